From an optimization exercise on the open Yosys and OpenROAD flow, aimed at small area; shortcuts taken in it are not production practice. RTL that was checked went through simulation tests only; none was proved equivalent to the original. Runs are listed by start time; runs that overlapped did not see each other's results, and the first one shown may already differ from the original design. The series may have gaps, and a smaller design here may also do less where the tests do not look. Function not checked in runs 3 to 7: the RTL went through the layout flow alone. No activity file was given, so power comes from the tool's default toggle rates.

$ cat flow/run.sh
#!/bin/bash
# synth_recipe.tcl (not shown) runs the flow's synth.tcl, then flattens the netlist and writes it again
# the make line also repeats each setting of config.mk as NAME=value (left out here)
make -C /OpenROAD-flow-scripts/flow DESIGN_CONFIG=/design/flow/config.mk WORK_HOME=/design/flow/orfs CLKGATE_MAP_FILE= SYNTH_SCRIPT=/design/flow/synth_recipe.tcl finish
$ cat flow/config.mk
export PLATFORM = sky130hd
export DESIGN_NAME = fir_lowpass
export DESIGN_NICKNAME = fir_lowpass
export VERILOG_FILES = /design/flow/design.v
export SDC_FILE = /design/flow/constraint.sdc
export NUM_CORES = 4
export LEC_CHECK = 0
export CAP_MARGIN = 20
export CORE_MARGIN = 2
export CORE_UTILIZATION = 40
export SLEW_MARGIN = 20
$ cat flow/constraint.sdc
create_clock -name core_clock -period 8.0 [get_ports {clk}]
set_input_delay 1.6000 -clock core_clock [delete_from_list [all_inputs] [get_ports {clk}]]
set_output_delay 1.6000 -clock core_clock [all_outputs]
set_load 0.01 [all_outputs]
$ cat flow/design.v
module fir_lowpass #(
    parameter DATA_WIDTH = 16
) (
    input signed [DATA_WIDTH-1:0] i2s_data_in,
    output reg signed [(DATA_WIDTH+16)-1:0] i2s_data_out,
    input clk,
    input resetn
);
  reg signed [15:0] buffer0, buffer1, buffer2, buffer3, buffer4, buffer5, buffer6, buffer7, buffer8, buffer9, buffer10, buffer11, buffer12, buffer13, buffer14, buffer15;
  reg signed [(DATA_WIDTH+16)-1:0] mul0, mul1, mul2, mul3, mul4, mul5, mul6, mul7, mul8, mul9, mul10, mul11, mul12, mul13, mul14, mul15;
  wire signed [15:0] coef0, coef1, coef2, coef3, coef4, coef5, coef6, coef7, coef8, coef9, coef10, coef11, coef12, coef13, coef14, coef15;
  assign coef0  = 16'hF70E;
  assign coef1  = 16'hFF78;
  assign coef2  = 16'h01A8;
  assign coef3  = 16'h052E;
  assign coef4  = 16'h09A2;
  assign coef5  = 16'h0E54;
  assign coef6  = 16'h1277;
  assign coef7  = 16'h1550;
  assign coef8  = 16'h1655;
  assign coef9  = 16'h1550;
  assign coef10 = 16'h1277;
  assign coef11 = 16'h0E54;
  assign coef12 = 16'h09A2;
  assign coef13 = 16'h052E;
  assign coef14 = 16'h01A8;
  assign coef15 = 16'hFF78;
  always @(posedge clk) begin
    if (!resetn) begin
      buffer0  <= 'h00;
      buffer1  <= 'h00;
      buffer2  <= 'h00;
      buffer3  <= 'h00;
      buffer4  <= 'h00;
      buffer5  <= 'h00;
      buffer6  <= 'h00;
      buffer7  <= 'h00;
      buffer8  <= 'h00;
      buffer9  <= 'h00;
      buffer10 <= 'h00;
      buffer11 <= 'h00;
      buffer12 <= 'h00;
      buffer13 <= 'h00;
      buffer14 <= 'h00;
      buffer15 <= 'h00;
    end else begin
      buffer0  <= i2s_data_in;
      buffer1  <= buffer0;
      buffer2  <= buffer1;
      buffer3  <= buffer2;
      buffer4  <= buffer3;
      buffer5  <= buffer4;
      buffer6  <= buffer5;
      buffer7  <= buffer6;
      buffer8  <= buffer7;
      buffer9  <= buffer8;
      buffer10 <= buffer9;
      buffer11 <= buffer10;
      buffer12 <= buffer11;
      buffer13 <= buffer12;
      buffer14 <= buffer13;
      buffer15 <= buffer14;
    end
  end
  always @(posedge clk) begin
    if (!resetn) begin
      mul0  <= 'h00;
      mul1  <= 'h00;
      mul2  <= 'h00;
      mul3  <= 'h00;
      mul4  <= 'h00;
      mul5  <= 'h00;
      mul6  <= 'h00;
      mul7  <= 'h00;
      mul8  <= 'h00;
      mul9  <= 'h00;
      mul10 <= 'h00;
      mul11 <= 'h00;
      mul12 <= 'h00;
      mul13 <= 'h00;
      mul14 <= 'h00;
      mul15 <= 'h00;
    end else begin
      mul0  <= coef0 * buffer0;
      mul1  <= coef1 * buffer1;
      mul2  <= coef2 * buffer2;
      mul3  <= coef3 * buffer3;
      mul4  <= coef4 * buffer4;
      mul5  <= coef5 * buffer5;
      mul6  <= coef6 * buffer6;
      mul7  <= coef7 * buffer7;
      mul8  <= coef8 * buffer8;
      mul9  <= coef9 * buffer9;
      mul10 <= coef10 * buffer10;
      mul11 <= coef11 * buffer11;
      mul12 <= coef12 * buffer12;
      mul13 <= coef13 * buffer13;
      mul14 <= coef14 * buffer14;
      mul15 <= coef15 * buffer15;
    end
  end
  always @(posedge clk) begin
    if (!resetn) begin
      i2s_data_out <= 'h00;
    end else begin
      i2s_data_out <= mul0 + mul1 + mul2 + mul3 + mul4 + mul5 + mul6 + mul7 + mul8 + mul9 + mul10 + mul11 + mul12 + mul13 + mul14 + mul15;
    end
  end
endmodule
==> results of run 1 <==
==> layout by cell type (no fill, tap or decap), drive strengths merged, types with 20 or more instances in the layout <==
cell           instances
clkbuf               111
fa                  1254
nor3                  98
nand3                 54
mux2i                 30
ha                  1368
a21oi                247
nor2b                 46
nand2                166
o21ai                177
dfxtp                684
o21a                  35
nand2b                47
and2                 209
and3                  30
nand4                 20
clkinv                24
clkdlybuf4s50         48
o21bai                45
a211oi                31
o211ai                21
xor2                 178
inv                 2219
nor2                 606
a21o                 132
xnor2                233
a31oi                 28
==> final cells by class <==
type / instances / share of cell area (%)
antenna: 2 / 0.00575
clock buffer: 110 / 2.68
clock inverter: 43 / 0.731
inverter: 2219 / 9.58
multi-input combinational: 5259 / 66.7
sequential: 684 / 15.7
tap: 2656 / 3.82
timing repair buffer: 64 / 0.741
==> kinds of logic after synthesis <==
logic type / after synthesis
compound gates: 846
fa+ha+maj: 2623
flops: 684
xor+xnor: 411
buf+inv: 2315
mux: 33
simple gates: 1346
==> metrics by stage <==
stage	instances	setup slack [ns]	util, %	power (mW)
floorplan	8258	1.73	-	6.93
global placement	10900	1.63	42.0	8.60
detailed placement	10900	1.66	42.0	8.60
CTS	11000	1.67	43.5	12.8
global route	11000	1.41	43.5	13.5
finish	11000	1.66	43.5	12.7
==> worst max path at each step <==
stage | endpoint | slack (ns) | cells after the start
floorplan | mul10[28]$_SDFF_PN0_ | 1.73 | 18
global placement | i2s_data_out[29]$_SDFF_PN0_ | 1.63 | 22
detailed placement | i2s_data_out[29]$_SDFF_PN0_ | 1.66 | 22
CTS | i2s_data_out[29]$_SDFF_PN0_ | 1.67 | 22
global route | i2s_data_out[29]$_SDFF_PN0_ | 1.41 | 20
finish | i2s_data_out[19]$_SDFF_PN0_ | 1.66 | 22
==> state kept, by name, summed over array words and instances (netlist names), 23 cells and up <==
| name | cells |
|---|---|
| mul12 | 24 |
| mul4 | 28 |
| mul13 | 26 |
| mul5 | 27 |
| i2s_data_out | 32 |
| mul3 | 27 |
| mul2 | 23 |
| mul10 | 30 |
| mul9 | 26 |
| mul0 | 28 |
| mul11 | 27 |
| mul8 | 30 |
| mul7 | 26 |
| mul6 | 30 |
==> routing by layer <==
layer	wire length [µm]	part of all wire, %
met1	95400	47
met2	94400	46
met3	8420	4.1
met4	6580	3.2
met5	0	0
==> report_power, final <==
group          switching, mW  internal, mW  leakage, nW
clock network           1.69          2.46         1.43
logic                   2.86          1.96         39.7
registers              0.161          3.60         5.54
==> critical path: stages, from the launching register on <==
cell	delay, ns
sky130_fd_sc_hd__dfxtp_1	0.45
sky130_fd_sc_hd__inv_1	0.15
sky130_fd_sc_hd__fa_1	0.53
sky130_fd_sc_hd__fa_1	0.59
sky130_fd_sc_hd__fa_1	0.53
sky130_fd_sc_hd__inv_1	0.05
sky130_fd_sc_hd__fa_1	0.52
sky130_fd_sc_hd__inv_1	0.05
sky130_fd_sc_hd__fa_1	0.35
sky130_fd_sc_hd__inv_1	0.08
sky130_fd_sc_hd__fa_1	0.42
sky130_fd_sc_hd__ha_1	0.23
sky130_fd_sc_hd__fa_1	0.46
sky130_fd_sc_hd__a21oi_1	0.18
sky130_fd_sc_hd__o21bai_1	0.13
sky130_fd_sc_hd__a211o_1	0.34
sky130_fd_sc_hd__nand2_1	0.14
sky130_fd_sc_hd__o21bai_1	0.08
sky130_fd_sc_hd__a21oi_1	0.25
sky130_fd_sc_hd__o22ai_1	0.13
sky130_fd_sc_hd__o41a_1	0.35
sky130_fd_sc_hd__xnor2_1	0.14
sky130_fd_sc_hd__nor2_1	0.05
==> impl_metrics.env, run 1 <==
export IMPL_power_density_normalized_to_cell_area_nw_per_um2=146
export IMPL_synth_top_cell_by_area="sky130_fd_sc_hd__fa_1"
export IMPL_slew_worst_pin_ns=0.903
export IMPL_number_of_hold_buffers_added_after_cts=0
export IMPL_worst_case_reg_to_reg_path_depth=22
export IMPL_post_cts_setup_buffers=0
export IMPL_route_detailed_drc=0
export IMPL_route_final_wire_length_um=205000
export IMPL_die_height_um=452
export IMPL_fraction_of_synthesized_area_in_multiplexers_pct=0.415
export IMPL_post_route_period_util_pct=79.2
export IMPL_placement_rows=164
export IMPL_synth_edff_count=0
export IMPL_io_buffers=49
export IMPL_prevailing_post_synth_register_cell="sky130_fd_sc_hd__dfxtp_1"
export IMPL_nFillCells=19400
export IMPL_holdCritPathClass="flop to flop"
export IMPL_synth_seq_area_share_pct=17.0
export IMPL_cts_repair_resized=0
export IMPL_synth_cell_type_count=82
export IMPL_yosysTopAreaCellShare_pct=31.2
export IMPL_finalSetupViolations=0
export IMPL_drtIter0Drc=2862
export IMPL_htree_levels=3
export IMPL_slew_violations=0
export IMPL_clock_skew_final_ns=0.0518
export IMPL_worstPathArrival_ns=6.89
export IMPL_netlist_top_cells_area="sky130_fd_sc_hd__fa_1 31%, sky130_fd_sc_hd__ha_1 21%, sky130_fd_sc_hd__dfxtp_1 17%"
export IMPL_final_design_area_no_fill_um2=87000
export IMPL_post_synth_xor_area_fraction_pct=4.48
export IMPL_dominant_combinational_cell_family_by_area_after_synthesis="adder cells"
export IMPL_vdd_drop_max_uv=174
export IMPL_use_met2_pct=33.5
export IMPL_dpl_hpwl_um=174000
export IMPL_clock_fmax_mhz=158
export IMPL_layout_area_seq_um2=13700
export IMPL_dieArea_um2=205000
export IMPL_grt_overflow=0
export IMPL_timing_hold_ws_ns=0.579
export IMPL_final_report_hold_violation_count=0
export IMPL_core_area_um2=200000
export IMPL_critical_path_reg2reg_startpoint="buffer15[1]$_SDFF_PN0_"
export IMPL_cts_root_buf="sky130_fd_sc_hd__clkbuf_16"
export IMPL_io_pin_count=50
export IMPL_post_layout_nets=11000
export IMPL_synth_ff_latch_count=684
export IMPL_ctsLongestPathBuffers=3
export IMPL_outcome="finished clean"
export IMPL_clkLatencyLatePin_ns=0.72
export IMPL_crit_path_start="buffer15[1]$_SDFF_PN0_"
export IMPL_syn_area_um2=80400
export IMPL_post_synth_cell_area_avg_um2=9.74
export IMPL_via_count_of_the_first_global_routing_pass=56700
export IMPL_min_path_cells=1
export IMPL_largest_net_degree_at_the_start_of_global_routing=151
export IMPL_antenna_violating_nets_post_route=0
export IMPL_synth_simple_gate_area_share_pct=7.92
export IMPL_max_cap_violations=0
export IMPL_via_count=53200
export IMPL_grt_setup_unrepaired="false"
export IMPL_maxSlewHeadroom_pct=39.7
export IMPL_synth_compound_gate_area_share_pct=6.83
export IMPL_first_pass_grt_wire_length_um=325000
export IMPL_worst_path_maximum_fanout=5
export IMPL_detailedRoute_firstPassIterationCount=6
export IMPL_tritoncts="done"
export IMPL_cts_sink_count=684
export IMPL_grt_total_usage_pct=20.6
export IMPL_syn_inst=8258
export IMPL_gr_peak_layer="met2"
export IMPL_p_leak_nw=46.7
export IMPL_finalWeightedCongestion=0.930
export IMPL_period_minus_ws_final_ns=6.34
export IMPL_start_util_pct=40.2
export IMPL_clk_pin_slew_worst_paths_ns=0.06
export IMPL_end_of_the_worst_register_to_register_path="i2s_data_out[19]$_SDFF_PN0_"
export IMPL_grt_met3_usage_pct=2.55
export IMPL_multiInputGateArea_um2=58000
export IMPL_r2r_slack_ns=1.66
export IMPL_crit_type="flop to flop"
export IMPL_hp_start="buffer14[2]$_SDFF_PN0_"
export IMPL_grtUsageMet1_pct=28.8
export IMPL_cts_buffers=84
export IMPL_synth_top_cells_by_count="2216 x sky130_fd_sc_hd__inv_1, 1368 x sky130_fd_sc_hd__ha_1, 1254 x sky130_fd_sc_hd__fa_1, 684 x sky130_fd_sc_hd__dfxtp_1, 606 x sky130_fd_sc_hd__nor2_1"
export IMPL_post_drt_wl_per_cell_um=18.6
export IMPL_cp_start_kind="flop"
export IMPL_synth_adder_area_share_pct=52.5
export IMPL_worstSetupEndpointType="flop"
export IMPL_dpl_instance_area_um2=84000
export IMPL_vias_per_cell=4.82
export IMPL_layout_drive_gt1_share_pct=2.34
export IMPL_holdPathEnd="buffer15[2]$_SDFF_PN0_"
export IMPL_synthMostInstantiatedCell="sky130_fd_sc_hd__inv_1"
export IMPL_floorplan_die_width_um=452
export IMPL_cp_data_required_time_ns=8.55
export IMPL_synth_async_sr_flop_share_pct=0
export IMPL_final_setup_tns_ns=0
export IMPL_antenna_found_initial=11
export IMPL_synthesis_yosys_warnings=1
export IMPL_flow_area_growth_from_synthesis_pct=8.19
==> inputs of run 2 (changes only) <==
==> flow/design.v (replaced) <==
module fir_lowpass #(
    parameter DATA_WIDTH = 16
) (
    input signed [DATA_WIDTH-1:0] i2s_data_in,
    output reg signed [(DATA_WIDTH+16)-1:0] i2s_data_out,
    input clk,
    input resetn
);
  reg [15:0] r0;
  reg [15:0] r1;
  reg [15:0] r2;
  reg [15:0] r3;
  reg [15:0] r4;
  reg [15:0] r5;
  reg [15:0] r6;
  reg [15:0] r7;
  reg [15:0] r8;
  reg [15:0] r9;
  reg [15:0] r10;
  reg [15:0] r11;
  reg [15:0] r12;
  reg [15:0] r13;
  reg [15:0] r14;
  reg [15:0] r15;
  reg rst_d;
  reg q0_0;
  reg q1_0;
  reg q2_0;
  reg q3_0;
  reg q4_0;
  reg q4_1;
  reg q5_0;
  reg q5_1;
  reg q6_0;
  reg q7_0;
  reg q7_1;
  reg q8_0;
  reg q8_1;
  reg q9_0;
  reg q10_0;
  reg q10_1;
  reg q11_0;
  reg q12_0;
  reg q13_0;
  reg q14_0;
  reg q15_0;
  reg q16_0;
  reg q16_1;
  reg q17_0;
  reg q18_0;
  reg q18_1;
  reg q19_0;
  reg q19_1;
  reg q20_0;
  reg q21_0;
  reg q21_1;
  reg q22_0;
  reg q22_1;
  reg q23_0;
  reg q23_1;
  reg q24_0;
  reg q25_0;
  reg q25_1;
  reg q26_0;
  reg q26_1;
  reg q27_0;
  reg q28_0;
  reg q28_1;
  reg q29_0;
  reg q30_0;
  wire s1, c2;
  fir_ha us1 (r1[0], r15[0], s1, c2);
  wire s3, c4;
  fir_fa us3 (r1[1], r15[1], c2, s3, c4);
  wire s5, c6;
  fir_fa us5 (r1[2], r15[2], c4, s5, c6);
  wire s7, c8;
  fir_fa us7 (r1[3], r15[3], c6, s7, c8);
  wire s9, c10;
  fir_fa us9 (r1[4], r15[4], c8, s9, c10);
  wire s11, c12;
  fir_fa us11 (r1[5], r15[5], c10, s11, c12);
  wire s13, c14;
  fir_fa us13 (r1[6], r15[6], c12, s13, c14);
  wire s15, c16;
  fir_fa us15 (r1[7], r15[7], c14, s15, c16);
  wire s17, c18;
  fir_ha us17 (r1[8], r15[8], s17, c18);
  wire s19, c20;
  fir_fa us19 (r1[9], r15[9], c18, s19, c20);
  wire s21, c22;
  fir_fa us21 (r1[10], r15[10], c20, s21, c22);
  wire s23, c24;
  fir_fa us23 (r1[11], r15[11], c22, s23, c24);
  wire s25, c26;
  fir_fa us25 (r1[12], r15[12], c24, s25, c26);
  wire s27, c28;
  fir_fa us27 (r1[13], r15[13], c26, s27, c28);
  wire s29, c30;
  fir_fa us29 (r1[14], r15[14], c28, s29, c30);
  wire s31, c32;
  fir_fa us31 (r1[15], r15[15], c30, s31, c32);
  wire s33 = r1[15] ^ r15[15] ^ c32;
  wire s34, c35;
  fir_ha us34 (r2[0], r14[0], s34, c35);
  wire s36, c37;
  fir_fa us36 (r2[1], r14[1], c35, s36, c37);
  wire s38, c39;
  fir_fa us38 (r2[2], r14[2], c37, s38, c39);
  wire s40, c41;
  fir_fa us40 (r2[3], r14[3], c39, s40, c41);
  wire s42, c43;
  fir_fa us42 (r2[4], r14[4], c41, s42, c43);
  wire s44, c45;
  fir_fa us44 (r2[5], r14[5], c43, s44, c45);
  wire s46, c47;
  fir_fa us46 (r2[6], r14[6], c45, s46, c47);
  wire s48, c49;
  fir_fa us48 (r2[7], r14[7], c47, s48, c49);
  wire s50, c51;
  fir_ha us50 (r2[8], r14[8], s50, c51);
  wire s52, c53;
  fir_fa us52 (r2[9], r14[9], c51, s52, c53);
  wire s54, c55;
  fir_fa us54 (r2[10], r14[10], c53, s54, c55);
  wire s56, c57;
  fir_fa us56 (r2[11], r14[11], c55, s56, c57);
  wire s58, c59;
  fir_fa us58 (r2[12], r14[12], c57, s58, c59);
  wire s60, c61;
  fir_fa us60 (r2[13], r14[13], c59, s60, c61);
  wire s62, c63;
  fir_fa us62 (r2[14], r14[14], c61, s62, c63);
  wire s64, c65;
  fir_fa us64 (r2[15], r14[15], c63, s64, c65);
  wire s66 = r2[15] ^ r14[15] ^ c65;
  wire s67, c68;
  fir_ha us67 (r3[0], r13[0], s67, c68);
  wire s69, c70;
  fir_fa us69 (r3[1], r13[1], c68, s69, c70);
  wire s71, c72;
  fir_fa us71 (r3[2], r13[2], c70, s71, c72);
  wire s73, c74;
  fir_fa us73 (r3[3], r13[3], c72, s73, c74);
  wire s75, c76;
  fir_fa us75 (r3[4], r13[4], c74, s75, c76);
  wire s77, c78;
  fir_fa us77 (r3[5], r13[5], c76, s77, c78);
  wire s79, c80;
  fir_fa us79 (r3[6], r13[6], c78, s79, c80);
  wire s81, c82;
  fir_fa us81 (r3[7], r13[7], c80, s81, c82);
  wire s83, c84;
  fir_ha us83 (r3[8], r13[8], s83, c84);
  wire s85, c86;
  fir_fa us85 (r3[9], r13[9], c84, s85, c86);
  wire s87, c88;
  fir_fa us87 (r3[10], r13[10], c86, s87, c88);
  wire s89, c90;
  fir_fa us89 (r3[11], r13[11], c88, s89, c90);
  wire s91, c92;
  fir_fa us91 (r3[12], r13[12], c90, s91, c92);
  wire s93, c94;
  fir_fa us93 (r3[13], r13[13], c92, s93, c94);
  wire s95, c96;
  fir_fa us95 (r3[14], r13[14], c94, s95, c96);
  wire s97, c98;
  fir_fa us97 (r3[15], r13[15], c96, s97, c98);
  wire s99 = r3[15] ^ r13[15] ^ c98;
  wire s100, c101;
  fir_ha us100 (r4[0], r12[0], s100, c101);
  wire s102, c103;
  fir_fa us102 (r4[1], r12[1], c101, s102, c103);
  wire s104, c105;
  fir_fa us104 (r4[2], r12[2], c103, s104, c105);
  wire s106, c107;
  fir_fa us106 (r4[3], r12[3], c105, s106, c107);
  wire s108, c109;
  fir_fa us108 (r4[4], r12[4], c107, s108, c109);
  wire s110, c111;
  fir_fa us110 (r4[5], r12[5], c109, s110, c111);
  wire s112, c113;
  fir_fa us112 (r4[6], r12[6], c111, s112, c113);
  wire s114, c115;
  fir_fa us114 (r4[7], r12[7], c113, s114, c115);
  wire s116, c117;
  fir_ha us116 (r4[8], r12[8], s116, c117);
  wire s118, c119;
  fir_fa us118 (r4[9], r12[9], c117, s118, c119);
  wire s120, c121;
  fir_fa us120 (r4[10], r12[10], c119, s120, c121);
  wire s122, c123;
  fir_fa us122 (r4[11], r12[11], c121, s122, c123);
  wire s124, c125;
  fir_fa us124 (r4[12], r12[12], c123, s124, c125);
  wire s126, c127;
  fir_fa us126 (r4[13], r12[13], c125, s126, c127);
  wire s128, c129;
  fir_fa us128 (r4[14], r12[14], c127, s128, c129);
  wire s130, c131;
  fir_fa us130 (r4[15], r12[15], c129, s130, c131);
  wire s132 = r4[15] ^ r12[15] ^ c131;
  wire s133, c134;
  fir_ha us133 (r5[0], r11[0], s133, c134);
  wire s135, c136;
  fir_fa us135 (r5[1], r11[1], c134, s135, c136);
  wire s137, c138;
  fir_fa us137 (r5[2], r11[2], c136, s137, c138);
  wire s139, c140;
  fir_fa us139 (r5[3], r11[3], c138, s139, c140);
  wire s141, c142;
  fir_fa us141 (r5[4], r11[4], c140, s141, c142);
  wire s143, c144;
  fir_fa us143 (r5[5], r11[5], c142, s143, c144);
  wire s145, c146;
  fir_fa us145 (r5[6], r11[6], c144, s145, c146);
  wire s147, c148;
  fir_fa us147 (r5[7], r11[7], c146, s147, c148);
  wire s149, c150;
  fir_ha us149 (r5[8], r11[8], s149, c150);
  wire s151, c152;
  fir_fa us151 (r5[9], r11[9], c150, s151, c152);
  wire s153, c154;
  fir_fa us153 (r5[10], r11[10], c152, s153, c154);
  wire s155, c156;
  fir_fa us155 (r5[11], r11[11], c154, s155, c156);
  wire s157, c158;
  fir_fa us157 (r5[12], r11[12], c156, s157, c158);
  wire s159, c160;
  fir_fa us159 (r5[13], r11[13], c158, s159, c160);
  wire s161, c162;
  fir_fa us161 (r5[14], r11[14], c160, s161, c162);
  wire s163, c164;
  fir_fa us163 (r5[15], r11[15], c162, s163, c164);
  wire s165 = r5[15] ^ r11[15] ^ c164;
  wire s166, c167;
  fir_ha us166 (r6[0], r10[0], s166, c167);
  wire s168, c169;
  fir_fa us168 (r6[1], r10[1], c167, s168, c169);
  wire s170, c171;
  fir_fa us170 (r6[2], r10[2], c169, s170, c171);
  wire s172, c173;
  fir_fa us172 (r6[3], r10[3], c171, s172, c173);
  wire s174, c175;
  fir_fa us174 (r6[4], r10[4], c173, s174, c175);
  wire s176, c177;
  fir_fa us176 (r6[5], r10[5], c175, s176, c177);
  wire s178, c179;
  fir_fa us178 (r6[6], r10[6], c177, s178, c179);
  wire s180, c181;
  fir_fa us180 (r6[7], r10[7], c179, s180, c181);
  wire s182, c183;
  fir_ha us182 (r6[8], r10[8], s182, c183);
  wire s184, c185;
  fir_fa us184 (r6[9], r10[9], c183, s184, c185);
  wire s186, c187;
  fir_fa us186 (r6[10], r10[10], c185, s186, c187);
  wire s188, c189;
  fir_fa us188 (r6[11], r10[11], c187, s188, c189);
  wire s190, c191;
  fir_fa us190 (r6[12], r10[12], c189, s190, c191);
  wire s192, c193;
  fir_fa us192 (r6[13], r10[13], c191, s192, c193);
  wire s194, c195;
  fir_fa us194 (r6[14], r10[14], c193, s194, c195);
  wire s196, c197;
  fir_fa us196 (r6[15], r10[15], c195, s196, c197);
  wire s198 = r6[15] ^ r10[15] ^ c197;
  wire s199, c200;
  fir_ha us199 (r7[0], r9[0], s199, c200);
  wire s201, c202;
  fir_fa us201 (r7[1], r9[1], c200, s201, c202);
  wire s203, c204;
  fir_fa us203 (r7[2], r9[2], c202, s203, c204);
  wire s205, c206;
  fir_fa us205 (r7[3], r9[3], c204, s205, c206);
  wire s207, c208;
  fir_fa us207 (r7[4], r9[4], c206, s207, c208);
  wire s209, c210;
  fir_fa us209 (r7[5], r9[5], c208, s209, c210);
  wire s211, c212;
  fir_fa us211 (r7[6], r9[6], c210, s211, c212);
  wire s213, c214;
  fir_fa us213 (r7[7], r9[7], c212, s213, c214);
  wire s215, c216;
  fir_ha us215 (r7[8], r9[8], s215, c216);
  wire s217, c218;
  fir_fa us217 (r7[9], r9[9], c216, s217, c218);
  wire s219, c220;
  fir_fa us219 (r7[10], r9[10], c218, s219, c220);
  wire s221, c222;
  fir_fa us221 (r7[11], r9[11], c220, s221, c222);
  wire s223, c224;
  fir_fa us223 (r7[12], r9[12], c222, s223, c224);
  wire s225, c226;
  fir_fa us225 (r7[13], r9[13], c224, s225, c226);
  wire s227, c228;
  fir_fa us227 (r7[14], r9[14], c226, s227, c228);
  wire s229, c230;
  fir_fa us229 (r7[15], r9[15], c228, s229, c230);
  wire s231 = r7[15] ^ r9[15] ^ c230;
  wire n232 = ~s168;
  wire s233, c234;
  fir_fa us233 (s67, s100, n232, s233, c234);
  wire n235 = ~s133;
  wire s236, c237;
  fir_fa us236 (n235, s69, s102, s236, c237);
  wire n238 = ~s170;
  wire s239, c240;
  fir_fa us239 (n238, c234, s236, s239, c240);
  wire n241 = ~s166;
  wire s242, c243;
  fir_fa us242 (s1, s34, n241, s242, c243);
  wire s244, c245;
  fir_fa us244 (s242, s71, s104, s244, c245);
  wire s246, c247;
  fir_fa us246 (c237, c240, s244, s246, c247);
  wire n248 = ~s246;
  wire s249, c250;
  fir_fa us249 (s135, s172, n248, s249, c250);
  wire n251 = ~s67;
  wire s252, c253;
  fir_fa us252 (n251, s133, s199, s252, c253);
  wire s254, c255;
  fir_fa us254 (s3, s36, c243, s254, c255);
  wire s256, c257;
  fir_fa us256 (s168, s252, s137, s256, c257);
  wire s258, c259;
  fir_fa us258 (s254, s73, s106, s258, c259);
  wire s260, c261;
  fir_fa us260 (c245, s258, c247, s260, c261);
  wire s262, c263;
  fir_fa us262 (s256, s174, c250, s262, c263);
  wire s264, c265;
  fir_fa us264 (s34, s100, s69, s264, c265);
  wire s266, c267;
  fir_fa us266 (s135, s201, c253, s266, c267);
  wire s268, c269;
  fir_fa us268 (s5, s38, c255, s268, c269);
  wire n270 = ~s264;
  wire s271, c272;
  fir_fa us271 (s170, n270, s266, s271, c272);
  wire s273, c274;
  fir_fa us273 (s139, c257, s271, s273, c274);
  wire s275, c276;
  fir_fa us275 (s268, s75, s108, s275, c276);
  wire s277, c278;
  fir_fa us277 (c259, c261, s275, s277, c278);
  wire s279, c280;
  fir_fa us279 (s273, s176, c263, s279, c280);
  wire s281, c282;
  fir_fa us281 (s67, s133, s199, s281, c282);
  wire n283 = ~s281;
  wire s284, c285;
  fir_fa us284 (s36, s102, n283, s284, c285);
  wire s286, c287;
  fir_fa us286 (s137, s203, c267, s286, c287);
  wire s288, c289;
  fir_fa us288 (s71, c265, s284, s288, c289);
  wire s290, c291;
  fir_fa us290 (s7, s40, c269, s290, c291);
  wire s292, c293;
  fir_fa us292 (s172, s286, c272, s292, c293);
  wire s294, c295;
  fir_fa us294 (s141, s292, c274, s294, c295);
  wire s296, c297;
  fir_fa us296 (s288, s290, s77, s296, c297);
  wire s298, c299;
  fir_fa us298 (s110, c276, c278, s298, c299);
  wire n300 = ~s296;
  wire s301, c302;
  fir_fa us301 (s294, s178, n300, s301, c302);
  wire n303 = ~s298;
  wire s304, c305;
  fir_fa us304 (n303, c280, s301, s304, c305);
  wire s306, c307;
  fir_fa us306 (s1, s34, s100, s306, c307);
  wire s308, c309;
  fir_fa us308 (c282, s69, s135, s308, c309);
  wire n310 = ~s201;
  wire s311, c312;
  fir_fa us311 (s166, n310, s306, s311, c312);
  wire s313, c314;
  fir_fa us313 (s38, s104, c285, s313, c314);
  wire s315, c316;
  fir_fa us315 (s308, s139, s205, s315, c316);
  wire s317, c318;
  fir_fa us317 (s311, s73, c289, s317, c318);
  wire s319, c320;
  fir_fa us319 (s313, s9, s42, s319, c320);
  wire s321, c322;
  fir_fa us321 (c287, s174, s315, s321, c322);
  wire s323, c324;
  fir_fa us323 (c291, s317, s319, s323, c324);
  wire s325, c326;
  fir_fa us325 (c293, s143, s321, s325, c326);
  wire s327, c328;
  fir_fa us327 (s79, s112, c297, s327, c328);
  wire s329, c330;
  fir_fa us329 (c295, s325, s180, s329, c330);
  wire s331, c332;
  fir_fa us331 (s323, c299, s327, s331, c332);
  wire s333, c334;
  fir_fa us333 (c302, s329, c305, s333, c334);
  wire s335, c336;
  fir_fa us335 (s67, s182, s199, s335, c336);
  wire s337, c338;
  fir_fa us337 (s34, s100, c307, s337, c338);
  wire s339, c340;
  fir_fa us339 (s3, s36, s102, s339, c340);
  wire s341, c342;
  fir_fa us341 (s335, s71, s137, s341, c342);
  wire s343, c344;
  fir_fa us343 (s168, s337, c312, s343, c344);
  wire n345 = ~s339;
  wire s346, c347;
  fir_fa us346 (s203, c309, n345, s346, c347);
  wire s348, c349;
  fir_fa us348 (s40, s106, c314, s348, c349);
  wire s350, c351;
  fir_fa us350 (s341, s346, s141, s350, c351);
  wire s352, c353;
  fir_fa us352 (s343, s75, c318, s352, c353);
  wire s354, c355;
  fir_fa us354 (s348, s11, s44, s354, c355);
  wire s356, c357;
  fir_fa us356 (s207, c316, s176, s356, c357);
  wire n358 = ~c320;
  wire s359, c360;
  fir_fa us359 (n358, c322, s350, s359, c360);
  wire s361, c362;
  fir_fa us361 (s352, c324, s354, s361, c362);
  wire s363, c364;
  fir_fa us363 (s145, s356, c326, s363, c364);
  wire s365, c366;
  fir_fa us365 (s81, s114, c328, s365, c366);
  wire s367, c368;
  fir_fa us367 (s359, c181, s363, s367, c368);
  wire s369, c370;
  fir_fa us369 (s361, c332, s365, s369, c370);
  wire s371, c372;
  fir_fa us371 (c330, s367, c334, s371, c372);
  wire s373, c374;
  fir_fa us373 (s83, s116, s133, s373, c374);
  wire s375, c376;
  fir_fa us375 (s166, s36, s102, s375, c376);
  wire s377, c378;
  fir_fa us377 (c336, s69, s184, s377, c378);
  wire s379, c380;
  fir_fa us379 (s373, c338, s5, s379, c380);
  wire s381, c382;
  fir_fa us381 (s38, s104, s170, s381, c382);
  wire n383 = ~s201;
  wire s384, c385;
  fir_fa us384 (n383, c340, s375, s384, c385);
  wire s386, c387;
  fir_fa us386 (s377, s73, s139, s386, c387);
  wire s388, c389;
  fir_fa us388 (c344, s379, s381, s388, c389);
  wire s390, c391;
  fir_fa us390 (s205, c342, c347, s390, c391);
  wire s392, c393;
  fir_fa us392 (s384, s42, s108, s392, c393);
  wire s394, c395;
  fir_fa us394 (c349, s388, s77, s394, c395);
  wire s396, c397;
  fir_fa us396 (s386, s390, s143, s396, c397);
  wire n398 = ~s392;
  wire s399, c400;
  fir_fa us399 (s209, c351, n398, s399, c400);
  wire s401, c402;
  fir_fa us401 (c353, s13, s46, s401, c402);
  wire s403, c404;
  fir_fa us403 (s178, c357, c360, s403, c404);
  wire s405, c406;
  fir_fa us405 (c355, s394, c82, s405, c406);
  wire s407, c408;
  fir_fa us407 (s396, s399, s147, s407, c408);
  wire s409, c410;
  fir_fa us409 (c115, c362, s401, s409, c410);
  wire s411, c412;
  fir_fa us411 (c364, s403, s407, s411, c412);
  wire s413, c414;
  fir_fa us413 (c366, s405, s409, s413, c414);
  wire n415 = ~c370;
  wire s416, c417;
  fir_fa us416 (c368, n415, s411, s416, c417);
  wire n418 = ~s413;
  wire s419, c420;
  fir_fa us419 (n418, c372, s416, s419, c420);
  wire s421, c422;
  fir_fa us421 (s67, s149, s199, s421, c422);
  wire s423, c424;
  fir_fa us423 (c374, s85, s118, s423, c424);
  wire n425 = ~s421;
  wire s426, c427;
  fir_fa us426 (s135, s168, n425, s426, c427);
  wire s428, c429;
  fir_fa us428 (s38, s104, c376, s428, c429);
  wire s430, c431;
  fir_fa us430 (s71, s186, s203, s430, c431);
  wire s432, c433;
  fir_fa us432 (s423, s426, s7, s432, c433);
  wire s434, c435;
  fir_fa us434 (s40, s106, s172, s434, c435);
  wire s436, c437;
  fir_fa us436 (c380, c382, c385, s436, c437);
  wire n438 = ~s428;
  wire s439, c440;
  fir_fa us439 (c378, n438, s430, s439, c440);
  wire s441, c442;
  fir_fa us441 (s75, s141, s207, s441, c442);
  wire s443, c444;
  fir_fa us443 (s432, s434, c389, s443, c444);
  wire s445, c446;
  fir_fa us445 (c387, c391, s439, s445, c446);
  wire s447, c448;
  fir_fa us447 (s436, s44, s110, s447, c448);
  wire s449, c450;
  fir_fa us449 (c393, s443, s79, s449, c450);
  wire s451, c452;
  fir_fa us451 (s441, s445, s145, s451, c452);
  wire s453, c454;
  fir_fa us453 (s211, c397, c400, s453, c454);
  wire s455, c456;
  fir_fa us455 (c395, s447, s15, s455, c456);
  wire s457, c458;
  fir_fa us457 (s48, c402, s449, s457, c458);
  wire s459, c460;
  fir_fa us459 (c148, s180, c404, s459, c460);
  wire s461, c462;
  fir_fa us461 (s451, s453, c408, s461, c462);
  wire s463, c464;
  fir_fa us463 (c406, c410, s455, s463, c464);
  wire s465, c466;
  fir_fa us465 (s459, s461, c412, s465, c466);
  wire s467, c468;
  fir_fa us467 (s457, c414, s463, s467, c468);
  wire n469 = ~s467;
  wire s470, c471;
  fir_fa us470 (c417, s465, n469, s470, c471);
  wire s472, c473;
  fir_fa us472 (s17, s50, s100, s472, c473);
  wire s474, c475;
  fir_fa us474 (s182, c422, s69, s474, c475);
  wire n476 = ~s472;
  wire s477, c478;
  fir_fa us477 (s151, s201, n476, s477, c478);
  wire s479, c480;
  fir_fa us479 (s87, s120, s137, s479, c480);
  wire s481, c482;
  fir_fa us481 (s170, c424, c427, s481, c482);
  wire s483, c484;
  fir_fa us483 (s40, s106, c429, s483, c484);
  wire s485, c486;
  fir_fa us485 (s474, s477, s73, s485, c486);
  wire s487, c488;
  fir_fa us487 (s188, s205, c431, s487, c488);
  wire s489, c490;
  fir_fa us489 (s479, s481, s9, s489, c490);
  wire s491, c492;
  fir_fa us491 (s42, s108, s174, s491, c492);
  wire s493, c494;
  fir_fa us493 (c433, c435, s483, s493, c494);
  wire s495, c496;
  fir_fa us495 (s485, s487, c440, s495, c496);
  wire s497, c498;
  fir_fa us497 (s77, s143, s209, s497, c498);
  wire s499, c500;
  fir_fa us499 (c437, c444, s489, s499, c500);
  wire s501, c502;
  fir_fa us501 (c442, c446, s495, s501, c502);
  wire s503, c504;
  fir_fa us503 (s491, s493, s46, s503, c504);
  wire s505, c506;
  fir_fa us505 (s112, c448, s499, s505, c506);
  wire s507, c508;
  fir_fa us507 (s497, s501, c181, s507, c508);
  wire s509, c510;
  fir_fa us509 (c16, c49, s81, s509, c510);
  wire s511, c512;
  fir_fa us511 (s147, s213, c452, s511, c512);
  wire s513, c514;
  fir_fa us513 (c450, s503, s505, s513, c514);
  wire s515, c516;
  fir_fa us515 (c456, c458, s509, s515, c516);
  wire s517, c518;
  fir_fa us517 (c454, s507, c460, s517, c518);
  wire s519, c520;
  fir_fa us519 (s513, c464, s515, s519, c520);
  wire s521, c522;
  fir_fa us521 (s511, c462, s517, s521, c522);
  wire n523 = ~c466;
  wire s524, c525;
  fir_fa us524 (n523, c468, s519, s524, c525);
  wire n526 = ~s524;
  wire s527, c528;
  fir_fa us527 (s521, c471, n526, s527, c528);
  wire s529, c530;
  fir_fa us529 (s149, s133, s215, s529, c530);
  wire n531 = ~s199;
  wire s532, c533;
  fir_fa us532 (s83, s166, n531, s532, c533);
  wire s534, c535;
  fir_fa us534 (c473, s19, s52, s534, c535);
  wire n536 = ~s102;
  wire s537, c538;
  fir_fa us537 (n536, s184, s529, s537, c538);
  wire s539, c540;
  fir_fa us539 (s71, s153, s203, s539, c540);
  wire s541, c542;
  fir_fa us541 (c475, c478, s537, s541, c542);
  wire s543, c544;
  fir_fa us543 (s532, s534, s89, s543, c544);
  wire s545, c546;
  fir_fa us545 (s122, s139, s172, s545, c546);
  wire n547 = ~s539;
  wire s548, c549;
  fir_fa us548 (c480, c482, n547, s548, c549);
  wire s550, c551;
  fir_fa us550 (s42, s108, c484, s550, c551);
  wire s552, c553;
  fir_fa us552 (s541, s75, s190, s552, c553);
  wire s554, c555;
  fir_fa us554 (s207, c486, c488, s554, c555);
  wire s556, c557;
  fir_fa us556 (s543, s545, s548, s556, c557);
  wire s558, c559;
  fir_fa us558 (s11, s44, s110, s558, c559);
  wire s560, c561;
  fir_fa us560 (s176, c490, c492, s560, c561);
  wire s562, c563;
  fir_fa us562 (s552, s554, c496, s562, c563);
  wire s564, c565;
  fir_fa us564 (c494, s550, s556, s564, c565);
  wire s566, c567;
  fir_fa us566 (s79, s145, s211, s566, c567);
  wire s568, c569;
  fir_fa us568 (c500, s558, s560, s568, c569);
  wire s570, c571;
  fir_fa us570 (c498, c502, s562, s570, c571);
  wire s572, c573;
  fir_fa us572 (s564, c82, s48, s572, c573);
  wire s574, c575;
  fir_fa us574 (c148, c214, s566, s574, c575);
  wire s576, c577;
  fir_fa us576 (s114, c504, c506, s576, c577);
  wire s578, c579;
  fir_fa us578 (s570, c508, c512, s578, c579);
  wire s580, c581;
  fir_fa us580 (s568, c510, s572, s580, c581);
  wire s582, c583;
  fir_fa us582 (c514, s576, c516, s582, c583);
  wire s584, c585;
  fir_fa us584 (s574, s578, c518, s584, c585);
  wire s586, c587;
  fir_fa us586 (s580, c520, s582, s586, c587);
  wire n588 = ~c525;
  wire s589, c590;
  fir_fa us589 (c522, s584, n588, s589, c590);
  wire n591 = ~s586;
  wire s592, c593;
  fir_fa us592 (n591, s589, c528, s592, c593);
  wire s594, c595;
  fir_fa us594 (s50, s116, s85, s594, c595);
  wire s596, c597;
  fir_fa us596 (c530, s151, s135, s596, c597);
  wire n598 = ~s168;
  wire s599, c600;
  fir_fa us599 (n598, s217, s201, s599, c600);
  wire s601, c602;
  fir_fa us601 (c533, s21, s54, s601, c602);
  wire s603, c604;
  fir_fa us603 (s104, c535, s594, s603, c604);
  wire s605, c606;
  fir_fa us605 (s186, c538, s596, s605, c606);
  wire s607, c608;
  fir_fa us607 (s599, s73, s155, s607, c608);
  wire s609, c610;
  fir_fa us609 (s205, c540, c542, s609, c610);
  wire s611, c612;
  fir_fa us611 (s601, s603, s91, s611, c612);
  wire s613, c614;
  fir_fa us613 (s124, s141, s174, s613, c614);
  wire s615, c616;
  fir_fa us615 (c544, c546, c549, s615, c616);
  wire s617, c618;
  fir_fa us617 (s605, s607, s609, s617, c618);
  wire s619, c620;
  fir_fa us619 (s44, s110, c551, s619, c620);
  wire s621, c622;
  fir_fa us621 (s77, s192, s209, s621, c622);
  wire s623, c624;
  fir_fa us623 (s611, s613, c557, s623, c624);
  wire s625, c626;
  fir_fa us625 (c553, c555, s617, s625, c626);
  wire s627, c628;
  fir_fa us627 (s615, s13, s46, s627, c628);
  wire s629, c630;
  fir_fa us629 (s112, s178, c559, s629, c630);
  wire s631, c632;
  fir_fa us631 (c561, s619, c565, s631, c632);
  wire s633, c634;
  fir_fa us633 (s621, c563, s625, s633, c634);
  wire s635, c636;
  fir_fa us635 (s623, c49, c115, s635, c636);
  wire s637, c638;
  fir_fa us637 (s81, s147, s213, s637, c638);
  wire s639, c640;
  fir_fa us639 (c569, s627, s629, s639, c640);
  wire s641, c642;
  fir_fa us641 (c567, c571, s633, s641, c642);
  wire s643, c644;
  fir_fa us643 (s631, c573, s635, s643, c644);
  wire s645, c646;
  fir_fa us645 (c575, s637, c579, s645, c646);
  wire s647, c648;
  fir_fa us647 (c577, s639, s643, s647, c648);
  wire s649, c650;
  fir_fa us649 (s641, s645, c585, s649, c650);
  wire s651, c652;
  fir_fa us651 (c581, c583, s647, s651, c652);
  wire n653 = ~s649;
  wire s654, c655;
  fir_fa us654 (c587, n653, s651, s654, c655);
  wire n656 = ~s654;
  wire s657, c658;
  fir_fa us657 (c590, n656, c593, s657, c658);
  wire s659, c660;
  fir_fa us659 (s83, s149, s215, s659, c660);
  wire n661 = ~s659;
  wire s662, c663;
  fir_fa us662 (s52, s118, n661, s662, c663);
  wire s664, c665;
  fir_fa us664 (s87, s170, c595, s664, c665);
  wire s666, c667;
  fir_fa us666 (s153, s137, s219, s666, c667);
  wire s668, c669;
  fir_fa us668 (s203, c597, c600, s668, c669);
  wire s670, c671;
  fir_fa us670 (s662, s23, s56, s670, c671);
  wire s672, c673;
  fir_fa us672 (s106, c602, c604, s672, c673);
  wire s674, c675;
  fir_fa us674 (s188, c606, s666, s674, c675);
  wire s676, c677;
  fir_fa us676 (s668, s75, s157, s676, c677);
  wire s678, c679;
  fir_fa us678 (s664, s670, s672, s678, c679);
  wire s680, c681;
  fir_fa us680 (s207, c608, c610, s680, c681);
  wire s682, c683;
  fir_fa us682 (s93, s126, s143, s682, c683);
  wire s684, c685;
  fir_fa us684 (s176, c612, c614, s684, c685);
  wire s686, c687;
  fir_fa us686 (s674, s676, c618, s686, c687);
  wire s688, c689;
  fir_fa us688 (c616, s678, s46, s688, c689);
  wire s690, c691;
  fir_fa us690 (s680, s79, s194, s690, c691);
  wire s692, c693;
  fir_fa us692 (s112, c620, s682, s692, c693);
  wire s694, c695;
  fir_fa us694 (s211, c622, c626, s694, c695);
  wire s696, c697;
  fir_fa us696 (s686, c82, c148, s696, c697);
  wire s698, c699;
  fir_fa us698 (s684, c624, s15, s698, c699);
  wire s700, c701;
  fir_fa us700 (s48, s114, s180, s700, c701);
  wire s702, c703;
  fir_fa us702 (c628, c630, s688, s702, c703);
  wire s704, c705;
  fir_fa us704 (c214, s690, c634, s704, c705);
  wire s706, c707;
  fir_fa us706 (s692, c632, c636, s706, c707);
  wire s708, c709;
  fir_fa us708 (s694, c638, s696, s708, c709);
  wire s710, c711;
  fir_fa us710 (c640, s698, s700, s710, c711);
  wire s712, c713;
  fir_fa us712 (s702, c644, s706, s712, c713);
  wire s714, c715;
  fir_fa us714 (c642, s704, s708, s714, c715);
  wire s716, c717;
  fir_fa us716 (s710, c648, s712, s716, c717);
  wire s718, c719;
  fir_fa us718 (c646, s714, c650, s718, c719);
  wire s720, c721;
  fir_fa us720 (c652, s716, c655, s720, c721);
  wire n722 = ~s720;
  wire s723, c724;
  fir_fa us723 (s718, n722, c658, s723, c724);
  wire s725, c726;
  fir_fa us725 (s17, s50, s116, s725, c726);
  wire s727, c728;
  fir_fa us727 (c660, s85, s151, s727, c728);
  wire n729 = ~s217;
  wire s730, c731;
  fir_fa us730 (s182, n729, s725, s730, c731);
  wire s732, c733;
  fir_fa us732 (s54, s120, c663, s732, c733);
  wire s734, c735;
  fir_fa us734 (s730, s89, s172, s734, c735);
  wire s736, c737;
  fir_fa us736 (s727, s155, s139, s736, c737);
  wire s738, c739;
  fir_fa us738 (s221, s205, c667, s738, c739);
  wire s740, c741;
  fir_fa us740 (c665, s732, s25, s740, c741);
  wire s742, c743;
  fir_fa us742 (s58, s108, c671, s742, c743);
  wire s744, c745;
  fir_fa us744 (c669, s190, s736, s744, c745);
  wire n746 = ~s738;
  wire s747, c748;
  fir_fa us747 (s734, n746, c673, s747, c748);
  wire s749, c750;
  fir_fa us749 (c675, s77, s159, s749, c750);
  wire s751, c752;
  fir_fa us751 (s209, c677, s744, s751, c752);
  wire s753, c754;
  fir_fa us753 (s740, s742, c679, s753, c754);
  wire s755, c756;
  fir_fa us755 (s747, s95, s128, s755, c756);
  wire s757, c758;
  fir_fa us757 (s145, s178, c683, s757, c758);
  wire s759, c760;
  fir_fa us759 (c681, s749, c687, s759, c760);
  wire s761, c762;
  fir_fa us761 (c685, s753, c16, s761, c762);
  wire s763, c764;
  fir_fa us763 (c49, c115, c181, s763, c764);
  wire s765, c766;
  fir_fa us765 (s48, s114, c689, s765, c766);
  wire s767, c768;
  fir_fa us767 (s751, s81, s196, s767, c768);
  wire s769, c770;
  fir_fa us769 (c693, s755, s757, s769, c770);
  wire s771, c772;
  fir_fa us771 (s213, c691, c695, s771, c772);
  wire s773, c774;
  fir_fa us773 (c699, c701, s761, s773, c774);
  wire s775, c776;
  fir_fa us775 (s763, c703, s765, s775, c776);
  wire s777, c778;
  fir_fa us777 (s759, c697, s767, s777, c778);
  wire s779, c780;
  fir_fa us779 (c705, s771, c709, s779, c780);
  wire s781, c782;
  fir_fa us781 (s769, c707, s773, s781, c782);
  wire s783, c784;
  fir_fa us783 (c711, s775, c713, s783, c784);
  wire s785, c786;
  fir_fa us785 (s777, c715, s779, s785, c786);
  wire s787, c788;
  fir_fa us787 (s781, c717, s783, s787, c788);
  wire n789 = ~s787;
  wire s790, c791;
  fir_fa us790 (s785, c719, n789, s790, c791);
  wire n792 = ~c721;
  wire s793, c794;
  fir_fa us793 (n792, s790, c724, s793, c794);
  wire n795 = ~s83;
  wire s796, c797;
  fir_fa us796 (s50, n795, s116, s796, c797);
  wire s798, c799;
  fir_fa us798 (c726, s19, s52, s798, c799);
  wire s800, c801;
  fir_fa us800 (s118, s184, s796, s800, c801);
  wire s802, c803;
  fir_fa us802 (s215, s87, s153, s802, c803);
  wire s804, c805;
  fir_fa us804 (c731, s798, s800, s804, c805);
  wire s806, c807;
  fir_fa us806 (s56, s122, c733, s806, c807);
  wire s808, c809;
  fir_fa us808 (s219, c728, s802, s808, c809);
  wire s810, c811;
  fir_fa us810 (s804, s91, s174, s810, c811);
  wire s812, c813;
  fir_fa us812 (s157, s141, s223, s812, c813);
  wire s814, c815;
  fir_fa us814 (s207, c737, c739, s814, c815);
  wire s816, c817;
  fir_fa us816 (c735, s806, s27, s816, c817);
  wire s818, c819;
  fir_fa us818 (s60, s110, c741, s818, c819);
  wire s820, c821;
  fir_fa us820 (s808, s192, c745, s820, c821);
  wire s822, c823;
  fir_fa us822 (c743, s810, c748, s822, c823);
  wire s824, c825;
  fir_fa us824 (s812, s814, s79, s824, c825);
  wire s826, c827;
  fir_fa us826 (s161, s211, c750, s826, c827);
  wire s828, c829;
  fir_fa us828 (s816, s818, c754, s828, c829);
  wire s830, c831;
  fir_fa us830 (s822, c49, c115, s830, c831);
  wire s832, c833;
  fir_fa us832 (c752, s820, c82, s832, c833);
  wire s834, c835;
  fir_fa us834 (s97, s130, s147, s834, c835);
  wire s836, c837;
  fir_fa us836 (s180, c756, c758, s836, c837);
  wire s838, c839;
  fir_fa us838 (c214, s824, s826, s838, c839);
  wire s840, c841;
  fir_fa us840 (s828, c762, c764, s840, c841);
  wire s842, c843;
  fir_fa us842 (s198, c766, s830, s842, c843);
  wire s844, c845;
  fir_fa us844 (c760, c768, s832, s844, c845);
  wire s846, c847;
  fir_fa us846 (c770, s834, s836, s846, c847);
  wire s848, c849;
  fir_fa us848 (c774, s840, s842, s848, c849);
  wire s850, c851;
  fir_fa us850 (s838, c772, s844, s850, c851);
  wire n852 = ~c778;
  wire s853, c854;
  fir_fa us853 (c776, n852, s846, s853, c854);
  wire s855, c856;
  fir_fa us855 (c782, s848, s853, s855, c856);
  wire s857, c858;
  fir_fa us857 (c780, s850, c786, s857, c858);
  wire s859, c860;
  fir_fa us859 (c784, s855, c788, s859, c860);
  wire n861 = ~s859;
  wire s862, c863;
  fir_fa us862 (s857, n861, c791, s862, c863);
  wire s864, c865;
  fir_fa us864 (s149, s182, s52, s864, c865);
  wire n866 = ~s118;
  wire s867, c868;
  fir_fa us867 (s85, n866, s217, s867, c868);
  wire s869, c870;
  fir_fa us869 (c797, s21, s54, s869, c870);
  wire s871, c872;
  fir_fa us871 (s120, s186, c799, s871, c872);
  wire s873, c874;
  fir_fa us873 (s867, s89, s155, s873, c874);
  wire s875, c876;
  fir_fa us875 (c801, s864, s869, s875, c876);
  wire n877 = ~s871;
  wire s878, c879;
  fir_fa us878 (s221, c803, n877, s878, c879);
  wire s880, c881;
  fir_fa us880 (c805, s58, s124, s880, c881);
  wire s882, c883;
  fir_fa us882 (s873, c809, s878, s882, c883);
  wire s884, c885;
  fir_fa us884 (c807, s875, s93, s884, c885);
  wire s886, c887;
  fir_fa us886 (s159, s143, s225, s886, c887);
  wire s888, c889;
  fir_fa us888 (s209, c813, c815, s888, c889);
  wire s890, c891;
  fir_fa us890 (s176, c811, s880, s890, c891);
  wire s892, c893;
  fir_fa us892 (s29, s62, s112, s892, c893);
  wire s894, c895;
  fir_fa us894 (s882, s194, c821, s894, c895);
  wire s896, c897;
  fir_fa us896 (c817, c819, s884, s896, c897);
  wire s898, c899;
  fir_fa us898 (c823, s890, c148, s898, c899);
  wire s900, c901;
  fir_fa us900 (s886, s888, s81, s900, c901);
  wire s902, c903;
  fir_fa us902 (s163, s213, c825, s902, c903);
  wire s904, c905;
  fir_fa us904 (c181, s892, c829, s904, c905);
  wire s906, c907;
  fir_fa us906 (c827, s894, c833, s906, c907);
  wire s908, c909;
  fir_fa us908 (s896, c831, c835, s908, c909);
  wire s910, c911;
  fir_fa us910 (s99, s132, c839, s910, c911);
  wire s912, c913;
  fir_fa us912 (c837, s898, s904, s912, c913);
  wire s914, c915;
  fir_fa us914 (s900, s902, c845, s914, c915);
  wire s916, c917;
  fir_fa us916 (c841, c843, s908, s916, c917);
  wire n918 = ~c847;
  wire s919, c920;
  fir_fa us919 (s906, n918, s910, s919, c920);
  wire s921, c922;
  fir_fa us921 (s912, c849, c854, s921, c922);
  wire s923, c924;
  fir_fa us923 (c851, s914, s919, s923, c924);
  wire s925, c926;
  fir_fa us925 (s916, c856, s921, s925, c926);
  wire n927 = ~s925;
  wire s928, c929;
  fir_fa us928 (s923, c858, n927, s928, c929);
  wire n930 = ~c860;
  wire s931, c932;
  fir_fa us931 (n930, s928, c863, s931, c932);
  wire n933 = ~s151;
  wire s934, c935;
  fir_fa us934 (s83, s215, n933, s934, c935);
  wire s936, c937;
  fir_fa us936 (s184, s54, s120, s936, c937);
  wire s938, c939;
  fir_fa us938 (s87, s219, c868, s938, c939);
  wire s940, c941;
  fir_fa us940 (c865, s23, s56, s940, c941);
  wire s942, c943;
  fir_fa us942 (s122, s188, c870, s942, c943);
  wire n944 = ~s934;
  wire s945, c946;
  fir_fa us945 (n944, c872, s936, s945, c946);
  wire s947, c948;
  fir_fa us947 (s938, s91, s157, s947, c948);
  wire s949, c950;
  fir_fa us949 (s940, s942, c876, s949, c950);
  wire s951, c952;
  fir_fa us951 (s223, c874, c879, s951, c952);
  wire s953, c954;
  fir_fa us953 (s945, s60, s126, s953, c954);
  wire s955, c956;
  fir_fa us955 (s947, c883, s951, s955, c956);
  wire s957, c958;
  fir_fa us957 (c881, s949, s95, s957, c958);
  wire s959, c960;
  fir_fa us959 (s161, s145, s227, s959, c960);
  wire s961, c962;
  fir_fa us961 (s211, c887, c889, s961, c962);
  wire s963, c964;
  fir_fa us963 (s178, c885, c891, s963, c964);
  wire s965, c966;
  fir_fa us965 (s955, c82, c214, s965, c966);
  wire s967, c968;
  fir_fa us967 (s953, s31, s64, s967, c968);
  wire s969, c970;
  fir_fa us969 (s114, c893, c897, s969, c970);
  wire s971, c972;
  fir_fa us971 (s196, c895, s959, s971, c972);
  wire s973, c974;
  fir_fa us973 (s957, s963, c899, s973, c974);
  wire s975, c976;
  fir_fa us975 (s961, c901, c903, s975, c976);
  wire s977, c978;
  fir_fa us977 (s165, s967, c905, s977, c978);
  wire s979, c980;
  fir_fa us979 (s965, s971, c907, s979, c980);
  wire s981, c982;
  fir_fa us981 (s969, c909, s973, s981, c982);
  wire s983, c984;
  fir_fa us983 (s975, c911, c915, s983, c984);
  wire s985, c986;
  fir_fa us985 (c913, s977, c917, s985, c986);
  wire n987 = ~s981;
  wire s988, c989;
  fir_fa us988 (s979, n987, c920, s988, c989);
  wire s990, c991;
  fir_fa us990 (s983, c924, s988, s990, c991);
  wire s992, c993;
  fir_fa us992 (c922, s985, c926, s992, c993);
  wire n994 = ~s992;
  wire s995, c996;
  fir_fa us995 (s990, n994, c929, s995, c996);
  wire n997 = ~s116;
  wire s998, c999;
  fir_fa us998 (n997, s85, s217, s998, c999);
  wire n1000 = ~c935;
  wire s1001, c1002;
  fir_fa us1001 (s153, s186, n1000, s1001, c1002);
  wire s1003, c1004;
  fir_fa us1003 (s56, s122, c937, s1003, c1004);
  wire s1005, c1006;
  fir_fa us1005 (s998, s89, s221, s1005, c1006);
  wire s1007, c1008;
  fir_fa us1007 (s1001, s25, s58, s1007, c1008);
  wire s1009, c1010;
  fir_fa us1009 (s124, s190, c941, s1009, c1010);
  wire s1011, c1012;
  fir_fa us1011 (c943, s1003, c946, s1011, c1012);
  wire s1013, c1014;
  fir_fa us1013 (c939, s1005, s93, s1013, c1014);
  wire s1015, c1016;
  fir_fa us1015 (s159, s225, c948, s1015, c1016);
  wire s1017, c1018;
  fir_fa us1017 (c950, s1007, s1009, s1017, c1018);
  wire s1019, c1020;
  fir_fa us1019 (s1011, s62, s128, s1019, c1020);
  wire s1021, c1022;
  fir_fa us1021 (c952, s1013, s1015, s1021, c1022);
  wire s1023, c1024;
  fir_fa us1023 (c954, s1017, c115, s1023, c1024);
  wire s1025, c1026;
  fir_fa us1025 (s97, s180, c958, s1025, c1026);
  wire s1027, c1028;
  fir_fa us1027 (c956, s163, s147, s1027, c1028);
  wire s1029, c1030;
  fir_fa us1029 (s229, s213, c960, s1029, c1030);
  wire s1031, c1032;
  fir_fa us1031 (c962, s1021, c966, s1031, c1032);
  wire s1033, c1034;
  fir_fa us1033 (c964, s1019, s198, s1033, c1034);
  wire s1035, c1036;
  fir_fa us1035 (c968, s1023, c970, s1035, c1036);
  wire s1037, c1038;
  fir_fa us1037 (s33, s66, c972, s1037, c1038);
  wire n1039 = ~s1025;
  wire s1040, c1041;
  fir_fa us1040 (n1039, s1027, s1029, s1040, c1041);
  wire s1042, c1043;
  fir_fa us1042 (c974, s1033, c978, s1042, c1043);
  wire s1044, c1045;
  fir_fa us1044 (c976, s1031, s1037, s1044, c1045);
  wire s1046, c1047;
  fir_fa us1046 (s1035, c982, s1042, s1046, c1047);
  wire s1048, c1049;
  fir_fa us1048 (s1040, c980, s1044, s1048, c1049);
  wire s1050, c1051;
  fir_fa us1050 (c984, c989, s1048, s1050, c1051);
  wire n1052 = ~c991;
  wire s1053, c1054;
  fir_fa us1053 (c986, s1046, n1052, s1053, c1054);
  wire n1055 = ~s1050;
  wire s1056, c1057;
  fir_fa us1056 (n1055, c993, s1053, s1056, c1057);
  wire n1058 = ~s182;
  wire s1059, c1060;
  fir_fa us1059 (s149, n1058, s215, s1059, c1060);
  wire s1061, c1062;
  fir_fa us1061 (s1059, s87, s219, s1061, c1062);
  wire s1063, c1064;
  fir_fa us1063 (s118, s155, s188, s1063, c1064);
  wire s1065, c1066;
  fir_fa us1065 (c1002, s58, s124, s1065, c1066);
  wire s1067, c1068;
  fir_fa us1067 (c999, s1061, s91, s1067, c1068);
  wire n1069 = ~c1004;
  wire s1070, c1071;
  fir_fa us1070 (s223, n1069, c1006, s1070, c1071);
  wire s1072, c1073;
  fir_fa us1072 (s1063, s27, s60, s1072, c1073);
  wire s1074, c1075;
  fir_fa us1074 (s126, s192, c1008, s1074, c1075);
  wire s1076, c1077;
  fir_fa us1076 (c1010, c1012, s1065, s1076, c1077);
  wire s1078, c1079;
  fir_fa us1078 (s1067, s1070, s95, s1078, c1079);
  wire s1080, c1081;
  fir_fa us1080 (s161, s227, c1014, s1080, c1081);
  wire s1082, c1083;
  fir_fa us1082 (c1018, s1072, s1074, s1082, c1083);
  wire s1084, c1085;
  fir_fa us1084 (c1016, c148, c214, s1084, c1085);
  wire s1086, c1087;
  fir_fa us1086 (s1076, c181, s64, s1086, c1087);
  wire s1088, c1089;
  fir_fa us1088 (c1022, s1078, s1080, s1088, c1089);
  wire s1090, c1091;
  fir_fa us1090 (s130, c1020, s1082, s1090, c1091);
  wire s1092, c1093;
  fir_fa us1092 (c1024, s165, s231, s1092, c1093);
  wire s1094, c1095;
  fir_fa us1094 (s99, c1028, c1030, s1094, c1095);
  wire s1096, c1097;
  fir_fa us1096 (c1026, s1086, s1090, s1096, c1097);
  wire s1098, c1099;
  fir_fa us1098 (s1084, s1088, c1032, s1098, c1099);
  wire s1100, c1101;
  fir_fa us1100 (c1034, s1092, c1036, s1100, c1101);
  wire s1102, c1103;
  fir_fa us1102 (s1094, c1038, c1041, s1102, c1103);
  wire s1104, c1105;
  fir_fa us1104 (s1096, c1043, s1100, s1104, c1105);
  wire s1106, c1107;
  fir_fa us1106 (s1098, c1045, s1102, s1106, c1107);
  wire n1108 = ~c1049;
  wire s1109, c1110;
  fir_fa us1109 (c1047, n1108, s1104, s1109, c1110);
  wire n1111 = ~s1109;
  wire s1112, c1113;
  fir_fa us1112 (s1106, c1051, n1111, s1112, c1113);
  wire n1114 = ~s1112;
  wire s1115, c1116;
  fir_fa us1115 (c1054, n1114, c1057, s1115, c1116);
  wire s1117, c1118;
  fir_fa us1117 (s151, s217, c1060, s1117, c1118);
  wire n1119 = ~s1117;
  wire s1120, c1121;
  fir_fa us1120 (s184, s120, n1119, s1120, c1121);
  wire s1122, c1123;
  fir_fa us1122 (s89, s221, c1062, s1122, c1123);
  wire s1124, c1125;
  fir_fa us1124 (s1120, s157, s190, s1124, c1125);
  wire s1126, c1127;
  fir_fa us1126 (c1064, s60, s126, s1126, c1127);
  wire s1128, c1129;
  fir_fa us1128 (s1122, s93, s225, s1128, c1129);
  wire n1130 = ~c1066;
  wire s1131, c1132;
  fir_fa us1131 (n1130, c1068, c1071, s1131, c1132);
  wire s1133, c1134;
  fir_fa us1133 (s1124, s29, s62, s1133, c1134);
  wire s1135, c1136;
  fir_fa us1135 (s128, s194, c1073, s1135, c1136);
  wire s1137, c1138;
  fir_fa us1137 (c1075, c1077, s1126, s1137, c1138);
  wire s1139, c1140;
  fir_fa us1139 (s1128, s1131, s97, s1139, c1140);
  wire s1141, c1142;
  fir_fa us1141 (s163, s229, c1079, s1141, c1142);
  wire s1143, c1144;
  fir_fa us1143 (c1083, s1133, s1135, s1143, c1144);
  wire s1145, c1146;
  fir_fa us1145 (c1081, c1085, s66, s1145, c1146);
  wire s1147, c1148;
  fir_fa us1147 (s132, c1089, s1139, s1147, c1148);
  wire s1149, c1150;
  fir_fa us1149 (s1137, c1087, c1091, s1149, c1150);
  wire s1151, c1152;
  fir_fa us1151 (s1141, c1095, s1145, s1151, c1152);
  wire s1153, c1154;
  fir_fa us1153 (s1143, c1093, c1097, s1153, c1154);
  wire s1155, c1156;
  fir_fa us1155 (s1147, c1099, c1103, s1155, c1156);
  wire s1157, c1158;
  fir_fa us1157 (s1149, c1101, s1153, s1157, c1158);
  wire s1159, c1160;
  fir_fa us1159 (s1151, c1107, s1155, s1159, c1160);
  wire s1161, c1162;
  fir_fa us1161 (c1105, s1157, c1110, s1161, c1162);
  wire n1163 = ~s1161;
  wire s1164, c1165;
  fir_fa us1164 (s1159, n1163, c1113, s1164, c1165);
  wire s1166, c1167;
  fir_fa us1166 (s153, s219, c1118, s1166, c1167);
  wire s1168, c1169;
  fir_fa us1168 (s186, s122, c1121, s1168, c1169);
  wire s1170, c1171;
  fir_fa us1170 (s1166, s91, s223, s1170, c1171);
  wire s1172, c1173;
  fir_fa us1172 (s1168, s159, s192, s1172, c1173);
  wire n1174 = ~c1125;
  wire s1175, c1176;
  fir_fa us1175 (c1123, n1174, s1170, s1175, c1176);
  wire s1177, c1178;
  fir_fa us1177 (s62, s128, c1127, s1177, c1178);
  wire s1179, c1180;
  fir_fa us1179 (s95, s227, c1129, s1179, c1180);
  wire s1181, c1182;
  fir_fa us1181 (s1172, s31, s64, s1181, c1182);
  wire s1183, c1184;
  fir_fa us1183 (s130, s196, c1134, s1183, c1184);
  wire s1185, c1186;
  fir_fa us1185 (c1136, c1138, s1177, s1185, c1186);
  wire s1187, c1188;
  fir_fa us1187 (c1132, s1175, s1179, s1187, c1188);
  wire s1189, c1190;
  fir_fa us1189 (s99, s165, s231, s1189, c1190);
  wire s1191, c1192;
  fir_fa us1191 (c1144, s1181, s1183, s1191, c1192);
  wire s1193, c1194;
  fir_fa us1193 (c1140, c1142, s1187, s1193, c1194);
  wire s1195, c1196;
  fir_fa us1195 (s1185, s1189, c1150, s1195, c1196);
  wire s1197, c1198;
  fir_fa us1197 (c1146, c1148, s1193, s1197, c1198);
  wire s1199, c1200;
  fir_fa us1199 (s1191, c1154, s1195, s1199, c1200);
  wire s1201, c1202;
  fir_fa us1201 (c1152, s1197, c1156, s1201, c1202);
  wire n1203 = ~c1160;
  wire s1204, c1205;
  fir_fa us1204 (c1158, s1199, n1203, s1204, c1205);
  wire n1206 = ~s1201;
  wire s1207, c1208;
  fir_fa us1207 (n1206, c1162, s1204, s1207, c1208);
  wire s1209, c1210;
  fir_fa us1209 (s155, s221, c1167, s1209, c1210);
  wire s1211, c1212;
  fir_fa us1211 (s188, s124, c1169, s1211, c1212);
  wire s1213, c1214;
  fir_fa us1213 (s1209, s93, s225, s1213, c1214);
  wire s1215, c1216;
  fir_fa us1215 (s1211, s161, s194, s1215, c1216);
  wire s1217, c1218;
  fir_fa us1217 (c1171, c1176, s1213, s1217, c1218);
  wire s1219, c1220;
  fir_fa us1219 (c1173, s64, s130, s1219, c1220);
  wire s1221, c1222;
  fir_fa us1221 (s97, s229, c1180, s1221, c1222);
  wire s1223, c1224;
  fir_fa us1223 (c1178, s1215, c1182, s1223, c1224);
  wire s1225, c1226;
  fir_fa us1225 (s1217, s33, s66, s1225, c1226);
  wire s1227, c1228;
  fir_fa us1227 (c1184, c1186, s1219, s1227, c1228);
  wire s1229, c1230;
  fir_fa us1229 (s132, s198, c1188, s1229, c1230);
  wire s1231, c1232;
  fir_fa us1231 (c1190, s1223, c1192, s1231, c1232);
  wire s1233, c1234;
  fir_fa us1233 (s1221, s1225, c1194, s1233, c1234);
  wire s1235, c1236;
  fir_fa us1235 (s1227, c1196, s1231, s1235, c1236);
  wire s1237, c1238;
  fir_fa us1237 (s1229, c1198, s1233, s1237, c1238);
  wire n1239 = ~s1237;
  wire s1240, c1241;
  fir_fa us1240 (c1200, s1235, n1239, s1240, c1241);
  wire n1242 = ~c1202;
  wire s1243, c1244;
  fir_fa us1243 (n1242, s1240, c1205, s1243, c1244);
  wire s1245, c1246;
  fir_fa us1245 (s157, s223, c1210, s1245, c1246);
  wire s1247, c1248;
  fir_fa us1247 (s190, s126, c1212, s1247, c1248);
  wire s1249, c1250;
  fir_fa us1249 (s1245, s95, s227, s1249, c1250);
  wire s1251, c1252;
  fir_fa us1251 (s1247, s163, s196, s1251, c1252);
  wire s1253, c1254;
  fir_fa us1253 (c1214, c1218, s1249, s1253, c1254);
  wire s1255, c1256;
  fir_fa us1255 (c1216, s99, s231, s1255, c1256);
  wire s1257, c1258;
  fir_fa us1257 (s66, s132, c1222, s1257, c1258);
  wire s1259, c1260;
  fir_fa us1259 (c1220, s1251, c1224, s1259, c1260);
  wire s1261, c1262;
  fir_fa us1261 (s1253, c1226, s1257, s1261, c1262);
  wire n1263 = ~c1230;
  wire s1264, c1265;
  fir_fa us1264 (s1255, c1228, n1263, s1264, c1265);
  wire s1266, c1267;
  fir_fa us1266 (s1259, c1232, s1264, s1266, c1267);
  wire s1268, c1269;
  fir_fa us1268 (c1234, s1261, c1238, s1268, c1269);
  wire s1270, c1271;
  fir_fa us1270 (c1236, s1266, c1241, s1270, c1271);
  wire n1272 = ~s1268;
  wire s1273, c1274;
  fir_fa us1273 (n1272, s1270, c1244, s1273, c1274);
  wire s1275, c1276;
  fir_fa us1275 (s159, s225, c1246, s1275, c1276);
  wire s1277, c1278;
  fir_fa us1277 (s192, s128, c1248, s1277, c1278);
  wire s1279, c1280;
  fir_fa us1279 (s1275, s97, s229, s1279, c1280);
  wire s1281, c1282;
  fir_fa us1281 (c1250, s165, s198, s1281, c1282);
  wire n1283 = ~c1254;
  wire s1284, c1285;
  fir_fa us1284 (s1277, c1252, n1283, s1284, c1285);
  wire s1286, c1287;
  fir_fa us1286 (s1279, c1258, s1281, s1286, c1287);
  wire s1288, c1289;
  fir_fa us1288 (c1256, s1284, c1260, s1288, c1289);
  wire n1290 = ~c1265;
  wire s1291, c1292;
  fir_fa us1291 (c1262, n1290, s1286, s1291, c1292);
  wire n1293 = ~s1291;
  wire s1294, c1295;
  fir_fa us1294 (s1288, c1267, n1293, s1294, c1295);
  wire n1296 = ~c1269;
  wire s1297, c1298;
  fir_fa us1297 (n1296, s1294, c1271, s1297, c1298);
  wire s1299, c1300;
  fir_fa us1299 (s161, s227, c1276, s1299, c1300);
  wire s1301, c1302;
  fir_fa us1301 (s194, s130, c1278, s1301, c1302);
  wire s1303, c1304;
  fir_fa us1303 (s99, s231, s1301, s1303, c1304);
  wire s1305, c1306;
  fir_fa us1305 (s1299, c1280, c1282, s1305, c1306);
  wire n1307 = ~c1287;
  wire s1308, c1309;
  fir_fa us1308 (c1285, s1303, n1307, s1308, c1309);
  wire n1310 = ~s1305;
  wire s1311, c1312;
  fir_fa us1311 (n1310, c1289, s1308, s1311, c1312);
  wire n1313 = ~c1292;
  wire s1314, c1315;
  fir_fa us1314 (n1313, s1311, c1295, s1314, c1315);
  wire s1316, c1317;
  fir_fa us1316 (s163, s229, c1300, s1316, c1317);
  wire n1318 = ~s196;
  wire s1319, c1320;
  fir_fa us1319 (n1318, s132, s1316, s1319, c1320);
  wire n1321 = ~s1319;
  wire s1322, c1323;
  fir_fa us1322 (c1302, n1321, c1304, s1322, c1323);
  wire n1324 = ~c1306;
  wire s1325, c1326;
  fir_fa us1325 (n1324, s1322, c1309, s1325, c1326);
  wire s1327, c1328;
  fir_fa us1327 (c1312, s1325, c1315, s1327, c1328);
  wire n1329 = ~s198;
  wire s1330, c1331;
  fir_fa us1330 (s165, n1329, s231, s1330, c1331);
  wire n1332 = ~s1330;
  wire s1333, c1334;
  fir_fa us1333 (c1317, c1320, n1332, s1333, c1334);
  wire n1335 = ~s1333;
  wire s1336, c1337;
  fir_fa us1336 (c1323, n1335, c1326, s1336, c1337);
  wire n1338 = ~c1334;
  wire s1339, c1340;
  fir_fa us1339 (c1331, n1338, c1337, s1339, c1340);
  wire n1341 = ~q0_0;
  wire n1342 = ~r9[1];
  wire n1343 = ~r9[2];
  wire n1344 = ~q3_0;
  wire n1345 = ~q5_1;
  wire n1346 = ~q6_0;
  wire n1347 = ~q7_1;
  wire n1348 = ~q8_1;
  wire n1349 = ~q9_0;
  wire n1350 = ~q13_0;
  wire n1351 = ~q14_0;
  wire n1352 = ~q15_0;
  wire n1353 = ~q19_0;
  wire n1354 = ~r9[14];
  wire n1355 = ~q21_1;
  wire n1356 = ~q22_0;
  wire n1357 = ~r1[15];
  wire n1358 = ~r1[15];
  wire n1359 = ~r9[0];
  wire s1360, c1361;
  fir_fa us1360 (q1_0, r1[0], n1342, s1360, c1361);
  wire s1362, c1363;
  fir_fa us1362 (q2_0, r1[1], n1343, s1362, c1363);
  wire n1364 = ~r9[0];
  wire s1365, c1366;
  fir_fa us1365 (n1364, c1361, s1362, s1365, c1366);
  wire n1367 = ~r1[2];
  wire s1368, c1369;
  fir_fa us1368 (n1367, r9[3], r9[1], s1368, c1369);
  wire n1370 = ~s1368;
  wire s1371, c1372;
  fir_fa us1371 (n1344, c1363, n1370, s1371, c1372);
  wire s1373, c1374;
  fir_fa us1373 (q4_1, r1[0], r9[4], s1373, c1374);
  wire n1375 = ~r9[2];
  wire s1376, c1377;
  fir_fa us1376 (q4_0, r1[3], n1375, s1376, c1377);
  wire s1378, c1379;
  fir_fa us1378 (r9[0], c1369, s1373, s1378, c1379);
  wire n1380 = ~s1378;
  wire s1381, c1382;
  fir_fa us1381 (s1376, n1380, c1372, s1381, c1382);
  wire s1383, c1384;
  fir_fa us1383 (r1[1], r9[5], r9[3], s1383, c1384);
  wire s1385, c1386;
  fir_fa us1385 (q5_0, r1[4], n1345, s1385, c1386);
  wire s1387, c1388;
  fir_fa us1387 (r9[1], c1374, s1383, s1387, c1388);
  wire n1389 = ~c1379;
  wire s1390, c1391;
  fir_fa us1390 (c1377, s1385, n1389, s1390, c1391);
  wire n1392 = ~s1387;
  wire s1393, c1394;
  fir_fa us1393 (n1392, c1382, s1390, s1393, c1394);
  wire s1395, c1396;
  fir_fa us1395 (r1[2], r9[6], r9[4], s1395, c1396);
  wire n1397 = ~r1[5];
  wire s1398, c1399;
  fir_fa us1398 (n1397, r9[2], r9[0], s1398, c1399);
  wire s1400, c1401;
  fir_fa us1400 (c1384, s1395, s1398, s1400, c1401);
  wire n1402 = ~c1388;
  wire s1403, c1404;
  fir_fa us1403 (n1346, c1386, n1402, s1403, c1404);
  wire n1405 = ~s1400;
  wire s1406, c1407;
  fir_fa us1406 (n1405, c1391, s1403, s1406, c1407);
  wire s1408, c1409;
  fir_fa us1408 (r1[3], r9[7], r9[5], s1408, c1409);
  wire s1410, c1411;
  fir_fa us1410 (q7_0, r1[6], n1347, s1410, c1411);
  wire s1412, c1413;
  fir_fa us1412 (r9[3], r9[1], c1396, s1412, c1413);
  wire n1414 = ~s1410;
  wire s1415, c1416;
  fir_fa us1415 (c1399, s1408, n1414, s1415, c1416);
  wire s1417, c1418;
  fir_fa us1417 (s1412, c1401, s1415, s1417, c1418);
  wire n1419 = ~s1417;
  wire s1420, c1421;
  fir_fa us1420 (c1404, n1419, c1407, s1420, c1421);
  wire s1422, c1423;
  fir_fa us1422 (q8_0, r1[7], r1[0], s1422, c1423);
  wire s1424, c1425;
  fir_fa us1424 (r1[4], r9[8], r9[6], s1424, c1425);
  wire n1426 = ~n1348;
  wire s1427, c1428;
  fir_fa us1427 (r9[4], r9[2], n1426, s1427, c1428);
  wire s1429, c1430;
  fir_fa us1429 (c1409, s1424, s1427, s1429, c1430);
  wire s1431, c1432;
  fir_fa us1431 (c1413, c1416, s1429, s1431, c1432);
  wire n1433 = ~c1418;
  wire s1434, c1435;
  fir_fa us1434 (c1411, s1422, n1433, s1434, c1435);
  wire n1436 = ~s1431;
  wire s1437, c1438;
  fir_fa us1437 (n1436, s1434, c1421, s1437, c1438);
  wire s1439, c1440;
  fir_fa us1439 (r1[5], r9[9], r9[7], s1439, c1440);
  wire s1441, c1442;
  fir_fa us1441 (r9[5], r9[3], r9[0], s1441, c1442);
  wire s1443, c1444;
  fir_fa us1443 (r1[8], r1[1], n1349, s1443, c1444);
  wire s1445, c1446;
  fir_fa us1445 (c1425, s1439, s1441, s1445, c1446);
  wire n1447 = ~c1428;
  wire s1448, c1449;
  fir_fa us1448 (c1423, n1447, s1443, s1448, c1449);
  wire n1450 = ~s1448;
  wire s1451, c1452;
  fir_fa us1451 (s1445, c1430, n1450, s1451, c1452);
  wire n1453 = ~c1435;
  wire s1454, c1455;
  fir_fa us1454 (c1432, s1451, n1453, s1454, c1455);
  wire n1456 = ~s1454;
  wire s1457, c1458;
  fir_fa us1457 (q10_0, q10_1, r1[6], s1457, c1458);
  wire s1459, c1460;
  fir_fa us1459 (r9[10], r9[8], r9[6], s1459, c1460);
  wire s1461, c1462;
  fir_fa us1461 (r9[4], r9[1], r9[0], s1461, c1462);
  wire s1463, c1464;
  fir_fa us1463 (r1[9], r1[2], c1444, s1463, c1464);
  wire s1465, c1466;
  fir_fa us1465 (c1440, c1442, s1457, s1465, c1466);
  wire s1467, c1468;
  fir_fa us1467 (s1459, s1461, c1446, s1467, c1468);
  wire n1469 = ~s1465;
  wire s1470, c1471;
  fir_fa us1470 (s1463, n1469, c1449, s1470, c1471);
  wire n1472 = ~s1470;
  wire s1473, c1474;
  fir_fa us1473 (s1467, n1472, c1452, s1473, c1474);
  wire n1475 = ~c1455;
  wire n1476 = ~s1473;
  wire s1477, c1478;
  fir_fa us1477 (r1[10], r1[3], r1[0], s1477, c1478);
  wire s1479, c1480;
  fir_fa us1479 (q11_0, r1[7], r9[11], s1479, c1480);
  wire s1481, c1482;
  fir_fa us1481 (r9[9], r9[7], r9[5], s1481, c1482);
  wire s1483, c1484;
  fir_fa us1483 (r9[2], r9[1], c1458, s1483, c1484);
  wire s1485, c1486;
  fir_fa us1485 (c1460, c1462, s1479, s1485, c1486);
  wire s1487, c1488;
  fir_fa us1487 (s1481, c1466, s1483, s1487, c1488);
  wire n1489 = ~s1485;
  wire s1490, c1491;
  fir_fa us1490 (s1477, c1464, n1489, s1490, c1491);
  wire n1492 = ~c1471;
  wire s1493, c1494;
  fir_fa us1493 (c1468, s1487, n1492, s1493, c1494);
  wire n1495 = ~s1490;
  wire s1496, c1497;
  fir_fa us1496 (n1495, c1474, s1493, s1496, c1497);
  wire n1498 = ~s1496;
  wire s1499, c1500;
  fir_fa us1499 (r1[11], r1[4], r1[1], s1499, c1500);
  wire s1501, c1502;
  fir_fa us1501 (q12_0, r1[8], r9[12], s1501, c1502);
  wire s1503, c1504;
  fir_fa us1503 (r9[10], r9[8], r9[6], s1503, c1504);
  wire s1505, c1506;
  fir_fa us1505 (r9[3], r9[2], r9[0], s1505, c1506);
  wire s1507, c1508;
  fir_fa us1507 (c1480, c1482, s1501, s1507, c1508);
  wire n1509 = ~s1503;
  wire s1510, c1511;
  fir_fa us1510 (c1478, s1499, n1509, s1510, c1511);
  wire s1512, c1513;
  fir_fa us1512 (s1505, c1484, c1486, s1512, c1513);
  wire s1514, c1515;
  fir_fa us1514 (s1507, c1488, s1512, s1514, c1515);
  wire n1516 = ~s1514;
  wire s1517, c1518;
  fir_fa us1517 (s1510, c1491, n1516, s1517, c1518);
  wire n1519 = ~s1517;
  wire s1520, c1521;
  fir_fa us1520 (c1494, c1497, n1519, s1520, c1521);
  wire n1522 = ~s1520;
  wire s1523, c1524;
  fir_fa us1523 (r1[12], r1[5], r1[2], s1523, c1524);
  wire s1525, c1526;
  fir_fa us1525 (r1[9], r9[13], r9[11], s1525, c1526);
  wire s1527, c1528;
  fir_fa us1527 (r9[9], r9[7], r9[4], s1527, c1528);
  wire n1529 = ~n1350;
  wire s1530, c1531;
  fir_fa us1530 (r9[3], r9[1], n1529, s1530, c1531);
  wire s1532, c1533;
  fir_fa us1532 (c1502, c1504, c1506, s1532, c1533);
  wire s1534, c1535;
  fir_fa us1534 (s1525, s1527, s1530, s1534, c1535);
  wire s1536, c1537;
  fir_fa us1536 (c1500, s1523, c1511, s1536, c1537);
  wire s1538, c1539;
  fir_fa us1538 (c1508, s1532, s1534, s1538, c1539);
  wire s1540, c1541;
  fir_fa us1540 (c1513, s1538, c1515, s1540, c1541);
  wire n1542 = ~s1540;
  wire s1543, c1544;
  fir_fa us1543 (s1536, n1542, c1518, s1543, c1544);
  wire n1545 = ~c1521;
  wire s1546, c1547;
  fir_fa us1546 (r1[13], r1[6], r1[3], s1546, c1547);
  wire s1548, c1549;
  fir_fa us1548 (r1[10], r9[14], r9[12], s1548, c1549);
  wire s1550, c1551;
  fir_fa us1550 (r9[10], r9[8], r9[5], s1550, c1551);
  wire n1552 = ~n1351;
  wire s1553, c1554;
  fir_fa us1553 (r9[4], r9[2], n1552, s1553, c1554);
  wire s1555, c1556;
  fir_fa us1555 (c1526, c1528, s1548, s1555, c1556);
  wire s1557, c1558;
  fir_fa us1557 (s1550, c1531, s1553, s1557, c1558);
  wire s1559, c1560;
  fir_fa us1559 (c1533, s1555, c1535, s1559, c1560);
  wire s1561, c1562;
  fir_fa us1561 (c1524, s1546, c1537, s1561, c1562);
  wire s1563, c1564;
  fir_fa us1563 (s1557, c1539, s1559, s1563, c1564);
  wire n1565 = ~s1561;
  wire s1566, c1567;
  fir_fa us1566 (n1565, s1563, c1541, s1566, c1567);
  wire n1568 = ~s1566;
  wire s1569, c1570;
  fir_fa us1569 (r1[14], r1[7], r1[4], s1569, c1570);
  wire s1571, c1572;
  fir_fa us1571 (r1[11], r9[13], r9[11], s1571, c1572);
  wire s1573, c1574;
  fir_fa us1573 (r9[9], r9[6], r9[5], s1573, c1574);
  wire n1575 = ~r9[3];
  wire s1576, c1577;
  fir_fa us1576 (r9[15], n1575, n1352, s1576, c1577);
  wire s1578, c1579;
  fir_fa us1578 (c1549, c1551, s1571, s1578, c1579);
  wire s1580, c1581;
  fir_fa us1580 (c1547, s1569, s1576, s1580, c1581);
  wire s1582, c1583;
  fir_fa us1582 (s1573, c1554, c1556, s1582, c1583);
  wire n1584 = ~s1580;
  wire s1585, c1586;
  fir_fa us1585 (s1578, c1558, n1584, s1585, c1586);
  wire s1587, c1588;
  fir_fa us1587 (s1582, c1560, s1585, s1587, c1588);
  wire n1589 = ~c1562;
  wire s1590, c1591;
  fir_fa us1590 (n1589, c1564, s1587, s1590, c1591);
  wire n1592 = ~c1567;
  wire n1593 = ~s1590;
  wire s1594, c1595;
  fir_fa us1594 (q16_0, q16_1, r1[15], s1594, c1595);
  wire s1596, c1597;
  fir_fa us1596 (r1[12], r9[14], r9[12], s1596, c1597);
  wire s1598, c1599;
  fir_fa us1598 (r9[10], r9[7], r9[6], s1598, c1599);
  wire n1600 = ~r9[4];
  wire s1601, c1602;
  fir_fa us1601 (r1[8], r1[5], n1600, s1601, c1602);
  wire s1603, c1604;
  fir_fa us1603 (c1572, c1574, s1594, s1603, c1604);
  wire s1605, c1606;
  fir_fa us1605 (c1570, c1577, s1601, s1605, c1606);
  wire s1607, c1608;
  fir_fa us1607 (s1596, s1598, c1579, s1607, c1608);
  wire n1609 = ~s1603;
  wire s1610, c1611;
  fir_fa us1610 (c1581, n1609, s1605, s1610, c1611);
  wire s1612, c1613;
  fir_fa us1612 (c1583, s1607, c1586, s1612, c1613);
  wire n1614 = ~s1610;
  wire s1615, c1616;
  fir_fa us1615 (n1614, c1588, s1612, s1615, c1616);
  wire n1617 = ~c1591;
  wire n1618 = ~s1615;
  wire s1619, c1620;
  fir_fa us1619 (r1[9], r1[6], r9[15], s1619, c1620);
  wire s1621, c1622;
  fir_fa us1621 (q17_0, r1[13], r9[13], s1621, c1622);
  wire s1623, c1624;
  fir_fa us1623 (r9[11], r9[8], r9[7], s1623, c1624);
  wire s1625, c1626;
  fir_fa us1625 (r9[5], c1595, c1597, s1625, c1626);
  wire s1627, c1628;
  fir_fa us1627 (c1599, s1621, s1623, s1627, c1628);
  wire s1629, c1630;
  fir_fa us1629 (c1602, s1619, c1606, s1629, c1630);
  wire s1631, c1632;
  fir_fa us1631 (c1604, s1625, s1627, s1631, c1632);
  wire n1633 = ~c1608;
  wire s1634, c1635;
  fir_fa us1634 (n1633, c1611, s1629, s1634, c1635);
  wire n1636 = ~s1634;
  wire s1637, c1638;
  fir_fa us1637 (s1631, c1613, n1636, s1637, c1638);
  wire n1639 = ~c1616;
  wire n1640 = ~s1637;
  wire s1641, c1642;
  fir_fa us1641 (q18_0, q18_1, r1[14], s1641, c1642);
  wire s1643, c1644;
  fir_fa us1643 (r9[14], r9[12], r9[9], s1643, c1644);
  wire n1645 = ~r9[8];
  wire s1646, c1647;
  fir_fa us1646 (r1[10], r1[7], n1645, s1646, c1647);
  wire s1648, c1649;
  fir_fa us1648 (r9[6], c1622, c1624, s1648, c1649);
  wire n1650 = ~c1620;
  wire s1651, c1652;
  fir_fa us1651 (n1650, s1641, s1643, s1651, c1652);
  wire s1653, c1654;
  fir_fa us1653 (c1626, c1628, s1648, s1653, c1654);
  wire s1655, c1656;
  fir_fa us1655 (s1651, c1632, s1653, s1655, c1656);
  wire s1657, c1658;
  fir_fa us1657 (s1646, c1630, c1635, s1657, c1658);
  wire n1659 = ~s1657;
  wire s1660, c1661;
  fir_fa us1660 (s1655, n1659, c1638, s1660, c1661);
  wire n1662 = ~s1660;
  wire s1663, c1664;
  fir_fa us1663 (q19_1, r1[15], r1[11], s1663, c1664);
  wire s1665, c1666;
  fir_fa us1665 (r9[13], r9[10], r9[9], s1665, c1666);
  wire s1667, c1668;
  fir_fa us1667 (r1[8], r9[15], n1353, s1667, c1668);
  wire s1669, c1670;
  fir_fa us1669 (r9[7], c1642, c1644, s1669, c1670);
  wire s1671, c1672;
  fir_fa us1671 (c1647, s1663, s1667, s1671, c1672);
  wire s1673, c1674;
  fir_fa us1673 (s1665, c1649, c1652, s1673, c1674);
  wire s1675, c1676;
  fir_fa us1675 (s1669, c1654, s1673, s1675, c1676);
  wire n1677 = ~s1671;
  wire s1678, c1679;
  fir_fa us1678 (n1677, c1656, s1675, s1678, c1679);
  wire n1680 = ~c1658;
  wire s1681, c1682;
  fir_fa us1681 (n1680, s1678, c1661, s1681, c1682);
  wire n1683 = ~s1681;
  wire s1684, c1685;
  fir_fa us1684 (q20_0, r1[12], r1[9], s1684, c1685);
  wire s1686, c1687;
  fir_fa us1686 (r9[11], r9[10], r9[8], s1686, c1687);
  wire s1688, c1689;
  fir_fa us1688 (n1354, c1664, c1668, s1688, c1689);
  wire n1690 = ~s1684;
  wire s1691, c1692;
  fir_fa us1691 (c1666, n1690, s1686, s1691, c1692);
  wire n1693 = ~c1670;
  wire s1694, c1695;
  fir_fa us1694 (n1693, c1672, s1688, s1694, c1695);
  wire n1696 = ~s1694;
  wire s1697, c1698;
  fir_fa us1697 (s1691, c1674, n1696, s1697, c1698);
  wire s1699, c1700;
  fir_fa us1699 (c1676, s1697, c1679, s1699, c1700);
  wire n1701 = ~c1682;
  wire n1702 = ~s1699;
  wire s1703, c1704;
  fir_fa us1703 (q21_0, r1[13], r1[10], s1703, c1704);
  wire s1705, c1706;
  fir_fa us1705 (r9[12], r9[11], r9[9], s1705, c1706);
  wire s1707, c1708;
  fir_fa us1707 (r9[15], n1355, c1685, s1707, c1708);
  wire n1709 = ~s1703;
  wire s1710, c1711;
  fir_fa us1710 (c1687, n1709, s1705, s1710, c1711);
  wire n1712 = ~c1692;
  wire s1713, c1714;
  fir_fa us1713 (c1689, s1707, n1712, s1713, c1714);
  wire n1715 = ~s1710;
  wire s1716, c1717;
  fir_fa us1716 (n1715, c1695, s1713, s1716, c1717);
  wire n1718 = ~s1716;
  wire s1719, c1720;
  fir_fa us1719 (c1698, n1718, c1700, s1719, c1720);
  wire n1721 = ~s1719;
  wire s1722, c1723;
  fir_fa us1722 (q22_1, r1[14], r1[11], s1722, c1723);
  wire s1724, c1725;
  fir_fa us1724 (r9[13], r9[12], r9[10], s1724, c1725);
  wire s1726, c1727;
  fir_fa us1726 (n1356, c1704, s1722, s1726, c1727);
  wire s1728, c1729;
  fir_fa us1728 (c1706, s1724, c1711, s1728, c1729);
  wire s1730, c1731;
  fir_fa us1730 (c1708, s1726, c1714, s1730, c1731);
  wire n1732 = ~s1728;
  wire s1733, c1734;
  fir_fa us1733 (n1732, c1717, s1730, s1733, c1734);
  wire n1735 = ~c1720;
  wire s1736, c1737;
  fir_fa us1736 (q23_0, q23_1, r1[12], s1736, c1737);
  wire s1738, c1739;
  fir_fa us1738 (r9[14], r9[13], r9[11], s1738, c1739);
  wire s1740, c1741;
  fir_fa us1740 (n1357, c1723, s1736, s1740, c1741);
  wire n1742 = ~c1727;
  wire s1743, c1744;
  fir_fa us1743 (c1725, s1738, n1742, s1743, c1744);
  wire n1745 = ~s1740;
  wire s1746, c1747;
  fir_fa us1746 (n1745, c1729, s1743, s1746, c1747);
  wire n1748 = ~s1746;
  wire s1749, c1750;
  fir_fa us1749 (c1731, n1748, c1734, s1749, c1750);
  wire s1751, c1752;
  fir_fa us1751 (q24_0, r1[13], r9[15], s1751, c1752);
  wire s1753, c1754;
  fir_fa us1753 (r9[14], r9[12], c1739, s1753, c1754);
  wire s1755, c1756;
  fir_fa us1755 (c1737, s1751, c1741, s1755, c1756);
  wire n1757 = ~s1755;
  wire s1758, c1759;
  fir_fa us1758 (s1753, c1744, n1757, s1758, c1759);
  wire n1760 = ~c1750;
  wire s1761, c1762;
  fir_fa us1761 (c1747, s1758, n1760, s1761, c1762);
  wire n1763 = ~s1761;
  wire s1764, c1765;
  fir_fa us1764 (q25_0, q25_1, r1[14], s1764, c1765);
  wire s1766, c1767;
  fir_fa us1766 (r9[15], c1752, s1764, s1766, c1767);
  wire n1768 = ~s1766;
  wire s1769, c1770;
  fir_fa us1769 (r9[13], c1754, n1768, s1769, c1770);
  wire n1771 = ~c1756;
  wire s1772, c1773;
  fir_fa us1772 (n1771, s1769, c1759, s1772, c1773);
  wire n1774 = ~c1762;
  wire n1775 = ~s1772;
  wire s1776, c1777;
  fir_fa us1776 (q26_0, q26_1, n1358, s1776, c1777);
  wire n1778 = ~r9[14];
  wire s1779, c1780;
  fir_fa us1779 (n1778, c1765, s1776, s1779, c1780);
  wire n1781 = ~c1770;
  wire s1782, c1783;
  fir_fa us1782 (c1767, s1779, n1781, s1782, c1783);
  wire n1784 = ~c1773;
  wire s1785, c1786;
  fir_fa us1785 (q27_0, r9[15], c1777, s1785, c1786);
  wire s1787, c1788;
  fir_fa us1787 (c1780, s1785, c1783, s1787, c1788);
  wire s1789, c1790;
  fir_fa us1789 (1'b1, q28_0, q28_1, s1789, c1790);
  wire s1791, c1792;
  fir_fa us1791 (s1789, c1786, c1788, s1791, c1792);
  wire s1793, c1794;
  fir_fa us1793 (1'b1, q29_0, c1790, s1793, c1794);
  wire s1795, c1796;
  fir_fa us1795 (1'b1, n1359, n1341, s1795, c1796);
  wire s1797, c1798;
  fir_fa us1797 (1'b1, c1796, s1360, s1797, c1798);
  wire s1799, c1800;
  fir_fa us1799 (1'b1, c1366, s1371, s1799, c1800);
  wire s1801, c1802;
  fir_fa us1801 (1'b1, s1381, c1800, s1801, c1802);
  wire s1803, c1804;
  fir_fa us1803 (1'b1, c1394, s1406, s1803, c1804);
  wire s1805, c1806;
  fir_fa us1805 (1'b1, n1456, c1438, s1805, c1806);
  wire s1807, c1808;
  fir_fa us1807 (1'b1, n1476, n1475, s1807, c1808);
  wire s1809, c1810;
  fir_fa us1809 (1'b1, s1543, n1545, s1809, c1810);
  wire s1811, c1812;
  fir_fa us1811 (1'b1, c1544, n1568, s1811, c1812);
  wire s1813, c1814;
  fir_fa us1813 (n1593, n1592, c1812, s1813, c1814);
  wire s1815, c1816;
  fir_fa us1815 (n1617, n1618, c1814, s1815, c1816);
  wire s1817, c1818;
  fir_fa us1817 (n1639, n1640, c1816, s1817, c1818);
  wire s1819, c1820;
  fir_fa us1819 (1'b1, n1702, n1701, s1819, c1820);
  wire s1821, c1822;
  fir_fa us1821 (1'b1, s1733, n1735, s1821, c1822);
  wire s1823, c1824;
  fir_fa us1823 (1'b1, s1749, c1822, s1823, c1824);
  wire s1825, c1826;
  fir_fa us1825 (1'b1, s1782, n1784, s1825, c1826);
  wire s1827, c1828;
  fir_fa us1827 (1'b1, s1793, c1792, s1827, c1828);
  wire s1829, c1830;
  fir_fa us1829 (1'b1, q30_0, c1794, s1829, c1830);
  wire s1831, c1832;
  fir_fa us1831 (1'b1, 1'b1, c1830, s1831, c1832);
  wire [31:0] fa_a = {s1831, c1828, s1827, s1791, s1787, s1825, n1774, n1763, s1823, s1821, n1721, s1819, n1683, n1662, s1817, s1815, s1813, c1810, s1809, n1522, n1498, c1806, s1805, s1437, s1420, s1803, s1393, s1801, s1799, s1365, s1797, s1795};
  wire [31:0] fa_b = {1'b0, s1829, 1'b0, 1'b1, c1826, 1'b0, n1775, c1824, 1'b0, 1'b0, c1820, 1'b0, 1'b0, c1818, 1'b0, 1'b0, 1'b0, s1811, 1'b0, 1'b1, c1808, s1807, 1'b0, 1'b0, c1804, 1'b0, c1802, 1'b0, 1'b0, c1798, 1'b0, 1'b0};
  wire [31:0] acc = fa_a + fa_b;
  always @(posedge clk) begin
    if (!resetn) begin
      r0 <= 16'h0000;
      r1 <= 16'hffff;
      r2 <= 16'h0000;
      r3 <= 16'hffff;
      r4 <= 16'h0000;
      r5 <= 16'hffff;
      r6 <= 16'h0000;
      r7 <= 16'hffff;
      r8 <= 16'h0000;
      r9 <= 16'hffff;
      r10 <= 16'h0000;
      r11 <= 16'hffff;
      r12 <= 16'h0000;
      r13 <= 16'hffff;
      r14 <= 16'h0000;
      r15 <= 16'hffff;
    end else begin
      r0 <= i2s_data_in;
      r1 <= ~r0;
      r2 <= ~r1;
      r3 <= ~r2;
      r4 <= ~r3;
      r5 <= ~r4;
      r6 <= ~r5;
      r7 <= ~r6;
      r8 <= ~r7;
      r9 <= ~r8;
      r10 <= ~r9;
      r11 <= ~r10;
      r12 <= ~r11;
      r13 <= ~r12;
      r14 <= ~r13;
      r15 <= ~r14;
    end
  end
  always @(posedge clk) begin
    rst_d <= resetn;
      q0_0 <= s166;
      q1_0 <= s233;
      q2_0 <= s239;
      q3_0 <= s249;
      q4_0 <= s260;
      q4_1 <= s262;
      q5_0 <= s277;
      q5_1 <= s279;
      q6_0 <= s304;
      q7_0 <= s331;
      q7_1 <= s333;
      q8_0 <= s369;
      q8_1 <= s371;
      q9_0 <= s419;
      q10_0 <= c420;
      q10_1 <= s470;
      q11_0 <= s527;
      q12_0 <= s592;
      q13_0 <= s657;
      q14_0 <= s723;
      q15_0 <= s793;
      q16_0 <= c794;
      q16_1 <= s862;
      q17_0 <= s931;
      q18_0 <= c932;
      q18_1 <= s995;
      q19_0 <= c996;
      q19_1 <= s1056;
      q20_0 <= s1115;
      q21_0 <= c1116;
      q21_1 <= s1164;
      q22_0 <= c1165;
      q22_1 <= s1207;
      q23_0 <= c1208;
      q23_1 <= s1243;
      q24_0 <= s1273;
      q25_0 <= c1274;
      q25_1 <= s1297;
      q26_0 <= c1298;
      q26_1 <= s1314;
      q27_0 <= s1327;
      q28_0 <= c1328;
      q28_1 <= s1336;
      q29_0 <= s1339;
      q30_0 <= c1340;
  end
  always @(posedge clk) begin
    if (!resetn || !rst_d)
      i2s_data_out <= 32'd0;
    else
      i2s_data_out <= acc;
  end
endmodule
module fir_fa (input a, input b, input c, output s, output co);
  assign s = a ^ b ^ c;
  assign co = (a & b) | (c & (a ^ b));
endmodule
module fir_ha (input a, input b, output s, output co);
  assign s = a ^ b;
  assign co = a & b;
endmodule
--- a/flow/config.mk
+++ b/flow/config.mk
@@ -10,2 +10,4 @@
 export CORE_UTILIZATION = 40
 export SLEW_MARGIN = 20
+export SYNTH_HIERARCHICAL = 1
+export SYNTH_MINIMUM_KEEP_SIZE = 0
==> run 2 against run 1 <==
Net effect: maximum frequency down 18%; final area decreased by 66%; die area fell by 67%; area after synthesis is 67% lower; clock-buffer cell count shrank 57; via count fell by 74%; critical path depth shrank 4; largest cell class unchanged; non-clock buffer count rose by 69; clock power fell by 54%.
==> impl_metrics.env, run 2 <==
export IMPL_outcome="finished clean"
export IMPL_post_layout_nets=2831
export IMPL_layout_drive_gt1_share_pct=7.72
export IMPL_htree_levels=2
export IMPL_start_util_pct=40.3
export IMPL_vias_per_cell=4.87
export IMPL_tritoncts="done"
export IMPL_worst_path_buf_inv=1
export IMPL_worst_case_reg_to_reg_path_depth=18
export IMPL_largest_register_ff_count=32
export IMPL_synth_top_cell_by_area="sky130_fd_sc_hd__fa_1"
export IMPL_ctsLongestPathBuffers=3
export IMPL_grt_overflow=0
export IMPL_clk_pin_slew_worst_paths_ns=0.06
export IMPL_number_of_hold_buffers_added_after_cts=0
export IMPL_finalSetupViolations=0
export IMPL_crit_family="adder cells"
export IMPL_netlist_top_cells_area="sky130_fd_sc_hd__fa_1 61%, sky130_fd_sc_hd__dfxtp_1 25%, sky130_fd_sc_hd__nor2b_1 2.7%"
export IMPL_power_density_normalized_to_cell_area_nw_per_um2=359
export IMPL_die_height_um=261
export IMPL_synthesis_yosys_warnings=7
export IMPL_slew_violations=0
export IMPL_synthMostInstantiatedCell="sky130_fd_sc_hd__fa_1"
export IMPL_cpMostUsedCell="sky130_fd_sc_hd__fa_1"
export IMPL_cts_sink_count=334
export IMPL_hp_start="r8[6]$_SDFF_PN0_"
export IMPL_clock_fmax_mhz=129
export IMPL_cp_start_kind="flop"
export IMPL_crit_type="flop to flop"
export IMPL_synth_edff_count=0
export IMPL_worstPathArrival_ns=8.18
export IMPL_antenna_violating_nets_post_route=0
export IMPL_first_pass_grt_wire_length_um=101000
export IMPL_final_setup_tns_ns=0
export IMPL_post_synth_cell_area_avg_um2=14.5
export IMPL_detailedRoute_firstPassIterationCount=4
export IMPL_cp_data_required_time_ns=8.44
export IMPL_most_frequent_cells_in_the_layout="806 x sky130_fd_sc_hd__fa_1, 334 x sky130_fd_sc_hd__dfxtp_1, 175 x sky130_fd_sc_hd__inv_1, 142 x sky130_fd_sc_hd__nand2_1, 114 x sky130_fd_sc_hd__nor2b_1"
export IMPL_drtIter0Drc=923
export IMPL_synth_seq_area_share_pct=25.2
export IMPL_post_cts_setup_buffers=0
export IMPL_holdPathEnd="r9[6]$_SDFF_PN1_"
export IMPL_final_report_hold_violation_count=0
export IMPL_dieArea_um2=68400
export IMPL_clock_skew_final_ns=0.0218
export IMPL_p_leak_nw=11.1
export IMPL_clkLatencyLatePin_ns=0.56
export IMPL_yosysTopAreaCellShare_pct=60.8
export IMPL_mostFrequentLayoutCell="sky130_fd_sc_hd__fa_1"
export IMPL_antenna_found_initial=0
export IMPL_vdd_drop_max_uv=411
export IMPL_flow_area_growth_from_synthesis_pct=13.1
export IMPL_worst_path_max_delay_cell="sky130_fd_sc_hd__fa_1"
export IMPL_finalWeightedCongestion=0.959
export IMPL_worst_path_maximum_fanout=3
export IMPL_dpl_hpwl_um=58000
export IMPL_max_stage_delay_ns=0.70
export IMPL_via_count=14000
export IMPL_core_area_um2=65700
export IMPL_cts_root_buf="sky130_fd_sc_hd__clkbuf_16"
export IMPL_grt_setup_unrepaired="false"
export IMPL_largest_net_degree_at_the_start_of_global_routing=149
export IMPL_route_final_wire_length_um=65400
export IMPL_post_route_period_util_pct=96.9
export IMPL_insertedDiodeCount=0
export IMPL_route_detailed_drc=0
export IMPL_cts_buffers=39
export IMPL_ordered_cell_list_for_the_critical_path="ha_1 > fa_1 > fa_1 > fa_1 > fa_1 > fa_1 > fa_1 > fa_1 > fa_1 > fa_1 > fa_1 > fa_1 > inv_1 > fa_1 > fa_1 > fa_1 > fa_1 > fa_1"
export IMPL_end_of_the_worst_register_to_register_path="q15_0$_DFF_P_"
export IMPL_synth_top_cells_by_count="806 x sky130_fd_sc_hd__fa_1, 334 x sky130_fd_sc_hd__dfxtp_1, 175 x sky130_fd_sc_hd__inv_1, 142 x sky130_fd_sc_hd__nand2_1, 114 x sky130_fd_sc_hd__nor2b_1"
export IMPL_post_drt_wl_per_cell_um=22.8
export IMPL_io_buffers=49
export IMPL_slew_worst_pin_ns=0.963
export IMPL_registers_top_by_ff_count="i2s_data_out"
export IMPL_holdCritPathClass="flop to flop"
export IMPL_synth_cell_type_count=60
export IMPL_io_pin_count=50
export IMPL_via_count_of_the_first_global_routing_pass=16400
export IMPL_timing_hold_ws_ns=0.360
export IMPL_placement_rows=94
export IMPL_cts_repair_resized=0
export IMPL_synth_async_sr_flop_share_pct=0
export IMPL_worstSetupEndpointType="flop"
export IMPL_period_minus_ws_final_ns=7.75
export IMPL_critical_path_reg2reg_startpoint="r3[0]$_SDFF_PN1_"
export IMPL_syn_inst=1825
export IMPL_maxSlewHeadroom_pct=34.1
export IMPL_floorplan_die_width_um=261
export IMPL_max_cap_violations=0
export IMPL_min_path_cells=1
export IMPL_syn_area_um2=26500
export IMPL_r2r_slack_ns=0.25
export IMPL_grt_total_usage_pct=20.4
export IMPL_prevailing_post_synth_register_cell="sky130_fd_sc_hd__dfxtp_1"
export IMPL_synth_ff_latch_count=334
-- run 2: changes by cell type after synthesis, sizes merged, moves of 68 or more --
cell | before | now
nor2b | 46 | 114
nor2 | 606 | 21
dfxtp | 684 | 334
ha | 1368 | 27
inv | 2217 | 175
xor2 | 178 | 7
nor3 | 98 | 6
fa | 1254 | 806
and2 | 209 | 18
o21ai | 177 | 10
a21oi | 247 | 13
a21o | 132 | 3
xnor2 | 233 | 22
-- run 2: metal layers --
layer	global-route usage (%)	wire, µm	vias to the layer above
met3	3.37	3310	67
met2	34.0	32800	337
met1	28.1	27700	7747
met5	0	0	-
li1	-	-	5819
met4	5.21	1570	0
-- run 2: worst reg2reg max path: cells and delay by family, from the launching register on --
kind	cells	cell delay [ns]
fa+ha+maj	17	7.25
flops	1	0.32
buf+inv	1	0.05
-- run 2: where the power goes --
group	total (mW)	switching [mW]	internal, mW
Clock	1.89	0.729	1.16
Combinational	6.90	3.94	2.96
Sequential	1.97	0.0732	1.90
Total	10.8	4.74	6.02
-- run 2: cell families after synthesis --
logic type               count (synthesis)  share of synthesized area (%)
flip-flops                             334                           25.2
multiplexers                             3                          0.113
other                                    1                         0.0141
AND/OR/NAND/NOR                        346                           6.68
adder cells (fa/ha/maj)                833                           62.1
AO/OA/AOI/OAI                           67                           1.82
buffers and inverters                  212                           3.09
XOR/XNOR                                29                          0.958
-- run 2: through the flow --
stage	utilization [%]	cell area, µm²	worst slack, ns	power, mW	std cells
2_1_floorplan	-	26600	0.564	7.20	1843
3_3_place_gp	43.6	28600	0.288	8.76	2803
3_5_place_dp	43.6	28600	0.234	8.88	2803
4_1_cts	45.6	30000	0.237	10.9	2871
5_1_grt	45.6	30000	0.0106	11.8	2871
6_report	45.6	30000	0.251	10.8	2871
-- run 2: final cells by class --
class	instances	area, µm²
fill	5879	35700
multi-input combinational	1297	19100
sequential	334	6690
timing repair buffer	133	1130
clock buffer	53	1100
tap	864	1080
inverter	175	657
clock inverter	15	256
-- run 2: how the worst max path moves through the flow --
stage | startpoint | end | cells after the start
5_1_grt | r2[0]$_SDFF_PN0_ | q15_0$_DFF_P_ | 18
3_5_place_dp | r2[0]$_SDFF_PN0_ | q15_0$_DFF_P_ | 18
4_1_cts | r3[0]$_SDFF_PN1_ | q15_0$_DFF_P_ | 18
6_report | r3[0]$_SDFF_PN1_ | q15_0$_DFF_P_ | 18
2_1_floorplan | r9[0]$_SDFF_PN1_ | q15_0$_DFF_P_ | 18
3_3_place_gp | r2[0]$_SDFF_PN0_ | q15_0$_DFF_P_ | 18
-- run 2: per-module statistics from Yosys (local to each module, per instance) --
module	flip-flops and latches	cells	cell area, µm²
fir_fa	0	1	20.0
fir_ha	0	1	12.5
fir_lowpass	334	1005	10200
==> inputs of run 3 (changes only) <==
--- a/flow/design.v
+++ b/flow/design.v
@@ -1904,38 +1904,45 @@
   wire [31:0] fa_b = {1'b0, s1829, 1'b0, 1'b1, c1826, 1'b0, n1775, c1824, 1'b0, 1'b0, c1820, 1'b0, 1'b0, c1818, 1'b0, 1'b0, 1'b0, s1811, 1'b0, 1'b1, c1808, s1807, 1'b0, 1'b0, c1804, 1'b0, c1802, 1'b0, 1'b0, c1798, 1'b0, 1'b0};
   wire [31:0] acc = fa_a + fa_b;
+  wire rstb;
+  fir_inv u_rstb (resetn, rstb);
   always @(posedge clk) begin
-    if (!resetn) begin
+    if (rstb) begin
       r0 <= 16'h0000;
-      r1 <= 16'hffff;
       r2 <= 16'h0000;
-      r3 <= 16'hffff;
       r4 <= 16'h0000;
-      r5 <= 16'hffff;
       r6 <= 16'h0000;
-      r7 <= 16'hffff;
       r8 <= 16'h0000;
-      r9 <= 16'hffff;
       r10 <= 16'h0000;
-      r11 <= 16'hffff;
       r12 <= 16'h0000;
-      r13 <= 16'hffff;
       r14 <= 16'h0000;
-      r15 <= 16'hffff;
     end else begin
       r0 <= i2s_data_in;
-      r1 <= ~r0;
       r2 <= ~r1;
-      r3 <= ~r2;
       r4 <= ~r3;
-      r5 <= ~r4;
       r6 <= ~r5;
-      r7 <= ~r6;
       r8 <= ~r7;
-      r9 <= ~r8;
       r10 <= ~r9;
-      r11 <= ~r10;
       r12 <= ~r11;
-      r13 <= ~r12;
       r14 <= ~r13;
+    end
+  end
+  always @(posedge clk) begin
+    if (!resetn) begin
+      r1 <= 16'hffff;
+      r3 <= 16'hffff;
+      r5 <= 16'hffff;
+      r7 <= 16'hffff;
+      r9 <= 16'hffff;
+      r11 <= 16'hffff;
+      r13 <= 16'hffff;
+      r15 <= 16'hffff;
+    end else begin
+      r1 <= ~r0;
+      r3 <= ~r2;
+      r5 <= ~r4;
+      r7 <= ~r6;
+      r9 <= ~r8;
+      r11 <= ~r10;
+      r13 <= ~r12;
       r15 <= ~r14;
     end
@@ -2000,4 +2007,7 @@
   assign co = (a & b) | (c & (a ^ b));
 endmodule
+module fir_inv (input a, output y);
+  assign y = ~a;
+endmodule
 module fir_ha (input a, input b, output s, output co);
   assign s = a ^ b;
--- a/flow/config.mk
+++ b/flow/config.mk
@@ -8,5 +8,6 @@
 export CAP_MARGIN = 20
 export CORE_MARGIN = 2
-export CORE_UTILIZATION = 40
+export CORE_UTILIZATION = 60
+export PLACE_DENSITY = 0.7
 export SLEW_MARGIN = 20
 export SYNTH_HIERARCHICAL = 1
==> run 3 against run 2 <==
Net effect: still clean on timing, DRC and antenna; sequential power about the same; die area down 34%; wire length down 3.3%; critical endpoint unchanged; largest cell class unchanged.
==> impl_metrics.env, run 3 <==
export IMPL_final_setup_tns_ns=0
export IMPL_htree_levels=2
export IMPL_floorplan_die_width_um=213
export IMPL_antenna_found_initial=2
export IMPL_netlist_top_cells_area="sky130_fd_sc_hd__fa_1 61%, sky130_fd_sc_hd__dfxtp_1 25%, sky130_fd_sc_hd__inv_1 2.5%"
export IMPL_clock_skew_final_ns=0.0215
export IMPL_io_pin_count=50
export IMPL_end_of_the_worst_register_to_register_path="q15_0$_DFF_P_"
export IMPL_holdPathEnd="r9[3]$_SDFF_PN1_"
export IMPL_stdcell_count=2583
export IMPL_r2r_slack_ns=0.29
export IMPL_mostFrequentLayoutCell="sky130_fd_sc_hd__fa_1"
export IMPL_clock_fmax_mhz=130
export IMPL_post_cts_setup_buffers=0
export IMPL_start_util_pct=60.8
export IMPL_final_report_hold_violation_count=0
export IMPL_outcome="finished clean"
export IMPL_finalWorstSetupSlack_ns=0.291
export IMPL_slew_violations=0
export IMPL_power_density_normalized_to_cell_area_nw_per_um2=366
export IMPL_period_minus_ws_final_ns=7.71
export IMPL_finalSetupViolations=0
export IMPL_cts_sink_count=334
export IMPL_most_frequent_cells_in_the_layout="806 x sky130_fd_sc_hd__fa_1, 334 x sky130_fd_sc_hd__dfxtp_1, 175 x sky130_fd_sc_hd__inv_1, 142 x sky130_fd_sc_hd__nand2_1, 133 x sky130_fd_sc_hd__nor2_1"
export IMPL_core_area_um2=43200
export IMPL_timing_hold_ws_ns=0.363
export IMPL_hp_start="r8[3]$_SDFF_PP0_"
export IMPL_worstPathArrival_ns=8.15
export IMPL_tritoncts="done"
export IMPL_number_of_hold_buffers_added_after_cts=0
export IMPL_synthMostInstantiatedCell="sky130_fd_sc_hd__fa_1"
export IMPL_cts_buffers=37
export IMPL_placement_rows=76
export IMPL_critical_path_reg2reg_startpoint="r2[0]$_SDFF_PP0_"
export IMPL_via_count=14200
export IMPL_dp_cells=2518
export IMPL_post_synth_cell_area_avg_um2=14.4
export IMPL_syn_inst=1826
export IMPL_finalWeightedCongestion=1.01
export IMPL_power_combinational_fraction_pct=64.7
export IMPL_synth_edff_count=0
export IMPL_internal_power_mw=5.95
export IMPL_synth_top_cell_by_area="sky130_fd_sc_hd__fa_1"
export IMPL_largest_register_ff_count=32
export IMPL_worst_path_maximum_fanout=4
export IMPL_vias_per_cell=5.48
export IMPL_p_seq_share_pct=18.5
export IMPL_detailedRoute_firstPassIterationCount=5
export IMPL_route_detailed_drc=0
export IMPL_largest_net_degree_at_the_start_of_global_routing=82
export IMPL_synth_cell_type_count=60
export IMPL_flow_area_growth_from_synthesis_pct=11.3
export IMPL_vdd_drop_max_uv=557
export IMPL_synth_ff_latch_count=334
export IMPL_synth_seq_area_share_pct=25.5
export IMPL_io_buffers=49
export IMPL_place_ws_ns=0.252
export IMPL_post_drt_wl_per_cell_um=24.5
export IMPL_registers_top_by_ff_count="i2s_data_out"
export IMPL_layout_drive_gt1_share_pct=7.46
export IMPL_crit_path_start="r2[0]$_SDFF_PP0_"
export IMPL_synthesis_yosys_warnings=7
export IMPL_cp_start_kind="flop"
export IMPL_p_leak_nw=11.0
export IMPL_p_switching_mw=4.76
export IMPL_synth_async_sr_flop_share_pct=0
export IMPL_route_final_wire_length_um=63200
export IMPL_yosysTopAreaCellShare_pct=61.5
export IMPL_grt_total_usage_pct=30.8
export IMPL_post_layout_nets=2823
export IMPL_dieArea_um2=45400
export IMPL_grt_setup_unrepaired="false"
export IMPL_crit_type="flop to flop"
export IMPL_insertedDiodeCount=0
export IMPL_cts_repair_resized=0
export IMPL_clkLatencyLatePin_ns=0.56
export IMPL_dpl_hpwl_um=54800
export IMPL_clk_pin_slew_worst_paths_ns=0.06
export IMPL_antenna_violating_nets_post_route=0
export IMPL_switching_share_pct=44.4
export IMPL_drtIter0Drc=927
export IMPL_die_height_um=213
export IMPL_cp_data_required_time_ns=8.44
export IMPL_worst_case_reg_to_reg_path_depth=18
export IMPL_maxSlewHeadroom_pct=35.4
export IMPL_syn_area_um2=26200
export IMPL_grt_overflow=0
export IMPL_holdCritPathClass="flop to flop"
export IMPL_max_cap_violations=0
export IMPL_min_path_cells=1
export IMPL_first_pass_grt_wire_length_um=98700
export IMPL_cts_root_buf="sky130_fd_sc_hd__clkbuf_16"
export IMPL_slew_worst_pin_ns=0.969
export IMPL_worstSetupEndpointType="flop"
export IMPL_prevailing_post_synth_register_cell="sky130_fd_sc_hd__dfxtp_1"
export IMPL_via_count_of_the_first_global_routing_pass=16900
export IMPL_ctsLongestPathBuffers=3
export IMPL_synth_top_cells_by_count="806 x sky130_fd_sc_hd__fa_1, 334 x sky130_fd_sc_hd__dfxtp_1, 176 x sky130_fd_sc_hd__inv_1, 142 x sky130_fd_sc_hd__nand2_1, 133 x sky130_fd_sc_hd__nor2_1"
export IMPL_power_clock_fraction_pct=16.8
export IMPL_post_route_period_util_pct=96.4
[run 3: worst max-delay path by stage]
stage | endpoint | slack (ns) | cells after the start
2_1_floorplan | q15_0$_DFF_P_ | 0.56 | 18
3_3_place_gp | q15_0$_DFF_P_ | 0.38 | 18
3_5_place_dp | q15_0$_DFF_P_ | 0.25 | 18
4_1_cts | q15_0$_DFF_P_ | 0.26 | 18
5_1_grt | q15_0$_DFF_P_ | 0.06 | 18
6_report | q15_0$_DFF_P_ | 0.29 | 18
[run 3: layer usage]
metal / up-vias / GRT usage [%] / routed length, µm
met4: 2 / 12.7 / 2770
met3: 120 / 6.38 / 3810
met1: 7818 / 40.7 / 24300
met5: - / 0 / 10
met2: 428 / 50.6 / 32300
li1: 5794 / - / -
[run 3: logic make-up (layout without fill, tap and decap cells)]
| family | after synthesis | in the layout | synth area share, % |
|---|---|---|---|
| compound gates | 67 | 67 | 1.84 |
| xor+xnor | 29 | 29 | 0.968 |
| fa+ha+maj | 833 | 833 | 62.8 |
| buf+inv | 213 | 367 | 3.15 |
| flops | 334 | 334 | 25.5 |
| mux | 3 | 3 | 0.114 |
| other cells | 1 | 19 | 0.0143 |
| simple gates | 346 | 346 | 5.68 |
[run 3: critical path, cell delays in order (launching register included)]
cell and delay (ns):
sky130_fd_sc_hd__dfxtp_1 0.32, sky130_fd_sc_hd__ha_1 0.21, sky130_fd_sc_hd__fa_1 0.38, sky130_fd_sc_hd__fa_1 0.41
sky130_fd_sc_hd__fa_1 0.40, sky130_fd_sc_hd__fa_1 0.39, sky130_fd_sc_hd__fa_1 0.43, sky130_fd_sc_hd__fa_1 0.71
sky130_fd_sc_hd__fa_1 0.49, sky130_fd_sc_hd__fa_1 0.41, sky130_fd_sc_hd__fa_1 0.48, sky130_fd_sc_hd__fa_1 0.41
sky130_fd_sc_hd__fa_1 0.41, sky130_fd_sc_hd__inv_1 0.08, sky130_fd_sc_hd__fa_1 0.43, sky130_fd_sc_hd__fa_1 0.42
sky130_fd_sc_hd__fa_1 0.39, sky130_fd_sc_hd__fa_1 0.39, sky130_fd_sc_hd__fa_1 0.44
[run 3: cell type report]
class / count / area [µm²]
Timing Repair Buffer: 126 / 1070
Inverter: 176 / 663
Fill cell: 3186 / 13900
Tap cell: 585 / 732
Clock inverter: 18 / 228
Sequential cell: 334 / 6690
Clock buffer: 47 / 1050
Multi-Input combinational cell: 1297 / 18800
[run 3: stage by stage]
stage,power [mW],instance area (µm²),utilization [%]
global route,11.8,29200,67.7
global placement,8.66,27900,64.7
detailed placement,8.91,27900,64.7
CTS,10.8,29200,67.7
floorplan,7.19,26300,-
finish,10.7,29200,67.7
[run 3: power by group through the flow]
stage / sequential, mW / combinational [mW] / clock, mW
after floorplan: 2.02 / 5.17 / 0
after global placement: 2.01 / 6.65 / 0
after detailed placement: 2.02 / 6.89 / 0
after CTS: 1.98 / 6.95 / 1.84
after global routing: 1.99 / 7.86 / 1.91
final: 1.98 / 6.93 / 1.80
[run 3: per-module statistics from Yosys (local to each module, per instance)]
| module | area (µm²) | flip-flops and latches | cells inside | times used |
|---|---|---|---|---|
| fir_ha | 12.5 | 0 | 1 | 14 |
| fir_lowpass | 9930 | 334 | 1005 | 1 |
| fir_fa | 20.0 | 0 | 1 | 806 |
| fir_inv | 3.75 | 0 | 1 | 1 |
==> inputs of run 4 (changes only) <==
--- a/flow/config.mk
+++ b/flow/config.mk
@@ -9,4 +9,5 @@
 export CORE_MARGIN = 2
 export CORE_UTILIZATION = 60
+export CTS_BUF_LIST = sky130_fd_sc_hd__clkbuf_4 sky130_fd_sc_hd__clkbuf_8
 export PLACE_DENSITY = 0.7
 export SLEW_MARGIN = 20
==> run 4 against run 3 <==
Net effect: sequential cell count is the same; wire length shrank 0.18%; sequential power is essentially flat; combinational power is essentially flat; area after synthesis is the same; clock power shrank 4%; die area is the same; sequential share of layout area is essentially flat; still clean on timing, DRC and antenna; synthesized cell count is the same; critical endpoint unchanged; maximum frequency is essentially flat; first-iteration DRC count shrank 5.7%; global-route usage shrank 0.090 points.
==> impl_metrics.env, run 4 <==
export IMPL_outcome="finished clean"
export IMPL_htree_levels=2
export IMPL_synthesis_yosys_warnings=7
export IMPL_synth_top_cell_by_area="sky130_fd_sc_hd__fa_1"
export IMPL_number_of_hold_buffers_added_after_cts=0
export IMPL_synthMostInstantiatedCell="sky130_fd_sc_hd__fa_1"
export IMPL_post_synth_xor_area_fraction_pct=0.968
export IMPL_netlist_top_cells_area="sky130_fd_sc_hd__fa_1 61%, sky130_fd_sc_hd__dfxtp_1 25%, sky130_fd_sc_hd__inv_1 2.5%"
export IMPL_cp_data_required_time_ns=8.56
export IMPL_first_pass_grt_wire_length_um=98700
export IMPL_worstSetupEndpointType="flop"
export IMPL_ordered_cell_list_for_the_critical_path="ha_1 > fa_1 > fa_1 > fa_1 > fa_1 > fa_1 > fa_1 > fa_1 > fa_1 > fa_1 > fa_1 > fa_1 > inv_1 > fa_1 > fa_1 > fa_1 > fa_1 > fa_1"
export IMPL_grt_setup_unrepaired="false"
export IMPL_dieArea_um2=45400
export IMPL_route_final_wire_length_um=63100
export IMPL_p_seq_share_pct=18.6
export IMPL_core_area_um2=43200
export IMPL_clk_pin_slew_worst_paths_ns=0.07
export IMPL_route_detailed_drc=0
export IMPL_period_minus_ws_final_ns=7.71
export IMPL_vias_per_cell=5.45
export IMPL_internal_power_mw=5.85
export IMPL_final_report_hold_violation_count=0
export IMPL_p_leak_nw=11.1
export IMPL_crit_family="adder cells"
export IMPL_synth_top_cells_by_count="806 x sky130_fd_sc_hd__fa_1, 334 x sky130_fd_sc_hd__dfxtp_1, 176 x sky130_fd_sc_hd__inv_1, 142 x sky130_fd_sc_hd__nand2_1, 133 x sky130_fd_sc_hd__nor2_1"
export IMPL_die_height_um=213
export IMPL_synth_cell_type_count=60
export IMPL_cts_repair_resized=0
export IMPL_placement_rows=76
export IMPL_antenna_violating_nets_post_route=0
export IMPL_most_frequent_cells_in_the_layout="806 x sky130_fd_sc_hd__fa_1, 334 x sky130_fd_sc_hd__dfxtp_1, 175 x sky130_fd_sc_hd__inv_1, 142 x sky130_fd_sc_hd__nand2_1, 133 x sky130_fd_sc_hd__nor2_1"
export IMPL_synth_simple_gate_area_share_pct=5.68
export IMPL_cts_sink_count=334
export IMPL_finalCoreUtilization_pct=67.8
export IMPL_yosysTopAreaCellShare_pct=61.5
export IMPL_drtIter0Drc=874
export IMPL_clock_fmax_mhz=130
export IMPL_p_switching_mw=4.77
export IMPL_synth_ff_latch_count=334
export IMPL_power_clock_fraction_pct=16.3
export IMPL_vdd_drop_max_uv=547
export IMPL_syn_inst=1826
export IMPL_largest_register_ff_count=32
export IMPL_worst_path_max_delay_cell="sky130_fd_sc_hd__fa_1"
export IMPL_finalSetupViolations=0
export IMPL_post_cts_setup_buffers=0
export IMPL_cts_buffers=57
export IMPL_dominant_combinational_cell_family_by_area_after_synthesis="adder cells"
export IMPL_post_layout_nets=2843
export IMPL_grt_overflow=0
export IMPL_post_drt_wl_per_cell_um=24.1
export IMPL_maxSlewHeadroom_pct=35.1
export IMPL_tritoncts="done"
export IMPL_cts_root_buf="sky130_fd_sc_hd__clkbuf_8"
export IMPL_clock_skew_final_ns=0.0444
export IMPL_syn_area_um2=26200
export IMPL_post_synth_cell_area_avg_um2=14.4
export IMPL_largest_net_degree_at_the_start_of_global_routing=82
export IMPL_io_pin_count=50
export IMPL_worst_path_maximum_fanout=4
export IMPL_floorplan_die_width_um=213
export IMPL_layout_drive_gt1_share_pct=9.43
export IMPL_via_count=14300
export IMPL_post_route_period_util_pct=96.4
export IMPL_synth_seq_area_share_pct=25.5
export IMPL_synth_adder_area_share_pct=62.8
export IMPL_flow_area_growth_from_synthesis_pct=11.5
export IMPL_antenna_found_initial=1
export IMPL_power_combinational_fraction_pct=65.1
export IMPL_slew_violations=0
export IMPL_synth_async_sr_flop_share_pct=0
export IMPL_worstPathArrival_ns=8.27
export IMPL_io_buffers=49
export IMPL_power_density_normalized_to_cell_area_nw_per_um2=363
export IMPL_slew_worst_pin_ns=0.973
export IMPL_cpMostUsedCell="sky130_fd_sc_hd__fa_1"
export IMPL_cp_start_kind="flop"
export IMPL_worst_path_buf_inv=1
export IMPL_insertedDiodeCount=0
export IMPL_final_setup_tns_ns=0
export IMPL_clkLatencyLatePin_ns=0.69
export IMPL_finalWeightedCongestion=1.01
export IMPL_ctsLongestPathBuffers=3
export IMPL_detailedRoute_firstPassIterationCount=5
export IMPL_synth_compound_gate_area_share_pct=1.84
export IMPL_registers_top_by_ff_count="i2s_data_out"
export IMPL_fraction_of_synthesized_area_in_multiplexers_pct=0.114
export IMPL_start_util_pct=60.8
export IMPL_via_count_of_the_first_global_routing_pass=16900
export IMPL_prevailing_post_synth_register_cell="sky130_fd_sc_hd__dfxtp_1"
export IMPL_nFillCells=3207
export IMPL_max_cap_violations=0
export IMPL_synth_edff_count=0
export IMPL_mostFrequentLayoutCell="sky130_fd_sc_hd__fa_1"
export IMPL_switching_share_pct=44.9
export IMPL_dpl_hpwl_um=54800
export IMPL_max_stage_delay_ns=0.72
export IMPL_holdCritPathClass="flop to flop"
export IMPL_crit_type="flop to flop"
export IMPL_grt_total_usage_pct=30.7
export IMPL_total_power_mw=10.6
-- run 4: cell counts after synthesis --
Identical to the previous run, type by type.
-- run 4: per-module statistics from Yosys, one instance, submodules excluded --
module	copies in the design	flip-flops and latches	cells
fir_inv	1	0	1
fir_lowpass	1	334	1005
fir_ha	14	0	1
fir_fa	806	0	1
-- run 4: cell families (layout without fill, tap and decap cells) --
group,after synthesis,after routing
AO/OA/AOI/OAI,67,67
XOR/XNOR,29,29
adder cells (fa/ha/maj),833,833
buffers and inverters,213,406
flip-flops,334,334
multiplexers,3,3
other,1,19
AND/OR/NAND/NOR,346,346
-- run 4: final cells by class --
type / count / area, µm² / share of cell area, %
multi-input combinational: 1297 / 18800 / 64.3
clock inverter: 15 / 139 / 0.475
inverter: 176 / 663 / 2.27
sequential: 334 / 6690 / 22.9
timing repair buffer: 126 / 1070 / 3.64
clock buffer: 89 / 1170 / 3.99
tap: 585 / 732 / 2.50
-- run 4: worst register-to-register path: cells and delay by family (launching register included) --
kind / cells / cell delay (ns)
buffers and inverters: 1 / 0.08
flip-flops: 1 / 0.32
adder cells (fa/ha/maj): 17 / 7.22
-- run 4: final timing paths --
path | from | to | slack (ns) | cells past startpoint
worst max register to register | r2[0]$_SDFF_PP0_ | q15_0$_DFF_P_ | 0.29 | 18
worst min register to register | r8[8]$_SDFF_PP0_ | r9[8]$_SDFF_PN1_ | 0.35 | 1
worst min-delay path | r8[8]$_SDFF_PP0_ | r9[8]$_SDFF_PN1_ | 0.35 | 1
worst max-delay path | r2[0]$_SDFF_PP0_ | q15_0$_DFF_P_ | 0.29 | 18
-- run 4: through the flow --
step	instance area, µm²	setup WS (ns)	hold WS [ns]	cells
6_report	29300	0.290	0.355	2622
5_1_grt	29300	0.0732	0.369	2622
4_1_cts	29300	0.276	0.357	2622
3_5_place_dp	27900	0.252	0.347	2518
3_3_place_gp	27900	0.375	0.345	2518
2_1_floorplan	26300	0.564	0.343	1844
-- run 4: power groups by stage --
stage,clock network [mW],logic [mW],registers [mW]
4_1_cts,1.77,6.95,1.98
5_1_grt,1.84,7.85,1.99
3_3_place_gp,0,6.65,2.01
2_1_floorplan,0,5.17,2.02
3_5_place_dp,0,6.89,2.02
6_report,1.73,6.92,1.98
-- run 4: metal layers --
layer,global-route usage [%],vias to the layer above,wire [µm]
met4,11.7,0,2560
li1,-,5850,-
met1,40.9,7876,24400
met3,6.57,117,4030
met2,50.4,438,32100
met5,0,-,0
==> inputs of run 5 (changes only) <==
--- a/flow/config.mk
+++ b/flow/config.mk
@@ -9,5 +9,6 @@
 export CORE_MARGIN = 2
 export CORE_UTILIZATION = 60
-export CTS_BUF_LIST = sky130_fd_sc_hd__clkbuf_4 sky130_fd_sc_hd__clkbuf_8
+export CTS_CLUSTER_DIAMETER = 80
+export CTS_CLUSTER_SIZE = 30
 export PLACE_DENSITY = 0.7
 export SLEW_MARGIN = 20
==> run 5 against run 4 <==
Net effect: final area down 1.6%; power is 3.9% lower; sequential power about the same; largest power group unchanged.
==> impl_metrics.env, run 5 <==
export IMPL_cp_data_required_time_ns=8.44
export IMPL_finalSetupViolations=0
export IMPL_p_leak_nw=10.8
export IMPL_synth_ff_latch_count=334
export IMPL_tritoncts="done"
export IMPL_grt_setup_unrepaired="false"
export IMPL_die_height_um=213
export IMPL_registers_top_by_ff_count="i2s_data_out"
export IMPL_crit_type="flop to flop"
export IMPL_start_util_pct=60.8
export IMPL_syn_area_um2=26200
export IMPL_nFillCells=3217
export IMPL_cts_root_buf="sky130_fd_sc_hd__clkbuf_16"
export IMPL_io_buffers=49
export IMPL_route_final_wire_length_um=61900
export IMPL_floorplan_die_width_um=213
export IMPL_synth_seq_area_share_pct=25.5
export IMPL_detailedRoute_firstPassIterationCount=6
export IMPL_worstSetupEndpointType="flop"
export IMPL_final_report_hold_violation_count=0
export IMPL_finalWeightedCongestion=1.01
export IMPL_post_layout_nets=2809
export IMPL_core_area_um2=43200
export IMPL_cp_start_kind="flop"
export IMPL_cts_repair_resized=0
export IMPL_via_count=14000
export IMPL_most_frequent_cells_in_the_layout="806 x sky130_fd_sc_hd__fa_1, 334 x sky130_fd_sc_hd__dfxtp_1, 175 x sky130_fd_sc_hd__inv_1, 142 x sky130_fd_sc_hd__nand2_1, 133 x sky130_fd_sc_hd__nor2_1"
export IMPL_flow_area_growth_from_synthesis_pct=9.69
export IMPL_clkLatencyLatePin_ns=0.57
export IMPL_post_drt_wl_per_cell_um=24.2
export IMPL_prevailing_post_synth_register_cell="sky130_fd_sc_hd__dfxtp_1"
export IMPL_via_count_of_the_first_global_routing_pass=16600
export IMPL_ctsLongestPathBuffers=3
export IMPL_io_pin_count=50
export IMPL_cts_buffers=23
export IMPL_worstPathArrival_ns=8.17
export IMPL_first_pass_grt_wire_length_um=97200
export IMPL_grt_overflow=0
export IMPL_final_setup_tns_ns=0
export IMPL_synthesis_yosys_warnings=7
export IMPL_period_minus_ws_final_ns=7.73
export IMPL_synth_edff_count=0
export IMPL_synthMostInstantiatedCell="sky130_fd_sc_hd__fa_1"
export IMPL_clock_skew_final_ns=0.0200
export IMPL_layout_drive_gt1_share_pct=6.49
export IMPL_mostFrequentLayoutCell="sky130_fd_sc_hd__fa_1"
export IMPL_yosysTopAreaCellShare_pct=61.5
export IMPL_synth_cell_type_count=60
export IMPL_clk_pin_slew_worst_paths_ns=0.09
export IMPL_slew_worst_pin_ns=0.952
export IMPL_post_cts_setup_buffers=0
export IMPL_synth_async_sr_flop_share_pct=0
export IMPL_clock_fmax_mhz=129
export IMPL_outcome="finished clean"
export IMPL_number_of_hold_buffers_added_after_cts=0
export IMPL_htree_levels=1
export IMPL_largest_net_degree_at_the_start_of_global_routing=82
export IMPL_insertedDiodeCount=0
export IMPL_synth_top_cells_by_count="806 x sky130_fd_sc_hd__fa_1, 334 x sky130_fd_sc_hd__dfxtp_1, 176 x sky130_fd_sc_hd__inv_1, 142 x sky130_fd_sc_hd__nand2_1, 133 x sky130_fd_sc_hd__nor2_1"
export IMPL_route_detailed_drc=0
export IMPL_max_cap_violations=0
export IMPL_largest_register_ff_count=32
export IMPL_holdCritPathClass="flop to flop"
export IMPL_cts_sink_count=334
export IMPL_total_power_mw=10.2
export IMPL_post_route_period_util_pct=96.6
export IMPL_synth_top_cell_by_area="sky130_fd_sc_hd__fa_1"
export IMPL_maxSlewHeadroom_pct=36.5
export IMPL_dieArea_um2=45400
export IMPL_worst_path_maximum_fanout=4
export IMPL_dpl_hpwl_um=54800
export IMPL_antenna_violating_nets_post_route=0
export IMPL_r2r_slack_ns=0.27
export IMPL_grt_total_usage_pct=30.1
export IMPL_vias_per_cell=5.46
export IMPL_netlist_top_cells_area="sky130_fd_sc_hd__fa_1 61%, sky130_fd_sc_hd__dfxtp_1 25%, sky130_fd_sc_hd__inv_1 2.5%"
export IMPL_post_synth_cell_area_avg_um2=14.4
export IMPL_drtIter0Drc=885
export IMPL_vdd_drop_max_uv=558
export IMPL_slew_violations=0
export IMPL_power_density_normalized_to_cell_area_nw_per_um2=355
export IMPL_placement_rows=76
export IMPL_antenna_found_initial=1
export IMPL_syn_inst=1826
## run 5: critical path: stages, from the launching register on
cell	delay, ns
sky130_fd_sc_hd__dfxtp_1	0.33
sky130_fd_sc_hd__ha_1	0.21
sky130_fd_sc_hd__fa_1	0.38
sky130_fd_sc_hd__fa_1	0.41
sky130_fd_sc_hd__fa_1	0.40
sky130_fd_sc_hd__fa_1	0.39
sky130_fd_sc_hd__fa_1	0.69
sky130_fd_sc_hd__fa_1	0.49
sky130_fd_sc_hd__fa_1	0.42
sky130_fd_sc_hd__fa_1	0.44
sky130_fd_sc_hd__fa_1	0.48
sky130_fd_sc_hd__fa_1	0.41
sky130_fd_sc_hd__fa_1	0.41
sky130_fd_sc_hd__inv_1	0.08
sky130_fd_sc_hd__fa_1	0.43
sky130_fd_sc_hd__fa_1	0.42
sky130_fd_sc_hd__fa_1	0.39
sky130_fd_sc_hd__fa_1	0.39
sky130_fd_sc_hd__fa_1	0.44
## run 5: per-module statistics from Yosys, one instance, submodules excluded
module	flip-flops and latches	copies in the design
fir_lowpass	334	1
fir_inv	0	1
fir_ha	0	14
fir_fa	0	806
## run 5: per-stage QoR
| stage | utilization, % | instances | hold slack [ns] | cell area [µm²] | worst slack [ns] |
|---|---|---|---|---|---|
| after floorplan | - | 1844 | 0.343 | 26300 | 0.564 |
| after global placement | 64.7 | 2518 | 0.345 | 27900 | 0.375 |
| after detailed placement | 64.7 | 2518 | 0.347 | 27900 | 0.252 |
| after CTS | 66.7 | 2558 | 0.368 | 28800 | 0.250 |
| after global routing | 66.7 | 2558 | 0.378 | 28800 | 0.0592 |
| final | 66.7 | 2558 | 0.367 | 28800 | 0.270 |
## run 5: area by class of cell
class / count / area, µm² / share of cell area (%)
inverters: 176 / 663 / 2.30
clock inverters: 16 / 253 / 0.878
repair buffers: 126 / 1070 / 3.70
flip-flops and latches: 334 / 6690 / 23.2
well taps: 585 / 732 / 2.54
multi-input cells: 1297 / 18800 / 65.3
clock buffers: 24 / 589 / 2.05
## run 5: kinds of logic after synthesis
kind of cell	after synthesis	share of synthesized area, %
buffers and inverters	213	3.15
adder cells (fa/ha/maj)	833	62.8
AND/OR/NAND/NOR	346	5.68
AO/OA/AOI/OAI	67	1.84
flip-flops	334	25.5
multiplexers	3	0.114
other	1	0.0143
XOR/XNOR	29	0.968
## run 5: path summary, 6_finish.rpt
kind	end	depth (start not counted)	from
max	q15_0$_DFF_P_	18	r2[0]$_SDFF_PP0_
min	r9[7]$_SDFF_PN1_	1	r8[7]$_SDFF_PP0_
max reg2reg	q15_0$_DFF_P_	18	r2[0]$_SDFF_PP0_
min reg2reg	r9[7]$_SDFF_PN1_	1	r8[7]$_SDFF_PP0_
## run 5: layer usage
metal  up-vias  GRT usage [%]  share of wire, %
met3       105           5.91               6.3
met5         -              0                 0
met4         0           10.4               3.9
li1       5756              -                 -
met1      7679           40.4                38
met2       418           50.1                51
## run 5: where the power goes
group | leakage [nW] | total [mW] | switching (mW) | internal [mW]
sequential | 2.73 | 1.97 | 0.0768 | 1.90
combinational | 7.68 | 6.93 | 3.96 | 2.96
clock | 0.404 | 1.31 | 0.710 | 0.599
total | 10.8 | 10.2 | 4.75 | 5.46
==> inputs of run 6 (changes only) <==
--- a/flow/config.mk
+++ b/flow/config.mk
@@ -9,6 +9,5 @@
 export CORE_MARGIN = 2
 export CORE_UTILIZATION = 60
-export CTS_CLUSTER_DIAMETER = 80
-export CTS_CLUSTER_SIZE = 30
+export GPL_TIMING_DRIVEN = 0
 export PLACE_DENSITY = 0.7
 export SLEW_MARGIN = 20
==> run 6 against run 5 <==
Net effect: clock skew shrank 0.0029 ns; clock-buffer cell count up 30; critical path depth shrank 1; clock power rose by 46%; sequential power about the same; global-route usage grew 1.5 points; setup slack lost 0.13 ns; sequential share of layout area is 0.18 points lower; critical path type unchanged; critical endpoint unchanged.
==> impl_metrics.env, run 6 <==
export IMPL_outcome="finished clean"
export IMPL_tritoncts="done"
export IMPL_core_area_um2=43200
export IMPL_synth_cell_type_count=60
export IMPL_largest_net_degree_at_the_start_of_global_routing=15
export IMPL_layout_area_seq_um2=6700
export IMPL_htree_levels=2
export IMPL_final_setup_tns_ns=0
export IMPL_finalWeightedCongestion=0.985
export IMPL_floorplan_die_width_um=213
export IMPL_antenna_violating_nets_post_route=0
export IMPL_total_power_mw=10.8
export IMPL_finalCoreUtilization_pct=67.3
export IMPL_post_drt_wl_per_cell_um=25.5
export IMPL_clkLatencyLatePin_ns=0.57
export IMPL_mostFrequentLayoutCell="sky130_fd_sc_hd__fa_1"
export IMPL_synth_seq_area_share_pct=25.5
export IMPL_die_height_um=213
export IMPL_flow_area_growth_from_synthesis_pct=10.7
export IMPL_hp_start="r8[13]$_SDFF_PP0_"
export IMPL_power_density_normalized_to_cell_area_nw_per_um2=373
export IMPL_worstPathArrival_ns=8.29
export IMPL_place_ws_ns=-0.219
export IMPL_antenna_found_initial=0
export IMPL_synth_top_cell_by_area="sky130_fd_sc_hd__fa_1"
export IMPL_dpl_hpwl_um=55800
export IMPL_maxSlewHeadroom_pct=31.2
export IMPL_crit_type="flop to flop"
export IMPL_period_minus_ws_final_ns=7.86
export IMPL_cp_data_required_time_ns=8.43
export IMPL_most_frequent_cells_in_the_layout="797 x sky130_fd_sc_hd__fa_1, 329 x sky130_fd_sc_hd__dfxtp_1, 176 x sky130_fd_sc_hd__inv_1, 142 x sky130_fd_sc_hd__nand2_1, 133 x sky130_fd_sc_hd__nor2_1"
export IMPL_multiInputGateArea_um2=18900
export IMPL_post_route_period_util_pct=98.2
export IMPL_route_final_wire_length_um=65200
export IMPL_p_leak_nw=10.8
export IMPL_route_detailed_drc=0
export IMPL_slew_worst_pin_ns=1.03
export IMPL_power_clock_fraction_pct=17.6
export IMPL_number_of_hold_buffers_added_after_cts=0
export IMPL_worst_path_maximum_fanout=5
export IMPL_holdPathEnd="r9[13]$_SDFF_PN1_"
export IMPL_worst_case_reg_to_reg_path_depth=17
export IMPL_final_report_hold_violation_count=0
export IMPL_grt_total_usage_pct=31.7
export IMPL_cts_sink_count=334
export IMPL_netlist_top_cells_area="sky130_fd_sc_hd__fa_1 61%, sky130_fd_sc_hd__dfxtp_1 25%, sky130_fd_sc_hd__inv_1 2.5%"
export IMPL_synthesis_yosys_warnings=7
export IMPL_internal_power_mw=6.04
export IMPL_largest_register_ff_count=32
export IMPL_power_combinational_fraction_pct=64.0
export IMPL_synth_top_cells_by_count="806 x sky130_fd_sc_hd__fa_1, 334 x sky130_fd_sc_hd__dfxtp_1, 176 x sky130_fd_sc_hd__inv_1, 142 x sky130_fd_sc_hd__nand2_1, 133 x sky130_fd_sc_hd__nor2_1"
export IMPL_dieArea_um2=45400
export IMPL_grt_overflow=0
export IMPL_layout_drive_gt1_share_pct=5.53
export IMPL_synth_async_sr_flop_share_pct=0
export IMPL_via_count=14400
export IMPL_vias_per_cell=5.63
export IMPL_vdd_drop_max_uv=561
export IMPL_synth_ff_latch_count=334
export IMPL_grt_setup_unrepaired="false"
export IMPL_yosysTopAreaCellShare_pct=61.5
export IMPL_synth_edff_count=0
export IMPL_registers_top_by_ff_count="i2s_data_out"
export IMPL_first_pass_grt_wire_length_um=99900
export IMPL_clock_fmax_mhz=127
export IMPL_detailedRoute_firstPassIterationCount=6
export IMPL_p_seq_share_pct=18.3
export IMPL_synthMostInstantiatedCell="sky130_fd_sc_hd__fa_1"
export IMPL_io_buffers=49
export IMPL_min_path_cells=1
export IMPL_nFillCells=3149
export IMPL_clk_pin_slew_worst_paths_ns=0.06
export IMPL_r2r_slack_ns=0.14
export IMPL_syn_area_um2=26200
export IMPL_max_cap_violations=0
export IMPL_finalSetupViolations=0
export IMPL_finalWorstSetupSlack_ns=0.142
export IMPL_holdCritPathClass="flop to flop"
export IMPL_io_pin_count=50
export IMPL_slew_violations=0
export IMPL_critical_path_reg2reg_startpoint="r5[0]$_SDFF_PN1_"
export IMPL_placement_rows=76
export IMPL_cts_root_buf="sky130_fd_sc_hd__clkbuf_16"
export IMPL_p_switching_mw=4.81
export IMPL_switching_share_pct=44.3
export IMPL_syn_inst=1826
export IMPL_clock_skew_final_ns=0.0171
export IMPL_worstSetupEndpointType="flop"
export IMPL_cp_start_kind="flop"
export IMPL_end_of_the_worst_register_to_register_path="q15_0$_DFF_P_"
export IMPL_ctsLongestPathBuffers=3
export IMPL_via_count_of_the_first_global_routing_pass=16500
export IMPL_start_util_pct=60.8
export IMPL_post_synth_cell_area_avg_um2=14.4
export IMPL_cts_buffers=39
export IMPL_post_layout_nets=2791
export IMPL_drtIter0Drc=886
export IMPL_prevailing_post_synth_register_cell="sky130_fd_sc_hd__dfxtp_1"
[run 6: cell counts after synthesis]
Identical to the previous run, type by type.
[run 6: repair_timing]
| action | 4_1_cts | 5_1_grt |
|---|---|---|
| setup endpoints to repair | 2 | 4 |
| gates resized for setup | 4 | 15 |
| pin swaps | 0 | 4 |
| setup buffers | 0 | 6 |
[run 6: logic make-up after synthesis]
logic type / count (synthesis) / share of synthesized area (%)
AOI/OAI and AO/OA: 67 / 1.84
buffers and inverters: 213 / 3.15
adders and majority gates: 833 / 62.8
DFF: 334 / 25.5
xor gates and xnor gates: 29 / 0.968
other: 1 / 0.0143
muxes: 3 / 0.114
and+or+nand+nor: 346 / 5.68
[run 6: modules after synthesis (local to each module, per instance)]
module       area (µm²)  flops+latches  times used  cells inside
fir_ha             12.5              0          14             1
fir_fa             20.0              0         806             1
fir_lowpass        9930            334           1          1005
fir_inv            3.75              0           1             1
[run 6: area by class of cell]
type | instances | area share [%]
diodes | 1 | 0.00861
plain buffers | 37 | 0.573
clock buffers | 54 | 3.93
clock inverters | 17 | 0.866
inverters | 176 | 2.27
multi-input cells | 1297 | 64.9
flip-flops and latches | 334 | 23.0
well taps | 585 | 2.52
repair buffers | 55 | 1.84
[run 6: power groups by stage]
stage          clock (mW)  combinational [mW]  sequential (mW)
2_1_floorplan           0                5.17             2.02
3_3_place_gp            0                6.63             2.02
3_5_place_dp            0                6.87             2.03
4_1_cts              1.95                6.95             1.99
5_1_grt              2.01                7.81             2.01
6_report             1.91                6.95             1.99
[run 6: worst max-delay path by stage]
stage                startpoint            end
3_5_place_dp   r9[0]$_SDFF_PN1_  q15_0$_DFF_P_
3_3_place_gp   r9[0]$_SDFF_PN1_  q15_0$_DFF_P_
6_report       r5[0]$_SDFF_PN1_  q15_0$_DFF_P_
4_1_cts        r9[8]$_SDFF_PN1_  q15_0$_DFF_P_
2_1_floorplan  r9[0]$_SDFF_PN1_  q15_0$_DFF_P_
5_1_grt        r1[0]$_SDFF_PN1_  q15_0$_DFF_P_
[run 6: per-stage QoR]
stage / hold slack (ns) / area (µm²) / std cells
final: 0.364 / 29100 / 2556
after detailed placement: 0.348 / 27500 / 2478
after global placement: 0.345 / 27500 / 2478
after CTS: 0.363 / 28900 / 2549
after global routing: 0.371 / 29000 / 2555
after floorplan: 0.343 / 26300 / 1844
[run 6: per-layer routing]
layer	vias to the layer above	wire (µm)	global-route usage (%)
met5	-	0	0
met4	0	3000	13.1
met3	143	4430	6.46
met2	509	33200	52.1
met1	8005	24600	41.8
li1	5738	-	-
[run 6: worst max-delay path, stage by stage (launching register included)]
cell and delay [ns]:
sky130_fd_sc_hd__dfxtp_1 0.33, sky130_fd_sc_hd__ha_2 0.19, sky130_fd_sc_hd__fa_1 0.40, sky130_fd_sc_hd__fa_1 0.39, sky130_fd_sc_hd__fa_1 0.40, sky130_fd_sc_hd__fa_1 0.41
sky130_fd_sc_hd__fa_1 0.41, sky130_fd_sc_hd__fa_1 0.41, sky130_fd_sc_hd__fa_1 0.93, sky130_fd_sc_hd__fa_1 0.55, sky130_fd_sc_hd__fa_1 0.45, sky130_fd_sc_hd__fa_1 0.40
sky130_fd_sc_hd__fa_1 0.45, sky130_fd_sc_hd__fa_1 0.41, sky130_fd_sc_hd__fa_1 0.38, sky130_fd_sc_hd__fa_1 0.39, sky130_fd_sc_hd__fa_1 0.39, sky130_fd_sc_hd__fa_1 0.42
==> inputs of run 7 (changes only) <==
--- a/flow/design.v
+++ b/flow/design.v
@@ -1857,28 +1857,28 @@
   wire s1787, c1788;
   fir_fa us1787 (c1780, s1785, c1783, s1787, c1788);
-  wire s1789, c1790;
-  fir_fa us1789 (1'b1, q28_0, q28_1, s1789, c1790);
+  wire s1789 = 1'b1 ^ q28_0 ^ q28_1;
+  wire c1790 = (1'b1 & q28_0) | (q28_1 & (1'b1 ^ q28_0));
   wire s1791, c1792;
   fir_fa us1791 (s1789, c1786, c1788, s1791, c1792);
-  wire s1793, c1794;
-  fir_fa us1793 (1'b1, q29_0, c1790, s1793, c1794);
-  wire s1795, c1796;
-  fir_fa us1795 (1'b1, n1359, n1341, s1795, c1796);
-  wire s1797, c1798;
-  fir_fa us1797 (1'b1, c1796, s1360, s1797, c1798);
-  wire s1799, c1800;
-  fir_fa us1799 (1'b1, c1366, s1371, s1799, c1800);
-  wire s1801, c1802;
-  fir_fa us1801 (1'b1, s1381, c1800, s1801, c1802);
-  wire s1803, c1804;
-  fir_fa us1803 (1'b1, c1394, s1406, s1803, c1804);
-  wire s1805, c1806;
-  fir_fa us1805 (1'b1, n1456, c1438, s1805, c1806);
-  wire s1807, c1808;
-  fir_fa us1807 (1'b1, n1476, n1475, s1807, c1808);
-  wire s1809, c1810;
-  fir_fa us1809 (1'b1, s1543, n1545, s1809, c1810);
-  wire s1811, c1812;
-  fir_fa us1811 (1'b1, c1544, n1568, s1811, c1812);
+  wire s1793 = 1'b1 ^ q29_0 ^ c1790;
+  wire c1794 = (1'b1 & q29_0) | (c1790 & (1'b1 ^ q29_0));
+  wire s1795 = 1'b1 ^ n1359 ^ n1341;
+  wire c1796 = (1'b1 & n1359) | (n1341 & (1'b1 ^ n1359));
+  wire s1797 = 1'b1 ^ c1796 ^ s1360;
+  wire c1798 = (1'b1 & c1796) | (s1360 & (1'b1 ^ c1796));
+  wire s1799 = 1'b1 ^ c1366 ^ s1371;
+  wire c1800 = (1'b1 & c1366) | (s1371 & (1'b1 ^ c1366));
+  wire s1801 = 1'b1 ^ s1381 ^ c1800;
+  wire c1802 = (1'b1 & s1381) | (c1800 & (1'b1 ^ s1381));
+  wire s1803 = 1'b1 ^ c1394 ^ s1406;
+  wire c1804 = (1'b1 & c1394) | (s1406 & (1'b1 ^ c1394));
+  wire s1805 = 1'b1 ^ n1456 ^ c1438;
+  wire c1806 = (1'b1 & n1456) | (c1438 & (1'b1 ^ n1456));
+  wire s1807 = 1'b1 ^ n1476 ^ n1475;
+  wire c1808 = (1'b1 & n1476) | (n1475 & (1'b1 ^ n1476));
+  wire s1809 = 1'b1 ^ s1543 ^ n1545;
+  wire c1810 = (1'b1 & s1543) | (n1545 & (1'b1 ^ s1543));
+  wire s1811 = 1'b1 ^ c1544 ^ n1568;
+  wire c1812 = (1'b1 & c1544) | (n1568 & (1'b1 ^ c1544));
   wire s1813, c1814;
   fir_fa us1813 (n1593, n1592, c1812, s1813, c1814);
@@ -1887,18 +1887,18 @@
   wire s1817, c1818;
   fir_fa us1817 (n1639, n1640, c1816, s1817, c1818);
-  wire s1819, c1820;
-  fir_fa us1819 (1'b1, n1702, n1701, s1819, c1820);
-  wire s1821, c1822;
-  fir_fa us1821 (1'b1, s1733, n1735, s1821, c1822);
-  wire s1823, c1824;
-  fir_fa us1823 (1'b1, s1749, c1822, s1823, c1824);
-  wire s1825, c1826;
-  fir_fa us1825 (1'b1, s1782, n1784, s1825, c1826);
-  wire s1827, c1828;
-  fir_fa us1827 (1'b1, s1793, c1792, s1827, c1828);
-  wire s1829, c1830;
-  fir_fa us1829 (1'b1, q30_0, c1794, s1829, c1830);
-  wire s1831, c1832;
-  fir_fa us1831 (1'b1, 1'b1, c1830, s1831, c1832);
+  wire s1819 = 1'b1 ^ n1702 ^ n1701;
+  wire c1820 = (1'b1 & n1702) | (n1701 & (1'b1 ^ n1702));
+  wire s1821 = 1'b1 ^ s1733 ^ n1735;
+  wire c1822 = (1'b1 & s1733) | (n1735 & (1'b1 ^ s1733));
+  wire s1823 = 1'b1 ^ s1749 ^ c1822;
+  wire c1824 = (1'b1 & s1749) | (c1822 & (1'b1 ^ s1749));
+  wire s1825 = 1'b1 ^ s1782 ^ n1784;
+  wire c1826 = (1'b1 & s1782) | (n1784 & (1'b1 ^ s1782));
+  wire s1827 = 1'b1 ^ s1793 ^ c1792;
+  wire c1828 = (1'b1 & s1793) | (c1792 & (1'b1 ^ s1793));
+  wire s1829 = 1'b1 ^ q30_0 ^ c1794;
+  wire c1830 = (1'b1 & q30_0) | (c1794 & (1'b1 ^ q30_0));
+  wire s1831 = 1'b1 ^ 1'b1 ^ c1830;
+  wire c1832 = (1'b1 & 1'b1) | (c1830 & (1'b1 ^ 1'b1));
   wire [31:0] fa_a = {s1831, c1828, s1827, s1791, s1787, s1825, n1774, n1763, s1823, s1821, n1721, s1819, n1683, n1662, s1817, s1815, s1813, c1810, s1809, n1522, n1498, c1806, s1805, s1437, s1420, s1803, s1393, s1801, s1799, s1365, s1797, s1795};
   wire [31:0] fa_b = {1'b0, s1829, 1'b0, 1'b1, c1826, 1'b0, n1775, c1824, 1'b0, 1'b0, c1820, 1'b0, 1'b0, c1818, 1'b0, 1'b0, 1'b0, s1811, 1'b0, 1'b1, c1808, s1807, 1'b0, 1'b0, c1804, 1'b0, c1802, 1'b0, 1'b0, c1798, 1'b0, 1'b0};
--- a/flow/config.mk
+++ b/flow/config.mk
@@ -9,4 +9,6 @@
 export CORE_MARGIN = 2
 export CORE_UTILIZATION = 60
+export CTS_CLUSTER_DIAMETER = 80
+export CTS_CLUSTER_SIZE = 30
 export GPL_TIMING_DRIVEN = 0
 export PLACE_DENSITY = 0.7
==> run 7 against run 6 <==
Net effect: still clean; final cell count shrank 2.5%; wire length is 4.6% lower; global-route usage is 1.1 points lower; setup slack better by 0.0020 ns; sequential cell count unchanged; critical path type unchanged.
==> impl_metrics.env, run 7 <==
export IMPL_final_setup_tns_ns=0
export IMPL_ordered_cell_list_for_the_critical_path="ha_1 > fa_1 > fa_1 > fa_1 > fa_1 > fa_1 > fa_1 > fa_1 > fa_1 > fa_1 > fa_1 > inv_1 > fa_1 > fa_1 > fa_1 > fa_1 > fa_1"
export IMPL_met3WireLength_um=3700
export IMPL_drtIter0Drc=748
export IMPL_max_stage_delay_ns=0.61
export IMPL_insertedDiodeCount=0
export IMPL_via_count_of_the_first_global_routing_pass=16000
export IMPL_finalWorstSetupSlack_ns=0.144
export IMPL_synth_adder_area_share_pct=63.0
export IMPL_tritoncts="done"
export IMPL_synth_cell_type_count=50
export IMPL_slew_violations=0
export IMPL_synth_edff_count=0
export IMPL_syn_area_um2=25900
export IMPL_cp_data_required_time_ns=8.42
export IMPL_clkLatencyLatePin_ns=0.59
export IMPL_synth_ff_latch_count=334
export IMPL_start_util_pct=60.4
export IMPL_ctsLongestPathBuffers=3
export IMPL_via_count=13900
export IMPL_antenna_violating_nets_post_route=0
export IMPL_largest_register_ff_count=32
export IMPL_place_ws_ns=-0.0909
export IMPL_fraction_of_synthesized_area_in_multiplexers_pct=0.0386
export IMPL_dpl_instance_area_um2=27200
export IMPL_end_of_the_worst_register_to_register_path="q15_0$_DFF_P_"
export IMPL_grt_total_usage_pct=30.6
export IMPL_hp_start="r8[9]$_SDFF_PP0_"
export IMPL_outcome="finished clean"
export IMPL_route_final_wire_length_um=62200
export IMPL_critical_path_reg2reg_startpoint="r12[0]$_SDFF_PP0_"
export IMPL_layout_drive_gt1_share_pct=3.78
export IMPL_io_pin_count=50
export IMPL_core_area_um2=42900
export IMPL_synth_compound_gate_area_share_pct=1.19
export IMPL_vdd_drop_max_uv=554
export IMPL_cpMostUsedCell="sky130_fd_sc_hd__fa_1"
export IMPL_crit_type="flop to flop"
export IMPL_p_leak_nw=10.5
export IMPL_cts_root_buf="sky130_fd_sc_hd__clkbuf_16"
export IMPL_synth_simple_gate_area_share_pct=5.54
export IMPL_clock_fmax_mhz=127
export IMPL_synthMostInstantiatedCell="sky130_fd_sc_hd__fa_1"
export IMPL_die_height_um=212
export IMPL_netlist_top_cells_area="sky130_fd_sc_hd__fa_1 61%, sky130_fd_sc_hd__dfxtp_1 26%, sky130_fd_sc_hd__inv_1 2.9%"
export IMPL_flow_area_growth_from_synthesis_pct=8.20
export IMPL_cts_sink_count=334
export IMPL_first_pass_grt_wire_length_um=96100
export IMPL_mostFrequentLayoutCell="sky130_fd_sc_hd__fa_1"
export IMPL_post_layout_nets=2743
export IMPL_min_path_cells=1
export IMPL_htree_levels=1
export IMPL_io_buffers=49
export IMPL_power_density_normalized_to_cell_area_nw_per_um2=352
export IMPL_max_cap_violations=0
export IMPL_cts_buffers=22
export IMPL_nFillCells=3194
export IMPL_period_minus_ws_final_ns=7.86
export IMPL_syn_inst=1814
export IMPL_grt_overflow=0
export IMPL_finalSetupViolations=0
export IMPL_worst_path_buf_inv=1
export IMPL_synth_top_cells_by_count="788 x sky130_fd_sc_hd__fa_1, 334 x sky130_fd_sc_hd__dfxtp_1, 198 x sky130_fd_sc_hd__inv_1, 147 x sky130_fd_sc_hd__nor2_1, 137 x sky130_fd_sc_hd__nand2_1"
export IMPL_worstPathArrival_ns=8.28
export IMPL_most_frequent_cells_in_the_layout="780 x sky130_fd_sc_hd__fa_1, 331 x sky130_fd_sc_hd__dfxtp_1, 198 x sky130_fd_sc_hd__inv_1, 147 x sky130_fd_sc_hd__nor2_1, 137 x sky130_fd_sc_hd__nand2_1"
export IMPL_dpl_hpwl_um=54300
export IMPL_wirelength_met1_um=23200
export IMPL_post_route_period_util_pct=98.2
export IMPL_worst_path_maximum_fanout=5
export IMPL_floorplan_die_width_um=212
export IMPL_crit_family="adder cells"
export IMPL_worstSetupEndpointType="flop"
export IMPL_antenna_found_initial=1
export IMPL_grt_setup_unrepaired="true"
export IMPL_route_detailed_drc=0
export IMPL_maxUsedRoutingLayer="met4"
export IMPL_vias_per_cell=5.56
export IMPL_dominant_combinational_cell_family_by_area_after_synthesis="adder cells"
export IMPL_largest_net_degree_at_the_start_of_global_routing=31
export IMPL_final_design_area_no_fill_um2=28000
export IMPL_final_report_hold_violation_count=0
export IMPL_synthesis_yosys_warnings=7
export IMPL_detailroute_wirelength_met2_um=31500
export IMPL_synth_seq_area_share_pct=25.8
export IMPL_slew_worst_pin_ns=1.00
export IMPL_post_synth_cell_area_avg_um2=14.3
export IMPL_placement_rows=76
export IMPL_prevailing_post_synth_register_cell="sky130_fd_sc_hd__dfxtp_1"
export IMPL_detailedRoute_firstPassIterationCount=4
export IMPL_registers_top_by_ff_count="i2s_data_out"
export IMPL_post_drt_wl_per_cell_um=25.0
export IMPL_holdCritPathClass="flop to flop"
export IMPL_r2r_slack_ns=0.14
export IMPL_holdPathEnd="r9[9]$_SDFF_PN1_"
export IMPL_synth_top_cell_by_area="sky130_fd_sc_hd__fa_1"
export IMPL_finalWeightedCongestion=0.956
export IMPL_clk_pin_slew_worst_paths_ns=0.11
export IMPL_worst_case_reg_to_reg_path_depth=17
export IMPL_post_synth_xor_area_fraction_pct=1.08
export IMPL_maxSlewHeadroom_pct=33.3
export IMPL_worst_path_max_delay_cell="sky130_fd_sc_hd__ha_1"
export IMPL_dieArea_um2=44900
export IMPL_clock_skew_final_ns=0.0535
export IMPL_cp_start_kind="flop"
export IMPL_number_of_hold_buffers_added_after_cts=0
export IMPL_synth_async_sr_flop_share_pct=0
export IMPL_yosysTopAreaCellShare_pct=60.9
-- run 7: changes by cell type after synthesis, moves of 7 or more --
cell and delta:
sky130_fd_sc_hd__nor2_1 +14, sky130_fd_sc_hd__inv_1 +22, sky130_fd_sc_hd__fa_1 -18, sky130_fd_sc_hd__a211oi_1 -7, sky130_fd_sc_hd__ha_1 +17
-- run 7: worst max path at each step --
| stage | start | to | slack, ns | cells after the start |
|---|---|---|---|---|
| finish | r12[0]$_SDFF_PP0_ | q15_0$_DFF_P_ | 0.14 | 17 |
| global route | r14[0]$_SDFF_PP0_ | q15_0$_DFF_P_ | -0.07 | 18 |
| CTS | r14[0]$_SDFF_PP0_ | q15_0$_DFF_P_ | 0.003 | 18 |
| detailed placement | r9[0]$_SDFF_PN1_ | q15_0$_DFF_P_ | -0.09 | 18 |
| global placement | r9[0]$_SDFF_PN1_ | q15_0$_DFF_P_ | -0.06 | 18 |
| floorplan | r9[0]$_SDFF_PN1_ | q15_0$_DFF_P_ | 0.55 | 18 |
-- run 7: final cells by class --
| class | count | area [µm²] | area share (%) |
|---|---|---|---|
| inverter | 198 | 743 | 2.65 |
| timing repair buffer | 55 | 536 | 1.91 |
| buffer | 34 | 128 | 0.455 |
| clock buffer | 23 | 576 | 2.05 |
| sequential | 334 | 6690 | 23.9 |
| multi-input combinational | 1248 | 18400 | 65.7 |
| tap | 585 | 732 | 2.61 |
| clock inverter | 15 | 218 | 0.776 |
-- run 7: per-module statistics from Yosys (local to each module, per instance) --
module       cells inside  copies in the design  area (µm²)  flops+latches
fir_fa                  1                   788        20.0              0
fir_lowpass          1011                     1        9960            334
fir_ha                  1                    14        12.5              0
fir_inv                 1                     1        3.75              0
-- run 7: kinds of logic (layout without fill, tap and decap cells) --
logic type / count (synthesis) / in the layout
adders and majority gates: 832 / 832
and+or+nand+nor: 340 / 340
DFF: 334 / 334
buffers and inverters: 232 / 325
AOI/OAI and AO/OA: 43 / 43
xor gates and xnor gates: 32 / 32
muxes: 1 / 1
-- run 7: report_power, final --
group          leakage (nW)  total [mW]  internal, mW  switching, mW
Sequential             2.72        1.98          1.90         0.0853
Combinational          7.38        6.60          2.93           3.67
Clock                 0.386        1.28         0.601          0.682
Total                  10.5        9.87          5.43           4.44
-- run 7: layer usage --
metal,up-vias,global-route usage (%)
li1,5577,-
met3,150,5.22
met1,7666,39.8
met5,-,0
met2,457,50.5
met4,0,15.4
-- run 7: through the flow --
stage / hold WS, ns / power (mW) / std cells / util [%]
after floorplan: 0.343 / 7.09 / 1814 / -
after global placement: 0.344 / 8.45 / 2448 / 63.3
after detailed placement: 0.347 / 8.64 / 2448 / 63.4
after CTS: 0.357 / 9.97 / 2486 / 65.2
after global routing: 0.362 / 10.9 / 2492 / 65.4
final: 0.348 / 9.87 / 2492 / 65.4
-- run 7: what timing repair did --
item,in CTS,in global routing
pin swaps,0,3
setup buffers,0,6
resized for setup,5,8
setup endpoints to repair,2,4
hold endpoints to repair,0,0
==> inputs of run 8 (changes only) <==
==> flow/design.v (replaced) <==
module fir_lowpass #(
    parameter DATA_WIDTH = 16
) (
    input signed [DATA_WIDTH-1:0] i2s_data_in,
    output reg signed [(DATA_WIDTH+16)-1:0] i2s_data_out,
    input clk,
    input resetn
);
  reg [15:0] r0;
  reg [15:0] r1;
  reg [15:0] r2;
  reg [15:0] r3;
  reg [15:0] r4;
  reg [15:0] r5;
  reg [15:0] r6;
  reg [15:0] r7;
  reg [15:0] r8;
  reg [15:0] r9;
  reg [15:0] r10;
  reg [15:0] r11;
  reg [15:0] r12;
  reg [15:0] r13;
  reg [15:0] r14;
  reg [15:0] r15;
  reg rst_d;
  reg q0_0;
  reg q1_0;
  reg q2_0;
  reg q3_0;
  reg q4_0;
  reg q4_1;
  reg q5_0;
  reg q6_0;
  reg q7_0;
  reg q8_0;
  reg q9_0;
  reg q10_0;
  reg q11_0;
  reg q12_0;
  reg q12_1;
  reg q13_0;
  reg q13_1;
  reg q14_0;
  reg q14_1;
  reg q15_0;
  reg q16_0;
  reg q17_0;
  reg q17_1;
  reg q18_0;
  reg q18_1;
  reg q19_0;
  reg q19_1;
  reg q20_0;
  reg q20_1;
  reg q21_0;
  reg q22_0;
  reg q23_0;
  reg q23_1;
  reg q24_0;
  reg q24_1;
  reg q25_0;
  reg q26_0;
  reg q26_1;
  reg q27_0;
  reg q27_1;
  reg q28_0;
  reg q29_0;
  reg q29_1;
  reg q30_0;
  wire n1 = ~r1[15];
  wire n2 = ~r15[15];
  wire s3, c4;
  fir_ha us3 (r1[0], r15[0], s3, c4);
  wire s5, c6;
  fir_fa us5 (r1[1], r15[1], c4, s5, c6);
  wire s7, c8;
  fir_fa us7 (r1[2], r15[2], c6, s7, c8);
  wire s9, c10;
  fir_fa us9 (r1[3], r15[3], c8, s9, c10);
  wire s11, c12;
  fir_fa us11 (r1[4], r15[4], c10, s11, c12);
  wire s13, c14;
  fir_fa us13 (r1[5], r15[5], c12, s13, c14);
  wire s15, c16;
  fir_fa us15 (r1[6], r15[6], c14, s15, c16);
  wire s17, c18;
  fir_fa us17 (r1[7], r15[7], c16, s17, c18);
  wire s19, c20;
  fir_ha us19 (r1[8], r15[8], s19, c20);
  wire s21, c22;
  fir_fa us21 (r1[9], r15[9], c20, s21, c22);
  wire s23, c24;
  fir_fa us23 (r1[10], r15[10], c22, s23, c24);
  wire s25, c26;
  fir_fa us25 (r1[11], r15[11], c24, s25, c26);
  wire s27, c28;
  fir_fa us27 (r1[12], r15[12], c26, s27, c28);
  wire s29, c30;
  fir_fa us29 (r1[13], r15[13], c28, s29, c30);
  wire s31, c32;
  fir_fa us31 (r1[14], r15[14], c30, s31, c32);
  wire s33, c34;
  fir_fa us33 (n1, n2, c32, s33, c34);
  wire n35 = ~r2[15];
  wire n36 = ~r14[15];
  wire s37, c38;
  fir_ha us37 (r2[0], r14[0], s37, c38);
  wire s39, c40;
  fir_fa us39 (r2[1], r14[1], c38, s39, c40);
  wire s41, c42;
  fir_fa us41 (r2[2], r14[2], c40, s41, c42);
  wire s43, c44;
  fir_fa us43 (r2[3], r14[3], c42, s43, c44);
  wire s45, c46;
  fir_fa us45 (r2[4], r14[4], c44, s45, c46);
  wire s47, c48;
  fir_fa us47 (r2[5], r14[5], c46, s47, c48);
  wire s49, c50;
  fir_fa us49 (r2[6], r14[6], c48, s49, c50);
  wire s51, c52;
  fir_fa us51 (r2[7], r14[7], c50, s51, c52);
  wire s53, c54;
  fir_ha us53 (r2[8], r14[8], s53, c54);
  wire s55, c56;
  fir_fa us55 (r2[9], r14[9], c54, s55, c56);
  wire s57, c58;
  fir_fa us57 (r2[10], r14[10], c56, s57, c58);
  wire s59, c60;
  fir_fa us59 (r2[11], r14[11], c58, s59, c60);
  wire s61, c62;
  fir_fa us61 (r2[12], r14[12], c60, s61, c62);
  wire s63, c64;
  fir_fa us63 (r2[13], r14[13], c62, s63, c64);
  wire s65, c66;
  fir_fa us65 (r2[14], r14[14], c64, s65, c66);
  wire s67, c68;
  fir_fa us67 (n35, n36, c66, s67, c68);
  wire n69 = ~r3[15];
  wire n70 = ~r13[15];
  wire s71, c72;
  fir_ha us71 (r3[0], r13[0], s71, c72);
  wire s73, c74;
  fir_fa us73 (r3[1], r13[1], c72, s73, c74);
  wire s75, c76;
  fir_fa us75 (r3[2], r13[2], c74, s75, c76);
  wire s77, c78;
  fir_fa us77 (r3[3], r13[3], c76, s77, c78);
  wire s79, c80;
  fir_fa us79 (r3[4], r13[4], c78, s79, c80);
  wire s81, c82;
  fir_fa us81 (r3[5], r13[5], c80, s81, c82);
  wire s83, c84;
  fir_fa us83 (r3[6], r13[6], c82, s83, c84);
  wire s85, c86;
  fir_fa us85 (r3[7], r13[7], c84, s85, c86);
  wire s87, c88;
  fir_ha us87 (r3[8], r13[8], s87, c88);
  wire s89, c90;
  fir_fa us89 (r3[9], r13[9], c88, s89, c90);
  wire s91, c92;
  fir_fa us91 (r3[10], r13[10], c90, s91, c92);
  wire s93, c94;
  fir_fa us93 (r3[11], r13[11], c92, s93, c94);
  wire s95, c96;
  fir_fa us95 (r3[12], r13[12], c94, s95, c96);
  wire s97, c98;
  fir_fa us97 (r3[13], r13[13], c96, s97, c98);
  wire s99, c100;
  fir_fa us99 (r3[14], r13[14], c98, s99, c100);
  wire s101, c102;
  fir_fa us101 (n69, n70, c100, s101, c102);
  wire n103 = ~r4[15];
  wire n104 = ~r12[15];
  wire s105, c106;
  fir_ha us105 (r4[0], r12[0], s105, c106);
  wire s107, c108;
  fir_fa us107 (r4[1], r12[1], c106, s107, c108);
  wire s109, c110;
  fir_fa us109 (r4[2], r12[2], c108, s109, c110);
  wire s111, c112;
  fir_fa us111 (r4[3], r12[3], c110, s111, c112);
  wire s113, c114;
  fir_fa us113 (r4[4], r12[4], c112, s113, c114);
  wire s115, c116;
  fir_fa us115 (r4[5], r12[5], c114, s115, c116);
  wire s117, c118;
  fir_fa us117 (r4[6], r12[6], c116, s117, c118);
  wire s119, c120;
  fir_fa us119 (r4[7], r12[7], c118, s119, c120);
  wire s121, c122;
  fir_ha us121 (r4[8], r12[8], s121, c122);
  wire s123, c124;
  fir_fa us123 (r4[9], r12[9], c122, s123, c124);
  wire s125, c126;
  fir_fa us125 (r4[10], r12[10], c124, s125, c126);
  wire s127, c128;
  fir_fa us127 (r4[11], r12[11], c126, s127, c128);
  wire s129, c130;
  fir_fa us129 (r4[12], r12[12], c128, s129, c130);
  wire s131, c132;
  fir_fa us131 (r4[13], r12[13], c130, s131, c132);
  wire s133, c134;
  fir_fa us133 (r4[14], r12[14], c132, s133, c134);
  wire s135, c136;
  fir_fa us135 (n103, n104, c134, s135, c136);
  wire n137 = ~r5[15];
  wire n138 = ~r11[15];
  wire s139, c140;
  fir_ha us139 (r5[0], r11[0], s139, c140);
  wire s141, c142;
  fir_fa us141 (r5[1], r11[1], c140, s141, c142);
  wire s143, c144;
  fir_fa us143 (r5[2], r11[2], c142, s143, c144);
  wire s145, c146;
  fir_fa us145 (r5[3], r11[3], c144, s145, c146);
  wire s147, c148;
  fir_fa us147 (r5[4], r11[4], c146, s147, c148);
  wire s149, c150;
  fir_fa us149 (r5[5], r11[5], c148, s149, c150);
  wire s151, c152;
  fir_fa us151 (r5[6], r11[6], c150, s151, c152);
  wire s153, c154;
  fir_fa us153 (r5[7], r11[7], c152, s153, c154);
  wire s155, c156;
  fir_ha us155 (r5[8], r11[8], s155, c156);
  wire s157, c158;
  fir_fa us157 (r5[9], r11[9], c156, s157, c158);
  wire s159, c160;
  fir_fa us159 (r5[10], r11[10], c158, s159, c160);
  wire s161, c162;
  fir_fa us161 (r5[11], r11[11], c160, s161, c162);
  wire s163, c164;
  fir_fa us163 (r5[12], r11[12], c162, s163, c164);
  wire s165, c166;
  fir_fa us165 (r5[13], r11[13], c164, s165, c166);
  wire s167, c168;
  fir_fa us167 (r5[14], r11[14], c166, s167, c168);
  wire s169, c170;
  fir_fa us169 (n137, n138, c168, s169, c170);
  wire n171 = ~r6[15];
  wire n172 = ~r10[15];
  wire s173, c174;
  fir_ha us173 (r6[0], r10[0], s173, c174);
  wire s175, c176;
  fir_fa us175 (r6[1], r10[1], c174, s175, c176);
  wire s177, c178;
  fir_fa us177 (r6[2], r10[2], c176, s177, c178);
  wire s179, c180;
  fir_fa us179 (r6[3], r10[3], c178, s179, c180);
  wire s181, c182;
  fir_fa us181 (r6[4], r10[4], c180, s181, c182);
  wire s183, c184;
  fir_fa us183 (r6[5], r10[5], c182, s183, c184);
  wire s185, c186;
  fir_fa us185 (r6[6], r10[6], c184, s185, c186);
  wire s187, c188;
  fir_fa us187 (r6[7], r10[7], c186, s187, c188);
  wire s189, c190;
  fir_ha us189 (r6[8], r10[8], s189, c190);
  wire s191, c192;
  fir_fa us191 (r6[9], r10[9], c190, s191, c192);
  wire s193, c194;
  fir_fa us193 (r6[10], r10[10], c192, s193, c194);
  wire s195, c196;
  fir_fa us195 (r6[11], r10[11], c194, s195, c196);
  wire s197, c198;
  fir_fa us197 (r6[12], r10[12], c196, s197, c198);
  wire s199, c200;
  fir_fa us199 (r6[13], r10[13], c198, s199, c200);
  wire s201, c202;
  fir_fa us201 (r6[14], r10[14], c200, s201, c202);
  wire s203, c204;
  fir_fa us203 (n171, n172, c202, s203, c204);
  wire n205 = ~r7[15];
  wire n206 = ~r9[15];
  wire s207, c208;
  fir_ha us207 (r7[0], r9[0], s207, c208);
  wire s209, c210;
  fir_fa us209 (r7[1], r9[1], c208, s209, c210);
  wire s211, c212;
  fir_fa us211 (r7[2], r9[2], c210, s211, c212);
  wire s213, c214;
  fir_fa us213 (r7[3], r9[3], c212, s213, c214);
  wire s215, c216;
  fir_fa us215 (r7[4], r9[4], c214, s215, c216);
  wire s217, c218;
  fir_fa us217 (r7[5], r9[5], c216, s217, c218);
  wire s219, c220;
  fir_fa us219 (r7[6], r9[6], c218, s219, c220);
  wire s221, c222;
  fir_fa us221 (r7[7], r9[7], c220, s221, c222);
  wire s223, c224;
  fir_ha us223 (r7[8], r9[8], s223, c224);
  wire s225, c226;
  fir_fa us225 (r7[9], r9[9], c224, s225, c226);
  wire s227, c228;
  fir_fa us227 (r7[10], r9[10], c226, s227, c228);
  wire s229, c230;
  fir_fa us229 (r7[11], r9[11], c228, s229, c230);
  wire s231, c232;
  fir_fa us231 (r7[12], r9[12], c230, s231, c232);
  wire s233, c234;
  fir_fa us233 (r7[13], r9[13], c232, s233, c234);
  wire s235, c236;
  fir_fa us235 (r7[14], r9[14], c234, s235, c236);
  wire s237, c238;
  fir_fa us237 (n205, n206, c236, s237, c238);
  wire n239 = ~r4[15];
  wire n240 = ~r12[15];
  wire n241 = ~r8[15];
  wire s242, c243;
  fir_fa us242 (r4[1], r12[1], r8[0], s242, c243);
  wire s244, c245;
  fir_fa us244 (r4[2], r12[2], r8[1], s244, c245);
  wire s246, c247;
  fir_fa us246 (r4[3], r12[3], r8[2], s246, c247);
  wire s248, c249;
  fir_fa us248 (r4[4], r12[4], r8[3], s248, c249);
  wire s250, c251;
  fir_fa us250 (r4[5], r12[5], r8[4], s250, c251);
  wire s252, c253;
  fir_fa us252 (r4[6], r12[6], r8[5], s252, c253);
  wire s254, c255;
  fir_fa us254 (r4[7], r12[7], r8[6], s254, c255);
  wire s256, c257;
  fir_fa us256 (r4[8], r12[8], r8[7], s256, c257);
  wire s258, c259;
  fir_fa us258 (r4[9], r12[9], r8[8], s258, c259);
  wire s260, c261;
  fir_fa us260 (r4[10], r12[10], r8[9], s260, c261);
  wire s262, c263;
  fir_fa us262 (r4[11], r12[11], r8[10], s262, c263);
  wire s264, c265;
  fir_fa us264 (r4[12], r12[12], r8[11], s264, c265);
  wire s266, c267;
  fir_fa us266 (r4[13], r12[13], r8[12], s266, c267);
  wire s268, c269;
  fir_fa us268 (r4[14], r12[14], r8[13], s268, c269);
  wire s270, c271;
  fir_fa us270 (r8[14], n239, n240, s270, c271);
  wire s272, c273;
  fir_ha us272 (r4[0], r12[0], s272, c273);
  wire s274, c275;
  fir_ha us274 (s242, c273, s274, c275);
  wire s276, c277;
  fir_fa us276 (c243, s244, c275, s276, c277);
  wire s278, c279;
  fir_fa us278 (c245, s246, c277, s278, c279);
  wire s280, c281;
  fir_fa us280 (c247, s248, c279, s280, c281);
  wire s282, c283;
  fir_ha us282 (c249, s250, s282, c283);
  wire s284, c285;
  fir_fa us284 (c251, s252, c283, s284, c285);
  wire s286, c287;
  fir_fa us286 (c253, s254, c285, s286, c287);
  wire s288, c289;
  fir_fa us288 (c255, s256, c287, s288, c289);
  wire s290, c291;
  fir_fa us290 (c257, s258, c289, s290, c291);
  wire s292, c293;
  fir_ha us292 (c259, s260, s292, c293);
  wire s294, c295;
  fir_fa us294 (c261, s262, c293, s294, c295);
  wire s296, c297;
  fir_fa us296 (c263, s264, c295, s296, c297);
  wire s298, c299;
  fir_fa us298 (c265, s266, c297, s298, c299);
  wire s300, c301;
  fir_fa us300 (c267, s268, c299, s300, c301);
  wire s302, c303;
  fir_ha us302 (c269, s270, s302, c303);
  wire s304, c305;
  fir_fa us304 (n241, c271, c303, s304, c305);
  wire n306 = ~s175;
  wire s307, c308;
  fir_fa us307 (s272, s71, n306, s307, c308);
  wire n309 = ~s139;
  wire s310, c311;
  fir_fa us310 (n309, s274, s73, s310, c311);
  wire n312 = ~s177;
  wire s313, c314;
  fir_fa us313 (n312, c308, s310, s313, c314);
  wire n315 = ~s173;
  wire s316, c317;
  fir_fa us316 (s3, s37, n315, s316, c317);
  wire s318, c319;
  fir_fa us318 (s316, s75, c311, s318, c319);
  wire s320, c321;
  fir_fa us320 (s276, c314, s318, s320, c321);
  wire n322 = ~s320;
  wire s323, c324;
  fir_fa us323 (s141, s179, n322, s323, c324);
  wire s325, c326;
  fir_fa us325 (s71, s139, s207, s325, c326);
  wire s327, c328;
  fir_fa us327 (s5, s39, c317, s327, c328);
  wire s329, c330;
  fir_fa us329 (s175, s325, s143, s329, c330);
  wire s331, c332;
  fir_fa us331 (s327, s77, c319, s331, c332);
  wire s333, c334;
  fir_fa us333 (s278, s331, c321, s333, c334);
  wire s335, c336;
  fir_fa us335 (s329, s181, c324, s335, c336);
  wire n337 = ~s71;
  wire s338, c339;
  fir_fa us338 (s272, s37, n337, s338, c339);
  wire s340, c341;
  fir_fa us340 (c326, s73, s141, s340, c341);
  wire s342, c343;
  fir_fa us342 (s338, s7, s41, s342, c343);
  wire s344, c345;
  fir_fa us344 (s209, s177, s340, s344, c345);
  wire s346, c347;
  fir_fa us346 (s145, c330, s344, s346, c347);
  wire s348, c349;
  fir_fa us348 (c328, s342, s79, s348, c349);
  wire s350, c351;
  fir_fa us350 (c332, s280, c334, s350, c351);
  wire n352 = ~s348;
  wire s353, c354;
  fir_fa us353 (s346, s183, n352, s353, c354);
  wire n355 = ~s350;
  wire s356, c357;
  fir_fa us356 (n355, c336, s353, s356, c357);
  wire s358, c359;
  fir_fa us358 (s282, s274, s39, s358, c359);
  wire s360, c361;
  fir_fa us360 (s139, s207, s73, s360, c361);
  wire s362, c363;
  fir_fa us362 (s75, s143, s211, s362, c363);
  wire n364 = ~c341;
  wire s365, c366;
  fir_fa us365 (c339, n364, s358, s365, c366);
  wire s367, c368;
  fir_fa us367 (s9, s43, c343, s367, c368);
  wire s369, c370;
  fir_fa us369 (s360, s179, c345, s369, c370);
  wire s371, c372;
  fir_fa us371 (s365, c281, s367, s371, c372);
  wire s373, c374;
  fir_fa us373 (s362, s147, c347, s373, c374);
  wire s375, c376;
  fir_fa us375 (s81, c349, s371, s375, c376);
  wire s377, c378;
  fir_fa us377 (s369, s373, s185, s377, c378);
  wire n379 = ~c354;
  wire s380, c381;
  fir_fa us380 (c351, n379, s375, s380, c381);
  wire n382 = ~s380;
  wire s383, c384;
  fir_fa us383 (s377, c357, n382, s383, c384);
  wire s385, c386;
  fir_fa us385 (s105, s3, s37, s385, c386);
  wire n387 = ~s173;
  wire s388, c389;
  fir_fa us388 (n387, s141, s209, s388, c389);
  wire s390, c391;
  fir_fa us390 (s385, s41, c359, s390, c391);
  wire s392, c393;
  fir_fa us392 (s75, c361, s388, s392, c393);
  wire s394, c395;
  fir_fa us394 (s77, s145, s213, s394, c395);
  wire s396, c397;
  fir_fa us396 (s284, s276, c366, s396, c397);
  wire s398, c399;
  fir_fa us398 (s390, s11, s45, s398, c399);
  wire s400, c401;
  fir_fa us400 (c363, s392, s181, s400, c401);
  wire n402 = ~c368;
  wire s403, c404;
  fir_fa us403 (n402, s394, c370, s403, c404);
  wire s405, c406;
  fir_fa us405 (s396, c372, s398, s405, c406);
  wire s407, c408;
  fir_fa us407 (s149, s400, c374, s407, c408);
  wire s409, c410;
  fir_fa us409 (s83, c376, s405, s409, c410);
  wire s411, c412;
  fir_fa us411 (s403, s407, s187, s411, c412);
  wire n413 = ~c378;
  wire s414, c415;
  fir_fa us414 (n413, c381, s409, s414, c415);
  wire n416 = ~s414;
  wire s417, c418;
  fir_fa us417 (s411, n416, c384, s417, c418);
  wire s419, c420;
  fir_fa us419 (s71, s189, s207, s419, c420);
  wire s421, c422;
  fir_fa us421 (s272, s37, c386, s421, c422);
  wire s423, c424;
  fir_fa us423 (s107, s5, s39, s423, c424);
  wire s425, c426;
  fir_fa us425 (s419, s143, s211, s425, c426);
  wire s427, c428;
  fir_fa us427 (s175, s421, s423, s427, c428);
  wire s429, c430;
  fir_fa us429 (s43, c391, s286, s429, c430);
  wire s431, c432;
  fir_fa us431 (c389, s77, c393, s431, c432);
  wire s433, c434;
  fir_fa us433 (s425, s79, s147, s433, c434);
  wire s435, c436;
  fir_fa us435 (s278, s427, c397, s435, c436);
  wire s437, c438;
  fir_fa us437 (s215, c395, s431, s437, c438);
  wire s439, c440;
  fir_fa us439 (s429, s13, s47, s439, c440);
  wire s441, c442;
  fir_fa us441 (s183, c401, c404, s441, c442);
  wire s443, c444;
  fir_fa us443 (s433, s437, s151, s443, c444);
  wire s445, c446;
  fir_fa us445 (c399, s435, c406, s445, c446);
  wire s447, c448;
  fir_fa us447 (c408, s441, c188, s447, c448);
  wire s449, c450;
  fir_fa us449 (s439, s85, c410, s449, c450);
  wire s451, c452;
  fir_fa us451 (s443, c412, s447, s451, c452);
  wire s453, c454;
  fir_fa us453 (s445, c415, s449, s453, c454);
  wire n455 = ~s453;
  wire s456, c457;
  fir_fa us456 (s451, n455, c418, s456, c457);
  wire s458, c459;
  fir_fa us458 (s87, s139, s173, s458, c459);
  wire s460, c461;
  fir_fa us460 (s274, s39, s458, s460, c461);
  wire s462, c463;
  fir_fa us462 (c420, s73, s191, s462, c463);
  wire s464, c465;
  fir_fa us464 (c422, s109, s7, s464, c465);
  wire s466, c467;
  fir_fa us466 (s41, s177, c424, s466, c467);
  wire n468 = ~s460;
  wire s469, c470;
  fir_fa us469 (s209, n468, s462, s469, c470);
  wire s471, c472;
  fir_fa us471 (s145, s213, c426, s471, c472);
  wire s473, c474;
  fir_fa us473 (c428, s464, s466, s473, c474);
  wire s475, c476;
  fir_fa us475 (s45, s288, s280, s475, c476);
  wire s477, c478;
  fir_fa us477 (s469, s79, s471, s477, c478);
  wire s479, c480;
  fir_fa us479 (c432, s81, s149, s479, c480);
  wire s481, c482;
  fir_fa us481 (c430, s473, c436, s481, c482);
  wire s483, c484;
  fir_fa us483 (s217, c434, s477, s483, c484);
  wire s485, c486;
  fir_fa us485 (s475, s15, s49, s485, c486);
  wire s487, c488;
  fir_fa us487 (c438, s185, c442, s487, c488);
  wire s489, c490;
  fir_fa us489 (c440, s481, c86, s489, c490);
  wire s491, c492;
  fir_fa us491 (s479, s483, s153, s491, c492);
  wire s493, c494;
  fir_fa us493 (c444, s487, c448, s493, c494);
  wire s495, c496;
  fir_fa us495 (c446, s485, s489, s495, c496);
  wire s497, c498;
  fir_fa us497 (s491, c452, s493, s497, c498);
  wire s499, c500;
  fir_fa us499 (c450, s495, c454, s499, c500);
  wire n501 = ~s499;
  wire s502, c503;
  fir_fa us502 (s497, n501, c457, s502, c503);
  wire s504, c505;
  fir_fa us504 (s71, s155, s207, s504, c505);
  wire s506, c507;
  fir_fa us506 (c459, s282, s89, s506, c507);
  wire n508 = ~s504;
  wire s509, c510;
  fir_fa us509 (s141, s175, n508, s509, c510);
  wire s511, c512;
  fir_fa us511 (s75, s193, s211, s511, c512);
  wire s513, c514;
  fir_fa us513 (s41, c461, s276, s513, c514);
  wire s515, c516;
  fir_fa us515 (s506, s509, s111, s515, c516);
  wire s517, c518;
  fir_fa us517 (s9, s43, s179, s517, c518);
  wire s519, c520;
  fir_fa us519 (c465, c467, s513, s519, c520);
  wire s521, c522;
  fir_fa us521 (c463, s511, c470, s521, c522);
  wire s523, c524;
  fir_fa us523 (s147, s215, c472, s523, c524);
  wire s525, c526;
  fir_fa us525 (c281, s515, s517, s525, c526);
  wire s527, c528;
  fir_fa us527 (c474, s519, s47, s527, c528);
  wire s529, c530;
  fir_fa us529 (s521, s81, c478, s529, c530);
  wire s531, c532;
  fir_fa us531 (c476, s290, s525, s531, c532);
  wire s533, c534;
  fir_fa us533 (s523, s83, s151, s533, c534);
  wire s535, c536;
  fir_fa us535 (s219, c480, c484, s535, c536);
  wire s537, c538;
  fir_fa us537 (c482, s527, s531, s537, c538);
  wire s539, c540;
  fir_fa us539 (s17, s51, c486, s539, c540);
  wire s541, c542;
  fir_fa us541 (s529, c154, s187, s541, c542);
  wire s543, c544;
  fir_fa us543 (c488, s533, s535, s543, c544);
  wire s545, c546;
  fir_fa us545 (s537, c490, s539, s545, c546);
  wire s547, c548;
  fir_fa us547 (c492, s541, s543, s547, c548);
  wire s549, c550;
  fir_fa us549 (c494, s547, c498, s549, c550);
  wire s551, c552;
  fir_fa us551 (c496, s545, c500, s551, c552);
  wire n553 = ~s551;
  wire s554, c555;
  fir_fa us554 (s549, n553, c503, s554, c555);
  wire s556, c557;
  fir_fa us556 (s272, s19, s53, s556, c557);
  wire s558, c559;
  fir_fa us558 (s189, c505, s73, s558, c559);
  wire n560 = ~s292;
  wire s561, c562;
  fir_fa us561 (n560, s157, s209, s561, c562);
  wire s563, c564;
  fir_fa us563 (s556, s91, s143, s563, c564);
  wire s565, c566;
  fir_fa us565 (s177, c507, s284, s565, c566);
  wire s567, c568;
  fir_fa us567 (s558, s561, s77, s567, c568);
  wire s569, c570;
  fir_fa us569 (s195, s213, c512, s569, c570);
  wire s571, c572;
  fir_fa us571 (c510, s43, s278, s571, c572);
  wire s573, c574;
  fir_fa us573 (c514, s563, s565, s573, c574);
  wire s575, c576;
  fir_fa us575 (s113, s11, s45, s575, c576);
  wire s577, c578;
  fir_fa us577 (s181, c516, c518, s577, c578);
  wire s579, c580;
  fir_fa us579 (s567, s569, c522, s579, c580);
  wire s581, c582;
  fir_fa us581 (c520, s571, s573, s581, c582);
  wire s583, c584;
  fir_fa us583 (s149, s217, c524, s583, c584);
  wire s585, c586;
  fir_fa us585 (c291, c526, s575, s585, c586);
  wire s587, c588;
  fir_fa us587 (s577, s581, s49, s587, c588);
  wire s589, c590;
  fir_fa us589 (s579, s83, c530, s589, c590);
  wire s591, c592;
  fir_fa us591 (c528, c532, s585, s591, c592);
  wire s593, c594;
  fir_fa us593 (s583, c188, s85, s593, c594);
  wire s595, c596;
  fir_fa us595 (s153, s221, c534, s595, c596);
  wire s597, c598;
  fir_fa us597 (c18, c52, s587, s597, c598);
  wire s599, c600;
  fir_fa us599 (c538, s591, c540, s599, c600);
  wire s601, c602;
  fir_fa us601 (c536, s589, c542, s601, c602);
  wire s603, c604;
  fir_fa us603 (s593, s595, c544, s603, c604);
  wire s605, c606;
  fir_fa us605 (s597, s599, c546, s605, c606);
  wire s607, c608;
  fir_fa us607 (s601, s603, c548, s607, c608);
  wire n609 = ~s605;
  wire s610, c611;
  fir_fa us610 (n609, s607, c550, s610, c611);
  wire n612 = ~c552;
  wire s613, c614;
  fir_fa us613 (n612, s610, c555, s613, c614);
  wire s615, c616;
  fir_fa us615 (s87, s139, s155, s615, c616);
  wire n617 = ~s173;
  wire s618, c619;
  fir_fa us618 (n617, s207, s223, s618, c619);
  wire s620, c621;
  fir_fa us620 (c557, s274, s21, s620, c621);
  wire s622, c623;
  fir_fa us622 (s191, s615, s618, s622, c623);
  wire s624, c625;
  fir_fa us624 (s75, s159, s211, s624, c625);
  wire s626, c627;
  fir_fa us626 (s55, s294, s620, s626, c627);
  wire s628, c629;
  fir_fa us628 (c559, c562, s622, s628, c629);
  wire s630, c631;
  fir_fa us630 (s93, s145, s179, s630, c631);
  wire s632, c633;
  fir_fa us632 (c564, s286, c566, s632, c633);
  wire s634, c635;
  fir_fa us634 (s624, s628, s79, s634, c635);
  wire s636, c637;
  fir_fa us636 (s197, s215, c568, s636, c637);
  wire s638, c639;
  fir_fa us638 (s626, s45, s280, s638, c639);
  wire s640, c641;
  fir_fa us640 (s630, c572, c574, s640, c641);
  wire s642, c643;
  fir_fa us642 (s632, s115, s13, s642, c643);
  wire s644, c645;
  fir_fa us644 (s47, s183, c576, s644, c645);
  wire s646, c647;
  fir_fa us646 (c570, s634, s636, s646, c647);
  wire s648, c649;
  fir_fa us648 (c578, s638, c582, s648, c649);
  wire s650, c651;
  fir_fa us650 (c580, s151, s219, s650, c651);
  wire s652, c653;
  fir_fa us652 (s640, c586, s642, s652, c653);
  wire s654, c655;
  fir_fa us654 (c584, s646, c86, s654, c655);
  wire s656, c657;
  fir_fa us656 (s644, s648, s51, s656, c657);
  wire s658, c659;
  fir_fa us658 (c154, c222, s85, s658, c659);
  wire s660, c661;
  fir_fa us660 (c588, c592, s652, s660, c661);
  wire s662, c663;
  fir_fa us662 (c590, s650, c594, s662, c663);
  wire s664, c665;
  fir_fa us664 (c596, s654, s658, s664, c665);
  wire s666, c667;
  fir_fa us666 (c598, s656, s660, s666, c667);
  wire s668, c669;
  fir_fa us668 (c602, s662, s664, s668, c669);
  wire s670, c671;
  fir_fa us670 (c600, s666, c606, s670, c671);
  wire s672, c673;
  fir_fa us672 (c604, s668, c608, s672, c673);
  wire n674 = ~s670;
  wire s675, c676;
  fir_fa us675 (n674, s672, c611, s675, c676);
  wire s677, c678;
  fir_fa us677 (s53, s282, s175, s677, c678);
  wire s679, c680;
  fir_fa us679 (s87, c616, s89, s679, c680);
  wire s681, c682;
  fir_fa us681 (s141, s157, s209, s681, c682);
  wire s683, c684;
  fir_fa us683 (s23, s57, c621, s683, c684);
  wire s685, c686;
  fir_fa us685 (s225, c619, s193, s685, c686);
  wire s687, c688;
  fir_fa us687 (c623, s679, s681, s687, c688);
  wire s689, c690;
  fir_fa us689 (s77, s161, s213, s689, c690);
  wire s691, c692;
  fir_fa us691 (s276, s677, s296, s691, c692);
  wire s693, c694;
  fir_fa us693 (c625, s685, c629, s693, c694);
  wire s695, c696;
  fir_fa us695 (c627, s683, c281, s695, c696);
  wire s697, c698;
  fir_fa us697 (s95, s147, s181, s697, c698);
  wire s699, c700;
  fir_fa us699 (c631, s288, c633, s699, c700);
  wire s701, c702;
  fir_fa us701 (s687, s689, s693, s701, c702);
  wire s703, c704;
  fir_fa us703 (s81, s199, s217, s703, c704);
  wire s705, c706;
  fir_fa us705 (s691, s47, c639, s705, c706);
  wire s707, c708;
  fir_fa us707 (s695, s697, c641, s707, c708);
  wire s709, c710;
  fir_fa us709 (c635, c637, s701, s709, c710);
  wire s711, c712;
  fir_fa us711 (s699, s117, s15, s711, c712);
  wire s713, c714;
  fir_fa us713 (s49, s185, c643, s713, c714);
  wire s715, c716;
  fir_fa us715 (c645, s705, c649, s715, c716);
  wire s717, c718;
  fir_fa us717 (c647, s703, s709, s717, c718);
  wire s719, c720;
  fir_fa us719 (c86, s153, s221, s719, c720);
  wire s721, c722;
  fir_fa us721 (s707, c52, c653, s721, c722);
  wire s723, c724;
  fir_fa us723 (s711, s713, s715, s723, c724);
  wire s725, c726;
  fir_fa us725 (c651, c655, s717, s725, c726);
  wire s727, c728;
  fir_fa us727 (c657, c661, s721, s727, c728);
  wire s729, c730;
  fir_fa us729 (c659, s719, c663, s729, c730);
  wire s731, c732;
  fir_fa us731 (s723, c667, s727, s731, c732);
  wire s733, c734;
  fir_fa us733 (s725, c665, s729, s733, c734);
  wire s735, c736;
  fir_fa us735 (c669, s733, c673, s735, c736);
  wire n737 = ~s735;
  wire s738, c739;
  fir_fa us738 (s731, c671, n737, s738, c739);
  wire s740, c741;
  fir_fa us740 (s155, s223, s89, s740, c741);
  wire s742, c743;
  fir_fa us742 (s55, s177, c678, s742, c743);
  wire s744, c745;
  fir_fa us744 (s91, s143, s159, s744, c745);
  wire s746, c747;
  fir_fa us746 (s211, s227, c680, s746, c747);
  wire n748 = ~s284;
  wire s749, c750;
  fir_fa us749 (c682, n748, s740, s749, c750);
  wire s751, c752;
  fir_fa us751 (s25, s59, c684, s751, c752);
  wire s753, c754;
  fir_fa us753 (s195, c686, c688, s753, c754);
  wire s755, c756;
  fir_fa us755 (s744, s746, s749, s755, c756);
  wire s757, c758;
  fir_fa us757 (s79, s163, s215, s757, c758);
  wire s759, c760;
  fir_fa us759 (s278, s742, s298, s759, c760);
  wire s761, c762;
  fir_fa us761 (c690, c694, s753, s761, c762);
  wire s763, c764;
  fir_fa us763 (s751, c692, s97, s763, c764);
  wire s765, c766;
  fir_fa us765 (s149, s183, c696, s765, c766);
  wire s767, c768;
  fir_fa us767 (c698, s290, c700, s767, c768);
  wire s769, c770;
  fir_fa us769 (s755, s757, c702, s769, c770);
  wire s771, c772;
  fir_fa us771 (s761, s83, s201, s771, c772);
  wire s773, c774;
  fir_fa us773 (s759, s49, c706, s773, c774);
  wire s775, c776;
  fir_fa us775 (s763, s765, c708, s775, c776);
  wire s777, c778;
  fir_fa us777 (s219, c704, c710, s777, c778);
  wire s779, c780;
  fir_fa us779 (s769, c154, c222, s779, c780);
  wire s781, c782;
  fir_fa us781 (s767, s119, s17, s781, c782);
  wire s783, c784;
  fir_fa us783 (s51, s187, c712, s783, c784);
  wire s785, c786;
  fir_fa us785 (c714, s773, c716, s785, c786);
  wire s787, c788;
  fir_fa us787 (s771, c718, s777, s787, c788);
  wire s789, c790;
  fir_fa us789 (s775, c722, s781, s789, c790);
  wire s791, c792;
  fir_fa us791 (s783, c724, s785, s791, c792);
  wire s793, c794;
  fir_fa us793 (c720, s779, c726, s793, c794);
  wire s795, c796;
  fir_fa us795 (c728, s789, s791, s795, c796);
  wire s797, c798;
  fir_fa us797 (s787, c730, s793, s797, c798);
  wire n799 = ~c734;
  wire s800, c801;
  fir_fa us800 (c732, s795, n799, s800, c801);
  wire n802 = ~s800;
  wire s803, c804;
  fir_fa us803 (s797, n802, c736, s803, c804);
  wire s805, c806;
  fir_fa us805 (s121, s19, s53, s805, c806);
  wire s807, c808;
  fir_fa us807 (s189, s292, s805, s807, c808);
  wire s809, c810;
  fir_fa us809 (s157, s225, s91, s809, c810);
  wire n811 = ~c741;
  wire s812, c813;
  fir_fa us812 (s57, n811, s807, s812, c813);
  wire s814, c815;
  fir_fa us814 (s93, s145, s161, s814, c815);
  wire s816, c817;
  fir_fa us816 (s213, s229, c745, s816, c817);
  wire s818, c819;
  fir_fa us818 (s179, c743, s286, s818, c819);
  wire s820, c821;
  fir_fa us820 (c747, s809, c750, s820, c821);
  wire s822, c823;
  fir_fa us822 (s812, s27, s61, s822, c823);
  wire s824, c825;
  fir_fa us824 (s197, s814, s816, s824, c825);
  wire s826, c827;
  fir_fa us826 (c752, s280, s818, s826, c827);
  wire s828, c829;
  fir_fa us828 (c754, s820, c756, s828, c829);
  wire s830, c831;
  fir_fa us830 (s81, s165, s217, s830, c831);
  wire s832, c833;
  fir_fa us832 (c291, c760, s300, s832, c833);
  wire s834, c835;
  fir_fa us834 (c758, s824, c762, s834, c835);
  wire s836, c837;
  fir_fa us836 (s822, s826, s99, s836, c837);
  wire s838, c839;
  fir_fa us838 (s151, s185, c764, s838, c839);
  wire s840, c841;
  fir_fa us840 (c766, c768, s832, s840, c841);
  wire s842, c843;
  fir_fa us842 (s828, s830, c770, s842, c843);
  wire s844, c845;
  fir_fa us844 (c120, c18, c52, s844, c845);
  wire s846, c847;
  fir_fa us846 (s834, s85, s203, s846, c847);
  wire s848, c849;
  fir_fa us848 (c188, s51, c774, s848, c849);
  wire s850, c851;
  fir_fa us850 (s836, s838, c776, s850, c851);
  wire s852, c853;
  fir_fa us852 (s221, c772, c778, s852, c853);
  wire s854, c855;
  fir_fa us854 (s840, c782, c784, s854, c855);
  wire s856, c857;
  fir_fa us856 (s842, c780, s846, s856, c857);
  wire s858, c859;
  fir_fa us858 (s844, s848, c786, s858, c859);
  wire s860, c861;
  fir_fa us860 (s850, s854, c790, s860, c861);
  wire s862, c863;
  fir_fa us862 (c788, s852, s856, s862, c863);
  wire s864, c865;
  fir_fa us864 (s858, c792, s860, s864, c865);
  wire s866, c867;
  fir_fa us866 (c794, s862, c798, s866, c867);
  wire s868, c869;
  fir_fa us868 (c796, s864, c801, s868, c869);
  wire n870 = ~s868;
  wire s871, c872;
  fir_fa us871 (s866, n870, c804, s871, c872);
  wire n873 = ~s53;
  wire s874, c875;
  fir_fa us874 (n873, s87, s223, s874, c875);
  wire s876, c877;
  fir_fa us876 (c806, s282, s123, s876, c877);
  wire s878, c879;
  fir_fa us878 (s21, s55, s191, s878, c879);
  wire s880, c881;
  fir_fa us880 (s874, s159, s227, s880, c881);
  wire s882, c883;
  fir_fa us882 (s302, c808, s294, s882, c883);
  wire s884, c885;
  fir_fa us884 (s876, s878, s59, s884, c885);
  wire s886, c887;
  fir_fa us886 (s93, c810, s880, s886, c887);
  wire s888, c889;
  fir_fa us888 (c813, s882, c281, s888, c889);
  wire s890, c891;
  fir_fa us890 (s95, s147, s163, s890, c891);
  wire s892, c893;
  fir_fa us892 (s215, s231, c815, s892, c893);
  wire s894, c895;
  fir_fa us894 (s181, s288, s884, s894, c895);
  wire s896, c897;
  fir_fa us896 (c817, c821, s886, s896, c897);
  wire s898, c899;
  fir_fa us898 (c819, c301, s29, s898, c899);
  wire s900, c901;
  fir_fa us900 (s63, c823, s888, s900, c901);
  wire s902, c903;
  fir_fa us902 (s199, c825, s890, s902, c903);
  wire s904, c905;
  fir_fa us904 (s892, c829, s896, s904, c905);
  wire s906, c907;
  fir_fa us906 (s83, s167, s219, s906, c907);
  wire s908, c909;
  fir_fa us908 (s894, c827, c833, s908, c909);
  wire s910, c911;
  fir_fa us910 (c831, c835, s902, s910, c911);
  wire s912, c913;
  fir_fa us912 (s898, s900, c52, s912, c913);
  wire s914, c915;
  fir_fa us914 (s904, c86, c204, s914, c915);
  wire s916, c917;
  fir_fa us916 (s101, s153, s187, s916, c917);
  wire s918, c919;
  fir_fa us918 (c837, c839, c841, s918, c919);
  wire s920, c921;
  fir_fa us920 (c222, s906, c843, s920, c921);
  wire s922, c923;
  fir_fa us922 (s908, c845, s912, s922, c923);
  wire s924, c925;
  fir_fa us924 (s910, c847, s914, s924, c925);
  wire s926, c927;
  fir_fa us926 (c849, s916, c851, s926, c927);
  wire s928, c929;
  fir_fa us928 (s918, c855, s922, s928, c929);
  wire s930, c931;
  fir_fa us930 (c853, s920, s924, s930, c931);
  wire s932, c933;
  fir_fa us932 (c859, s926, c861, s932, c933);
  wire s934, c935;
  fir_fa us934 (c857, c863, s930, s934, c935);
  wire s936, c937;
  fir_fa us936 (s928, c865, s932, s936, c937);
  wire n938 = ~s936;
  wire s939, c940;
  fir_fa us939 (s934, c867, n938, s939, c940);
  wire n941 = ~c869;
  wire s942, c943;
  fir_fa us942 (n941, s939, c872, s942, c943);
  wire s944, c945;
  fir_fa us944 (s155, s189, s55, s944, c945);
  wire s946, c947;
  fir_fa us946 (s89, s225, c875, s946, c947);
  wire s948, c949;
  fir_fa us948 (s125, s23, s57, s948, c949);
  wire s950, c951;
  fir_fa us950 (s193, c877, c879, s950, c951);
  wire s952, c953;
  fir_fa us952 (s284, s944, s304, s952, c953);
  wire s954, c955;
  fir_fa us954 (s946, s161, s229, s954, c955);
  wire s956, c957;
  fir_fa us956 (s296, c883, s948, s956, c957);
  wire s958, c959;
  fir_fa us958 (s950, s952, s61, s958, c959);
  wire s960, c961;
  fir_fa us960 (c881, s95, s954, s960, c961);
  wire s962, c963;
  fir_fa us962 (c885, s956, s183, s962, c963);
  wire s964, c965;
  fir_fa us964 (c887, s97, s149, s964, c965);
  wire s966, c967;
  fir_fa us966 (s165, s217, s233, s966, c967);
  wire s968, c969;
  fir_fa us968 (c889, c895, s290, s968, c969);
  wire s970, c971;
  fir_fa us970 (c891, c893, s960, s970, c971);
  wire s972, c973;
  fir_fa us972 (s958, s31, s65, s972, c973);
  wire s974, c975;
  fir_fa us974 (c899, c901, s962, s974, c975);
  wire s976, c977;
  fir_fa us976 (c897, s201, c903, s976, c977);
  wire s978, c979;
  fir_fa us978 (s964, s966, s970, s978, c979);
  wire s980, c981;
  fir_fa us980 (s968, c102, c154, s980, c981);
  wire s982, c983;
  fir_fa us982 (c905, s85, s169, s982, c983);
  wire s984, c985;
  fir_fa us984 (c188, c909, s972, s984, c985);
  wire s986, c987;
  fir_fa us986 (s221, c907, c911, s986, c987);
  wire s988, c989;
  fir_fa us988 (s976, s978, c915, s988, c989);
  wire s990, c991;
  fir_fa us990 (s974, c913, c917, s990, c991);
  wire s992, c993;
  fir_fa us992 (s980, c919, s984, s992, c993);
  wire s994, c995;
  fir_fa us994 (s982, c921, s986, s994, c995);
  wire s996, c997;
  fir_fa us996 (c923, s990, c927, s996, c997);
  wire s998, c999;
  fir_fa us998 (c925, s988, s994, s998, c999);
  wire s1000, c1001;
  fir_fa us1000 (s992, c929, s996, s1000, c1001);
  wire s1002, c1003;
  fir_fa us1002 (c931, s998, c935, s1002, c1003);
  wire s1004, c1005;
  fir_fa us1004 (c933, s1000, c937, s1004, c1005);
  wire n1006 = ~s1004;
  wire s1007, c1008;
  fir_fa us1007 (s1002, n1006, c940, s1007, c1008);
  wire s1009, c1010;
  fir_fa us1009 (s292, s157, s191, s1009, c1010);
  wire s1011, c1012;
  fir_fa us1011 (s87, s223, s91, s1011, c1012);
  wire s1013, c1014;
  fir_fa us1013 (s57, c945, c305, s1013, c1014);
  wire n1015 = ~s1009;
  wire s1016, c1017;
  fir_fa us1016 (s227, c947, n1015, s1016, c1017);
  wire s1018, c1019;
  fir_fa us1018 (s127, s25, s59, s1018, c1019);
  wire s1020, c1021;
  fir_fa us1020 (s195, c949, c951, s1020, c1021);
  wire s1022, c1023;
  fir_fa us1022 (s286, c953, s1013, s1022, c1023);
  wire s1024, c1025;
  fir_fa us1024 (s1011, s1016, s163, s1024, c1025);
  wire s1026, c1027;
  fir_fa us1026 (s298, s1018, s1020, s1026, c1027);
  wire n1028 = ~c957;
  wire s1029, c1030;
  fir_fa us1029 (s231, c955, n1028, s1029, c1030);
  wire s1031, c1032;
  fir_fa us1031 (s1022, c291, s63, s1031, c1032);
  wire s1033, c1034;
  fir_fa us1033 (s97, c961, s1024, s1033, c1034);
  wire s1035, c1036;
  fir_fa us1035 (c959, s1026, s185, s1035, c1036);
  wire s1037, c1038;
  fir_fa us1037 (s1029, s99, s151, s1037, c1038);
  wire s1039, c1040;
  fir_fa us1039 (s167, s219, s235, s1039, c1040);
  wire s1041, c1042;
  fir_fa us1041 (c963, c969, s1031, s1041, c1042);
  wire s1043, c1044;
  fir_fa us1043 (c965, c967, c971, s1043, c1044);
  wire s1045, c1046;
  fir_fa us1045 (s1033, c86, c170, s1045, c1046);
  wire s1047, c1048;
  fir_fa us1047 (s33, s67, c973, s1047, c1048);
  wire s1049, c1050;
  fir_fa us1049 (c222, s203, c977, s1049, c1050);
  wire s1051, c1052;
  fir_fa us1051 (c975, s1035, s1041, s1051, c1052);
  wire s1053, c1054;
  fir_fa us1053 (s1037, s1039, c979, s1053, c1054);
  wire s1055, c1056;
  fir_fa us1055 (s1043, c983, s1045, s1055, c1056);
  wire s1057, c1058;
  fir_fa us1057 (c981, c985, s1047, s1057, c1058);
  wire s1059, c1060;
  fir_fa us1059 (c987, s1049, s1053, s1059, c1060);
  wire s1061, c1062;
  fir_fa us1061 (s1051, c991, c993, s1061, c1062);
  wire s1063, c1064;
  fir_fa us1063 (c989, s1055, c995, s1063, c1064);
  wire s1065, c1066;
  fir_fa us1065 (s1057, c997, s1061, s1065, c1066);
  wire s1067, c1068;
  fir_fa us1067 (s1059, c999, s1063, s1067, c1068);
  wire n1069 = ~s1067;
  wire s1070, c1071;
  fir_fa us1070 (c1001, s1065, n1069, s1070, c1071);
  wire n1072 = ~c1003;
  wire s1073, c1074;
  fir_fa us1073 (n1072, s1070, c1005, s1073, c1074);
  wire s1075, c1076;
  fir_fa us1075 (s159, s193, c1010, s1075, c1076);
  wire n1077 = ~s294;
  wire s1078, c1079;
  fir_fa us1078 (s89, s225, n1077, s1078, c1079);
  wire s1080, c1081;
  fir_fa us1080 (s93, s229, c1012, s1080, c1081);
  wire s1082, c1083;
  fir_fa us1082 (s59, c1014, s1075, s1082, c1083);
  wire s1084, c1085;
  fir_fa us1084 (s129, s27, s61, s1084, c1085);
  wire s1086, c1087;
  fir_fa us1086 (s197, c1019, c1021, s1086, c1087);
  wire s1088, c1089;
  fir_fa us1088 (c1017, s1078, s1080, s1088, c1089);
  wire s1090, c1091;
  fir_fa us1090 (s288, c1023, s1082, s1090, c1091);
  wire s1092, c1093;
  fir_fa us1092 (s165, s233, c1025, s1092, c1093);
  wire s1094, c1095;
  fir_fa us1094 (c1027, s300, s1084, s1094, c1095);
  wire s1096, c1097;
  fir_fa us1096 (s1086, s1090, s65, s1096, c1097);
  wire s1098, c1099;
  fir_fa us1098 (s1088, c1030, s99, s1098, c1099);
  wire s1100, c1101;
  fir_fa us1100 (c1032, s1094, c34, s1100, c1101);
  wire s1102, c1103;
  fir_fa us1102 (c1034, s1092, c204, s1102, c1103);
  wire s1104, c1105;
  fir_fa us1104 (c68, s187, c1036, s1104, c1105);
  wire s1106, c1107;
  fir_fa us1106 (s101, s153, s169, s1106, c1107);
  wire s1108, c1109;
  fir_fa us1108 (s221, s237, c1038, s1108, c1109);
  wire s1110, c1111;
  fir_fa us1110 (c1040, s1098, c1044, s1110, c1111);
  wire s1112, c1113;
  fir_fa us1112 (c1042, s1096, c1048, s1112, c1113);
  wire s1114, c1115;
  fir_fa us1114 (c1046, s1102, c1050, s1114, c1115);
  wire s1116, c1117;
  fir_fa us1116 (s1100, s1104, c1052, s1116, c1117);
  wire s1118, c1119;
  fir_fa us1118 (s1106, s1108, c1054, s1118, c1119);
  wire s1120, c1121;
  fir_fa us1120 (s1110, c1056, s1114, s1120, c1121);
  wire s1122, c1123;
  fir_fa us1122 (s1112, c1058, s1116, s1122, c1123);
  wire s1124, c1125;
  fir_fa us1124 (s1118, c1060, c1064, s1124, c1125);
  wire n1126 = ~s1120;
  wire s1127, c1128;
  fir_fa us1127 (c1062, n1126, s1122, s1127, c1128);
  wire n1129 = ~c1066;
  wire s1130, c1131;
  fir_fa us1130 (n1129, c1068, s1124, s1130, c1131);
  wire n1132 = ~s1130;
  wire s1133, c1134;
  fir_fa us1133 (s1127, n1132, c1071, s1133, c1134);
  wire n1135 = ~s189;
  wire s1136, c1137;
  fir_fa us1136 (s155, n1135, s223, s1136, c1137);
  wire s1138, c1139;
  fir_fa us1138 (s1136, s91, s227, s1138, c1139);
  wire s1140, c1141;
  fir_fa us1140 (s302, s161, s195, s1140, c1141);
  wire n1142 = ~s1138;
  wire s1143, c1144;
  fir_fa us1143 (c1076, s296, n1142, s1143, c1144);
  wire s1145, c1146;
  fir_fa us1145 (c1079, s95, s231, s1145, c1146);
  wire s1147, c1148;
  fir_fa us1147 (s61, s1140, c1083, s1147, c1148);
  wire s1149, c1150;
  fir_fa us1149 (s1143, c301, s131, s1149, c1150);
  wire s1151, c1152;
  fir_fa us1151 (s29, s63, s199, s1151, c1152);
  wire s1153, c1154;
  fir_fa us1153 (c1085, c1087, s290, s1153, c1154);
  wire s1155, c1156;
  fir_fa us1155 (c1081, c1089, s1145, s1155, c1156);
  wire s1157, c1158;
  fir_fa us1157 (s167, s235, c1093, s1157, c1158);
  wire s1159, c1160;
  fir_fa us1159 (c1091, s1147, c1095, s1159, c1160);
  wire s1161, c1162;
  fir_fa us1161 (s1149, s1151, s1153, s1161, c1162);
  wire s1163, c1164;
  fir_fa us1163 (s1155, c102, c154, s1163, c1164);
  wire s1165, c1166;
  fir_fa us1165 (c170, c222, c238, s1165, c1166);
  wire s1167, c1168;
  fir_fa us1167 (c188, s67, c1097, s1167, c1168);
  wire s1169, c1170;
  fir_fa us1169 (s101, c1099, s1157, s1169, c1170);
  wire s1171, c1172;
  fir_fa us1171 (s1159, s1161, c1101, s1171, c1172);
  wire s1173, c1174;
  fir_fa us1173 (c1103, c1107, c1109, s1173, c1174);
  wire s1175, c1176;
  fir_fa us1175 (s1163, s1165, c1111, s1175, c1176);
  wire s1177, c1178;
  fir_fa us1177 (c1105, s1167, c1113, s1177, c1178);
  wire s1179, c1180;
  fir_fa us1179 (s1169, s1173, c1115, s1179, c1180);
  wire s1181, c1182;
  fir_fa us1181 (s1171, c1117, s1177, s1181, c1182);
  wire s1183, c1184;
  fir_fa us1183 (c1119, s1175, c1121, s1183, c1184);
  wire s1185, c1186;
  fir_fa us1185 (s1179, c1125, s1183, s1185, c1186);
  wire s1187, c1188;
  fir_fa us1187 (c1123, s1181, c1128, s1187, c1188);
  wire n1189 = ~s1187;
  wire s1190, c1191;
  fir_fa us1190 (c1131, s1185, n1189, s1190, c1191);
  wire s1192, c1193;
  fir_fa us1192 (s157, s225, c1137, s1192, c1193);
  wire s1194, c1195;
  fir_fa us1194 (s292, s191, s304, s1194, c1195);
  wire s1196, c1197;
  fir_fa us1196 (s1192, s93, s229, s1196, c1197);
  wire s1198, c1199;
  fir_fa us1198 (s1194, s163, s197, s1198, c1199);
  wire s1200, c1201;
  fir_fa us1200 (c1141, s298, c1144, s1200, c1201);
  wire s1202, c1203;
  fir_fa us1202 (c1139, s1196, s97, s1202, c1203);
  wire s1204, c1205;
  fir_fa us1204 (c291, s63, c1148, s1204, c1205);
  wire n1206 = ~s1198;
  wire s1207, c1208;
  fir_fa us1207 (s233, c1146, n1206, s1207, c1208);
  wire s1209, c1210;
  fir_fa us1209 (s1200, s133, s31, s1209, c1210);
  wire s1211, c1212;
  fir_fa us1211 (s65, s201, c1150, s1211, c1212);
  wire s1213, c1214;
  fir_fa us1213 (c1152, c1154, s1204, s1213, c1214);
  wire s1215, c1216;
  fir_fa us1215 (c1156, s1202, s1207, s1215, c1216);
  wire s1217, c1218;
  fir_fa us1217 (c102, s169, s237, s1217, c1218);
  wire s1219, c1220;
  fir_fa us1219 (c68, c1160, s1209, s1219, c1220);
  wire s1221, c1222;
  fir_fa us1221 (s1211, c1162, s1213, s1221, c1222);
  wire s1223, c1224;
  fir_fa us1223 (c1158, s1215, c1164, s1223, c1224);
  wire s1225, c1226;
  fir_fa us1225 (c1166, c1170, s1217, s1225, c1226);
  wire s1227, c1228;
  fir_fa us1227 (c1168, s1219, s1221, s1227, c1228);
  wire s1229, c1230;
  fir_fa us1229 (c1174, s1223, c1176, s1229, c1230);
  wire s1231, c1232;
  fir_fa us1231 (c1172, s1227, c1178, s1231, c1232);
  wire s1233, c1234;
  fir_fa us1233 (s1225, c1180, s1229, s1233, c1234);
  wire n1235 = ~c1184;
  wire s1236, c1237;
  fir_fa us1236 (c1182, s1231, n1235, s1236, c1237);
  wire n1238 = ~s1236;
  wire s1239, c1240;
  fir_fa us1239 (s1233, c1186, n1238, s1239, c1240);
  wire n1241 = ~c1188;
  wire s1242, c1243;
  fir_fa us1242 (n1241, s1239, c1191, s1242, c1243);
  wire s1244, c1245;
  fir_fa us1244 (s159, s227, c1193, s1244, c1245);
  wire s1246, c1247;
  fir_fa us1246 (s193, c305, s294, s1246, c1247);
  wire s1248, c1249;
  fir_fa us1248 (s1244, s95, s231, s1248, c1249);
  wire n1250 = ~c1197;
  wire s1251, c1252;
  fir_fa us1251 (c1195, s1246, n1250, s1251, c1252);
  wire s1253, c1254;
  fir_fa us1253 (s165, s199, c1199, s1253, c1254);
  wire s1255, c1256;
  fir_fa us1255 (s300, c1201, s1251, s1255, c1256);
  wire s1257, c1258;
  fir_fa us1257 (s1248, s99, s235, s1257, c1258);
  wire s1259, c1260;
  fir_fa us1259 (s65, c1205, s1253, s1259, c1260);
  wire s1261, c1262;
  fir_fa us1261 (c1203, c1208, c170, s1261, c1262);
  wire s1263, c1264;
  fir_fa us1263 (s1255, s135, s33, s1263, c1264);
  wire s1265, c1266;
  fir_fa us1265 (s67, s203, c1210, s1265, c1266);
  wire s1267, c1268;
  fir_fa us1267 (c1212, c1214, s1259, s1267, c1268);
  wire s1269, c1270;
  fir_fa us1269 (c238, s1257, c1216, s1269, c1270);
  wire s1271, c1272;
  fir_fa us1271 (c1220, s1263, s1265, s1271, c1272);
  wire s1273, c1274;
  fir_fa us1273 (c1218, s1261, s1269, s1273, c1274);
  wire s1275, c1276;
  fir_fa us1275 (c1222, s1267, s1271, s1275, c1276);
  wire s1277, c1278;
  fir_fa us1277 (c1224, c1226, s1273, s1277, c1278);
  wire s1279, c1280;
  fir_fa us1279 (c1228, s1275, c1232, s1279, c1280);
  wire s1281, c1282;
  fir_fa us1281 (c1230, s1277, c1234, s1281, c1282);
  wire n1283 = ~s1281;
  wire s1284, c1285;
  fir_fa us1284 (s1279, c1237, n1283, s1284, c1285);
  wire n1286 = ~s1284;
  wire s1287, c1288;
  fir_fa us1287 (c1240, n1286, c1243, s1287, c1288);
  wire s1289, c1290;
  fir_fa us1289 (s161, s229, c1245, s1289, c1290);
  wire s1291, c1292;
  fir_fa us1291 (s302, s195, s296, s1291, c1292);
  wire s1293, c1294;
  fir_fa us1293 (c1247, s1291, c301, s1293, c1294);
  wire s1295, c1296;
  fir_fa us1295 (s1289, s97, s233, s1295, c1296);
  wire s1297, c1298;
  fir_fa us1297 (c1252, s167, s201, s1297, c1298);
  wire s1299, c1300;
  fir_fa us1299 (c1254, s1293, c1256, s1299, c1300);
  wire s1301, c1302;
  fir_fa us1301 (c136, c34, c68, s1301, c1302);
  wire s1303, c1304;
  fir_fa us1303 (c1249, s1295, s101, s1303, c1304);
  wire s1305, c1306;
  fir_fa us1305 (c204, s67, c1260, s1305, c1306);
  wire s1307, c1308;
  fir_fa us1307 (s237, c1258, c1262, s1307, c1308);
  wire s1309, c1310;
  fir_fa us1309 (s1297, s1299, c1264, s1309, c1310);
  wire s1311, c1312;
  fir_fa us1311 (c1266, s1301, c1268, s1311, c1312);
  wire s1313, c1314;
  fir_fa us1313 (s1303, c1270, s1307, s1313, c1314);
  wire s1315, c1316;
  fir_fa us1315 (s1305, s1309, c1272, s1315, c1316);
  wire s1317, c1318;
  fir_fa us1317 (s1311, c1276, s1315, s1317, c1318);
  wire s1319, c1320;
  fir_fa us1319 (c1274, s1313, c1278, s1319, c1320);
  wire n1321 = ~s1319;
  wire s1322, c1323;
  fir_fa us1322 (s1317, n1321, c1280, s1322, c1323);
  wire n1324 = ~c1282;
  wire s1325, c1326;
  fir_fa us1325 (n1324, s1322, c1285, s1325, c1326);
  wire s1327, c1328;
  fir_fa us1327 (s163, s231, c1290, s1327, c1328);
  wire s1329, c1330;
  fir_fa us1329 (s304, s197, s298, s1329, c1330);
  wire s1331, c1332;
  fir_fa us1331 (c1292, s1329, c1294, s1331, c1332);
  wire s1333, c1334;
  fir_fa us1333 (s1327, s99, s235, s1333, c1334);
  wire s1335, c1336;
  fir_fa us1335 (c1296, c102, c238, s1335, c1336);
  wire s1337, c1338;
  fir_fa us1337 (c68, s169, s203, s1337, c1338);
  wire s1339, c1340;
  fir_fa us1339 (c1298, s1331, c1300, s1339, c1340);
  wire s1341, c1342;
  fir_fa us1341 (s1333, c1304, s1335, s1341, c1342);
  wire s1343, c1344;
  fir_fa us1343 (c1302, c1306, s1337, s1343, c1344);
  wire s1345, c1346;
  fir_fa us1345 (s1339, c1310, c1312, s1345, c1346);
  wire s1347, c1348;
  fir_fa us1347 (c1308, s1341, c1314, s1347, c1348);
  wire s1349, c1350;
  fir_fa us1349 (s1343, c1316, s1345, s1349, c1350);
  wire n1351 = ~s1347;
  wire s1352, c1353;
  fir_fa us1352 (n1351, c1318, s1349, s1352, c1353);
  wire n1354 = ~c1320;
  wire s1355, c1356;
  fir_fa us1355 (n1354, s1352, c1323, s1355, c1356);
  wire s1357, c1358;
  fir_fa us1357 (s165, s233, c1328, s1357, c1358);
  wire s1359, c1360;
  fir_fa us1359 (c305, s199, c1330, s1359, c1360);
  wire s1361, c1362;
  fir_fa us1361 (s300, s1359, c170, s1361, c1362);
  wire s1363, c1364;
  fir_fa us1363 (s1357, s101, s237, s1363, c1364);
  wire n1365 = ~c1334;
  wire s1366, c1367;
  fir_fa us1366 (c204, c1332, n1365, s1366, c1367);
  wire s1368, c1369;
  fir_fa us1368 (c1338, s1361, c1340, s1368, c1369);
  wire s1370, c1371;
  fir_fa us1370 (c1336, s1363, c1342, s1370, c1371);
  wire s1372, c1373;
  fir_fa us1372 (s1366, c1344, s1368, s1372, c1373);
  wire n1374 = ~s1370;
  wire s1375, c1376;
  fir_fa us1375 (n1374, c1346, s1372, s1375, c1376);
  wire n1377 = ~c1348;
  wire s1378, c1379;
  fir_fa us1378 (n1377, c1350, s1375, s1378, c1379);
  wire s1380, c1381;
  fir_fa us1380 (c1353, s1378, c1356, s1380, c1381);
  wire s1382, c1383;
  fir_fa us1382 (s302, c301, s201, s1382, c1383);
  wire s1384, c1385;
  fir_fa us1384 (s167, s235, c1358, s1384, c1385);
  wire s1386, c1387;
  fir_fa us1386 (c102, c238, s1384, s1386, c1387);
  wire s1388, c1389;
  fir_fa us1388 (c1360, s1382, c1362, s1388, c1389);
  wire n1390 = ~c1367;
  wire s1391, c1392;
  fir_fa us1391 (c1364, n1390, s1386, s1391, c1392);
  wire n1393 = ~s1391;
  wire s1394, c1395;
  fir_fa us1394 (s1388, c1369, n1393, s1394, c1395);
  wire n1396 = ~c1371;
  wire s1397, c1398;
  fir_fa us1397 (n1396, c1373, s1394, s1397, c1398);
  wire s1399, c1400;
  fir_fa us1399 (c1376, s1397, c1379, s1399, c1400);
  wire s1401, c1402;
  fir_fa us1401 (s304, s203, c1383, s1401, c1402);
  wire s1403, c1404;
  fir_fa us1403 (s169, s237, c1385, s1403, c1404);
  wire n1405 = ~s1401;
  wire s1406, c1407;
  fir_fa us1406 (c1387, n1405, s1403, s1406, c1407);
  wire n1408 = ~c1389;
  wire s1409, c1410;
  fir_fa us1409 (n1408, c1392, s1406, s1409, c1410);
  wire n1411 = ~s1409;
  wire s1412, c1413;
  fir_fa us1412 (c1395, n1411, c1398, s1412, c1413);
  wire n1414 = ~c170;
  wire s1415, c1416;
  fir_fa us1415 (c305, n1414, c204, s1415, c1416);
  wire n1417 = ~c1402;
  wire s1418, c1419;
  fir_fa us1418 (c238, n1417, c1404, s1418, c1419);
  wire n1420 = ~s1415;
  wire s1421, c1422;
  fir_fa us1421 (n1420, c1407, s1418, s1421, c1422);
  wire n1423 = ~c1413;
  wire s1424, c1425;
  fir_fa us1424 (c1410, s1421, n1423, s1424, c1425);
  wire n1426 = ~c1416;
  wire s1427, c1428;
  fir_fa us1427 (n1426, c1419, c1422, s1427, c1428);
  wire n1429 = ~r9[1];
  wire s1430, c1431;
  fir_fa us1430 (n1429, r1[0], q1_0, s1430, c1431);
  wire n1432 = ~r9[2];
  wire s1433, c1434;
  fir_fa us1433 (n1432, r1[1], q2_0, s1433, c1434);
  wire n1435 = ~r1[2];
  wire s1436, c1437;
  fir_fa us1436 (r9[3], n1435, q3_0, s1436, c1437);
  wire s1438, c1439;
  fir_fa us1438 (r9[4], r9[0], r1[0], s1438, c1439);
  wire n1440 = ~q4_1;
  wire s1441, c1442;
  fir_fa us1441 (r1[3], q4_0, n1440, s1441, c1442);
  wire n1443 = ~s1441;
  wire s1444, c1445;
  fir_fa us1444 (c1437, s1438, n1443, s1444, c1445);
  wire s1446, c1447;
  fir_fa us1446 (r9[5], r9[1], r1[1], s1446, c1447);
  wire s1448, c1449;
  fir_fa us1448 (q5_0, c1439, s1446, s1448, c1449);
  wire n1450 = ~s1448;
  wire s1451, c1452;
  fir_fa us1451 (r1[4], c1442, n1450, s1451, c1452);
  wire s1453, c1454;
  fir_fa us1453 (r9[6], r9[2], r1[2], s1453, c1454);
  wire s1455, c1456;
  fir_fa us1455 (q6_0, c1447, s1453, s1455, c1456);
  wire n1457 = ~r1[5];
  wire s1458, c1459;
  fir_fa us1458 (n1457, c1449, s1455, s1458, c1459);
  wire s1460, c1461;
  fir_fa us1460 (r9[7], r9[3], r1[3], s1460, c1461);
  wire s1462, c1463;
  fir_fa us1462 (q7_0, c1454, s1460, s1462, c1463);
  wire n1464 = ~r1[6];
  wire s1465, c1466;
  fir_fa us1465 (n1464, c1456, s1462, s1465, c1466);
  wire s1467, c1468;
  fir_fa us1467 (r9[8], r9[4], r1[4], s1467, c1468);
  wire n1469 = ~q8_0;
  wire s1470, c1471;
  fir_fa us1470 (r1[0], r1[7], n1469, s1470, c1471);
  wire n1472 = ~s1470;
  wire s1473, c1474;
  fir_fa us1473 (c1461, s1467, n1472, s1473, c1474);
  wire s1475, c1476;
  fir_fa us1475 (c1463, s1473, c1466, s1475, c1476);
  wire s1477, c1478;
  fir_fa us1477 (r9[9], r9[5], r1[5], s1477, c1478);
  wire n1479 = ~q9_0;
  wire s1480, c1481;
  fir_fa us1480 (r1[1], r1[8], n1479, s1480, c1481);
  wire n1482 = ~c1471;
  wire s1483, c1484;
  fir_fa us1483 (c1468, n1482, s1477, s1483, c1484);
  wire n1485 = ~s1480;
  wire s1486, c1487;
  fir_fa us1486 (n1485, c1474, s1483, s1486, c1487);
  wire s1488, c1489;
  fir_fa us1488 (r9[10], r9[6], r9[0], s1488, c1489);
  wire n1490 = ~r1[6];
  wire s1491, c1492;
  fir_fa us1491 (r1[2], n1490, r1[9], s1491, c1492);
  wire s1493, c1494;
  fir_fa us1493 (q10_0, c1478, s1488, s1493, c1494);
  wire n1495 = ~c1484;
  wire s1496, c1497;
  fir_fa us1496 (c1481, s1491, n1495, s1496, c1497);
  wire n1498 = ~s1496;
  wire s1499, c1500;
  fir_fa us1499 (s1493, c1487, n1498, s1499, c1500);
  wire s1501, c1502;
  fir_fa us1501 (r1[0], r1[3], r1[10], s1501, c1502);
  wire s1503, c1504;
  fir_fa us1503 (r9[11], r9[7], r9[1], s1503, c1504);
  wire s1505, c1506;
  fir_fa us1505 (r1[7], q11_0, c1489, s1505, c1506);
  wire n1507 = ~s1503;
  wire s1508, c1509;
  fir_fa us1508 (c1492, s1501, n1507, s1508, c1509);
  wire n1510 = ~s1508;
  wire s1511, c1512;
  fir_fa us1511 (c1494, s1505, n1510, s1511, c1512);
  wire n1513 = ~c1497;
  wire s1514, c1515;
  fir_fa us1514 (n1513, s1511, c1500, s1514, c1515);
  wire s1516, c1517;
  fir_fa us1516 (r1[1], r1[4], r1[11], s1516, c1517);
  wire s1518, c1519;
  fir_fa us1518 (r9[12], r9[8], r9[2], s1518, c1519);
  wire s1520, c1521;
  fir_fa us1520 (r1[8], q12_0, q12_1, s1520, c1521);
  wire s1522, c1523;
  fir_fa us1522 (c1504, s1518, s1520, s1522, c1523);
  wire s1524, c1525;
  fir_fa us1524 (c1502, s1516, c1509, s1524, c1525);
  wire s1526, c1527;
  fir_fa us1526 (c1506, s1522, c1512, s1526, c1527);
  wire n1528 = ~s1524;
  wire s1529, c1530;
  fir_fa us1529 (n1528, s1526, c1515, s1529, c1530);
  wire s1531, c1532;
  fir_fa us1531 (r1[2], r1[5], r1[12], s1531, c1532);
  wire s1533, c1534;
  fir_fa us1533 (r9[13], r9[9], r9[3], s1533, c1534);
  wire n1535 = ~q13_1;
  wire s1536, c1537;
  fir_fa us1536 (r1[9], q13_0, n1535, s1536, c1537);
  wire s1538, c1539;
  fir_fa us1538 (c1519, c1521, s1533, s1538, c1539);
  wire n1540 = ~s1536;
  wire s1541, c1542;
  fir_fa us1541 (c1517, s1531, n1540, s1541, c1542);
  wire n1543 = ~s1541;
  wire s1544, c1545;
  fir_fa us1544 (c1523, s1538, n1543, s1544, c1545);
  wire n1546 = ~c1525;
  wire s1547, c1548;
  fir_fa us1547 (n1546, s1544, c1527, s1547, c1548);
  wire s1549, c1550;
  fir_fa us1549 (r1[3], r1[6], r1[13], s1549, c1550);
  wire s1551, c1552;
  fir_fa us1551 (r9[14], r9[10], r9[4], s1551, c1552);
  wire n1553 = ~q14_0;
  wire s1554, c1555;
  fir_fa us1554 (r1[10], n1553, q14_1, s1554, c1555);
  wire s1556, c1557;
  fir_fa us1556 (c1534, c1537, s1551, s1556, c1557);
  wire n1558 = ~s1554;
  wire s1559, c1560;
  fir_fa us1559 (c1532, s1549, n1558, s1559, c1560);
  wire n1561 = ~c1542;
  wire s1562, c1563;
  fir_fa us1562 (c1539, s1556, n1561, s1562, c1563);
  wire n1564 = ~s1559;
  wire s1565, c1566;
  fir_fa us1565 (n1564, c1545, s1562, s1565, c1566);
  wire s1567, c1568;
  fir_fa us1567 (r9[15], r1[4], r1[7], s1567, c1568);
  wire s1569, c1570;
  fir_fa us1569 (r9[11], r9[5], r1[11], s1569, c1570);
  wire s1571, c1572;
  fir_fa us1571 (r1[14], c1550, s1567, s1571, c1572);
  wire s1573, c1574;
  fir_fa us1573 (q15_0, c1552, c1555, s1573, c1574);
  wire s1575, c1576;
  fir_fa us1575 (s1569, c1557, s1573, s1575, c1576);
  wire n1577 = ~s1575;
  wire s1578, c1579;
  fir_fa us1578 (s1571, c1560, n1577, s1578, c1579);
  wire n1580 = ~s1578;
  wire s1581, c1582;
  fir_fa us1581 (c1563, c1566, n1580, s1581, c1582);
  wire s1583, c1584;
  fir_fa us1583 (r9[12], r9[6], r1[12], s1583, c1584);
  wire n1585 = ~r1[15];
  wire s1586, c1587;
  fir_fa us1586 (r1[5], r1[8], n1585, s1586, c1587);
  wire s1588, c1589;
  fir_fa us1588 (q16_0, c1570, s1583, s1588, c1589);
  wire s1590, c1591;
  fir_fa us1590 (c1568, s1586, c1572, s1590, c1591);
  wire s1592, c1593;
  fir_fa us1592 (c1574, s1588, c1576, s1592, c1593);
  wire n1594 = ~s1592;
  wire s1595, c1596;
  fir_fa us1595 (s1590, n1594, c1579, s1595, c1596);
  wire s1597, c1598;
  fir_fa us1597 (r9[13], r9[7], r1[13], s1597, c1598);
  wire n1599 = ~q17_0;
  wire s1600, c1601;
  fir_fa us1600 (r1[6], r1[9], n1599, s1600, c1601);
  wire s1602, c1603;
  fir_fa us1602 (q17_1, c1584, s1597, s1602, c1603);
  wire n1604 = ~c1589;
  wire s1605, c1606;
  fir_fa us1605 (c1587, s1600, n1604, s1605, c1606);
  wire n1607 = ~s1602;
  wire s1608, c1609;
  fir_fa us1608 (n1607, c1591, s1605, s1608, c1609);
  wire n1610 = ~c1593;
  wire s1611, c1612;
  fir_fa us1611 (n1610, s1608, c1596, s1611, c1612);
  wire s1613, c1614;
  fir_fa us1613 (r1[7], r1[10], q18_1, s1613, c1614);
  wire s1615, c1616;
  fir_fa us1615 (r9[14], r9[8], r1[14], s1615, c1616);
  wire s1617, c1618;
  fir_fa us1617 (q18_0, c1598, s1615, s1617, c1618);
  wire n1619 = ~c1603;
  wire s1620, c1621;
  fir_fa us1620 (c1601, s1613, n1619, s1620, c1621);
  wire n1622 = ~s1617;
  wire s1623, c1624;
  fir_fa us1623 (n1622, c1606, s1620, s1623, c1624);
  wire s1625, c1626;
  fir_fa us1625 (c1609, s1623, c1612, s1625, c1626);
  wire s1627, c1628;
  fir_fa us1627 (r9[15], r1[8], r1[11], s1627, c1628);
  wire s1629, c1630;
  fir_fa us1629 (r1[15], q19_0, q19_1, s1629, c1630);
  wire s1631, c1632;
  fir_fa us1631 (c1614, s1627, s1629, s1631, c1632);
  wire s1633, c1634;
  fir_fa us1633 (r9[9], c1616, c1618, s1633, c1634);
  wire n1635 = ~s1633;
  wire s1636, c1637;
  fir_fa us1636 (s1631, c1621, n1635, s1636, c1637);
  wire s1638, c1639;
  fir_fa us1638 (c1624, s1636, c1626, s1638, c1639);
  wire s1640, c1641;
  fir_fa us1640 (r1[9], r1[12], q20_0, s1640, c1641);
  wire s1642, c1643;
  fir_fa us1642 (c1628, c1630, s1640, s1642, c1643);
  wire n1644 = ~c1632;
  wire s1645, c1646;
  fir_fa us1645 (r9[10], q20_1, n1644, s1645, c1646);
  wire n1647 = ~s1642;
  wire s1648, c1649;
  fir_fa us1648 (n1647, c1634, s1645, s1648, c1649);
  wire n1650 = ~s1648;
  wire s1651, c1652;
  fir_fa us1651 (c1637, n1650, c1639, s1651, c1652);
  wire n1653 = ~r9[11];
  wire s1654, c1655;
  fir_fa us1654 (n1653, r1[10], r1[13], s1654, c1655);
  wire n1656 = ~q21_0;
  wire s1657, c1658;
  fir_fa us1657 (n1656, c1641, s1654, s1657, c1658);
  wire n1659 = ~c1646;
  wire s1660, c1661;
  fir_fa us1660 (c1643, s1657, n1659, s1660, c1661);
  wire n1662 = ~c1649;
  wire s1663, c1664;
  fir_fa us1663 (n1662, s1660, c1652, s1663, c1664);
  wire n1665 = ~r9[12];
  wire s1666, c1667;
  fir_fa us1666 (n1665, r1[11], r1[14], s1666, c1667);
  wire n1668 = ~q22_0;
  wire s1669, c1670;
  fir_fa us1669 (n1668, c1655, s1666, s1669, c1670);
  wire s1671, c1672;
  fir_fa us1671 (c1658, s1669, c1661, s1671, c1672);
  wire s1673, c1674;
  fir_fa us1673 (r9[13], r1[15], q23_0, s1673, c1674);
  wire s1675, c1676;
  fir_fa us1675 (r1[12], q23_1, c1667, s1675, c1676);
  wire n1677 = ~s1673;
  wire s1678, c1679;
  fir_fa us1678 (n1677, c1670, s1675, s1678, c1679);
  wire s1680, c1681;
  fir_fa us1680 (r1[13], q24_0, q24_1, s1680, c1681);
  wire n1682 = ~s1680;
  wire s1683, c1684;
  fir_fa us1683 (r9[14], c1674, n1682, s1683, c1684);
  wire n1685 = ~s1683;
  wire s1686, c1687;
  fir_fa us1686 (c1676, n1685, c1679, s1686, c1687);
  wire s1688, c1689;
  fir_fa us1688 (r9[15], r1[14], q25_0, s1688, c1689);
  wire n1690 = ~c1684;
  wire s1691, c1692;
  fir_fa us1691 (c1681, s1688, n1690, s1691, c1692);
  wire n1693 = ~r1[15];
  wire s1694, c1695;
  fir_fa us1694 (n1693, q26_0, q26_1, s1694, c1695);
  wire s1696, c1697;
  fir_fa us1696 (c1689, s1694, c1692, s1696, c1697);
  wire s1698, c1699;
  fir_fa us1698 (q27_0, q27_1, c1695, s1698, c1699);
  wire n1700 = ~r9[0];
  wire n1701 = ~q0_0;
  wire n1702 = ~s1436;
  wire n1703 = ~s1444;
  wire n1704 = ~c1445;
  wire n1705 = ~s1458;
  wire n1706 = ~c1459;
  wire n1707 = ~s1465;
  wire n1708 = ~s1475;
  wire n1709 = ~c1476;
  wire n1710 = ~s1486;
  wire n1711 = ~s1499;
  wire n1712 = ~s1514;
  wire n1713 = ~s1529;
  wire n1714 = ~c1530;
  wire n1715 = ~s1547;
  wire n1716 = ~c1548;
  wire n1717 = ~s1565;
  wire n1718 = ~s1581;
  wire n1719 = ~c1582;
  wire n1720 = ~q28_0;
  wire n1721 = ~q29_0;
  wire n1722 = ~q29_1;
  wire n1723 = ~q30_0;
  wire s1724 = 1'b1 ^ n1700 ^ n1701;
  wire c1725 = (1'b1 & n1700) | (n1701 & (1'b1 ^ n1700));
  wire s1726 = 1'b1 ^ c1725 ^ s1430;
  wire c1727 = (1'b1 & c1725) | (s1430 & (1'b1 ^ c1725));
  wire s1728, c1729;
  fir_fa us1728 (c1431, s1433, c1727, s1728, c1729);
  wire s1730 = 1'b1 ^ c1434 ^ n1702;
  wire c1731 = (1'b1 & c1434) | (n1702 & (1'b1 ^ c1434));
  wire s1732 = 1'b1 ^ c1452 ^ n1705;
  wire c1733 = (1'b1 & c1452) | (n1705 & (1'b1 ^ c1452));
  wire s1734, c1735;
  fir_fa us1734 (n1706, n1707, c1733, s1734, c1735);
  wire s1736 = 1'b1 ^ n1710 ^ n1709;
  wire c1737 = (1'b1 & n1710) | (n1709 & (1'b1 ^ n1710));
  wire s1738 = 1'b1 ^ n1711 ^ c1737;
  wire c1739 = (1'b1 & n1711) | (c1737 & (1'b1 ^ n1711));
  wire s1740 = 1'b1 ^ s1671 ^ c1664;
  wire c1741 = (1'b1 & s1671) | (c1664 & (1'b1 ^ s1671));
  wire s1742 = 1'b1 ^ s1678 ^ c1672;
  wire c1743 = (1'b1 & s1678) | (c1672 & (1'b1 ^ s1678));
  wire s1744 = 1'b1 ^ n1721 ^ n1722;
  wire c1745 = (1'b1 & n1721) | (n1722 & (1'b1 ^ n1721));
  wire [31:0] fa_a = {1'b1, n1723, s1744, n1720, c1697, s1696, c1687, s1686, c1741, s1740, s1663, s1651, s1638, s1625, s1611, n1719, n1718, n1716, n1714, n1713, n1712, s1738, s1736, n1708, s1734, s1732, n1704, n1703, c1729, s1728, s1726, s1724};
  wire [31:0] fa_b = {1'b0, c1745, 1'b0, c1699, s1698, 1'b1, s1691, c1743, s1742, 1'b0, 1'b1, 1'b1, 1'b0, 1'b0, 1'b0, s1595, 1'b1, n1717, n1715, 1'b0, c1739, 1'b0, 1'b0, c1735, 1'b0, 1'b0, s1451, c1731, s1730, 1'b0, 1'b0, 1'b0};
  wire [31:0] acc = fa_a + fa_b;
  wire rstb;
  fir_inv u_rstb (resetn, rstb);
  always @(posedge clk) begin
    if (rstb) begin
      r0 <= 16'h0000;
      r2 <= 16'h0000;
      r4 <= 16'h0000;
      r6 <= 16'h0000;
      r8 <= 16'h0000;
      r10 <= 16'h0000;
      r12 <= 16'h0000;
      r14 <= 16'h0000;
    end else begin
      r0 <= i2s_data_in;
      r2 <= ~r1;
      r4 <= ~r3;
      r6 <= ~r5;
      r8 <= ~r7;
      r10 <= ~r9;
      r12 <= ~r11;
      r14 <= ~r13;
    end
  end
  always @(posedge clk) begin
    if (!resetn) begin
      r1 <= 16'hffff;
      r3 <= 16'hffff;
      r5 <= 16'hffff;
      r7 <= 16'hffff;
      r9 <= 16'hffff;
      r11 <= 16'hffff;
      r13 <= 16'hffff;
      r15 <= 16'hffff;
    end else begin
      r1 <= ~r0;
      r3 <= ~r2;
      r5 <= ~r4;
      r7 <= ~r6;
      r9 <= ~r8;
      r11 <= ~r10;
      r13 <= ~r12;
      r15 <= ~r14;
    end
  end
  always @(posedge clk) begin
    rst_d <= resetn;
      q0_0 <= s173;
      q1_0 <= s307;
      q2_0 <= s313;
      q3_0 <= s323;
      q4_0 <= s333;
      q4_1 <= s335;
      q5_0 <= s356;
      q6_0 <= s383;
      q7_0 <= s417;
      q8_0 <= s456;
      q9_0 <= s502;
      q10_0 <= s554;
      q11_0 <= s613;
      q12_0 <= c614;
      q12_1 <= s675;
      q13_0 <= c676;
      q13_1 <= s738;
      q14_0 <= c739;
      q14_1 <= s803;
      q15_0 <= s871;
      q16_0 <= s942;
      q17_0 <= c943;
      q17_1 <= s1007;
      q18_0 <= c1008;
      q18_1 <= s1073;
      q19_0 <= c1074;
      q19_1 <= s1133;
      q20_0 <= c1134;
      q20_1 <= s1190;
      q21_0 <= s1242;
      q22_0 <= s1287;
      q23_0 <= c1288;
      q23_1 <= s1325;
      q24_0 <= c1326;
      q24_1 <= s1355;
      q25_0 <= s1380;
      q26_0 <= c1381;
      q26_1 <= s1399;
      q27_0 <= c1400;
      q27_1 <= s1412;
      q28_0 <= s1424;
      q29_0 <= c1425;
      q29_1 <= s1427;
      q30_0 <= c1428;
  end
  always @(posedge clk) begin
    if (!resetn || !rst_d)
      i2s_data_out <= 32'd0;
    else
      i2s_data_out <= acc;
  end
endmodule
module fir_fa (input a, input b, input c, output s, output co);
  assign s = a ^ b ^ c;
  assign co = (a & b) | (c & (a ^ b));
endmodule
module fir_ha (input a, input b, output s, output co);
  assign s = a ^ b;
  assign co = a & b;
endmodule
module fir_inv (input a, output y);
  assign y = ~a;
endmodule
==> run 8 against run 7 <==
Net effect: still clean on timing, DRC and antenna; clock-buffer cell count fell by 2; first-iteration DRC count grew 51%; critical path depth unchanged; critical endpoint is now q22_0$_DFF_P_; largest power group unchanged.
==> impl_metrics.env, run 8 <==
export IMPL_cts_buffers=21
export IMPL_p_seq_share_pct=21.3
export IMPL_layout_drive_gt1_share_pct=3.54
export IMPL_syn_inst=1779
export IMPL_clk_pin_slew_worst_paths_ns=0.11
export IMPL_flow_area_growth_from_synthesis_pct=7.74
export IMPL_internal_power_mw=4.89
export IMPL_htree_levels=1
export IMPL_synth_top_cells_by_count="763 x sky130_fd_sc_hd__fa_1, 333 x sky130_fd_sc_hd__dfxtp_1, 168 x sky130_fd_sc_hd__inv_1, 140 x sky130_fd_sc_hd__nor2_1, 139 x sky130_fd_sc_hd__nand2_1"
export IMPL_worst_path_maximum_fanout=4
export IMPL_holdCritPathClass="flop to flop"
export IMPL_dieArea_um2=43900
export IMPL_ctsLongestPathBuffers=3
export IMPL_antenna_found_initial=2
export IMPL_largest_net_degree_at_the_start_of_global_routing=31
export IMPL_clkLatencyLatePin_ns=0.57
export IMPL_io_pin_count=50
export IMPL_insertedDiodeCount=0
export IMPL_final_design_area_no_fill_um2=27300
export IMPL_via_count=14000
export IMPL_crit_type="flop to flop"
export IMPL_floorplan_die_width_um=210
export IMPL_final_report_hold_violation_count=0
export IMPL_stdcell_count=2402
export IMPL_cp_start_kind="flop"
export IMPL_synth_seq_area_share_pct=26.3
export IMPL_drtIter0Drc=1129
export IMPL_grt_total_usage_pct=32.8
export IMPL_maxSlewHeadroom_pct=41.6
export IMPL_via_count_of_the_first_global_routing_pass=16100
export IMPL_start_util_pct=60.6
export IMPL_synth_ff_latch_count=333
export IMPL_power_density_normalized_to_cell_area_nw_per_um2=334
export IMPL_yosysTopAreaCellShare_pct=60.2
export IMPL_prevailing_post_synth_register_cell="sky130_fd_sc_hd__dfxtp_1"
export IMPL_syn_area_um2=25400
export IMPL_antenna_violating_nets_post_route=0
export IMPL_cts_root_buf="sky130_fd_sc_hd__clkbuf_16"
export IMPL_post_layout_nets=2676
export IMPL_p_switching_mw=4.24
export IMPL_r2r_slack_ns=0.22
export IMPL_first_pass_grt_wire_length_um=101000
export IMPL_vias_per_cell=5.82
export IMPL_core_area_um2=41900
export IMPL_slew_violations=0
export IMPL_grt_overflow=0
export IMPL_power_clock_fraction_pct=13.7
export IMPL_slew_worst_pin_ns=0.876
export IMPL_detailedRoute_firstPassIterationCount=5
export IMPL_mostFrequentLayoutCell="sky130_fd_sc_hd__fa_1"
export IMPL_post_route_period_util_pct=97.2
export IMPL_largest_register_ff_count=32
export IMPL_route_final_wire_length_um=67100
export IMPL_synth_async_sr_flop_share_pct=0
export IMPL_dp_cells=2367
export IMPL_io_buffers=49
export IMPL_finalSetupViolations=0
export IMPL_dpl_hpwl_um=56700
export IMPL_cp_data_required_time_ns=8.45
export IMPL_synth_cell_type_count=57
export IMPL_placement_rows=75
export IMPL_tritoncts="done"
export IMPL_clock_fmax_mhz=129
export IMPL_worstSetupEndpointType="flop"
export IMPL_post_synth_cell_area_avg_um2=14.3
export IMPL_outcome="finished clean"
export IMPL_synth_edff_count=0
export IMPL_vdd_drop_max_uv=541
export IMPL_period_minus_ws_final_ns=7.78
export IMPL_finalWeightedCongestion=0.952
export IMPL_switching_share_pct=46.4
export IMPL_dpl_instance_area_um2=26500
export IMPL_synthesis_yosys_warnings=7
export IMPL_cts_sink_count=333
export IMPL_synthMostInstantiatedCell="sky130_fd_sc_hd__fa_1"
export IMPL_synth_top_cell_by_area="sky130_fd_sc_hd__fa_1"
export IMPL_post_drt_wl_per_cell_um=27.9
export IMPL_clock_skew_final_ns=0.0277
export IMPL_die_height_um=210
export IMPL_p_leak_nw=10.5
export IMPL_number_of_hold_buffers_added_after_cts=0
export IMPL_netlist_top_cells_area="sky130_fd_sc_hd__fa_1 60%, sky130_fd_sc_hd__dfxtp_1 26%, sky130_fd_sc_hd__inv_1 2.5%"
export IMPL_registers_top_by_ff_count="i2s_data_out"
export IMPL_max_cap_violations=0
export IMPL_grt_setup_unrepaired="false"
export IMPL_most_frequent_cells_in_the_layout="759 x sky130_fd_sc_hd__fa_1, 330 x sky130_fd_sc_hd__dfxtp_1, 167 x sky130_fd_sc_hd__inv_1, 140 x sky130_fd_sc_hd__nor2_1, 139 x sky130_fd_sc_hd__nand2_1"
export IMPL_route_detailed_drc=0
export IMPL_worstPathArrival_ns=8.23
export IMPL_power_combinational_fraction_pct=65.0
run 8: cells by family after synthesis:
| logic type | count (synthesis) | synth area share, % |
|---|---|---|
| adders and majority gates | 805 | 62.3 |
| and+or+nand+nor | 347 | 5.92 |
| DFF | 333 | 26.3 |
| buffers and inverters | 204 | 3.04 |
| AOI/OAI and AO/OA | 75 | 1.93 |
| xor gates and xnor gates | 14 | 0.483 |
| muxes | 1 | 0.0444 |
run 8: cell type report:
cell class | instances | area, µm²
inverter | 169 | 638
sequential | 333 | 6670
buffer | 35 | 138
multi-input combinational | 1242 | 17900
fill | 3108 | 14500
timing repair buffer | 51 | 505
clock inverter | 12 | 229
clock buffer | 21 | 526
tap | 539 | 674
run 8: per-layer routing:
metal / GRT usage [%] / vias to the layer above / routed length, µm
met1: 43.6 / 7784 / 25700
met3: 5.33 / 160 / 4320
li1: - / 5525 / -
met4: 13.5 / 0 / 3410
met2: 54.9 / 510 / 33700
met5: 0 / - / 0
run 8: critical path: stages (launching register included):
cell and delay, ns:
sky130_fd_sc_hd__dfxtp_1 0.48, sky130_fd_sc_hd__fa_1 0.46, sky130_fd_sc_hd__ha_1 0.21, sky130_fd_sc_hd__fa_1 0.39, sky130_fd_sc_hd__fa_1 0.43, sky130_fd_sc_hd__fa_1 0.41
sky130_fd_sc_hd__fa_1 0.65, sky130_fd_sc_hd__fa_1 0.63, sky130_fd_sc_hd__fa_1 0.44, sky130_fd_sc_hd__fa_1 0.42, sky130_fd_sc_hd__fa_1 0.51, sky130_fd_sc_hd__fa_1 0.46
sky130_fd_sc_hd__fa_1 0.41, sky130_fd_sc_hd__fa_1 0.50, sky130_fd_sc_hd__inv_1 0.05, sky130_fd_sc_hd__fa_1 0.37, sky130_fd_sc_hd__fa_1 0.39, sky130_fd_sc_hd__fa_1 0.43
run 8: path summary, 6_finish.rpt:
kind / startpoint / endpoint / cells after the start
worst max-delay path: r4[5]$_SDFF_PP0_ / q22_0$_DFF_P_ / 17
worst min-delay path: r0[12]$_SDFF_PP0_ / r1[12]$_SDFF_PN1_ / 1
worst max register to register: r4[5]$_SDFF_PP0_ / q22_0$_DFF_P_ / 17
worst min register to register: r0[12]$_SDFF_PP0_ / r1[12]$_SDFF_PN1_ / 1
run 8: timing repair:
action / in CTS / in global routing
resized for setup: 1 / 11
buffers inserted: 0 / 2
setup endpoints to repair: 1 / 2
cloned: 0 / 0
run 8: power by group through the flow:
stage	sequential, mW	combinational, mW	clock [mW]
4_1_cts	1.95	5.92	1.27
2_1_floorplan	1.98	4.33	0
5_1_grt	1.96	6.65	1.32
3_3_place_gp	1.98	5.72	0
6_report	1.95	5.94	1.25
3_5_place_dp	1.99	5.87	0
run 8: per-stage QoR:
step,power (mW),hold WS [ns],worst slack (ns),utilization [%],TNS (ns)
after floorplan,6.31,0.343,0.743,-,0
after global placement,7.70,0.348,0.0182,63.4,0
after detailed placement,7.85,0.349,-0.00580,63.4,-0.00580
after CTS,9.14,0.371,0.0481,65.2,0
after global routing,9.94,0.375,0.00358,65.3,0
final,9.13,0.369,0.221,65.3,0
run 8: modules after synthesis, one instance, submodules excluded:
module / area [µm²] / copies in the design / flops+latches
fir_inv: 3.75 / 1 / 0
fir_ha: 12.5 / 19 / 0
fir_fa: 20.0 / 762 / 0
fir_lowpass: 9870 / 1 / 333
==> inputs of run 9 (changes only) <==
--- a/flow/config.mk
+++ b/flow/config.mk
@@ -8,9 +8,9 @@
 export CAP_MARGIN = 20
 export CORE_MARGIN = 2
-export CORE_UTILIZATION = 60
+export CORE_UTILIZATION = 70
 export CTS_CLUSTER_DIAMETER = 80
 export CTS_CLUSTER_SIZE = 30
 export GPL_TIMING_DRIVEN = 0
-export PLACE_DENSITY = 0.7
+export PLACE_DENSITY = 0.8
 export SLEW_MARGIN = 20
 export SYNTH_HIERARCHICAL = 1
==> run 9 against run 8 <==
Net effect: still clean on timing, DRC and antenna; sequential power hardly changed; area after synthesis stayed put; wire length is 1.8% higher; global-route usage is 6.3 points higher; first-iteration DRC count is 0.18% higher; register-to-register slack worse by 0.05 ns; die area is 14% lower; sequential cell count stayed put; clock-buffer cell count is 1 higher; synthesized cell count stayed put; critical endpoint unchanged; largest cell class unchanged; largest power group unchanged.
==> impl_metrics.env, run 9 <==
export IMPL_syn_area_um2=25400
export IMPL_grt_met3_usage_pct=9.80
export IMPL_period_minus_ws_final_ns=7.82
export IMPL_cpMostUsedCell="sky130_fd_sc_hd__fa_1"
export IMPL_maxSlewHeadroom_pct=37.3
export IMPL_worst_path_maximum_fanout=5
export IMPL_vias_per_cell=6.17
export IMPL_prevailing_post_synth_register_cell="sky130_fd_sc_hd__dfxtp_1"
export IMPL_synthesis_yosys_warnings=7
export IMPL_io_pin_count=50
export IMPL_largest_net_degree_at_the_start_of_global_routing=31
export IMPL_dpl_hpwl_um=56500
export IMPL_finalWorstSetupSlack_ns=0.176
export IMPL_cp_start_kind="flop"
export IMPL_synth_cell_type_count=57
export IMPL_layout_drive_gt1_share_pct=3.06
export IMPL_drtIter0Drc=1131
export IMPL_dieArea_um2=37800
export IMPL_clk_pin_slew_worst_paths_ns=0.11
export IMPL_most_frequent_cells_in_the_layout="761 x sky130_fd_sc_hd__fa_1, 330 x sky130_fd_sc_hd__dfxtp_1, 168 x sky130_fd_sc_hd__inv_1, 140 x sky130_fd_sc_hd__nor2_1, 139 x sky130_fd_sc_hd__nand2_1"
export IMPL_max_stage_delay_ns=0.96
export IMPL_start_util_pct=71.1
export IMPL_worst_path_max_delay_cell="sky130_fd_sc_hd__fa_1"
export IMPL_synth_ff_latch_count=333
export IMPL_max_cap_violations=0
export IMPL_largest_register_ff_count=32
export IMPL_cts_repair_resized=0
export IMPL_number_of_hold_buffers_added_after_cts=0
export IMPL_total_power_mw=9.11
export IMPL_vdd_drop_max_uv=504
export IMPL_syn_inst=1779
export IMPL_post_drt_wl_per_cell_um=29.4
export IMPL_stdcell_count=2323
export IMPL_route_final_wire_length_um=68300
export IMPL_final_setup_tns_ns=0
export IMPL_synth_seq_area_share_pct=26.3
export IMPL_post_route_period_util_pct=97.8
export IMPL_synth_edff_count=0
export IMPL_clock_skew_final_ns=0.0303
export IMPL_dp_cells=2289
export IMPL_grt_overflow=0
export IMPL_io_buffers=49
export IMPL_ordered_cell_list_for_the_critical_path="ha_1 > fa_1 > fa_1 > fa_1 > fa_1 > fa_1 > fa_1 > fa_1 > fa_1 > fa_1 > fa_1 > fa_1 > fa_1 > fa_1 > fa_1 > fa_1"
export IMPL_synth_top_cells_by_count="763 x sky130_fd_sc_hd__fa_1, 333 x sky130_fd_sc_hd__dfxtp_1, 168 x sky130_fd_sc_hd__inv_1, 140 x sky130_fd_sc_hd__nor2_1, 139 x sky130_fd_sc_hd__nand2_1"
export IMPL_detailedRoute_firstPassIterationCount=24
export IMPL_cts_root_buf="sky130_fd_sc_hd__clkbuf_16"
export IMPL_antenna_found_initial=0
export IMPL_place_ws_ns=0.00830
export IMPL_grt_setup_unrepaired="false"
export IMPL_cts_sink_count=333
export IMPL_finalSetupViolations=0
export IMPL_slew_violations=0
export IMPL_final_report_hold_violation_count=0
export IMPL_via_count_of_the_first_global_routing_pass=16700
export IMPL_antenna_violating_nets_post_route=0
export IMPL_mostFrequentLayoutCell="sky130_fd_sc_hd__fa_1"
export IMPL_floorplan_die_width_um=194
export IMPL_cts_buffers=21
export IMPL_worstSetupEndpointType="flop"
export IMPL_power_density_normalized_to_cell_area_nw_per_um2=335
export IMPL_power_clock_fraction_pct=13.8
export IMPL_die_height_um=194
export IMPL_tritoncts="done"
export IMPL_htree_levels=1
export IMPL_p_leak_nw=10.5
export IMPL_synth_async_sr_flop_share_pct=0
export IMPL_clock_fmax_mhz=128
export IMPL_synthMostInstantiatedCell="sky130_fd_sc_hd__fa_1"
export IMPL_via_count=14300
export IMPL_route_detailed_drc=0
export IMPL_grtUsageMet1_pct=48.7
export IMPL_registers_top_by_ff_count="i2s_data_out"
export IMPL_slew_worst_pin_ns=0.941
export IMPL_crit_family="adder cells"
export IMPL_use_met2_pct=65.1
export IMPL_insertedDiodeCount=0
export IMPL_post_layout_nets=2674
export IMPL_switching_share_pct=46.2
export IMPL_grt_total_usage_pct=39.2
export IMPL_ctsLongestPathBuffers=3
export IMPL_p_switching_mw=4.21
export IMPL_cp_data_required_time_ns=8.44
export IMPL_post_cts_setup_buffers=0
export IMPL_yosysTopAreaCellShare_pct=60.2
export IMPL_finalCoreUtilization_pct=76.3
export IMPL_clkLatencyLatePin_ns=0.57
export IMPL_internal_power_mw=4.90
export IMPL_placement_rows=69
export IMPL_synth_top_cell_by_area="sky130_fd_sc_hd__fa_1"
export IMPL_flow_area_growth_from_synthesis_pct=7.30
export IMPL_holdCritPathClass="flop to flop"
export IMPL_netlist_top_cells_area="sky130_fd_sc_hd__fa_1 60%, sky130_fd_sc_hd__dfxtp_1 26%, sky130_fd_sc_hd__inv_1 2.5%"
export IMPL_power_combinational_fraction_pct=64.9
export IMPL_finalWeightedCongestion=0.990
export IMPL_p_seq_share_pct=21.4
export IMPL_crit_type="flop to flop"
export IMPL_first_pass_grt_wire_length_um=103000
export IMPL_outcome="finished clean"
export IMPL_worst_path_buf_inv=0
export IMPL_nFillCells=2176
export IMPL_post_synth_cell_area_avg_um2=14.3
export IMPL_core_area_um2=35700
export IMPL_worstPathArrival_ns=8.27
export IMPL_gr_peak_layer="met2"
## run 9: cell counts after synthesis
Identical to the previous run, type by type.
## run 9: power by group through the flow
stage               logic, mW  registers, mW  clock network [mW]
global placement         5.68           1.98                   0
global route             6.61           1.96                1.32
detailed placement       5.82           1.99                   0
floorplan                4.33           1.98                   0
CTS                      5.88           1.95                1.26
finish                   5.91           1.95                1.25
## run 9: cell type report
type                       instances  area [µm²]  share of cell area, %
buffer                            35         138                  0.506
clock buffer                      22         529                   1.94
clock inverter                    12         245                  0.901
inverter                         169         634                   2.33
multi-input combinational       1242       17900                   65.9
sequential                       333        6670                   24.5
tap                              461         577                   2.12
timing repair buffer              49         490                   1.80
## run 9: through the flow
| stage | cell area [µm²] | hold WS (ns) |
|---|---|---|
| after floorplan | 25400 | 0.343 |
| after global placement | 26400 | 0.346 |
| after detailed placement | 26400 | 0.347 |
| after CTS | 27200 | 0.357 |
| after global routing | 27200 | 0.380 |
| final | 27200 | 0.366 |
## run 9: worst paths after layout
check | from | to | slack, ns | depth (start not counted)
max | r5[0]$_SDFF_PN1_ | q22_0$_DFF_P_ | 0.18 | 16
min | r0[12]$_SDFF_PP0_ | r1[12]$_SDFF_PN1_ | 0.37 | 1
max reg2reg | r5[0]$_SDFF_PN1_ | q22_0$_DFF_P_ | 0.18 | 16
min reg2reg | r0[12]$_SDFF_PP0_ | r1[12]$_SDFF_PN1_ | 0.37 | 1
## run 9: per-module statistics from Yosys, one instance, submodules excluded
module	copies in the design	cells inside	flip-flops and latches	area (µm²)
fir_fa	762	1	0	20.0
fir_ha	19	1	0	12.5
fir_inv	1	1	0	3.75
fir_lowpass	1	997	333	9870
## run 9: layer usage
layer  share of wire [%]  up-vias
li1                    -     5510
met1                  34     7876
met2                  50      712
met3                 9.4      236
met4                 6.7        0
met5                   0        -
## run 9: cell families after synthesis
| logic type | after synthesis | synth area share (%) |
|---|---|---|
| xor+xnor | 14 | 0.483 |
| compound gates | 75 | 1.93 |
| mux | 1 | 0.0444 |
| flops | 333 | 26.3 |
| fa+ha+maj | 805 | 62.3 |
| simple gates | 347 | 5.92 |
| buf+inv | 204 | 3.04 |
==> inputs of run 10 (changes only) <==
==> flow/design.v (replaced) <==
module fir_lowpass #(
    parameter DATA_WIDTH = 16
) (
    input signed [DATA_WIDTH-1:0] i2s_data_in,
    output reg signed [(DATA_WIDTH+16)-1:0] i2s_data_out,
    input clk,
    input resetn
);
  reg [15:0] r0;
  reg [15:0] r1;
  reg [15:0] r2;
  reg [15:0] r3;
  reg [15:0] r4;
  reg [15:0] r5;
  reg [15:0] r6;
  reg [15:0] r7;
  reg [15:0] r8;
  reg [15:0] r9;
  reg [15:0] r10;
  reg [15:0] r11;
  reg [15:0] r12;
  reg [15:0] r13;
  reg [15:0] r14;
  reg [15:0] r15;
  reg rst_d;
  reg rst_d2;
  reg q0_0;
  reg q1_0;
  reg q2_0;
  reg q3_0;
  reg q4_0;
  reg q4_1;
  reg q5_0;
  reg q6_0;
  reg q7_0;
  reg q8_0;
  reg q9_0;
  reg q10_0;
  reg q11_0;
  reg q12_0;
  reg q12_1;
  reg q13_0;
  reg q13_1;
  reg q14_0;
  reg q14_1;
  reg q15_0;
  reg q16_0;
  reg q17_0;
  reg q17_1;
  reg q18_0;
  reg q18_1;
  reg q19_0;
  reg q19_1;
  reg q20_0;
  reg q20_1;
  reg q21_0;
  reg q22_0;
  reg q23_0;
  reg q23_1;
  reg q24_0;
  reg q24_1;
  reg q25_0;
  reg q26_0;
  reg q26_1;
  reg q27_0;
  reg q27_1;
  reg q28_0;
  reg q29_0;
  reg q29_1;
  reg q30_0;
  wire n1 = ~r1[15];
  wire n2 = ~r15[15];
  wire s3, c4;
  fir_ha us3 (r1[0], r15[0], s3, c4);
  wire s5, c6;
  fir_fa us5 (r1[1], r15[1], c4, s5, c6);
  wire s7, c8;
  fir_fa us7 (r1[2], r15[2], c6, s7, c8);
  wire s9, c10;
  fir_fa us9 (r1[3], r15[3], c8, s9, c10);
  wire s11, c12;
  fir_fa us11 (r1[4], r15[4], c10, s11, c12);
  wire s13, c14;
  fir_fa us13 (r1[5], r15[5], c12, s13, c14);
  wire s15, c16;
  fir_fa us15 (r1[6], r15[6], c14, s15, c16);
  wire s17, c18;
  fir_fa us17 (r1[7], r15[7], c16, s17, c18);
  wire s19, c20;
  fir_ha us19 (r1[8], r15[8], s19, c20);
  wire s21, c22;
  fir_fa us21 (r1[9], r15[9], c20, s21, c22);
  wire s23, c24;
  fir_fa us23 (r1[10], r15[10], c22, s23, c24);
  wire s25, c26;
  fir_fa us25 (r1[11], r15[11], c24, s25, c26);
  wire s27, c28;
  fir_fa us27 (r1[12], r15[12], c26, s27, c28);
  wire s29, c30;
  fir_fa us29 (r1[13], r15[13], c28, s29, c30);
  wire s31, c32;
  fir_fa us31 (r1[14], r15[14], c30, s31, c32);
  wire s33, c34;
  fir_fa us33 (n1, n2, c32, s33, c34);
  wire n35 = ~r2[15];
  wire n36 = ~r14[15];
  wire s37, c38;
  fir_ha us37 (r2[0], r14[0], s37, c38);
  wire s39, c40;
  fir_fa us39 (r2[1], r14[1], c38, s39, c40);
  wire s41, c42;
  fir_fa us41 (r2[2], r14[2], c40, s41, c42);
  wire s43, c44;
  fir_fa us43 (r2[3], r14[3], c42, s43, c44);
  wire s45, c46;
  fir_fa us45 (r2[4], r14[4], c44, s45, c46);
  wire s47, c48;
  fir_fa us47 (r2[5], r14[5], c46, s47, c48);
  wire s49, c50;
  fir_fa us49 (r2[6], r14[6], c48, s49, c50);
  wire s51, c52;
  fir_fa us51 (r2[7], r14[7], c50, s51, c52);
  wire s53, c54;
  fir_ha us53 (r2[8], r14[8], s53, c54);
  wire s55, c56;
  fir_fa us55 (r2[9], r14[9], c54, s55, c56);
  wire s57, c58;
  fir_fa us57 (r2[10], r14[10], c56, s57, c58);
  wire s59, c60;
  fir_fa us59 (r2[11], r14[11], c58, s59, c60);
  wire s61, c62;
  fir_fa us61 (r2[12], r14[12], c60, s61, c62);
  wire s63, c64;
  fir_fa us63 (r2[13], r14[13], c62, s63, c64);
  wire s65, c66;
  fir_fa us65 (r2[14], r14[14], c64, s65, c66);
  wire s67, c68;
  fir_fa us67 (n35, n36, c66, s67, c68);
  wire n69 = ~r3[15];
  wire n70 = ~r13[15];
  wire s71, c72;
  fir_ha us71 (r3[0], r13[0], s71, c72);
  wire s73, c74;
  fir_fa us73 (r3[1], r13[1], c72, s73, c74);
  wire s75, c76;
  fir_fa us75 (r3[2], r13[2], c74, s75, c76);
  wire s77, c78;
  fir_fa us77 (r3[3], r13[3], c76, s77, c78);
  wire s79, c80;
  fir_fa us79 (r3[4], r13[4], c78, s79, c80);
  wire s81, c82;
  fir_fa us81 (r3[5], r13[5], c80, s81, c82);
  wire s83, c84;
  fir_fa us83 (r3[6], r13[6], c82, s83, c84);
  wire s85, c86;
  fir_fa us85 (r3[7], r13[7], c84, s85, c86);
  wire s87, c88;
  fir_ha us87 (r3[8], r13[8], s87, c88);
  wire s89, c90;
  fir_fa us89 (r3[9], r13[9], c88, s89, c90);
  wire s91, c92;
  fir_fa us91 (r3[10], r13[10], c90, s91, c92);
  wire s93, c94;
  fir_fa us93 (r3[11], r13[11], c92, s93, c94);
  wire s95, c96;
  fir_fa us95 (r3[12], r13[12], c94, s95, c96);
  wire s97, c98;
  fir_fa us97 (r3[13], r13[13], c96, s97, c98);
  wire s99, c100;
  fir_fa us99 (r3[14], r13[14], c98, s99, c100);
  wire s101, c102;
  fir_fa us101 (n69, n70, c100, s101, c102);
  wire n103 = ~r4[15];
  wire n104 = ~r12[15];
  wire s105, c106;
  fir_ha us105 (r4[0], r12[0], s105, c106);
  wire s107, c108;
  fir_fa us107 (r4[1], r12[1], c106, s107, c108);
  wire s109, c110;
  fir_fa us109 (r4[2], r12[2], c108, s109, c110);
  wire s111, c112;
  fir_fa us111 (r4[3], r12[3], c110, s111, c112);
  wire s113, c114;
  fir_fa us113 (r4[4], r12[4], c112, s113, c114);
  wire s115, c116;
  fir_fa us115 (r4[5], r12[5], c114, s115, c116);
  wire s117, c118;
  fir_fa us117 (r4[6], r12[6], c116, s117, c118);
  wire s119, c120;
  fir_fa us119 (r4[7], r12[7], c118, s119, c120);
  wire s121, c122;
  fir_ha us121 (r4[8], r12[8], s121, c122);
  wire s123, c124;
  fir_fa us123 (r4[9], r12[9], c122, s123, c124);
  wire s125, c126;
  fir_fa us125 (r4[10], r12[10], c124, s125, c126);
  wire s127, c128;
  fir_fa us127 (r4[11], r12[11], c126, s127, c128);
  wire s129, c130;
  fir_fa us129 (r4[12], r12[12], c128, s129, c130);
  wire s131, c132;
  fir_fa us131 (r4[13], r12[13], c130, s131, c132);
  wire s133, c134;
  fir_fa us133 (r4[14], r12[14], c132, s133, c134);
  wire s135, c136;
  fir_fa us135 (n103, n104, c134, s135, c136);
  wire n137 = ~r5[15];
  wire n138 = ~r11[15];
  wire s139, c140;
  fir_ha us139 (r5[0], r11[0], s139, c140);
  wire s141, c142;
  fir_fa us141 (r5[1], r11[1], c140, s141, c142);
  wire s143, c144;
  fir_fa us143 (r5[2], r11[2], c142, s143, c144);
  wire s145, c146;
  fir_fa us145 (r5[3], r11[3], c144, s145, c146);
  wire s147, c148;
  fir_fa us147 (r5[4], r11[4], c146, s147, c148);
  wire s149, c150;
  fir_fa us149 (r5[5], r11[5], c148, s149, c150);
  wire s151, c152;
  fir_fa us151 (r5[6], r11[6], c150, s151, c152);
  wire s153, c154;
  fir_fa us153 (r5[7], r11[7], c152, s153, c154);
  wire s155, c156;
  fir_ha us155 (r5[8], r11[8], s155, c156);
  wire s157, c158;
  fir_fa us157 (r5[9], r11[9], c156, s157, c158);
  wire s159, c160;
  fir_fa us159 (r5[10], r11[10], c158, s159, c160);
  wire s161, c162;
  fir_fa us161 (r5[11], r11[11], c160, s161, c162);
  wire s163, c164;
  fir_fa us163 (r5[12], r11[12], c162, s163, c164);
  wire s165, c166;
  fir_fa us165 (r5[13], r11[13], c164, s165, c166);
  wire s167, c168;
  fir_fa us167 (r5[14], r11[14], c166, s167, c168);
  wire s169, c170;
  fir_fa us169 (n137, n138, c168, s169, c170);
  wire n171 = ~r6[15];
  wire n172 = ~r10[15];
  wire s173, c174;
  fir_ha us173 (r6[0], r10[0], s173, c174);
  wire s175, c176;
  fir_fa us175 (r6[1], r10[1], c174, s175, c176);
  wire s177, c178;
  fir_fa us177 (r6[2], r10[2], c176, s177, c178);
  wire s179, c180;
  fir_fa us179 (r6[3], r10[3], c178, s179, c180);
  wire s181, c182;
  fir_fa us181 (r6[4], r10[4], c180, s181, c182);
  wire s183, c184;
  fir_fa us183 (r6[5], r10[5], c182, s183, c184);
  wire s185, c186;
  fir_fa us185 (r6[6], r10[6], c184, s185, c186);
  wire s187, c188;
  fir_fa us187 (r6[7], r10[7], c186, s187, c188);
  wire s189, c190;
  fir_ha us189 (r6[8], r10[8], s189, c190);
  wire s191, c192;
  fir_fa us191 (r6[9], r10[9], c190, s191, c192);
  wire s193, c194;
  fir_fa us193 (r6[10], r10[10], c192, s193, c194);
  wire s195, c196;
  fir_fa us195 (r6[11], r10[11], c194, s195, c196);
  wire s197, c198;
  fir_fa us197 (r6[12], r10[12], c196, s197, c198);
  wire s199, c200;
  fir_fa us199 (r6[13], r10[13], c198, s199, c200);
  wire s201, c202;
  fir_fa us201 (r6[14], r10[14], c200, s201, c202);
  wire s203, c204;
  fir_fa us203 (n171, n172, c202, s203, c204);
  wire n205 = ~r7[15];
  wire n206 = ~r9[15];
  wire s207, c208;
  fir_ha us207 (r7[0], r9[0], s207, c208);
  wire s209, c210;
  fir_fa us209 (r7[1], r9[1], c208, s209, c210);
  wire s211, c212;
  fir_fa us211 (r7[2], r9[2], c210, s211, c212);
  wire s213, c214;
  fir_fa us213 (r7[3], r9[3], c212, s213, c214);
  wire s215, c216;
  fir_fa us215 (r7[4], r9[4], c214, s215, c216);
  wire s217, c218;
  fir_fa us217 (r7[5], r9[5], c216, s217, c218);
  wire s219, c220;
  fir_fa us219 (r7[6], r9[6], c218, s219, c220);
  wire s221, c222;
  fir_fa us221 (r7[7], r9[7], c220, s221, c222);
  wire s223, c224;
  fir_ha us223 (r7[8], r9[8], s223, c224);
  wire s225, c226;
  fir_fa us225 (r7[9], r9[9], c224, s225, c226);
  wire s227, c228;
  fir_fa us227 (r7[10], r9[10], c226, s227, c228);
  wire s229, c230;
  fir_fa us229 (r7[11], r9[11], c228, s229, c230);
  wire s231, c232;
  fir_fa us231 (r7[12], r9[12], c230, s231, c232);
  wire s233, c234;
  fir_fa us233 (r7[13], r9[13], c232, s233, c234);
  wire s235, c236;
  fir_fa us235 (r7[14], r9[14], c234, s235, c236);
  wire s237, c238;
  fir_fa us237 (n205, n206, c236, s237, c238);
  wire n239 = ~r4[15];
  wire n240 = ~r12[15];
  wire n241 = ~r8[15];
  wire s242, c243;
  fir_fa us242 (r4[1], r12[1], r8[0], s242, c243);
  wire s244, c245;
  fir_fa us244 (r4[2], r12[2], r8[1], s244, c245);
  wire s246, c247;
  fir_fa us246 (r4[3], r12[3], r8[2], s246, c247);
  wire s248, c249;
  fir_fa us248 (r4[4], r12[4], r8[3], s248, c249);
  wire s250, c251;
  fir_fa us250 (r4[5], r12[5], r8[4], s250, c251);
  wire s252, c253;
  fir_fa us252 (r4[6], r12[6], r8[5], s252, c253);
  wire s254, c255;
  fir_fa us254 (r4[7], r12[7], r8[6], s254, c255);
  wire s256, c257;
  fir_fa us256 (r4[8], r12[8], r8[7], s256, c257);
  wire s258, c259;
  fir_fa us258 (r4[9], r12[9], r8[8], s258, c259);
  wire s260, c261;
  fir_fa us260 (r4[10], r12[10], r8[9], s260, c261);
  wire s262, c263;
  fir_fa us262 (r4[11], r12[11], r8[10], s262, c263);
  wire s264, c265;
  fir_fa us264 (r4[12], r12[12], r8[11], s264, c265);
  wire s266, c267;
  fir_fa us266 (r4[13], r12[13], r8[12], s266, c267);
  wire s268, c269;
  fir_fa us268 (r4[14], r12[14], r8[13], s268, c269);
  wire s270, c271;
  fir_fa us270 (r8[14], n239, n240, s270, c271);
  wire s272, c273;
  fir_ha us272 (r4[0], r12[0], s272, c273);
  wire s274, c275;
  fir_ha us274 (s242, c273, s274, c275);
  wire s276, c277;
  fir_fa us276 (c243, s244, c275, s276, c277);
  wire s278, c279;
  fir_fa us278 (c245, s246, c277, s278, c279);
  wire s280, c281;
  fir_fa us280 (c247, s248, c279, s280, c281);
  wire s282, c283;
  fir_ha us282 (c249, s250, s282, c283);
  wire s284, c285;
  fir_fa us284 (c251, s252, c283, s284, c285);
  wire s286, c287;
  fir_fa us286 (c253, s254, c285, s286, c287);
  wire s288, c289;
  fir_fa us288 (c255, s256, c287, s288, c289);
  wire s290, c291;
  fir_fa us290 (c257, s258, c289, s290, c291);
  wire s292, c293;
  fir_ha us292 (c259, s260, s292, c293);
  wire s294, c295;
  fir_fa us294 (c261, s262, c293, s294, c295);
  wire s296, c297;
  fir_fa us296 (c263, s264, c295, s296, c297);
  wire s298, c299;
  fir_fa us298 (c265, s266, c297, s298, c299);
  wire s300, c301;
  fir_fa us300 (c267, s268, c299, s300, c301);
  wire s302, c303;
  fir_ha us302 (c269, s270, s302, c303);
  wire s304, c305;
  fir_fa us304 (n241, c271, c303, s304, c305);
  wire s306, c307;
  fir_fa us306 (s272, s71, s175, s306, c307);
  wire s308, c309;
  fir_fa us308 (s139, s274, s73, s308, c309);
  wire s310, c311;
  fir_fa us310 (s177, c307, s308, s310, c311);
  wire n312 = ~s173;
  wire s313, c314;
  fir_fa us313 (s3, s37, n312, s313, c314);
  wire s315, c316;
  fir_fa us315 (s141, s75, c309, s315, c316);
  wire s317, c318;
  fir_fa us317 (s276, s179, c311, s317, c318);
  wire n319 = ~s313;
  wire s320, c321;
  fir_fa us320 (n319, s315, s317, s320, c321);
  wire n322 = ~s139;
  wire s323, c324;
  fir_fa us323 (s71, n322, s207, s323, c324);
  wire s325, c326;
  fir_fa us325 (s5, s39, c314, s325, c326);
  wire n327 = ~s323;
  wire s328, c329;
  fir_fa us328 (s175, n327, s143, s328, c329);
  wire s330, c331;
  fir_fa us330 (s77, c316, s278, s330, c331);
  wire s332, c333;
  fir_fa us332 (s328, s181, c318, s332, c333);
  wire s334, c335;
  fir_fa us334 (s330, c321, s332, s334, c335);
  wire n336 = ~s272;
  wire s337, c338;
  fir_fa us337 (n336, s37, s71, s337, c338);
  wire s339, c340;
  fir_fa us339 (s73, s209, c324, s339, c340);
  wire s341, c342;
  fir_fa us341 (s337, s7, s41, s341, c342);
  wire n343 = ~c326;
  wire s344, c345;
  fir_fa us344 (s141, s177, n343, s344, c345);
  wire s346, c347;
  fir_fa us346 (s145, c329, s344, s346, c347);
  wire s348, c349;
  fir_fa us348 (s79, s280, c331, s348, c349);
  wire s350, c351;
  fir_fa us350 (s346, s183, c333, s350, c351);
  wire n352 = ~s348;
  wire s353, c354;
  fir_fa us353 (s339, s341, n352, s353, c354);
  wire n355 = ~s353;
  wire s356, c357;
  fir_fa us356 (c335, s350, n355, s356, c357);
  wire s358, c359;
  fir_fa us358 (s207, s39, s73, s358, c359);
  wire s360, c361;
  fir_fa us360 (s139, s282, s274, s360, c361);
  wire s362, c363;
  fir_fa us362 (c338, s75, s211, s362, c363);
  wire n364 = ~s143;
  wire s365, c366;
  fir_fa us365 (n364, c340, s358, s365, c366);
  wire s367, c368;
  fir_fa us367 (s9, s43, c342, s367, c368);
  wire s369, c370;
  fir_fa us369 (s360, s179, c345, s369, c370);
  wire s371, c372;
  fir_fa us371 (s362, s365, s367, s371, c372);
  wire s373, c374;
  fir_fa us373 (c281, s147, c347, s373, c374);
  wire s375, c376;
  fir_fa us375 (s369, s81, c349, s375, c376);
  wire s377, c378;
  fir_fa us377 (s373, s185, c351, s377, c378);
  wire n379 = ~s375;
  wire s380, c381;
  fir_fa us380 (s371, n379, c354, s380, c381);
  wire n382 = ~s380;
  wire s383, c384;
  fir_fa us383 (s377, n382, c357, s383, c384);
  wire s385, c386;
  fir_fa us385 (s3, s37, s173, s385, c386);
  wire n387 = ~s209;
  wire s388, c389;
  fir_fa us388 (s105, s141, n387, s388, c389);
  wire s390, c391;
  fir_fa us390 (s385, s41, s75, s390, c391);
  wire s392, c393;
  fir_fa us392 (c361, s284, s276, s392, c393);
  wire s394, c395;
  fir_fa us394 (c359, s77, s213, s394, c395);
  wire s396, c397;
  fir_fa us396 (c363, c366, s390, s396, c397);
  wire s398, c399;
  fir_fa us398 (s388, s145, s392, s398, c399);
  wire s400, c401;
  fir_fa us400 (s11, s45, c368, s400, c401);
  wire s402, c403;
  fir_fa us402 (s181, c370, s398, s402, c403);
  wire s404, c405;
  fir_fa us404 (s394, s396, c372, s404, c405);
  wire s406, c407;
  fir_fa us406 (s149, c374, s402, s406, c407);
  wire s408, c409;
  fir_fa us408 (s83, c376, s406, s408, c409);
  wire s410, c411;
  fir_fa us410 (s400, s404, c381, s410, c411);
  wire s412, c413;
  fir_fa us412 (s187, c378, s408, s412, c413);
  wire n414 = ~s410;
  wire s415, c416;
  fir_fa us415 (n414, c384, s412, s415, c416);
  wire s417, c418;
  fir_fa us417 (s37, s71, s207, s417, c418);
  wire s419, c420;
  fir_fa us419 (c386, s5, s39, s419, c420);
  wire s421, c422;
  fir_fa us421 (s272, s189, s107, s421, c422);
  wire s423, c424;
  fir_fa us423 (s175, s417, s211, s423, c424);
  wire s425, c426;
  fir_fa us425 (s143, c389, s421, s425, c426);
  wire s427, c428;
  fir_fa us427 (s419, s43, s77, s427, c428);
  wire s429, c430;
  fir_fa us429 (s286, s278, c393, s429, c430);
  wire s431, c432;
  fir_fa us431 (c391, s423, s79, s431, c432);
  wire s433, c434;
  fir_fa us433 (s215, c395, s427, s433, c434);
  wire s435, c436;
  fir_fa us435 (s425, s147, c399, s435, c436);
  wire s437, c438;
  fir_fa us437 (c397, s13, s47, s437, c438);
  wire s439, c440;
  fir_fa us439 (c401, s431, s433, s439, c440);
  wire s441, c442;
  fir_fa us441 (s429, s183, c403, s441, c442);
  wire s443, c444;
  fir_fa us443 (c405, s437, s439, s443, c444);
  wire s445, c446;
  fir_fa us445 (s435, s151, c407, s445, c446);
  wire s447, c448;
  fir_fa us447 (s441, c188, s85, s447, c448);
  wire s449, c450;
  fir_fa us449 (c409, s445, s447, s449, c450);
  wire n451 = ~c413;
  wire s452, c453;
  fir_fa us452 (s443, c411, n451, s452, c453);
  wire n454 = ~s452;
  wire s455, c456;
  fir_fa us455 (s449, c416, n454, s455, c456);
  wire n457 = ~s87;
  wire s458, c459;
  fir_fa us458 (n457, s139, s173, s458, c459);
  wire s460, c461;
  fir_fa us460 (c418, s39, s73, s460, c461);
  wire n462 = ~s209;
  wire s463, c464;
  fir_fa us463 (s274, s191, n462, s463, c464);
  wire s465, c466;
  fir_fa us465 (s458, s7, s41, s465, c466);
  wire s467, c468;
  fir_fa us467 (s177, c420, s460, s467, c468);
  wire s469, c470;
  fir_fa us469 (s109, c422, s463, s469, c470);
  wire s471, c472;
  fir_fa us471 (s213, c424, s465, s471, c472);
  wire s473, c474;
  fir_fa us473 (s145, c426, s469, s473, c474);
  wire s475, c476;
  fir_fa us475 (s467, s45, s79, s475, c476);
  wire s477, c478;
  fir_fa us477 (s288, s280, c430, s477, c478);
  wire s479, c480;
  fir_fa us479 (c428, s471, s81, s479, c480);
  wire s481, c482;
  fir_fa us481 (s217, c432, c434, s481, c482);
  wire s483, c484;
  fir_fa us483 (s473, s149, c436, s483, c484);
  wire s485, c486;
  fir_fa us485 (s475, s15, s49, s485, c486);
  wire s487, c488;
  fir_fa us487 (c438, s479, c440, s487, c488);
  wire s489, c490;
  fir_fa us489 (s477, s185, c442, s489, c490);
  wire s491, c492;
  fir_fa us491 (s483, c86, s153, s491, c492);
  wire s493, c494;
  fir_fa us493 (s481, s485, c444, s493, c494);
  wire s495, c496;
  fir_fa us495 (c446, s489, c448, s495, c496);
  wire s497, c498;
  fir_fa us497 (s491, s495, c450, s497, c498);
  wire s499, c500;
  fir_fa us499 (s487, s493, c453, s499, c500);
  wire n501 = ~s499;
  wire s502, c503;
  fir_fa us502 (s497, n501, c456, s502, c503);
  wire n504 = ~s155;
  wire s505, c506;
  fir_fa us505 (s71, n504, s207, s505, c506);
  wire s507, c508;
  fir_fa us507 (s141, s175, c459, s507, c508);
  wire n509 = ~s505;
  wire s510, c511;
  fir_fa us510 (s282, s89, n509, s510, c511);
  wire s512, c513;
  fir_fa us512 (s41, s75, s211, s512, c513);
  wire s514, c515;
  fir_fa us514 (s193, s276, c464, s514, c515);
  wire s516, c517;
  fir_fa us516 (c461, s507, s9, s516, c517);
  wire s518, c519;
  fir_fa us518 (s43, s179, c466, s518, c519);
  wire s520, c521;
  fir_fa us520 (s510, s111, c470, s520, c521);
  wire s522, c523;
  fir_fa us522 (c468, s512, s215, s522, c523);
  wire s524, c525;
  fir_fa us524 (s514, c281, s147, s524, c525);
  wire s526, c527;
  fir_fa us526 (s516, s518, c472, s526, c527);
  wire s528, c529;
  fir_fa us528 (s47, s81, c476, s528, c529);
  wire s530, c531;
  fir_fa us530 (s520, c474, s290, s530, c531);
  wire n532 = ~s522;
  wire s533, c534;
  fir_fa us533 (c478, n532, s524, s533, c534);
  wire s535, c536;
  fir_fa us535 (s526, s83, s219, s535, c536);
  wire s537, c538;
  fir_fa us537 (c480, c482, s528, s537, c538);
  wire s539, c540;
  fir_fa us539 (s151, c484, s530, s539, c540);
  wire s541, c542;
  fir_fa us541 (s17, s51, c486, s541, c542);
  wire s543, c544;
  fir_fa us543 (s533, c154, s187, s543, c544);
  wire s545, c546;
  fir_fa us545 (s535, c488, s537, s545, c546);
  wire s547, c548;
  fir_fa us547 (c490, s539, c492, s547, c548);
  wire s549, c550;
  fir_fa us549 (s541, c494, s545, s549, c550);
  wire s551, c552;
  fir_fa us551 (s543, c496, s547, s551, c552);
  wire n553 = ~s549;
  wire s554, c555;
  fir_fa us554 (n553, c498, s551, s554, c555);
  wire n556 = ~c500;
  wire s557, c558;
  fir_fa us557 (n556, s554, c503, s557, c558);
  wire n559 = ~s272;
  wire s560, c561;
  fir_fa us560 (n559, s19, s53, s560, c561);
  wire s562, c563;
  fir_fa us562 (s73, s209, c506, s562, c563);
  wire s564, c565;
  fir_fa us564 (s189, s292, s157, s564, c565);
  wire s566, c567;
  fir_fa us566 (s560, s143, s177, s566, c567);
  wire s568, c569;
  fir_fa us568 (s91, s284, s564, s568, c569);
  wire s570, c571;
  fir_fa us570 (c508, s562, s43, s570, c571);
  wire s572, c573;
  fir_fa us572 (s77, s213, c513, s572, c573);
  wire s574, c575;
  fir_fa us574 (c511, s195, s278, s574, c575);
  wire s576, c577;
  fir_fa us576 (s566, s11, s45, s576, c577);
  wire s578, c579;
  fir_fa us578 (s181, c517, c519, s578, c579);
  wire s580, c581;
  fir_fa us580 (c515, s568, s113, s580, c581);
  wire s582, c583;
  fir_fa us582 (s570, s572, s217, s582, c583);
  wire s584, c585;
  fir_fa us584 (c521, s574, c291, s584, c585);
  wire s586, c587;
  fir_fa us586 (c523, c527, s576, s586, c587);
  wire s588, c589;
  fir_fa us588 (s149, c525, s580, s588, c589);
  wire s590, c591;
  fir_fa us590 (s578, s49, s83, s590, c591);
  wire s592, c593;
  fir_fa us592 (c529, s582, s586, s592, c593);
  wire s594, c595;
  fir_fa us594 (c531, s584, c534, s594, c595);
  wire s596, c597;
  fir_fa us596 (c18, c52, s85, s596, c597);
  wire s598, c599;
  fir_fa us598 (s588, c188, s153, s598, c599);
  wire s600, c601;
  fir_fa us600 (s221, c536, c538, s600, c601);
  wire s602, c603;
  fir_fa us602 (s590, s592, c542, s602, c603);
  wire s604, c605;
  fir_fa us604 (c540, s594, c544, s604, c605);
  wire s606, c607;
  fir_fa us606 (s596, c546, s600, s606, c607);
  wire s608, c609;
  fir_fa us608 (s598, c548, s604, s608, c609);
  wire s610, c611;
  fir_fa us610 (s602, c550, s606, s610, c611);
  wire s612, c613;
  fir_fa us612 (c552, s608, c555, s612, c613);
  wire n614 = ~s610;
  wire s615, c616;
  fir_fa us615 (n614, s612, c558, s615, c616);
  wire s617, c618;
  fir_fa us617 (s87, s173, s207, s617, c618);
  wire n619 = ~s223;
  wire s620, c621;
  fir_fa us620 (s139, s155, n619, s620, c621);
  wire s622, c623;
  fir_fa us622 (s21, s55, c561, s622, c623);
  wire s624, c625;
  fir_fa us624 (s274, s191, s620, s624, c625);
  wire s626, c627;
  fir_fa us626 (s617, s75, s211, s626, c627);
  wire s628, c629;
  fir_fa us628 (s159, c565, s294, s628, c629);
  wire s630, c631;
  fir_fa us630 (c563, s622, s145, s630, c631);
  wire s632, c633;
  fir_fa us632 (s179, c567, s626, s632, c633);
  wire s634, c635;
  fir_fa us634 (s624, s93, s286, s634, c635);
  wire s636, c637;
  fir_fa us636 (s45, s79, s215, s636, c637);
  wire s638, c639;
  fir_fa us638 (c569, s628, s197, s638, c639);
  wire s640, c641;
  fir_fa us640 (c571, c573, s630, s640, c641);
  wire s642, c643;
  fir_fa us642 (s280, c575, s634, s642, c643);
  wire s644, c645;
  fir_fa us644 (s632, s13, s47, s644, c645);
  wire s646, c647;
  fir_fa us646 (s183, c577, c579, s646, c647);
  wire s648, c649;
  fir_fa us648 (s115, c581, s638, s648, c649);
  wire s650, c651;
  fir_fa us650 (s636, s640, s219, s650, c651);
  wire s652, c653;
  fir_fa us652 (s642, s151, c585, s652, c653);
  wire s654, c655;
  fir_fa us654 (c583, c587, s644, s654, c655);
  wire s656, c657;
  fir_fa us656 (s646, c86, c222, s656, c657);
  wire s658, c659;
  fir_fa us658 (c589, s648, c154, s658, c659);
  wire s660, c661;
  fir_fa us660 (s51, s85, c591, s660, c661);
  wire s662, c663;
  fir_fa us662 (s650, c593, s654, s662, c663);
  wire s664, c665;
  fir_fa us664 (s652, c595, c599, s664, c665);
  wire s666, c667;
  fir_fa us666 (c597, s656, c601, s666, c667);
  wire s668, c669;
  fir_fa us668 (s660, s662, c603, s668, c669);
  wire s670, c671;
  fir_fa us670 (s658, c605, s664, s670, c671);
  wire s672, c673;
  fir_fa us672 (c607, s666, s668, s672, c673);
  wire n674 = ~c611;
  wire s675, c676;
  fir_fa us675 (c609, s670, n674, s675, c676);
  wire n677 = ~s672;
  wire s678, c679;
  fir_fa us678 (n677, s675, c613, s678, c679);
  wire s680, c681;
  fir_fa us680 (s53, s87, c618, s680, c681);
  wire s682, c683;
  fir_fa us682 (s89, s175, s209, s682, c683);
  wire s684, c685;
  fir_fa us684 (s282, s141, s157, s684, c685);
  wire s686, c687;
  fir_fa us686 (s225, s23, s57, s686, c687);
  wire s688, c689;
  fir_fa us688 (c623, s680, s682, s688, c689);
  wire s690, c691;
  fir_fa us690 (c621, s193, s276, s690, c691);
  wire s692, c693;
  fir_fa us692 (s77, s213, c627, s692, c693);
  wire s694, c695;
  fir_fa us694 (c625, s684, s161, s694, c695);
  wire s696, c697;
  fir_fa us696 (s296, c629, s690, s696, c697);
  wire s698, c699;
  fir_fa us698 (s686, s688, s147, s698, c699);
  wire s700, c701;
  fir_fa us700 (s181, c631, s692, s700, c701);
  wire s702, c703;
  fir_fa us702 (c281, s95, s288, s702, c703);
  wire s704, c705;
  fir_fa us704 (s694, c635, s696, s704, c705);
  wire s706, c707;
  fir_fa us706 (c633, s47, s81, s706, c707);
  wire s708, c709;
  fir_fa us708 (s217, c637, c641, s708, c709);
  wire s710, c711;
  fir_fa us710 (s199, c639, s702, s710, c711);
  wire s712, c713;
  fir_fa us712 (s698, s700, s15, s712, c713);
  wire s714, c715;
  fir_fa us714 (s49, s185, c645, s714, c715);
  wire s716, c717;
  fir_fa us716 (c643, s704, s117, s716, c717);
  wire s718, c719;
  fir_fa us718 (c647, s706, s708, s718, c719);
  wire s720, c721;
  fir_fa us720 (c52, c86, s221, s720, c721);
  wire s722, c723;
  fir_fa us722 (c649, s710, s153, s722, c723);
  wire s724, c725;
  fir_fa us724 (c651, c655, s712, s724, c725);
  wire s726, c727;
  fir_fa us726 (s714, s718, c657, s726, c727);
  wire s728, c729;
  fir_fa us728 (c653, s716, c659, s728, c729);
  wire s730, c731;
  fir_fa us730 (c661, s720, c663, s730, c731);
  wire s732, c733;
  fir_fa us732 (s722, c665, s728, s732, c733);
  wire s734, c735;
  fir_fa us734 (s724, s726, c667, s734, c735);
  wire s736, c737;
  fir_fa us736 (s730, c669, s734, s736, c737);
  wire s738, c739;
  fir_fa us738 (c671, s732, c676, s738, c739);
  wire n740 = ~s738;
  wire s741, c742;
  fir_fa us741 (c673, s736, n740, s741, c742);
  wire s743, c744;
  fir_fa us743 (s223, s55, s89, s743, c744);
  wire s745, c746;
  fir_fa us745 (c681, s91, s177, s745, c746);
  wire s747, c748;
  fir_fa us747 (s211, s227, c683, s747, c748);
  wire s749, c750;
  fir_fa us749 (s155, s143, s159, s749, c750);
  wire n751 = ~s743;
  wire s752, c753;
  fir_fa us752 (c685, s284, n751, s752, c753);
  wire s754, c755;
  fir_fa us754 (s25, s59, c687, s754, c755);
  wire s756, c757;
  fir_fa us756 (c689, s745, s747, s756, c757);
  wire s758, c759;
  fir_fa us758 (s195, s278, c691, s758, c759);
  wire s760, c761;
  fir_fa us760 (s79, s215, c693, s760, c761);
  wire s762, c763;
  fir_fa us762 (s749, s752, s163, s762, c763);
  wire s764, c765;
  fir_fa us764 (c695, s298, c697, s764, c765);
  wire s766, c767;
  fir_fa us766 (s754, s756, s149, s766, c767);
  wire s768, c769;
  fir_fa us768 (s183, c699, c701, s768, c769);
  wire s770, c771;
  fir_fa us770 (s758, s97, c703, s770, c771);
  wire s772, c773;
  fir_fa us772 (s290, s762, c705, s772, c773);
  wire s774, c775;
  fir_fa us774 (s760, s49, s83, s774, c775);
  wire s776, c777;
  fir_fa us776 (s219, c707, c709, s776, c777);
  wire s778, c779;
  fir_fa us778 (s764, s201, c711, s778, c779);
  wire s780, c781;
  fir_fa us780 (s766, s768, c222, s780, c781);
  wire s782, c783;
  fir_fa us782 (s770, s772, c154, s782, c783);
  wire s784, c785;
  fir_fa us784 (s17, s51, s187, s784, c785);
  wire s786, c787;
  fir_fa us786 (c713, c715, s774, s786, c787);
  wire s788, c789;
  fir_fa us788 (s119, c717, s778, s788, c789);
  wire s790, c791;
  fir_fa us790 (c719, s776, c721, s790, c791);
  wire s792, c793;
  fir_fa us792 (s780, c725, s784, s792, c793);
  wire s794, c795;
  fir_fa us794 (c723, s782, s788, s794, c795);
  wire s796, c797;
  fir_fa us796 (s786, c727, s790, s796, c797);
  wire s798, c799;
  fir_fa us798 (c729, s794, c733, s798, c799);
  wire s800, c801;
  fir_fa us800 (c731, s792, c735, s800, c801);
  wire s802, c803;
  fir_fa us802 (s796, c737, s800, s802, c803);
  wire n804 = ~s802;
  wire s805, c806;
  fir_fa us805 (s798, n804, c739, s805, c806);
  wire s807, c808;
  fir_fa us807 (s19, s53, s189, s807, c808);
  wire s809, c810;
  fir_fa us809 (s121, s292, s157, s809, c810);
  wire s811, c812;
  fir_fa us811 (s225, s807, s57, s811, c812);
  wire n813 = ~s809;
  wire s814, c815;
  fir_fa us814 (s91, c744, n813, s814, c815);
  wire s816, c817;
  fir_fa us816 (s93, s179, s213, s816, c817);
  wire s818, c819;
  fir_fa us818 (s229, c746, c748, s818, c819);
  wire s820, c821;
  fir_fa us820 (s145, s161, c750, s820, c821);
  wire s822, c823;
  fir_fa us822 (s811, s814, s27, s822, c823);
  wire s824, c825;
  fir_fa us824 (s286, c753, s197, s824, c825);
  wire s826, c827;
  fir_fa us826 (s61, c755, s816, s826, c827);
  wire s828, c829;
  fir_fa us828 (s280, s820, c759, s828, c829);
  wire s830, c831;
  fir_fa us830 (s818, c757, s81, s830, c831);
  wire s832, c833;
  fir_fa us832 (c291, s165, c763, s832, c833);
  wire s834, c835;
  fir_fa us834 (s217, c761, s822, s834, c835);
  wire s836, c837;
  fir_fa us836 (s300, s824, c765, s836, c837);
  wire s838, c839;
  fir_fa us838 (s826, s151, s185, s838, c839);
  wire s840, c841;
  fir_fa us840 (s828, s99, c771, s840, c841);
  wire s842, c843;
  fir_fa us842 (c767, c769, s830, s842, c843);
  wire s844, c845;
  fir_fa us844 (s832, c773, s836, s844, c845);
  wire s846, c847;
  fir_fa us846 (s834, c18, c52, s846, c847);
  wire s848, c849;
  fir_fa us848 (c188, s51, s85, s848, c849);
  wire s850, c851;
  fir_fa us850 (s221, c775, c777, s850, c851);
  wire s852, c853;
  fir_fa us852 (c120, s203, c779, s852, c853);
  wire s854, c855;
  fir_fa us854 (s838, s842, c781, s854, c855);
  wire s856, c857;
  fir_fa us856 (s840, s844, c783, s856, c857);
  wire s858, c859;
  fir_fa us858 (c785, s846, c787, s858, c859);
  wire s860, c861;
  fir_fa us860 (s848, s850, c791, s860, c861);
  wire s862, c863;
  fir_fa us862 (c789, s852, s856, s862, c863);
  wire s864, c865;
  fir_fa us864 (s854, c793, s858, s864, c865);
  wire s866, c867;
  fir_fa us866 (c797, s860, s864, s866, c867);
  wire s868, c869;
  fir_fa us868 (c795, s862, c799, s868, c869);
  wire s870, c871;
  fir_fa us870 (c801, s866, c803, s870, c871);
  wire n872 = ~s870;
  wire s873, c874;
  fir_fa us873 (s868, n872, c806, s873, c874);
  wire s875, c876;
  fir_fa us875 (s53, s87, s223, s875, c876);
  wire s877, c878;
  fir_fa us877 (c808, s21, s55, s877, c878);
  wire s879, c880;
  fir_fa us879 (s282, s123, s302, s879, c880);
  wire s881, c882;
  fir_fa us881 (s191, s875, s227, s881, c882);
  wire s883, c884;
  fir_fa us883 (s159, c810, s294, s883, c884);
  wire s885, c886;
  fir_fa us885 (s877, s59, s93, s885, c886);
  wire s887, c888;
  fir_fa us887 (c812, s881, c815, s887, c888);
  wire s889, c890;
  fir_fa us889 (s95, s181, s215, s889, c890);
  wire s891, c892;
  fir_fa us891 (s231, c817, c819, s891, c892);
  wire s893, c894;
  fir_fa us893 (s879, s883, c281, s893, c894);
  wire s895, c896;
  fir_fa us895 (s147, s163, c821, s895, c896);
  wire s897, c898;
  fir_fa us897 (s885, s887, s29, s897, c898);
  wire s899, c900;
  fir_fa us899 (s288, c301, s199, s899, c900);
  wire s901, c902;
  fir_fa us901 (s63, c823, c827, s901, c902);
  wire s903, c904;
  fir_fa us903 (c825, c829, s893, s903, c904);
  wire n905 = ~s895;
  wire s906, c907;
  fir_fa us906 (s889, s891, n905, s906, c907);
  wire s908, c909;
  fir_fa us908 (s83, s219, c831, s908, c909);
  wire s910, c911;
  fir_fa us910 (s167, c833, s899, s910, c911);
  wire s912, c913;
  fir_fa us912 (c835, s897, s901, s912, c913);
  wire s914, c915;
  fir_fa us914 (s906, c52, c86, s914, c915);
  wire s916, c917;
  fir_fa us916 (c837, s903, c204, s916, c917);
  wire s918, c919;
  fir_fa us918 (c222, s153, s187, s918, c919);
  wire s920, c921;
  fir_fa us920 (c839, c843, s908, s920, c921);
  wire s922, c923;
  fir_fa us922 (s101, c841, s910, s922, c923);
  wire s924, c925;
  fir_fa us924 (s912, c847, c849, s924, c925);
  wire s926, c927;
  fir_fa us926 (s914, c851, s918, s926, c927);
  wire s928, c929;
  fir_fa us928 (c845, s916, c853, s928, c929);
  wire s930, c931;
  fir_fa us930 (s920, c855, s924, s930, c931);
  wire s932, c933;
  fir_fa us932 (s922, c857, s928, s932, c933);
  wire s934, c935;
  fir_fa us934 (c859, s926, c861, s934, c935);
  wire n936 = ~c863;
  wire s937, c938;
  fir_fa us937 (n936, c865, s930, s937, c938);
  wire s939, c940;
  fir_fa us939 (s934, c867, s937, s939, c940);
  wire n941 = ~s939;
  wire s942, c943;
  fir_fa us942 (s932, c869, n941, s942, c943);
  wire n944 = ~c871;
  wire s945, c946;
  fir_fa us945 (n944, s942, c874, s945, c946);
  wire s947, c948;
  fir_fa us947 (s155, s189, c876, s947, c948);
  wire s949, c950;
  fir_fa us949 (s55, s89, s225, s949, c950);
  wire s951, c952;
  fir_fa us951 (s23, s57, s193, s951, c952);
  wire s953, c954;
  fir_fa us953 (c878, s947, s949, s953, c954);
  wire s955, c956;
  fir_fa us955 (s125, s284, c880, s955, c956);
  wire s957, c958;
  fir_fa us957 (s229, c882, s951, s957, c958);
  wire s959, c960;
  fir_fa us959 (s304, s161, s296, s959, c960);
  wire s961, c962;
  fir_fa us961 (s953, s61, s95, s961, c962);
  wire s963, c964;
  fir_fa us963 (c886, c888, s957, s963, c964);
  wire s965, c966;
  fir_fa us965 (c884, s955, s959, s965, c966);
  wire s967, c968;
  fir_fa us967 (s97, s183, s217, s967, c968);
  wire s969, c970;
  fir_fa us969 (s233, c890, c892, s969, c970);
  wire s971, c972;
  fir_fa us971 (s149, s165, c894, s971, c972);
  wire s973, c974;
  fir_fa us973 (c896, s290, s965, s973, c974);
  wire s975, c976;
  fir_fa us975 (s961, s963, s31, s975, c976);
  wire s977, c978;
  fir_fa us977 (s65, c898, c902, s977, c978);
  wire s979, c980;
  fir_fa us979 (s201, c900, c904, s979, c980);
  wire s981, c982;
  fir_fa us981 (s967, s969, c907, s981, c982);
  wire s983, c984;
  fir_fa us983 (s971, s973, c102, s983, c984);
  wire s985, c986;
  fir_fa us985 (c154, c188, s85, s985, c986);
  wire s987, c988;
  fir_fa us987 (s221, c909, s975, s987, c988);
  wire s989, c990;
  fir_fa us989 (s169, c911, s979, s989, c990);
  wire s991, c992;
  fir_fa us991 (c913, s977, s981, s991, c992);
  wire s993, c994;
  fir_fa us993 (c915, c919, c921, s993, c994);
  wire s995, c996;
  fir_fa us995 (c917, s983, c923, s995, c996);
  wire s997, c998;
  fir_fa us997 (s985, s987, s991, s997, c998);
  wire s999, c1000;
  fir_fa us999 (c925, c927, s993, s999, c1000);
  wire s1001, c1002;
  fir_fa us1001 (s989, c929, s995, s1001, c1002);
  wire s1003, c1004;
  fir_fa us1003 (s997, c931, s999, s1003, c1004);
  wire s1005, c1006;
  fir_fa us1005 (c935, c938, s1003, s1005, c1006);
  wire n1007 = ~c940;
  wire s1008, c1009;
  fir_fa us1008 (c933, s1001, n1007, s1008, c1009);
  wire n1010 = ~s1005;
  wire s1011, c1012;
  fir_fa us1011 (n1010, s1008, c943, s1011, c1012);
  wire s1013, c1014;
  fir_fa us1013 (s87, s223, s157, s1013, c1014);
  wire s1015, c1016;
  fir_fa us1015 (s191, c948, s57, s1015, c1016);
  wire s1017, c1018;
  fir_fa us1017 (s91, s227, c950, s1017, c1018);
  wire n1019 = ~s1013;
  wire s1020, c1021;
  fir_fa us1020 (s292, c305, n1019, s1020, c1021);
  wire s1022, c1023;
  fir_fa us1022 (s25, s59, s195, s1022, c1023);
  wire s1024, c1025;
  fir_fa us1024 (c952, c954, s1015, s1024, c1025);
  wire s1026, c1027;
  fir_fa us1026 (s127, s286, c956, s1026, c1027);
  wire s1028, c1029;
  fir_fa us1028 (s1017, s231, s1022, s1028, c1029);
  wire s1030, c1031;
  fir_fa us1030 (s1020, s163, s298, s1030, c1031);
  wire s1032, c1033;
  fir_fa us1032 (c958, s1024, s63, s1032, c1033);
  wire s1034, c1035;
  fir_fa us1034 (c960, s1026, c291, s1034, c1035);
  wire s1036, c1037;
  fir_fa us1036 (s97, c962, s1028, s1036, c1037);
  wire s1038, c1039;
  fir_fa us1038 (c964, s99, s185, s1038, c1039);
  wire s1040, c1041;
  fir_fa us1040 (s219, s235, c968, s1040, c1041);
  wire s1042, c1043;
  fir_fa us1042 (s1030, c966, s151, s1042, c1043);
  wire s1044, c1045;
  fir_fa us1044 (s167, c972, s1034, s1044, c1045);
  wire s1046, c1047;
  fir_fa us1046 (c970, s1032, s1036, s1046, c1047);
  wire s1048, c1049;
  fir_fa us1048 (c86, c222, s33, s1048, c1049);
  wire s1050, c1051;
  fir_fa us1050 (c974, c170, s203, s1050, c1051);
  wire s1052, c1053;
  fir_fa us1052 (s67, c976, c978, s1052, c1053);
  wire s1054, c1055;
  fir_fa us1054 (s1038, s1040, c982, s1054, c1055);
  wire s1056, c1057;
  fir_fa us1056 (c980, s1042, s1044, s1056, c1057);
  wire s1058, c1059;
  fir_fa us1058 (s1046, c986, c988, s1058, c1059);
  wire s1060, c1061;
  fir_fa us1060 (c984, s1050, c990, s1060, c1061);
  wire s1062, c1063;
  fir_fa us1062 (s1048, s1052, c992, s1062, c1063);
  wire s1064, c1065;
  fir_fa us1064 (s1054, c994, s1058, s1064, c1065);
  wire s1066, c1067;
  fir_fa us1066 (s1056, c996, s1060, s1066, c1067);
  wire s1068, c1069;
  fir_fa us1068 (c998, s1062, c1000, s1068, c1069);
  wire n1070 = ~s1064;
  wire s1071, c1072;
  fir_fa us1071 (c1002, n1070, s1066, s1071, c1072);
  wire n1073 = ~s1071;
  wire s1074, c1075;
  fir_fa us1074 (c1004, s1068, n1073, s1074, c1075);
  wire n1076 = ~c1009;
  wire s1077, c1078;
  fir_fa us1077 (c1006, s1074, n1076, s1077, c1078);
  wire s1079, c1080;
  fir_fa us1079 (s89, s225, s159, s1079, c1080);
  wire n1081 = ~s294;
  wire s1082, c1083;
  fir_fa us1082 (s193, c1014, n1081, s1082, c1083);
  wire s1084, c1085;
  fir_fa us1084 (s59, s93, s229, s1084, c1085);
  wire s1086, c1087;
  fir_fa us1086 (c1016, c1018, s1079, s1086, c1087);
  wire s1088, c1089;
  fir_fa us1088 (s1082, s27, s61, s1088, c1089);
  wire s1090, c1091;
  fir_fa us1090 (s197, c1023, s1084, s1090, c1091);
  wire s1092, c1093;
  fir_fa us1092 (c1021, s129, s288, s1092, c1093);
  wire s1094, c1095;
  fir_fa us1094 (c1025, s1086, s233, s1094, c1095);
  wire s1096, c1097;
  fir_fa us1096 (c1027, s165, c1031, s1096, c1097);
  wire s1098, c1099;
  fir_fa us1098 (c1029, s1088, s1090, s1098, c1099);
  wire s1100, c1101;
  fir_fa us1100 (s65, s99, c1033, s1100, c1101);
  wire s1102, c1103;
  fir_fa us1102 (s300, s1092, c1035, s1102, c1103);
  wire s1104, c1105;
  fir_fa us1104 (s1094, c1037, s1098, s1104, c1105);
  wire s1106, c1107;
  fir_fa us1106 (c34, c68, s101, s1106, c1107);
  wire s1108, c1109;
  fir_fa us1108 (s187, s221, s237, s1108, c1109);
  wire s1110, c1111;
  fir_fa us1110 (s1096, c204, s153, s1110, c1111);
  wire s1112, c1113;
  fir_fa us1112 (c1039, c1041, s1100, s1112, c1113);
  wire s1114, c1115;
  fir_fa us1114 (s169, c1043, c1045, s1114, c1115);
  wire s1116, c1117;
  fir_fa us1116 (c1047, s1104, c1049, s1116, c1117);
  wire s1118, c1119;
  fir_fa us1118 (c1053, s1106, s1108, s1118, c1119);
  wire s1120, c1121;
  fir_fa us1120 (s1102, c1051, s1110, s1120, c1121);
  wire n1122 = ~c1057;
  wire s1123, c1124;
  fir_fa us1123 (c1055, n1122, s1112, s1123, c1124);
  wire s1125, c1126;
  fir_fa us1125 (s1116, c1059, s1118, s1125, c1126);
  wire s1127, c1128;
  fir_fa us1127 (s1114, c1061, s1120, s1127, c1128);
  wire s1129, c1130;
  fir_fa us1129 (c1063, s1123, c1065, s1129, c1130);
  wire n1131 = ~s1125;
  wire s1132, c1133;
  fir_fa us1132 (c1067, n1131, s1127, s1132, c1133);
  wire n1134 = ~c1072;
  wire s1135, c1136;
  fir_fa us1135 (c1069, s1129, n1134, s1135, c1136);
  wire n1137 = ~s1132;
  wire s1138, c1139;
  fir_fa us1138 (n1137, s1135, c1075, s1138, c1139);
  wire n1140 = ~s155;
  wire s1141, c1142;
  fir_fa us1141 (n1140, s189, s223, s1141, c1142);
  wire s1143, c1144;
  fir_fa us1143 (s1141, s91, s227, s1143, c1144);
  wire s1145, c1146;
  fir_fa us1145 (s161, s195, c1080, s1145, c1146);
  wire n1147 = ~s1143;
  wire s1148, c1149;
  fir_fa us1148 (s302, s296, n1147, s1148, c1149);
  wire s1150, c1151;
  fir_fa us1150 (c1083, s61, s95, s1150, c1151);
  wire s1152, c1153;
  fir_fa us1152 (s231, c1085, s1145, s1152, c1153);
  wire s1154, c1155;
  fir_fa us1154 (c1087, s29, s63, s1154, c1155);
  wire s1156, c1157;
  fir_fa us1156 (s1148, c301, s131, s1156, c1157);
  wire s1158, c1159;
  fir_fa us1158 (s199, c1089, c1091, s1158, c1159);
  wire n1160 = ~s1150;
  wire s1161, c1162;
  fir_fa us1161 (c1093, s290, n1160, s1161, c1162);
  wire s1163, c1164;
  fir_fa us1163 (s1152, s235, c1095, s1163, c1164);
  wire s1165, c1166;
  fir_fa us1165 (s167, c1097, s1156, s1165, c1166);
  wire s1167, c1168;
  fir_fa us1167 (s1154, c1099, s1158, s1167, c1168);
  wire s1169, c1170;
  fir_fa us1169 (c102, c188, c222, s1169, c1170);
  wire s1171, c1172;
  fir_fa us1171 (s1161, c154, c170, s1171, c1172);
  wire s1173, c1174;
  fir_fa us1173 (c238, s67, s101, s1173, c1174);
  wire s1175, c1176;
  fir_fa us1175 (c1101, s1163, c1105, s1175, c1176);
  wire s1177, c1178;
  fir_fa us1177 (s1167, c1107, c1109, s1177, c1178);
  wire s1179, c1180;
  fir_fa us1179 (c1103, s1165, c1111, s1179, c1180);
  wire s1181, c1182;
  fir_fa us1181 (s1169, c1113, s1173, s1181, c1182);
  wire s1183, c1184;
  fir_fa us1183 (s1175, c1117, s1177, s1183, c1184);
  wire s1185, c1186;
  fir_fa us1185 (s1171, c1115, s1179, s1185, c1186);
  wire s1187, c1188;
  fir_fa us1187 (c1119, s1181, c1124, s1187, c1188);
  wire s1189, c1190;
  fir_fa us1189 (c1121, c1128, s1185, s1189, c1190);
  wire s1191, c1192;
  fir_fa us1191 (c1126, s1183, s1187, s1191, c1192);
  wire n1193 = ~c1130;
  wire s1194, c1195;
  fir_fa us1194 (n1193, s1189, c1133, s1194, c1195);
  wire n1196 = ~s1194;
  wire s1197, c1198;
  fir_fa us1197 (s1191, n1196, c1136, s1197, c1198);
  wire s1199, c1200;
  fir_fa us1199 (s191, s225, c1142, s1199, c1200);
  wire s1201, c1202;
  fir_fa us1201 (s292, s157, s304, s1201, c1202);
  wire s1203, c1204;
  fir_fa us1203 (s1199, s93, s229, s1203, c1204);
  wire s1205, c1206;
  fir_fa us1205 (c1144, s163, s197, s1205, c1206);
  wire s1207, c1208;
  fir_fa us1207 (s1201, s298, c1149, s1207, c1208);
  wire s1209, c1210;
  fir_fa us1209 (c1146, s1203, s63, s1209, c1210);
  wire s1211, c1212;
  fir_fa us1211 (s97, s233, c1151, s1211, c1212);
  wire n1213 = ~c291;
  wire s1214, c1215;
  fir_fa us1214 (n1213, c1153, s1205, s1214, c1215);
  wire s1216, c1217;
  fir_fa us1216 (s31, s65, s201, s1216, c1217);
  wire s1218, c1219;
  fir_fa us1218 (s1207, s133, c1157, s1218, c1219);
  wire s1220, c1221;
  fir_fa us1220 (c1155, c1159, s1209, s1220, c1221);
  wire s1222, c1223;
  fir_fa us1222 (s1211, s1214, c68, s1222, c1223);
  wire s1224, c1225;
  fir_fa us1224 (c102, s237, c1164, s1224, c1225);
  wire s1226, c1227;
  fir_fa us1226 (c1162, s169, c1166, s1226, c1227);
  wire s1228, c1229;
  fir_fa us1228 (s1216, c1168, s1220, s1228, c1229);
  wire s1230, c1231;
  fir_fa us1230 (c1170, c1174, s1222, s1230, c1231);
  wire s1232, c1233;
  fir_fa us1232 (s1218, c1172, s1226, s1232, c1233);
  wire s1234, c1235;
  fir_fa us1234 (s1224, c1176, s1228, s1234, c1235);
  wire s1236, c1237;
  fir_fa us1236 (c1178, s1230, c1182, s1236, c1237);
  wire s1238, c1239;
  fir_fa us1238 (c1180, s1232, c1186, s1238, c1239);
  wire s1240, c1241;
  fir_fa us1240 (s1234, c1184, s1236, s1240, c1241);
  wire s1242, c1243;
  fir_fa us1242 (c1188, s1240, c1192, s1242, c1243);
  wire s1244, c1245;
  fir_fa us1244 (c1190, s1238, c1195, s1244, c1245);
  wire n1246 = ~s1244;
  wire s1247, c1248;
  fir_fa us1247 (s1242, n1246, c1198, s1247, c1248);
  wire s1249, c1250;
  fir_fa us1249 (s193, s227, c1200, s1249, c1250);
  wire s1251, c1252;
  fir_fa us1251 (s159, c305, s294, s1251, c1252);
  wire s1253, c1254;
  fir_fa us1253 (s1249, s95, s231, s1253, c1254);
  wire n1255 = ~c1204;
  wire s1256, c1257;
  fir_fa us1256 (c1202, s1251, n1255, s1256, c1257);
  wire s1258, c1259;
  fir_fa us1258 (s165, s199, c1206, s1258, c1259);
  wire s1260, c1261;
  fir_fa us1260 (s300, c1208, s1256, s1260, c1261);
  wire s1262, c1263;
  fir_fa us1262 (s1253, s65, s99, s1262, c1263);
  wire s1264, c1265;
  fir_fa us1264 (s235, c1210, c1212, s1264, c1265);
  wire s1266, c1267;
  fir_fa us1266 (c1215, s1258, c238, s1266, c1267);
  wire s1268, c1269;
  fir_fa us1268 (s33, s67, s203, s1268, c1269);
  wire s1270, c1271;
  fir_fa us1270 (s1260, c170, s135, s1270, c1271);
  wire s1272, c1273;
  fir_fa us1272 (c1217, c1221, s1262, s1272, c1273);
  wire s1274, c1275;
  fir_fa us1274 (s1264, c1223, c1225, s1274, c1275);
  wire s1276, c1277;
  fir_fa us1276 (c1219, c1227, s1270, s1276, c1277);
  wire s1278, c1279;
  fir_fa us1278 (s1266, s1268, c1229, s1278, c1279);
  wire s1280, c1281;
  fir_fa us1280 (s1272, c1231, s1274, s1280, c1281);
  wire s1282, c1283;
  fir_fa us1282 (c1235, s1278, c1237, s1282, c1283);
  wire n1284 = ~s1280;
  wire s1285, c1286;
  fir_fa us1285 (c1233, s1276, n1284, s1285, c1286);
  wire n1287 = ~c1239;
  wire s1288, c1289;
  fir_fa us1288 (n1287, c1241, s1282, s1288, c1289);
  wire n1290 = ~s1285;
  wire s1291, c1292;
  fir_fa us1291 (n1290, s1288, c1243, s1291, c1292);
  wire n1293 = ~c1245;
  wire s1294, c1295;
  fir_fa us1294 (n1293, s1291, c1248, s1294, c1295);
  wire s1296, c1297;
  fir_fa us1296 (s195, s229, c1250, s1296, c1297);
  wire s1298, c1299;
  fir_fa us1298 (s302, s161, s296, s1298, c1299);
  wire s1300, c1301;
  fir_fa us1300 (s1296, s97, s233, s1300, c1301);
  wire s1302, c1303;
  fir_fa us1302 (c1252, s1298, c301, s1302, c1303);
  wire s1304, c1305;
  fir_fa us1304 (c1254, s167, s201, s1304, c1305);
  wire s1306, c1307;
  fir_fa us1306 (c1257, s1302, c1261, s1306, c1307);
  wire s1308, c1309;
  fir_fa us1308 (c1259, s1300, c34, s1308, c1309);
  wire s1310, c1311;
  fir_fa us1310 (c68, c204, s67, s1310, c1311);
  wire s1312, c1313;
  fir_fa us1312 (s101, s237, c1263, s1312, c1313);
  wire s1314, c1315;
  fir_fa us1314 (c1265, s1304, c1267, s1314, c1315);
  wire s1316, c1317;
  fir_fa us1316 (c136, s1306, c1271, s1316, c1317);
  wire s1318, c1319;
  fir_fa us1318 (c1269, s1308, c1273, s1318, c1319);
  wire s1320, c1321;
  fir_fa us1320 (s1310, s1312, c1275, s1320, c1321);
  wire s1322, c1323;
  fir_fa us1322 (s1314, c1279, s1318, s1322, c1323);
  wire s1324, c1325;
  fir_fa us1324 (c1281, s1320, s1322, s1324, c1325);
  wire s1326, c1327;
  fir_fa us1326 (s1316, c1277, c1286, s1326, c1327);
  wire s1328, c1329;
  fir_fa us1328 (c1283, s1324, c1289, s1328, c1329);
  wire n1330 = ~s1326;
  wire s1331, c1332;
  fir_fa us1331 (n1330, s1328, c1292, s1331, c1332);
  wire s1333, c1334;
  fir_fa us1333 (s197, s231, c1297, s1333, c1334);
  wire s1335, c1336;
  fir_fa us1335 (s304, s163, s298, s1335, c1336);
  wire s1337, c1338;
  fir_fa us1337 (s1333, s99, s235, s1337, c1338);
  wire s1339, c1340;
  fir_fa us1339 (c1299, s1335, c1303, s1339, c1340);
  wire s1341, c1342;
  fir_fa us1341 (c1301, c68, c102, s1341, c1342);
  wire s1343, c1344;
  fir_fa us1343 (c238, s169, s203, s1343, c1344);
  wire s1345, c1346;
  fir_fa us1345 (c1305, s1337, c1309, s1345, c1346);
  wire s1347, c1348;
  fir_fa us1347 (c1311, c1313, s1341, s1347, c1348);
  wire n1349 = ~s1343;
  wire s1350, c1351;
  fir_fa us1350 (s1339, c1307, n1349, s1350, c1351);
  wire s1352, c1353;
  fir_fa us1352 (c1315, s1345, s1347, s1352, c1353);
  wire n1354 = ~c1319;
  wire s1355, c1356;
  fir_fa us1355 (c1317, n1354, s1350, s1355, c1356);
  wire s1357, c1358;
  fir_fa us1357 (c1321, c1323, s1352, s1357, c1358);
  wire n1359 = ~s1355;
  wire s1360, c1361;
  fir_fa us1360 (n1359, c1325, s1357, s1360, c1361);
  wire n1362 = ~c1327;
  wire s1363, c1364;
  fir_fa us1363 (n1362, s1360, c1329, s1363, c1364);
  wire s1365, c1366;
  fir_fa us1365 (s199, s233, c1334, s1365, c1366);
  wire s1367, c1368;
  fir_fa us1367 (c305, s165, c1336, s1367, c1368);
  wire s1369, c1370;
  fir_fa us1369 (s1365, c170, c204, s1369, c1370);
  wire s1371, c1372;
  fir_fa us1371 (s101, s237, c1338, s1371, c1372);
  wire s1373, c1374;
  fir_fa us1373 (s300, s1367, c1340, s1373, c1374);
  wire s1375, c1376;
  fir_fa us1375 (c1342, c1344, s1369, s1375, c1376);
  wire s1377, c1378;
  fir_fa us1377 (s1371, c1346, c1348, s1377, c1378);
  wire n1379 = ~s1375;
  wire s1380, c1381;
  fir_fa us1380 (s1373, n1379, c1351, s1380, c1381);
  wire n1382 = ~c1356;
  wire s1383, c1384;
  fir_fa us1383 (c1353, s1377, n1382, s1383, c1384);
  wire s1385, c1386;
  fir_fa us1385 (c1358, s1383, c1361, s1385, c1386);
  wire n1387 = ~s1380;
  wire s1388, c1389;
  fir_fa us1388 (n1387, s1385, c1364, s1388, c1389);
  wire s1390, c1391;
  fir_fa us1390 (s201, s235, c1366, s1390, c1391);
  wire s1392, c1393;
  fir_fa us1392 (s302, c301, s167, s1392, c1393);
  wire s1394, c1395;
  fir_fa us1394 (c102, c238, s1390, s1394, c1395);
  wire s1396, c1397;
  fir_fa us1396 (c1368, s1392, c1374, s1396, c1397);
  wire s1398, c1399;
  fir_fa us1398 (c1370, c1372, s1394, s1398, c1399);
  wire s1400, c1401;
  fir_fa us1400 (c1376, s1398, c1378, s1400, c1401);
  wire n1402 = ~s1400;
  wire s1403, c1404;
  fir_fa us1403 (s1396, c1381, n1402, s1403, c1404);
  wire n1405 = ~s1403;
  wire s1406, c1407;
  fir_fa us1406 (c1384, n1405, c1386, s1406, c1407);
  wire s1408, c1409;
  fir_fa us1408 (s203, s237, c1391, s1408, c1409);
  wire s1410, c1411;
  fir_fa us1410 (s304, s169, c1393, s1410, c1411);
  wire n1412 = ~s1410;
  wire s1413, c1414;
  fir_fa us1413 (c1395, s1408, n1412, s1413, c1414);
  wire n1415 = ~c1397;
  wire s1416, c1417;
  fir_fa us1416 (n1415, c1399, s1413, s1416, c1417);
  wire n1418 = ~c1404;
  wire s1419, c1420;
  fir_fa us1419 (s1416, c1401, n1418, s1419, c1420);
  wire n1421 = ~c204;
  wire s1422, c1423;
  fir_fa us1422 (c305, c170, n1421, s1422, c1423);
  wire n1424 = ~c1411;
  wire s1425, c1426;
  fir_fa us1425 (c238, c1409, n1424, s1425, c1426);
  wire n1427 = ~s1422;
  wire s1428, c1429;
  fir_fa us1428 (n1427, c1414, s1425, s1428, c1429);
  wire s1430, c1431;
  fir_fa us1430 (c1417, s1428, c1420, s1430, c1431);
  wire n1432 = ~c1423;
  wire s1433, c1434;
  fir_fa us1433 (n1432, c1426, c1429, s1433, c1434);
  wire n1435 = ~q1_0;
  wire s1436, c1437;
  fir_fa us1436 (r9[1], r1[0], n1435, s1436, c1437);
  wire n1438 = ~q2_0;
  wire s1439, c1440;
  fir_fa us1439 (r9[2], r1[1], n1438, s1439, c1440);
  wire n1441 = ~q3_0;
  wire s1442, c1443;
  fir_fa us1442 (r9[3], r1[2], n1441, s1442, c1443);
  wire s1444, c1445;
  fir_fa us1444 (r9[4], r9[0], r1[3], s1444, c1445);
  wire n1446 = ~q4_0;
  wire s1447, c1448;
  fir_fa us1447 (r1[0], n1446, q4_1, s1447, c1448);
  wire n1449 = ~s1447;
  wire s1450, c1451;
  fir_fa us1450 (c1443, s1444, n1449, s1450, c1451);
  wire s1452, c1453;
  fir_fa us1452 (r9[5], r9[1], r1[4], s1452, c1453);
  wire s1454, c1455;
  fir_fa us1454 (r1[1], q5_0, c1448, s1454, c1455);
  wire s1456, c1457;
  fir_fa us1456 (c1445, s1452, c1451, s1456, c1457);
  wire s1458, c1459;
  fir_fa us1458 (r9[6], r9[2], r1[5], s1458, c1459);
  wire n1460 = ~c1453;
  wire s1461, c1462;
  fir_fa us1461 (r1[2], q6_0, n1460, s1461, c1462);
  wire n1463 = ~s1458;
  wire s1464, c1465;
  fir_fa us1464 (n1463, c1455, s1461, s1464, c1465);
  wire s1466, c1467;
  fir_fa us1466 (r9[7], r9[3], r1[6], s1466, c1467);
  wire n1468 = ~c1459;
  wire s1469, c1470;
  fir_fa us1469 (r1[3], q7_0, n1468, s1469, c1470);
  wire n1471 = ~s1466;
  wire s1472, c1473;
  fir_fa us1472 (n1471, c1462, s1469, s1472, c1473);
  wire s1474, c1475;
  fir_fa us1474 (r9[8], r9[4], r1[0], s1474, c1475);
  wire n1476 = ~r1[7];
  wire s1477, c1478;
  fir_fa us1477 (r1[4], n1476, q8_0, s1477, c1478);
  wire n1479 = ~s1477;
  wire s1480, c1481;
  fir_fa us1480 (c1467, s1474, n1479, s1480, c1481);
  wire n1482 = ~s1480;
  wire s1483, c1484;
  fir_fa us1483 (c1470, n1482, c1473, s1483, c1484);
  wire s1485, c1486;
  fir_fa us1485 (r9[9], r9[5], r1[1], s1485, c1486);
  wire n1487 = ~r1[8];
  wire s1488, c1489;
  fir_fa us1488 (r1[5], n1487, q9_0, s1488, c1489);
  wire n1490 = ~c1478;
  wire s1491, c1492;
  fir_fa us1491 (c1475, n1490, s1485, s1491, c1492);
  wire n1493 = ~s1488;
  wire s1494, c1495;
  fir_fa us1494 (n1493, c1481, s1491, s1494, c1495);
  wire s1496, c1497;
  fir_fa us1496 (r9[10], r9[6], r9[0], s1496, c1497);
  wire n1498 = ~r1[6];
  wire s1499, c1500;
  fir_fa us1499 (r1[2], n1498, r1[9], s1499, c1500);
  wire s1501, c1502;
  fir_fa us1501 (c1486, s1496, s1499, s1501, c1502);
  wire n1503 = ~c1492;
  wire s1504, c1505;
  fir_fa us1504 (q10_0, c1489, n1503, s1504, c1505);
  wire n1506 = ~s1504;
  wire s1507, c1508;
  fir_fa us1507 (s1501, c1495, n1506, s1507, c1508);
  wire s1509, c1510;
  fir_fa us1509 (r9[11], r9[7], r9[1], s1509, c1510);
  wire s1511, c1512;
  fir_fa us1511 (r1[0], r1[3], r1[10], s1511, c1512);
  wire s1513, c1514;
  fir_fa us1513 (c1497, c1500, s1509, s1513, c1514);
  wire n1515 = ~s1511;
  wire s1516, c1517;
  fir_fa us1516 (r1[7], q11_0, n1515, s1516, c1517);
  wire n1518 = ~s1516;
  wire s1519, c1520;
  fir_fa us1519 (c1502, s1513, n1518, s1519, c1520);
  wire n1521 = ~c1505;
  wire s1522, c1523;
  fir_fa us1522 (n1521, s1519, c1508, s1522, c1523);
  wire s1524, c1525;
  fir_fa us1524 (r9[12], r9[8], r9[2], s1524, c1525);
  wire s1526, c1527;
  fir_fa us1526 (r1[1], r1[4], r1[11], s1526, c1527);
  wire s1528, c1529;
  fir_fa us1528 (r1[8], q12_0, q12_1, s1528, c1529);
  wire s1530, c1531;
  fir_fa us1530 (c1510, c1512, s1524, s1530, c1531);
  wire s1532, c1533;
  fir_fa us1532 (s1526, c1514, s1530, s1532, c1533);
  wire n1534 = ~s1532;
  wire s1535, c1536;
  fir_fa us1535 (s1528, c1517, n1534, s1535, c1536);
  wire n1537 = ~s1535;
  wire s1538, c1539;
  fir_fa us1538 (c1520, n1537, c1523, s1538, c1539);
  wire s1540, c1541;
  fir_fa us1540 (r9[13], r9[9], r9[3], s1540, c1541);
  wire s1542, c1543;
  fir_fa us1542 (r1[2], r1[5], r1[12], s1542, c1543);
  wire n1544 = ~q13_1;
  wire s1545, c1546;
  fir_fa us1545 (r1[9], q13_0, n1544, s1545, c1546);
  wire s1547, c1548;
  fir_fa us1547 (c1525, c1527, s1540, s1547, c1548);
  wire n1549 = ~s1542;
  wire s1550, c1551;
  fir_fa us1550 (c1529, n1549, s1545, s1550, c1551);
  wire n1552 = ~s1550;
  wire s1553, c1554;
  fir_fa us1553 (c1531, s1547, n1552, s1553, c1554);
  wire n1555 = ~c1536;
  wire s1556, c1557;
  fir_fa us1556 (c1533, s1553, n1555, s1556, c1557);
  wire s1558, c1559;
  fir_fa us1558 (r9[14], r9[10], r9[4], s1558, c1559);
  wire s1560, c1561;
  fir_fa us1560 (r1[3], r1[6], r1[13], s1560, c1561);
  wire n1562 = ~q14_0;
  wire s1563, c1564;
  fir_fa us1563 (r1[10], n1562, q14_1, s1563, c1564);
  wire s1565, c1566;
  fir_fa us1565 (c1541, c1543, s1558, s1565, c1566);
  wire n1567 = ~s1560;
  wire s1568, c1569;
  fir_fa us1568 (c1546, n1567, s1563, s1568, c1569);
  wire n1570 = ~c1551;
  wire s1571, c1572;
  fir_fa us1571 (c1548, n1570, s1565, s1571, c1572);
  wire n1573 = ~s1568;
  wire s1574, c1575;
  fir_fa us1574 (n1573, c1554, s1571, s1574, c1575);
  wire s1576, c1577;
  fir_fa us1576 (r9[11], r9[5], r1[4], s1576, c1577);
  wire s1578, c1579;
  fir_fa us1578 (r9[15], r1[11], q15_0, s1578, c1579);
  wire s1580, c1581;
  fir_fa us1580 (r1[7], r1[14], c1559, s1580, c1581);
  wire n1582 = ~c1564;
  wire s1583, c1584;
  fir_fa us1583 (c1561, n1582, s1576, s1583, c1584);
  wire s1585, c1586;
  fir_fa us1585 (c1566, s1580, s1583, s1585, c1586);
  wire n1587 = ~c1572;
  wire s1588, c1589;
  fir_fa us1588 (s1578, c1569, n1587, s1588, c1589);
  wire n1590 = ~s1588;
  wire s1591, c1592;
  fir_fa us1591 (s1585, c1575, n1590, s1591, c1592);
  wire s1593, c1594;
  fir_fa us1593 (r9[12], r9[6], r1[5], s1593, c1594);
  wire s1595, c1596;
  fir_fa us1595 (r1[12], r1[15], q16_0, s1595, c1596);
  wire s1597, c1598;
  fir_fa us1597 (r1[8], c1577, s1593, s1597, c1598);
  wire s1599, c1600;
  fir_fa us1599 (c1581, c1584, s1597, s1599, c1600);
  wire n1601 = ~c1586;
  wire s1602, c1603;
  fir_fa us1602 (c1579, s1595, n1601, s1602, c1603);
  wire n1604 = ~s1599;
  wire s1605, c1606;
  fir_fa us1605 (n1604, c1589, s1602, s1605, c1606);
  wire s1607, c1608;
  fir_fa us1607 (r9[13], r9[7], r1[6], s1607, c1608);
  wire s1609, c1610;
  fir_fa us1609 (r1[13], q17_0, q17_1, s1609, c1610);
  wire s1611, c1612;
  fir_fa us1611 (r1[9], c1594, s1607, s1611, c1612);
  wire n1613 = ~c1598;
  wire s1614, c1615;
  fir_fa us1614 (c1596, s1609, n1613, s1614, c1615);
  wire n1616 = ~s1614;
  wire s1617, c1618;
  fir_fa us1617 (s1611, c1600, n1616, s1617, c1618);
  wire n1619 = ~s1617;
  wire s1620, c1621;
  fir_fa us1620 (c1603, n1619, c1606, s1620, c1621);
  wire s1622, c1623;
  fir_fa us1622 (r9[14], r9[8], r1[7], s1622, c1623);
  wire n1624 = ~r1[10];
  wire s1625, c1626;
  fir_fa us1625 (n1624, r1[14], q18_0, s1625, c1626);
  wire s1627, c1628;
  fir_fa us1627 (q18_1, c1608, s1622, s1627, c1628);
  wire n1629 = ~c1612;
  wire s1630, c1631;
  fir_fa us1630 (c1610, s1625, n1629, s1630, c1631);
  wire n1632 = ~s1627;
  wire s1633, c1634;
  fir_fa us1633 (n1632, c1615, s1630, s1633, c1634);
  wire n1635 = ~c1618;
  wire s1636, c1637;
  fir_fa us1636 (n1635, s1633, c1621, s1636, c1637);
  wire s1638, c1639;
  fir_fa us1638 (r9[9], r1[8], r1[11], s1638, c1639);
  wire s1640, c1641;
  fir_fa us1640 (r1[15], q19_0, q19_1, s1640, c1641);
  wire s1642, c1643;
  fir_fa us1642 (c1623, s1638, s1640, s1642, c1643);
  wire n1644 = ~c1628;
  wire s1645, c1646;
  fir_fa us1645 (r9[15], c1626, n1644, s1645, c1646);
  wire n1647 = ~s1642;
  wire s1648, c1649;
  fir_fa us1648 (n1647, c1631, s1645, s1648, c1649);
  wire s1650, c1651;
  fir_fa us1650 (c1634, s1648, c1637, s1650, c1651);
  wire s1652, c1653;
  fir_fa us1652 (r9[10], r1[9], r1[12], s1652, c1653);
  wire s1654, c1655;
  fir_fa us1654 (q20_0, q20_1, c1639, s1654, c1655);
  wire s1656, c1657;
  fir_fa us1656 (c1641, s1652, c1643, s1656, c1657);
  wire n1658 = ~c1646;
  wire s1659, c1660;
  fir_fa us1659 (s1654, n1658, s1656, s1659, c1660);
  wire n1661 = ~s1659;
  wire s1662, c1663;
  fir_fa us1662 (c1649, n1661, c1651, s1662, c1663);
  wire s1664, c1665;
  fir_fa us1664 (r9[11], r1[10], r1[13], s1664, c1665);
  wire s1666, c1667;
  fir_fa us1666 (q21_0, c1653, s1664, s1666, c1667);
  wire s1668, c1669;
  fir_fa us1668 (c1655, s1666, c1657, s1668, c1669);
  wire n1670 = ~c1663;
  wire s1671, c1672;
  fir_fa us1671 (s1668, c1660, n1670, s1671, c1672);
  wire s1673, c1674;
  fir_fa us1673 (r9[12], r1[11], r1[14], s1673, c1674);
  wire s1675, c1676;
  fir_fa us1675 (q22_0, c1665, s1673, s1675, c1676);
  wire s1677, c1678;
  fir_fa us1677 (c1667, s1675, c1669, s1677, c1678);
  wire s1679, c1680;
  fir_fa us1679 (r9[13], r1[12], q23_0, s1679, c1680);
  wire s1681, c1682;
  fir_fa us1681 (q23_1, c1674, s1679, s1681, c1682);
  wire n1683 = ~r1[15];
  wire s1684, c1685;
  fir_fa us1684 (n1683, c1676, s1681, s1684, c1685);
  wire s1686, c1687;
  fir_fa us1686 (r9[14], r1[13], q24_0, s1686, c1687);
  wire s1688, c1689;
  fir_fa us1688 (q24_1, c1680, s1686, s1688, c1689);
  wire s1690, c1691;
  fir_fa us1690 (c1682, s1688, c1685, s1690, c1691);
  wire n1692 = ~r9[15];
  wire s1693, c1694;
  fir_fa us1693 (n1692, r1[14], q25_0, s1693, c1694);
  wire s1695, c1696;
  fir_fa us1695 (c1687, s1693, c1689, s1695, c1696);
  wire n1697 = ~r1[15];
  wire s1698, c1699;
  fir_fa us1698 (n1697, q26_0, q26_1, s1698, c1699);
  wire s1700, c1701;
  fir_fa us1700 (c1694, s1698, c1696, s1700, c1701);
  wire s1702, c1703;
  fir_fa us1702 (q27_0, q27_1, c1699, s1702, c1703);
  wire n1704 = ~q0_0;
  wire n1705 = ~s1454;
  wire n1706 = ~s1464;
  wire n1707 = ~c1465;
  wire n1708 = ~s1472;
  wire n1709 = ~s1483;
  wire n1710 = ~c1484;
  wire n1711 = ~s1605;
  wire n1712 = ~s1620;
  wire n1713 = ~s1636;
  wire n1714 = ~s1650;
  wire n1715 = ~s1662;
  wire s1716 = 1'b1 ^ r9[0] ^ n1704;
  wire c1717 = (1'b1 & r9[0]) | (n1704 & (1'b1 ^ r9[0]));
  wire s1718 = 1'b1 ^ c1717 ^ s1436;
  wire c1719 = (1'b1 & c1717) | (s1436 & (1'b1 ^ c1717));
  wire s1720, c1721;
  fir_fa us1720 (c1437, s1439, c1719, s1720, c1721);
  wire s1722, c1723;
  fir_fa us1722 (c1440, s1442, c1721, s1722, c1723);
  wire s1724 = 1'b1 ^ n1705 ^ s1456;
  wire c1725 = (1'b1 & n1705) | (s1456 & (1'b1 ^ n1705));
  wire s1726, c1727;
  fir_fa us1726 (c1457, n1706, c1725, s1726, c1727);
  wire s1728 = 1'b1 ^ n1707 ^ n1708;
  wire c1729 = (1'b1 & n1707) | (n1708 & (1'b1 ^ n1707));
  wire s1730 = 1'b1 ^ s1494 ^ n1710;
  wire c1731 = (1'b1 & s1494) | (n1710 & (1'b1 ^ s1494));
  wire s1732 = 1'b1 ^ s1507 ^ c1731;
  wire c1733 = (1'b1 & s1507) | (c1731 & (1'b1 ^ s1507));
  wire s1734 = 1'b1 ^ s1574 ^ c1557;
  wire c1735 = (1'b1 & s1574) | (c1557 & (1'b1 ^ s1574));
  wire s1736 = 1'b1 ^ s1591 ^ c1735;
  wire c1737 = (1'b1 & s1591) | (c1735 & (1'b1 ^ s1591));
  wire s1738 = 1'b1 ^ c1592 ^ n1711;
  wire c1739 = (1'b1 & c1592) | (n1711 & (1'b1 ^ c1592));
  wire s1740 = 1'b1 ^ n1712 ^ c1739;
  wire c1741 = (1'b1 & n1712) | (c1739 & (1'b1 ^ n1712));
  wire s1742 = 1'b1 ^ s1677 ^ c1672;
  wire c1743 = (1'b1 & s1677) | (c1672 & (1'b1 ^ s1677));
  wire s1744, c1745;
  fir_fa us1744 (s1684, c1678, c1743, s1744, c1745);
  wire s1746 = 1'b1 ^ q29_0 ^ q29_1;
  wire c1747 = (1'b1 & q29_0) | (q29_1 & (1'b1 ^ q29_0));
  wire [31:0] fa_a = {1'b1, q30_0, s1746, q28_0, c1701, s1700, c1691, s1690, s1744, s1742, s1671, n1715, n1714, n1713, s1740, c1737, s1736, s1734, c1539, s1538, s1522, s1732, s1730, n1709, c1727, s1726, s1724, s1450, s1722, s1720, s1718, s1716};
  wire [31:0] fa_b = {1'b0, c1747, 1'b0, c1703, s1702, 1'b0, s1695, c1745, 1'b0, 1'b0, 1'b0, 1'b1, 1'b0, c1741, 1'b0, s1738, 1'b0, 1'b0, s1556, 1'b1, c1733, 1'b0, 1'b0, c1729, s1728, 1'b0, 1'b0, c1723, 1'b0, 1'b0, 1'b0, 1'b0};
  wire [31:0] acc = fa_a + fa_b;
  wire rstb, rsta, rstab;
  fir_inv u_rstb (resetn, rstb);
  fir_and u_rsta (resetn, rst_d, rsta);
  fir_inv u_rstab (rsta, rstab);
  always @(posedge clk)
    if (!resetn) r0 <= 16'hffff; else r0 <= ~i2s_data_in;
  always @(posedge clk)
    r1 <= r0;
  always @(posedge clk)
    if (rstab) r2 <= 16'h0000; else r2 <= ~r1;
  always @(posedge clk)
    r3 <= r2;
  always @(posedge clk)
    if (!rsta) r4 <= 16'hffff; else r4 <= ~r3;
  always @(posedge clk)
    r5 <= r4;
  always @(posedge clk)
    if (rstab) r6 <= 16'h0000; else r6 <= ~r5;
  always @(posedge clk)
    r7 <= r6;
  always @(posedge clk)
    if (!rsta) r8 <= 16'hffff; else r8 <= ~r7;
  always @(posedge clk)
    if (rstab) r9 <= 16'h0000; else r9 <= ~r8;
  always @(posedge clk)
    r10 <= r9;
  always @(posedge clk)
    if (!rsta) r11 <= 16'hffff; else r11 <= ~r10;
  always @(posedge clk)
    r12 <= r11;
  always @(posedge clk)
    if (rstab) r13 <= 16'h0000; else r13 <= ~r12;
  always @(posedge clk)
    r14 <= r13;
  always @(posedge clk)
    if (!rsta) r15 <= 16'hffff; else r15 <= ~r14;
  always @(posedge clk) begin
    rst_d <= resetn;
    rst_d2 <= rst_d;
      q0_0 <= s173;
      q1_0 <= s306;
      q2_0 <= s310;
      q3_0 <= s320;
      q4_0 <= s325;
      q4_1 <= s334;
      q5_0 <= s356;
      q6_0 <= s383;
      q7_0 <= s415;
      q8_0 <= s455;
      q9_0 <= s502;
      q10_0 <= s557;
      q11_0 <= s615;
      q12_0 <= c616;
      q12_1 <= s678;
      q13_0 <= c679;
      q13_1 <= s741;
      q14_0 <= c742;
      q14_1 <= s805;
      q15_0 <= s873;
      q16_0 <= s945;
      q17_0 <= c946;
      q17_1 <= s1011;
      q18_0 <= c1012;
      q18_1 <= s1077;
      q19_0 <= c1078;
      q19_1 <= s1138;
      q20_0 <= c1139;
      q20_1 <= s1197;
      q21_0 <= s1247;
      q22_0 <= s1294;
      q23_0 <= c1295;
      q23_1 <= s1331;
      q24_0 <= c1332;
      q24_1 <= s1363;
      q25_0 <= s1388;
      q26_0 <= c1389;
      q26_1 <= s1406;
      q27_0 <= c1407;
      q27_1 <= s1419;
      q28_0 <= s1430;
      q29_0 <= c1431;
      q29_1 <= s1433;
      q30_0 <= c1434;
  end
  always @(posedge clk) begin
    if (!resetn || !rst_d || !rst_d2)
      i2s_data_out <= 32'd0;
    else
      i2s_data_out <= acc;
  end
endmodule
module fir_fa (input a, input b, input c, output s, output co);
  assign s = a ^ b ^ c;
  assign co = (a & b) | (c & (a ^ b));
endmodule
module fir_ha (input a, input b, output s, output co);
  assign s = a ^ b;
  assign co = a & b;
endmodule
module fir_and (input a, input b, output y);
  assign y = a & b;
endmodule
module fir_inv (input a, output y);
  assign y = ~a;
endmodule
--- a/flow/config.mk
+++ b/flow/config.mk
@@ -8,9 +8,9 @@
 export CAP_MARGIN = 20
 export CORE_MARGIN = 2
-export CORE_UTILIZATION = 70
+export CORE_UTILIZATION = 60
 export CTS_CLUSTER_DIAMETER = 80
 export CTS_CLUSTER_SIZE = 30
 export GPL_TIMING_DRIVEN = 0
-export PLACE_DENSITY = 0.8
+export PLACE_DENSITY = 0.7
 export SLEW_MARGIN = 20
 export SYNTH_HIERARCHICAL = 1
==> run 10 against run 9 <==
Net effect: still clean; power is 12% higher; via count shrank 9.7%; clock power up 4%; critical path depth grew 2; global-route usage down 8.8 points; sequential power is essentially flat; final cell count is 2.1% lower; final area shrank 1.0%; die area increased by 14%; first-iteration DRC count decreased by 13%; largest cell class unchanged.
==> impl_metrics.env, run 10 <==
export IMPL_nFillCells=3012
export IMPL_clock_fmax_mhz=129
export IMPL_cts_sink_count=334
export IMPL_io_buffers=49
export IMPL_vdd_drop_max_uv=676
export IMPL_clock_skew_final_ns=0.0384
export IMPL_dieArea_um2=43200
export IMPL_post_layout_nets=2556
export IMPL_cp_data_required_time_ns=8.45
export IMPL_layout_drive_gt1_share_pct=2.93
export IMPL_insertedDiodeCount=0
export IMPL_outcome="finished clean"
export IMPL_max_stage_delay_ns=0.75
export IMPL_worstPathArrival_ns=8.22
export IMPL_clk_pin_slew_worst_paths_ns=0.11
export IMPL_synth_cell_type_count=56
export IMPL_max_cap_violations=0
export IMPL_mostFrequentLayoutCell="sky130_fd_sc_hd__fa_1"
export IMPL_post_route_period_util_pct=97.0
export IMPL_grt_setup_unrepaired="false"
export IMPL_route_detailed_drc=0
export IMPL_yosysTopAreaCellShare_pct=61.3
export IMPL_p_leak_nw=11.1
export IMPL_final_design_area_no_fill_um2=26900
export IMPL_clkLatencyLatePin_ns=0.56
export IMPL_synth_top_cell_by_area="sky130_fd_sc_hd__fa_1"
export IMPL_flow_area_growth_from_synthesis_pct=7.97
export IMPL_io_pin_count=50
export IMPL_most_frequent_cells_in_the_layout="758 x sky130_fd_sc_hd__fa_1, 334 x sky130_fd_sc_hd__dfxtp_1, 170 x sky130_fd_sc_hd__inv_1, 91 x sky130_fd_sc_hd__nand2_1, 82 x sky130_fd_sc_hd__nor2_1"
export IMPL_timing_hold_ws_ns=0.335
export IMPL_crit_type="flop to flop"
export IMPL_holdCritPathClass="flop to flop"
export IMPL_finalWeightedCongestion=0.973
export IMPL_worst_path_maximum_fanout=5
export IMPL_power_density_normalized_to_cell_area_nw_per_um2=378
export IMPL_crit_family="adder cells"
export IMPL_first_pass_grt_wire_length_um=92900
export IMPL_dpl_hpwl_um=53400
export IMPL_syn_inst=1658
export IMPL_die_height_um=208
export IMPL_cpMostUsedCell="sky130_fd_sc_hd__fa_1"
export IMPL_synthesis_yosys_warnings=7
export IMPL_stdcell_count=2275
export IMPL_synth_seq_area_share_pct=26.8
export IMPL_dp_cells=2239
export IMPL_synth_async_sr_flop_share_pct=0
export IMPL_synth_edff_count=0
export IMPL_post_drt_wl_per_cell_um=26.6
export IMPL_wirelength_met1_um=22300
export IMPL_prevailing_post_synth_register_cell="sky130_fd_sc_hd__dfxtp_1"
export IMPL_finalWorstSetupSlack_ns=0.236
export IMPL_detailedRoute_firstPassIterationCount=5
export IMPL_antenna_found_initial=0
export IMPL_cts_root_buf="sky130_fd_sc_hd__clkbuf_16"
export IMPL_netlist_top_cells_area="sky130_fd_sc_hd__fa_1 61%, sky130_fd_sc_hd__dfxtp_1 27%, sky130_fd_sc_hd__inv_1 2.6%"
export IMPL_finalCoreUtilization_pct=65.8
export IMPL_route_final_wire_length_um=60500
export IMPL_detailroute_wirelength_met2_um=29700
export IMPL_period_minus_ws_final_ns=7.76
export IMPL_final_setup_tns_ns=0
export IMPL_total_power_mw=10.2
export IMPL_core_area_um2=40900
export IMPL_worst_path_max_delay_cell="sky130_fd_sc_hd__fa_2"
export IMPL_slew_worst_pin_ns=0.896
export IMPL_place_ws_ns=0.0666
export IMPL_drtIter0Drc=981
export IMPL_registers_top_by_ff_count="i2s_data_out"
export IMPL_largest_register_ff_count=32
export IMPL_maxSlewHeadroom_pct=40.2
export IMPL_grt_total_usage_pct=30.3
export IMPL_grt_overflow=0
export IMPL_synth_top_cells_by_count="764 x sky130_fd_sc_hd__fa_1, 334 x sky130_fd_sc_hd__dfxtp_1, 170 x sky130_fd_sc_hd__inv_1, 91 x sky130_fd_sc_hd__nand2_1, 82 x sky130_fd_sc_hd__nor2_1"
export IMPL_vias_per_cell=5.69
export IMPL_final_report_hold_violation_count=0
export IMPL_start_util_pct=61.0
export IMPL_cts_buffers=21
export IMPL_dpl_instance_area_um2=26100
export IMPL_worstSetupEndpointType="flop"
export IMPL_slew_violations=0
export IMPL_floorplan_die_width_um=208
export IMPL_htree_levels=1
export IMPL_cp_start_kind="flop"
export IMPL_ctsLongestPathBuffers=3
export IMPL_r2r_slack_ns=0.24
export IMPL_placement_rows=74
export IMPL_tritoncts="done"
export IMPL_met3WireLength_um=4800
export IMPL_post_synth_cell_area_avg_um2=15.0
export IMPL_antenna_violating_nets_post_route=0
export IMPL_synth_ff_latch_count=334
export IMPL_finalSetupViolations=0
export IMPL_synthMostInstantiatedCell="sky130_fd_sc_hd__fa_1"
export IMPL_via_count_of_the_first_global_routing_pass=15200
export IMPL_syn_area_um2=24900
export IMPL_worst_path_buf_inv=2
export IMPL_maxUsedRoutingLayer="met4"
export IMPL_ordered_cell_list_for_the_critical_path="ha_1 > fa_1 > fa_1 > fa_2 > fa_1 > fa_1 > fa_1 > fa_1 > fa_1 > fa_1 > fa_1 > inv_1 > fa_1 > fa_1 > inv_1 > fa_1 > fa_1 > fa_1"
export IMPL_via_count=12900
export IMPL_largest_net_degree_at_the_start_of_global_routing=31
==> run 10: changes by cell type in the layout (fill, tap and decap cells not counted), sizes merged, moves of 4 or more <==
cell	change
a21oi	-7
a31oi	+5
and2	+4
clkbuf	-9
mux2i	+4
nand2	-48
nand3	+5
nor2	-59
nor2b	-19
o21a	-4
o21ai	-6
xnor2	-7
==> run 10: worst register-to-register path, cell delays in order, from the launching register on <==
cell	delay, ns
sky130_fd_sc_hd__dfxtp_1	0.48
sky130_fd_sc_hd__ha_1	0.28
sky130_fd_sc_hd__fa_1	0.39
sky130_fd_sc_hd__fa_1	0.41
sky130_fd_sc_hd__fa_2	0.75
sky130_fd_sc_hd__fa_1	0.52
sky130_fd_sc_hd__fa_1	0.40
sky130_fd_sc_hd__fa_1	0.41
sky130_fd_sc_hd__fa_1	0.41
sky130_fd_sc_hd__fa_1	0.41
sky130_fd_sc_hd__fa_1	0.51
sky130_fd_sc_hd__fa_1	0.49
sky130_fd_sc_hd__inv_1	0.05
sky130_fd_sc_hd__fa_1	0.39
sky130_fd_sc_hd__fa_1	0.48
sky130_fd_sc_hd__inv_1	0.05
sky130_fd_sc_hd__fa_1	0.40
sky130_fd_sc_hd__fa_1	0.39
sky130_fd_sc_hd__fa_1	0.43
==> run 10: logic make-up after synthesis <==
| group | Yosys count | synth area share, % |
|---|---|---|
| xor gates and xnor gates | 9 | 0.316 |
| AOI/OAI and AO/OA | 67 | 1.88 |
| muxes | 4 | 0.161 |
| adders and majority gates | 808 | 63.5 |
| buffers and inverters | 197 | 3.00 |
| and+or+nand+nor | 239 | 4.32 |
| DFF | 334 | 26.8 |
==> run 10: Yosys stat by module (local to each module, per instance) <==
module / area, µm² / copies in the design / cells inside
fir_fa: 20.0 / 764 / 1
fir_lowpass: 9400 / 1 / 873
fir_and: 6.26 / 1 / 1
fir_inv: 3.75 / 1 / 1
fir_ha: 12.5 / 19 / 1
==> run 10: final timing paths <==
check,start,endpoint,cells past startpoint
worst min-delay path,r0[9]$_SDFF_PN1_,r1[9]$_DFF_P_,0
worst min register to register,r0[9]$_SDFF_PN1_,r1[9]$_DFF_P_,0
worst max register to register,r9[0]$_SDFF_PP0_,q22_0$_DFF_P_,18
worst max-delay path,r9[0]$_SDFF_PP0_,q22_0$_DFF_P_,18
==> run 10: report_power, final <==
group	total (mW)	switching [mW]	internal (mW)
combinational	6.94	4.07	2.86
clock	1.30	0.688	0.609
sequential	1.95	0.0829	1.87
==> run 10: routing by layer <==
layer	GRT usage, %	vias up
met3	8.03	141
li1	-	5188
met1	39.6	7104
met4	13.1	0
met2	48.7	514
met5	0.445	-
==> run 10: area by class of cell <==
| cell class | instances | area [µm²] | share of cell area, % |
|---|---|---|---|
| clock inverter | 13 | 284 | 1.05 |
| timing repair buffer | 49 | 490 | 1.82 |
| buffer | 27 | 110 | 0.409 |
| clock buffer | 23 | 533 | 1.98 |
| sequential | 334 | 6690 | 24.8 |
| inverter | 170 | 638 | 2.37 |
| tap | 532 | 666 | 2.47 |
| multi-input combinational | 1127 | 17500 | 65.1 |
==> run 10: timing repair <==
| action | CTS | global route |
|---|---|---|
| setup buffers | 0 | 0 |
| hold buffers | 0 | 0 |
| endpoints found under the setup margin | 0 | 2 |
| gates resized for setup | 0 | 6 |
==> inputs of run 11 (changes only) <==
==> flow/flow/run.sh (new file) <==
#!/bin/bash
set -euo pipefail
export CTS_ARGS="-sink_clustering_enable -repair_clock_nets -sink_clustering_size 30 -sink_clustering_max_diameter 80 -dont_use_dummy_load"
bash standard.sh finish > standard.log 2>&1
==> flow/standard.sh (new file) <==
#!/bin/bash
# synth_recipe.tcl (not shown) runs the flow's synth.tcl, then flattens the netlist and writes it again
# the make line also repeats each setting of config.mk as NAME=value (left out here)
make -C /OpenROAD-flow-scripts/flow DESIGN_CONFIG=/design/flow/config.mk WORK_HOME=/design/flow/orfs CLKGATE_MAP_FILE= SYNTH_SCRIPT=/design/flow/synth_recipe.tcl "${@:-finish}"
removed: flow/run.sh
==> run 11 against run 10 <==
Net effect: synthesized cell count is the same; utilization shrank 0.63 points; still clean on timing, DRC and antenna; critical path depth is the same; register-to-register slack is essentially flat; maximum frequency is essentially flat; power shrank 3.0%; worst hold slack lost 0.0083 ns; largest power group unchanged; wire length shrank 0.53%; sequential power is essentially flat.
==> impl_metrics.env, run 11 <==
export IMPL_worst_path_maximum_fanout=5
export IMPL_dieArea_um2=43200
export IMPL_via_count_of_the_first_global_routing_pass=15100
export IMPL_crit_path_start="r9[0]$_SDFF_PP0_"
export IMPL_total_power_mw=9.89
export IMPL_cp_data_required_time_ns=8.44
export IMPL_nFillCells=3045
export IMPL_netlist_top_cells_area="sky130_fd_sc_hd__fa_1 61%, sky130_fd_sc_hd__dfxtp_1 27%, sky130_fd_sc_hd__inv_1 2.6%"
export IMPL_maxSlewHeadroom_pct=42.1
export IMPL_timing_hold_ws_ns=0.326
export IMPL_multiInputGateArea_um2=17500
export IMPL_cp_start_kind="flop"
export IMPL_worstPathArrival_ns=8.20
export IMPL_route_detailed_drc=0
export IMPL_outcome="finished clean"
export IMPL_synth_top_cells_by_count="764 x sky130_fd_sc_hd__fa_1, 334 x sky130_fd_sc_hd__dfxtp_1, 170 x sky130_fd_sc_hd__inv_1, 91 x sky130_fd_sc_hd__nand2_1, 82 x sky130_fd_sc_hd__nor2_1"
export IMPL_layout_drive_gt1_share_pct=2.48
export IMPL_fraction_of_synthesized_area_in_multiplexers_pct=0.161
export IMPL_end_of_the_worst_register_to_register_path="q22_0$_DFF_P_"
export IMPL_synth_compound_gate_area_share_pct=1.88
export IMPL_clk_pin_slew_worst_paths_ns=0.10
export IMPL_synth_edff_count=0
export IMPL_synthMostInstantiatedCell="sky130_fd_sc_hd__fa_1"
export IMPL_dp_cells=2239
export IMPL_dpl_instance_area_um2=26100
export IMPL_placement_rows=74
export IMPL_post_synth_xor_area_fraction_pct=0.316
export IMPL_post_layout_nets=2560
export IMPL_floorplan_die_width_um=208
export IMPL_r2r_slack_ns=0.24
export IMPL_clock_fmax_mhz=129
export IMPL_dominant_combinational_cell_family_by_area_after_synthesis="adder cells"
export IMPL_p_leak_nw=10.9
export IMPL_worstSetupEndpointType="flop"
export IMPL_yosysTopAreaCellShare_pct=61.3
export IMPL_slew_worst_pin_ns=0.869
export IMPL_cts_root_buf="sky130_fd_sc_hd__clkbuf_16"
export IMPL_vdd_drop_max_uv=671
export IMPL_grt_overflow=0
export IMPL_synth_ff_latch_count=334
export IMPL_most_frequent_cells_in_the_layout="757 x sky130_fd_sc_hd__fa_1, 334 x sky130_fd_sc_hd__dfxtp_1, 170 x sky130_fd_sc_hd__inv_1, 91 x sky130_fd_sc_hd__nand2_1, 82 x sky130_fd_sc_hd__nor2_1"
export IMPL_holdCritPathClass="flop to flop"
export IMPL_mostFrequentLayoutCell="sky130_fd_sc_hd__fa_1"
export IMPL_antenna_violating_nets_post_route=0
export IMPL_synth_top_cell_by_area="sky130_fd_sc_hd__fa_1"
export IMPL_htree_levels=1
export IMPL_final_report_hold_violation_count=0
export IMPL_finalWorstSetupSlack_ns=0.241
export IMPL_via_count=12800
export IMPL_largest_register_ff_count=32
export IMPL_max_cap_violations=0
export IMPL_largest_net_degree_at_the_start_of_global_routing=31
export IMPL_place_ws_ns=0.0666
export IMPL_stdcell_count=2264
export IMPL_synth_cell_type_count=56
export IMPL_first_pass_grt_wire_length_um=92500
export IMPL_detailedRoute_firstPassIterationCount=5
export IMPL_post_drt_wl_per_cell_um=26.6
export IMPL_period_minus_ws_final_ns=7.76
export IMPL_drtIter0Drc=903
export IMPL_synthesis_yosys_warnings=7
export IMPL_synth_seq_area_share_pct=26.8
export IMPL_clkLatencyLatePin_ns=0.56
export IMPL_synth_adder_area_share_pct=63.5
export IMPL_flow_area_growth_from_synthesis_pct=6.93
export IMPL_crit_type="flop to flop"
export IMPL_finalWeightedCongestion=0.973
export IMPL_power_density_normalized_to_cell_area_nw_per_um2=371
export IMPL_post_synth_cell_area_avg_um2=15.0
export IMPL_finalSetupViolations=0
export IMPL_synth_async_sr_flop_share_pct=0
export IMPL_vias_per_cell=5.66
export IMPL_cts_buffers=21
export IMPL_critical_path_endpoint="q22_0$_DFF_P_"
export IMPL_insertedDiodeCount=0
export IMPL_syn_inst=1658
export IMPL_synth_simple_gate_area_share_pct=4.32
export IMPL_syn_area_um2=24900
export IMPL_registers_top_by_ff_count="i2s_data_out"
export IMPL_antenna_found_initial=0
export IMPL_prevailing_post_synth_register_cell="sky130_fd_sc_hd__dfxtp_1"
export IMPL_slew_violations=0
export IMPL_io_pin_count=50
export IMPL_critical_path_reg2reg_startpoint="r9[0]$_SDFF_PP0_"
export IMPL_clock_skew_final_ns=0.0704
export IMPL_cpMostUsedCell="sky130_fd_sc_hd__fa_1"
export IMPL_final_design_area_no_fill_um2=26700
export IMPL_post_route_period_util_pct=97.0
export IMPL_worst_case_reg_to_reg_path_depth=18
export IMPL_final_setup_tns_ns=0
export IMPL_finalCoreUtilization_pct=65.2
export IMPL_layout_area_seq_um2=6690
export IMPL_die_height_um=208
export IMPL_max_stage_delay_ns=0.74
export IMPL_dpl_hpwl_um=53400
export IMPL_start_util_pct=61.0
export IMPL_route_final_wire_length_um=60100
export IMPL_ordered_cell_list_for_the_critical_path="ha_1 > fa_1 > fa_1 > fa_2 > fa_1 > fa_1 > fa_1 > fa_1 > fa_1 > fa_1 > fa_1 > inv_1 > fa_1 > fa_1 > inv_1 > fa_1 > fa_1 > fa_1"
export IMPL_ctsLongestPathBuffers=3
export IMPL_grt_total_usage_pct=30.2
export IMPL_io_buffers=49
export IMPL_cts_sink_count=334
export IMPL_core_area_um2=40900
export IMPL_worst_path_max_delay_cell="sky130_fd_sc_hd__fa_2"
export IMPL_tritoncts="done"
-- run 11: cell counts after synthesis --
No cell type changed its count.
-- run 11: critical path, delay by kind of cell, from the launching register on --
family	cells	cell delay [ns]
adder cells (fa/ha/maj)	16	7.06
flip-flops	1	0.48
buffers and inverters	2	0.10
-- run 11: per-layer routing --
layer | part of all wire, % | global-route usage (%) | vias to the layer above
li1 | - | - | 5172
met1 | 37 | 39.7 | 7039
met2 | 49 | 48.4 | 479
met3 | 7.4 | 7.74 | 125
met4 | 5.9 | 13.1 | 0
met5 | 0 | 0.445 | -
-- run 11: power by group --
group | switching (mW) | total, mW | internal, mW | leakage (nW)
combinational | 4.06 | 6.92 | 2.86 | 7.96
sequential | 0.0822 | 1.95 | 1.87 | 2.72
clock | 0.542 | 1.01 | 0.465 | 0.259
-- run 11: worst min-delay path by stage --
stage                                  from        endpoint  slack, ns  cells after the start
after floorplan            r0[0]$_SDFF_PN1_   r1[0]$_DFF_P_       0.31                      0
after global placement     r0[9]$_SDFF_PN1_   r1[9]$_DFF_P_       0.31                      0
after detailed placement   r0[7]$_SDFF_PN1_   r1[7]$_DFF_P_       0.31                      0
after CTS                 r13[8]$_SDFF_PP0_  r14[8]$_DFF_P_       0.32                      0
after global routing      r13[8]$_SDFF_PP0_  r14[8]$_DFF_P_       0.31                      0
final                      r0[9]$_SDFF_PN1_   r1[9]$_DFF_P_       0.33                      0
-- run 11: cell type report --
type                    count  share of cell area, %
inverters                 170                   2.39
repair buffers             53                   1.95
clock buffers              21                   1.97
plain buffers              27                  0.413
multi-input cells        1127                   65.7
well taps                 532                   2.50
flip-flops and latches    334                   25.1
-- run 11: per-module statistics from Yosys (local to each module, per instance) --
module       cell area (µm²)  cells
fir_fa                  20.0      1
fir_ha                  12.5      1
fir_and                 6.26      1
fir_inv                 3.75      1
fir_lowpass             9400    873
-- run 11: cell families (layout without fill, tap and decap cells) --
family                   count (synthesis)  in the layout
adder cells (fa/ha/maj)                808            808
flip-flops                             334            334
AND/OR/NAND/NOR                        239            239
buffers and inverters                  197            271
AO/OA/AOI/OAI                           67             67
XOR/XNOR                                 9              9
multiplexers                             4              4
-- run 11: what timing repair did --
action | in CTS | in global routing
hold endpoints to repair | 0 | 0
endpoints found under the setup margin | 0 | 2
resized for setup | 0 | 7
buffers inserted | 0 | 4
hold buffers | 0 | 0
==> inputs of run 12 (changes only) <==
==> flow/flow/run.sh (replaced) <==
#!/bin/bash
set -euo pipefail
export CTS_ARGS="-sink_clustering_enable -repair_clock_nets -sink_clustering_size 24 -sink_clustering_max_diameter 60 -dont_use_dummy_load"
bash standard.sh finish > standard.log 2>&1
==> run 12 against run 11 <==
Net effect: still clean; sequential power about the same; critical endpoint unchanged; maximum frequency up 0.24%; area after synthesis unchanged; die area unchanged; synthesized cell count unchanged; via count up 0.28%; sequential cell count unchanged; first-iteration DRC count down 3.5%; highest routed layer is now met5.
==> impl_metrics.env, run 12 <==
export IMPL_route_detailed_drc=0
export IMPL_die_height_um=208
export IMPL_p_leak_nw=11.0
export IMPL_min_path_cells=0
export IMPL_placement_rows=74
export IMPL_tritoncts="done"
export IMPL_most_frequent_cells_in_the_layout="756 x sky130_fd_sc_hd__fa_1, 334 x sky130_fd_sc_hd__dfxtp_1, 170 x sky130_fd_sc_hd__inv_1, 91 x sky130_fd_sc_hd__nand2_1, 82 x sky130_fd_sc_hd__nor2_1"
export IMPL_post_layout_nets=2564
export IMPL_crit_type="flop to flop"
export IMPL_synthMostInstantiatedCell="sky130_fd_sc_hd__fa_1"
export IMPL_end_of_the_worst_register_to_register_path="q22_0$_DFF_P_"
export IMPL_dpl_hpwl_um=53400
export IMPL_clock_fmax_mhz=129
export IMPL_place_ws_ns=0.0666
export IMPL_prevailing_post_synth_register_cell="sky130_fd_sc_hd__dfxtp_1"
export IMPL_holdPathEnd="r3[8]$_DFF_P_"
export IMPL_post_drt_wl_per_cell_um=26.6
export IMPL_worst_case_reg_to_reg_path_depth=18
export IMPL_max_cap_violations=0
export IMPL_via_count=12900
export IMPL_final_design_area_no_fill_um2=26800
export IMPL_first_pass_grt_wire_length_um=92900
export IMPL_vias_per_cell=5.67
export IMPL_outcome="finished clean"
export IMPL_synth_edff_count=0
export IMPL_registers_top_by_ff_count="i2s_data_out"
export IMPL_layout_drive_gt1_share_pct=2.76
export IMPL_critical_path_reg2reg_startpoint="r9[8]$_SDFF_PP0_"
export IMPL_period_minus_ws_final_ns=7.74
export IMPL_grt_total_usage_pct=30.4
export IMPL_yosysTopAreaCellShare_pct=61.3
export IMPL_cp_start_kind="flop"
export IMPL_worst_path_maximum_fanout=5
export IMPL_floorplan_die_width_um=208
export IMPL_dieArea_um2=43200
export IMPL_route_final_wire_length_um=60400
export IMPL_mostFrequentLayoutCell="sky130_fd_sc_hd__fa_1"
export IMPL_vdd_drop_max_uv=669
export IMPL_slew_violations=0
export IMPL_grt_overflow=0
export IMPL_drtIter0Drc=871
export IMPL_ctsLongestPathBuffers=3
export IMPL_power_density_normalized_to_cell_area_nw_per_um2=375
export IMPL_netlist_top_cells_area="sky130_fd_sc_hd__fa_1 61%, sky130_fd_sc_hd__dfxtp_1 27%, sky130_fd_sc_hd__inv_1 2.6%"
export IMPL_synthesis_yosys_warnings=7
export IMPL_final_setup_tns_ns=0
export IMPL_synth_top_cell_by_area="sky130_fd_sc_hd__fa_1"
export IMPL_cts_sink_count=334
export IMPL_insertedDiodeCount=0
export IMPL_final_report_hold_violation_count=0
export IMPL_r2r_slack_ns=0.26
export IMPL_total_power_mw=10.1
export IMPL_synth_async_sr_flop_share_pct=0
export IMPL_syn_area_um2=24900
export IMPL_synth_top_cells_by_count="764 x sky130_fd_sc_hd__fa_1, 334 x sky130_fd_sc_hd__dfxtp_1, 170 x sky130_fd_sc_hd__inv_1, 91 x sky130_fd_sc_hd__nand2_1, 82 x sky130_fd_sc_hd__nor2_1"
export IMPL_cp_data_required_time_ns=8.45
export IMPL_antenna_found_initial=0
export IMPL_dpl_instance_area_um2=26100
export IMPL_start_util_pct=61.0
export IMPL_antenna_violating_nets_post_route=0
export IMPL_clkLatencyLatePin_ns=0.60
export IMPL_cts_buffers=29
export IMPL_clk_pin_slew_worst_paths_ns=0.07
export IMPL_post_synth_cell_area_avg_um2=15.0
export IMPL_maxSlewHeadroom_pct=41.1
export IMPL_finalWorstSetupSlack_ns=0.260
export IMPL_core_area_um2=40900
export IMPL_largest_register_ff_count=32
export IMPL_cts_root_buf="sky130_fd_sc_hd__clkbuf_16"
export IMPL_finalSetupViolations=0
export IMPL_via_count_of_the_first_global_routing_pass=15200
export IMPL_hp_start="r2[8]$_SDFF_PP0_"
export IMPL_grt_setup_unrepaired="false"
export IMPL_worstSetupEndpointType="flop"
export IMPL_holdCritPathClass="flop to flop"
export IMPL_synth_ff_latch_count=334
export IMPL_largest_net_degree_at_the_start_of_global_routing=25
export IMPL_synth_seq_area_share_pct=26.8
export IMPL_post_route_period_util_pct=96.8
export IMPL_io_buffers=49
export IMPL_htree_levels=1
export IMPL_io_pin_count=50
export IMPL_worstPathArrival_ns=8.19
export IMPL_detailedRoute_firstPassIterationCount=5
export IMPL_syn_inst=1658
export IMPL_finalWeightedCongestion=0.973
export IMPL_slew_worst_pin_ns=0.883
export IMPL_timing_hold_ws_ns=0.321
export IMPL_flow_area_growth_from_synthesis_pct=7.62
export IMPL_synth_cell_type_count=56
export IMPL_clock_skew_final_ns=0.0593
## run 12: cell types whose count changed in the layout (fill, tap and decap cells not counted), sizes merged
cell / change
buf: -4
clkbuf: +8
## run 12: Yosys stat by module (local to each module, per instance)
module / cell area, µm² / copies in the design
fir_and: 6.26 / 1
fir_ha: 12.5 / 19
fir_inv: 3.75 / 1
fir_lowpass: 9400 / 1
fir_fa: 20.0 / 764
## run 12: per-layer routing
metal	vias to the layer above	routed length, µm	GRT usage [%]
met5	-	36	1.11
met4	2	3820	14.0
met2	515	29500	48.3
li1	5194	-	-
met1	7001	22300	39.7
met3	139	4790	7.86
## run 12: worst max path at each step
stage	start	end	slack [ns]	cells after the start
floorplan	r5[8]$_DFF_P_	q22_0$_DFF_P_	0.77	17
global placement	r9[0]$_SDFF_PP0_	q22_0$_DFF_P_	0.09	18
detailed placement	r9[0]$_SDFF_PP0_	q22_0$_DFF_P_	0.07	18
CTS	r9[0]$_SDFF_PP0_	q22_0$_DFF_P_	0.03	18
global route	r9[0]$_SDFF_PP0_	q22_0$_DFF_P_	0.0009	18
finish	r9[8]$_SDFF_PP0_	q22_0$_DFF_P_	0.26	18
## run 12: logic make-up (layout without fill, tap and decap cells)
kind of cell / after synthesis / count (layout) / share of synthesized area, %
flip-flops: 334 / 334 / 26.8
adder cells (fa/ha/maj): 808 / 808 / 63.5
AO/OA/AOI/OAI: 67 / 67 / 1.88
buffers and inverters: 197 / 275 / 3.00
multiplexers: 4 / 4 / 0.161
XOR/XNOR: 9 / 9 / 0.316
AND/OR/NAND/NOR: 239 / 239 / 4.32
## run 12: stage by stage
step | util (%) | instances
2_1_floorplan | - | 1658
3_3_place_gp | 63.8 | 2239
3_5_place_dp | 63.8 | 2239
4_1_cts | 65.6 | 2268
5_1_grt | 65.6 | 2268
6_report | 65.6 | 2268
## run 12: cell type report
cell class / count / area [µm²]
multi-input combinational: 1127 / 17500
timing repair buffer: 49 / 490
clock buffer: 29 / 726
tap: 532 / 666
sequential: 334 / 6690
buffer: 27 / 110
inverter: 170 / 638
fill: 3014 / 14100
## run 12: power by group
part           internal [mW]  total [mW]  switching (mW)  leakage [nW]
logic                   2.85        6.91            4.06          7.94
registers               1.87        1.95          0.0823          2.72
clock network          0.630        1.21           0.580         0.357
total                   5.36        10.1            4.72          11.0
## run 12: repair_timing
action,in CTS,in global routing
hold buffers,0,0
setup buffers,0,0
resized for setup,0,8
endpoints found under the setup margin,0,2
## run 12: worst max-delay path, cell delays in order, from the launching register on
cell	delay, ns
sky130_fd_sc_hd__dfxtp_1	0.54
sky130_fd_sc_hd__ha_1	0.32
sky130_fd_sc_hd__fa_1	0.41
sky130_fd_sc_hd__fa_2	0.36
sky130_fd_sc_hd__fa_2	0.36
sky130_fd_sc_hd__fa_1	0.42
sky130_fd_sc_hd__fa_2	0.36
sky130_fd_sc_hd__fa_1	0.44
sky130_fd_sc_hd__fa_1	0.76
sky130_fd_sc_hd__fa_1	0.50
sky130_fd_sc_hd__fa_1	0.46
sky130_fd_sc_hd__fa_1	0.49
sky130_fd_sc_hd__inv_1	0.05
sky130_fd_sc_hd__fa_1	0.39
sky130_fd_sc_hd__fa_1	0.48
sky130_fd_sc_hd__inv_1	0.05
sky130_fd_sc_hd__fa_1	0.40
sky130_fd_sc_hd__fa_1	0.38
sky130_fd_sc_hd__fa_1	0.43
==> inputs of run 13 (changes only) <==
==> flow/flow/run.sh (replaced) <==
#!/bin/bash
set -euo pipefail
export CTS_ARGS="-sink_clustering_enable -repair_clock_nets -sink_clustering_size 20 -sink_clustering_max_diameter 60 -dont_use_dummy_load -buf_list sky130_fd_sc_hd__clkbuf_8"
bash standard.sh finish > standard.log 2>&1
==> run 13 against run 12 <==
Net effect: final area decreased by 1.1%; register-to-register slack got worse by 0.04 ns; global-route usage decreased by 0.11 points; highest routed layer unchanged; synthesized cell count unchanged; clock-buffer cell count unchanged; critical path depth unchanged; utilization decreased by 0.71 points; sequential cell count unchanged; setup slack got worse by 0.043 ns; worst hold slack got worse by 0.037 ns; final cell count increased by 0.18%.
==> impl_metrics.env, run 13 <==
export IMPL_outcome="finished clean"
export IMPL_insertedDiodeCount=0
export IMPL_yosysTopAreaCellShare_pct=61.3
export IMPL_worstPathArrival_ns=8.29
export IMPL_clock_skew_final_ns=0.0782
export IMPL_syn_inst=1658
export IMPL_via_count_of_the_first_global_routing_pass=15100
export IMPL_cp_start_kind="flop"
export IMPL_power_density_normalized_to_cell_area_nw_per_um2=367
export IMPL_max_cap_violations=0
export IMPL_timing_hold_ws_ns=0.284
export IMPL_placement_rows=74
export IMPL_r2r_slack_ns=0.22
export IMPL_finalSetupViolations=0
export IMPL_grt_setup_unrepaired="false"
export IMPL_core_area_um2=40900
export IMPL_mostFrequentLayoutCell="sky130_fd_sc_hd__fa_1"
export IMPL_worstSetupEndpointType="flop"
export IMPL_crit_type="flop to flop"
export IMPL_finalWorstSetupSlack_ns=0.217
export IMPL_io_pin_count=50
export IMPL_nFillCells=3065
export IMPL_detailedRoute_firstPassIterationCount=5
export IMPL_tritoncts="done"
export IMPL_final_report_hold_violation_count=0
export IMPL_die_height_um=208
export IMPL_finalWeightedCongestion=0.973
export IMPL_post_drt_wl_per_cell_um=26.5
export IMPL_layout_drive_gt1_share_pct=3.16
export IMPL_prevailing_post_synth_register_cell="sky130_fd_sc_hd__dfxtp_1"
export IMPL_floorplan_die_width_um=208
export IMPL_synth_ff_latch_count=334
export IMPL_slew_worst_pin_ns=0.884
export IMPL_netlist_top_cells_area="sky130_fd_sc_hd__fa_1 61%, sky130_fd_sc_hd__dfxtp_1 27%, sky130_fd_sc_hd__inv_1 2.6%"
export IMPL_htree_levels=1
export IMPL_dpl_instance_area_um2=26100
export IMPL_flow_area_growth_from_synthesis_pct=6.46
export IMPL_synth_async_sr_flop_share_pct=0
export IMPL_syn_area_um2=24900
export IMPL_antenna_violating_nets_post_route=0
export IMPL_synthMostInstantiatedCell="sky130_fd_sc_hd__fa_1"
export IMPL_slew_violations=0
export IMPL_io_buffers=49
export IMPL_maxSlewHeadroom_pct=41.1
export IMPL_vias_per_cell=5.65
export IMPL_synth_edff_count=0
export IMPL_cp_data_required_time_ns=8.51
export IMPL_first_pass_grt_wire_length_um=92600
export IMPL_dpl_hpwl_um=53400
export IMPL_most_frequent_cells_in_the_layout="754 x sky130_fd_sc_hd__fa_1, 333 x sky130_fd_sc_hd__dfxtp_1, 170 x sky130_fd_sc_hd__inv_1, 91 x sky130_fd_sc_hd__nand2_1, 82 x sky130_fd_sc_hd__nor2_1"
export IMPL_largest_net_degree_at_the_start_of_global_routing=21
export IMPL_worst_path_maximum_fanout=5
export IMPL_total_power_mw=9.74
export IMPL_dieArea_um2=43200
export IMPL_synth_seq_area_share_pct=26.8
export IMPL_route_detailed_drc=0
export IMPL_ctsLongestPathBuffers=3
export IMPL_p_leak_nw=10.9
export IMPL_route_final_wire_length_um=60200
export IMPL_start_util_pct=61.0
export IMPL_cts_root_buf="sky130_fd_sc_hd__clkbuf_8"
export IMPL_largest_register_ff_count=32
export IMPL_post_layout_nets=2568
export IMPL_final_design_area_no_fill_um2=26600
export IMPL_registers_top_by_ff_count="i2s_data_out"
export IMPL_synthesis_yosys_warnings=7
export IMPL_antenna_found_initial=0
export IMPL_post_synth_cell_area_avg_um2=15.0
export IMPL_grt_overflow=0
export IMPL_final_setup_tns_ns=0
export IMPL_vdd_drop_max_uv=677
export IMPL_post_route_period_util_pct=97.3
export IMPL_place_ws_ns=0.0666
export IMPL_holdCritPathClass="flop to flop"
export IMPL_synth_top_cell_by_area="sky130_fd_sc_hd__fa_1"
export IMPL_synth_top_cells_by_count="764 x sky130_fd_sc_hd__fa_1, 334 x sky130_fd_sc_hd__dfxtp_1, 170 x sky130_fd_sc_hd__inv_1, 91 x sky130_fd_sc_hd__nand2_1, 82 x sky130_fd_sc_hd__nor2_1"
export IMPL_clk_pin_slew_worst_paths_ns=0.11
export IMPL_grt_total_usage_pct=30.3
export IMPL_cts_sink_count=334
export IMPL_synth_cell_type_count=56
export IMPL_cts_buffers=29
export IMPL_clkLatencyLatePin_ns=0.66
export IMPL_via_count=12800
export IMPL_period_minus_ws_final_ns=7.78
export IMPL_drtIter0Drc=873
export IMPL_clock_fmax_mhz=128
-- run 13: final cells by class --
class                           count  area [µm²]  share of cell area (%)
Timing Repair Buffer               53         520                    1.96
Inverter                          170         638                    2.40
Tap cell                          532         666                    2.51
Clock buffer                       29         399                    1.50
Multi-Input combinational cell   1127       17500                    66.0
Buffer                             27         110                   0.415
Sequential cell                   334        6690                    25.2
-- run 13: modules after synthesis, one instance, submodules excluded --
module | copies in the design | flip-flops and latches | cells
fir_fa | 764 | 0 | 1
fir_inv | 1 | 0 | 1
fir_and | 1 | 0 | 1
fir_lowpass | 1 | 334 | 873
fir_ha | 19 | 0 | 1
-- run 13: kinds of logic after synthesis --
| group | after synthesis | share of synthesized area [%] |
|---|---|---|
| xor gates and xnor gates | 9 | 0.316 |
| AOI/OAI and AO/OA | 67 | 1.88 |
| muxes | 4 | 0.161 |
| buffers and inverters | 197 | 3.00 |
| DFF | 334 | 26.8 |
| and+or+nand+nor | 239 | 4.32 |
| adders and majority gates | 808 | 63.5 |
-- run 13: repair_timing --
action / CTS / global route
gates resized for setup: 0 / 11
setup buffers: 0 / 4
setup endpoints to repair: 0 / 2
hold buffers: 0 / 0
-- run 13: path summary, 6_finish.rpt --
| path | cells after the start | endpoint | startpoint |
|---|---|---|---|
| min reg2reg | 0 | r3[8]$_DFF_P_ | r2[8]$_SDFF_PP0_ |
| min | 0 | r3[8]$_DFF_P_ | r2[8]$_SDFF_PP0_ |
| max reg2reg | 18 | q22_0$_DFF_P_ | r9[0]$_SDFF_PP0_ |
| max | 18 | q22_0$_DFF_P_ | r9[0]$_SDFF_PP0_ |
-- run 13: where the power goes --
group	internal, mW	switching (mW)	total, mW
sequential	1.87	0.0821	1.95
clock	0.320	0.530	0.850
combinational	2.85	4.08	6.94
-- run 13: critical path: stages, from the launching register on --
cell	delay [ns]
sky130_fd_sc_hd__dfxtp_1	0.48
sky130_fd_sc_hd__ha_1	0.28
sky130_fd_sc_hd__fa_1	0.39
sky130_fd_sc_hd__fa_1	0.43
sky130_fd_sc_hd__fa_2	0.73
sky130_fd_sc_hd__fa_1	0.50
sky130_fd_sc_hd__fa_1	0.40
sky130_fd_sc_hd__fa_1	0.42
sky130_fd_sc_hd__fa_1	0.41
sky130_fd_sc_hd__fa_1	0.41
sky130_fd_sc_hd__fa_1	0.51
sky130_fd_sc_hd__fa_1	0.49
sky130_fd_sc_hd__inv_1	0.05
sky130_fd_sc_hd__fa_1	0.39
sky130_fd_sc_hd__fa_1	0.48
sky130_fd_sc_hd__inv_1	0.05
sky130_fd_sc_hd__fa_1	0.40
sky130_fd_sc_hd__fa_1	0.38
sky130_fd_sc_hd__fa_1	0.43
-- run 13: per-stage QoR --
step,instances,utilization [%]
global route,2272,64.9
detailed placement,2239,63.8
finish,2272,64.9
CTS,2268,64.8
global placement,2239,63.8
floorplan,1658,-
-- run 13: layer usage --
metal,up-vias,wire length [µm],track usage [%]
li1,5192,-,-
met4,2,3750,13.8
met2,519,29500,48.0
met3,141,4580,7.47
met5,-,36,0.667
met1,6994,22400,40.0
==> inputs of run 14 (changes only) <==
==> flow/flow/run.sh (replaced) <==
#!/bin/bash
set -euo pipefail
export CTS_ARGS="-sink_clustering_enable -repair_clock_nets -sink_clustering_size 16 -sink_clustering_max_diameter 50 -dont_use_dummy_load -buf_list sky130_fd_sc_hd__clkbuf_8"
bash standard.sh finish > standard.log 2>&1
==> run 14 against run 13 <==
Net effect: sequential power about the same; critical path depth shrank 1; synthesized cell count unchanged; global-route usage grew 0.27 points; clock skew rose by 0.023 ns; final cell count up 0.26%; setup slack barely moved; critical path type unchanged; largest power group unchanged; utilization up 0.23 points; sequential share of layout area fell by 0.083 points; still clean; die area is the same; combinational power about the same.
==> impl_metrics.env, run 14 <==
export IMPL_outcome="finished clean"
export IMPL_grt_total_usage_pct=30.5
export IMPL_synth_ff_latch_count=334
export IMPL_placement_rows=74
export IMPL_tritoncts="done"
export IMPL_route_final_wire_length_um=60500
export IMPL_cts_root_buf="sky130_fd_sc_hd__clkbuf_8"
export IMPL_max_cap_violations=0
export IMPL_holdCritPathClass="flop to flop"
export IMPL_final_setup_tns_ns=0
export IMPL_flow_area_growth_from_synthesis_pct=6.83
export IMPL_min_path_cells=0
export IMPL_dpl_hpwl_um=53400
export IMPL_power_density_normalized_to_cell_area_nw_per_um2=368
export IMPL_first_pass_grt_wire_length_um=92800
export IMPL_slew_worst_pin_ns=0.878
export IMPL_largest_net_degree_at_the_start_of_global_routing=17
export IMPL_antenna_found_initial=0
export IMPL_final_report_hold_violation_count=0
export IMPL_syn_inst=1658
export IMPL_prevailing_post_synth_register_cell="sky130_fd_sc_hd__dfxtp_1"
export IMPL_registers_top_by_ff_count="i2s_data_out"
export IMPL_synth_top_cells_by_count="764 x sky130_fd_sc_hd__fa_1, 334 x sky130_fd_sc_hd__dfxtp_1, 170 x sky130_fd_sc_hd__inv_1, 91 x sky130_fd_sc_hd__nand2_1, 82 x sky130_fd_sc_hd__nor2_1"
export IMPL_p_leak_nw=10.9
export IMPL_insertedDiodeCount=0
export IMPL_number_of_hold_buffers_added_after_cts=0
export IMPL_ctsLongestPathBuffers=3
export IMPL_synth_cell_type_count=56
export IMPL_total_power_mw=9.82
export IMPL_worstPathArrival_ns=8.23
export IMPL_finalSetupViolations=0
export IMPL_detailedRoute_firstPassIterationCount=5
export IMPL_worst_case_reg_to_reg_path_depth=17
export IMPL_dieArea_um2=43200
export IMPL_clk_pin_slew_worst_paths_ns=0.09
export IMPL_htree_levels=2
export IMPL_antenna_violating_nets_post_route=0
export IMPL_cts_buffers=36
export IMPL_syn_area_um2=24900
export IMPL_post_route_period_util_pct=97.3
export IMPL_synth_async_sr_flop_share_pct=0
export IMPL_finalWeightedCongestion=0.973
export IMPL_post_synth_cell_area_avg_um2=15.0
export IMPL_cts_sink_count=334
export IMPL_via_count=12900
export IMPL_io_pin_count=50
export IMPL_drtIter0Drc=915
export IMPL_synth_top_cell_by_area="sky130_fd_sc_hd__fa_1"
export IMPL_via_count_of_the_first_global_routing_pass=15200
export IMPL_start_util_pct=61.0
export IMPL_maxUsedRoutingLayer="met5"
export IMPL_io_buffers=49
export IMPL_detailroute_wirelength_met2_um=30000
export IMPL_finalWorstSetupSlack_ns=0.217
export IMPL_cp_data_required_time_ns=8.45
export IMPL_most_frequent_cells_in_the_layout="753 x sky130_fd_sc_hd__fa_1, 332 x sky130_fd_sc_hd__dfxtp_1, 170 x sky130_fd_sc_hd__inv_1, 91 x sky130_fd_sc_hd__nand2_1, 82 x sky130_fd_sc_hd__nor2_1"
export IMPL_synthMostInstantiatedCell="sky130_fd_sc_hd__fa_1"
export IMPL_period_minus_ws_final_ns=7.78
export IMPL_crit_type="flop to flop"
export IMPL_cp_start_kind="flop"
export IMPL_route_detailed_drc=0
export IMPL_synth_edff_count=0
export IMPL_synth_seq_area_share_pct=26.8
export IMPL_grt_overflow=0
export IMPL_wirelength_met1_um=22000
export IMPL_largest_register_ff_count=32
export IMPL_die_height_um=208
export IMPL_yosysTopAreaCellShare_pct=61.3
export IMPL_maxSlewHeadroom_pct=41.5
export IMPL_final_design_area_no_fill_um2=26600
export IMPL_layout_drive_gt1_share_pct=3.61
export IMPL_post_drt_wl_per_cell_um=26.6
export IMPL_vias_per_cell=5.68
export IMPL_grt_setup_unrepaired="false"
export IMPL_core_area_um2=40900
export IMPL_clock_fmax_mhz=128
export IMPL_synthesis_yosys_warnings=7
export IMPL_netlist_top_cells_area="sky130_fd_sc_hd__fa_1 61%, sky130_fd_sc_hd__dfxtp_1 27%, sky130_fd_sc_hd__inv_1 2.6%"
export IMPL_clock_skew_final_ns=0.101
export IMPL_place_ws_ns=0.0666
export IMPL_slew_violations=0
export IMPL_mostFrequentLayoutCell="sky130_fd_sc_hd__fa_1"
export IMPL_met3WireLength_um=5070
export IMPL_worstSetupEndpointType="flop"
export IMPL_floorplan_die_width_um=208
export IMPL_vdd_drop_max_uv=668
export IMPL_worst_path_maximum_fanout=5
export IMPL_dpl_instance_area_um2=26100
export IMPL_post_layout_nets=2574
export IMPL_clkLatencyLatePin_ns=0.62
run 14: cell count changes in the layout (fill, tap and decap cells not counted):
cell | before | now
sky130_fd_sc_hd__buf_4 | 6 | 5
sky130_fd_sc_hd__dfxtp_1 | 333 | 332
sky130_fd_sc_hd__clkbuf_8 | 29 | 36
sky130_fd_sc_hd__fa_2 | 10 | 11
sky130_fd_sc_hd__dfxtp_2 | 1 | 2
sky130_fd_sc_hd__fa_1 | 754 | 753
run 14: critical path, stage by stage, from the launching register on:
cell and delay [ns]:
sky130_fd_sc_hd__dfxtp_1 0.32, sky130_fd_sc_hd__ha_1 0.21, sky130_fd_sc_hd__fa_1 0.39, sky130_fd_sc_hd__fa_1 0.41, sky130_fd_sc_hd__fa_1 0.40, sky130_fd_sc_hd__fa_1 0.40, sky130_fd_sc_hd__fa_1 0.41, sky130_fd_sc_hd__fa_1 0.42
sky130_fd_sc_hd__fa_1 0.94, sky130_fd_sc_hd__fa_1 0.56, sky130_fd_sc_hd__fa_1 0.43, sky130_fd_sc_hd__fa_1 0.43, sky130_fd_sc_hd__fa_1 0.52, sky130_fd_sc_hd__fa_1 0.52, sky130_fd_sc_hd__inv_1 0.05, sky130_fd_sc_hd__fa_1 0.40
sky130_fd_sc_hd__fa_1 0.38, sky130_fd_sc_hd__fa_1 0.43
run 14: final timing paths:
path              endpoint             start  slack (ns)
min          r3[7]$_DFF_P_  r2[7]$_SDFF_PP0_        0.32
max reg2reg  q22_0$_DFF_P_  r6[8]$_SDFF_PP0_        0.22
min reg2reg  r3[7]$_DFF_P_  r2[7]$_SDFF_PP0_        0.32
max          q22_0$_DFF_P_  r6[8]$_SDFF_PP0_        0.22
run 14: through the flow:
stage | instances | util, % | hold WS (ns)
final | 2278 | 65.1 | 0.323
after global placement | 2239 | 63.8 | 0.310
after CTS | 2275 | 65.0 | 0.326
after floorplan | 1658 | - | 0.310
after detailed placement | 2239 | 63.8 | 0.312
after global routing | 2278 | 65.1 | 0.322
run 14: per-module statistics from Yosys (local to each module, per instance):
module | flip-flops and latches | area (µm²)
fir_and | 0 | 6.26
fir_fa | 0 | 20.0
fir_ha | 0 | 12.5
fir_inv | 0 | 3.75
fir_lowpass | 334 | 9400
run 14: what timing repair did:
item,4_1_cts,5_1_grt
pin swaps,0,1
setup buffers,0,3
resized for setup,1,12
endpoints found under the setup margin,1,2
run 14: area by class of cell:
cell class / instances / area, µm²
sequential: 334 / 6690
clock buffer: 36 / 495
inverter: 170 / 638
multi-input combinational: 1127 / 17500
timing repair buffer: 52 / 513
fill: 3047 / 14300
tap: 532 / 666
buffer: 27 / 110
run 14: logic make-up after synthesis:
logic type / share of synthesized area, %
adder cells (fa/ha/maj): 63.5
flip-flops: 26.8
AND/OR/NAND/NOR: 4.32
buffers and inverters: 3.00
AO/OA/AOI/OAI: 1.88
XOR/XNOR: 0.316
multiplexers: 0.161
run 14: routing by layer:
layer | GRT usage [%] | vias up
li1 | - | 5206
met1 | 39.4 | 7058
met2 | 48.5 | 539
met3 | 8.47 | 127
met4 | 14.4 | 2
met5 | 1.11 | -
run 14: power breakdown:
group / leakage, nW / internal (mW) / total, mW / switching (mW)
logic: 7.95 / 2.85 / 6.91 / 4.06
registers: 2.73 / 1.87 / 1.95 / 0.0823
clock network: 0.259 / 0.400 / 0.949 / 0.549
total: 10.9 / 5.13 / 9.82 / 4.69
==> inputs of run 15 (changes only) <==
==> flow/flow/run.sh (replaced) <==
#!/bin/bash
set -euo pipefail
export CTS_ARGS="-sink_clustering_enable -repair_clock_nets -sink_clustering_size 20 -sink_clustering_max_diameter 60 -dont_use_dummy_load -buf_list sky130_fd_sc_hd__clkbuf_8"
export BUFFER_PORTS_ARGS="-buffer_cell sky130_fd_sc_hd__buf_1"
bash standard.sh finish > standard.log 2>&1
==> run 15 against run 14 <==
Net effect: first-iteration DRC count rose by 0.22%; synthesized cell count unchanged; critical path depth stayed put; utilization down 1.1 points; via count is 0.25% lower; sequential share of layout area increased by 0.42 points; setup slack better by 0.014 ns; power is 0.61% lower; final area shrank 1.7%; largest power group unchanged.
==> impl_metrics.env, run 15 <==
export IMPL_outcome="finished clean"
export IMPL_flow_area_growth_from_synthesis_pct=5.04
export IMPL_core_area_um2=40900
export IMPL_yosysTopAreaCellShare_pct=61.3
export IMPL_slew_worst_pin_ns=0.922
export IMPL_registers_top_by_ff_count="i2s_data_out"
export IMPL_detailedRoute_firstPassIterationCount=5
export IMPL_io_buffers=49
export IMPL_largest_register_ff_count=32
export IMPL_vias_per_cell=5.69
export IMPL_antenna_found_initial=0
export IMPL_floorplan_die_width_um=208
export IMPL_ctsLongestPathBuffers=3
export IMPL_route_final_wire_length_um=60200
export IMPL_most_frequent_cells_in_the_layout="755 x sky130_fd_sc_hd__fa_1, 334 x sky130_fd_sc_hd__dfxtp_1, 170 x sky130_fd_sc_hd__inv_1, 91 x sky130_fd_sc_hd__nand2_1, 82 x sky130_fd_sc_hd__nor2_1"
export IMPL_p_leak_nw=10.7
export IMPL_dpl_hpwl_um=54000
export IMPL_synthesis_yosys_warnings=7
export IMPL_post_synth_cell_area_avg_um2=15.0
export IMPL_maxSlewHeadroom_pct=38.5
export IMPL_vdd_drop_max_uv=762
export IMPL_htree_levels=1
export IMPL_post_drt_wl_per_cell_um=26.6
export IMPL_insertedDiodeCount=0
export IMPL_power_clock_fraction_pct=8.7
export IMPL_synth_async_sr_flop_share_pct=0
export IMPL_clk_pin_slew_worst_paths_ns=0.10
export IMPL_tritoncts="done"
export IMPL_dieArea_um2=43200
export IMPL_synth_top_cells_by_count="764 x sky130_fd_sc_hd__fa_1, 334 x sky130_fd_sc_hd__dfxtp_1, 170 x sky130_fd_sc_hd__inv_1, 91 x sky130_fd_sc_hd__nand2_1, 82 x sky130_fd_sc_hd__nor2_1"
export IMPL_layout_area_seq_um2=6690
export IMPL_synth_ff_latch_count=334
export IMPL_switching_share_pct=48.7
export IMPL_multiInputGateArea_um2=17500
export IMPL_synth_seq_area_share_pct=26.8
export IMPL_syn_inst=1658
export IMPL_clkLatencyLatePin_ns=0.67
export IMPL_cts_sink_count=334
export IMPL_via_count_of_the_first_global_routing_pass=15000
export IMPL_max_cap_violations=0
export IMPL_mostFrequentLayoutCell="sky130_fd_sc_hd__fa_1"
export IMPL_finalWeightedCongestion=0.955
export IMPL_netlist_top_cells_area="sky130_fd_sc_hd__fa_1 61%, sky130_fd_sc_hd__dfxtp_1 27%, sky130_fd_sc_hd__inv_1 2.6%"
export IMPL_grt_total_usage_pct=30.3
export IMPL_layout_drive_gt1_share_pct=2.77
export IMPL_place_ws_ns=0.0855
export IMPL_cp_data_required_time_ns=8.47
export IMPL_clock_fmax_mhz=129
export IMPL_final_report_hold_violation_count=0
export IMPL_final_setup_tns_ns=0
export IMPL_holdCritPathClass="flop to flop"
export IMPL_crit_type="flop to flop"
export IMPL_cts_buffers=28
export IMPL_post_cts_setup_buffers=0
export IMPL_start_util_pct=61.0
export IMPL_slew_violations=0
export IMPL_power_combinational_fraction_pct=71.3
export IMPL_nFillCells=3045
export IMPL_prevailing_post_synth_register_cell="sky130_fd_sc_hd__dfxtp_1"
export IMPL_total_power_mw=9.76
export IMPL_p_seq_share_pct=20.0
export IMPL_synth_cell_type_count=56
export IMPL_finalWorstSetupSlack_ns=0.231
export IMPL_synth_top_cell_by_area="sky130_fd_sc_hd__fa_1"
export IMPL_grt_setup_unrepaired="false"
export IMPL_first_pass_grt_wire_length_um=92700
export IMPL_finalSetupViolations=0
export IMPL_placement_rows=74
export IMPL_antenna_violating_nets_post_route=0
export IMPL_cp_start_kind="flop"
export IMPL_io_pin_count=50
export IMPL_die_height_um=208
export IMPL_syn_area_um2=24900
export IMPL_cts_root_buf="sky130_fd_sc_hd__clkbuf_8"
export IMPL_worst_path_maximum_fanout=5
export IMPL_p_switching_mw=4.75
export IMPL_post_layout_nets=2563
export IMPL_worstPathArrival_ns=8.24
export IMPL_post_route_period_util_pct=97.1
export IMPL_largest_net_degree_at_the_start_of_global_routing=21
export IMPL_period_minus_ws_final_ns=7.77
export IMPL_internal_power_mw=5.01
export IMPL_grt_overflow=0
export IMPL_drtIter0Drc=917
export IMPL_power_density_normalized_to_cell_area_nw_per_um2=372
export IMPL_route_detailed_drc=0
export IMPL_via_count=12900
export IMPL_finalCoreUtilization_pct=64.0
export IMPL_clock_skew_final_ns=0.0849
export IMPL_synthMostInstantiatedCell="sky130_fd_sc_hd__fa_1"
export IMPL_synth_edff_count=0
export IMPL_worstSetupEndpointType="flop"
-- run 15: repair_timing --
action | 4_1_cts | 5_1_grt
hold buffers | 0 | 0
setup endpoints to repair | 0 | 2
hold endpoints to repair | 0 | 0
gates resized for setup | 0 | 9
-- run 15: worst max-delay path, stage by stage (launching register included) --
cell and delay (ns):
sky130_fd_sc_hd__dfxtp_1 0.32, sky130_fd_sc_hd__ha_1 0.21, sky130_fd_sc_hd__fa_1 0.40, sky130_fd_sc_hd__fa_1 0.75
sky130_fd_sc_hd__fa_1 0.53, sky130_fd_sc_hd__fa_1 0.49, sky130_fd_sc_hd__fa_1 0.45, sky130_fd_sc_hd__fa_1 0.43
sky130_fd_sc_hd__fa_1 0.45, sky130_fd_sc_hd__fa_1 0.39, sky130_fd_sc_hd__fa_1 0.40, sky130_fd_sc_hd__fa_1 0.42
sky130_fd_sc_hd__fa_1 0.55, sky130_fd_sc_hd__fa_1 0.43, sky130_fd_sc_hd__fa_1 0.49, sky130_fd_sc_hd__inv_1 0.05
sky130_fd_sc_hd__fa_1 0.40, sky130_fd_sc_hd__fa_1 0.43
-- run 15: routing by layer --
| layer | up-vias | share of wire, % | GRT usage [%] |
|---|---|---|---|
| li1 | 5182 | - | - |
| met1 | 7157 | 39 | 41.9 |
| met2 | 446 | 50 | 48.7 |
| met3 | 115 | 6.9 | 5.87 |
| met4 | 0 | 4.6 | 11.1 |
| met5 | - | 0 | 0 |
-- run 15: kinds of logic after synthesis --
logic type,count (synthesis),synth area share [%]
compound gates,67,1.88
xor+xnor,9,0.316
fa+ha+maj,808,63.5
buf+inv,197,3.00
flops,334,26.8
mux,4,0.161
simple gates,239,4.32
-- run 15: through the flow --
| step | hold slack [ns] | cell area (µm²) | cells |
|---|---|---|---|
| final | 0.294 | 26200 | 2267 |
| after global routing | 0.299 | 26200 | 2267 |
| after CTS | 0.294 | 26200 | 2267 |
| after detailed placement | 0.312 | 25800 | 2239 |
| after global placement | 0.312 | 25800 | 2239 |
| after floorplan | 0.310 | 24900 | 1658 |
-- run 15: final cells by class --
class	instances	share of cell area [%]
Inverter	170	2.44
Tap cell	532	2.54
Sequential cell	334	25.5
Timing Repair Buffer	49	0.702
Buffer	27	0.420
Multi-Input combinational cell	1127	66.9
Clock buffer	28	1.47
-- run 15: power groups by stage --
| stage | sequential, mW | combinational, mW | clock (mW) |
|---|---|---|---|
| floorplan | 1.98 | 5.22 | 0 |
| global placement | 1.99 | 6.78 | 0 |
| detailed placement | 1.99 | 6.92 | 0 |
| CTS | 1.96 | 6.95 | 0.873 |
| global route | 1.97 | 7.89 | 0.928 |
| finish | 1.95 | 6.96 | 0.846 |
-- run 15: final timing paths --
path | from | endpoint | depth (start not counted) | slack (ns)
worst max-delay path | r5[0]$_DFF_P_ | q22_0$_DFF_P_ | 17 | 0.23
worst min-delay path | r0[4]$_SDFF_PN1_ | r1[4]$_DFF_P_ | 0 | 0.29
worst max register to register | r5[0]$_DFF_P_ | q22_0$_DFF_P_ | 17 | 0.23
worst min register to register | r0[4]$_SDFF_PN1_ | r1[4]$_DFF_P_ | 0 | 0.29
-- run 15: modules after synthesis, one instance, submodules excluded --
module,cell area [µm²],cells,flip-flops and latches
fir_lowpass,9400,873,334
fir_fa,20.0,1,0
fir_ha,12.5,1,0
fir_and,6.26,1,0
fir_inv,3.75,1,0
==> inputs of run 16 (changes only) <==
==> flow/flow/run.sh (replaced) <==
#!/bin/bash
set -euo pipefail
export CTS_ARGS="-sink_clustering_enable -repair_clock_nets -sink_clustering_size 16 -sink_clustering_max_diameter 50 -dont_use_dummy_load -buf_list sky130_fd_sc_hd__clkbuf_8"
export BUFFER_PORTS_ARGS="-buffer_cell sky130_fd_sc_hd__buf_1"
bash standard.sh finish > standard.log 2>&1
==> run 16 against run 15 <==
Net effect: final cell count grew 0.35%; sequential power is essentially flat; via count grew 0.60%; maximum frequency grew 0.26%; first-iteration DRC count grew 0.33%; final area grew 0.46%; clock-buffer cell count grew 8; critical endpoint unchanged; largest cell class unchanged.
==> impl_metrics.env, run 16 <==
export IMPL_route_final_wire_length_um=60500
export IMPL_post_synth_cell_area_avg_um2=15.0
export IMPL_detailedRoute_firstPassIterationCount=5
export IMPL_finalWeightedCongestion=0.955
export IMPL_synth_edff_count=0
export IMPL_crit_path_start="r13[8]$_SDFF_PP0_"
export IMPL_worstPathArrival_ns=8.18
export IMPL_htree_levels=2
export IMPL_cts_root_buf="sky130_fd_sc_hd__clkbuf_8"
export IMPL_insertedDiodeCount=0
export IMPL_hp_start="r0[4]$_SDFF_PN1_"
export IMPL_drtIter0Drc=920
export IMPL_clkLatencyLatePin_ns=0.63
export IMPL_grt_total_usage_pct=30.6
export IMPL_post_layout_nets=2571
export IMPL_place_ws_ns=0.0855
export IMPL_synth_top_cells_by_count="764 x sky130_fd_sc_hd__fa_1, 334 x sky130_fd_sc_hd__dfxtp_1, 170 x sky130_fd_sc_hd__inv_1, 91 x sky130_fd_sc_hd__nand2_1, 82 x sky130_fd_sc_hd__nor2_1"
export IMPL_most_frequent_cells_in_the_layout="751 x sky130_fd_sc_hd__fa_1, 334 x sky130_fd_sc_hd__dfxtp_1, 170 x sky130_fd_sc_hd__inv_1, 91 x sky130_fd_sc_hd__nand2_1, 82 x sky130_fd_sc_hd__nor2_1"
export IMPL_power_density_normalized_to_cell_area_nw_per_um2=376
export IMPL_grt_setup_unrepaired="false"
export IMPL_vdd_drop_max_uv=773
export IMPL_syn_area_um2=24900
export IMPL_floorplan_die_width_um=208
export IMPL_die_height_um=208
export IMPL_synth_cell_type_count=56
export IMPL_synth_top_cell_by_area="sky130_fd_sc_hd__fa_1"
export IMPL_ctsLongestPathBuffers=3
export IMPL_post_drt_wl_per_cell_um=26.6
export IMPL_io_buffers=49
export IMPL_clock_skew_final_ns=0.0789
export IMPL_worstSetupEndpointType="flop"
export IMPL_flow_area_growth_from_synthesis_pct=5.52
export IMPL_tritoncts="done"
export IMPL_finalWorstSetupSlack_ns=0.251
export IMPL_largest_net_degree_at_the_start_of_global_routing=17
export IMPL_number_of_hold_buffers_added_after_cts=0
export IMPL_r2r_slack_ns=0.25
export IMPL_via_count=13000
export IMPL_slew_violations=0
export IMPL_first_pass_grt_wire_length_um=93200
export IMPL_post_route_period_util_pct=96.9
export IMPL_period_minus_ws_final_ns=7.75
export IMPL_cts_buffers=36
export IMPL_finalSetupViolations=0
export IMPL_finalCoreUtilization_pct=64.3
export IMPL_largest_register_ff_count=32
export IMPL_end_of_the_worst_register_to_register_path="q22_0$_DFF_P_"
export IMPL_route_detailed_drc=0
export IMPL_synthMostInstantiatedCell="sky130_fd_sc_hd__fa_1"
export IMPL_grt_overflow=0
export IMPL_worst_case_reg_to_reg_path_depth=18
export IMPL_dpl_hpwl_um=54000
export IMPL_min_path_cells=0
export IMPL_cp_data_required_time_ns=8.43
export IMPL_crit_type="flop to flop"
export IMPL_netlist_top_cells_area="sky130_fd_sc_hd__fa_1 61%, sky130_fd_sc_hd__dfxtp_1 27%, sky130_fd_sc_hd__inv_1 2.6%"
export IMPL_syn_inst=1658
export IMPL_outcome="finished clean"
export IMPL_clock_fmax_mhz=129
export IMPL_registers_top_by_ff_count="i2s_data_out"
export IMPL_synth_async_sr_flop_share_pct=0
export IMPL_vias_per_cell=5.70
export IMPL_holdPathEnd="r1[4]$_DFF_P_"
export IMPL_holdCritPathClass="flop to flop"
export IMPL_placement_rows=74
export IMPL_final_setup_tns_ns=0
export IMPL_dieArea_um2=43200
export IMPL_worst_path_maximum_fanout=5
export IMPL_synth_seq_area_share_pct=26.8
export IMPL_synth_ff_latch_count=334
export IMPL_post_cts_setup_buffers=0
export IMPL_maxSlewHeadroom_pct=38.0
export IMPL_antenna_found_initial=0
export IMPL_io_pin_count=50
export IMPL_p_leak_nw=10.8
export IMPL_clk_pin_slew_worst_paths_ns=0.10
export IMPL_antenna_violating_nets_post_route=0
export IMPL_core_area_um2=40900
export IMPL_nFillCells=3035
export IMPL_prevailing_post_synth_register_cell="sky130_fd_sc_hd__dfxtp_1"
export IMPL_final_report_hold_violation_count=0
export IMPL_synthesis_yosys_warnings=7
export IMPL_start_util_pct=61.0
export IMPL_via_count_of_the_first_global_routing_pass=15100
export IMPL_cp_start_kind="flop"
export IMPL_mostFrequentLayoutCell="sky130_fd_sc_hd__fa_1"
export IMPL_yosysTopAreaCellShare_pct=61.3
export IMPL_slew_worst_pin_ns=0.930
export IMPL_max_cap_violations=0
export IMPL_critical_path_reg2reg_startpoint="r13[8]$_SDFF_PP0_"
export IMPL_cts_sink_count=334
export IMPL_layout_drive_gt1_share_pct=3.44
-- run 16: cell counts after synthesis --
Identical to the previous run, type by type.
-- run 16: cells by family (layout without fill, tap and decap cells) --
logic type	Yosys count	in the layout	synth area share [%]
muxes	4	4	0.161
xor gates and xnor gates	9	9	0.316
adders and majority gates	808	808	63.5
buffers and inverters	197	282	3.00
and+or+nand+nor	239	239	4.32
DFF	334	334	26.8
AOI/OAI and AO/OA	67	67	1.88
-- run 16: metal layers --
layer	global-route usage, %	up-vias	wire length, µm
met5	0	-	0
met4	12.5	0	3050
met3	6.37	133	4100
met2	48.8	449	30000
met1	41.9	7195	23300
li1	-	5200	-
-- run 16: worst max path at each step --
stage | end | depth (start not counted)
2_1_floorplan | q22_0$_DFF_P_ | 17
3_3_place_gp | q22_0$_DFF_P_ | 18
3_5_place_dp | q22_0$_DFF_P_ | 17
4_1_cts | q22_0$_DFF_P_ | 17
5_1_grt | q22_0$_DFF_P_ | 18
6_report | q22_0$_DFF_P_ | 18
-- run 16: area by class of cell --
type	instances	area [µm²]	share of cell area (%)
Inverter	170	638	2.42
Sequential cell	334	6690	25.4
Clock buffer	36	495	1.88
Tap cell	532	666	2.53
Multi-Input combinational cell	1127	17500	66.6
Buffer	27	110	0.418
Timing Repair Buffer	49	184	0.699
-- run 16: metrics by stage --
step / hold slack, ns / total power [mW] / area, µm² / instances
5_1_grt: 0.300 / 10.9 / 26300 / 2275
3_5_place_dp: 0.312 / 8.92 / 25800 / 2239
3_3_place_gp: 0.312 / 8.77 / 25800 / 2239
4_1_cts: 0.294 / 9.91 / 26300 / 2275
6_report: 0.294 / 9.90 / 26300 / 2275
2_1_floorplan: 0.310 / 7.20 / 24900 / 1658
-- run 16: where the power goes --
group | leakage (nW) | switching, mW | internal (mW)
combinational | 7.81 | 4.16 | 2.83
clock | 0.259 | 0.561 | 0.401
sequential | 2.72 | 0.0820 | 1.87
-- run 16: repair_timing --
action	4_1_cts	5_1_grt
endpoints found under the setup margin	1	2
gates resized for setup	1	12
endpoints found under the hold margin	0	0
cloned	0	0
-- run 16: modules after synthesis, one instance, submodules excluded --
module	flip-flops and latches	cell area, µm²
fir_and	0	6.26
fir_inv	0	3.75
fir_ha	0	12.5
fir_lowpass	334	9400
fir_fa	0	20.0
-- run 16: worst max-delay path, stage by stage, from the launching register on --
cell                      delay, ns
sky130_fd_sc_hd__dfxtp_1       0.34
sky130_fd_sc_hd__ha_1          0.20
sky130_fd_sc_hd__fa_1          0.39
sky130_fd_sc_hd__fa_1          0.39
sky130_fd_sc_hd__fa_1          0.39
sky130_fd_sc_hd__fa_1          0.42
sky130_fd_sc_hd__fa_1          0.40
sky130_fd_sc_hd__fa_1          0.43
sky130_fd_sc_hd__fa_1          0.87
sky130_fd_sc_hd__fa_1          0.54
sky130_fd_sc_hd__fa_1          0.48
sky130_fd_sc_hd__fa_1          0.49
sky130_fd_sc_hd__inv_1         0.05
sky130_fd_sc_hd__fa_1          0.41
sky130_fd_sc_hd__fa_1          0.39
sky130_fd_sc_hd__fa_1          0.49
sky130_fd_sc_hd__inv_1         0.05
sky130_fd_sc_hd__fa_1          0.40
sky130_fd_sc_hd__fa_1          0.44
==> inputs of run 17 (changes only) <==
==> flow/flow/run.sh (replaced) <==
#!/bin/bash
set -euo pipefail
export CTS_ARGS="-sink_clustering_enable -repair_clock_nets -sink_clustering_size 18 -sink_clustering_max_diameter 55 -dont_use_dummy_load -buf_list sky130_fd_sc_hd__clkbuf_8"
export BUFFER_PORTS_ARGS="-buffer_cell sky130_fd_sc_hd__buf_1"
bash standard.sh finish > standard.log 2>&1
==> run 17 against run 16 <==
Net effect: register-to-register slack worse by 0.05 ns; critical path depth is 1 lower; power hardly changed; still clean on timing, DRC and antenna; die area stayed put; sequential share of layout area hardly changed; critical path type unchanged; clock power is 2% lower; combinational power hardly changed; setup slack worse by 0.051 ns; sequential cell count stayed put; clock-buffer cell count is 1 lower.
==> impl_metrics.env, run 17 <==
export IMPL_grt_setup_unrepaired="false"
export IMPL_layout_drive_gt1_share_pct=3.16
export IMPL_use_met2_pct=48.7
export IMPL_insertedDiodeCount=0
export IMPL_internal_power_mw=5.09
export IMPL_slew_worst_pin_ns=0.944
export IMPL_timing_hold_ws_ns=0.294
export IMPL_registers_top_by_ff_count="i2s_data_out"
export IMPL_htree_levels=2
export IMPL_synth_edff_count=0
export IMPL_antenna_violating_nets_post_route=0
export IMPL_worstSetupEndpointType="flop"
export IMPL_finalWeightedCongestion=0.955
export IMPL_most_frequent_cells_in_the_layout="755 x sky130_fd_sc_hd__fa_1, 334 x sky130_fd_sc_hd__dfxtp_1, 170 x sky130_fd_sc_hd__inv_1, 91 x sky130_fd_sc_hd__nand2_1, 82 x sky130_fd_sc_hd__nor2_1"
export IMPL_finalCoreUtilization_pct=64.3
export IMPL_detailedRoute_firstPassIterationCount=5
export IMPL_critical_path_reg2reg_startpoint="r5[0]$_DFF_P_"
export IMPL_largest_net_degree_at_the_start_of_global_routing=19
export IMPL_vias_per_cell=5.69
export IMPL_cp_data_required_time_ns=8.43
export IMPL_nFillCells=3028
export IMPL_final_setup_tns_ns=0
export IMPL_cts_root_buf="sky130_fd_sc_hd__clkbuf_8"
export IMPL_p_seq_share_pct=19.7
export IMPL_gr_peak_layer="met2"
export IMPL_synth_async_sr_flop_share_pct=0
export IMPL_worst_path_max_delay_cell="sky130_fd_sc_hd__fa_1"
export IMPL_synth_cell_type_count=56
export IMPL_hp_start="r0[4]$_SDFF_PN1_"
export IMPL_clk_pin_slew_worst_paths_ns=0.09
export IMPL_power_clock_fraction_pct=9.6
export IMPL_synth_ff_latch_count=334
export IMPL_post_drt_wl_per_cell_um=26.6
export IMPL_vdd_drop_max_uv=777
export IMPL_maxSlewHeadroom_pct=37.1
export IMPL_die_height_um=208
export IMPL_ctsLongestPathBuffers=3
export IMPL_drtIter0Drc=864
export IMPL_p_leak_nw=10.8
export IMPL_switching_share_pct=48.6
export IMPL_synthMostInstantiatedCell="sky130_fd_sc_hd__fa_1"
export IMPL_worst_path_maximum_fanout=5
export IMPL_ordered_cell_list_for_the_critical_path="ha_1 > fa_1 > fa_1 > fa_1 > fa_1 > fa_1 > fa_1 > fa_1 > fa_1 > fa_1 > fa_1 > fa_1 > fa_1 > fa_1 > inv_1 > fa_1 > fa_1"
export IMPL_start_util_pct=61.0
export IMPL_holdCritPathClass="flop to flop"
export IMPL_io_pin_count=50
export IMPL_first_pass_grt_wire_length_um=93000
export IMPL_synth_top_cell_by_area="sky130_fd_sc_hd__fa_1"
export IMPL_syn_inst=1658
export IMPL_total_power_mw=9.90
export IMPL_io_buffers=49
export IMPL_core_area_um2=40900
export IMPL_dpl_instance_area_um2=25800
export IMPL_post_route_period_util_pct=97.5
export IMPL_cp_start_kind="flop"
export IMPL_route_detailed_drc=0
export IMPL_crit_path_start="r5[0]$_DFF_P_"
export IMPL_clock_skew_final_ns=0.115
export IMPL_yosysTopAreaCellShare_pct=61.3
export IMPL_tritoncts="done"
export IMPL_antenna_found_initial=0
export IMPL_worstPathArrival_ns=8.23
export IMPL_final_design_area_no_fill_um2=26300
export IMPL_power_combinational_fraction_pct=70.7
export IMPL_cts_sink_count=334
export IMPL_power_density_normalized_to_cell_area_nw_per_um2=376
export IMPL_outcome="finished clean"
export IMPL_dpl_hpwl_um=54000
export IMPL_grt_met3_usage_pct=6.55
export IMPL_max_cap_violations=0
export IMPL_route_final_wire_length_um=60400
export IMPL_synthesis_yosys_warnings=7
export IMPL_flow_area_growth_from_synthesis_pct=5.43
export IMPL_synth_top_cells_by_count="764 x sky130_fd_sc_hd__fa_1, 334 x sky130_fd_sc_hd__dfxtp_1, 170 x sky130_fd_sc_hd__inv_1, 91 x sky130_fd_sc_hd__nand2_1, 82 x sky130_fd_sc_hd__nor2_1"
export IMPL_grtUsageMet1_pct=41.9
export IMPL_slew_violations=0
export IMPL_post_synth_cell_area_avg_um2=15.0
export IMPL_synth_seq_area_share_pct=26.8
export IMPL_clkLatencyLatePin_ns=0.64
export IMPL_grt_overflow=0
export IMPL_period_minus_ws_final_ns=7.80
export IMPL_cpMostUsedCell="sky130_fd_sc_hd__fa_1"
export IMPL_via_count_of_the_first_global_routing_pass=15100
export IMPL_p_switching_mw=4.81
export IMPL_via_count=12900
export IMPL_largest_register_ff_count=32
export IMPL_prevailing_post_synth_register_cell="sky130_fd_sc_hd__dfxtp_1"
export IMPL_mostFrequentLayoutCell="sky130_fd_sc_hd__fa_1"
export IMPL_floorplan_die_width_um=208
export IMPL_syn_area_um2=24900
export IMPL_cts_buffers=35
export IMPL_clock_fmax_mhz=128
export IMPL_dieArea_um2=43200
export IMPL_max_stage_delay_ns=0.75
export IMPL_post_layout_nets=2570
export IMPL_grt_total_usage_pct=30.6
export IMPL_placement_rows=74
export IMPL_final_report_hold_violation_count=0
export IMPL_netlist_top_cells_area="sky130_fd_sc_hd__fa_1 61%, sky130_fd_sc_hd__dfxtp_1 27%, sky130_fd_sc_hd__inv_1 2.6%"
export IMPL_crit_type="flop to flop"
export IMPL_finalSetupViolations=0
==> run 17: cell counts after synthesis <==
No cell type changed its count.
==> run 17: worst paths after layout <==
check / to / slack [ns] / cells after the start
worst max register to register: q22_0$_DFF_P_ / 0.20 / 17
worst max-delay path: q22_0$_DFF_P_ / 0.20 / 17
worst min-delay path: r1[4]$_DFF_P_ / 0.29 / 0
worst min register to register: r1[4]$_DFF_P_ / 0.29 / 0
==> run 17: cells by family after synthesis <==
kind of cell	after synthesis	share of synthesized area, %
multiplexers	4	0.161
buffers and inverters	197	3.00
flip-flops	334	26.8
XOR/XNOR	9	0.316
adder cells (fa/ha/maj)	808	63.5
AO/OA/AOI/OAI	67	1.88
AND/OR/NAND/NOR	239	4.32
==> run 17: routing by layer <==
layer	routed length, µm	share of wire, %
met5	0	0
met4	2960	4.9
met3	3930	6.5
met2	30100	50
met1	23400	39
==> run 17: stage by stage <==
step,std cells,setup WS [ns]
floorplan,1658,0.773
global placement,2239,0.146
detailed placement,2239,0.0855
CTS,2274,0.00969
global route,2274,0.00430
finish,2274,0.200
==> run 17: timing repair <==
item	CTS	global route
hold buffers	0	0
buffers inserted	0	0
resized for setup	0	9
setup endpoints to repair	0	2
==> run 17: power groups by stage <==
stage,clock (mW),sequential (mW),combinational [mW]
4_1_cts,0.976,1.96,6.95
3_5_place_dp,0,1.99,6.92
6_report,0.947,1.95,7.00
2_1_floorplan,0,1.98,5.22
3_3_place_gp,0,1.99,6.78
5_1_grt,1.04,1.97,7.90
==> run 17: worst max-delay path: cells and delay by family (launching register included) <==
family     cells  cell delay [ns]
flops          1             0.32
fa+ha+maj     16             7.25
buf+inv        1             0.05
==> run 17: area by class of cell <==
cell class	count	area [µm²]	area share, %
Clock buffer	35	482	1.83
Multi-Input combinational cell	1127	17500	66.7
Sequential cell	334	6690	25.4
Buffer	27	110	0.419
Timing Repair Buffer	49	184	0.699
Inverter	170	638	2.43
Tap cell	532	666	2.53
==> run 17: per-module statistics from Yosys (local to each module, per instance) <==
| module | area (µm²) | flip-flops and latches | times used | cells |
|---|---|---|---|---|
| fir_and | 6.26 | 0 | 1 | 1 |
| fir_lowpass | 9400 | 334 | 1 | 873 |
| fir_inv | 3.75 | 0 | 1 | 1 |
| fir_ha | 12.5 | 0 | 19 | 1 |
| fir_fa | 20.0 | 0 | 764 | 1 |
==> inputs of run 18 (changes only) <==
--- a/flow/config.mk
+++ b/flow/config.mk
@@ -8,9 +8,9 @@
 export CAP_MARGIN = 20
 export CORE_MARGIN = 2
-export CORE_UTILIZATION = 60
+export CORE_UTILIZATION = 70
 export CTS_CLUSTER_DIAMETER = 80
 export CTS_CLUSTER_SIZE = 30
 export GPL_TIMING_DRIVEN = 0
-export PLACE_DENSITY = 0.7
+export PLACE_DENSITY = 0.8
 export SLEW_MARGIN = 20
 export SYNTH_HIERARCHICAL = 1
==> run 18 against run 17 <==
Net effect: first-iteration DRC count increased by 4.9%; global-route usage increased by 4.8 points; final area decreased by 0.59%; maximum frequency increased by 0.12%; critical endpoint unchanged; highest routed layer unchanged.
==> impl_metrics.env, run 18 <==
export IMPL_synth_top_cell_by_area="sky130_fd_sc_hd__fa_1"
export IMPL_dieArea_um2=37200
export IMPL_placement_rows=69
export IMPL_syn_inst=1658
export IMPL_netlist_top_cells_area="sky130_fd_sc_hd__fa_1 61%, sky130_fd_sc_hd__dfxtp_1 27%, sky130_fd_sc_hd__inv_1 2.6%"
export IMPL_dpl_hpwl_um=52500
export IMPL_layout_drive_gt1_share_pct=2.70
export IMPL_crit_type="flop to flop"
export IMPL_io_pin_count=50
export IMPL_htree_levels=1
export IMPL_mostFrequentLayoutCell="sky130_fd_sc_hd__fa_1"
export IMPL_synth_top_cells_by_count="764 x sky130_fd_sc_hd__fa_1, 334 x sky130_fd_sc_hd__dfxtp_1, 170 x sky130_fd_sc_hd__inv_1, 91 x sky130_fd_sc_hd__nand2_1, 82 x sky130_fd_sc_hd__nor2_1"
export IMPL_synthMostInstantiatedCell="sky130_fd_sc_hd__fa_1"
export IMPL_prevailing_post_synth_register_cell="sky130_fd_sc_hd__dfxtp_1"
export IMPL_cp_data_required_time_ns=8.50
export IMPL_antenna_found_initial=0
export IMPL_post_drt_wl_per_cell_um=26.8
export IMPL_cts_buffers=31
export IMPL_most_frequent_cells_in_the_layout="759 x sky130_fd_sc_hd__fa_1, 334 x sky130_fd_sc_hd__dfxtp_1, 170 x sky130_fd_sc_hd__inv_1, 91 x sky130_fd_sc_hd__nand2_1, 82 x sky130_fd_sc_hd__nor2_1"
export IMPL_registers_top_by_ff_count="i2s_data_out"
export IMPL_clkLatencyLatePin_ns=0.67
export IMPL_cts_sink_count=334
export IMPL_worst_case_reg_to_reg_path_depth=18
export IMPL_via_count_of_the_first_global_routing_pass=15300
export IMPL_route_detailed_drc=0
export IMPL_layout_area_seq_um2=6690
export IMPL_holdCritPathClass="flop to flop"
export IMPL_finalCoreUtilization_pct=74.0
export IMPL_synth_ff_latch_count=334
export IMPL_finalWorstSetupSlack_ns=0.209
export IMPL_first_pass_grt_wire_length_um=90300
export IMPL_detailedRoute_firstPassIterationCount=5
export IMPL_cp_start_kind="flop"
export IMPL_max_cap_violations=0
export IMPL_power_density_normalized_to_cell_area_nw_per_um2=374
export IMPL_via_count=13100
export IMPL_timing_hold_ws_ns=0.301
export IMPL_post_cts_setup_buffers=0
export IMPL_place_ws_ns=0.106
export IMPL_grt_total_usage_pct=35.4
export IMPL_core_area_um2=35300
export IMPL_final_report_hold_violation_count=0
export IMPL_syn_area_um2=24900
export IMPL_min_path_cells=0
export IMPL_grt_met3_usage_pct=7.47
export IMPL_largest_register_ff_count=32
export IMPL_vias_per_cell=5.97
export IMPL_synth_cell_type_count=56
export IMPL_post_layout_nets=2566
export IMPL_number_of_hold_buffers_added_after_cts=0
export IMPL_multiInputGateArea_um2=17500
export IMPL_slew_worst_pin_ns=0.923
export IMPL_synth_edff_count=0
export IMPL_worst_path_maximum_fanout=5
export IMPL_gr_peak_layer="met2"
export IMPL_route_final_wire_length_um=59000
export IMPL_ctsLongestPathBuffers=3
export IMPL_insertedDiodeCount=0
export IMPL_grt_setup_unrepaired="false"
export IMPL_final_design_area_no_fill_um2=26100
export IMPL_final_setup_tns_ns=0
export IMPL_tritoncts="done"
export IMPL_antenna_violating_nets_post_route=0
export IMPL_period_minus_ws_final_ns=7.79
export IMPL_synthesis_yosys_warnings=7
export IMPL_flow_area_growth_from_synthesis_pct=4.81
export IMPL_maxSlewHeadroom_pct=38.4
export IMPL_clock_fmax_mhz=128
export IMPL_p_leak_nw=10.8
export IMPL_grt_overflow=0
export IMPL_use_met2_pct=55.8
export IMPL_outcome="finished clean"
export IMPL_worstPathArrival_ns=8.29
export IMPL_finalWeightedCongestion=0.990
export IMPL_slew_violations=0
export IMPL_post_synth_cell_area_avg_um2=15.0
export IMPL_cts_root_buf="sky130_fd_sc_hd__clkbuf_8"
export IMPL_worstSetupEndpointType="flop"
export IMPL_start_util_pct=70.6
export IMPL_yosysTopAreaCellShare_pct=61.3
export IMPL_die_height_um=193
export IMPL_grtUsageMet1_pct=46.9
export IMPL_synth_seq_area_share_pct=26.8
export IMPL_vdd_drop_max_uv=739
export IMPL_nFillCells=2259
export IMPL_drtIter0Drc=906
export IMPL_clk_pin_slew_worst_paths_ns=0.11
export IMPL_cts_repair_resized=0
export IMPL_post_route_period_util_pct=97.4
export IMPL_floorplan_die_width_um=193
export IMPL_synth_async_sr_flop_share_pct=0
export IMPL_io_buffers=49
export IMPL_largest_net_degree_at_the_start_of_global_routing=19
export IMPL_dpl_instance_area_um2=25700
export IMPL_finalSetupViolations=0
export IMPL_clock_skew_final_ns=0.0877
## run 18: layer usage
metal / wire length, µm / part of all wire, %
met1: 21100 / 36
met2: 28900 / 49
met3: 4810 / 8.1
met4: 4130 / 7.0
met5: 0 / 0
## run 18: worst max-delay path, stage by stage, from the launching register on
cell	delay, ns
sky130_fd_sc_hd__dfxtp_1	0.33
sky130_fd_sc_hd__ha_1	0.22
sky130_fd_sc_hd__fa_1	0.40
sky130_fd_sc_hd__fa_1	0.39
sky130_fd_sc_hd__fa_1	0.39
sky130_fd_sc_hd__fa_1	0.41
sky130_fd_sc_hd__fa_1	0.39
sky130_fd_sc_hd__fa_1	0.40
sky130_fd_sc_hd__fa_1	0.97
sky130_fd_sc_hd__fa_1	0.53
sky130_fd_sc_hd__fa_1	0.46
sky130_fd_sc_hd__fa_1	0.49
sky130_fd_sc_hd__inv_1	0.05
sky130_fd_sc_hd__fa_1	0.40
sky130_fd_sc_hd__fa_1	0.49
sky130_fd_sc_hd__inv_1	0.06
sky130_fd_sc_hd__fa_1	0.41
sky130_fd_sc_hd__fa_1	0.39
sky130_fd_sc_hd__fa_1	0.43
## run 18: power by group
part | switching (mW) | internal [mW] | total [mW]
sequential | 0.0817 | 1.87 | 1.95
combinational | 4.11 | 2.84 | 6.95
clock | 0.537 | 0.342 | 0.879
## run 18: final timing paths
check	from	endpoint	slack (ns)
max	r6[0]$_SDFF_PP0_	q22_0$_DFF_P_	0.21
min	r0[12]$_SDFF_PN1_	r1[12]$_DFF_P_	0.30
max reg2reg	r6[0]$_SDFF_PP0_	q22_0$_DFF_P_	0.21
min reg2reg	r0[12]$_SDFF_PN1_	r1[12]$_DFF_P_	0.30
## run 18: final cells by class
cell class / count / area share (%)
clock buffers: 31 / 1.63
plain buffers: 27 / 0.421
well taps: 461 / 2.21
repair buffers: 49 / 0.703
flip-flops and latches: 334 / 25.6
inverters: 170 / 2.44
multi-input cells: 1127 / 67.0
## run 18: cells by family (layout without fill, tap and decap cells)
family	after synthesis	after routing	share of synthesized area (%)
adders and majority gates	808	808	63.5
xor gates and xnor gates	9	9	0.316
DFF	334	334	26.8
buffers and inverters	197	277	3.00
muxes	4	4	0.161
AOI/OAI and AO/OA	67	67	1.88
and+or+nand+nor	239	239	4.32
## run 18: metrics by stage
step | power [mW] | instances
after detailed placement | 8.86 | 2168
after floorplan | 7.20 | 1658
final | 9.78 | 2199
after global routing | 10.7 | 2199
after global placement | 8.65 | 2168
after CTS | 9.76 | 2199
## run 18: per-module statistics from Yosys, one instance, submodules excluded
module       cells  copies in the design
fir_lowpass    873                     1
fir_ha           1                    19
fir_and          1                     1
fir_fa           1                   764
fir_inv          1                     1
==> inputs of run 19 (changes only) <==
==> flow/flow/run.sh (replaced) <==
#!/bin/bash
set -euo pipefail
export CTS_ARGS="-sink_clustering_enable -repair_clock_nets -sink_clustering_size 18 -sink_clustering_max_diameter 55 -dont_use_dummy_load -buf_list sky130_fd_sc_hd__clkbuf_8"
export BUFFER_PORTS_ARGS="-buffer_cell sky130_fd_sc_hd__buf_1"
bash standard.sh REMOVE_ABC_BUFFERS=1 finish > standard.log 2>&1
--- a/flow/config.mk
+++ b/flow/config.mk
@@ -8,9 +8,9 @@
 export CAP_MARGIN = 20
 export CORE_MARGIN = 2
-export CORE_UTILIZATION = 70
+export CORE_UTILIZATION = 60
 export CTS_CLUSTER_DIAMETER = 80
 export CTS_CLUSTER_SIZE = 30
 export GPL_TIMING_DRIVEN = 0
-export PLACE_DENSITY = 0.8
+export PLACE_DENSITY = 0.7
 export SLEW_MARGIN = 20
 export SYNTH_HIERARCHICAL = 1
==> run 19 against run 18 <==
Net effect: via count is 2.3% lower; power is 1.1% lower; final area is 0.52% higher; synthesized cell count stayed put; first-iteration DRC count is 2.2% higher; combinational power is 3% lower; sequential power hardly changed; global-route usage is 6.5 points lower; non-clock buffer count is 19 lower; clock skew is 0.0084 ns higher; area after synthesis stayed put; clock-buffer cell count is 4 higher.
==> impl_metrics.env, run 19 <==
export IMPL_post_drt_wl_per_cell_um=25.4
export IMPL_finalSetupViolations=0
export IMPL_antenna_found_initial=0
export IMPL_crit_family="adder cells"
export IMPL_prevailing_post_synth_register_cell="sky130_fd_sc_hd__dfxtp_1"
export IMPL_crit_type="flop to flop"
export IMPL_clkLatencyLatePin_ns=0.62
export IMPL_finalWeightedCongestion=0.947
export IMPL_syn_area_um2=24900
export IMPL_most_frequent_cells_in_the_layout="757 x sky130_fd_sc_hd__fa_1, 333 x sky130_fd_sc_hd__dfxtp_1, 169 x sky130_fd_sc_hd__inv_1, 91 x sky130_fd_sc_hd__nand2_1, 82 x sky130_fd_sc_hd__nor2_1"
export IMPL_die_height_um=208
export IMPL_synth_async_sr_flop_share_pct=0
export IMPL_cp_start_kind="flop"
export IMPL_synthMostInstantiatedCell="sky130_fd_sc_hd__fa_1"
export IMPL_synth_top_cells_by_count="764 x sky130_fd_sc_hd__fa_1, 334 x sky130_fd_sc_hd__dfxtp_1, 170 x sky130_fd_sc_hd__inv_1, 91 x sky130_fd_sc_hd__nand2_1, 82 x sky130_fd_sc_hd__nor2_1"
export IMPL_synth_seq_area_share_pct=26.8
export IMPL_worst_path_maximum_fanout=5
export IMPL_floorplan_die_width_um=208
export IMPL_via_count=12800
export IMPL_synth_edff_count=0
export IMPL_use_met2_pct=47.3
export IMPL_flow_area_growth_from_synthesis_pct=5.35
export IMPL_power_density_normalized_to_cell_area_nw_per_um2=368
export IMPL_worstSetupEndpointType="flop"
export IMPL_mostFrequentLayoutCell="sky130_fd_sc_hd__fa_1"
export IMPL_grt_overflow=0
export IMPL_max_stage_delay_ns=0.71
export IMPL_worst_path_max_delay_cell="sky130_fd_sc_hd__fa_2"
export IMPL_vias_per_cell=5.69
export IMPL_final_report_hold_violation_count=0
export IMPL_io_pin_count=50
export IMPL_dieArea_um2=43200
export IMPL_cts_root_buf="sky130_fd_sc_hd__clkbuf_8"
export IMPL_antenna_violating_nets_post_route=0
export IMPL_grt_total_usage_pct=28.8
export IMPL_grt_met3_usage_pct=6.31
export IMPL_gr_peak_layer="met2"
export IMPL_cpMostUsedCell="sky130_fd_sc_hd__fa_1"
export IMPL_tritoncts="done"
export IMPL_synth_top_cell_by_area="sky130_fd_sc_hd__fa_1"
export IMPL_htree_levels=2
export IMPL_dpl_hpwl_um=50600
export IMPL_vdd_drop_max_uv=784
export IMPL_post_synth_cell_area_avg_um2=15.0
export IMPL_route_detailed_drc=0
export IMPL_route_final_wire_length_um=57200
export IMPL_drtIter0Drc=926
export IMPL_post_route_period_util_pct=97.1
export IMPL_via_count_of_the_first_global_routing_pass=15100
export IMPL_timing_hold_ws_ns=0.314
export IMPL_clock_fmax_mhz=129
export IMPL_cp_data_required_time_ns=8.45
export IMPL_clock_skew_final_ns=0.0961
export IMPL_start_util_pct=61.0
export IMPL_post_layout_nets=2551
export IMPL_final_setup_tns_ns=0
export IMPL_syn_inst=1658
export IMPL_grtUsageMet1_pct=37.3
export IMPL_insertedDiodeCount=0
export IMPL_layout_drive_gt1_share_pct=3.60
export IMPL_outcome="finished clean"
export IMPL_holdCritPathClass="flop to flop"
export IMPL_synth_cell_type_count=56
export IMPL_largest_net_degree_at_the_start_of_global_routing=39
export IMPL_worst_path_buf_inv=2
export IMPL_max_cap_violations=0
export IMPL_p_leak_nw=10.8
export IMPL_ctsLongestPathBuffers=3
export IMPL_yosysTopAreaCellShare_pct=61.3
export IMPL_clk_pin_slew_worst_paths_ns=0.10
export IMPL_cts_buffers=35
export IMPL_worstPathArrival_ns=8.22
export IMPL_first_pass_grt_wire_length_um=89100
export IMPL_slew_violations=0
export IMPL_slew_worst_pin_ns=1.08
export IMPL_io_buffers=49
export IMPL_grt_setup_unrepaired="false"
export IMPL_placement_rows=74
export IMPL_period_minus_ws_final_ns=7.77
export IMPL_synthesis_yosys_warnings=7
export IMPL_core_area_um2=40900
export IMPL_registers_top_by_ff_count="i2s_data_out"
export IMPL_ordered_cell_list_for_the_critical_path="ha_1 > fa_1 > fa_1 > fa_2 > fa_1 > fa_1 > fa_1 > fa_1 > fa_1 > fa_1 > fa_1 > inv_1 > fa_1 > fa_1 > fa_1 > inv_1 > fa_1 > fa_1"
export IMPL_netlist_top_cells_area="sky130_fd_sc_hd__fa_1 61%, sky130_fd_sc_hd__dfxtp_1 27%, sky130_fd_sc_hd__inv_1 2.6%"
export IMPL_cts_sink_count=334
export IMPL_largest_register_ff_count=32
export IMPL_detailedRoute_firstPassIterationCount=5
export IMPL_maxSlewHeadroom_pct=27.9
export IMPL_synth_ff_latch_count=334
==> run 19: cell families (layout without fill, tap and decap cells) <==
kind of cell	count (synthesis)	after routing	share of synthesized area [%]
adder cells (fa/ha/maj)	808	808	63.5
flip-flops	334	334	26.8
AND/OR/NAND/NOR	239	239	4.32
buffers and inverters	197	262	3.00
AO/OA/AOI/OAI	67	67	1.88
XOR/XNOR	9	9	0.316
multiplexers	4	4	0.161
==> run 19: stage by stage <==
stage	worst slack (ns)	power, mW	util (%)	std cells	area [µm²]
2_1_floorplan	0.773	7.17	-	1631	24800
3_3_place_gp	0.0996	8.53	62.8	2212	25700
3_5_place_dp	0.0327	8.72	62.9	2214	25700
4_1_cts	0.0256	9.70	64.1	2249	26200
5_1_grt	0.000506	10.7	64.2	2255	26300
6_report	0.230	9.67	64.2	2255	26300
==> run 19: timing repair <==
item,4_1_cts,5_1_grt
pin swaps,0,2
buffers inserted,0,6
gates cloned,0,0
endpoints found under the setup margin,1,2
hold buffers,0,0
gates resized for setup,1,7
==> run 19: report_power, final <==
| part | leakage [nW] | switching [mW] | internal (mW) | total [mW] |
|---|---|---|---|---|
| sequential | 2.72 | 0.0839 | 1.87 | 1.96 |
| combinational | 7.83 | 3.96 | 2.81 | 6.77 |
| clock | 0.252 | 0.555 | 0.390 | 0.945 |
| total | 10.8 | 4.60 | 5.07 | 9.67 |
==> run 19: worst reg2reg max path, stage by stage (launching register included) <==
cell	delay (ns)
sky130_fd_sc_hd__dfxtp_1	0.46
sky130_fd_sc_hd__ha_1	0.27
sky130_fd_sc_hd__fa_1	0.39
sky130_fd_sc_hd__fa_1	0.42
sky130_fd_sc_hd__fa_2	0.72
sky130_fd_sc_hd__fa_1	0.50
sky130_fd_sc_hd__fa_1	0.39
sky130_fd_sc_hd__fa_1	0.42
sky130_fd_sc_hd__fa_1	0.41
sky130_fd_sc_hd__fa_1	0.42
sky130_fd_sc_hd__fa_1	0.50
sky130_fd_sc_hd__fa_1	0.49
sky130_fd_sc_hd__inv_1	0.05
sky130_fd_sc_hd__fa_1	0.40
sky130_fd_sc_hd__fa_1	0.38
sky130_fd_sc_hd__fa_1	0.52
sky130_fd_sc_hd__inv_1	0.06
sky130_fd_sc_hd__fa_1	0.40
sky130_fd_sc_hd__fa_1	0.42
==> run 19: final timing paths <==
check | start | to | slack (ns) | cells after the start
min reg2reg | r2[13]$_SDFF_PP0_ | r3[13]$_DFF_P_ | 0.31 | 0
min | r2[13]$_SDFF_PP0_ | r3[13]$_DFF_P_ | 0.31 | 0
max reg2reg | r9[0]$_SDFF_PP0_ | q22_0$_DFF_P_ | 0.23 | 18
max | r9[0]$_SDFF_PP0_ | q22_0$_DFF_P_ | 0.23 | 18
==> run 19: metal layers <==
| metal | share of wire (%) | wire [µm] | vias to the layer above |
|---|---|---|---|
| met5 | 0 | 0 | - |
| met1 | 36 | 20800 | 7086 |
| met3 | 7.1 | 4060 | 133 |
| met2 | 51 | 29300 | 445 |
| met4 | 5.3 | 3020 | 0 |
| li1 | - | - | 5165 |
==> run 19: area by class of cell <==
type                    count  area [µm²]
repair buffers             57         269
inverters                 170         641
multi-input cells        1127       17500
well taps                 532         666
fillers                  3058       14600
clock buffers              35         482
flip-flops and latches    334        6690
==> run 19: per-module statistics from Yosys, one instance, submodules excluded <==
module       flops+latches  copies in the design
fir_fa                   0                   764
fir_inv                  0                     1
fir_ha                   0                    19
fir_and                  0                     1
fir_lowpass            334                     1
==> inputs of run 20 (changes only) <==
--- a/flow/config.mk
+++ b/flow/config.mk
@@ -8,9 +8,9 @@
 export CAP_MARGIN = 20
 export CORE_MARGIN = 2
-export CORE_UTILIZATION = 60
+export CORE_UTILIZATION = 70
 export CTS_CLUSTER_DIAMETER = 80
 export CTS_CLUSTER_SIZE = 30
 export GPL_TIMING_DRIVEN = 0
-export PLACE_DENSITY = 0.7
+export PLACE_DENSITY = 0.8
 export SLEW_MARGIN = 20
 export SYNTH_HIERARCHICAL = 1
==> run 20 against run 19 <==
Net effect: area after synthesis is the same; via count increased by 2.9%; wire length is 4.0% higher; non-clock buffer count shrank 3; sequential cell count did not move; sequential share of layout area increased by 0.16 points.
==> impl_metrics.env, run 20 <==
export IMPL_grt_setup_unrepaired="false"
export IMPL_finalWeightedCongestion=0.964
export IMPL_post_route_period_util_pct=97.6
export IMPL_cts_sink_count=334
export IMPL_synth_ff_latch_count=334
export IMPL_io_buffers=49
export IMPL_vias_per_cell=6.06
export IMPL_via_count_of_the_first_global_routing_pass=15800
export IMPL_final_report_hold_violation_count=0
export IMPL_finalWorstSetupSlack_ns=0.191
export IMPL_finalSetupViolations=0
export IMPL_drtIter0Drc=971
export IMPL_layout_area_seq_um2=6690
export IMPL_route_detailed_drc=0
export IMPL_io_pin_count=50
export IMPL_cp_start_kind="flop"
export IMPL_post_synth_cell_area_avg_um2=15.0
export IMPL_power_clock_fraction_pct=9.0
export IMPL_synthesis_yosys_warnings=7
export IMPL_first_pass_grt_wire_length_um=91700
export IMPL_grt_overflow=0
export IMPL_flow_area_growth_from_synthesis_pct=4.72
export IMPL_period_minus_ws_final_ns=7.81
export IMPL_maxSlewHeadroom_pct=31.1
export IMPL_max_stage_delay_ns=0.72
export IMPL_prevailing_post_synth_register_cell="sky130_fd_sc_hd__dfxtp_1"
export IMPL_multiInputGateArea_um2=17500
export IMPL_min_path_cells=0
export IMPL_cp_data_required_time_ns=8.51
export IMPL_antenna_violating_nets_post_route=0
export IMPL_power_combinational_fraction_pct=71.1
export IMPL_final_setup_tns_ns=0
export IMPL_worst_path_max_delay_cell="sky130_fd_sc_hd__fa_2"
export IMPL_post_drt_wl_per_cell_um=27.3
export IMPL_placement_rows=69
export IMPL_cts_root_buf="sky130_fd_sc_hd__clkbuf_8"
export IMPL_most_frequent_cells_in_the_layout="755 x sky130_fd_sc_hd__fa_1, 332 x sky130_fd_sc_hd__dfxtp_1, 169 x sky130_fd_sc_hd__inv_1, 91 x sky130_fd_sc_hd__nand2_1, 82 x sky130_fd_sc_hd__nor2_1"
export IMPL_place_ws_ns=0.00301
export IMPL_end_of_the_worst_register_to_register_path="q22_0$_DFF_P_"
export IMPL_ordered_cell_list_for_the_critical_path="ha_1 > fa_1 > fa_2 > fa_2 > fa_1 > fa_1 > fa_1 > fa_2 > fa_1 > fa_1 > fa_1 > inv_1 > fa_1 > fa_1 > inv_1 > fa_1 > fa_1 > fa_1"
export IMPL_holdCritPathClass="flop to flop"
export IMPL_power_density_normalized_to_cell_area_nw_per_um2=376
export IMPL_worst_path_maximum_fanout=5
export IMPL_max_cap_violations=0
export IMPL_hp_start="r6[7]$_SDFF_PP0_"
export IMPL_synth_seq_area_share_pct=26.8
export IMPL_synth_edff_count=0
export IMPL_cpMostUsedCell="sky130_fd_sc_hd__fa_1"
export IMPL_holdPathEnd="r7[7]$_DFF_P_"
export IMPL_tritoncts="done"
export IMPL_nFillCells=2147
export IMPL_netlist_top_cells_area="sky130_fd_sc_hd__fa_1 61%, sky130_fd_sc_hd__dfxtp_1 27%, sky130_fd_sc_hd__inv_1 2.6%"
export IMPL_largest_register_ff_count=32
export IMPL_worstPathArrival_ns=8.31
export IMPL_switching_share_pct=48.4
export IMPL_post_layout_nets=2544
export IMPL_syn_inst=1658
export IMPL_synth_cell_type_count=56
export IMPL_mostFrequentLayoutCell="sky130_fd_sc_hd__fa_1"
export IMPL_grt_total_usage_pct=35.7
export IMPL_p_leak_nw=10.8
export IMPL_route_final_wire_length_um=59500
export IMPL_slew_violations=0
export IMPL_registers_top_by_ff_count="i2s_data_out"
export IMPL_slew_worst_pin_ns=1.03
export IMPL_internal_power_mw=5.07
export IMPL_layout_drive_gt1_share_pct=3.38
export IMPL_worstSetupEndpointType="flop"
export IMPL_vdd_drop_max_uv=847
export IMPL_synth_top_cells_by_count="764 x sky130_fd_sc_hd__fa_1, 334 x sky130_fd_sc_hd__dfxtp_1, 170 x sky130_fd_sc_hd__inv_1, 91 x sky130_fd_sc_hd__nand2_1, 82 x sky130_fd_sc_hd__nor2_1"
export IMPL_clock_fmax_mhz=128
export IMPL_p_switching_mw=4.76
export IMPL_syn_area_um2=24900
export IMPL_antenna_found_initial=1
export IMPL_floorplan_die_width_um=193
export IMPL_cts_buffers=31
export IMPL_start_util_pct=70.6
export IMPL_outcome="finished clean"
export IMPL_detailedRoute_firstPassIterationCount=5
export IMPL_die_height_um=193
export IMPL_ctsLongestPathBuffers=3
export IMPL_yosysTopAreaCellShare_pct=61.3
export IMPL_critical_path_reg2reg_startpoint="r9[8]$_SDFF_PP0_"
export IMPL_via_count=13200
export IMPL_clock_skew_final_ns=0.118
export IMPL_clkLatencyLatePin_ns=0.69
export IMPL_synthMostInstantiatedCell="sky130_fd_sc_hd__fa_1"
export IMPL_core_area_um2=35300
export IMPL_clk_pin_slew_worst_paths_ns=0.09
export IMPL_largest_net_degree_at_the_start_of_global_routing=44
export IMPL_htree_levels=1
export IMPL_dieArea_um2=37200
export IMPL_synth_top_cell_by_area="sky130_fd_sc_hd__fa_1"
export IMPL_dpl_hpwl_um=52200
export IMPL_worst_case_reg_to_reg_path_depth=18
export IMPL_r2r_slack_ns=0.19
export IMPL_crit_type="flop to flop"
export IMPL_number_of_hold_buffers_added_after_cts=0
export IMPL_synth_async_sr_flop_share_pct=0
export IMPL_p_seq_share_pct=19.9
-- run 20: through the flow --
stage / total power, mW / area, µm² / cells / utilization [%] / hold WS (ns)
finish: 9.82 / 26100 / 2178 / 74.0 / 0.277
global route: 10.7 / 26100 / 2178 / 74.0 / 0.294
CTS: 9.74 / 26100 / 2174 / 73.9 / 0.276
detailed placement: 8.83 / 25600 / 2143 / 72.6 / 0.314
global placement: 8.47 / 25600 / 2141 / 72.5 / 0.312
floorplan: 7.17 / 24800 / 1631 / - / 0.310
-- run 20: worst max-delay path: cells and delay by family, from the launching register on --
kind	cells	cell delay, ns
flip-flops	1	0.53
buffers and inverters	2	0.12
adder cells (fa/ha/maj)	16	7.01
-- run 20: per-module statistics from Yosys (local to each module, per instance) --
module	cells	flip-flops and latches	cell area, µm²
fir_fa	1	0	20.0
fir_inv	1	0	3.75
fir_ha	1	0	12.5
fir_and	1	0	6.26
fir_lowpass	873	334	9400
-- run 20: how the worst max path moves through the flow --
| stage | cells after the start | start | end |
|---|---|---|---|
| finish | 18 | r9[8]$_SDFF_PP0_ | q22_0$_DFF_P_ |
| global route | 18 | r9[0]$_SDFF_PP0_ | q22_0$_DFF_P_ |
| CTS | 18 | r6[0]$_SDFF_PP0_ | q22_0$_DFF_P_ |
| detailed placement | 18 | r9[8]$_SDFF_PP0_ | q22_0$_DFF_P_ |
| global placement | 18 | r9[8]$_SDFF_PP0_ | q22_0$_DFF_P_ |
| floorplan | 17 | r5[8]$_DFF_P_ | q22_0$_DFF_P_ |
-- run 20: kinds of logic after synthesis --
| family | Yosys count | share of synthesized area [%] |
|---|---|---|
| XOR/XNOR | 9 | 0.316 |
| adder cells (fa/ha/maj) | 808 | 63.5 |
| buffers and inverters | 197 | 3.00 |
| AO/OA/AOI/OAI | 67 | 1.88 |
| flip-flops | 334 | 26.8 |
| AND/OR/NAND/NOR | 239 | 4.32 |
| multiplexers | 4 | 0.161 |
-- run 20: per-layer routing --
metal / global-route usage, % / part of all wire (%)
met5: 0 / 0
met4: 21.5 / 7.5
met3: 8.11 / 8.3
met2: 59.1 / 51
met1: 43.2 / 33
-- run 20: area by class of cell --
type	count	area share (%)
diodes	1	0.00958
clock buffers	31	1.63
inverters	170	2.45
multi-input cells	1127	67.1
flip-flops and latches	334	25.6
well taps	461	2.21
repair buffers	54	0.944
-- run 20: power by group through the flow --
stage	logic [mW]	clock network, mW	registers [mW]
after global routing	7.76	0.955	1.97
final	6.98	0.887	1.96
after floorplan	5.18	0	1.98
after global placement	6.48	0	1.99
after detailed placement	6.83	0	2.00
after CTS	6.88	0.908	1.96
-- run 20: timing repair --
action	in CTS	in global routing
setup endpoints to repair	1	2
pin swaps	0	1
gates resized for setup	2	9
buffers inserted	0	3
gates cloned	0	0

separate check: timing with driven ports:
In the flow no input, the clock included, has a driving cell. The finished layouts below were timed again as built, in two steps.
Step 1: set_driving_cell puts a clkbuf_16 on clk and a buf_2 on each other input, an assumption about the parent block.
Step 2, shift: input delay + t, output delay - t, t = (earliest + latest rising clock arrival at the registers) / 2. This alone moves slack from input paths to output paths.
Three values: no drivers, after step 1, after step 2; two values: the first two.
| run | shift t [ns] | setup WS [ns] | worst slew at a driven data input, ns |
|---|---|---|---|
| run 1 | 0.775 | 1.665 / 1.665 / 1.665 | 0.06 |
| run 2 | 0.612 | 0.251 / 0.251 / 0.251 | 0.05 |
| run 3 | 0.609 | 0.291 / 0.291 / 0.291 | 0.03 |
| run 4 | 0.722 | 0.290 / 0.290 / 0.290 | 0.03 |
| run 5 | 0.615 | 0.270 / 0.270 / 0.270 | 0.03 |
| run 6 | 0.611 | 0.142 / 0.142 / 0.142 | 0.04 |
| run 7 | 0.618 | 0.144 / 0.144 / 0.144 | 0.04 |
| run 8 | 0.613 | 0.221 / 0.221 / 0.221 | 0.04 |
| run 9 | 0.613 | 0.176 / 0.176 / 0.176 | 0.05 |
| run 10 | 0.599 | 0.236 / 0.236 / 0.236 | 0.05 |
| run 11 | 0.582 | 0.241 / 0.241 / 0.241 | 0.05 |
| run 12 | 0.621 | 0.260 / 0.260 / 0.260 | 0.04 |
| run 13 | 0.668 | 0.217 / 0.217 / 0.217 | 0.04 |
| run 14 | 0.624 | 0.217 / 0.217 / 0.217 | 0.05 |
| run 15 | 0.675 | 0.231 / 0.231 / 0.231 | 0.03 |
| run 16 | 0.639 | 0.251 / 0.251 / 0.251 | 0.03 |
| run 17 | 0.630 | 0.200 / 0.200 / 0.200 | 0.03 |
| run 18 | 0.680 | 0.209 / 0.209 / 0.209 | 0.03 |
| run 19 | 0.623 | 0.230 / 0.230 / 0.230 | 0.05 |
| run 20 | 0.683 | 0.191 / 0.191 / 0.191 | 0.04 |
After both steps setup and hold are still met in every run listed.
